From an optimization exercise on the open Yosys and OpenROAD flow, aimed at small area; shortcuts taken in it are not production practice. At most, simulation tests tie the RTL to the original design; equivalence was not proved. Order is by start time. A run may have started before the one above it ended, and the first run may already hold edits. Some runs may be left out. An edit can pass the tests and still lose a function that they never use. The RTL of runs 2, 15 to 17, 21, 24, 36 and 37 was laid out without a check of its function. The flow treats the clock pin as an ideal source, which a real chip does not have.

[design/flow/run.sh]
#!/bin/bash
# synth_recipe.tcl (not shown) runs the flow's synth.tcl, then flattens the netlist and writes it again
# the make line also repeats each setting of config.mk as NAME=value (left out here)
make -C /OpenROAD-flow-scripts/flow DESIGN_CONFIG=/design/flow/config.mk WORK_HOME=/design/flow/orfs CLKGATE_MAP_FILE= SYNTH_SCRIPT=/design/flow/synth_recipe.tcl finish
[design/flow/config.mk]
export PLATFORM = sky130hd
export DESIGN_NAME = filter_fir
export DESIGN_NICKNAME = filter_fir
export VERILOG_FILES = /design/flow/design.v
export SDC_FILE = /design/flow/constraint.sdc
export NUM_CORES = 8
export LEC_CHECK = 0
export CAP_MARGIN = 20
export CORE_MARGIN = 2
export CORE_UTILIZATION = 40
export SLEW_MARGIN = 20
[design/flow/constraint.sdc]
create_clock -name core_clock -period 6.5 [get_ports {clk}]
set_input_delay 1.3000 -clock core_clock [delete_from_list [all_inputs] [get_ports {clk}]]
set_output_delay 1.3000 -clock core_clock [all_outputs]
set_load 0.01 [all_outputs]
[design/flow/design.v]
module fir_direct #(
    parameter int tap_len = 63,
    parameter int data_width = 16,
    parameter int coef_width = 16
)(
    input  logic clk,
    input  logic rst,
    input  logic cke, 
    input  logic signed [data_width-1:0] din,
    output logic signed [data_width-1:0] dout,
    input  logic [tap_len*coef_width-1:0] fir_coef  
);
localparam int mul_width = data_width + coef_width;  
localparam int acc_width = mul_width + $clog2(tap_len);  
localparam int num_stages = $clog2(tap_len);  
logic signed [data_width-1:0] sr [tap_len-1:0];
always_ff @(posedge clk) begin
    if (rst) begin
        for (integer i = 0; i < tap_len; i = i + 1) begin
            sr[i] <= '0;
        end
    end else if (cke) begin
        for (integer i = 0; i < tap_len - 1; i = i + 1) begin
            sr[i] <= sr[i+1];  
        end
        sr[tap_len-1] <= din;  
    end
end
logic signed [mul_width-1:0] mul_results [tap_len-1:0];
always_ff @(posedge clk) begin
    if (cke) begin
        for (int i = 0; i < tap_len; i = i + 1) begin
            mul_results[i] <= sr[tap_len - 1 - i] * $signed(fir_coef[i*coef_width +: coef_width]);
        end
    end
end
logic signed [acc_width-1:0] p_sums [num_stages:0][tap_len-1:0];
genvar stage, i;
generate
    for (i = 0; i < tap_len; i = i + 1) begin : gen_init_sum
        always_ff @(posedge clk) begin  
            if (cke) begin
                p_sums[0][i] <= mul_results[i];
            end
        end
    end
    for (stage = 0; stage < num_stages; stage = stage + 1) begin : gen_adder_stages
        localparam int num_inputs = (tap_len + (1 << stage) - 1) >> stage;
        localparam int num_outputs = (num_inputs + 1) >> 1;
        always_ff @(posedge clk) begin
            if (cke) begin
                for (int j = 0; j < num_outputs; j = j + 1) begin
                    if ( (2*j + 1) < num_inputs ) begin  
                        p_sums[stage+1][j] <= p_sums[stage][2*j] + p_sums[stage][2*j+1];
                    end else begin   
                        p_sums[stage+1][j] <= p_sums[stage][2*j];
                    end
                end
            end
        end
    end
endgenerate
logic signed [acc_width-1:0] mac_out;
assign mac_out = p_sums[num_stages][0];
logic signed [data_width-1:0] dout_reg;
logic signed [acc_width-1:0] scaled_out_reg;
assign scaled_out_reg = mac_out >>> 15;  
localparam int PIPELINE_LATENCY = 2 + num_stages;  
localparam signed [data_width-1:0] MAX_VAL = (1 << (data_width - 1)) - 1;
localparam signed [data_width-1:0] MIN_VAL = -(1 << (data_width - 1));
logic [$clog2(PIPELINE_LATENCY):0] latency_cnt;
logic output_valid;
always_ff @(posedge clk) begin
    if (rst) begin
        latency_cnt <= '0;
        output_valid <= 1'b0;
        dout_reg <= '0;
    end else if (cke) begin
        if (latency_cnt < PIPELINE_LATENCY) begin
            latency_cnt <= latency_cnt + 1;
            dout_reg <= '0;  
            output_valid <= 1'b0;
        end else begin
            output_valid <= 1'b1;
            if (scaled_out_reg > MAX_VAL) begin
                dout_reg <= MAX_VAL;     
            end else if (scaled_out_reg < MIN_VAL) begin
                dout_reg <= MIN_VAL;     
            end else begin
                dout_reg <= scaled_out_reg[data_width-1:0];
            end
        end
    end
end
assign dout = dout_reg;
endmodule
module filter_fir(
    input clk,rst,
    input signed [15:0]din,
    output signed [15:0]dout
    );
    parameter tap_len=63;
    parameter [tap_len*16-1:0]fir_coef = {
                                            16'd77, 16'd50, 16'd66, 16'd84, 16'd104, 16'd128, 16'd154, 16'd183, 16'd215, 16'd249,
                                            16'd286, 16'd325, 16'd366, 16'd408, 16'd453, 16'd498, 16'd543, 16'd589, 16'd635, 16'd680,
                                            16'd723, 16'd765, 16'd805, 16'd842, 16'd875, 16'd906, 16'd932, 16'd954, 16'd971, 16'd984,
                                            16'd991, 16'd994, 16'd991, 16'd984, 16'd971, 16'd954, 16'd932, 16'd906, 16'd875, 16'd842,
                                            16'd805, 16'd765, 16'd723, 16'd680, 16'd635, 16'd589, 16'd543, 16'd498, 16'd453, 16'd408,
                                            16'd366, 16'd325, 16'd286, 16'd249, 16'd215, 16'd183, 16'd154, 16'd128, 16'd104, 16'd84,
                                            16'd66, 16'd50, 16'd77};
    fir_direct #(.tap_len(tap_len))fir(
        .clk(clk),
        .rst(rst),
        .cke(1'b1),  
        .din(din),
        .dout(dout),
        .fir_coef(fir_coef)
        );
endmodule
==> results of run 1 <==
[cell families (layout without fill, tap and decap cells)]
family                   after synthesis  count (layout)  synth area share
AND/OR/NAND/NOR                     6214            6214            0.0806
XOR/XNOR                            2973            2973            0.0691
AO/OA/AOI/OAI                       6375            6375             0.108
flip-flops                          6178            6178             0.328
multiplexers                          58              58           0.00161
other                                  0              20                 0
buffers and inverters               6514            7668            0.0649
adder cells (fa/ha/maj)             8731            8731             0.347
[layout by cell type (no fill, tap or decap), drive strengths merged, types with 141 or more instances in the layout]
cell    count
inv      6344
o21a      404
or2       141
nand2b    342
a21o      979
dfxtp    6178
nand3     468
clkbuf    910
nor2     2051
nand2    1019
and3      237
ha       5839
xor2      828
xnor2    2145
o21ai    1273
a31oi     197
a21oi    1962
o21bai    342
nor3      441
nor2b     985
fa       2877
a211oi    191
clkinv    159
[synth_stat cells, types with 34 or more instances]
master / number
a2111oi_0: 43
a211o_1: 50
a211oi_1: 190
a21boi_0: 98
a21o_1: 979
a21oi_1: 1960
a31o_2: 66
a31oi_1: 197
a41o_1: 34
a41oi_1: 54
and2_1: 117
and3_1: 237
and4_1: 34
clkbuf_1: 211
dfxtp_1: 6178
fa_1: 2877
ha_1: 5839
inv_1: 6287
mux2i_1: 38
nand2_1: 1019
nand2b_1: 342
nand3_1: 468
nand4_1: 117
nor2_1: 2051
nor2b_1: 985
nor3_1: 441
nor4_1: 45
o2111ai_1: 57
o211ai_1: 96
o21a_1: 404
o21ai_0: 1267
o21bai_1: 342
o31a_1: 39
o31ai_1: 94
o41ai_1: 72
or2_2: 140
or3_1: 106
xnor2_1: 2145
xor2_1: 828
[critical path: cells and delay by family (launching register included)]
kind | cells | cell delay, ps
AOI/OAI and AO/OA | 9 | 2010
xor gates and xnor gates | 1 | 170
adders and majority gates | 6 | 2740
buffers and inverters | 3 | 280
DFF | 1 | 520
and+or+nand+nor | 1 | 220
[cell type report]
cell class                 instances  area, um2  area share
multi-input combinational      24400     229000       0.548
sequential                      6178     124000       0.297
inverter                        6289      23600      0.0566
clock buffer                     910      19700      0.0472
tap                            12500      15700      0.0376
clock inverter                   353       4780      0.0115
timing repair buffer             116       1070     0.00257
antenna                           20       50.0    0.000120
[layer usage]
metal,up-vias,global-route usage,share of wire
met5,-,0,0.00012
met4,16,0.0517,0.031
met3,1147,0.0206,0.034
met2,3336,0.304,0.46
met1,118000,0.247,0.48
li1,123000,-,-
[per-stage QoR]
step | hold slack (ps) | setup WS (ps) | util
after floorplan | 310 | 867 | -
after global placement | 310 | 250 | 0.418
after detailed placement | 312 | 476 | 0.418
after CTS | 246 | 430 | 0.444
after global routing | 258 | 117 | 0.444
final | 253 | 474 | 0.444
[worst max-delay path by stage]
stage	from	end	slack, ps	cells past startpoint
after global placement	fir.sr[32][6]$_SDFF_PP0_	fir.mul_results[30][26]$_DFF_P_	250	20
after global routing	fir.sr[16][2]$_SDFF_PP0_	fir.mul_results[46][25]$_DFF_P_	120	21
final	fir.sr[32][6]$_SDFF_PP0_	fir.mul_results[30][26]$_DFF_P_	470	20
after CTS	fir.sr[32][6]$_SDFF_PP0_	fir.mul_results[30][26]$_DFF_P_	430	20
after floorplan	fir.sr[32][9]$_SDFF_PP0_	fir.mul_results[30][26]$_DFF_P_	870	19
after detailed placement	fir.sr[32][6]$_SDFF_PP0_	fir.mul_results[30][26]$_DFF_P_	480	20
==> reports/qor.txt, run 1 <==
HP Class - flop to flop
RSZ-0062 raised after global routing - no
CTS sink count - 6178
synthesized instance count - 37000
dpl cells - 49500
Sum Neg Setup Slack - 0 ps
GR Overflow Total - 0
hold bufs inserted after CTS - 0
row cnt - 356
Syn Nets - 45800
CTS tree - done
Reg-to-Reg Start - fir.sr[32][6]$_SDFF_PP0_
Hold Path Sink - fir.p_sums[413][15]$_DFF_P_
DR vias - 245000
Starting Density - 0.401
Vias/cell - 4.84
Ys Warns - 4
top-area cell type share of the netlist area - 0.328
CP cell instances - fa_1 -> fa_1 -> fa_1 -> fa_1 -> inv_1 -> fa_1 -> inv_1 -> ha_1 -> a21o_1 -> a21o_1 -> a22oi_1 -> o21ai_1 -> o41a_1 -> and4_1 -> a2111oi_0 -> buf_4 -> o21ai_0 -> a21o_1 -> a211oi_1 -> xnor2_1
cell count of the worst hold path - 0
Die Height - 974 um
final setup violation count - 0
status - finished clean
Slew HR - 0.141
Post-Syn Area - 377000 um2
worst-margin pin slew - 1290 ps
Max FO, Critical Path - 6
post-route ant nets - 0
Tcrit/Tclk final - 0.927
register bit total from synthesis - 6178
placed wire-length estimate - 703000 um
Post-DP Area - 393000 um2
fill cell count - 88400
Period minus WS final - 6030 ps
Worst R2R End - fir.mul_results[30][26]$_DFF_P_
Port Buf Inserts - 33
H-tree Lvls - 6
worst setup path class - flop to flop
R2R depth - 20
post-synth top area cell - dfxtp_1
Req. time, crit path - 7490 ps
Max clock buf depth - 5
register name with the most flops - fir.p_sums
Die ar. - 949000 um2
final clock skew - 102 ps
Post-layout nets - 46400
Max Cap Violations - 0
final non-filler cell total - 50700
Core Box Area - 939000 um2
Fmax achieved - 166 MHz
Root Buffer - clkbuf_16
Yosys cell types - 89
Post-CTS Setup Inserts - 0
CTS resizes - 0
Worst-Skew Late Latency - 1070 ps
Global Route Usage Sum - 0.181
share of layout cells above drive strength 1 - 0.0404
max FFs per register - 3582
Final Instance Area - 417000 um2
first-pass GRT wire length - 1390000 um
max-slew violations - 0
Post-Syn Area per Cell - 10.2 um2
routed length per instance - 17.0 um
number of global-route vias before repair - 255000
top cells by area, synth - dfxtp_1 (33%), ha_1 (19%), fa_1 (15%)
TritonRoute pass-1 iters - 7
sequential area share after synthesis - 0.328
number of flops mapped to enable cells by yosys - 0
IO Count - 34
CP most frequent cell - fa_1
number of DRC markers in iteration 0 - 12100
Hold Path Origin - fir.mul_results[27][15]$_DFF_P_
Critical Path Max Stage Delay - 520 ps
routability cong. - 0.881
final hold vios - 0
largest net degree at the start of global routing - 129
drt drc - 0
ys async rst share - 0
slowest CP cell - dfxtp_1
Die X-Extent - 974 um
clock slew at reported path FFs - 60 ps
Synth Flop Type - dfxtp_1
Layout area overhead - 10.7%
Worst Setup End Kind - flop
top flop regs - fir.p_sums x3582, fir.mul_results x1568, fir.sr x1008
arrival time worst endpoint - 7020 ps
Worst setup SP type - flop
Post-Route WL - 865000 um
initial antenna violation count - 75
Inserted Clock Buffers - 699
R2R setup slack - 470 ps
Power of run 1 is not shown: the default activity estimate is doubtful for this run.
==> run 2: changes to the inputs <==
==> design/flow/design.v (replaced) <==
module filter_fir(input clk, input rst, input signed [15:0] din, output signed [15:0] dout);
  reg [15:0] dl [0:7];
  reg [3:0] cnt;
  reg [15:0] w [0:62];
  reg [30:0] s1, s2;
  reg [15:0] yo;
  wire signed [30:0] W0 = {{15{w[0][15]}}, w[0]};
  wire signed [30:0] W1 = {{15{w[1][15]}}, w[1]};
  wire signed [30:0] W2 = {{15{w[2][15]}}, w[2]};
  wire signed [30:0] W3 = {{15{w[3][15]}}, w[3]};
  wire signed [30:0] W4 = {{15{w[4][15]}}, w[4]};
  wire signed [30:0] W5 = {{15{w[5][15]}}, w[5]};
  wire signed [30:0] W6 = {{15{w[6][15]}}, w[6]};
  wire signed [30:0] W7 = {{15{w[7][15]}}, w[7]};
  wire signed [30:0] W8 = {{15{w[8][15]}}, w[8]};
  wire signed [30:0] W9 = {{15{w[9][15]}}, w[9]};
  wire signed [30:0] W10 = {{15{w[10][15]}}, w[10]};
  wire signed [30:0] W11 = {{15{w[11][15]}}, w[11]};
  wire signed [30:0] W12 = {{15{w[12][15]}}, w[12]};
  wire signed [30:0] W13 = {{15{w[13][15]}}, w[13]};
  wire signed [30:0] W14 = {{15{w[14][15]}}, w[14]};
  wire signed [30:0] W15 = {{15{w[15][15]}}, w[15]};
  wire signed [30:0] W16 = {{15{w[16][15]}}, w[16]};
  wire signed [30:0] W17 = {{15{w[17][15]}}, w[17]};
  wire signed [30:0] W18 = {{15{w[18][15]}}, w[18]};
  wire signed [30:0] W19 = {{15{w[19][15]}}, w[19]};
  wire signed [30:0] W20 = {{15{w[20][15]}}, w[20]};
  wire signed [30:0] W21 = {{15{w[21][15]}}, w[21]};
  wire signed [30:0] W22 = {{15{w[22][15]}}, w[22]};
  wire signed [30:0] W23 = {{15{w[23][15]}}, w[23]};
  wire signed [30:0] W24 = {{15{w[24][15]}}, w[24]};
  wire signed [30:0] W25 = {{15{w[25][15]}}, w[25]};
  wire signed [30:0] W26 = {{15{w[26][15]}}, w[26]};
  wire signed [30:0] W27 = {{15{w[27][15]}}, w[27]};
  wire signed [30:0] W28 = {{15{w[28][15]}}, w[28]};
  wire signed [30:0] W29 = {{15{w[29][15]}}, w[29]};
  wire signed [30:0] W30 = {{15{w[30][15]}}, w[30]};
  wire signed [30:0] W31 = {{15{w[31][15]}}, w[31]};
  wire signed [30:0] W32 = {{15{w[32][15]}}, w[32]};
  wire signed [30:0] W33 = {{15{w[33][15]}}, w[33]};
  wire signed [30:0] W34 = {{15{w[34][15]}}, w[34]};
  wire signed [30:0] W35 = {{15{w[35][15]}}, w[35]};
  wire signed [30:0] W36 = {{15{w[36][15]}}, w[36]};
  wire signed [30:0] W37 = {{15{w[37][15]}}, w[37]};
  wire signed [30:0] W38 = {{15{w[38][15]}}, w[38]};
  wire signed [30:0] W39 = {{15{w[39][15]}}, w[39]};
  wire signed [30:0] W40 = {{15{w[40][15]}}, w[40]};
  wire signed [30:0] W41 = {{15{w[41][15]}}, w[41]};
  wire signed [30:0] W42 = {{15{w[42][15]}}, w[42]};
  wire signed [30:0] W43 = {{15{w[43][15]}}, w[43]};
  wire signed [30:0] W44 = {{15{w[44][15]}}, w[44]};
  wire signed [30:0] W45 = {{15{w[45][15]}}, w[45]};
  wire signed [30:0] W46 = {{15{w[46][15]}}, w[46]};
  wire signed [30:0] W47 = {{15{w[47][15]}}, w[47]};
  wire signed [30:0] W48 = {{15{w[48][15]}}, w[48]};
  wire signed [30:0] W49 = {{15{w[49][15]}}, w[49]};
  wire signed [30:0] W50 = {{15{w[50][15]}}, w[50]};
  wire signed [30:0] W51 = {{15{w[51][15]}}, w[51]};
  wire signed [30:0] W52 = {{15{w[52][15]}}, w[52]};
  wire signed [30:0] W53 = {{15{w[53][15]}}, w[53]};
  wire signed [30:0] W54 = {{15{w[54][15]}}, w[54]};
  wire signed [30:0] W55 = {{15{w[55][15]}}, w[55]};
  wire signed [30:0] W56 = {{15{w[56][15]}}, w[56]};
  wire signed [30:0] W57 = {{15{w[57][15]}}, w[57]};
  wire signed [30:0] W58 = {{15{w[58][15]}}, w[58]};
  wire signed [30:0] W59 = {{15{w[59][15]}}, w[59]};
  wire signed [30:0] W60 = {{15{w[60][15]}}, w[60]};
  wire signed [30:0] W61 = {{15{w[61][15]}}, w[61]};
  wire signed [30:0] W62 = {{15{w[62][15]}}, w[62]};
  wire [30:0] a = +(W0<<<1) +(W0<<<4) +(W3<<<3) +(W6<<<3) +(W8<<<2) -(W11<<<0) +(W11<<<3) -(W18<<<1) -(W20<<<2) -(W22<<<3) +(W25<<<1) -(W25<<<4) -(W27<<<3) -(W30<<<4) -(W33<<<4) -(W37<<<4) -(W40<<<2) -(W42<<<1) +(W48<<<2) +(W51<<<3) -(W55<<<0) +(W56<<<4) +(W61<<<2) -(W62<<<1) +(W62<<<4);
  wire [30:0] b = -(W0<<<4) +(W0<<<6) +(W6<<<0) +(W16<<<1) -(W36<<<1) -(W44<<<1) -(W49<<<0) -(W51<<<1) +(W55<<<2) -(W61<<<4);
  wire [30:0] o = +(W0<<<0) -(W0<<<2) +(W0<<<4) +(W0<<<6) +(W1<<<1) +(W4<<<1) +(W7<<<1) -(W10<<<0) -(W12<<<0) +(W12<<<2) -(W17<<<0) -(W21<<<0) -(W23<<<1) -(W26<<<0) -(W26<<<2) +(W29<<<2) +(W30<<<1) -(W31<<<2) +(W34<<<1) -(W34<<<3) +(W36<<<0) -(W38<<<3) -(W39<<<1) -(W41<<<0) +(W45<<<0) +(W52<<<2) -(W54<<<0) +(W57<<<3) +(W58<<<1) +(W61<<<1) -(W62<<<0) +(W62<<<6);
  wire [30:0] yv = s1 + o;
  integer i;
  always @(posedge clk) begin
    dl[0] <= din;
    for (i=1;i<8;i=i+1) dl[i] <= dl[i-1];
    if (rst) cnt <= 4'd8; else if (cnt != 4'd0) cnt <= cnt - 4'd1;
    if (rst) begin
      for (i=0;i<63;i=i+1) w[i] <= 16'd0;
      s1 <= 31'd0; s2 <= 31'd0; yo <= 16'd0;
    end else begin
      w[0] <= (cnt != 4'd0) ? 16'd0 : dl[7];
      for (i=1;i<63;i=i+1) w[i] <= w[i-1];
      s2 <= s2 + a;
      s1 <= s1 + s2 + b;
      yo <= yv[30:15];
    end
  end
  assign dout = yo;
endmodule
==> reports/qor.txt, run 2 <==
final clock skew - 26.9 ps
Core Box Area - 172000 um2
final setup violation count - 21
Req. time, crit path - 7220 ps
met2 wire length - 87500 um
post-synth top area cell - fa_1
setup ws final - -689 ps
slowest CP cell - nor3_4
worst setup path class - flop to flop
Sum Neg Setup Slack - -9370 ps
Synth Flop Type - dfxtp_1
Inserted Clock Buffers - 134
first-pass GRT wire length - 269000 um
Max clock buf depth - 3
register bit total from synthesis - 1218
row cnt - 152
most frequent cell after synthesis - inv_1
Failing Checks - setup timing
sequential area share after synthesis - 0.352
IO Count - 34
share of layout cells above drive strength 1 - 0.136
R2R setup slack - -690 ps
hold bufs inserted after CTS - 0
routability cong. - 0.900
top cells by area, synth - fa_1 (40%), dfxtp_1 (35%), inv_1 (8.1%)
ys async rst share - 0
final hold vios - 0
number of global-route vias before repair - 44000
Post-DP Area - 76200 um2
max FFs per register - 1008
Final Instance Area - 81300 um2
CTS tree - done
Post-Syn Area - 69200 um2
CTS sink count - 1218
top flop regs - w x1008, dl x128
Post-Syn Area per Cell - 11.7 um2
Worst Setup End Kind - flop
Syn Nets - 7461
Critical Path Max Stage Delay - 590 ps
Ys Warns - 3
initial antenna violation count - 4
Layout area overhead - 17.4%
Slew HR - 0.336
Post-Route WL - 172000 um
Starting Density - 0.403
GR Overflow Total - 0
arrival time worst endpoint - 7900 ps
Max Cap Violations - 0
Die Height - 420 um
largest net degree at the start of global routing - 202
clock slew at reported path FFs - 60 ps
CP most frequent cell - fa_1
max-slew violations - 0
RSZ-0062 raised after global routing - yes
routed length per instance - 19.4 um
metal3 WL - 5750 um
drt drc - 0
Period minus WS final - 7190 ps
top-area cell type share of the netlist area - 0.402
dpl cells - 8621
CP bufs+invs - 8
TritonRoute pass-1 iters - 5
status - complete, but fails checks
Tcrit/Tclk final - 1.11
DR vias - 38700
Worst setup SP type - flop
number of DRC markers in iteration 0 - 1907
Yosys cell types - 65
Vias/cell - 4.36
met1 WL - 71500 um
Global Route Usage Sum - 0.206
Fmax achieved - 139 MHz
Worst-Skew Late Latency - 780 ps
Die ar. - 176000 um2
top sig layer - met4
Max FO, Critical Path - 3
synthesized instance count - 5892
Port Buf Inserts - 33
final non-filler cell total - 8878
most common cell after layout, fill and taps aside - inv_1
HP Class - flop to flop
CP delay by family, top - adder cells
post-route ant nets - 0
worst-margin pin slew - 996 ps
register name with the most flops - w
Root Buffer - clkbuf_16
most frequent cells in the layout - inv_1 (1467), fa_1 (1360), dfxtp_1 (1186), nor2b_1 (772), buf_4 (487)
Die X-Extent - 420 um
placed wire-length estimate - 143000 um
top post-synthesis cells by count - inv_1 (1497), fa_1 (1391), dfxtp_1 (1218)
number of flops mapped to enable cells by yosys - 0
H-tree Lvls - 4
fin util - 0.473
Post-layout nets - 8031
[run 2: repair_timing]
item	CTS	global route
gates resized for setup	99	56
setup buffers	13	8
gates cloned	0	0
hold endpoints to repair	0	0
pin swaps	63	53
setup endpoints to repair	30	30
[run 2: path summary, 6_finish.rpt]
kind / endpoint / start / cells after the start
max reg2reg: yo[13]$_SDFF_PP0_ / w[0][4]$_SDFF_PP0_ / 26
min: dl[6][14]$_DFF_P_ / dl[5][14]$_DFF_P_ / 0
min reg2reg: dl[6][14]$_DFF_P_ / dl[5][14]$_DFF_P_ / 0
max: yo[13]$_SDFF_PP0_ / w[0][4]$_SDFF_PP0_ / 26
[run 2: worst register-to-register path: stages (launching register included)]
cell and delay, ps:
dfxtp_4 370, inv_2 60, buf_12 130, fa_1 520
inv_2 50, fa_1 500, inv_1 60, fa_2 360
fa_1 540, inv_1 50, fa_1 540, fa_1 480
fa_1 500, inv_1 50, fa_1 480, inv_1 50
ha_1 280, nand4_1 100, o21ai_2 140, buf_6 180
a211oi_4 90, nor3_4 600, nor3_4 110, o21ai_4 260
a311oi_2 150, or3_1 320, a21oi_1 140
[run 2: layout make-up]
type | instances | area [um2]
fill | 15500 | 90500
multi-input combinational | 3053 | 39300
sequential | 1218 | 24500
inverter | 1497 | 5630
timing repair buffer | 558 | 4580
clock buffer | 184 | 3780
tap | 2310 | 2890
clock inverter | 55 | 642
antenna | 3 | 7.51
[run 2: per-layer routing]
layer | vias up | global-route usage
li1 | 17900 | -
met5 | - | 0
met3 | 263 | 0.0282
met2 | 592 | 0.358
met1 | 19900 | 0.261
met4 | 0 | 0.0803
[run 2: stage by stage]
| step | hold WS, ps | setup slack, ps |
|---|---|---|
| after floorplan | 310 | -282 |
| after global placement | 311 | -853 |
| after detailed placement | 312 | -868 |
| after CTS | 324 | -700 |
| after global routing | 328 | -905 |
| final | 322 | -689 |
[run 2: logic make-up (layout without fill, tap and decap cells)]
kind of cell | count (synthesis) | in the layout | share of synthesized area
DFF | 1218 | 1218 | 0.352
adders and majority gates | 1551 | 1551 | 0.431
other | 0 | 3 | 0
muxes | 1 | 1 | 0.000145
and+or+nand+nor | 1204 | 1204 | 0.0967
xor gates and xnor gates | 103 | 103 | 0.0130
buffers and inverters | 1621 | 2294 | 0.0879
AOI/OAI and AO/OA | 194 | 194 | 0.0188
Power of run 2 is not shown: default switching activity piles up to over one toggle a cycle in this logic, so the estimate is an artifact.
--- run 3: outline of the changes from run 2 ---
design/flow/design.v: 91 -> 4616 lines; modules unchanged: 0
  filter_fir: edited, 91 -> 4602 lines, shown in part
  fir_fa: new, 4 lines
  fir_ha: new, 4 lines
  fir_nand2: new, 3 lines
  fir_nor2: new, 3 lines
==> module filter_fir, changes in run 3, first 81 of 4688 lines <==
@@ -1,91 +1,4602 @@
 module filter_fir(input clk, input rst, input signed [15:0] din, output signed [15:0] dout);
-  reg [15:0] dl [0:7];
-  reg [3:0] cnt;
-  reg [15:0] w [0:62];
-  reg [30:0] s1, s2;
+  reg [15:0] d0;
+  reg [15:0] d1;
+  reg [15:0] d2;
+  reg [15:0] d3;
+  reg [15:0] d4;
+  reg [15:0] d5;
+  reg [15:0] d6;
+  reg [2:0] cnt;
+  reg [15:0] w0;   
+  reg [15:0] w1;   
+  reg [15:0] w2;   
+  reg [15:0] w3;   
+  reg [15:0] w4;   
+  reg [15:0] w5;   
+  reg [15:0] w6;   
+  reg [15:0] w7;   
+  reg [15:0] w8;   
+  reg [15:0] w9;   
+  reg [15:0] w10;   
+  reg [15:0] w11;   
+  reg [15:0] w12;   
+  reg [15:0] w13;   
+  reg [15:0] w14;   
+  reg [15:0] w15;   
+  reg [15:0] w16;   
+  reg [15:0] w17;   
+  reg [15:0] w18;   
+  reg [15:0] w19;   
+  reg [15:0] w20;   
+  reg [15:0] w21;   
+  reg [15:0] w22;   
+  reg [15:0] w23;   
+  reg [15:0] w24;   
+  reg [15:0] w25;   
+  reg [15:0] w26;   
+  reg [15:0] w27;   
+  reg [15:0] w28;   
+  reg [15:0] w29;   
+  reg [15:0] w30;   
+  reg [15:0] w31;   
+  reg [15:0] w32;   
+  reg [15:0] w33;   
+  reg [15:0] w34;   
+  reg [15:0] w35;   
+  reg [15:0] w36;   
+  reg [15:0] w37;   
+  reg [15:0] w38;   
+  reg [15:0] w39;   
+  reg [15:0] w40;   
+  reg [15:0] w41;   
+  reg [15:0] w42;   
+  reg [15:0] w43;   
+  reg [15:0] w44;   
+  reg [15:0] w45;   
+  reg [15:0] w46;   
+  reg [15:0] w47;   
+  reg [15:0] w48;   
+  reg [15:0] w49;   
+  reg [15:0] w50;   
+  reg [15:0] w51;   
+  reg [15:0] w52;   
+  reg [15:0] w53;   
+  reg [15:0] w54;   
+  reg [15:0] w55;   
+  reg [15:0] w56;   
+  reg [15:0] w57;   
+  reg [15:0] w58;   
+  reg [15:0] w59;   
+  reg [15:0] w60;   
+  reg [15:0] w61;   
+  reg [15:0] w62;   
+  reg [30:0] s2, s1;   
+  reg s2_c8;
+  reg s2_c12;
+  reg s2_c15;
==> module fir_fa as of run 3 <==
module fir_fa(input a, input b, input ci, output s, output co);
  assign s = a ^ b ^ ci;
  assign co = (a & b) | (ci & (a ^ b));
endmodule
==> module fir_ha as of run 3 <==
module fir_ha(input a, input b, output s, output co);
  assign s = a ^ b;
  assign co = a & b;
endmodule
==> module fir_nand2 as of run 3 <==
module fir_nand2 #(parameter N = 1) (input [N-1:0] a, input [N-1:0] b, output [N-1:0] y);
  assign y = ~(a & b);
endmodule
==> module fir_nor2 as of run 3 <==
module fir_nor2 #(parameter N = 1) (input [N-1:0] a, input [N-1:0] b, output [N-1:0] y);
  assign y = ~(a | b);
endmodule
--- a/design/flow/config.mk
+++ b/design/flow/config.mk
@@ -9,3 +9,4 @@
 export CORE_MARGIN = 2
 export CORE_UTILIZATION = 40
 export SLEW_MARGIN = 20
+export SYNTH_HIERARCHICAL = 1
==> reports/qor.txt, run 3 <==
Ys Warns - 7
Worst setup SP type - flop
CTS sink count - 1246
RSZ-0062 raised after global routing - no
Period minus WS final - 5790 ps
worst-margin pin slew - 1140 ps
Post-Syn Area per Cell - 13.8 um2
Syn Nets - 5280
Post-layout nets - 5474
final clock skew - 31.4 ps
CTS resizes - 0
largest net degree at the start of global routing - 176
fin util - 0.456
row cnt - 136
Yosys cell types - 35
Post-CTS Setup Inserts - 0
status - finished clean
register bit total from synthesis - 1246
Sum Neg Setup Slack - 0 ps
GR Util met3 - 0.0357
Die X-Extent - 375 um
top post-synthesis cells by count - dfxtp_1 (1246), fa_1 (1111), nand2_1 (593)
Fmax achieved - 173 MHz
slowest CP cell - dfxtp_1
arrival time worst endpoint - 6390 ps
dpl cells - 5840
Ant. Diodes - 0
ys async rst share - 0
Slew HR - 0.240
routability cong. - 0.907
final setup violation count - 0
number of flops mapped to enable cells by yosys - 0
drt drc - 0
Synth Flop Type - dfxtp_1
H-tree Lvls - 4
cell count of the worst hold path - 0
CTS tree - done
Hold Path Origin - d2[5]$_DFF_P_
R2R depth - 14
fill cell count - 12300
Core Box Area - 137000 um2
post-route ant nets - 0
top-area cell type share of the netlist area - 0.453
top flop regs - s1 x31, s2 x31, ya x25
placed wire-length estimate - 118000 um
IO Count - 34
hold bufs inserted after CTS - 0
synthesized instance count - 3987
Die Height - 375 um
first-pass GRT wire length - 219000 um
Req. time, crit path - 7110 ps
Layout area overhead - 13.6%
sequential area share after synthesis - 0.453
share of layout cells above drive strength 1 - 0.0596
Global Route Usage Sum - 0.219
routed length per instance - 24.2 um
CP most frequent cell - fa_1
post-synth top area cell - dfxtp_1
Max clock buf depth - 3
critical path launch point - w0[5]$_DFF_P_
initial antenna violation count - 0
final non-filler cell total - 6075
CP cell instances - buf_4 -> fa_1 -> fa_1 -> fa_1 -> fa_1 -> fa_1 -> fa_1 -> inv_1 -> fa_1 -> fa_1 -> ha_1 -> fa_1 -> fa_1 -> nand2_1
Starting Density - 0.402
Inserted Clock Buffers - 133
global routing's busiest layer - met2
most common cell after layout, fill and taps aside - dfxtp_1
GR Overflow Total - 0
Post-DP Area - 57900 um2
clock slew at reported path FFs - 60 ps
Root Buffer - clkbuf_16
Die ar. - 141000 um2
Post-Syn Area - 55100 um2
number of DRC markers in iteration 0 - 1750
Worst-Skew Late Latency - 770 ps
Post-Route WL - 147000 um
Vias/cell - 4.70
Critical Path Max Stage Delay - 520 ps
Port Buf Inserts - 33
routing usage on met2 - 0.393
grt met1 use - 0.248
TritonRoute pass-1 iters - 5
Max FO, Critical Path - 5
Reg-to-Reg Start - w0[5]$_DFF_P_
Final Instance Area - 62500 um2
DR vias - 28600
max-slew violations - 0
most frequent cells in the layout - dfxtp_1 (1246), fa_1 (1111), nand2_1 (593), nor2_1 (510), inv_1 (258)
HP Class - flop to flop
final hold vios - 0
Max Cap Violations - 0
number of global-route vias before repair - 32600
top cells by area, synth - dfxtp_1 (45%), fa_1 (40%), nand2_1 (4.0%)
worst setup path class - flop to flop
most frequent cell after synthesis - dfxtp_1
Worst Setup End Kind - flop
Tcrit/Tclk final - 0.890
==> run 3: cell count changes after synthesis, moves of 34 or more <==
cell      delta
inv_1     -1238
nor2b_1    -734
nand2_1    +573
fa_1       -280
nor2_1     +196
clkbuf_1   -117
xnor2_1     -69
a21oi_1     -49
a21o_1      -34
==> run 3: path summary, 6_finish.rpt <==
check / end / slack [ps]
worst max-delay path: s2[14]$_DFF_P_ / 710
worst min-delay path: d3[5]$_DFF_P_ / 320
worst max register to register: s2[14]$_DFF_P_ / 710
worst min register to register: d3[5]$_DFF_P_ / 320
==> run 3: final cells by class <==
| type | count | area (um2) | share of cell area |
|---|---|---|---|
| clock inverters | 49 | 717 | 0.0115 |
| repair buffers | 65 | 626 | 0.0100 |
| clock buffers | 186 | 3890 | 0.0623 |
| multi-input cells | 2476 | 29100 | 0.466 |
| flip-flops and latches | 1246 | 24900 | 0.399 |
| well taps | 1794 | 2240 | 0.0359 |
| inverters | 259 | 976 | 0.0156 |
==> run 3: worst max-delay path, delay by kind of cell, from the launching register on <==
family / cells / cell delay, ps
adders and majority gates: 11 / 4630
DFF: 1 / 520
buffers and inverters: 2 / 410
and+or+nand+nor: 1 / 50
==> run 3: logic make-up (layout without fill, tap and decap cells) <==
kind of cell / after synthesis / in the layout / synth area share
fa+ha+maj: 1276 / 1276 / 0.441
mux: 1 / 1 / 0.000273
xor+xnor: 10 / 10 / 0.00159
flops: 1246 / 1246 / 0.453
compound gates: 29 / 29 / 0.00405
simple gates: 1160 / 1160 / 0.0816
buf+inv: 265 / 559 / 0.0181
==> run 3: layer usage <==
| metal | vias up | routed length, um |
|---|---|---|
| li1 | 12500 | - |
| met1 | 15100 | 54800 |
| met2 | 687 | 77400 |
| met3 | 310 | 5700 |
| met4 | 0 | 8990 |
| met5 | - | 0 |
==> run 3: per-module statistics from Yosys (local to each module, per instance), excerpt <==
module,cells,copies in the design
filter_fir,1667,1
fir_fa,1,1111
fir_ha,1,129
==> run 3: per-stage QoR <==
| step | hold WS [ps] | worst slack (ps) |
|---|---|---|
| after floorplan | 310 | -356 |
| after global placement | 311 | 701 |
| after detailed placement | 312 | 667 |
| after CTS | 318 | 667 |
| after global routing | 316 | 496 |
| final | 316 | 714 |
Power of run 3 is not shown: the default activity estimate is doubtful for this run.
==> run 4: changes to the inputs <==
--- a/design/flow/config.mk
+++ b/design/flow/config.mk
@@ -8,5 +8,7 @@
 export CAP_MARGIN = 20
 export CORE_MARGIN = 2
 export CORE_UTILIZATION = 40
+export CTS_BUF_LIST = sky130_fd_sc_hd__clkbuf_4
+export CTS_CLUSTER_SIZE = 30
 export SLEW_MARGIN = 20
 export SYNTH_HIERARCHICAL = 1
==> reports/qor.txt, run 4 <==
Max clock buf depth - 4
mux cell area share after synthesis - 0.000273
Vias/cell - 4.65
Syn Nets - 5280
row cnt - 136
Post-CTS Setup Inserts - 0
Layout area overhead - 12.4%
Slew HR - 0.241
fin util - 0.452
Post-Syn Area - 55100 um2
status - finished clean
initial antenna violation count - 2
final setup violation count - 0
RSZ-0062 raised after global routing - no
CP bufs+invs - 0
Post-Syn Area per Cell - 13.8 um2
top post-synthesis cells by count - dfxtp_1 (1246), fa_1 (1111), nand2_1 (593)
IO Count - 34
Max Cap Violations - 0
number of global-route vias before repair - 34300
most common cell after layout, fill and taps aside - dfxtp_1
Period minus WS final - 5870 ps
Max FO, Critical Path - 6
Tcrit/Tclk final - 0.903
Critical Path Max Stage Delay - 610 ps
Post-layout nets - 5681
adder-cell share of the synthesized area - 0.441
arrival time worst endpoint - 6910 ps
Synth Area in XOR/XNOR - 0.00159
sequential area share after synthesis - 0.453
routed length per instance - 23.1 um
top flop regs - s1 x31, s2 x31, ya x25
simple-gate share of the synthesized area - 0.0816
Core Box Area - 137000 um2
hold bufs inserted after CTS - 0
Fmax achieved - 170 MHz
pre-CTS setup slack - 667 ps
share of layout cells above drive strength 1 - 0.114
Synth Flop Type - dfxtp_1
CTS resizes - 0
clock slew at reported path FFs - 60 ps
final clock skew - 83.3 ps
Die Height - 375 um
worst-margin pin slew - 1140 ps
CP cell instances - fa_1 -> fa_1 -> fa_1 -> fa_1 -> fa_1 -> fa_1 -> fa_1 -> fa_1 -> ha_1 -> fa_1 -> fa_1 -> fa_1 -> nor2b_1
Req. time, crit path - 7540 ps
Compound-Gate Fraction of Synth Area - 0.00405
TritonRoute pass-1 iters - 5
CP delay by family, top - adder cells
placed wire-length estimate - 118000 um
H-tree Lvls - 5
first-pass GRT wire length - 222000 um
Global Route Usage Sum - 0.221
top-area cell type share of the netlist area - 0.453
slowest CP cell - dfxtp_1
Port Buf Inserts - 33
largest family of logic cells by synthesized area - adder cells
top cells by area, synth - dfxtp_1 (45%), fa_1 (40%), nand2_1 (4.0%)
setup ws final - 629 ps
GR Overflow Total - 0
synthesized instance count - 3987
post-synth top area cell - dfxtp_1
number of DRC markers in iteration 0 - 1683
Die ar. - 141000 um2
CTS sink count - 1246
DR vias - 29800
Worst Setup End Kind - flop
number of flops mapped to enable cells by yosys - 0
most frequent cell after synthesis - dfxtp_1
Worst setup SP type - flop
Ys Warns - 7
ys async rst share - 0
CTS tree - done
most frequent cells in the layout - dfxtp_1 (1246), fa_1 (1111), nand2_1 (593), nor2_1 (510), clkbuf_4 (462)
routability cong. - 0.907
largest net degree at the start of global routing - 176
Root Buffer - clkbuf_4
Yosys cell types - 35
Starting Density - 0.402
Post-Route WL - 148000 um
Worst-Skew Late Latency - 1250 ps
max-slew violations - 0
HP Class - flop to flop
Die X-Extent - 375 um
final hold vios - 0
WHS - 286 ps
CP most frequent cell - fa_1
register bit total from synthesis - 1246
drt drc - 0
post-route ant nets - 0
worst setup path class - flop to flop
Inserted Clock Buffers - 340
==> run 4: cells by family (layout without fill, tap and decap cells) <==
logic type / count (synthesis) / count (layout)
fa+ha+maj: 1276 / 1276
buf+inv: 265 / 881
xor+xnor: 10 / 10
compound gates: 29 / 29
simple gates: 1160 / 1160
mux: 1 / 1
flops: 1246 / 1246
other cells: 0 / 10
==> run 4: Yosys stat by module (local to each module, per instance), a selection <==
module	area (um2)	flip-flops and latches
filter_fir	27100	1246
fir_fa	20.0	0
fir_ha	12.5	0
==> run 4: routing by layer <==
layer | track usage | vias up | routed length (um)
li1 | - | 13100 | -
met1 | 0.245 | 15500 | 54800
met2 | 0.393 | 810 | 78300
met3 | 0.0432 | 368 | 5790
met4 | 0.132 | 0 | 9330
met5 | 0 | - | 0
==> run 4: worst paths after layout <==
path | from | end | slack, ps | depth (start not counted)
worst max-delay path | w0[13]$_DFF_P_ | ya[24]$_SDFF_PP0_ | 630 | 13
worst min-delay path | d5[7]$_DFF_P_ | d6[7]$_DFF_P_ | 290 | 0
worst max register to register | w0[13]$_DFF_P_ | ya[24]$_SDFF_PP0_ | 630 | 13
worst min register to register | d5[7]$_DFF_P_ | d6[7]$_DFF_P_ | 290 | 0
==> run 4: cell type report <==
class / instances / area [um2]
inverter: 259 / 976
timing repair buffer: 65 / 626
sequential: 1246 / 24900
tap: 1794 / 2240
multi-input combinational: 2476 / 29100
fill: 12500 / 75100
clock inverter: 95 / 503
antenna: 10 / 25.0
clock buffer: 462 / 3470
==> run 4: metrics by stage <==
step,instances,cell area [um2],setup TNS [ps]
floorplan,3987,55100,-203460
global placement,5840,57900,0
detailed placement,5840,57900,0
CTS,6397,61900,0
global route,6407,61900,0
finish,6407,61900,0
Power of run 4 is not shown: the default activity estimate is doubtful for this run.
==> run 5: changes to the inputs <==
--- a/design/flow/config.mk
+++ b/design/flow/config.mk
@@ -8,7 +8,8 @@
 export CAP_MARGIN = 20
 export CORE_MARGIN = 2
 export CORE_UTILIZATION = 40
-export CTS_BUF_LIST = sky130_fd_sc_hd__clkbuf_4
-export CTS_CLUSTER_SIZE = 30
+export CTS_BUF_LIST = sky130_fd_sc_hd__clkbuf_2 sky130_fd_sc_hd__clkbuf_4 sky130_fd_sc_hd__clkbuf_8
+export CTS_CLUSTER_DIAMETER = 60
+export CTS_CLUSTER_SIZE = 20
 export SLEW_MARGIN = 20
 export SYNTH_HIERARCHICAL = 1
==> reports/qor.txt, run 5 <==
cell count of the worst hold path - 0
final setup violation count - 0
Hold Path Origin - d2[8]$_DFF_P_
Post-Syn Area per Cell - 13.8 um2
top cells by area, synth - dfxtp_1 (45%), fa_1 (40%), nand2_1 (4.0%)
Synth Flop Type - dfxtp_1
Worst setup SP type - flop
row cnt - 136
ys async rst share - 0
fill cell count - 12500
Post-layout nets - 5445
final clock skew - 65.3 ps
Slew HR - 0.228
status - finished clean
Global Route Usage Sum - 0.216
Req. time, crit path - 7220 ps
Worst Setup End Kind - flop
worst-margin pin slew - 1160 ps
Post-DP Area - 57900 um2
Compound-Gate Fraction of Synth Area - 0.00405
placed wire-length estimate - 118000 um
Worst-Skew Late Latency - 880 ps
R2R depth - 14
most frequent cell after synthesis - dfxtp_1
H-tree Lvls - 3
Starting Density - 0.402
most frequent cells in the layout - dfxtp_1 (1246), fa_1 (1111), nand2_1 (593), nor2_1 (510), inv_1 (258)
TritonRoute pass-1 iters - 5
Port Buf Inserts - 33
Post-Route WL - 145000 um
Die X-Extent - 375 um
HP Class - flop to flop
setup ws final - 701 ps
register bit total from synthesis - 1246
Root Buffer - clkbuf_8
Tcrit/Tclk final - 0.892
CTS resizes - 0
routability cong. - 0.907
arrival time worst endpoint - 6510 ps
simple-gate share of the synthesized area - 0.0816
mux cell area share after synthesis - 0.000273
R2R setup slack - 700 ps
synthesized instance count - 3987
fin util - 0.441
Worst R2R End - s2[17]$_DFF_P_
Post-Syn Area - 55100 um2
slowest CP cell - dfxtp_1
Vias/cell - 4.67
Inserted Clock Buffers - 104
pre-CTS setup slack - 667 ps
DR vias - 28200
clock slew at reported path FFs - 110 ps
Layout area overhead - 9.68%
number of DRC markers in iteration 0 - 1697
Final Instance Area - 60400 um2
dpl cells - 5840
sequential area share after synthesis - 0.453
CP most frequent cell - fa_1
final non-filler cell total - 6031
largest family of logic cells by synthesized area - adder cells
Hold Path Sink - d3[8]$_DFF_P_
Die ar. - 141000 um2
worst setup path class - flop to flop
Die Height - 375 um
Max FO, Critical Path - 5
CP delay by family, top - adder cells
most common cell after layout, fill and taps aside - dfxtp_1
Syn Nets - 5280
top post-synthesis cells by count - dfxtp_1 (1246), fa_1 (1111), nand2_1 (593)
adder-cell share of the synthesized area - 0.441
RSZ-0062 raised after global routing - no
number of global-route vias before repair - 32200
CTS tree - done
IO Count - 34
Period minus WS final - 5800 ps
post-synth top area cell - dfxtp_1
hold bufs inserted after CTS - 0
Synth Area in XOR/XNOR - 0.00159
Max clock buf depth - 3
Reg-to-Reg Start - w0[6]$_DFF_P_
CP cell instances - buf_4 -> fa_1 -> fa_1 -> fa_1 -> fa_1 -> fa_1 -> fa_1 -> inv_1 -> fa_1 -> fa_1 -> ha_1 -> fa_1 -> fa_1 -> nand2_1
drt drc - 0
Yosys cell types - 35
Fmax achieved - 172 MHz
top flop regs - s1 x31, s2 x31, ya x25
largest net degree at the start of global routing - 176
top-area cell type share of the netlist area - 0.453
initial antenna violation count - 2
Max Cap Violations - 0
max-slew violations - 0
number of flops mapped to enable cells by yosys - 0
routed length per instance - 24.0 um
Ys Warns - 7
Post-CTS Setup Inserts - 0
GR Overflow Total - 0
post-route ant nets - 0
share of layout cells above drive strength 1 - 0.0539
final hold vios - 0
CP bufs+invs - 2
first-pass GRT wire length - 216000 um
CTS sink count - 1246
Core Box Area - 137000 um2
Critical Path Max Stage Delay - 530 ps
run 5: cell counts after synthesis:
No cell type changed its count.
run 5: how the worst max path moves through the flow:
stage                              start             endpoint  slack [ps]  depth (start not counted)
after floorplan                      rst  cnt[0]$_SDFFE_PP1P_        -360                          3
after global placement    w0[11]$_DFF_P_       s2[24]$_DFF_P_         700                         14
after detailed placement  w0[11]$_DFF_P_       s2[24]$_DFF_P_         670                         14
after CTS                 w0[11]$_DFF_P_       s2[24]$_DFF_P_         660                         14
after global routing      w0[13]$_DFF_P_    ya[24]$_SDFF_PP0_         490                         13
final                      w0[6]$_DFF_P_       s2[17]$_DFF_P_         700                         14
run 5: Yosys stat by module, one instance, submodules excluded, excerpt:
module	flip-flops and latches	copies in the design
filter_fir	1246	1
fir_ha	0	129
fir_fa	0	1111
run 5: metrics by stage:
stage	setup TNS (ps)	hold WS [ps]
floorplan	-203460	310
global placement	0	311
detailed placement	0	312
CTS	0	323
global route	0	330
finish	0	326
run 5: worst register-to-register path, stage by stage, from the launching register on:
cell	delay, ps
dfxtp_1	530
buf_4	320
fa_1	450
fa_1	440
fa_1	530
fa_1	400
fa_1	470
fa_1	390
inv_1	80
fa_1	420
fa_1	430
ha_1	260
fa_1	400
fa_1	490
nand2_1	50
run 5: area by class of cell:
| class | count | area, um2 | share of cell area |
|---|---|---|---|
| Antenna cell | 4 | 10.0 | 0.000166 |
| Clock buffer | 115 | 1550 | 0.0257 |
| Clock inverter | 72 | 916 | 0.0152 |
| Inverter | 259 | 976 | 0.0162 |
| Multi-Input combinational cell | 2476 | 29100 | 0.482 |
| Sequential cell | 1246 | 24900 | 0.413 |
| Tap cell | 1794 | 2240 | 0.0372 |
| Timing Repair Buffer | 65 | 626 | 0.0104 |
run 5: metal layers:
layer,vias up,share of wire,GRT usage
met5,-,0,0
met4,0,0.063,0.117
met3,294,0.034,0.0313
met2,585,0.53,0.388
met1,14900,0.38,0.248
li1,12400,-,-
run 5: cells by family after synthesis:
group / Yosys count
AO/OA/AOI/OAI: 29
XOR/XNOR: 10
adder cells (fa/ha/maj): 1276
buffers and inverters: 265
flip-flops: 1246
multiplexers: 1
AND/OR/NAND/NOR: 1160
Power of run 5 is not shown: the default activity estimate is doubtful for this run.
--- run 6: outline of the changes from run 5 ---
design/flow/design.v: 4616 -> 3884 lines; modules unchanged: 4
  filter_fir: edited, 4602 -> 3870 lines, shown in part
==> module filter_fir, changes in run 6, first 109 of 7402 lines <==
@@ -70,528 +70,1705 @@
   reg [15:0] w60;   
   reg [15:0] w61;   
   reg [15:0] w62;   
-  reg [30:0] s2, s1;   
+  reg [30:0] s1;   
+  reg s1_c8;
+  reg s1_c13;
+  reg s1_c18;
+  reg s1_c24;
+  reg [27:0] s2;   
   reg s2_c8;
   reg s2_c12;
   reg s2_c15;
   reg s2_c18;
-  reg s2_c21;
-  reg s2_c25;
-  reg s1_c9;
-  reg s1_c14;
-  reg s1_c19;
-  reg s1_c25;
-  reg [30:6] ya;
-  reg ya_c6;
+  reg s2_c22;
+  reg [24:0] s3;   
+  reg s3_c9;
+  reg s3_c15;
+  reg s3_c21;
+  reg [30:8] ya;
   reg ya_c8;
-  reg ya_c10;
-  reg ya_c12;
-  reg ya_c14;
+  reg ya_c13;
   reg ya_c15;
-  reg ya_c16;
   reg ya_c18;
-  reg ya_c21;
-  reg ya_c25;
+  reg ya_c24;
   reg [15:0] yo;
   wire ONE = 1'b1;
   wire rstn = ~rst;
-  wire gn = ~(rst | (cnt != 3'd0));
-  wire s11447;
-  wire c11448;
-  wire s11449;
-  wire c11450;
-  wire s11451;
-  wire c11452;
-  wire s11453;
-  wire c11454;
-  wire s11455;
-  wire c11456;
-  wire s11457;
-  wire c11458;
-  wire s11459;
-  wire c11460;
-  wire s11461;
-  wire c11462;
-  wire s11463;
-  wire c11464;
-  wire s11465;
-  wire c11466;
-  wire s11467;
-  wire c11468;
-  wire s11469;
-  wire c11470;
-  wire s11471;
-  wire c11472;
-  wire s11473;
-  wire c11474;
-  wire s11475;
-  wire c11476;
-  wire s11477;
-  wire c11478;
-  wire s11479;
-  wire c11480;
-  wire s11481;
-  wire c11482;
-  wire s11483;
-  wire c11484;
-  wire s11485;
-  wire c11486;
-  wire s11487;
-  wire c11488;
-  wire s11489;
-  wire c11490;
-  wire s11491;
-  wire c11492;
-  wire s11493;
-  wire c11494;
-  wire s11495;
-  wire c11496;
-  wire s11497;
-  wire c11498;
-  wire s11499;
-  wire c11500;
-  wire s11501;
-  wire c11502;
-  wire s11503;
-  wire c11504;
-  wire s11505;
-  wire c11506;
-  wire s11507;
-  wire c11508;
-  wire s11509;
-  wire c11510;
-  wire s11511;
==> design/flow/config.mk (replaced) <==
export PLATFORM = sky130hd
export DESIGN_NAME = filter_fir
export DESIGN_NICKNAME = filter_fir
export VERILOG_FILES = /design/flow/design.v
export SDC_FILE = /design/flow/constraint.sdc
export NUM_CORES = 8
export LEC_CHECK = 0
export CAP_MARGIN = 20
export CORE_MARGIN = 2
export CORE_UTILIZATION = 60
export CTS_BUF_LIST = sky130_fd_sc_hd__clkbuf_4 sky130_fd_sc_hd__clkbuf_8
export CTS_CLUSTER_DIAMETER = 50
export CTS_CLUSTER_SIZE = 18
export PLACE_DENSITY = 0.7
export SLEW_MARGIN = 20
export SYNTH_HIERARCHICAL = 1
==> reports/qor.txt, run 6 <==
status - finished clean
arrival time worst endpoint - 6550 ps
Max FO, Critical Path - 6
final setup violation count - 0
top post-synthesis cells by count - dfxtp_1 (1263), fa_1 (824), nand2_1 (381)
Core Box Area - 79300 um2
register name with the most flops - s1
Root Buffer - clkbuf_8
synthesized instance count - 3314
drt drc - 0
HP Class - flop to flop
CTS resizes - 0
sequential area share after synthesis - 0.524
Worst-Skew Late Latency - 760 ps
Period minus WS final - 5920 ps
worst-margin pin slew - 1220 ps
top-area cell type share of the netlist area - 0.524
hold bufs inserted after CTS - 0
setup ws final - 576 ps
Die X-Extent - 288 um
slowest CP cell - dfxtp_1
IO Count - 34
most frequent cell after synthesis - dfxtp_1
final hold vios - 0
DR vias - 23700
ys async rst share - 0
number of flops mapped to enable cells by yosys - 0
Worst Setup End Kind - flop
initial antenna violation count - 6
post-synth top area cell - dfxtp_1
share of layout cells above drive strength 1 - 0.0681
Fmax achieved - 169 MHz
Slew HR - 0.181
Post-Syn Area - 48200 um2
Layout area overhead - 9.26%
final clock skew - 44.0 ps
Syn Nets - 4329
final non-filler cell total - 4623
Inserted Clock Buffers - 109
Starting Density - 0.609
R2R setup slack - 580 ps
Sum Neg Setup Slack - 0 ps
Max Cap Violations - 0
post-route ant nets - 0
Die ar. - 82700 um2
routed length per instance - 24.2 um
CTS sink count - 1263
largest net degree at the start of global routing - 145
Die Height - 288 um
register bit total from synthesis - 1263
register area - 25300 um2
Worst setup SP type - flop
max FFs per register - 31
CP cell instances - buf_4 -> fa_1 -> fa_1 -> fa_1 -> fa_1 -> inv_1 -> fa_1 -> fa_1 -> ha_1 -> fa_1 -> fa_1 -> fa_1 -> fa_1 -> fa_1 -> nand2_1
H-tree Lvls - 3
GR Overflow Total - 0
first-pass GRT wire length - 171000 um
Yosys cell types - 38
worst setup path class - flop to flop
number of global-route vias before repair - 27700
most frequent cells in the layout - dfxtp_1 (1263), fa_1 (824), nand2_1 (378), inv_1 (300), nor2_1 (267)
Synth Flop Type - dfxtp_1
TritonRoute pass-1 iters - 5
Port Buf Inserts - 33
CP delay by family, top - adder cells
Post-layout nets - 4505
placed wire-length estimate - 86500 um
Vias/cell - 5.13
Max clock buf depth - 3
top flop regs - s1 x31, s2 x28, s3 x25
most common cell after layout, fill and taps aside - dfxtp_1
top cells by area, synth - dfxtp_1 (52%), fa_1 (34%), ha_1 (4.5%)
multi-input logic area - 21800 um2
CP bufs+invs - 2
RSZ-0062 raised after global routing - no
Critical Path Max Stage Delay - 640 ps
Req. time, crit path - 7120 ps
clock slew at reported path FFs - 110 ps
row cnt - 103
Post-Syn Area per Cell - 14.6 um2
routability cong. - 0.969
CP most frequent cell - fa_1
Post-Route WL - 112000 um
Ys Warns - 7
dpl cells - 4429
CTS tree - done
max-slew violations - 0
pre-CTS setup slack - 600 ps
Tcrit/Tclk final - 0.911
Post-CTS Setup Inserts - 0
fill cell count - 5737
Global Route Usage Sum - 0.289
number of DRC markers in iteration 0 - 1309
[run 6: final cells by class]
type                    instances  area share
flip-flops and latches       1263       0.480
multi-input cells            1742       0.413
clock buffers                 126      0.0321
well taps                    1050      0.0249
inverters                     304      0.0218
clock inverters                64      0.0156
repair buffers                 70      0.0120
diodes                          4    0.000190
[run 6: Yosys stat by module, one instance, submodules excluded, a selection]
module	cell area, um2	copies in the design	flops+latches
filter_fir	27700	1	1263
fir_fa	20.0	824	0
fir_ha	12.5	135	0
[run 6: per-stage QoR]
| step | hold slack [ps] | instance area [um2] | utilization |
|---|---|---|---|
| global placement | 310 | 50200 | 0.633 |
| detailed placement | 312 | 50200 | 0.633 |
| floorplan | 310 | 48200 | - |
| CTS | 310 | 52700 | 0.665 |
| global route | 308 | 52700 | 0.665 |
| finish | 300 | 52700 | 0.665 |
[run 6: final timing paths]
| check | cells past startpoint | to | startpoint |
|---|---|---|---|
| setup reg to reg | 15 | s1[23]$_DFF_P_ | w0[14]$_DFF_P_ |
| setup / recovery | 15 | s1[23]$_DFF_P_ | w0[14]$_DFF_P_ |
| hold reg to reg | 0 | w36[0]$_DFF_P_ | w35[0]$_DFF_P_ |
| hold / removal | 0 | w36[0]$_DFF_P_ | w35[0]$_DFF_P_ |
[run 6: routing by layer]
| layer | part of all wire | up-vias | routed length (um) | global-route usage |
|---|---|---|---|---|
| met5 | 0 | - | 0 | 0 |
| met4 | 0.048 | 0 | 5330 | 0.119 |
| met3 | 0.052 | 227 | 5870 | 0.0502 |
| met2 | 0.49 | 667 | 55000 | 0.482 |
| met1 | 0.41 | 12400 | 45800 | 0.379 |
| li1 | - | 10400 | - | - |
[run 6: kinds of logic after synthesis]
group | synth area share
DFF | 0.524
adders and majority gates | 0.387
and+or+nand+nor | 0.0573
buffers and inverters | 0.0244
AOI/OAI and AO/OA | 0.00498
xor gates and xnor gates | 0.00182
Power of run 6 is not shown: the default activity estimate is doubtful for this run.
==> run 7: changes to the inputs <==
==> design/flow/config.mk (replaced) <==
export PLATFORM = sky130hd
export DESIGN_NAME = filter_fir
export DESIGN_NICKNAME = filter_fir
export VERILOG_FILES = /design/flow/design.v
export SDC_FILE = /design/flow/constraint.sdc
export NUM_CORES = 8
export LEC_CHECK = 0
export CAP_MARGIN = 20
export CORE_MARGIN = 2
export CORE_UTILIZATION = 40
export CTS_BUF_LIST = sky130_fd_sc_hd__clkbuf_2 sky130_fd_sc_hd__clkbuf_4 sky130_fd_sc_hd__clkbuf_8
export CTS_CLUSTER_DIAMETER = 60
export CTS_CLUSTER_SIZE = 20
export SLEW_MARGIN = 20
export SYNTH_HIERARCHICAL = 1
==> reports/qor.txt, run 7 <==
register bit total from synthesis - 1263
Period minus WS final - 5840 ps
Compound-Gate Fraction of Synth Area - 0.00498
Worst setup SP type - flop
critical path launch point - w0[13]$_DFF_P_
most frequent cell after synthesis - dfxtp_1
pre-CTS setup slack - 684 ps
number of DRC markers in iteration 0 - 1314
CTS tree - done
setup ws final - 657 ps
number of flops mapped to enable cells by yosys - 0
Reg-to-Reg Start - w0[13]$_DFF_P_
DR vias - 22500
Global Route Usage Sum - 0.194
worst-margin pin slew - 910 ps
CTS resizes - 0
mux cell area share after synthesis - 0
placed wire-length estimate - 88400 um
most common cell after layout, fill and taps aside - dfxtp_1
final clock skew - 55.1 ps
Syn Nets - 4329
most frequent cells in the layout - dfxtp_1 (1263), fa_1 (824), nand2_1 (379), inv_1 (301), nor2_1 (267)
final setup violation count - 0
register name with the most flops - s1
R2R setup slack - 660 ps
worst setup path class - flop to flop
Root Buffer - clkbuf_8
top post-synthesis cells by count - dfxtp_1 (1263), fa_1 (824), nand2_1 (381)
adder-cell share of the synthesized area - 0.387
Synth Flop Type - dfxtp_1
RSZ-0062 raised after global routing - no
row cnt - 127
status - finished clean
IO Count - 34
Ys Warns - 7
HP Class - flop to flop
ys async rst share - 0
Post-layout nets - 4494
top-area cell type share of the netlist area - 0.524
Max Cap Violations - 0
Post-Route WL - 112000 um
Hold Path Sink - w10[8]$_DFF_P_
synthesized instance count - 3314
Tcrit/Tclk final - 0.899
Core Box Area - 120000 um2
fill cell count - 10900
Worst R2R End - s3[20]$_DFF_P_
Max clock buf depth - 3
post-synth top area cell - dfxtp_1
max-slew violations - 0
Post-Syn Area per Cell - 14.6 um2
share of layout cells above drive strength 1 - 0.0607
Slew HR - 0.393
Vias/cell - 4.36
top cells by area, synth - dfxtp_1 (52%), fa_1 (34%), ha_1 (4.5%)
Die ar. - 123000 um2
GR Overflow Total - 0
TritonRoute pass-1 iters - 5
Die X-Extent - 351 um
sequential area share after synthesis - 0.524
Synth Area in XOR/XNOR - 0.00182
Inserted Clock Buffers - 96
fin util - 0.442
largest family of logic cells by synthesized area - adder cells
max FFs per register - 31
top flop regs - s1 x31, s2 x28, s3 x25
largest net degree at the start of global routing - 72
post-route ant nets - 0
Hold Path Origin - w9[8]$_DFF_P_
H-tree Lvls - 3
Layout area overhead - 9.81%
Die Height - 351 um
simple-gate share of the synthesized area - 0.0573
cell count of the worst hold path - 0
Yosys cell types - 38
routed length per instance - 21.7 um
Worst Setup End Kind - flop
Req. time, crit path - 7210 ps
CTS sink count - 1263
Post-Syn Area - 48200 um2
first-pass GRT wire length - 170000 um
arrival time worst endpoint - 6550 ps
Worst-Skew Late Latency - 870 ps
Sum Neg Setup Slack - 0 ps
Post-CTS Setup Inserts - 0
drt drc - 0
Max FO, Critical Path - 8
Starting Density - 0.403
final hold vios - 0
Port Buf Inserts - 33
WHS - 318 ps
hold bufs inserted after CTS - 0
number of global-route vias before repair - 26000
clock slew at reported path FFs - 110 ps
Fmax achieved - 171 MHz
routability cong. - 0.893
initial antenna violation count - 3
R2R depth - 13
run 7: worst max-delay path, stage by stage, from the launching register on:
cell and delay [ps]:
dfxtp_1 760, fa_1 530, fa_1 390, fa_1 450, fa_1 450, inv_1 100, fa_1 430, fa_1 470
fa_1 420, fa_1 380, fa_1 380, fa_1 400, fa_1 490, nand2_1 50
run 7: cell type report:
type                            count  area [um2]  area share
Tap cell                         1612        2020      0.0381
Timing Repair Buffer               72         624      0.0118
Clock inverter                     56         667      0.0126
Sequential cell                  1263       25300       0.477
Clock buffer                      106        1420      0.0267
Antenna cell                        4        10.0    0.000189
Inverter                          304        1150      0.0217
Multi-Input combinational cell   1742       21800       0.411
run 7: modules after synthesis, one instance, submodules excluded, excerpt:
module	flops+latches	times used	cell area (um2)
filter_fir	1263	1	27700
fir_ha	0	135	12.5
fir_fa	0	824	20.0
run 7: stage by stage:
stage | cell area (um2) | std cells
floorplan | 48200 | 3314
global placement | 50900 | 4993
detailed placement | 50900 | 4993
CTS | 53000 | 5155
global route | 53000 | 5158
finish | 53000 | 5159
run 7: routing by layer:
metal	up-vias	share of wire	track usage
li1	10300	-	-
met1	11600	0.40	0.231
met2	337	0.52	0.345
met3	207	0.028	0.0293
met4	0	0.055	0.0913
met5	-	0	0
run 7: kinds of logic (layout without fill, tap and decap cells):
group | after synthesis | after routing
AO/OA/AOI/OAI | 33 | 33
XOR/XNOR | 10 | 10
adder cells (fa/ha/maj) | 999 | 999
buffers and inverters | 309 | 538
flip-flops | 1263 | 1263
other | 0 | 4
AND/OR/NAND/NOR | 700 | 700
run 7: how the worst max path moves through the flow:
stage,endpoint,slack [ps]
finish,s3[20]$_DFF_P_,660
global route,s3[20]$_DFF_P_,460
CTS,s3[20]$_DFF_P_,660
detailed placement,s2[11]$_DFF_P_,680
global placement,ya[23]$_SDFF_PP0_,740
floorplan,w24[0]$_DFF_P_,420
Power of run 7 is not shown: the default activity estimate is doubtful for this run.
==> run 8: changes to the inputs <==
==> design/flow/flow/run.sh (new file) <==
#!/bin/bash
set -euo pipefail
CTS="-sink_clustering_enable -repair_clock_nets -dont_use_dummy_load -sink_clustering_size 20 -sink_clustering_max_diameter 60 -buf_list {sky130_fd_sc_hd__clkbuf_2 sky130_fd_sc_hd__clkbuf_4 sky130_fd_sc_hd__clkbuf_8}"
bash standard.sh "CTS_ARGS=$CTS" "BUFFER_PORTS_ARGS=-buffer_cell sky130_fd_sc_hd__buf_1" finish > standard_flow.log 2>&1
==> design/flow/standard.sh (new file) <==
#!/bin/bash
# synth_recipe.tcl (not shown) runs the flow's synth.tcl, then flattens the netlist and writes it again
# the make line also repeats each setting of config.mk as NAME=value (left out here)
make -C /OpenROAD-flow-scripts/flow DESIGN_CONFIG=/design/flow/config.mk WORK_HOME=/design/flow/orfs CLKGATE_MAP_FILE= SYNTH_SCRIPT=/design/flow/synth_recipe.tcl "${@:-finish}"
removed: design/flow/run.sh
==> reports/qor.txt, run 8 <==
status - finished clean
final clock skew - 99.0 ps
Post-Syn Area per Cell - 14.6 um2
top post-synthesis cells by count - dfxtp_1 (1263), fa_1 (824), nand2_1 (381)
Req. time, crit path - 7140 ps
Die ar. - 123000 um2
number of DRC markers in iteration 0 - 1123
row cnt - 127
Core Box Area - 120000 um2
top-area cell type share of the netlist area - 0.524
sequential area share after synthesis - 0.524
arrival time worst endpoint - 6730 ps
final setup violation count - 0
register bit total from synthesis - 1263
max FFs per register - 31
Global Route Usage Sum - 0.192
Starting Density - 0.403
initial antenna violation count - 4
Post-CTS Setup Inserts - 0
Max clock buf depth - 3
share of layout cells above drive strength 1 - 0.0412
placed wire-length estimate - 87300 um
Ys Warns - 7
Critical Path Max Stage Delay - 900 ps
Die X-Extent - 351 um
Slew HR - 0.309
first-pass GRT wire length - 169000 um
routed length per instance - 22.0 um
top flop regs - s1 x31, s2 x28, s3 x25
GR Overflow Total - 0
largest net degree at the start of global routing - 157
post-synth top area cell - dfxtp_1
CTS sink count - 1263
final hold vios - 0
max-slew violations - 0
H-tree Lvls - 3
drt drc - 0
CP cell instances - fa_1 -> fa_1 -> fa_1 -> fa_1 -> inv_1 -> fa_1 -> fa_1 -> fa_1 -> fa_1 -> fa_1 -> fa_1 -> fa_1 -> nand2_1
RSZ-0062 raised after global routing - no
IO Count - 34
register name with the most flops - s1
worst setup path class - flop to flop
HP Class - flop to flop
Vias/cell - 4.41
Layout area overhead - 7.76%
slowest CP cell - dfxtp_1
Max FO, Critical Path - 10
Root Buffer - clkbuf_8
Synth Flop Type - dfxtp_1
hold bufs inserted after CTS - 0
Inserted Clock Buffers - 95
Die Height - 351 um
number of global-route vias before repair - 25900
critical path launch point - w0[13]$_DFF_P_
fill cell count - 11000
TritonRoute pass-1 iters - 5
top cells by area, synth - dfxtp_1 (52%), fa_1 (34%), ha_1 (4.5%)
Hold Path Origin - w50[14]$_DFF_P_
number of flops mapped to enable cells by yosys - 0
Syn Nets - 4329
Sum Neg Setup Slack - 0 ps
CTS tree - done
most frequent cell after synthesis - dfxtp_1
Post-Route WL - 112000 um
Port Buf Inserts - 33
worst-margin pin slew - 1040 ps
DR vias - 22500
Tcrit/Tclk final - 0.937
ys async rst share - 0
clock slew at reported path FFs - 120 ps
CTS resizes - 0
Fmax achieved - 164 MHz
Period minus WS final - 6090 ps
most common cell after layout, fill and taps aside - dfxtp_1
most frequent cells in the layout - dfxtp_1 (1263), fa_1 (824), nand2_1 (379), inv_1 (301), nor2_1 (267)
Yosys cell types - 38
Worst setup SP type - flop
Max Cap Violations - 0
routability cong. - 0.891
CP most frequent cell - fa_1
Post-Syn Area - 48200 um2
Post-layout nets - 4488
post-route ant nets - 0
Worst-Skew Late Latency - 850 ps
synthesized instance count - 3314
Worst Setup End Kind - flop
Reg-to-Reg Start - w0[13]$_DFF_P_
run 8: through the flow:
step	setup WS [ps]	hold slack [ps]	util	area, um2	std cells
2_1_floorplan	421	310	-	48200	3314
3_3_place_gp	658	310	0.423	50700	4988
3_5_place_dp	498	312	0.423	50700	4988
4_1_cts	424	256	0.434	52000	5083
5_1_grt	172	256	0.434	52000	5089
6_report	411	247	0.434	52000	5089
run 8: critical path: cells and delay by family, from the launching register on:
family                   cells  cell delay [ps]
buffers and inverters        1              110
adder cells (fa/ha/maj)     11             4830
flip-flops                   1              900
AND/OR/NAND/NOR              1               40
run 8: final timing paths:
path | end | slack (ps) | depth (start not counted)
max | s3[20]$_DFF_P_ | 410 | 13
min | w51[14]$_DFF_P_ | 250 | 0
max reg2reg | s3[20]$_DFF_P_ | 410 | 13
min reg2reg | w51[14]$_DFF_P_ | 250 | 0
run 8: metal layers:
metal,share of wire,up-vias,track usage,wire length [um]
li1,-,10200,-,-
met1,0.40,11600,0.230,44800
met2,0.51,382,0.339,57200
met3,0.030,227,0.0290,3320
met4,0.058,0,0.0941,6450
met5,0,-,0,0
run 8: cells by family after synthesis:
kind of cell,after synthesis,share of synthesized area
DFF,1263,0.524
adders and majority gates,999,0.387
and+or+nand+nor,700,0.0573
buffers and inverters,309,0.0244
AOI/OAI and AO/OA,33,0.00498
xor gates and xnor gates,10,0.00182
run 8: area by class of cell:
type | count | area (um2) | area share
Sequential cell | 1263 | 25300 | 0.486
Multi-Input combinational cell | 1742 | 21800 | 0.419
Tap cell | 1612 | 2020 | 0.0388
Clock buffer | 95 | 1310 | 0.0252
Inverter | 304 | 1150 | 0.0221
Timing Repair Buffer | 67 | 408 | 0.00785
Antenna cell | 6 | 15.0 | 0.000289
run 8: per-module statistics from Yosys (local to each module, per instance), excerpt:
module,cell area (um2),flip-flops and latches,times used,cells
filter_fir,27700,1263,1,1731
fir_fa,20.0,0,824,1
fir_ha,12.5,0,135,1
Power of run 8 is not shown: the default activity estimate is doubtful for this run.
==> run 9: changes to the inputs <==
==> design/flow/flow/run.sh (replaced) <==
#!/bin/bash
set -euo pipefail
CTS="-sink_clustering_enable -repair_clock_nets -dont_use_dummy_load -sink_clustering_size 30 -sink_clustering_max_diameter 80 -buf_list {sky130_fd_sc_hd__clkbuf_16}"
bash standard.sh "CTS_ARGS=$CTS" "BUFFER_PORTS_ARGS=-buffer_cell sky130_fd_sc_hd__buf_1" finish > standard_flow.log 2>&1
==> design/flow/config.mk (replaced) <==
export PLATFORM = sky130hd
export DESIGN_NAME = filter_fir
export DESIGN_NICKNAME = filter_fir
export VERILOG_FILES = /design/flow/design.v
export SDC_FILE = /design/flow/constraint.sdc
export NUM_CORES = 8
export LEC_CHECK = 0
export CAP_MARGIN = 20
export CORE_MARGIN = 2
export CORE_UTILIZATION = 40
export SLEW_MARGIN = 20
export SYNTH_HIERARCHICAL = 1
==> reports/qor.txt, run 9 <==
status - finished clean
arrival time worst endpoint - 6590 ps
Hold Path Sink - d2[7]$_DFF_P_
Port Buf Inserts - 33
Core Box Area - 120000 um2
largest net degree at the start of global routing - 157
fill cell count - 11000
Die ar. - 123000 um2
number of DRC markers in iteration 0 - 1174
Post-CTS Setup Inserts - 0
IO Count - 34
share of layout cells above drive strength 1 - 0.0309
Die Height - 351 um
post-synth top area cell - dfxtp_1
row cnt - 127
R2R setup slack - 480 ps
number of global-route vias before repair - 25600
routed length per instance - 22.1 um
CTS resizes - 0
Ant. Diodes - 0
ys async rst share - 0
top cells by area, synth - dfxtp_1 (52%), fa_1 (34%), ha_1 (4.5%)
routability cong. - 0.891
placed wire-length estimate - 87300 um
number of flops mapped to enable cells by yosys - 0
Post-layout nets - 4451
Max Cap Violations - 0
Sum Neg Setup Slack - 0 ps
Max clock buf depth - 3
initial antenna violation count - 2
Yosys cell types - 38
CTS tree - done
clock slew at reported path FFs - 110 ps
Layout area overhead - 8.03%
H-tree Lvls - 2
Max FO, Critical Path - 10
final hold vios - 0
Worst Setup End Kind - flop
CTS sink count - 1263
Period minus WS final - 6020 ps
max FFs per register - 31
Global Route Usage Sum - 0.191
DR vias - 22300
Slew HR - 0.299
register area - 25300 um2
RSZ-0062 raised after global routing - no
slowest CP cell - dfxtp_1
Worst setup SP type - flop
Tcrit/Tclk final - 0.927
post-route ant nets - 0
most frequent cell after synthesis - dfxtp_1
HP Class - flop to flop
Worst-Skew Late Latency - 720 ps
multi-input logic area - 21800 um2
Fmax achieved - 166 MHz
TritonRoute pass-1 iters - 5
CP cell instances - fa_1 -> fa_1 -> fa_1 -> fa_1 -> inv_1 -> fa_1 -> fa_1 -> fa_1 -> fa_1 -> fa_1 -> fa_1 -> fa_1 -> nand2_1
Ys Warns - 7
Worst R2R End - s3[20]$_DFF_P_
first-pass GRT wire length - 168000 um
most frequent cells in the layout - dfxtp_1 (1263), fa_1 (824), nand2_1 (379), inv_1 (301), nor2_1 (267)
final setup violation count - 0
Post-Route WL - 111000 um
Reg-to-Reg Start - w0[13]$_DFF_P_
top flop regs - s1 x31, s2 x28, s3 x25
Inserted Clock Buffers - 58
Die X-Extent - 351 um
Post-Syn Area - 48200 um2
Critical Path Max Stage Delay - 880 ps
Synth Flop Type - dfxtp_1
register bit total from synthesis - 1263
drt drc - 0
CP bufs+invs - 1
hold bufs inserted after CTS - 0
top-area cell type share of the netlist area - 0.524
Starting Density - 0.403
Syn Nets - 4329
final clock skew - 81.3 ps
max-slew violations - 0
CP delay by family, top - adder cells
Req. time, crit path - 7070 ps
cell count of the worst hold path - 0
Post-Syn Area per Cell - 14.6 um2
top post-synthesis cells by count - dfxtp_1 (1263), fa_1 (824), nand2_1 (381)
Root Buffer - clkbuf_16
synthesized instance count - 3314
register name with the most flops - s1
worst setup path class - flop to flop
most common cell after layout, fill and taps aside - dfxtp_1
GR Overflow Total - 0
sequential area share after synthesis - 0.524
Vias/cell - 4.43
R2R depth - 13
worst-margin pin slew - 1050 ps
CP most frequent cell - fa_1
Hold Path Origin - d1[7]$_DFF_P_
[run 9: area by class of cell]
type / count / area share
Clock buffer: 58 / 0.0279
Inverter: 304 / 0.0221
Multi-Input combinational cell: 1742 / 0.418
Sequential cell: 1263 / 0.485
Tap cell: 1612 / 0.0387
Timing Repair Buffer: 67 / 0.00783
[run 9: kinds of logic (layout without fill, tap and decap cells)]
family / after synthesis / after routing / share of synthesized area
fa+ha+maj: 999 / 999 / 0.387
buf+inv: 309 / 429 / 0.0244
flops: 1263 / 1263 / 0.524
simple gates: 700 / 700 / 0.0573
compound gates: 33 / 33 / 0.00498
xor+xnor: 10 / 10 / 0.00182
[run 9: per-module statistics from Yosys (local to each module, per instance), excerpt]
| module | cells inside | cell area [um2] | flip-flops and latches |
|---|---|---|---|
| fir_fa | 1 | 20.0 | 0 |
| filter_fir | 1731 | 27700 | 1263 |
| fir_ha | 1 | 12.5 | 0 |
[run 9: through the flow]
stage | hold WS (ps) | instance area, um2 | setup slack (ps) | utilization | instances
floorplan | 310 | 48200 | 421 | - | 3314
global placement | 310 | 50700 | 658 | 0.423 | 4988
detailed placement | 312 | 50700 | 498 | 0.423 | 4988
CTS | 261 | 52100 | 449 | 0.435 | 5046
global route | 249 | 52100 | 216 | 0.435 | 5046
finish | 258 | 52100 | 475 | 0.435 | 5046
[run 9: worst max path at each step]
stage,slack [ps],depth (start not counted),end,from
after global routing,220,13,s3[20]$_DFF_P_,w0[13]$_DFF_P_
after CTS,450,13,s3[20]$_DFF_P_,w0[13]$_DFF_P_
after floorplan,420,5,w24[0]$_DFF_P_,rst
final,480,13,s3[20]$_DFF_P_,w0[13]$_DFF_P_
after global placement,660,13,s3[20]$_DFF_P_,w0[13]$_DFF_P_
after detailed placement,500,13,s3[20]$_DFF_P_,w0[13]$_DFF_P_
[run 9: metal layers]
metal	wire, um	track usage	vias to the layer above	part of all wire
met4	6250	0.0931	0	0.056
met2	57100	0.337	331	0.51
met3	3020	0.0222	195	0.027
li1	-	-	10200	-
met5	0	0	-	0
met1	45000	0.232	11600	0.40
Power of run 9 is not shown: the default activity estimate is doubtful for this run.
==> run 10: changes to the inputs <==
==> design/flow/flow/run.sh (replaced) <==
#!/bin/bash
set -euo pipefail
CTS="-sink_clustering_enable -repair_clock_nets -dont_use_dummy_load -sink_clustering_size 20 -sink_clustering_max_diameter 60 -buf_list {sky130_fd_sc_hd__clkbuf_8}"
bash standard.sh "CTS_ARGS=$CTS" "BUFFER_PORTS_ARGS=-buffer_cell sky130_fd_sc_hd__buf_1" finish > standard_flow.log 2>&1
--- a/design/flow/config.mk
+++ b/design/flow/config.mk
@@ -7,6 +7,7 @@
 export LEC_CHECK = 0
 export CAP_MARGIN = 20
 export CORE_MARGIN = 2
-export CORE_UTILIZATION = 40
+export CORE_UTILIZATION = 60
+export PLACE_DENSITY = 0.7
 export SLEW_MARGIN = 20
 export SYNTH_HIERARCHICAL = 1
==> reports/qor.txt, run 10 <==
status - finished clean
most frequent cells in the layout - dfxtp_1 (1263), fa_1 (824), nand2_1 (378), inv_1 (300), nor2_1 (267)
Worst-Skew Late Latency - 730 ps
Die ar. - 82700 um2
Reg-to-Reg Start - w0[13]$_DFF_P_
DR vias - 23400
Post-Route WL - 111000 um
worst-margin pin slew - 1030 ps
Die Height - 288 um
Post-Syn Area - 48200 um2
register bit total from synthesis - 1263
Vias/cell - 5.19
clock slew at reported path FFs - 110 ps
number of DRC markers in iteration 0 - 1559
Tcrit/Tclk final - 0.917
Post-CTS Setup Inserts - 0
share of layout cells above drive strength 1 - 0.0398
routability cong. - 0.965
Syn Nets - 4329
Max FO, Critical Path - 7
Worst Setup End Kind - flop
Sum Neg Setup Slack - 0 ps
placed wire-length estimate - 87000 um
final setup violation count - 0
H-tree Lvls - 3
most frequent cell after synthesis - dfxtp_1
Die X-Extent - 288 um
initial antenna violation count - 2
HP Class - flop to flop
Period minus WS final - 5960 ps
Inserted Clock Buffers - 84
critical path launch point - w0[13]$_DFF_P_
Synth Flop Type - dfxtp_1
IO Count - 34
RSZ-0062 raised after global routing - no
Max clock buf depth - 3
drt drc - 0
number of global-route vias before repair - 27200
final clock skew - 69.2 ps
Hold Path Origin - w16[9]$_DFF_P_
worst setup path class - flop to flop
post-route ant nets - 0
final hold vios - 0
Yosys cell types - 38
register name with the most flops - s1
Worst setup SP type - flop
Layout area overhead - 5.97%
max FFs per register - 31
CTS sink count - 1263
Ys Warns - 7
Port Buf Inserts - 33
top flop regs - s1 x31, s2 x28, s3 x25
Post-Syn Area per Cell - 14.6 um2
top post-synthesis cells by count - dfxtp_1 (1263), fa_1 (824), nand2_1 (381)
Max Cap Violations - 0
Post-layout nets - 4481
synthesized instance count - 3314
Slew HR - 0.310
first-pass GRT wire length - 170000 um
Global Route Usage Sum - 0.289
Final Instance Area - 51100 um2
TritonRoute pass-1 iters - 5
routed length per instance - 24.7 um
ys async rst share - 0
largest net degree at the start of global routing - 69
CTS tree - done
GR Overflow Total - 0
number of flops mapped to enable cells by yosys - 0
Core Box Area - 79300 um2
top-area cell type share of the netlist area - 0.524
Root Buffer - clkbuf_8
max-slew violations - 0
sequential area share after synthesis - 0.524
hold bufs inserted after CTS - 0
Req. time, crit path - 7050 ps
post-synth top area cell - dfxtp_1
top cells by area, synth - dfxtp_1 (52%), fa_1 (34%), ha_1 (4.5%)
Fmax achieved - 168 MHz
row cnt - 103
arrival time worst endpoint - 6500 ps
most common cell after layout, fill and taps aside - dfxtp_1
Post-DP Area - 50000 um2
CTS resizes - 0
Starting Density - 0.609
-- run 10: final cells by class --
cell class | instances | area, um2
Antenna cell | 2 | 5.00
Clock buffer | 84 | 1160
Fill cell | 5891 | 28100
Inverter | 304 | 1150
Multi-Input combinational cell | 1742 | 21800
Sequential cell | 1263 | 25300
Tap cell | 1050 | 1310
Timing Repair Buffer | 71 | 413
-- run 10: worst paths after layout --
check | end | slack [ps] | cells past startpoint
max | s3[20]$_DFF_P_ | 540 | 13
min | w17[9]$_DFF_P_ | 290 | 0
max reg2reg | s3[20]$_DFF_P_ | 540 | 13
min reg2reg | w17[9]$_DFF_P_ | 290 | 0
-- run 10: Yosys stat by module, one instance, submodules excluded, a selection --
| module | flip-flops and latches | cells inside |
|---|---|---|
| filter_fir | 1263 | 1731 |
| fir_ha | 0 | 1 |
| fir_fa | 0 | 1 |
-- run 10: per-stage QoR --
step            util  setup WS, ps  hold slack, ps  std cells
4_1_cts        0.645           489             279       4514
2_1_floorplan      -           421             310       3314
5_1_grt        0.645           379             293       4516
3_5_place_dp   0.630           519             312       4430
3_3_place_gp   0.630           707             310       4430
6_report       0.645           541             288       4516
-- run 10: kinds of logic (layout without fill, tap and decap cells) --
group	Yosys count	in the layout	synth area share
DFF	1263	1263	0.524
buffers and inverters	309	459	0.0244
AOI/OAI and AO/OA	33	33	0.00498
and+or+nand+nor	700	700	0.0573
adders and majority gates	999	999	0.387
other	0	2	0
xor gates and xnor gates	10	10	0.00182
-- run 10: worst max-delay path: stages (launching register included) --
cell     delay (ps)
dfxtp_1         690
fa_1            530
fa_1            390
fa_1            450
fa_1            420
inv_1           100
fa_1            440
fa_1            490
fa_1            440
fa_1            440
fa_1            400
fa_1            420
fa_1            520
nand2_1          60
-- run 10: routing by layer --
metal  wire (um)  up-vias  GRT usage
met4        5390        0      0.124
met3        6590      239     0.0605
met5           0        -          0
met2       54600      652      0.477
met1       44900    12300      0.374
li1            -    10200          -
Power of run 10 is not shown: the default activity estimate is doubtful for this run.
## Run 11: large edit since run 10, in outline
design/flow/design.v: 3884 -> 3825 lines; modules unchanged: 4
  filter_fir: edited, 3870 -> 3811 lines, shown in part
==> module filter_fir, changes in run 11, first 116 of 7312 lines <==
@@ -71,3568 +71,3483 @@
   reg [15:0] w61;   
   reg [15:0] w62;   
   reg [30:0] s1;   
-  reg s1_c8;
-  reg s1_c13;
-  reg s1_c18;
-  reg s1_c24;
+  reg s1_c10;
+  reg s1_c16;
+  reg s1_c21;
+  reg s1_c28;
   reg [27:0] s2;   
-  reg s2_c8;
-  reg s2_c12;
-  reg s2_c15;
-  reg s2_c18;
-  reg s2_c22;
+  reg s2_c9;
+  reg s2_c14;
+  reg s2_c19;
+  reg s2_c25;
   reg [24:0] s3;   
-  reg s3_c9;
-  reg s3_c15;
-  reg s3_c21;
-  reg [30:8] ya;
-  reg ya_c8;
-  reg ya_c13;
+  reg s3_c11;
+  reg s3_c20;
+  reg [30:10] ya;
+  reg ya_c10;
   reg ya_c15;
-  reg ya_c18;
-  reg ya_c24;
+  reg ya_c16;
+  reg ya_c22;
   reg [15:0] yo;
   wire ONE = 1'b1;
   wire rstn = ~rst;
-  wire s8586;
-  wire c8587;
-  wire s8588;
-  wire c8589;
-  wire s8590;
-  wire c8591;
-  wire s8592;
-  wire c8593;
-  wire s8594;
-  wire c8595;
-  wire s8596;
-  wire c8597;
-  wire s8598;
-  wire c8599;
-  wire s8600;
-  wire c8601;
-  wire s8602;
-  wire c8603;
-  wire s8604;
-  wire c8605;
-  wire s8606;
-  wire c8607;
-  wire s8608;
-  wire c8609;
-  wire s8610;
-  wire c8611;
-  wire s8612;
-  wire c8613;
-  wire s8614;
-  wire c8615;
-  wire s8616;
-  wire c8617;
-  wire s8618;
-  wire c8619;
-  wire s8620;
-  wire c8621;
-  wire s8622;
-  wire c8623;
-  wire s8624;
-  wire c8625;
-  wire s8626;
-  wire c8627;
-  wire s8628;
-  wire c8629;
-  wire s8630;
-  wire c8631;
-  wire s8632;
-  wire c8633;
-  wire s8634;
-  wire c8635;
-  wire s8636;
-  wire c8637;
-  wire s8638;
-  wire c8639;
-  wire s8640;
-  wire c8641;
-  wire s8642;
-  wire c8643;
-  wire s8644;
-  wire c8645;
-  wire s8646;
-  wire c8647;
-  wire s8648;
-  wire c8649;
-  wire s8650;
-  wire c8651;
-  wire s8652;
-  wire c8653;
-  wire s8654;
-  wire c8655;
-  wire s8656;
-  wire c8657;
-  wire s8658;
-  wire c8659;
-  wire s8660;
==> design/flow/flow/run.sh (replaced) <==
#!/bin/bash
# The standard layout (standard.sh) with the clock tree built without dummy load cells
# and the port buffers made of the smallest buffer cell.
set -euo pipefail
CTS="-sink_clustering_enable -repair_clock_nets -dont_use_dummy_load -sink_clustering_size 18 -sink_clustering_max_diameter 50 -buf_list {sky130_fd_sc_hd__clkbuf_8}"
bash standard.sh "CTS_ARGS=$CTS" "BUFFER_PORTS_ARGS=-buffer_cell sky130_fd_sc_hd__buf_1" finish > standard_flow.log 2>&1
==> reports/qor.txt, run 11 <==
status - finished clean
number of DRC markers in iteration 0 - 1461
most frequent cells in the layout - dfxtp_1 (1258), fa_1 (823), nor2_1 (325), nand2_1 (322), inv_1 (296)
CTS resizes - 0
number of flops mapped to enable cells by yosys - 0
top-area cell type share of the netlist area - 0.529
most common cell after layout, fill and taps aside - dfxtp_1
Max clock buf depth - 3
post-synth top area cell - dfxtp_1
Layout area overhead - 6.84%
top cells by area, synth - dfxtp_1 (53%), fa_1 (35%), ha_1 (4.0%)
Port Buf Inserts - 33
Die Height - 286 um
register area - 25200 um2
Synth Flop Type - dfxtp_1
hold bufs inserted after CTS - 0
routability cong. - 0.943
top post-synthesis cells by count - dfxtp_1 (1258), fa_1 (823), nor2_1 (325)
worst setup path class - flop to flop
post-route ant nets - 0
multi-input logic area - 21300 um2
first-pass GRT wire length - 166000 um
TritonRoute pass-1 iters - 5
sequential area share after synthesis - 0.529
Post-Syn Area per Cell - 14.6 um2
initial antenna violation count - 6
Inserted Clock Buffers - 109
Die ar. - 81700 um2
share of layout cells above drive strength 1 - 0.0475
Post-Syn Area - 47600 um2
drt drc - 0
Root Buffer - clkbuf_8
row cnt - 103
routed length per instance - 24.4 um
final clock skew - 119 ps
Die X-Extent - 286 um
Sum Neg Setup Slack - 0 ps
top flop regs - s1 x31, s2 x28, s3 x25
Global Route Usage Sum - 0.285
Syn Nets - 4248
RSZ-0062 raised after global routing - no
Fmax achieved - 162 MHz
Vias/cell - 5.15
register name with the most flops - s1
Max Cap Violations - 0
Req. time, crit path - 7100 ps
most frequent cell after synthesis - dfxtp_1
Post-CTS Setup Inserts - 0
final hold vios - 0
max-slew violations - 0
H-tree Lvls - 3
register bit total from synthesis - 1258
Ys Warns - 7
Core Box Area - 78700 um2
IO Count - 34
fill cell count - 5747
GR Overflow Total - 0
Post-Route WL - 109000 um
Tcrit/Tclk final - 0.951
number of global-route vias before repair - 27000
HP Class - flop to flop
Post-layout nets - 4430
ys async rst share - 0
Starting Density - 0.605
clock slew at reported path FFs - 110 ps
max FFs per register - 31
Yosys cell types - 35
largest net degree at the start of global routing - 71
Worst setup SP type - flop
worst-margin pin slew - 1130 ps
placed wire-length estimate - 84400 um
Worst-Skew Late Latency - 770 ps
Period minus WS final - 6180 ps
CTS tree - done
Max FO, Critical Path - 3
DR vias - 23100
fin util - 0.646
final setup violation count - 0
arrival time worst endpoint - 6790 ps
Worst Setup End Kind - flop
Slew HR - 0.247
CTS sink count - 1258
synthesized instance count - 3255
## run 11: cell count changes after synthesis, moves of 3 or more
cell,delta
inv_1,-4
nor2b_1,-28
and2_1,+4
ha_1,-21
nand2_1,-57
nor3_1,-4
nand3_1,+5
o31ai_1,+3
nor2_1,+58
dfxtp_1,-5
o21ai_0,-3
## run 11: kinds of logic (layout without fill, tap and decap cells)
group,Yosys count,count (layout),synth area share
flops,1258,1258,0.529
fa+ha+maj,975,975,0.386
xor+xnor,10,10,0.00184
other cells,0,3,0
compound gates,33,33,0.00489
buf+inv,302,482,0.0240
simple gates,677,677,0.0550
## run 11: per-module statistics from Yosys (local to each module, per instance), a selection
| module | flip-flops and latches | copies in the design |
|---|---|---|
| fir_ha | 0 | 116 |
| fir_fa | 0 | 823 |
| filter_fir | 1258 | 1 |
## run 11: final timing paths
| path | depth (start not counted) | to | start | slack (ps) |
|---|---|---|---|---|
| hold / removal | 0 | d2[5]$_DFF_P_ | d1[5]$_DFF_P_ | 300 |
| setup / recovery | 15 | s3[19]$_DFF_P_ | w0[9]$_DFF_P_ | 320 |
| hold reg to reg | 0 | d2[5]$_DFF_P_ | d1[5]$_DFF_P_ | 300 |
| setup reg to reg | 15 | s3[19]$_DFF_P_ | w0[9]$_DFF_P_ | 320 |
## run 11: metrics by stage
stage                     setup WS, ps  cell area [um2]  hold WS [ps]  std cells
after floorplan                    516            47600           310       3255
after global placement             348            49400           310       4376
after detailed placement           275            49400           312       4376
after CTS                          288            50900           297       4485
after global routing               143            50900           299       4488
final                              318            50900           298       4488
## run 11: cell type report
class / count / share of cell area
clock buffers: 109 / 0.0295
well taps: 1050 / 0.0258
multi-input cells: 1695 / 0.419
inverters: 299 / 0.0222
diodes: 3 / 0.000147
repair buffers: 74 / 0.00855
flip-flops and latches: 1258 / 0.495
## run 11: critical path: stages, from the launching register on
cell and delay (ps):
dfxtp_1 360, buf_4 170, fa_1 500, fa_1 430
fa_1 540, fa_1 420, ha_1 200, fa_1 390
fa_1 410, fa_1 440, fa_1 410, fa_1 390
fa_1 400, fa_1 390, fa_1 510, nor2_1 50
## run 11: per-layer routing
layer  up-vias  track usage  wire length [um]
met2       667        0.463             52700
met5         -            0                 0
li1      10100            -                 -
met4         0        0.130              5690
met1     12100        0.373             44300
met3       258       0.0595              6650
Power of run 11 is not shown: the default activity estimate is doubtful for this run.
==> run 12: changes to the inputs <==
==> design/flow/flow/run.sh (replaced) <==
#!/bin/bash
# The standard layout (standard.sh) with the clock tree built without dummy load cells
# and the port buffers made of the smallest buffer cell.
set -euo pipefail
CTS="-sink_clustering_enable -repair_clock_nets -dont_use_dummy_load -sink_clustering_size 20 -sink_clustering_max_diameter 60 -buf_list {sky130_fd_sc_hd__clkbuf_2 sky130_fd_sc_hd__clkbuf_4 sky130_fd_sc_hd__clkbuf_8}"
bash standard.sh "CTS_ARGS=$CTS" "BUFFER_PORTS_ARGS=-buffer_cell sky130_fd_sc_hd__buf_1" finish > standard_flow.log 2>&1
--- a/design/flow/config.mk
+++ b/design/flow/config.mk
@@ -7,7 +7,6 @@
 export LEC_CHECK = 0
 export CAP_MARGIN = 20
 export CORE_MARGIN = 2
-export CORE_UTILIZATION = 60
-export PLACE_DENSITY = 0.7
+export CORE_UTILIZATION = 40
 export SLEW_MARGIN = 20
 export SYNTH_HIERARCHICAL = 1
==> reports/qor.txt, run 12 <==
number of flops mapped to enable cells by yosys - 0
Die Height - 349 um
arrival time worst endpoint - 6860 ps
Synth Flop Type - dfxtp_1
Slew HR - 0.293
RSZ-0062 raised after global routing - no
Fmax achieved - 162 MHz
cell count of the worst hold path - 1
status - finished clean
placed wire-length estimate - 85900 um
number of global-route vias before repair - 25600
drt drc - 0
ys async rst share - 0
post-synth top area cell - dfxtp_1
fill cell count - 10700
worst-margin pin slew - 1060 ps
max-slew violations - 0
most frequent cells in the layout - dfxtp_1 (1258), fa_1 (823), nor2_1 (325), nand2_1 (322), inv_1 (296)
Die ar. - 122000 um2
CTS tree - done
post-route ant nets - 0
routed length per instance - 22.4 um
Syn Nets - 4248
Post-Route WL - 111000 um
R2R depth - 15
Worst R2R End - s2[24]$_DFF_P_
share of layout cells above drive strength 1 - 0.0438
most common cell after layout, fill and taps aside - dfxtp_1
hold bufs inserted after CTS - 0
top flop regs - s1 x31, s2 x28, s3 x25
Ys Warns - 7
Sum Neg Setup Slack - 0 ps
most frequent cell after synthesis - dfxtp_1
Root Buffer - clkbuf_8
largest net degree at the start of global routing - 148
Core Box Area - 118000 um2
register bit total from synthesis - 1258
top post-synthesis cells by count - dfxtp_1 (1258), fa_1 (823), nor2_1 (325)
Hold Path Origin - w4[13]$_DFF_P_
Post-CTS Setup Inserts - 0
Starting Density - 0.403
Global Route Usage Sum - 0.193
max FFs per register - 31
number of DRC markers in iteration 0 - 1287
CTS resizes - 0
Layout area overhead - 7.80%
initial antenna violation count - 5
final setup violation count - 0
worst setup path class - flop to flop
Post-Syn Area - 47600 um2
row cnt - 126
Max clock buf depth - 3
Port Buf Inserts - 33
Worst-Skew Late Latency - 860 ps
Worst setup SP type - flop
final clock skew - 151 ps
first-pass GRT wire length - 168000 um
Max FO, Critical Path - 3
register name with the most flops - s1
top-area cell type share of the netlist area - 0.529
sequential area share after synthesis - 0.529
R2R setup slack - 320 ps
IO Count - 34
Post-layout nets - 4417
Die X-Extent - 349 um
final hold vios - 0
synthesized instance count - 3255
HP Class - flop to flop
Period minus WS final - 6180 ps
TritonRoute pass-1 iters - 5
CTS sink count - 1258
Max Cap Violations - 0
Worst Setup End Kind - flop
routability cong. - 0.868
clock slew at reported path FFs - 110 ps
Req. time, crit path - 7180 ps
H-tree Lvls - 3
Vias/cell - 4.50
Tcrit/Tclk final - 0.951
DR vias - 22300
Hold Path Sink - w5[13]$_DFF_P_
Reg-to-Reg Start - w0[10]$_DFF_P_
Inserted Clock Buffers - 97
top cells by area, synth - dfxtp_1 (53%), fa_1 (35%), ha_1 (4.0%)
Yosys cell types - 35
GR Overflow Total - 0
Post-Syn Area per Cell - 14.6 um2
## run 12: worst max path at each step
stage | start | end | slack [ps]
after floorplan | w0[11]$_DFF_P_ | s2[24]$_DFF_P_ | 520
after global placement | w0[10]$_DFF_P_ | s2[24]$_DFF_P_ | 400
after detailed placement | w0[9]$_DFF_P_ | s3[19]$_DFF_P_ | 320
after CTS | w0[10]$_DFF_P_ | s2[24]$_DFF_P_ | 290
after global routing | w0[10]$_DFF_P_ | s2[24]$_DFF_P_ | 90
final | w0[10]$_DFF_P_ | s2[24]$_DFF_P_ | 320
## run 12: cell families (layout without fill, tap and decap cells)
family | Yosys count | after routing | synth area share
simple gates | 677 | 677 | 0.0550
buf+inv | 302 | 469 | 0.0240
compound gates | 33 | 33 | 0.00489
xor+xnor | 10 | 10 | 0.00184
flops | 1258 | 1258 | 0.529
other cells | 0 | 1 | 0
fa+ha+maj | 975 | 975 | 0.386
## run 12: worst max-delay path: stages, from the launching register on
cell and delay [ps]:
dfxtp_1 500, fa_1 480, fa_1 400, fa_1 460, fa_1 460, fa_1 410, inv_1 90, fa_1 430
fa_1 420, ha_1 240, fa_1 390, fa_1 410, fa_1 400, fa_1 390, fa_1 500, nand2_1 50
## run 12: per-module statistics from Yosys (local to each module, per instance), excerpt
module,area (um2),flops+latches,times used,cells
fir_fa,20.0,0,823,1
filter_fir,27400,1258,1,1694
fir_ha,12.5,0,116,1
## run 12: through the flow
step	instances	utilization	hold slack [ps]	cell area, um2	worst slack [ps]
final	4959	0.435	249	51400	316
after CTS	4958	0.435	257	51400	292
after floorplan	3255	-	310	47600	516
after global placement	4861	0.424	310	50000	400
after global routing	4959	0.435	271	51400	89.1
after detailed placement	4861	0.424	312	50000	321
## run 12: layout make-up
cell class | instances | area (um2) | share of cell area
flip-flops and latches | 1258 | 25200 | 0.490
multi-input cells | 1695 | 21300 | 0.415
well taps | 1536 | 1920 | 0.0374
clock buffers | 97 | 1340 | 0.0260
inverters | 299 | 1130 | 0.0220
repair buffers | 73 | 453 | 0.00882
diodes | 1 | 2.50 | 0.0000487
## run 12: routing by layer
layer  share of wire  vias up  track usage
li1                -    10100            -
met1            0.42    11700        0.242
met2            0.50      380        0.329
met3           0.041      205       0.0384
met4           0.045        2       0.0752
met5        0.000099        -            0
Power of run 12 is not shown: the default activity estimate is doubtful for this run.
## Run 13: large edit since run 12, in outline
design/flow/design.v: 3825 -> 3833 lines; modules unchanged: 4
  filter_fir: edited, 3811 -> 3819 lines, shown in part
==> module filter_fir, changes in run 13, first 109 of 7298 lines <==
@@ -6,7 +6,7 @@
   reg [15:0] d4;
   reg [15:0] d5;
   reg [15:0] d6;
-  reg [2:0] cnt;
+  reg [6:0] cnt;
   reg [15:0] w0;   
   reg [15:0] w1;   
   reg [15:0] w2;   
@@ -73,3648 +73,3654 @@
   reg [30:0] s1;   
   reg s1_c10;
   reg s1_c16;
-  reg s1_c21;
-  reg s1_c28;
-  reg [27:0] s2;   
-  reg s2_c9;
-  reg s2_c14;
-  reg s2_c19;
-  reg s2_c25;
+  reg s1_c22;
+  reg [28:0] s2;   
+  reg s2_c8;
+  reg s2_c12;
+  reg s2_c15;
+  reg s2_c18;
+  reg s2_c21;
+  reg s2_c27;
   reg [24:0] s3;   
   reg s3_c11;
   reg s3_c20;
-  reg [30:10] ya;
-  reg ya_c10;
+  reg [30:9] ya;
+  reg ya_c9;
+  reg ya_c14;
   reg ya_c15;
-  reg ya_c16;
-  reg ya_c22;
+  reg ya_c19;
+  reg ya_c25;
   reg [15:0] yo;
   wire ONE = 1'b1;
   wire rstn = ~rst;
-  wire i26098;
-  wire i26099;
-  wire i26100;
-  wire i26101;
-  wire i26102;
-  wire i26103;
-  wire i26104;
-  wire i26105;
-  wire i26106;
-  wire i26107;
-  wire i26108;
-  wire i26109;
-  wire i26110;
-  wire i26111;
-  wire i26112;
-  wire i26113;
-  wire i26114;
-  wire i26115;
-  wire i26116;
-  wire i26117;
-  wire i26118;
-  wire i26119;
-  wire i26120;
-  wire i26121;
-  wire i26122;
-  wire i26123;
-  wire i26124;
-  wire i26125;
-  wire i26126;
-  wire i26127;
-  wire i26128;
-  wire i26129;
-  wire i26130;
-  wire i26131;
-  wire i26132;
-  wire i26133;
-  wire i26134;
-  wire i26135;
-  wire i26136;
-  wire i26137;
-  wire i26138;
-  wire i26139;
-  wire i26140;
-  wire s26141;
-  wire c26142;
-  wire s26143;
-  wire c26144;
-  wire s26145;
-  wire c26146;
-  wire s26147;
-  wire c26148;
-  wire s26149;
-  wire c26150;
-  wire s26151;
-  wire c26152;
-  wire s26153;
-  wire c26154;
-  wire s26155;
-  wire c26156;
-  wire s26157;
-  wire c26158;
-  wire s26159;
-  wire c26160;
-  wire s26161;
-  wire c26162;
==> design/flow/flow/run.sh (replaced) <==
#!/bin/bash
# The standard layout (standard.sh) with the clock tree built without dummy load cells
# and the port buffers made of the smallest buffer cell.
set -euo pipefail
CTS="-sink_clustering_enable -repair_clock_nets -dont_use_dummy_load -sink_clustering_size 16 -sink_clustering_max_diameter 50 -buf_list {sky130_fd_sc_hd__clkbuf_4 sky130_fd_sc_hd__clkbuf_8}"
bash standard.sh "CTS_ARGS=$CTS" "BUFFER_PORTS_ARGS=-buffer_cell sky130_fd_sc_hd__buf_1" finish > standard_flow.log 2>&1
==> reports/qor.txt, run 13 <==
status - finished clean
Fmax achieved - 163 MHz
Port Buf Inserts - 33
first-pass GRT wire length - 155000 um
drt drc - 0
TritonRoute pass-1 iters - 5
clock slew at reported path FFs - 90 ps
Sum Neg Setup Slack - 0 ps
Synth Flop Type - dfxtp_1
Layout area overhead - 8.42%
max FFs per register - 31
Yosys cell types - 41
top flop regs - s1 x31, s2 x29, s3 x25
GR Overflow Total - 0
Die X-Extent - 345 um
R2R setup slack - 350 ps
placed wire-length estimate - 83300 um
Worst Setup End Kind - flop
Tcrit/Tclk final - 0.946
CTS sink count - 1266
RSZ-0062 raised after global routing - no
Root Buffer - clkbuf_8
Die ar. - 119000 um2
Max FO, Critical Path - 3
Starting Density - 0.402
initial antenna violation count - 5
post-route ant nets - 0
arrival time worst endpoint - 6820 ps
Max Cap Violations - 0
Inserted Clock Buffers - 116
routed length per instance - 21.9 um
CTS tree - done
Req. time, crit path - 7170 ps
most frequent cell after synthesis - dfxtp_1
Ys Warns - 7
number of flops mapped to enable cells by yosys - 0
ys async rst share - 0
hold bufs inserted after CTS - 0
HP Class - flop to flop
Worst-Skew Late Latency - 860 ps
top cells by area, synth - dfxtp_1 (54%), fa_1 (35%), ha_1 (4.1%)
Die Height - 345 um
DR vias - 19900
post-synth top area cell - dfxtp_1
top-area cell type share of the netlist area - 0.544
top post-synthesis cells by count - dfxtp_1 (1266), fa_1 (826), inv_1 (334)
Global Route Usage Sum - 0.181
worst-margin pin slew - 1120 ps
Post-Route WL - 102000 um
share of layout cells above drive strength 1 - 0.0529
worst setup path class - flop to flop
largest net degree at the start of global routing - 38
final clock skew - 116 ps
Period minus WS final - 6150 ps
final setup violation count - 0
Post-Syn Area - 46600 um2
CTS resizes - 0
synthesized instance count - 2919
H-tree Lvls - 3
most common cell after layout, fill and taps aside - dfxtp_1
Worst setup SP type - flop
Vias/cell - 4.31
routability cong. - 0.869
Max clock buf depth - 3
Syn Nets - 3915
fill cell count - 10400
Slew HR - 0.255
register bit total from synthesis - 1266
max-slew violations - 0
IO Count - 34
Post-Syn Area per Cell - 16.0 um2
Core Box Area - 116000 um2
number of DRC markers in iteration 0 - 873
sequential area share after synthesis - 0.544
most frequent cells in the layout - dfxtp_1 (1266), fa_1 (826), inv_1 (333), ha_1 (152), nor2_1 (127)
Post-CTS Setup Inserts - 0
final hold vios - 0
row cnt - 125
number of global-route vias before repair - 23700
Post-layout nets - 4099
register name with the most flops - s1
==> run 13: path summary, 6_finish.rpt <==
| kind | start | cells after the start | end |
|---|---|---|---|
| hold / removal | w6[11]$_DFF_P_ | 0 | w7[11]$_DFF_P_ |
| hold reg to reg | w6[11]$_DFF_P_ | 0 | w7[11]$_DFF_P_ |
| setup reg to reg | w12[1]$_DFF_P_ | 14 | s1[9]$_DFF_P_ |
| setup / recovery | w12[1]$_DFF_P_ | 14 | s1[9]$_DFF_P_ |
==> run 13: logic make-up (layout without fill, tap and decap cells) <==
kind of cell | Yosys count | after routing | synth area share
xor gates and xnor gates | 15 | 15 | 0.00282
buffers and inverters | 339 | 521 | 0.0273
DFF | 1266 | 1266 | 0.544
AOI/OAI and AO/OA | 42 | 42 | 0.00628
other | 0 | 1 | 0
adders and majority gates | 978 | 978 | 0.395
and+or+nand+nor | 279 | 279 | 0.0246
==> run 13: per-module statistics from Yosys, one instance, submodules excluded, excerpt <==
| module | copies in the design | area [um2] |
|---|---|---|
| fir_ha | 111 | 12.5 |
| fir_fa | 826 | 20.0 |
| filter_fir | 1 | 27900 |
==> run 13: routing by layer <==
metal / vias to the layer above / share of wire / GRT usage
met1: 10400 / 0.42 / 0.227
li1: 9096 / - / -
met5: - / 0.00026 / 0
met2: 300 / 0.51 / 0.318
met4: 4 / 0.031 / 0.0582
met3: 179 / 0.036 / 0.0325
==> run 13: layout make-up <==
| type | instances | area [um2] | area share |
|---|---|---|---|
| well taps | 1524 | 1910 | 0.0377 |
| multi-input cells | 1314 | 20000 | 0.396 |
| clock buffers | 116 | 1600 | 0.0316 |
| diodes | 1 | 2.50 | 0.0000495 |
| repair buffers | 71 | 409 | 0.00809 |
| inverters | 334 | 1250 | 0.0248 |
| flip-flops and latches | 1266 | 25300 | 0.501 |
==> run 13: per-stage QoR <==
step	instance area (um2)	worst slack, ps	cells	hold WS, ps	utilization
finish	50600	354	4626	220	0.436
global route	50600	170	4626	228	0.436
CTS	50600	302	4625	210	0.436
detailed placement	49000	306	4509	312	0.422
global placement	49000	413	4509	310	0.422
floorplan	46600	339	2919	310	-
==> run 13: critical path, stage by stage (launching register included) <==
cell	delay [ps]
dfxtp_1	480
ha_1	320
fa_1	460
fa_1	520
fa_1	440
fa_1	430
fa_1	410
fa_1	410
fa_1	410
fa_1	400
fa_1	390
fa_1	400
fa_1	400
fa_1	490
nor2_1	50
Power of run 13 is not shown: the default activity estimate is doubtful for this run.
==> run 14: changes to the inputs <==
==> design/flow/flow/run.sh (replaced) <==
#!/bin/bash
# The standard layout (standard.sh) with the clock tree built without dummy load cells
# and the port buffers made of the smallest buffer cell.
set -euo pipefail
CTS="-sink_clustering_enable -repair_clock_nets -dont_use_dummy_load -sink_clustering_size 20 -sink_clustering_max_diameter 60 -buf_list {sky130_fd_sc_hd__clkbuf_2 sky130_fd_sc_hd__clkbuf_4 sky130_fd_sc_hd__clkbuf_8}"
bash standard.sh "CTS_ARGS=$CTS" "BUFFER_PORTS_ARGS=-buffer_cell sky130_fd_sc_hd__buf_1" finish > standard_flow.log 2>&1
==> reports/qor.txt, run 14 <==
Critical Path Max Stage Delay - 520 ps
Syn Nets - 3915
TritonRoute pass-1 iters - 4
share of layout cells above drive strength 1 - 0.0455
slowest CP cell - fa_1
status - finished clean
most common cell after layout, fill and taps aside - dfxtp_1
number of flops mapped to enable cells by yosys - 0
Max FO, Critical Path - 3
most frequent cells in the layout - dfxtp_1 (1266), fa_1 (826), inv_1 (333), ha_1 (152), nor2_1 (127)
clock slew at reported path FFs - 120 ps
Root Buffer - clkbuf_8
placed wire-length estimate - 83300 um
H-tree Lvls - 3
register area - 25300 um2
Post-Syn Area - 46600 um2
largest family of logic cells by synthesized area - adder cells
HP Class - flop to flop
register name with the most flops - s1
mux cell area share after synthesis - 0
CP most frequent cell - fa_1
IO Count - 34
Global Route Usage Sum - 0.179
Worst Setup End Kind - flop
post-synth top area cell - dfxtp_1
most frequent cell after synthesis - dfxtp_1
first-pass GRT wire length - 153000 um
Post-layout nets - 4075
top post-synthesis cells by count - dfxtp_1 (1266), fa_1 (826), inv_1 (334)
CTS tree - done
Die X-Extent - 345 um
drt drc - 0
Tcrit/Tclk final - 0.951
multi-input logic area - 20000 um2
Post-DP Area - 49000 um2
Max clock buf depth - 3
routability cong. - 0.869
final clock skew - 125 ps
Die Height - 345 um
Inserted Clock Buffers - 92
top cells by area, synth - dfxtp_1 (54%), fa_1 (35%), ha_1 (4.1%)
CTS resizes - 0
Synth Area in XOR/XNOR - 0.00282
Slew HR - 0.241
sequential area share after synthesis - 0.544
post-route ant nets - 0
final hold vios - 0
Core Box Area - 116000 um2
CP bufs+invs - 0
register bit total from synthesis - 1266
RSZ-0062 raised after global routing - no
row cnt - 125
DR vias - 19800
Req. time, crit path - 7110 ps
Die ar. - 119000 um2
fin util - 0.433
top flop regs - s1 x31, s2 x29, s3 x25
worst-margin pin slew - 1140 ps
initial antenna violation count - 5
Post-Syn Area per Cell - 16.0 um2
Post-CTS Setup Inserts - 0
synthesized instance count - 2919
Period minus WS final - 6180 ps
CP delay by family, top - adder cells
Worst setup SP type - flop
Worst-Skew Late Latency - 830 ps
Vias/cell - 4.31
simple-gate share of the synthesized area - 0.0246
worst setup path class - flop to flop
max-slew violations - 0
Ys Warns - 7
CTS sink count - 1266
Port Buf Inserts - 33
Fmax achieved - 162 MHz
Layout area overhead - 7.72%
final setup violation count - 0
Starting Density - 0.402
WHS - 233 ps
Max Cap Violations - 0
Post-Route WL - 101000 um
Sum Neg Setup Slack - 0 ps
arrival time worst endpoint - 6800 ps
Yosys cell types - 41
number of global-route vias before repair - 23400
Final Instance Area - 50200 um2
fill cell count - 10400
GR Overflow Total - 0
ys async rst share - 0
adder-cell share of the synthesized area - 0.395
CP cell instances - ha_1 -> fa_1 -> fa_1 -> fa_1 -> fa_1 -> fa_1 -> fa_1 -> fa_1 -> fa_1 -> fa_1 -> fa_1 -> fa_1 -> fa_1 -> nor2_1
top-area cell type share of the netlist area - 0.544
hold bufs inserted after CTS - 0
max FFs per register - 31
Compound-Gate Fraction of Synth Area - 0.00628
Synth Flop Type - dfxtp_1
largest net degree at the start of global routing - 38
routed length per instance - 21.9 um
number of DRC markers in iteration 0 - 911
==> run 14: cell counts after synthesis <==
No cell type changed its count.
==> run 14: kinds of logic (layout without fill, tap and decap cells) <==
logic type | Yosys count | in the layout
compound gates | 42 | 42
xor+xnor | 15 | 15
fa+ha+maj | 978 | 978
buf+inv | 339 | 497
flops | 1266 | 1266
other cells | 0 | 2
simple gates | 279 | 279
==> run 14: area by class of cell <==
cell class / instances / share of cell area
multi-input cells: 1314 / 0.399
inverters: 334 / 0.0250
diodes: 2 / 0.0000996
repair buffers: 71 / 0.00815
flip-flops and latches: 1266 / 0.505
clock buffers: 92 / 0.0252
well taps: 1524 / 0.0380
==> run 14: per-module statistics from Yosys (local to each module, per instance), excerpt <==
module      copies in the design  cell area, um2  cells inside  flops+latches
filter_fir                     1           27900          1774           1266
fir_ha                       111            12.5             1              0
fir_fa                       826            20.0             1              0
==> run 14: through the flow <==
step | setup slack (ps) | cells
after floorplan | 339 | 2919
after global placement | 413 | 4509
after detailed placement | 306 | 4509
after CTS | 243 | 4601
after global routing | 118 | 4602
final | 316 | 4603
==> run 14: path summary, 6_finish.rpt <==
check | startpoint | end | slack (ps) | cells past startpoint
setup / recovery | w12[1]$_DFF_P_ | s1[9]$_DFF_P_ | 320 | 14
hold / removal | w48[2]$_DFF_P_ | w49[2]$_DFF_P_ | 230 | 0
setup reg to reg | w12[1]$_DFF_P_ | s1[9]$_DFF_P_ | 320 | 14
hold reg to reg | w48[2]$_DFF_P_ | w49[2]$_DFF_P_ | 230 | 0
==> run 14: worst reg2reg max path, delay by kind of cell (launching register included) <==
kind / cells / cell delay [ps]
fa+ha+maj: 13 / 5480
flops: 1 / 480
simple gates: 1 / 50
==> run 14: routing by layer <==
metal	vias up	GRT usage	wire [um]
met1	10300	0.227	42400
met5	-	0	13
li1	9048	-	-
met4	2	0.0559	3370
met2	295	0.316	51800
met3	174	0.0285	3220
Power of run 14 is not shown: the default activity estimate is doubtful for this run.
==> run 15: too many edits to list; what changed since run 14 <==
design/flow/design.v: 3833 -> 3639 lines; modules unchanged: 4
  filter_fir: edited, 3819 -> 3625 lines, shown in part
==> module filter_fir, changes in run 15, first 111 of 6961 lines <==
@@ -71,3531 +71,3254 @@
   reg [15:0] w61;   
   reg [15:0] w62;   
   reg [30:0] s1;   
-  reg s1_c10;
-  reg s1_c16;
-  reg s1_c22;
-  reg [28:0] s2;   
-  reg s2_c8;
-  reg s2_c12;
-  reg s2_c15;
-  reg s2_c18;
-  reg s2_c21;
-  reg s2_c27;
+  reg s1_c9;
+  reg s1_c13;
+  reg s1_c17;
+  reg s1_c21;
+  reg s1_c27;
+  reg [27:0] s2;   
+  reg s2_c9;
+  reg s2_c14;
+  reg s2_c19;
+  reg s2_c25;
   reg [24:0] s3;   
   reg s3_c11;
-  reg s3_c20;
-  reg [30:9] ya;
-  reg ya_c9;
-  reg ya_c14;
+  reg s3_c18;
+  reg [30:10] ya;
+  reg ya_c10;
   reg ya_c15;
-  reg ya_c19;
-  reg ya_c25;
+  reg ya_c20;
+  reg ya_c29;
   reg [15:0] yo;
   wire ONE = 1'b1;
   wire rstn = ~rst;
-  wire i50807;
-  wire i50808;
-  wire i50809;
-  wire i50810;
-  wire i50811;
-  wire i50812;
-  wire i50813;
-  wire i50814;
-  wire i50815;
-  wire i50816;
-  wire i50817;
-  wire i50818;
-  wire i50819;
-  wire i50820;
-  wire i50821;
-  wire i50822;
-  wire i50823;
-  wire i50824;
-  wire i50825;
-  wire i50826;
-  wire i50827;
-  wire i50828;
-  wire i50829;
-  wire i50830;
-  wire i50831;
-  wire i50832;
-  wire i50833;
-  wire i50834;
-  wire i50835;
-  wire i50836;
-  wire i50837;
-  wire i50838;
-  wire i50839;
-  wire i50840;
-  wire i50841;
-  wire i50842;
-  wire i50843;
-  wire i50844;
-  wire i50845;
-  wire i50846;
-  wire i50847;
-  wire i50848;
-  wire i50849;
-  wire i50850;
-  wire i50851;
-  wire i50852;
-  wire i50853;
-  wire i50854;
-  wire i50855;
-  wire i50856;
-  wire i50857;
-  wire i50858;
-  wire i50859;
-  wire i50860;
-  wire i50861;
-  wire i50862;
-  wire i50863;
-  wire i50864;
-  wire i50865;
-  wire s50866;
-  wire c50867;
-  wire s50868;
-  wire c50869;
-  wire s50870;
-  wire c50871;
-  wire s50872;
-  wire c50873;
-  wire s50874;
-  wire c50875;
-  wire s50876;
==> design/flow/flow/run.sh (replaced) <==
#!/bin/bash
# The standard layout (standard.sh) with the clock tree built without dummy load cells
# and the port buffers made of the smallest buffer cell.
set -euo pipefail
CTS="-sink_clustering_enable -repair_clock_nets -dont_use_dummy_load -sink_clustering_size 18 -sink_clustering_max_diameter 55 -buf_list {sky130_fd_sc_hd__clkbuf_4 sky130_fd_sc_hd__clkbuf_8}"
bash standard.sh "CTS_ARGS=$CTS" "BUFFER_PORTS_ARGS=-buffer_cell sky130_fd_sc_hd__buf_1" finish > standard_flow.log 2>&1
==> reports/qor.txt, run 15 <==
dpl cells - 4318
Max clock buf depth - 3
largest net degree at the start of global routing - 39
Die X-Extent - 341 um
Worst-Skew Late Latency - 800 ps
final hold vios - 0
Vias/cell - 4.42
max-slew violations - 0
Tcrit/Tclk final - 0.953
register name with the most flops - s1
status - finished clean
drt drc - 0
post-route ant nets - 0
worst-margin pin slew - 1060 ps
Slew HR - 0.293
top post-synthesis cells by count - dfxtp_1 (1263), fa_1 (806), inv_1 (226)
Req. time, crit path - 7070 ps
Post-Syn Area per Cell - 16.5 um2
Sum Neg Setup Slack - 0 ps
placed wire-length estimate - 79900 um
arrival time worst endpoint - 6770 ps
top-area cell type share of the netlist area - 0.558
setup ws final - 306 ps
routed length per instance - 22.4 um
Syn Nets - 3698
number of flops mapped to enable cells by yosys - 0
pre-CTS setup slack - 278 ps
Max Cap Violations - 0
GR Overflow Total - 0
final non-filler cell total - 4425
fin util - 0.436
most common cell after layout, fill and taps aside - dfxtp_1
number of global-route vias before repair - 23800
share of layout cells above drive strength 1 - 0.0503
first-pass GRT wire length - 153000 um
max FFs per register - 31
Core Box Area - 112000 um2
Post-Route WL - 98900 um
worst setup path class - flop to flop
CTS sink count - 1263
initial antenna violation count - 3
Synth Flop Type - dfxtp_1
TritonRoute pass-1 iters - 5
Root Buffer - clkbuf_8
most frequent cell after synthesis - dfxtp_1
Period minus WS final - 6190 ps
register bit total from synthesis - 1263
routability cong. - 0.884
top cells by area, synth - dfxtp_1 (56%), fa_1 (36%), ha_1 (3.3%)
Starting Density - 0.403
Global Route Usage Sum - 0.182
Max FO, Critical Path - 7
HP Class - flop to flop
final clock skew - 115 ps
Worst Setup End Kind - flop
Post-CTS Setup Inserts - 0
Fmax achieved - 161 MHz
CTS tree - done
Post-Syn Area - 45300 um2
row cnt - 123
final setup violation count - 0
Inserted Clock Buffers - 103
DR vias - 19600
H-tree Lvls - 3
top flop regs - s1 x31, s2 x28, s3 x25
number of DRC markers in iteration 0 - 923
ys async rst share - 0
Die ar. - 116000 um2
RSZ-0062 raised after global routing - no
post-synth top area cell - dfxtp_1
Worst setup SP type - flop
most frequent cells in the layout - dfxtp_1 (1263), fa_1 (806), inv_1 (224), nand2_1 (134), ha_1 (118)
Ys Warns - 7
hold bufs inserted after CTS - 0
Port Buf Inserts - 33
Yosys cell types - 40
Die Height - 341 um
clock slew at reported path FFs - 110 ps
Layout area overhead - 8.11%
sequential area share after synthesis - 0.558
Post-layout nets - 3865
synthesized instance count - 2756
IO Count - 34
CTS resizes - 0
==> run 15: cell count changes after synthesis, moves of 4 or more <==
cell     previous run  this run
fa_1              826       806
ha_1              152       118
inv_1             334       226
nand2_1           111       135
nor2_1            127       100
o31ai_1             2         6
xnor2_1            10         5
==> run 15: worst paths after layout <==
kind                                    start              to  slack, ps  cells after the start
worst max-delay path            w0[7]$_DFF_P_  s1[20]$_DFF_P_        310                     14
worst min-delay path            w6[9]$_DFF_P_   w7[9]$_DFF_P_        220                      0
worst max register to register  w0[7]$_DFF_P_  s1[20]$_DFF_P_        310                     14
worst min register to register  w6[9]$_DFF_P_   w7[9]$_DFF_P_        220                      0
==> run 15: area by class of cell <==
cell class	count	area, um2
Tap cell	1500	1880
Clock buffer	103	1420
Sequential cell	1263	25300
Inverter	226	848
Antenna cell	4	10.0
Timing Repair Buffer	69	394
Fill cell	9873	63500
Multi-Input combinational cell	1260	19200
==> run 15: kinds of logic after synthesis <==
logic type | after synthesis | synth area share
AO/OA/AOI/OAI | 45 | 0.00673
XOR/XNOR | 11 | 0.00212
adder cells (fa/ha/maj) | 926 | 0.389
buffers and inverters | 233 | 0.0195
flip-flops | 1263 | 0.558
multiplexers | 1 | 0.000221
AND/OR/NAND/NOR | 277 | 0.0249
==> run 15: Yosys stat by module, one instance, submodules excluded, excerpt <==
module | flip-flops and latches | copies in the design | cells
fir_fa | 0 | 806 | 1
filter_fir | 1263 | 1 | 1638
fir_ha | 0 | 105 | 1
==> run 15: metal layers <==
layer / part of all wire / up-vias / GRT usage
li1: - / 8654 / -
met1: 0.43 / 10500 / 0.235
met2: 0.51 / 304 / 0.317
met3: 0.029 / 148 / 0.0275
met4: 0.028 / 0 / 0.0517
met5: 0 / - / 0
==> run 15: stage by stage <==
stage | hold WS, ps | instance area (um2)
floorplan | 310 | 45300
global placement | 310 | 47600
detailed placement | 312 | 47600
CTS | 215 | 49000
global route | 229 | 49000
finish | 217 | 49000
==> run 15: critical path: stages, from the launching register on <==
cell and delay, ps:
dfxtp_1 780, fa_1 560, fa_1 430, fa_1 490, fa_1 490, inv_1 50
fa_1 450, fa_1 400, fa_1 390, fa_1 390, ha_1 240, fa_1 380
fa_1 410, fa_1 490, nor2_1 40
Power of run 15 is not shown: the default activity estimate is doubtful for this run.
==> run 16: changes to the inputs <==
==> design/flow/flow/run.sh (replaced) <==
#!/bin/bash
# The standard layout (standard.sh) with the clock tree built without dummy load cells
# and the port buffers made of the smallest buffer cell.
set -euo pipefail
CTS="-sink_clustering_enable -repair_clock_nets -dont_use_dummy_load -sink_clustering_size 20 -sink_clustering_max_diameter 60 -buf_list {sky130_fd_sc_hd__clkbuf_2 sky130_fd_sc_hd__clkbuf_4 sky130_fd_sc_hd__clkbuf_8}"
bash standard.sh "CTS_ARGS=$CTS" "BUFFER_PORTS_ARGS=-buffer_cell sky130_fd_sc_hd__buf_1" finish > standard_flow.log 2>&1
==> reports/qor.txt, run 16 <==
status - finished clean
setup ws final - 275 ps
Hold Path Origin - w1[4]$_DFF_P_
Inserted Clock Buffers - 96
Fmax achieved - 161 MHz
Hold Path Sink - w2[4]$_DFF_P_
Yosys cell types - 40
routability cong. - 0.884
drt drc - 0
post-synth top area cell - dfxtp_1
R2R depth - 15
Period minus WS final - 6230 ps
post-route ant nets - 0
Max clock buf depth - 3
Max Cap Violations - 0
top post-synthesis cells by count - dfxtp_1 (1263), fa_1 (806), inv_1 (226)
max-slew violations - 0
number of flops mapped to enable cells by yosys - 0
Tcrit/Tclk final - 0.958
DR vias - 19600
register bit total from synthesis - 1263
TritonRoute pass-1 iters - 5
Post-Syn Area - 45300 um2
fill cell count - 9910
HP Class - flop to flop
max FFs per register - 31
most common cell after layout, fill and taps aside - dfxtp_1
Port Buf Inserts - 33
ys async rst share - 0
Layout area overhead - 7.89%
Vias/cell - 4.43
top flop regs - s1 x31, s2 x28, s3 x25
Reg-to-Reg Start - w0[7]$_DFF_P_
Synth Flop Type - dfxtp_1
Die Height - 341 um
Req. time, crit path - 7110 ps
Global Route Usage Sum - 0.181
IO Count - 34
Post-Route WL - 98600 um
worst setup path class - flop to flop
register name with the most flops - s1
Starting Density - 0.403
Worst-Skew Late Latency - 800 ps
final hold vios - 0
Ys Warns - 7
pre-CTS setup slack - 278 ps
Worst setup SP type - flop
GR Overflow Total - 0
initial antenna violation count - 3
most frequent cells in the layout - dfxtp_1 (1263), fa_1 (806), inv_1 (224), nand2_1 (134), ha_1 (118)
R2R setup slack - 270 ps
Post-Syn Area per Cell - 16.5 um2
Post-DP Area - 47600 um2
Max FO, Critical Path - 7
top-area cell type share of the netlist area - 0.558
CTS tree - done
multi-input logic area - 19200 um2
routed length per instance - 22.3 um
Post-layout nets - 3858
CTS sink count - 1263
Worst Setup End Kind - flop
top cells by area, synth - dfxtp_1 (56%), fa_1 (36%), ha_1 (3.3%)
number of DRC markers in iteration 0 - 995
Slew HR - 0.292
final clock skew - 124 ps
H-tree Lvls - 3
Die X-Extent - 341 um
Final Instance Area - 48900 um2
Syn Nets - 3698
final setup violation count - 0
Die ar. - 116000 um2
register area - 25300 um2
RSZ-0062 raised after global routing - no
cell count of the worst hold path - 0
clock slew at reported path FFs - 110 ps
most frequent cell after synthesis - dfxtp_1
largest net degree at the start of global routing - 39
sequential area share after synthesis - 0.558
Core Box Area - 112000 um2
Post-CTS Setup Inserts - 0
placed wire-length estimate - 79900 um
final non-filler cell total - 4417
worst-margin pin slew - 1060 ps
dpl cells - 4318
first-pass GRT wire length - 152000 um
CTS resizes - 0
share of layout cells above drive strength 1 - 0.0480
hold bufs inserted after CTS - 0
arrival time worst endpoint - 6840 ps
row cnt - 123
Worst R2R End - s3[17]$_DFF_P_
Sum Neg Setup Slack - 0 ps
synthesized instance count - 2756
Root Buffer - clkbuf_8
number of global-route vias before repair - 23700
run 16: cell counts after synthesis:
Identical to the previous run, type by type.
run 16: cells by family after synthesis:
logic type	count (synthesis)	share of synthesized area
DFF	1263	0.558
adders and majority gates	926	0.389
and+or+nand+nor	277	0.0249
buffers and inverters	233	0.0195
AOI/OAI and AO/OA	45	0.00673
xor gates and xnor gates	11	0.00212
muxes	1	0.000221
run 16: per-stage QoR:
stage,utilization,hold slack [ps]
after floorplan,-,310
after global placement,0.423,310
after detailed placement,0.423,312
after CTS,0.435,205
after global routing,0.435,226
final,0.435,218
run 16: area by class of cell:
cell class,count,area share
sequential,1263,0.517
multi-input combinational,1260,0.392
tap,1500,0.0384
clock buffer,96,0.0270
inverter,226,0.0173
timing repair buffer,69,0.00806
antenna,3,0.000153
run 16: layer usage:
layer,track usage,vias to the layer above,wire (um)
met5,0,-,0
met4,0.0492,0,2720
met3,0.0274,151,3200
met2,0.318,311,50600
met1,0.234,10500,42100
li1,-,8641,-
run 16: critical path, cell delays in order, from the launching register on:
cell and delay [ps]:
dfxtp_1 770, buf_4 240, fa_1 400, fa_1 410, fa_1 410, inv_1 90, fa_1 440, fa_1 470
ha_1 260, fa_1 390, fa_1 400, fa_1 400, fa_1 400, fa_1 400, fa_1 500, nand2_1 50
run 16: worst max-delay path by stage:
stage	from	end	slack [ps]	depth (start not counted)
global route	w0[0]$_DFF_P_	s1[12]$_DFF_P_	120	15
CTS	w0[7]$_DFF_P_	s1[20]$_DFF_P_	260	14
detailed placement	w0[7]$_DFF_P_	s3[17]$_DFF_P_	280	15
floorplan	w0[0]$_DFF_P_	s1[8]$_DFF_P_	440	14
finish	w0[7]$_DFF_P_	s3[17]$_DFF_P_	270	15
global placement	w0[7]$_DFF_P_	s1[20]$_DFF_P_	350	14
run 16: per-module statistics from Yosys, one instance, submodules excluded, a selection:
module / flops+latches / cells / copies in the design / area [um2]
filter_fir: 1263 / 1638 / 1 / 27100
fir_ha: 0 / 1 / 105 / 12.5
fir_fa: 0 / 1 / 806 / 20.0
Power of run 16 is not shown: the default activity estimate is doubtful for this run.
## Run 17: large edit since run 16, in outline
design/flow/design.v: 3639 -> 3609 lines; modules unchanged: 4
  filter_fir: edited, 3625 -> 3595 lines, shown in part
==> module filter_fir, changes in run 17, first 111 of 6648 lines <==
@@ -71,1166 +71,1568 @@
   reg [15:0] w61;   
   reg [15:0] w62;   
   reg [30:0] s1;   
-  reg s1_c9;
-  reg s1_c13;
+  reg s1_c10;
   reg s1_c17;
-  reg s1_c21;
-  reg s1_c27;
+  reg s1_c24;
   reg [27:0] s2;   
-  reg s2_c9;
-  reg s2_c14;
-  reg s2_c19;
-  reg s2_c25;
+  reg s2_c10;
+  reg s2_c16;
+  reg s2_c22;
   reg [24:0] s3;   
-  reg s3_c11;
-  reg s3_c18;
+  reg s3_c12;
+  reg s3_c21;
   reg [30:10] ya;
   reg ya_c10;
   reg ya_c15;
-  reg ya_c20;
-  reg ya_c29;
+  reg ya_c16;
+  reg ya_c21;
   reg [15:0] yo;
   wire ONE = 1'b1;
   wire rstn = ~rst;
-  wire s29448;
-  wire c29449;
-  wire s29450;
-  wire c29451;
-  wire s29452;
-  wire c29453;
-  wire s29454;
-  wire c29455;
-  wire s29456;
-  wire c29457;
-  wire s29458;
-  wire c29459;
-  wire s29460;
-  wire c29461;
-  wire s29462;
-  wire c29463;
-  wire s29464;
-  wire c29465;
-  wire s29466;
-  wire c29467;
-  wire s29468;
-  wire c29469;
-  wire s29470;
-  wire c29471;
-  wire s29472;
-  wire c29473;
-  wire s29474;
-  wire c29475;
-  wire s29476;
-  wire c29477;
-  wire s29478;
-  wire c29479;
-  wire s29480;
-  wire c29481;
-  wire s29482;
-  wire c29483;
-  wire s29484;
-  wire c29485;
-  wire s29486;
-  wire c29487;
-  wire s29488;
-  wire c29489;
-  wire s29490;
-  wire c29491;
-  wire s29492;
-  wire c29493;
-  wire s29494;
-  wire c29495;
-  wire s29496;
-  wire c29497;
-  wire s29498;
-  wire c29499;
-  wire s29500;
-  wire c29501;
-  wire s29502;
-  wire c29503;
-  wire s29504;
-  wire c29505;
-  wire s29506;
-  wire c29507;
-  wire s29508;
-  wire c29509;
-  wire s29510;
-  wire c29511;
-  wire s29512;
-  wire c29513;
-  wire s29514;
-  wire c29515;
-  wire s29516;
-  wire c29517;
-  wire s29518;
-  wire c29519;
-  wire s29520;
-  wire c29521;
-  wire s29522;
-  wire c29523;
-  wire s29524;
==> reports/qor.txt, run 17 <==
Core Box Area - 112000 um2
Critical Path Max Stage Delay - 600 ps
mux cell area share after synthesis - 0
most frequent cell after synthesis - dfxtp_1
clock slew at reported path FFs - 120 ps
post-synth top area cell - dfxtp_1
Die ar. - 116000 um2
register bit total from synthesis - 1260
IO Count - 34
register name with the most flops - s1
ys async rst share - 0
Tcrit/Tclk final - 0.978
simple-gate share of the synthesized area - 0.0263
metal3 WL - 2450 um
most frequent cells in the layout - dfxtp_1 (1257), fa_1 (804), inv_1 (289), nor2_1 (115), nand2_1 (101)
Max FO, Critical Path - 5
Yosys cell types - 41
Post-Syn Area per Cell - 16.2 um2
row cnt - 123
Die X-Extent - 340 um
Port Buf Inserts - 33
met1 WL - 41800 um
final clock skew - 75.8 ps
number of global-route vias before repair - 23100
Worst R2R End - s2[15]$_DFF_P_
CTS tree - done
Vias/cell - 4.35
first-pass GRT wire length - 147000 um
setup ws final - 141 ps
routability cong. - 0.887
Global Route Usage Sum - 0.174
Layout area overhead - 7.62%
routed length per instance - 21.6 um
sequential area share after synthesis - 0.558
final setup violation count - 0
number of DRC markers in iteration 0 - 909
Syn Nets - 3695
max FFs per register - 31
Inserted Clock Buffers - 84
Fmax achieved - 157 MHz
Starting Density - 0.403
post-route ant nets - 0
top-area cell type share of the netlist area - 0.558
Post-Route WL - 95900 um
WHS - 266 ps
share of layout cells above drive strength 1 - 0.0526
synthesized instance count - 2782
Post-Syn Area - 45200 um2
worst-margin pin slew - 1110 ps
arrival time worst endpoint - 6970 ps
Max clock buf depth - 3
cell count of the worst hold path - 0
drt drc - 0
HP Class - flop to flop
final hold vios - 0
met2 wire length - 49100 um
Synth Flop Type - dfxtp_1
placed wire-length estimate - 77400 um
Worst Setup End Kind - flop
top sig layer - met4
CP cell instances - inv_1 -> fa_1 -> fa_1 -> fa_1 -> fa_1 -> fa_1 -> fa_1 -> ha_1 -> fa_1 -> fa_1 -> fa_1 -> fa_1 -> fa_1 -> nor2_1
R2R depth - 14
Compound-Gate Fraction of Synth Area - 0.00571
R2R setup slack - 140 ps
Reg-to-Reg Start - w0[2]$_DFF_P_
CTS sink count - 1260
Post-CTS Setup Inserts - 0
Sum Neg Setup Slack - 0 ps
GR Overflow Total - 0
CP bufs+invs - 1
Synth Area in XOR/XNOR - 0.00310
pre-CTS setup slack - 38.0 ps
Ys Warns - 7
Worst-Skew Late Latency - 750 ps
TritonRoute pass-1 iters - 5
Slew HR - 0.258
top cells by area, synth - dfxtp_1 (56%), fa_1 (36%), ha_1 (2.5%)
RSZ-0062 raised after global routing - no
Max Cap Violations - 0
top flop regs - s1 x31, s2 x28, s3 x25
number of flops mapped to enable cells by yosys - 0
Worst setup SP type - flop
Hold Path Origin - w46[4]$_DFF_P_
largest family of logic cells by synthesized area - adder cells
initial antenna violation count - 3
worst setup path class - flop to flop
Period minus WS final - 6360 ps
Req. time, crit path - 7110 ps
Final Instance Area - 48600 um2
max-slew violations - 0
Hold Path Sink - w47[4]$_DFF_P_
fill cell count - 9973
CP most frequent cell - fa_1
CP delay by family, top - adder cells
Post-DP Area - 47500 um2
slowest CP cell - fa_1
top post-synthesis cells by count - dfxtp_1 (1260), fa_1 (804), inv_1 (290)
Root Buffer - clkbuf_8
Die Height - 340 um
largest net degree at the start of global routing - 52
Post-layout nets - 3842
DR vias - 19300
adder-cell share of the synthesized area - 0.382
status - finished clean
most common cell after layout, fill and taps aside - dfxtp_1
H-tree Lvls - 3
[run 17: cell count changes in the layout (fill, tap and decap cells not counted), moves of 12 or more]
| cell | change |
|---|---|
| clkbuf_8 | -12 |
| nor2_1 | +15 |
| ha_1 | -27 |
| and2_1 | +13 |
| nand2_1 | -33 |
| or2_2 | +16 |
| inv_1 | +65 |
[run 17: worst max path at each step]
stage                        startpoint        endpoint  cells after the start
after floorplan           w0[3]$_DFF_P_  s1[16]$_DFF_P_                     14
after global placement    w0[8]$_DFF_P_  s1[23]$_DFF_P_                     14
after detailed placement  w0[8]$_DFF_P_  s1[23]$_DFF_P_                     14
after CTS                 w0[9]$_DFF_P_  s1[23]$_DFF_P_                     14
after global routing      w0[5]$_DFF_P_  s1[16]$_DFF_P_                     14
final                     w0[2]$_DFF_P_  s2[15]$_DFF_P_                     14
[run 17: routing by layer]
| layer | up-vias | track usage |
|---|---|---|
| li1 | 8578 | - |
| met1 | 10300 | 0.229 |
| met2 | 249 | 0.303 |
| met3 | 132 | 0.0242 |
| met4 | 0 | 0.0453 |
| met5 | - | 0 |
[run 17: cell families after synthesis]
kind of cell,after synthesis
and+or+nand+nor,277
xor gates and xnor gates,16
AOI/OAI and AO/OA,35
buffers and inverters,299
DFF,1260
adders and majority gates,895
[run 17: cell type report]
class                      count  area (um2)  area share
antenna                        1        2.50   0.0000515
clock buffer                  84        1160      0.0238
inverter                     290        1090      0.0224
multi-input combinational   1223       18900       0.388
sequential                  1260       25200       0.519
tap                         1500        1880      0.0386
timing repair buffer          70         402     0.00826
[run 17: modules after synthesis, one instance, submodules excluded, a selection]
module | cells | copies in the design
fir_fa | 1 | 804
fir_ha | 1 | 79
filter_fir | 1727 | 1
[run 17: timing repair]
action | 4_1_cts | 5_1_grt
hold buffers | 0 | 0
setup endpoints to repair | 1 | 2
gates resized for setup | 1 | 2
[run 17: per-stage QoR]
step                       util  instances
after floorplan               -       2782
after global placement    0.423       4343
after detailed placement  0.423       4343
after CTS                 0.433       4427
after global routing      0.433       4428
final                     0.433       4428
Power of run 17 is not shown: the default activity estimate is doubtful for this run.
--- run 18: outline of the changes from run 17 ---
design/flow/design.v: 3609 -> 3541 lines; modules unchanged: 4
  filter_fir: edited, 3595 -> 3527 lines, shown in part
==> module filter_fir, changes in run 18, first 111 of 6677 lines <==
@@ -72,3232 +72,3158 @@
   reg [15:0] w62;   
   reg [30:0] s1;   
   reg s1_c10;
-  reg s1_c17;
-  reg s1_c24;
+  reg s1_c16;
+  reg s1_c23;
   reg [27:0] s2;   
-  reg s2_c10;
-  reg s2_c16;
-  reg s2_c22;
+  reg s2_c8;
+  reg s2_c13;
+  reg s2_c17;
+  reg s2_c20;
+  reg s2_c26;
   reg [24:0] s3;   
-  reg s3_c12;
-  reg s3_c21;
+  reg s3_c11;
+  reg s3_c19;
   reg [30:10] ya;
   reg ya_c10;
   reg ya_c15;
-  reg ya_c16;
-  reg ya_c21;
+  reg ya_c17;
+  reg ya_c24;
   reg [15:0] yo;
   wire ONE = 1'b1;
   wire rstn = ~rst;
-  wire i28066;
-  wire i28067;
-  wire i28068;
-  wire i28069;
-  wire i28070;
-  wire i28071;
-  wire i28072;
-  wire i28073;
-  wire i28074;
-  wire i28075;
-  wire i28076;
-  wire i28077;
-  wire i28078;
-  wire i28079;
-  wire i28080;
-  wire i28081;
-  wire i28082;
-  wire i28083;
-  wire i28084;
-  wire i28085;
-  wire i28086;
-  wire i28087;
-  wire i28088;
-  wire i28089;
-  wire i28090;
-  wire i28091;
-  wire i28092;
-  wire i28093;
-  wire i28094;
-  wire i28095;
-  wire i28096;
-  wire i28097;
-  wire i28098;
-  wire i28099;
-  wire i28100;
-  wire i28101;
-  wire i28102;
-  wire i28103;
-  wire i28104;
-  wire i28105;
-  wire i28106;
-  wire i28107;
-  wire i28108;
-  wire i28109;
-  wire i28110;
-  wire i28111;
-  wire i28112;
-  wire i28113;
-  wire i28114;
-  wire i28115;
-  wire i28116;
-  wire i28117;
-  wire i28118;
-  wire i28119;
-  wire i28120;
-  wire i28121;
-  wire i28122;
-  wire i28123;
-  wire i28124;
-  wire s28125;
-  wire c28126;
-  wire s28127;
-  wire c28128;
-  wire s28129;
-  wire c28130;
-  wire s28131;
-  wire c28132;
-  wire s28133;
-  wire c28134;
-  wire s28135;
-  wire c28136;
-  wire s28137;
-  wire c28138;
-  wire s28139;
-  wire c28140;
-  wire s28141;
-  wire c28142;
-  wire s28143;
-  wire c28144;
==> reports/qor.txt, run 18 <==
status - finished clean
placed wire-length estimate - 80800 um
arrival time worst endpoint - 6850 ps
final non-filler cell total - 4416
hold bufs inserted after CTS - 0
CP cell instances - inv_1 -> fa_1 -> fa_1 -> fa_1 -> ha_1 -> fa_1 -> fa_1 -> ha_1 -> fa_1 -> fa_1 -> fa_1 -> fa_1 -> fa_1 -> fa_1 -> nand2_1
first-pass GRT wire length - 151000 um
top-area cell type share of the netlist area - 0.559
Post-Syn Area per Cell - 16.4 um2
number of global-route vias before repair - 23100
sequential area share after synthesis - 0.559
Post-CTS Setup Inserts - 0
IO Count - 34
Vias/cell - 4.41
TritonRoute pass-1 iters - 5
Starting Density - 0.403
Yosys cell types - 42
pre-CTS setup slack - 151 ps
synthesized instance count - 2761
initial antenna violation count - 8
Ys Warns - 7
max FFs per register - 31
worst-margin pin slew - 987 ps
Post-layout nets - 3835
fin util - 0.434
Max clock buf depth - 3
Layout area overhead - 7.72%
register bit total from synthesis - 1262
number of flops mapped to enable cells by yosys - 0
Slew HR - 0.342
ys async rst share - 0
most frequent cells in the layout - dfxtp_1 (1261), fa_1 (806), inv_1 (253), nand2_1 (141), ha_1 (95)
routed length per instance - 22.5 um
fill cell count - 9913
final hold vios - 0
H-tree Lvls - 3
CTS tree - done
Root Buffer - clkbuf_8
CP delay by family, top - adder cells
Worst Setup End Kind - flop
top flop regs - s1 x31, s2 x28, s3 x25
Post-Route WL - 99500 um
Global Route Usage Sum - 0.181
HP Class - flop to flop
drt drc - 0
Period minus WS final - 6280 ps
most frequent cell after synthesis - dfxtp_1
Req. time, crit path - 7070 ps
final clock skew - 89.5 ps
Worst-Skew Late Latency - 770 ps
post-route ant nets - 0
register name with the most flops - s1
Tcrit/Tclk final - 0.965
CTS sink count - 1262
Max FO, Critical Path - 6
Die X-Extent - 340 um
Sum Neg Setup Slack - 0 ps
Worst setup SP type - flop
Fmax achieved - 159 MHz
top cells by area, synth - dfxtp_1 (56%), fa_1 (36%), ha_1 (2.6%)
CTS resizes - 0
Synth Flop Type - dfxtp_1
worst setup path class - flop to flop
Max Cap Violations - 0
CP most frequent cell - fa_1
most common cell after layout, fill and taps aside - dfxtp_1
share of layout cells above drive strength 1 - 0.0491
slowest CP cell - dfxtp_1
setup ws final - 225 ps
largest net degree at the start of global routing - 61
Die Height - 340 um
post-synth top area cell - dfxtp_1
CP bufs+invs - 1
number of DRC markers in iteration 0 - 1048
RSZ-0062 raised after global routing - no
Die ar. - 116000 um2
row cnt - 123
Syn Nets - 3680
clock slew at reported path FFs - 110 ps
final setup violation count - 0
top post-synthesis cells by count - dfxtp_1 (1262), fa_1 (806), inv_1 (254)
Post-Syn Area - 45200 um2
Critical Path Max Stage Delay - 570 ps
Inserted Clock Buffers - 87
routability cong. - 0.887
Port Buf Inserts - 33
max-slew violations - 0
DR vias - 19500
dpl cells - 4327
GR Overflow Total - 0
Core Box Area - 112000 um2
==> run 18: changes by cell type in the layout (fill, tap and decap cells not counted), sizes merged, moves of 8 or more <==
cell   previous run  this run
nand2           103       142
inv             290       254
nor2            115        80
or2              17         0
nand3             6        14
==> run 18: cell families (layout without fill, tap and decap cells) <==
family,count (synthesis),after routing,synth area share
flip-flops,1262,1262,0.559
adder cells (fa/ha/maj),901,901,0.383
AND/OR/NAND/NOR,277,277,0.0259
buffers and inverters,260,413,0.0216
AO/OA/AOI/OAI,49,49,0.00751
XOR/XNOR,12,12,0.00233
other,0,2,0
==> run 18: layout make-up <==
class                      instances  area (um2)  area share
sequential                      1262       25300       0.519
antenna                            2        5.00    0.000103
inverter                         254         953      0.0196
clock buffer                      87        1200      0.0246
tap                             1500        1880      0.0386
multi-input combinational       1239       19000       0.389
timing repair buffer              72         417     0.00856
==> run 18: path summary, 6_finish.rpt <==
kind | end | slack [ps] | start | cells after the start
max reg2reg | s1[22]$_DFF_P_ | 220 | w0[8]$_DFF_P_ | 15
min | w49[12]$_DFF_P_ | 280 | w48[12]$_DFF_P_ | 0
max | s1[22]$_DFF_P_ | 220 | w0[8]$_DFF_P_ | 15
min reg2reg | w49[12]$_DFF_P_ | 280 | w48[12]$_DFF_P_ | 0
==> run 18: metal layers <==
layer | global-route usage | share of wire | wire length, um
met4 | 0.0574 | 0.032 | 3180
met5 | 0 | 0 | 0
met2 | 0.300 | 0.49 | 49000
met3 | 0.0318 | 0.043 | 4320
met1 | 0.243 | 0.43 | 42900
==> run 18: Yosys stat by module (local to each module, per instance), excerpt <==
module      flops+latches  copies in the design
filter_fir           1262                     1
fir_fa                  0                   806
fir_ha                  0                    77
==> run 18: worst register-to-register path, stage by stage, from the launching register on <==
cell	delay [ps]
dfxtp_1	570
inv_1	180
fa_1	440
fa_1	410
fa_1	510
ha_1	320
fa_1	560
fa_1	420
ha_1	210
fa_1	400
fa_1	390
fa_1	400
fa_1	420
fa_1	390
fa_1	490
nand2_1	50
==> run 18: per-stage QoR <==
stage,hold slack (ps),cell area (um2)
floorplan,310,45200
global placement,310,47500
detailed placement,312,47500
CTS,267,48700
global route,269,48700
finish,279,48700
Power of run 18 is not shown: the default activity estimate is doubtful for this run.
==> run 19: changes to the inputs <==
==> design/flow/flow/run.sh (replaced) <==
#!/bin/bash
# The standard layout (standard.sh) with the clock tree built without dummy load cells
# and the port buffers made of the smallest buffer cell.
set -euo pipefail
CTS="-sink_clustering_enable -repair_clock_nets -dont_use_dummy_load -sink_clustering_size 22 -sink_clustering_max_diameter 50 -buf_list {sky130_fd_sc_hd__clkbuf_8}"
bash standard.sh "CTS_ARGS=$CTS" "BUFFER_PORTS_ARGS=-buffer_cell sky130_fd_sc_hd__buf_1" finish > standard_flow.log 2>&1
==> reports/qor.txt, run 19 <==
share of layout cells above drive strength 1 - 0.0549
largest net degree at the start of global routing - 61
Root Buffer - clkbuf_8
Max Cap Violations - 0
Worst setup SP type - flop
IO Count - 34
Req. time, crit path - 7100 ps
Port Buf Inserts - 33
worst setup path class - flop to flop
Critical Path Max Stage Delay - 560 ps
max-slew violations - 0
routability cong. - 0.887
GR Overflow Total - 0
hold bufs inserted after CTS - 0
DR vias - 19600
most common cell after layout, fill and taps aside - dfxtp_1
slowest CP cell - dfxtp_1
Max clock buf depth - 3
Starting Density - 0.403
top-area cell type share of the netlist area - 0.559
Post-Route WL - 99800 um
TritonRoute pass-1 iters - 5
Period minus WS final - 6270 ps
Core Box Area - 112000 um2
Post-DP Area - 47500 um2
most frequent cells in the layout - dfxtp_1 (1262), fa_1 (806), inv_1 (253), nand2_1 (141), clkbuf_8 (106)
Syn Nets - 3680
CTS tree - done
initial antenna violation count - 8
Vias/cell - 4.42
Slew HR - 0.350
CP bufs+invs - 1
worst-margin pin slew - 975 ps
max FFs per register - 31
H-tree Lvls - 3
Post-layout nets - 3854
Max FO, Critical Path - 6
ys async rst share - 0
status - finished clean
Sum Neg Setup Slack - 0 ps
register name with the most flops - s1
final setup violation count - 0
post-route ant nets - 0
Post-Syn Area per Cell - 16.4 um2
Ys Warns - 7
placed wire-length estimate - 80800 um
Global Route Usage Sum - 0.182
Yosys cell types - 42
first-pass GRT wire length - 152000 um
cell count of the worst hold path - 0
final clock skew - 104 ps
CP cell instances - inv_1 -> fa_1 -> fa_1 -> fa_1 -> ha_1 -> fa_1 -> fa_1 -> ha_1 -> fa_1 -> fa_1 -> fa_1 -> fa_1 -> fa_1 -> fa_1 -> nand2_1
register bit total from synthesis - 1262
CP delay by family, top - adder cells
sequential area share after synthesis - 0.559
number of global-route vias before repair - 23300
Tcrit/Tclk final - 0.965
top flop regs - s1 x31, s2 x28, s3 x25
HP Class - flop to flop
CTS sink count - 1262
final hold vios - 0
arrival time worst endpoint - 6870 ps
Synth Flop Type - dfxtp_1
pre-CTS setup slack - 151 ps
Worst-Skew Late Latency - 810 ps
number of DRC markers in iteration 0 - 1045
Final Instance Area - 48900 um2
Die ar. - 116000 um2
number of flops mapped to enable cells by yosys - 0
clock slew at reported path FFs - 110 ps
R2R depth - 15
Layout area overhead - 8.31%
Inserted Clock Buffers - 106
most frequent cell after synthesis - dfxtp_1
top cells by area, synth - dfxtp_1 (56%), fa_1 (36%), ha_1 (2.6%)
Die X-Extent - 340 um
Post-Syn Area - 45200 um2
CTS resizes - 0
synthesized instance count - 2761
Die Height - 340 um
RSZ-0062 raised after global routing - no
post-synth top area cell - dfxtp_1
drt drc - 0
CP Depth - 15
CP most frequent cell - fa_1
Worst Setup End Kind - flop
routed length per instance - 22.5 um
setup ws final - 227 ps
Post-CTS Setup Inserts - 0
Fmax achieved - 159 MHz
row cnt - 123
top post-synthesis cells by count - dfxtp_1 (1262), fa_1 (806), inv_1 (254)
[run 19: cell count changes in the layout (fill, tap and decap cells not counted), sizes merged]
cell / delta
diode: +2
clkbuf: +19
[run 19: through the flow]
| step | cells | hold WS, ps | util |
|---|---|---|---|
| final | 4437 | 252 | 0.436 |
| after global routing | 4436 | 243 | 0.436 |
| after CTS | 4433 | 251 | 0.436 |
| after detailed placement | 4327 | 312 | 0.423 |
| after global placement | 4327 | 310 | 0.423 |
| after floorplan | 2761 | 310 | - |
[run 19: final timing paths]
| check | slack [ps] | to | from |
|---|---|---|---|
| setup / recovery | 230 | s1[22]$_DFF_P_ | w0[8]$_DFF_P_ |
| hold / removal | 250 | w44[4]$_DFF_P_ | w43[4]$_DFF_P_ |
| setup reg to reg | 230 | s1[22]$_DFF_P_ | w0[8]$_DFF_P_ |
| hold reg to reg | 250 | w44[4]$_DFF_P_ | w43[4]$_DFF_P_ |
[run 19: per-module statistics from Yosys, one instance, submodules excluded, excerpt]
module / copies in the design / area [um2] / flops+latches / cells
filter_fir: 1 / 27400 / 1262 / 1688
fir_fa: 806 / 20.0 / 0 / 1
fir_ha: 77 / 12.5 / 0 / 1
[run 19: cells by family (layout without fill, tap and decap cells)]
family,after synthesis,in the layout,synth area share
fa+ha+maj,901,901,0.383
flops,1262,1262,0.559
other cells,0,4,0
simple gates,277,277,0.0259
compound gates,49,49,0.00751
xor+xnor,12,12,0.00233
buf+inv,260,432,0.0216
[run 19: layout make-up]
cell class | count | area (um2)
antenna | 4 | 10.0
clock buffer | 106 | 1460
fill | 9887 | 63300
inverter | 254 | 953
multi-input combinational | 1239 | 19000
sequential | 1262 | 25300
tap | 1500 | 1880
timing repair buffer | 72 | 417
[run 19: per-layer routing]
layer  vias to the layer above  global-route usage  routed length [um]
met5                         -                   0                   0
met4                         0              0.0676                3880
met3                       185              0.0364                4590
met2                       404               0.297               48600
met1                     10400               0.242               42800
li1                       8628                   -                   -
Power of run 19 is not shown: the default activity estimate is doubtful for this run.
==> run 20: changes to the inputs <==
==> design/flow/flow/run.sh (replaced) <==
#!/bin/bash
# The standard layout (standard.sh) with the clock tree built without dummy load cells
# and the port buffers made of the smallest buffer cell.
set -euo pipefail
CTS="-sink_clustering_enable -repair_clock_nets -dont_use_dummy_load -sink_clustering_size 30 -sink_clustering_max_diameter 60 -buf_list {sky130_fd_sc_hd__clkbuf_16}"
bash standard.sh "CTS_ARGS=$CTS" "BUFFER_PORTS_ARGS=-buffer_cell sky130_fd_sc_hd__buf_1" finish > standard_flow.log 2>&1
==> reports/qor.txt, run 20 <==
Port Buf Inserts - 33
Slew HR - 0.346
CP delay by family, top - adder cells
worst-margin pin slew - 981 ps
global routing's busiest layer - met2
number of global-route vias before repair - 23000
top post-synthesis cells by count - dfxtp_1 (1262), fa_1 (806), inv_1 (254)
row cnt - 123
register bit total from synthesis - 1262
slowest CP cell - dfxtp_1
Worst-Skew Late Latency - 670 ps
worst setup path class - flop to flop
drt drc - 0
TritonRoute pass-1 iters - 4
HP Class - flop to flop
Layout area overhead - 9.33%
most frequent cells in the layout - dfxtp_1 (1262), fa_1 (806), inv_1 (253), nand2_1 (141), ha_1 (95)
CTS resizes - 0
status - finished clean
Post-CTS Setup Inserts - 0
Max FO, Critical Path - 6
arrival time worst endpoint - 6760 ps
initial antenna violation count - 7
top cells by area, synth - dfxtp_1 (56%), fa_1 (36%), ha_1 (2.6%)
Post-layout nets - 3825
Die ar. - 116000 um2
IO Count - 34
Starting Density - 0.403
Die X-Extent - 340 um
Global Route Usage Sum - 0.182
routing usage on met2 - 0.299
H-tree Lvls - 3
Syn Nets - 3680
Root Buffer - clkbuf_16
CP cell instances - inv_1 -> fa_1 -> fa_1 -> fa_1 -> ha_1 -> fa_1 -> fa_1 -> ha_1 -> fa_1 -> fa_1 -> fa_1 -> fa_1 -> fa_1 -> fa_1 -> nand2_1
share of layout cells above drive strength 1 - 0.0455
grt met1 use - 0.243
final hold vios - 0
Max clock buf depth - 3
Worst setup SP type - flop
clock slew at reported path FFs - 90 ps
Post-Syn Area per Cell - 16.4 um2
Vias/cell - 4.41
Fmax achieved - 159 MHz
most common cell after layout, fill and taps aside - dfxtp_1
first-pass GRT wire length - 151000 um
GR Util met3 - 0.0352
post-synth top area cell - dfxtp_1
Req. time, crit path - 6980 ps
Synth Flop Type - dfxtp_1
largest net degree at the start of global routing - 61
Sum Neg Setup Slack - 0 ps
synthesized instance count - 2761
Worst Setup End Kind - flop
final clock skew - 85.3 ps
most frequent cell after synthesis - dfxtp_1
Post-Syn Area - 45200 um2
ys async rst share - 0
max-slew violations - 0
placed wire-length estimate - 80800 um
top flop regs - s1 x31, s2 x28, s3 x25
GR Overflow Total - 0
Tcrit/Tclk final - 0.966
Critical Path Max Stage Delay - 570 ps
DR vias - 19400
CTS tree - done
routed length per instance - 22.6 um
max FFs per register - 31
Max Cap Violations - 0
sequential area share after synthesis - 0.559
final setup violation count - 0
RSZ-0062 raised after global routing - no
top-area cell type share of the netlist area - 0.559
Inserted Clock Buffers - 77
routability cong. - 0.887
Ys Warns - 7
CTS sink count - 1262
Yosys cell types - 42
Die Height - 340 um
CP most frequent cell - fa_1
post-route ant nets - 0
register name with the most flops - s1
Core Box Area - 112000 um2
Post-Route WL - 99400 um
Period minus WS final - 6280 ps
number of flops mapped to enable cells by yosys - 0
hold bufs inserted after CTS - 0
CP bufs+invs - 1
number of DRC markers in iteration 0 - 1092
## run 20: cell counts after synthesis
No cell type changed its count.
## run 20: per-layer routing
metal  vias to the layer above  share of wire
met1                     10300           0.43
met2                       387           0.49
met4                         0          0.034
met5                         -              0
li1                       8572              -
met3                       156          0.048
## run 20: worst paths after layout
| path | startpoint | endpoint | slack (ps) | cells past startpoint |
|---|---|---|---|---|
| worst max register to register | w0[8]$_DFF_P_ | s1[22]$_DFF_P_ | 220 | 15 |
| worst min register to register | w9[5]$_DFF_P_ | w10[5]$_DFF_P_ | 270 | 0 |
| worst max-delay path | w0[8]$_DFF_P_ | s1[22]$_DFF_P_ | 220 | 15 |
| worst min-delay path | w9[5]$_DFF_P_ | w10[5]$_DFF_P_ | 270 | 0 |
## run 20: cell families (layout without fill, tap and decap cells)
family	after synthesis	count (layout)	share of synthesized area
DFF	1262	1262	0.559
adders and majority gates	901	901	0.383
and+or+nand+nor	277	277	0.0259
buffers and inverters	260	403	0.0216
AOI/OAI and AO/OA	49	49	0.00751
xor gates and xnor gates	12	12	0.00233
other	0	1	0
## run 20: metrics by stage
stage / utilization / hold WS (ps) / instances / setup WS [ps] / area (um2)
after floorplan: - / 310 / 2761 / 307 / 45200
after global placement: 0.423 / 310 / 4327 / 229 / 47500
after detailed placement: 0.423 / 312 / 4327 / 151 / 47500
after CTS: 0.440 / 267 / 4404 / 147 / 49400
after global routing: 0.440 / 261 / 4404 / 24.2 / 49400
final: 0.440 / 271 / 4405 / 220 / 49400
## run 20: area by class of cell
class / instances / area (um2)
Inverter: 254 / 953
Antenna cell: 1 / 2.50
Fill cell: 9827 / 62800
Clock buffer: 77 / 1930
Tap cell: 1500 / 1880
Sequential cell: 1262 / 25300
Multi-Input combinational cell: 1239 / 19000
Timing Repair Buffer: 72 / 417
## run 20: worst register-to-register path, stage by stage (launching register included)
cell,delay [ps]
dfxtp_1,570
inv_1,180
fa_1,440
fa_1,400
fa_1,510
ha_1,320
fa_1,560
fa_1,420
ha_1,220
fa_1,400
fa_1,390
fa_1,400
fa_1,410
fa_1,390
fa_1,490
nand2_1,50
## run 20: Yosys stat by module (local to each module, per instance), excerpt
module	area, um2	flip-flops and latches	cells
filter_fir	27400	1262	1688
fir_fa	20.0	0	1
fir_ha	12.5	0	1
Power of run 20 is not shown: the default activity estimate is doubtful for this run.
==> run 21: too many edits to list; what changed since run 20 <==
design/flow/design.v: 3541 -> 3397 lines; modules unchanged: 4
  filter_fir: edited, 3527 -> 3383 lines, shown in part
==> module filter_fir, changes in run 21, first 110 of 6457 lines <==
@@ -71,15 +71,14 @@
   reg [15:0] w61;   
   reg [15:0] w62;   
   reg [30:0] s1;   
-  reg s1_c10;
-  reg s1_c16;
-  reg s1_c23;
+  reg s1_c9;
+  reg s1_c15;
+  reg s1_c20;
+  reg s1_c26;
   reg [27:0] s2;   
-  reg s2_c8;
-  reg s2_c13;
-  reg s2_c17;
-  reg s2_c20;
-  reg s2_c26;
+  reg s2_c10;
+  reg s2_c16;
+  reg s2_c22;
   reg [24:0] s3;   
   reg s3_c11;
   reg s3_c19;
@@ -87,3143 +86,3003 @@
   reg ya_c10;
   reg ya_c15;
   reg ya_c17;
-  reg ya_c24;
+  reg ya_c25;
   reg [15:0] yo;
   wire ONE = 1'b1;
   wire rstn = ~rst;
-  wire s54085;
-  wire c54086;
-  wire s54087;
-  wire c54088;
-  wire s54089;
-  wire c54090;
-  wire s54091;
-  wire c54092;
-  wire s54093;
-  wire c54094;
-  wire s54095;
-  wire c54096;
-  wire s54097;
-  wire c54098;
-  wire s54099;
-  wire c54100;
-  wire s54101;
-  wire c54102;
-  wire s54103;
-  wire c54104;
-  wire s54105;
-  wire c54106;
-  wire s54107;
-  wire c54108;
-  wire s54109;
-  wire c54110;
-  wire s54111;
-  wire c54112;
-  wire s54113;
-  wire c54114;
-  wire s54115;
-  wire c54116;
-  wire s54117;
-  wire c54118;
-  wire s54119;
-  wire c54120;
-  wire s54121;
-  wire c54122;
-  wire s54123;
-  wire c54124;
-  wire s54125;
-  wire c54126;
-  wire s54127;
-  wire c54128;
-  wire s54129;
-  wire c54130;
-  wire s54131;
-  wire c54132;
-  wire s54133;
-  wire c54134;
-  wire s54135;
-  wire c54136;
-  wire s54137;
-  wire c54138;
-  wire s54139;
-  wire c54140;
-  wire s54141;
-  wire c54142;
-  wire s54143;
-  wire c54144;
-  wire s54145;
-  wire c54146;
-  wire s54147;
-  wire c54148;
-  wire s54149;
-  wire c54150;
-  wire s54151;
-  wire c54152;
-  wire s54153;
-  wire c54154;
-  wire s54155;
-  wire c54156;
-  wire s54157;
-  wire c54158;
-  wire s54159;
-  wire c54160;
-  wire s54161;
-  wire c54162;
==> design/flow/flow/run.sh (replaced) <==
#!/bin/bash
# The standard layout (standard.sh) with the clock tree built without dummy load cells
# and the port buffers made of the smallest buffer cell.
set -euo pipefail
CTS="-sink_clustering_enable -repair_clock_nets -dont_use_dummy_load -sink_clustering_size 20 -sink_clustering_max_diameter 60 -buf_list {sky130_fd_sc_hd__clkbuf_2 sky130_fd_sc_hd__clkbuf_4 sky130_fd_sc_hd__clkbuf_8}"
bash standard.sh "CTS_ARGS=$CTS" "BUFFER_PORTS_ARGS=-buffer_cell sky130_fd_sc_hd__buf_1" finish > standard_flow.log 2>&1
==> reports/qor.txt, run 21 <==
setup ws final - 280 ps
Syn Nets - 3591
status - finished clean
pre-CTS setup slack - 186 ps
number of flops mapped to enable cells by yosys - 0
initial antenna violation count - 5
GR Overflow Total - 0
final setup violation count - 0
clock slew at reported path FFs - 110 ps
worst-margin pin slew - 919 ps
Worst Setup End Kind - flop
most common cell after layout, fill and taps aside - dfxtp_1
DR vias - 19100
top post-synthesis cells by count - dfxtp_1 (1261), fa_1 (807), inv_1 (209)
CP most frequent cell - fa_1
most frequent cells in the layout - dfxtp_1 (1260), fa_1 (807), inv_1 (208), nor2_1 (100), clkbuf_8 (89)
Period minus WS final - 6220 ps
Ys Warns - 7
CTS tree - done
Port Buf Inserts - 33
CP bufs+invs - 1
adder-cell share of the synthesized area - 0.381
IO Count - 34
synthesized instance count - 2691
simple-gate share of the synthesized area - 0.0291
top-area cell type share of the netlist area - 0.562
row cnt - 122
Starting Density - 0.405
register name with the most flops - s1
Fmax achieved - 161 MHz
Max FO, Critical Path - 6
Root Buffer - clkbuf_8
fill cell count - 9871
worst setup path class - flop to flop
HP Class - flop to flop
Post-Syn Area - 44900 um2
Synth Area in XOR/XNOR - 0.00254
Inserted Clock Buffers - 89
Post-Syn Area per Cell - 16.7 um2
CP delay by family, top - adder cells
routed length per instance - 22.3 um
number of DRC markers in iteration 0 - 965
Post-Route WL - 96700 um
RSZ-0062 raised after global routing - no
final hold vios - 0
slowest CP cell - dfxtp_1
CTS sink count - 1261
post-synth top area cell - dfxtp_1
register bit total from synthesis - 1261
Tcrit/Tclk final - 0.957
Die X-Extent - 339 um
final clock skew - 111 ps
sequential area share after synthesis - 0.562
placed wire-length estimate - 77100 um
final non-filler cell total - 4336
ys async rst share - 0
top flop regs - s1 x31, s2 x28, s3 x25
Synth Flop Type - dfxtp_1
dpl cells - 4245
Layout area overhead - 7.86%
Vias/cell - 4.40
routability cong. - 0.885
Req. time, crit path - 7060 ps
Worst-Skew Late Latency - 760 ps
Critical Path Max Stage Delay - 580 ps
share of layout cells above drive strength 1 - 0.0576
Yosys cell types - 46
Max Cap Violations - 0
mux cell area share after synthesis - 0.000446
post-route ant nets - 0
Max clock buf depth - 3
H-tree Lvls - 3
drt drc - 0
max-slew violations - 0
Compound-Gate Fraction of Synth Area - 0.00621
largest family of logic cells by synthesized area - adder cells
CP cell instances - buf_4 -> fa_1 -> fa_1 -> fa_1 -> fa_1 -> ha_1 -> fa_1 -> fa_1 -> fa_1 -> fa_1 -> fa_1 -> fa_1 -> fa_1 -> nand2_1
max FFs per register - 31
Sum Neg Setup Slack - 0 ps
Die Height - 339 um
first-pass GRT wire length - 148000 um
Global Route Usage Sum - 0.176
Post-layout nets - 3748
largest net degree at the start of global routing - 38
Worst setup SP type - flop
Slew HR - 0.385
number of global-route vias before repair - 22800
most frequent cell after synthesis - dfxtp_1
fin util - 0.436
arrival time worst endpoint - 6780 ps
top cells by area, synth - dfxtp_1 (56%), fa_1 (36%), ha_1 (2.1%)
Core Box Area - 111000 um2
Die ar. - 115000 um2
TritonRoute pass-1 iters - 4
==> run 21: changes by cell type in the layout (fill, tap and decap cells not counted), sizes merged, moves of 15 or more <==
cell	change
nand2	-69
ha	-20
nor2	+21
nor2b	+15
or2	+18
and2	+19
inv	-45
==> run 21: cell families after synthesis <==
logic type	after synthesis
AO/OA/AOI/OAI	37
XOR/XNOR	13
adder cells (fa/ha/maj)	884
buffers and inverters	219
flip-flops	1261
multiplexers	2
AND/OR/NAND/NOR	275
==> run 21: through the flow <==
stage / cell area [um2] / hold WS, ps
5_1_grt: 48400 / 263
3_3_place_gp: 47200 / 310
3_5_place_dp: 47200 / 312
6_report: 48400 / 264
4_1_cts: 48400 / 256
2_1_floorplan: 44900 / 310
==> run 21: layout make-up <==
cell class / instances / area [um2] / share of cell area
antenna: 2 / 5.00 / 0.000103
tap: 1488 / 1860 / 0.0384
inverter: 209 / 785 / 0.0162
multi-input combinational: 1211 / 18900 / 0.389
sequential: 1261 / 25200 / 0.521
clock buffer: 89 / 1220 / 0.0253
timing repair buffer: 76 / 454 / 0.00938
==> run 21: path summary, 6_finish.rpt <==
path | start | end | slack, ps | cells past startpoint
max | w0[7]$_DFF_P_ | s1[19]$_DFF_P_ | 280 | 14
min | w9[12]$_DFF_P_ | w10[12]$_DFF_P_ | 260 | 0
max reg2reg | w0[7]$_DFF_P_ | s1[19]$_DFF_P_ | 280 | 14
min reg2reg | w9[12]$_DFF_P_ | w10[12]$_DFF_P_ | 260 | 0
==> run 21: modules after synthesis, one instance, submodules excluded, excerpt <==
module | copies in the design | flops+latches | cells
filter_fir | 1 | 1261 | 1679
fir_fa | 807 | 0 | 1
fir_ha | 64 | 0 | 1
==> run 21: repair_timing <==
action | in CTS | in global routing
setup endpoints to repair | 0 | 1
setup buffers | 0 | 0
gates resized for setup | 0 | 1
hold buffers | 0 | 0
==> run 21: worst reg2reg max path: stages, from the launching register on <==
cell and delay (ps):
dfxtp_1 580, buf_4 300, fa_1 450, fa_1 560
fa_1 440, fa_1 390, ha_1 230, fa_1 410
fa_1 430, fa_1 450, fa_1 410, fa_1 420
fa_1 400, fa_1 490, nand2_1 50
==> run 21: routing by layer <==
metal / vias up / GRT usage / wire, um
met4: 0 / 0.0400 / 2010
met5: - / 0 / 0
li1: 8386 / - / -
met3: 127 / 0.0238 / 3180
met1: 10300 / 0.243 / 43400
met2: 294 / 0.297 / 48000
Power of run 21 is not shown: the default activity estimate is doubtful for this run.
==> run 22: too many edits to list; what changed since run 21 <==
design/flow/design.v: 3397 -> 3397 lines; modules unchanged: 4
  filter_fir: edited, 3383 -> 3383 lines, shown in part
==> module filter_fir as of run 22, first 88 of 3383 lines <==
module filter_fir(input clk, input rst, input signed [15:0] din, output signed [15:0] dout);
  reg [15:0] d0;
  reg [15:0] d1;
  reg [15:0] d2;
  reg [15:0] d3;
  reg [15:0] d4;
  reg [15:0] d5;
  reg [15:0] d6;
  reg [6:0] cnt;
  reg [15:0] w0;   
  reg [15:0] w1;   
  reg [15:0] w2;   
  reg [15:0] w3;   
  reg [15:0] w4;   
  reg [15:0] w5;   
  reg [15:0] w6;   
  reg [15:0] w7;   
  reg [15:0] w8;   
  reg [15:0] w9;   
  reg [15:0] w10;   
  reg [15:0] w11;   
  reg [15:0] w12;   
  reg [15:0] w13;   
  reg [15:0] w14;   
  reg [15:0] w15;   
  reg [15:0] w16;   
  reg [15:0] w17;   
  reg [15:0] w18;   
  reg [15:0] w19;   
  reg [15:0] w20;   
  reg [15:0] w21;   
  reg [15:0] w22;   
  reg [15:0] w23;   
  reg [15:0] w24;   
  reg [15:0] w25;   
  reg [15:0] w26;   
  reg [15:0] w27;   
  reg [15:0] w28;   
  reg [15:0] w29;   
  reg [15:0] w30;   
  reg [15:0] w31;   
  reg [15:0] w32;   
  reg [15:0] w33;   
  reg [15:0] w34;   
  reg [15:0] w35;   
  reg [15:0] w36;   
  reg [15:0] w37;   
  reg [15:0] w38;   
  reg [15:0] w39;   
  reg [15:0] w40;   
  reg [15:0] w41;   
  reg [15:0] w42;   
  reg [15:0] w43;   
  reg [15:0] w44;   
  reg [15:0] w45;   
  reg [15:0] w46;   
  reg [15:0] w47;   
  reg [15:0] w48;   
  reg [15:0] w49;   
  reg [15:0] w50;   
  reg [15:0] w51;   
  reg [15:0] w52;   
  reg [15:0] w53;   
  reg [15:0] w54;   
  reg [15:0] w55;   
  reg [15:0] w56;   
  reg [15:0] w57;   
  reg [15:0] w58;   
  reg [15:0] w59;   
  reg [15:0] w60;   
  reg [15:0] w61;   
  reg [15:0] w62;   
  reg [30:0] s1;   
  reg s1_c9;
  reg s1_c15;
  reg s1_c20;
  reg s1_c26;
  reg [27:0] s2;   
  reg s2_c10;
  reg s2_c16;
  reg s2_c22;
  reg [24:0] s3;   
  reg s3_c11;
  reg s3_c19;
  reg [30:10] ya;
  reg ya_c10;
  reg ya_c15;
  reg ya_c17;
==> design/flow/flow/run.sh (replaced) <==
#!/bin/bash
# The standard layout (standard.sh) with the clock tree built without dummy load cells
# and the port buffers made of the smallest buffer cell.
set -euo pipefail
CTS="-sink_clustering_enable -repair_clock_nets -dont_use_dummy_load -sink_clustering_size 18 -sink_clustering_max_diameter 55 -buf_list {sky130_fd_sc_hd__clkbuf_4 sky130_fd_sc_hd__clkbuf_8}"
bash standard.sh "CTS_ARGS=$CTS" "BUFFER_PORTS_ARGS=-buffer_cell sky130_fd_sc_hd__buf_1" finish > standard_flow.log 2>&1
==> reports/qor.txt, run 22 <==
status - finished clean
top post-synthesis cells by count - dfxtp_1 (1261), fa_1 (807), inv_1 (207)
fill cell count - 9856
final setup violation count - 0
first-pass GRT wire length - 147000 um
Post-Route WL - 95800 um
worst-margin pin slew - 900 ps
clock slew at reported path FFs - 100 ps
drt drc - 0
CTS resizes - 0
Max clock buf depth - 3
Sum Neg Setup Slack - 0 ps
Global Route Usage Sum - 0.177
DR vias - 19000
Worst Setup End Kind - flop
GR Overflow Total - 0
most frequent cell after synthesis - dfxtp_1
Max FO, Critical Path - 4
number of DRC markers in iteration 0 - 1228
arrival time worst endpoint - 6820 ps
synthesized instance count - 2685
max-slew violations - 0
most common cell after layout, fill and taps aside - dfxtp_1
Post-Syn Area per Cell - 16.7 um2
register name with the most flops - s1
Worst setup SP type - flop
H-tree Lvls - 3
CP delay by family, top - adder cells
Root Buffer - clkbuf_8
Die Height - 339 um
hold bufs inserted after CTS - 0
WHS - 271 ps
Core Box Area - 111000 um2
max FFs per register - 31
post-synth top area cell - dfxtp_1
Syn Nets - 3585
final hold vios - 0
Die ar. - 115000 um2
routability cong. - 0.897
Fmax achieved - 160 MHz
CP bufs+invs - 1
Post-Syn Area - 44800 um2
Post-layout nets - 3743
worst setup path class - flop to flop
top cells by area, synth - dfxtp_1 (56%), fa_1 (36%), ha_1 (2.1%)
CP cell instances - inv_1 -> fa_1 -> fa_1 -> fa_1 -> fa_1 -> fa_1 -> ha_1 -> fa_1 -> fa_1 -> fa_1 -> fa_1 -> fa_1 -> fa_1 -> nor2_1
top flop regs - s1 x31, s2 x28, s3 x25
Max Cap Violations - 0
Post-CTS Setup Inserts - 0
routed length per instance - 22.1 um
final non-filler cell total - 4335
number of global-route vias before repair - 22800
register bit total from synthesis - 1261
IO Count - 34
Ys Warns - 7
Worst-Skew Late Latency - 780 ps
Die X-Extent - 339 um
largest net degree at the start of global routing - 36
Period minus WS final - 6270 ps
CTS tree - done
Yosys cell types - 48
slowest CP cell - fa_1
Tcrit/Tclk final - 0.964
Vias/cell - 4.37
Req. time, crit path - 7060 ps
Layout area overhead - 7.99%
Synth Flop Type - dfxtp_1
final clock skew - 94.9 ps
Port Buf Inserts - 33
CP most frequent cell - fa_1
Slew HR - 0.396
most frequent cells in the layout - dfxtp_1 (1261), fa_1 (807), inv_1 (205), nand2_1 (136), clkbuf_8 (97)
share of layout cells above drive strength 1 - 0.0630
TritonRoute pass-1 iters - 5
Critical Path Max Stage Delay - 570 ps
post-route ant nets - 0
row cnt - 122
Inserted Clock Buffers - 97
dpl cells - 4232
RSZ-0062 raised after global routing - no
top-area cell type share of the netlist area - 0.563
placed wire-length estimate - 77700 um
Starting Density - 0.404
initial antenna violation count - 7
CTS sink count - 1261
sequential area share after synthesis - 0.563
HP Class - flop to flop
number of flops mapped to enable cells by yosys - 0
ys async rst share - 0
-- run 22: final cells by class --
class	instances	area, um2	share of cell area
sequential	1261	25200	0.522
multi-input combinational	1208	18800	0.388
tap	1488	1860	0.0385
clock buffer	97	1340	0.0276
inverter	207	777	0.0161
timing repair buffer	68	399	0.00825
antenna	6	15.0	0.000310
-- run 22: logic make-up after synthesis --
logic type                 count (synthesis)  synth area share
DFF                                     1261             0.563
adders and majority gates                884             0.382
and+or+nand+nor                          271            0.0276
buffers and inverters                    216            0.0181
AOI/OAI and AO/OA                         42           0.00659
xor gates and xnor gates                  10           0.00195
muxes                                      1          0.000223
-- run 22: per-layer routing --
| metal | vias to the layer above | global-route usage | part of all wire |
|---|---|---|---|
| met1 | 10100 | 0.239 | 0.44 |
| met3 | 150 | 0.0333 | 0.044 |
| met2 | 329 | 0.290 | 0.49 |
| met4 | 0 | 0.0525 | 0.029 |
| met5 | - | 0 | 0 |
| li1 | 8368 | - | - |
-- run 22: through the flow --
stage | area, um2 | worst slack (ps) | utilization
final | 48400 | 232 | 0.437
after floorplan | 44800 | 489 | -
after detailed placement | 47000 | 214 | 0.424
after global routing | 48400 | 66.7 | 0.437
after CTS | 48400 | 170 | 0.436
after global placement | 47000 | 209 | 0.424
-- run 22: path summary, 6_finish.rpt --
| kind | start | endpoint | slack, ps | cells after the start |
|---|---|---|---|---|
| worst max-delay path | w62[1]$_DFF_P_ | s2[9]$_DFF_P_ | 230 | 14 |
| worst min-delay path | w37[7]$_DFF_P_ | w38[7]$_DFF_P_ | 270 | 0 |
| worst max register to register | w62[1]$_DFF_P_ | s2[9]$_DFF_P_ | 230 | 14 |
| worst min register to register | w37[7]$_DFF_P_ | w38[7]$_DFF_P_ | 270 | 0 |
-- run 22: per-module statistics from Yosys (local to each module, per instance), excerpt --
| module | cell area (um2) | times used | cells inside | flip-flops and latches |
|---|---|---|---|---|
| fir_fa | 20.0 | 807 | 1 | 0 |
| filter_fir | 27300 | 1 | 1657 | 1261 |
| fir_ha | 12.5 | 64 | 1 | 0 |
Power of run 22 is not shown: the default activity estimate is doubtful for this run.
==> run 23: changes to the inputs <==
==> design/flow/flow/run.sh (replaced) <==
#!/bin/bash
# The standard layout (standard.sh) with the clock tree built without dummy load cells
# and the port buffers made of the smallest buffer cell.
set -euo pipefail
CTS="-sink_clustering_enable -repair_clock_nets -dont_use_dummy_load -sink_clustering_size 19 -sink_clustering_max_diameter 58 -buf_list {sky130_fd_sc_hd__clkbuf_2 sky130_fd_sc_hd__clkbuf_4 sky130_fd_sc_hd__clkbuf_8}"
bash standard.sh "CTS_ARGS=$CTS" "BUFFER_PORTS_ARGS=-buffer_cell sky130_fd_sc_hd__buf_1" finish > standard_flow.log 2>&1
==> reports/qor.txt, run 23 <==
Sum Neg Setup Slack - 0 ps
fill cell count - 9869
top post-synthesis cells by count - dfxtp_1 (1261), fa_1 (807), inv_1 (207)
worst-margin pin slew - 917 ps
Hold Path Sink - w54[5]$_DFF_P_
dpl cells - 4232
Vias/cell - 4.39
top cells by area, synth - dfxtp_1 (56%), fa_1 (36%), ha_1 (2.1%)
placed wire-length estimate - 77700 um
routability cong. - 0.897
clock slew at reported path FFs - 110 ps
DR vias - 19000
Port Buf Inserts - 33
row cnt - 122
final setup violation count - 0
Worst setup SP type - flop
Die Height - 339 um
Period minus WS final - 6270 ps
CTS sink count - 1261
Max clock buf depth - 3
max FFs per register - 31
routed length per instance - 22.1 um
Core Box Area - 111000 um2
synthesized instance count - 2685
Synth Flop Type - dfxtp_1
WHS - 268 ps
Worst R2R End - s2[9]$_DFF_P_
most common cell after layout, fill and taps aside - dfxtp_1
cell count of the worst hold path - 0
Worst Setup End Kind - flop
Final Instance Area - 48200 um2
Global Route Usage Sum - 0.176
sequential area share after synthesis - 0.563
most frequent cell after synthesis - dfxtp_1
hold bufs inserted after CTS - 0
status - finished clean
post-route ant nets - 0
Slew HR - 0.388
GR Overflow Total - 0
CTS tree - done
Inserted Clock Buffers - 87
HP Class - flop to flop
number of global-route vias before repair - 22700
ys async rst share - 0
number of flops mapped to enable cells by yosys - 0
share of layout cells above drive strength 1 - 0.0597
Root Buffer - clkbuf_8
final clock skew - 96.5 ps
final non-filler cell total - 4322
Die ar. - 115000 um2
arrival time worst endpoint - 6790 ps
Post-CTS Setup Inserts - 0
drt drc - 0
register bit total from synthesis - 1261
R2R depth - 14
H-tree Lvls - 3
Yosys cell types - 48
Post-layout nets - 3733
final hold vios - 0
Tcrit/Tclk final - 0.964
register area - 25200 um2
CTS resizes - 0
RSZ-0062 raised after global routing - no
Hold Path Origin - w53[5]$_DFF_P_
Starting Density - 0.404
register name with the most flops - s1
Layout area overhead - 7.66%
post-synth top area cell - dfxtp_1
Post-Syn Area per Cell - 16.7 um2
Reg-to-Reg Start - w62[1]$_DFF_P_
multi-input logic area - 18800 um2
TritonRoute pass-1 iters - 5
Worst-Skew Late Latency - 750 ps
R2R setup slack - 230 ps
number of DRC markers in iteration 0 - 1260
IO Count - 34
top-area cell type share of the netlist area - 0.563
Fmax achieved - 160 MHz
initial antenna violation count - 6
Post-DP Area - 47000 um2
top flop regs - s1 x31, s2 x28, s3 x25
Max Cap Violations - 0
Syn Nets - 3585
Post-Syn Area - 44800 um2
most frequent cells in the layout - dfxtp_1 (1261), fa_1 (807), inv_1 (205), nand2_1 (136), clkbuf_8 (87)
largest net degree at the start of global routing - 36
Max FO, Critical Path - 4
worst setup path class - flop to flop
first-pass GRT wire length - 146000 um
Post-Route WL - 95700 um
Ys Warns - 7
max-slew violations - 0
Req. time, crit path - 7020 ps
Die X-Extent - 339 um
## run 23: cell types whose count changed in the layout (fill, tap and decap cells not counted), sizes merged
cell / change
clkbuf: -10
diode: -3
## run 23: cells by family after synthesis
group                    share of synthesized area
AO/OA/AOI/OAI                              0.00659
XOR/XNOR                                   0.00195
adder cells (fa/ha/maj)                      0.382
buffers and inverters                       0.0181
flip-flops                                   0.563
multiplexers                              0.000223
AND/OR/NAND/NOR                             0.0276
## run 23: per-layer routing
metal  global-route usage  up-vias  share of wire
met5                    0        -              0
met4               0.0556        0          0.032
met3               0.0314      150          0.043
met2                0.288      365           0.49
met1                0.239    10100           0.44
li1                     -     8341              -
## run 23: per-stage QoR
step	util	setup slack (ps)
6_report	0.435	234
5_1_grt	0.435	40.8
4_1_cts	0.435	173
3_5_place_dp	0.424	214
3_3_place_gp	0.424	209
2_1_floorplan	-	489
## run 23: Yosys stat by module (local to each module, per instance), excerpt
module | area, um2 | cells inside
fir_ha | 12.5 | 1
filter_fir | 27300 | 1657
fir_fa | 20.0 | 1
## run 23: final cells by class
cell class / count / area share
multi-input cells: 1208 / 0.389
repair buffers: 68 / 0.00827
clock buffers: 87 / 0.0248
diodes: 3 / 0.000156
flip-flops and latches: 1261 / 0.523
inverters: 207 / 0.0161
well taps: 1488 / 0.0386
## run 23: worst max path at each step
stage / start / endpoint / slack [ps]
4_1_cts: w62[1]$_DFF_P_ / s2[9]$_DFF_P_ / 170
6_report: w62[1]$_DFF_P_ / s2[9]$_DFF_P_ / 230
3_3_place_gp: w0[11]$_DFF_P_ / s2[21]$_DFF_P_ / 210
2_1_floorplan: w0[3]$_DFF_P_ / s1[14]$_DFF_P_ / 490
3_5_place_dp: w0[11]$_DFF_P_ / ya[24]$_DFF_P_ / 210
5_1_grt: w0[10]$_DFF_P_ / s1[25]$_DFF_P_ / 40
## run 23: critical path, cell delays in order, from the launching register on
cell and delay [ps]:
dfxtp_1 550, inv_1 110, fa_1 480, fa_1 580
fa_1 430, fa_1 520, fa_1 430, ha_1 310
fa_1 420, fa_1 460, fa_1 410, fa_1 410
fa_1 400, fa_1 500, nor2_1 50
Power of run 23 is not shown: the default activity estimate is doubtful for this run.
--- run 24: outline of the changes from run 23 ---
design/flow/design.v: 3397 -> 3504 lines; modules unchanged: 4
  filter_fir: edited, 3383 -> 3490 lines, shown in part
==> module filter_fir, changes in run 24, first 110 of 6418 lines <==
@@ -71,1833 +71,1970 @@
   reg [15:0] w61;   
   reg [15:0] w62;   
   reg [30:0] s1;   
-  reg s1_c9;
-  reg s1_c15;
-  reg s1_c20;
-  reg s1_c26;
+  reg s1_c12;
+  reg s1_c19;
+  reg s1_c27;
   reg [27:0] s2;   
   reg s2_c10;
   reg s2_c16;
   reg s2_c22;
   reg [24:0] s3;   
-  reg s3_c11;
-  reg s3_c19;
-  reg [30:10] ya;
-  reg ya_c10;
+  reg s3_c10;
+  reg s3_c15;
+  reg s3_c20;
+  reg [30:11] ya;
+  reg ya_c11;
   reg ya_c15;
   reg ya_c17;
-  reg ya_c25;
+  reg ya_c24;
   reg [15:0] yo;
   wire ONE = 1'b1;
   wire rstn = ~rst;
-  wire i25284;
-  wire i25285;
-  wire s27238;
-  wire c27239;
-  wire s27240;
-  wire c27241;
-  wire s27242;
-  wire c27243;
-  wire s27244;
-  wire c27245;
-  wire s27246;
-  wire c27247;
-  wire s27248;
-  wire c27249;
-  wire s27250;
-  wire c27251;
-  wire s27252;
-  wire c27253;
-  wire s27254;
-  wire c27255;
-  wire s27256;
-  wire c27257;
-  wire s27258;
-  wire c27259;
-  wire s27260;
-  wire c27261;
-  wire s27262;
-  wire c27263;
-  wire s27264;
-  wire c27265;
-  wire s27266;
-  wire c27267;
-  wire s27268;
-  wire c27269;
-  wire s27270;
-  wire c27271;
-  wire s27272;
-  wire c27273;
-  wire s27274;
-  wire c27275;
-  wire s27276;
-  wire c27277;
-  wire s27278;
-  wire c27279;
-  wire s27280;
-  wire c27281;
-  wire s27282;
-  wire c27283;
-  wire s27284;
-  wire c27285;
-  wire s27286;
-  wire c27287;
-  wire s27288;
-  wire c27289;
-  wire s27290;
-  wire c27291;
-  wire s27292;
-  wire c27293;
-  wire s27294;
-  wire c27295;
-  wire s27296;
-  wire c27297;
-  wire s27298;
-  wire c27299;
-  wire s27300;
-  wire c27301;
-  wire s27302;
-  wire c27303;
-  wire s27304;
-  wire c27305;
-  wire s27306;
-  wire c27307;
-  wire s27308;
-  wire c27309;
-  wire s27310;
-  wire c27311;
-  wire s27312;
-  wire c27313;
==> reports/qor.txt, run 24 <==
status - finished clean
IO Count - 34
number of global-route vias before repair - 22500
worst-margin pin slew - 1100 ps
Post-Syn Area per Cell - 16.6 um2
sequential area share after synthesis - 0.565
RSZ-0062 raised after global routing - no
placed wire-length estimate - 80700 um
Syn Nets - 3574
clock slew at reported path FFs - 110 ps
GR Overflow Total - 0
Max Cap Violations - 0
CTS resizes - 0
Period minus WS final - 6220 ps
routing usage on met2 - 0.295
top flop regs - s1 x31, s2 x28, s3 x25
global routing's busiest layer - met2
Critical Path Max Stage Delay - 590 ps
drt drc - 0
Root Buffer - clkbuf_8
TritonRoute pass-1 iters - 5
largest net degree at the start of global routing - 39
Fmax achieved - 161 MHz
R2R depth - 13
most common cell after layout, fill and taps aside - dfxtp_1
Max clock buf depth - 3
initial antenna violation count - 5
max FFs per register - 31
Max FO, Critical Path - 3
Worst-Skew Late Latency - 760 ps
Die ar. - 114000 um2
first-pass GRT wire length - 149000 um
top-area cell type share of the netlist area - 0.565
CP most frequent cell - fa_1
final clock skew - 124 ps
max-slew violations - 0
DR vias - 19200
final hold vios - 0
synthesized instance count - 2684
post-synth top area cell - dfxtp_1
Yosys cell types - 43
most frequent cell after synthesis - dfxtp_1
Port Buf Inserts - 33
Post-layout nets - 3740
Sum Neg Setup Slack - 0 ps
Starting Density - 0.404
top post-synthesis cells by count - dfxtp_1 (1260), fa_1 (804), inv_1 (222)
register name with the most flops - s1
pre-CTS setup slack - 301 ps
H-tree Lvls - 3
Tcrit/Tclk final - 0.956
CTS sink count - 1260
Vias/cell - 4.41
Synth Flop Type - dfxtp_1
Ys Warns - 7
CTS tree - done
Core Box Area - 111000 um2
HP Class - flop to flop
grt met1 use - 0.239
register bit total from synthesis - 1260
Slew HR - 0.269
hold bufs inserted after CTS - 0
Global Route Usage Sum - 0.181
Worst Setup End Kind - flop
most frequent cells in the layout - dfxtp_1 (1260), fa_1 (804), inv_1 (221), nand2_1 (99), clkbuf_8 (91)
top cells by area, synth - dfxtp_1 (56%), fa_1 (36%), ha_1 (1.9%)
cell count of the worst hold path - 0
Worst setup SP type - flop
row cnt - 122
Post-Syn Area - 44700 um2
Layout area overhead - 8.06%
routed length per instance - 22.9 um
Inserted Clock Buffers - 91
Die X-Extent - 338 um
Post-Route WL - 99200 um
CP cell instances - fa_1 -> fa_1 -> fa_1 -> fa_1 -> fa_1 -> fa_1 -> fa_1 -> fa_1 -> fa_1 -> fa_1 -> fa_1 -> fa_1 -> nand2_1
Req. time, crit path - 7090 ps
number of flops mapped to enable cells by yosys - 0
worst setup path class - flop to flop
ys async rst share - 0
number of DRC markers in iteration 0 - 1029
setup ws final - 284 ps
Post-CTS Setup Inserts - 0
slowest CP cell - dfxtp_1
share of layout cells above drive strength 1 - 0.0548
arrival time worst endpoint - 6810 ps
post-route ant nets - 0
final setup violation count - 0
GR Util met3 - 0.0437
Die Height - 338 um
routability cong. - 0.894
## run 24: cell count changes after synthesis, moves of 3 or more
cell,before,now
a31o_1,0,3
nand2_1,136,101
ha_1,75,68
nand2b_1,3,18
nor2_1,55,88
inv_1,207,222
a211oi_1,3,0
fa_1,807,804
or2_2,33,3
and3_1,5,18
## run 24: per-module statistics from Yosys (local to each module, per instance), excerpt
| module | copies in the design | cells inside |
|---|---|---|
| fir_ha | 54 | 1 |
| filter_fir | 1 | 1669 |
| fir_fa | 804 | 1 |
## run 24: worst max-delay path: cells and delay by family, from the launching register on
kind | cells | cell delay, ps
DFF | 1 | 590
and+or+nand+nor | 1 | 50
adders and majority gates | 12 | 5440
## run 24: cell type report
cell class / instances / area (um2)
flip-flops and latches: 1260 / 25200
well taps: 1488 / 1860
diodes: 4 / 10.0
multi-input cells: 1190 / 18600
clock buffers: 91 / 1250
repair buffers: 85 / 514
inverters: 222 / 833
fillers: 9710 / 62400
## run 24: kinds of logic after synthesis
group                      synth area share
DFF                                   0.565
adders and majority gates             0.380
and+or+nand+nor                      0.0264
buffers and inverters                0.0200
AOI/OAI and AO/OA                   0.00639
xor gates and xnor gates            0.00255
muxes                              0.000224
## run 24: through the flow
step                      utilization  std cells  hold WS [ps]  area, um2
after floorplan                     -       2684           310      44700
after global placement          0.425       4245           309      47000
after detailed placement        0.425       4245           312      47000
after CTS                       0.436       4336           265      48300
after global routing            0.436       4339           257      48300
final                           0.436       4340           253      48300
## run 24: worst paths after layout
check | end | from | slack [ps]
setup / recovery | s2[21]$_DFF_P_ | w1[7]$_DFF_P_ | 280
hold / removal | w34[12]$_DFF_P_ | w33[12]$_DFF_P_ | 250
setup reg to reg | s2[21]$_DFF_P_ | w1[7]$_DFF_P_ | 280
hold reg to reg | w34[12]$_DFF_P_ | w33[12]$_DFF_P_ | 250
## run 24: routing by layer
metal	routed length, um	part of all wire	vias up
li1	-	-	8368
met4	3120	0.031	0
met1	42500	0.43	10200
met2	47800	0.48	447
met3	5740	0.058	173
met5	0	0	-
Power of run 24 is not shown: the default activity estimate is doubtful for this run.
## Run 25: large edit since run 24, in outline
design/flow/design.v: 3504 -> 3496 lines; modules unchanged: 4
  filter_fir: edited, 3490 -> 3482 lines, shown in part
==> module filter_fir as of run 25, first 88 of 3482 lines <==
module filter_fir(input clk, input rst, input signed [15:0] din, output signed [15:0] dout);
  reg [15:0] d0;
  reg [15:0] d1;
  reg [15:0] d2;
  reg [15:0] d3;
  reg [15:0] d4;
  reg [15:0] d5;
  reg [15:0] d6;
  reg [6:0] cnt;
  reg [15:0] w0;   
  reg [15:0] w1;   
  reg [15:0] w2;   
  reg [15:0] w3;   
  reg [15:0] w4;   
  reg [15:0] w5;   
  reg [15:0] w6;   
  reg [15:0] w7;   
  reg [15:0] w8;   
  reg [15:0] w9;   
  reg [15:0] w10;   
  reg [15:0] w11;   
  reg [15:0] w12;   
  reg [15:0] w13;   
  reg [15:0] w14;   
  reg [15:0] w15;   
  reg [15:0] w16;   
  reg [15:0] w17;   
  reg [15:0] w18;   
  reg [15:0] w19;   
  reg [15:0] w20;   
  reg [15:0] w21;   
  reg [15:0] w22;   
  reg [15:0] w23;   
  reg [15:0] w24;   
  reg [15:0] w25;   
  reg [15:0] w26;   
  reg [15:0] w27;   
  reg [15:0] w28;   
  reg [15:0] w29;   
  reg [15:0] w30;   
  reg [15:0] w31;   
  reg [15:0] w32;   
  reg [15:0] w33;   
  reg [15:0] w34;   
  reg [15:0] w35;   
  reg [15:0] w36;   
  reg [15:0] w37;   
  reg [15:0] w38;   
  reg [15:0] w39;   
  reg [15:0] w40;   
  reg [15:0] w41;   
  reg [15:0] w42;   
  reg [15:0] w43;   
  reg [15:0] w44;   
  reg [15:0] w45;   
  reg [15:0] w46;   
  reg [15:0] w47;   
  reg [15:0] w48;   
  reg [15:0] w49;   
  reg [15:0] w50;   
  reg [15:0] w51;   
  reg [15:0] w52;   
  reg [15:0] w53;   
  reg [15:0] w54;   
  reg [15:0] w55;   
  reg [15:0] w56;   
  reg [15:0] w57;   
  reg [15:0] w58;   
  reg [15:0] w59;   
  reg [15:0] w60;   
  reg [15:0] w61;   
  reg [15:0] w62;   
  reg [30:0] s1;   
  reg s1_c12;
  reg s1_c19;
  reg s1_c27;
  reg [27:0] s2;   
  reg s2_c10;
  reg s2_c16;
  reg s2_c22;
  reg [24:0] s3;   
  reg s3_c9;
  reg s3_c15;
  reg s3_c21;
  reg [30:11] ya;
  reg ya_c11;
  reg ya_c15;
  reg ya_c17;
==> reports/qor.txt, run 25 <==
Yosys cell types - 45
max-slew violations - 0
Post-layout nets - 3718
Worst setup SP type - flop
Max clock buf depth - 3
CTS resizes - 0
number of global-route vias before repair - 22400
TritonRoute pass-1 iters - 5
Compound-Gate Fraction of Synth Area - 0.00693
Sum Neg Setup Slack - 0 ps
hold bufs inserted after CTS - 0
Die Height - 338 um
CP cell instances - fa_1 -> fa_1 -> fa_1 -> ha_1 -> fa_1 -> fa_1 -> fa_1 -> fa_1 -> fa_1 -> fa_1 -> fa_1 -> fa_1 -> nand2_1
routed length per instance - 22.4 um
CTS tree - done
final setup violation count - 0
placed wire-length estimate - 78400 um
IO Count - 34
most frequent cells in the layout - dfxtp_1 (1260), fa_1 (804), inv_1 (203), nand2_1 (127), clkbuf_8 (87)
HP Class - flop to flop
max FFs per register - 31
Synth Flop Type - dfxtp_1
Fmax achieved - 160 MHz
Max FO, Critical Path - 5
cell count of the worst hold path - 0
Layout area overhead - 7.72%
top cells by area, synth - dfxtp_1 (57%), fa_1 (36%), ha_1 (2.0%)
mux cell area share after synthesis - 0.000224
Worst R2R End - s2[21]$_DFF_P_
Reg-to-Reg Start - w62[10]$_DFF_P_
Tcrit/Tclk final - 0.964
synthesized instance count - 2672
Req. time, crit path - 7050 ps
metal3 WL - 3520 um
number of DRC markers in iteration 0 - 1041
Hold Path Origin - w18[5]$_DFF_P_
Worst Setup End Kind - flop
DR vias - 19100
CP most frequent cell - fa_1
top post-synthesis cells by count - dfxtp_1 (1260), fa_1 (804), inv_1 (206)
top flop regs - s1 x31, s2 x28, s3 x25
slowest CP cell - dfxtp_1
met2 wire length - 47300 um
Syn Nets - 3564
register name with the most flops - s1
Post-Syn Area - 44600 um2
final clock skew - 106 ps
Port Buf Inserts - 33
GR Overflow Total - 0
R2R setup slack - 240 ps
Global Route Usage Sum - 0.180
arrival time worst endpoint - 6810 ps
row cnt - 122
ys async rst share - 0
CTS sink count - 1260
first-pass GRT wire length - 146000 um
Inserted Clock Buffers - 87
Slew HR - 0.393
sequential area share after synthesis - 0.565
Root Buffer - clkbuf_8
Synth Area in XOR/XNOR - 0.00196
most common cell after layout, fill and taps aside - dfxtp_1
worst setup path class - flop to flop
Core Box Area - 111000 um2
top-area cell type share of the netlist area - 0.565
drt drc - 0
number of flops mapped to enable cells by yosys - 0
Vias/cell - 4.42
worst-margin pin slew - 910 ps
Die ar. - 114000 um2
share of layout cells above drive strength 1 - 0.0492
R2R depth - 13
RSZ-0062 raised after global routing - no
clock slew at reported path FFs - 120 ps
Post-CTS Setup Inserts - 0
Hold Path Sink - w19[5]$_DFF_P_
final hold vios - 0
initial antenna violation count - 6
Die X-Extent - 338 um
most frequent cell after synthesis - dfxtp_1
largest net degree at the start of global routing - 36
CP bufs+invs - 0
CP delay by family, top - adder cells
Critical Path Max Stage Delay - 700 ps
status - finished clean
Worst-Skew Late Latency - 780 ps
Ys Warns - 7
Period minus WS final - 6260 ps
largest family of logic cells by synthesized area - adder cells
met1 WL - 43400 um
Max Cap Violations - 0
Post-Route WL - 96800 um
Post-Syn Area per Cell - 16.7 um2
simple-gate share of the synthesized area - 0.0264
routability cong. - 0.913
H-tree Lvls - 3
post-synth top area cell - dfxtp_1
post-route ant nets - 0
Starting Density - 0.403
register bit total from synthesis - 1260
adder-cell share of the synthesized area - 0.381
top sig layer - met4
run 25: cell count changes in the layout (fill, tap and decap cells not counted), moves of 7 or more:
cell,change
nand2_1,+28
buf_4,-14
inv_1,-18
nor2_1,-18
and3_1,-15
a21oi_1,+7
run 25: cell type report:
cell class | count | area (um2)
Fill cell | 9775 | 62600
Sequential cell | 1260 | 25200
Multi-Input combinational cell | 1200 | 18600
Tap cell | 1488 | 1860
Clock buffer | 87 | 1200
Inverter | 206 | 773
Timing Repair Buffer | 71 | 409
Antenna cell | 1 | 2.50
run 25: modules after synthesis (local to each module, per instance), excerpt:
module,times used,cell area [um2]
filter_fir,1,27200
fir_fa,804,20.0
fir_ha,56,12.5
run 25: worst max path at each step:
stage / slack, ps / cells past startpoint / endpoint / startpoint
after global placement: 300 / 13 / s2[21]$_DFF_P_ / w62[10]$_DFF_P_
final: 240 / 13 / s2[21]$_DFF_P_ / w62[10]$_DFF_P_
after floorplan: 520 / 14 / s1[26]$_DFF_P_ / w0[14]$_DFF_P_
after detailed placement: 230 / 13 / s2[21]$_DFF_P_ / w62[10]$_DFF_P_
after CTS: 190 / 13 / ya[23]$_DFF_P_ / w0[10]$_DFF_P_
after global routing: 60 / 13 / ya[23]$_DFF_P_ / w0[10]$_DFF_P_
run 25: logic make-up after synthesis:
logic type | Yosys count
AOI/OAI and AO/OA | 48
DFF | 1260
and+or+nand+nor | 266
xor gates and xnor gates | 10
adders and majority gates | 875
muxes | 1
buffers and inverters | 212
run 25: routing by layer:
layer | vias to the layer above | track usage
li1 | 8330 | -
met1 | 10300 | 0.248
met2 | 326 | 0.298
met3 | 146 | 0.0248
met4 | 0 | 0.0510
met5 | - | 0
run 25: per-stage QoR:
| stage | instances | setup WS, ps | hold WS [ps] | cell area (um2) | utilization |
|---|---|---|---|---|---|
| floorplan | 2672 | 522 | 310 | 44600 | - |
| global placement | 4225 | 296 | 310 | 46900 | 0.423 |
| detailed placement | 4225 | 227 | 312 | 46900 | 0.423 |
| CTS | 4312 | 186 | 231 | 48100 | 0.434 |
| global route | 4313 | 60.4 | 225 | 48100 | 0.434 |
| finish | 4313 | 236 | 228 | 48100 | 0.434 |
Power of run 25 is not shown: the default activity estimate is doubtful for this run.
==> run 26: changes to the inputs <==
--- a/design/flow/config.mk
+++ b/design/flow/config.mk
@@ -7,6 +7,7 @@
 export LEC_CHECK = 0
 export CAP_MARGIN = 20
 export CORE_MARGIN = 2
-export CORE_UTILIZATION = 40
+export CORE_UTILIZATION = 55
+export PLACE_DENSITY = 0.65
 export SLEW_MARGIN = 20
 export SYNTH_HIERARCHICAL = 1
==> reports/qor.txt, run 26 <==
top-area cell type share of the netlist area - 0.565
Yosys cell types - 45
Synth Area in XOR/XNOR - 0.00196
GR Overflow Total - 0
Die ar. - 83400 um2
Die X-Extent - 289 um
final non-filler cell total - 3889
Tcrit/Tclk final - 0.948
largest family of logic cells by synthesized area - adder cells
Worst Setup End Kind - flop
mux cell area share after synthesis - 0.000224
hold bufs inserted after CTS - 0
initial antenna violation count - 2
final hold vios - 0
Max FO, Critical Path - 6
Synth Flop Type - dfxtp_1
CP delay by family, top - adder cells
most frequent cells in the layout - dfxtp_1 (1260), fa_1 (804), inv_1 (205), nand2_1 (127), clkbuf_8 (91)
Period minus WS final - 6160 ps
arrival time worst endpoint - 6690 ps
routability cong. - 0.930
max FFs per register - 31
CP most frequent cell - fa_1
first-pass GRT wire length - 142000 um
Die Height - 289 um
HP Class - flop to flop
slowest CP cell - dfxtp_1
H-tree Lvls - 3
Critical Path Max Stage Delay - 580 ps
Starting Density - 0.555
CTS resizes - 0
sequential area share after synthesis - 0.565
Post-layout nets - 3722
clock slew at reported path FFs - 110 ps
Core Box Area - 80400 um2
register bit total from synthesis - 1260
CTS sink count - 1260
WHS - 245 ps
Worst setup SP type - flop
CP bufs+invs - 1
number of DRC markers in iteration 0 - 940
Ys Warns - 7
final clock skew - 99.2 ps
status - finished clean
simple-gate share of the synthesized area - 0.0264
Post-Syn Area per Cell - 16.7 um2
Fmax achieved - 162 MHz
Global Route Usage Sum - 0.241
top flop regs - s1 x31, s2 x28, s3 x25
drt drc - 0
CTS tree - done
synthesized instance count - 2672
Root Buffer - clkbuf_8
post-synth top area cell - dfxtp_1
most frequent cell after synthesis - dfxtp_1
number of flops mapped to enable cells by yosys - 0
DR vias - 19000
Slew HR - 0.374
TritonRoute pass-1 iters - 4
most common cell after layout, fill and taps aside - dfxtp_1
max-slew violations - 0
worst setup path class - flop to flop
adder-cell share of the synthesized area - 0.381
routed length per instance - 24.0 um
final setup violation count - 0
worst-margin pin slew - 937 ps
register name with the most flops - s1
Max clock buf depth - 3
Req. time, crit path - 7030 ps
row cnt - 104
Vias/cell - 4.88
placed wire-length estimate - 75800 um
Post-Syn Area - 44600 um2
number of global-route vias before repair - 22400
largest net degree at the start of global routing - 36
IO Count - 34
Port Buf Inserts - 33
share of layout cells above drive strength 1 - 0.0509
CP cell instances - buf_4 -> fa_1 -> fa_1 -> fa_1 -> fa_1 -> ha_1 -> fa_1 -> fa_1 -> fa_1 -> fa_1 -> fa_1 -> fa_1 -> fa_1 -> nor2_1
RSZ-0062 raised after global routing - no
Sum Neg Setup Slack - 0 ps
Layout area overhead - 6.65%
ys async rst share - 0
post-route ant nets - 0
Compound-Gate Fraction of Synth Area - 0.00693
Syn Nets - 3564
Max Cap Violations - 0
dpl cells - 3797
top cells by area, synth - dfxtp_1 (57%), fa_1 (36%), ha_1 (2.0%)
Worst-Skew Late Latency - 740 ps
Post-Route WL - 93500 um
Inserted Clock Buffers - 91
top post-synthesis cells by count - dfxtp_1 (1260), fa_1 (804), inv_1 (206)
Post-CTS Setup Inserts - 0
[run 26: cell families (layout without fill, tap and decap cells)]
| group | Yosys count | in the layout |
|---|---|---|
| compound gates | 48 | 48 |
| xor+xnor | 10 | 10 |
| fa+ha+maj | 875 | 875 |
| buf+inv | 212 | 368 |
| flops | 1260 | 1260 |
| mux | 1 | 1 |
| other cells | 0 | 1 |
| simple gates | 266 | 266 |
[run 26: final cells by class]
class	instances	area, um2
Antenna cell	1	2.50
Clock buffer	91	1250
Fill cell	6153	32800
Inverter	206	773
Multi-Input combinational cell	1200	18600
Sequential cell	1260	25200
Tap cell	1060	1330
Timing Repair Buffer	71	409
[run 26: routing by layer]
metal / vias up / track usage / part of all wire
met5: - / 0 / 0
met4: 0 / 0.0499 / 0.020
met3: 110 / 0.0367 / 0.036
met2: 318 / 0.420 / 0.52
met1: 10200 / 0.324 / 0.43
li1: 8342 / - / -
[run 26: through the flow]
step           cell area, um2  utilization  setup slack [ps]
6_report                47600        0.592               339
5_1_grt                 47600        0.592               153
4_1_cts                 47600        0.592               317
3_5_place_dp            46300        0.576               329
3_3_place_gp            46300        0.576               311
2_1_floorplan           44600            -               522
[run 26: worst paths after layout]
path,from,depth (start not counted),slack (ps),to
setup / recovery,w0[10]$_DFF_P_,14,340,s1[18]$_DFF_P_
hold / removal,w40[2]$_DFF_P_,0,250,w41[2]$_DFF_P_
setup reg to reg,w0[10]$_DFF_P_,14,340,s1[18]$_DFF_P_
hold reg to reg,w40[2]$_DFF_P_,0,250,w41[2]$_DFF_P_
[run 26: worst register-to-register path, cell delays in order (launching register included)]
cell	delay [ps]
dfxtp_1	580
buf_4	240
fa_1	430
fa_1	460
fa_1	540
fa_1	420
ha_1	310
fa_1	410
fa_1	400
fa_1	410
fa_1	440
fa_1	410
fa_1	390
fa_1	490
nor2_1	40
[run 26: modules after synthesis, one instance, submodules excluded, a selection]
module / area [um2] / flops+latches
fir_ha: 12.5 / 0
filter_fir: 27200 / 1260
fir_fa: 20.0 / 0
Power of run 26 is not shown: the default activity estimate is doubtful for this run.
==> run 27: changes to the inputs <==
==> design/flow/flow/run.sh (replaced) <==
#!/bin/bash
# The standard layout (standard.sh) with the clock tree built without dummy load cells
# and the port buffers made of the smallest buffer cell.
set -euo pipefail
CTS="-sink_clustering_enable -repair_clock_nets -dont_use_dummy_load -sink_clustering_size 20 -sink_clustering_max_diameter 45 -buf_list {sky130_fd_sc_hd__clkbuf_8}"
bash standard.sh "CTS_ARGS=$CTS" "BUFFER_PORTS_ARGS=-buffer_cell sky130_fd_sc_hd__buf_1" finish > standard_flow.log 2>&1
--- a/design/flow/config.mk
+++ b/design/flow/config.mk
@@ -7,7 +7,7 @@
 export LEC_CHECK = 0
 export CAP_MARGIN = 20
 export CORE_MARGIN = 2
-export CORE_UTILIZATION = 55
-export PLACE_DENSITY = 0.65
+export CORE_UTILIZATION = 40
+export PLACE_DENSITY = 0.85
 export SLEW_MARGIN = 20
 export SYNTH_HIERARCHICAL = 1
==> reports/qor.txt, run 27 <==
status - finished clean
Slew HR - 0.221
max FFs per register - 31
share of layout cells above drive strength 1 - 0.0506
Max clock buf depth - 3
Post-CTS Setup Inserts - 0
DR vias - 19300
top-area cell type share of the netlist area - 0.565
IO Count - 34
number of flops mapped to enable cells by yosys - 0
post-route ant nets - 0
final hold vios - 0
Worst Setup End Kind - flop
most frequent cells in the layout - dfxtp_1 (1260), fa_1 (804), inv_1 (205), nand2_1 (127), clkbuf_8 (92)
Vias/cell - 4.47
top flop regs - s1 x31, s2 x28, s3 x25
Fmax achieved - 164 MHz
final clock skew - 118 ps
synthesized instance count - 2672
Ys Warns - 7
initial antenna violation count - 1
worst-margin pin slew - 1170 ps
Syn Nets - 3564
arrival time worst endpoint - 6700 ps
Root Buffer - clkbuf_8
Period minus WS final - 6110 ps
routing usage on met2 - 0.276
CTS resizes - 0
worst setup path class - flop to flop
hold bufs inserted after CTS - 0
grt met1 use - 0.215
most frequent cell after synthesis - dfxtp_1
CTS sink count - 1260
most common cell after layout, fill and taps aside - dfxtp_1
Yosys cell types - 45
Max Cap Violations - 0
H-tree Lvls - 3
placed wire-length estimate - 72000 um
Global Route Usage Sum - 0.168
top cells by area, synth - dfxtp_1 (57%), fa_1 (36%), ha_1 (2.0%)
Tcrit/Tclk final - 0.940
final setup violation count - 0
ys async rst share - 0
number of global-route vias before repair - 22500
largest net degree at the start of global routing - 40
Synth Flop Type - dfxtp_1
routability cong. - 0.942
max-slew violations - 0
register bit total from synthesis - 1260
Req. time, crit path - 7090 ps
first-pass GRT wire length - 139000 um
routed length per instance - 20.9 um
Inserted Clock Buffers - 92
top post-synthesis cells by count - dfxtp_1 (1260), fa_1 (804), inv_1 (206)
RSZ-0062 raised after global routing - no
Worst setup SP type - flop
number of DRC markers in iteration 0 - 1305
Post-Syn Area per Cell - 16.7 um2
CTS tree - done
Sum Neg Setup Slack - 0 ps
Port Buf Inserts - 33
drt drc - 0
global routing's busiest layer - met2
Post-layout nets - 3722
clock slew at reported path FFs - 110 ps
R2R depth - 14
GR Overflow Total - 0
Post-Route WL - 90100 um
register name with the most flops - s1
Worst-Skew Late Latency - 780 ps
Core Box Area - 111000 um2
sequential area share after synthesis - 0.565
Max FO, Critical Path - 5
cell count of the worst hold path - 0
Starting Density - 0.403
post-synth top area cell - dfxtp_1
GR Util met3 - 0.0367
HP Class - flop to flop
Die X-Extent - 338 um
Post-Syn Area - 44600 um2
Die Height - 338 um
TritonRoute pass-1 iters - 6
Layout area overhead - 7.86%
row cnt - 122
Die ar. - 114000 um2
==> run 27: Yosys stat by module, one instance, submodules excluded, excerpt <==
module      cells  flip-flops and latches
filter_fir   1639                    1260
fir_fa          1                       0
fir_ha          1                       0
==> run 27: cell type report <==
cell class	count	area, um2
Fill cell	9410	62600
Sequential cell	1260	25200
Multi-Input combinational cell	1200	18600
Tap cell	1488	1860
Clock buffer	92	1270
Inverter	206	773
Timing Repair Buffer	70	402
Antenna cell	1	2.50
==> run 27: critical path, cell delays in order, from the launching register on <==
cell and delay [ps]:
dfxtp_1 530, fa_1 480, fa_1 490, fa_1 420, fa_1 490, ha_1 230, fa_1 380, fa_1 400
fa_1 390, fa_1 420, fa_1 400, fa_1 390, fa_1 390, fa_1 500, nand2_1 50
==> run 27: cells by family (layout without fill, tap and decap cells) <==
logic type / count (synthesis) / after routing / synth area share
flops: 1260 / 1260 / 0.565
fa+ha+maj: 875 / 875 / 0.381
simple gates: 266 / 266 / 0.0264
buf+inv: 212 / 368 / 0.0184
compound gates: 48 / 48 / 0.00693
xor+xnor: 10 / 10 / 0.00196
mux: 1 / 1 / 0.000224
other cells: 0 / 1 / 0
==> run 27: per-layer routing <==
metal | vias to the layer above | wire (um)
li1 | 8324 | -
met1 | 10200 | 36800
met2 | 561 | 43900
met3 | 221 | 5320
met4 | 0 | 4130
met5 | - | 0
==> run 27: through the flow <==
step	cell area [um2]	hold WS (ps)	util	instances	setup WS [ps]
2_1_floorplan	44600	310	-	2672	522
3_3_place_gp	46800	310	0.423	4224	482
3_5_place_dp	46800	312	0.423	4224	384
4_1_cts	48100	259	0.435	4316	372
5_1_grt	48100	257	0.435	4317	253
6_report	48100	255	0.435	4317	389
==> run 27: worst paths after layout <==
check | startpoint | endpoint | slack [ps]
min reg2reg | w27[13]$_DFF_P_ | w28[13]$_DFF_P_ | 260
max reg2reg | w0[1]$_DFF_P_ | s1[11]$_DFF_P_ | 390
max | w0[1]$_DFF_P_ | s1[11]$_DFF_P_ | 390
min | w27[13]$_DFF_P_ | w28[13]$_DFF_P_ | 260
Power of run 27 is not shown: the default activity estimate is doubtful for this run.
==> run 28: changes to the inputs <==
==> design/flow/flow/run.sh (replaced) <==
#!/bin/bash
# The standard layout (standard.sh) with the clock tree built without dummy load cells
# and the port buffers made of the smallest buffer cell.
set -euo pipefail
CTS="-sink_clustering_enable -repair_clock_nets -dont_use_dummy_load -sink_clustering_size 19 -sink_clustering_max_diameter 55 -buf_list {sky130_fd_sc_hd__clkbuf_4 sky130_fd_sc_hd__clkbuf_8}"
bash standard.sh "CTS_ARGS=$CTS" "BUFFER_PORTS_ARGS=-buffer_cell sky130_fd_sc_hd__buf_1" finish > standard_flow.log 2>&1
--- a/design/flow/config.mk
+++ b/design/flow/config.mk
@@ -8,6 +8,6 @@
 export CAP_MARGIN = 20
 export CORE_MARGIN = 2
 export CORE_UTILIZATION = 40
-export PLACE_DENSITY = 0.85
+export PLACE_DENSITY = 0.75
 export SLEW_MARGIN = 20
 export SYNTH_HIERARCHICAL = 1
==> reports/qor.txt, run 28 <==
initial antenna violation count - 1
post-route ant nets - 0
Worst setup SP type - flop
IO Count - 34
share of layout cells above drive strength 1 - 0.0475
HP Class - flop to flop
Layout area overhead - 7.56%
Fmax achieved - 161 MHz
Post-Route WL - 88700 um
Tcrit/Tclk final - 0.954
max-slew violations - 0
top post-synthesis cells by count - dfxtp_1 (1260), fa_1 (804), inv_1 (206)
status - finished clean
top cells by area, synth - dfxtp_1 (57%), fa_1 (36%), ha_1 (2.0%)
Die Height - 338 um
R2R depth - 13
most common cell after layout, fill and taps aside - dfxtp_1
max FFs per register - 31
final clock skew - 123 ps
Vias/cell - 4.35
most frequent cell after synthesis - dfxtp_1
number of global-route vias before repair - 21600
Post-Syn Area per Cell - 16.7 um2
GR Overflow Total - 0
hold bufs inserted after CTS - 0
Max clock buf depth - 3
Global Route Usage Sum - 0.166
sequential area share after synthesis - 0.565
Synth Flop Type - dfxtp_1
register bit total from synthesis - 1260
Period minus WS final - 6200 ps
arrival time worst endpoint - 6780 ps
Post-layout nets - 3713
TritonRoute pass-1 iters - 5
Sum Neg Setup Slack - 0 ps
fill cell count - 9735
CTS resizes - 0
DR vias - 18700
Worst-Skew Late Latency - 780 ps
Syn Nets - 3564
Inserted Clock Buffers - 81
clock slew at reported path FFs - 120 ps
largest net degree at the start of global routing - 42
worst-margin pin slew - 964 ps
post-synth top area cell - dfxtp_1
Root Buffer - clkbuf_8
R2R setup slack - 300 ps
CP cell instances - fa_1 -> fa_1 -> fa_1 -> ha_1 -> fa_1 -> fa_1 -> fa_1 -> fa_1 -> fa_1 -> fa_1 -> fa_1 -> fa_1 -> nand2_1
ys async rst share - 0
setup ws final - 300 ps
top-area cell type share of the netlist area - 0.565
final setup violation count - 0
CTS sink count - 1260
number of flops mapped to enable cells by yosys - 0
Starting Density - 0.403
crit path capture - s2[21]$_DFF_P_
worst setup path class - flop to flop
RSZ-0062 raised after global routing - no
Worst R2R End - s2[21]$_DFF_P_
placed wire-length estimate - 71900 um
CTS tree - done
number of DRC markers in iteration 0 - 1117
critical path launch point - w62[10]$_DFF_P_
most frequent cells in the layout - dfxtp_1 (1260), fa_1 (804), inv_1 (205), nand2_1 (127), clkbuf_8 (81)
synthesized instance count - 2672
routed length per instance - 20.6 um
CP bufs+invs - 0
Post-Syn Area - 44600 um2
routability cong. - 0.916
Die X-Extent - 338 um
Critical Path Max Stage Delay - 660 ps
Req. time, crit path - 7080 ps
Port Buf Inserts - 33
Yosys cell types - 45
CP Depth - 13
WHS - 270 ps
row cnt - 122
CP delay by family, top - adder cells
first-pass GRT wire length - 135000 um
Core Box Area - 111000 um2
Max Cap Violations - 0
final hold vios - 0
pre-CTS setup slack - 353 ps
Slew HR - 0.357
Die ar. - 114000 um2
Max FO, Critical Path - 5
drt drc - 0
Post-CTS Setup Inserts - 0
register name with the most flops - s1
top flop regs - s1 x31, s2 x28, s3 x25
slowest CP cell - dfxtp_1
Ys Warns - 7
Worst Setup End Kind - flop
Reg-to-Reg Start - w62[10]$_DFF_P_
CP most frequent cell - fa_1
H-tree Lvls - 3
## run 28: cell types whose count changed in the layout (fill, tap and decap cells not counted)
| cell | before | now |
|---|---|---|
| o21ai_2 | 2 | 1 |
| o21ai_1 | 1 | 2 |
| buf_4 | 37 | 39 |
| a21o_1 | 2 | 1 |
| diode_2 | 1 | 2 |
| clkbuf_8 | 92 | 81 |
| inv_2 | 1 | 0 |
| a21o_2 | 0 | 1 |
| clkinv_2 | 0 | 1 |
## run 28: how the worst min path moves through the flow
stage | depth (start not counted) | start | to | slack [ps]
3_5_place_dp | 0 | w50[14]$_DFF_P_ | w51[14]$_DFF_P_ | 310
6_report | 0 | w13[13]$_DFF_P_ | w14[13]$_DFF_P_ | 270
4_1_cts | 0 | w13[13]$_DFF_P_ | w14[13]$_DFF_P_ | 270
3_3_place_gp | 0 | w51[5]$_DFF_P_ | w52[5]$_DFF_P_ | 310
2_1_floorplan | 0 | d0[0]$_DFF_P_ | d1[0]$_DFF_P_ | 310
5_1_grt | 0 | w33[12]$_DFF_P_ | w34[12]$_DFF_P_ | 270
## run 28: logic make-up (layout without fill, tap and decap cells)
kind of cell / Yosys count / after routing / synth area share
flops: 1260 / 1260 / 0.565
fa+ha+maj: 875 / 875 / 0.381
simple gates: 266 / 266 / 0.0264
buf+inv: 212 / 359 / 0.0184
compound gates: 48 / 48 / 0.00693
xor+xnor: 10 / 10 / 0.00196
mux: 1 / 1 / 0.000224
other cells: 0 / 2 / 0
## run 28: area by class of cell
class                   instances  area (um2)  share of cell area
repair buffers                 72         417             0.00868
flip-flops and latches       1260       25200               0.526
well taps                    1488        1860              0.0388
multi-input cells            1200       18600               0.387
diodes                          2        5.00            0.000104
clock buffers                  81        1110              0.0232
inverters                     206         774              0.0161
## run 28: metal layers
layer / up-vias / GRT usage / share of wire
li1: 8310 / - / -
met1: 9875 / 0.218 / 0.42
met2: 412 / 0.270 / 0.49
met3: 150 / 0.0346 / 0.051
met4: 0 / 0.0629 / 0.038
met5: - / 0 / 0
## run 28: Yosys stat by module (local to each module, per instance), a selection
| module | flip-flops and latches | cells inside | cell area [um2] | copies in the design |
|---|---|---|---|---|
| fir_ha | 0 | 1 | 12.5 | 56 |
| fir_fa | 0 | 1 | 20.0 | 804 |
| filter_fir | 1260 | 1639 | 27200 | 1 |
## run 28: metrics by stage
| stage | area [um2] | std cells | utilization |
|---|---|---|---|
| global route | 48000 | 4308 | 0.434 |
| global placement | 46900 | 4226 | 0.423 |
| floorplan | 44600 | 2672 | - |
| detailed placement | 46900 | 4226 | 0.423 |
| CTS | 48000 | 4307 | 0.434 |
| finish | 48000 | 4309 | 0.434 |
## run 28: worst reg2reg max path, stage by stage (launching register included)
cell	delay (ps)
dfxtp_1	660
fa_1	530
fa_1	400
fa_1	480
ha_1	330
fa_1	550
fa_1	440
fa_1	460
fa_1	430
fa_1	400
fa_1	390
fa_1	390
fa_1	480
nand2_1	50
Power of run 28 is not shown: the default activity estimate is doubtful for this run.
==> run 29: changes to the inputs <==
==> design/flow/flow/run.sh (replaced) <==
#!/bin/bash
# The standard layout (standard.sh) with: the clock tree built without dummy load cells,
# port buffers of the smallest buffer cell, and a post-CTS step that upsizes clock leaf buffers
# whose sinks would see a slow clock slew.
set -euo pipefail
CTS="-sink_clustering_enable -repair_clock_nets -dont_use_dummy_load -sink_clustering_size 24 -sink_clustering_max_diameter 50 -buf_list {sky130_fd_sc_hd__clkbuf_4 sky130_fd_sc_hd__clkbuf_8}"
export LEAF_SLEW_PS=90
bash standard.sh "CTS_ARGS=$CTS" "BUFFER_PORTS_ARGS=-buffer_cell sky130_fd_sc_hd__buf_1" "POST_CTS_TCL=$(pwd)/flow/post_cts.tcl" finish > standard_flow.log 2>&1
==> design/flow/flow/post_cts.tcl (new file) <==
# Upsize the clock-tree leaf buffers whose flip-flop clock pins see a slow slew
# (placement-based estimate), so that the routed clock meets the slew limit.
estimate_parasitics -placement
set thr $::env(LEAF_SLEW_PS)
set n_up 0
set gworst 0.0
foreach net [get_nets -quiet clknet_leaf_*] {
  set worst 0.0
  foreach pin [get_pins -quiet -of_objects $net -filter "direction==input"] {
    foreach a {max min} {
      foreach e {rise fall} {
        set s [get_property $pin slew_${a}_$e]
        if {[string is double -strict $s]} {
          set ps [expr {[sta::time_ui_sta $s] * 1e12}]
          if {$ps > $worst} { set worst $ps }
        }
      }
    }
  }
  if {$worst > $gworst} { set gworst $worst }
  if {$worst > $thr} {
    foreach d [get_pins -quiet -of_objects $net -filter "direction==output"] {
      set inst [get_cells -of_objects $d]
      set cname [get_property $inst ref_name]
      set to ""
      if {$cname eq "sky130_fd_sc_hd__clkbuf_4"} { set to sky130_fd_sc_hd__clkbuf_8 }
      if {$cname eq "sky130_fd_sc_hd__clkbuf_8"} { set to sky130_fd_sc_hd__clkbuf_16 }
      if {$to ne ""} {
        replace_cell [get_full_name $inst] $to
        incr n_up
        puts "post_cts: upsized [get_full_name $inst] $cname -> $to (estimated sink slew [format %.1f $worst] ps)"
      }
    }
  }
}
puts "post_cts: worst estimated leaf sink slew [format %.1f $gworst] ps, upsized $n_up clock buffers"
if {$n_up > 0} {
  detailed_placement
  check_placement -verbose
  estimate_parasitics -placement
}
--- a/design/flow/config.mk
+++ b/design/flow/config.mk
@@ -8,6 +8,6 @@
 export CAP_MARGIN = 20
 export CORE_MARGIN = 2
 export CORE_UTILIZATION = 40
-export PLACE_DENSITY = 0.75
+export PLACE_DENSITY = 0.85
 export SLEW_MARGIN = 20
 export SYNTH_HIERARCHICAL = 1
==> reports/qor.txt, run 29 <==
status - finished clean
synthesized instance count - 2672
final clock skew - 98.1 ps
sequential area share after synthesis - 0.565
Die X-Extent - 338 um
Core Box Area - 111000 um2
worst-margin pin slew - 860 ps
Starting Density - 0.403
final hold vios - 0
arrival time worst endpoint - 6820 ps
Max FO, Critical Path - 5
Post-Syn Area per Cell - 16.7 um2
Max Cap Violations - 0
top-area cell type share of the netlist area - 0.565
CP cell instances - fa_1 -> fa_1 -> fa_1 -> ha_1 -> fa_1 -> fa_1 -> fa_1 -> fa_1 -> fa_1 -> fa_1 -> fa_1 -> fa_1 -> nand2_1
Post-Syn Area - 44600 um2
TritonRoute pass-1 iters - 5
IO Count - 34
Synth Flop Type - dfxtp_1
ys async rst share - 0
routed length per instance - 21.0 um
post-synth top area cell - dfxtp_1
drt drc - 0
CP most frequent cell - fa_1
final setup violation count - 0
Tcrit/Tclk final - 0.951
Worst Setup End Kind - flop
number of flops mapped to enable cells by yosys - 0
CTS tree - done
Vias/cell - 4.46
Slew HR - 0.427
Port Buf Inserts - 33
multi-input logic area - 18600 um2
Syn Nets - 3564
most frequent cell after synthesis - dfxtp_1
top cells by area, synth - dfxtp_1 (57%), fa_1 (36%), ha_1 (2.0%)
slowest CP cell - dfxtp_1
Layout area overhead - 8.65%
CTS sink count - 1260
WHS - 258 ps
RSZ-0062 raised after global routing - no
max FFs per register - 31
worst setup path class - flop to flop
max-slew violations - 0
Worst setup SP type - flop
R2R depth - 13
register bit total from synthesis - 1260
Die ar. - 114000 um2
top flop regs - s1 x31, s2 x28, s3 x25
Post-layout nets - 3702
post-route ant nets - 0
final non-filler cell total - 4299
Req. time, crit path - 7130 ps
Post-Route WL - 90400 um
routability cong. - 0.942
Ys Warns - 7
most frequent cells in the layout - dfxtp_1 (1260), fa_1 (804), inv_1 (205), nand2_1 (127), ha_1 (70)
HP Class - flop to flop
R2R setup slack - 320 ps
Critical Path Max Stage Delay - 650 ps
dpl cells - 4224
number of global-route vias before repair - 22300
Fmax achieved - 162 MHz
Hold Path Sink - w6[6]$_DFF_P_
largest net degree at the start of global routing - 40
Worst R2R End - s2[21]$_DFF_P_
Yosys cell types - 45
Reg-to-Reg Start - w62[10]$_DFF_P_
clock slew at reported path FFs - 90 ps
Worst-Skew Late Latency - 790 ps
DR vias - 19200
placed wire-length estimate - 72000 um
first-pass GRT wire length - 138000 um
Global Route Usage Sum - 0.168
Hold Path Origin - w5[6]$_DFF_P_
cell count of the worst hold path - 0
register name with the most flops - s1
register area - 25200 um2
fill cell count - 9362
Period minus WS final - 6180 ps
top post-synthesis cells by count - dfxtp_1 (1260), fa_1 (804), inv_1 (206)
GR Overflow Total - 0
Die Height - 338 um
initial antenna violation count - 2
number of DRC markers in iteration 0 - 1373
most common cell after layout, fill and taps aside - dfxtp_1
row cnt - 122
share of layout cells above drive strength 1 - 0.0438
Sum Neg Setup Slack - 0 ps
[run 29: layer usage]
metal  vias up  wire (um)  global-route usage  part of all wire
met4         0       4390              0.0748             0.049
met2       575      44100               0.277              0.49
li1       8299          -                   -                 -
met3       226       5590              0.0390             0.062
met1     10100      36300               0.212              0.40
met5         -          0                   0                 0
[run 29: kinds of logic (layout without fill, tap and decap cells)]
kind of cell | after synthesis | count (layout) | share of synthesized area
AO/OA/AOI/OAI | 48 | 48 | 0.00693
adder cells (fa/ha/maj) | 875 | 875 | 0.381
buffers and inverters | 212 | 348 | 0.0184
multiplexers | 1 | 1 | 0.000224
other | 0 | 3 | 0
XOR/XNOR | 10 | 10 | 0.00196
AND/OR/NAND/NOR | 266 | 266 | 0.0264
flip-flops | 1260 | 1260 | 0.565
[run 29: worst max path at each step]
stage	to	cells after the start	start
floorplan	s1[26]$_DFF_P_	14	w0[14]$_DFF_P_
global placement	s2[21]$_DFF_P_	13	w62[10]$_DFF_P_
detailed placement	s3[20]$_DFF_P_	15	w0[11]$_DFF_P_
global route	s2[21]$_DFF_P_	13	w62[10]$_DFF_P_
finish	s2[21]$_DFF_P_	13	w62[10]$_DFF_P_
[run 29: worst max-delay path: cells and delay by family, from the launching register on]
family	cells	cell delay, ps
flip-flops	1	650
adder cells (fa/ha/maj)	12	5330
AND/OR/NAND/NOR	1	50
[run 29: through the flow]
step,worst slack (ps),cell area [um2],util
2_1_floorplan,522,44600,-
3_3_place_gp,482,46800,0.423
5_1_grt,215,48500,0.438
6_report,316,48500,0.438
3_5_place_dp,384,46800,0.423
[run 29: cell type report]
| cell class | instances | share of cell area |
|---|---|---|
| inverters | 206 | 0.0160 |
| repair buffers | 71 | 0.00870 |
| clock buffers | 71 | 0.0329 |
| multi-input cells | 1200 | 0.383 |
| flip-flops and latches | 1260 | 0.520 |
| diodes | 3 | 0.000155 |
| well taps | 1488 | 0.0384 |
[run 29: per-module statistics from Yosys, one instance, submodules excluded, a selection]
module	cells inside	area, um2	flip-flops and latches	times used
filter_fir	1639	27200	1260	1
fir_fa	1	20.0	0	804
fir_ha	1	12.5	0	56
Power of run 29 is not shown: the default activity estimate is doubtful for this run.
==> run 30: changes to the inputs <==
==> design/flow/flow/run.sh (replaced) <==
#!/bin/bash
# The standard layout (standard.sh) with the clock tree built without dummy load cells
# and the port buffers made of the smallest buffer cell.
set -euo pipefail
CTS="-sink_clustering_enable -repair_clock_nets -dont_use_dummy_load -sink_clustering_size 19 -sink_clustering_max_diameter 58 -buf_list {sky130_fd_sc_hd__clkbuf_2 sky130_fd_sc_hd__clkbuf_4 sky130_fd_sc_hd__clkbuf_8}"
bash standard.sh "CTS_ARGS=$CTS" "BUFFER_PORTS_ARGS=-buffer_cell sky130_fd_sc_hd__buf_1" finish > standard_flow.log 2>&1
==> design/flow/config.mk (replaced) <==
export PLATFORM = sky130hd
export DESIGN_NAME = filter_fir
export DESIGN_NICKNAME = filter_fir
export VERILOG_FILES = /design/flow/design.v
export SDC_FILE = /design/flow/constraint.sdc
export NUM_CORES = 8
export LEC_CHECK = 0
export CAP_MARGIN = 5
export CORE_MARGIN = 2
export CORE_UTILIZATION = 40
export SLEW_MARGIN = 5
export SYNTH_HIERARCHICAL = 1
removed: design/flow/flow/post_cts.tcl
==> reports/qor.txt, run 30 <==
Period minus WS final - 6200 ps
Critical Path Max Stage Delay - 780 ps
hold bufs inserted after CTS - 0
register bit total from synthesis - 1260
Post-Route WL - 96700 um
Worst setup SP type - flop
Fmax achieved - 161 MHz
CP cell instances - fa_1 -> fa_1 -> fa_1 -> fa_1 -> fa_1 -> fa_1 -> ha_1 -> fa_1 -> fa_1 -> fa_1 -> fa_1 -> fa_1 -> fa_1
max FFs per register - 31
Synth Flop Type - dfxtp_1
RSZ-0062 raised after global routing - no
slowest CP cell - dfxtp_1
CP Depth - 13
IO Count - 34
worst-margin pin slew - 1210 ps
first-pass GRT wire length - 147000 um
post-route ant nets - 0
R2R setup slack - 300 ps
top sig layer - met4
register name with the most flops - s1
top flop regs - s1 x31, s2 x28, s3 x25
cell count of the worst hold path - 0
arrival time worst endpoint - 6790 ps
Worst R2R End - ya[23]$_DFF_P_
fin util - 0.434
final hold vios - 0
GR Overflow Total - 0
Worst Setup End Kind - flop
CP bufs+invs - 0
Max FO, Critical Path - 8
Global Route Usage Sum - 0.180
sequential area share after synthesis - 0.565
TritonRoute pass-1 iters - 5
clock slew at reported path FFs - 100 ps
ys async rst share - 0
Yosys cell types - 45
Sum Neg Setup Slack - 0 ps
most frequent cells in the layout - dfxtp_1 (1260), fa_1 (804), inv_1 (203), nand2_1 (127), clkbuf_8 (85)
Ys Warns - 7
most common cell after layout, fill and taps aside - dfxtp_1
number of flops mapped to enable cells by yosys - 0
crit path capture - ya[23]$_DFF_P_
met1 WL - 43400 um
number of global-route vias before repair - 22400
worst setup path class - flop to flop
Tcrit/Tclk final - 0.954
Inserted Clock Buffers - 85
Vias/cell - 4.40
CP delay by family, top - adder cells
CTS tree - done
routed length per instance - 22.4 um
Post-CTS Setup Inserts - 0
placed wire-length estimate - 78400 um
H-tree Lvls - 3
row cnt - 122
max-slew violations - 0
initial antenna violation count - 4
met2 wire length - 47100 um
HP Class - flop to flop
CP most frequent cell - fa_1
final clock skew - 94.5 ps
Layout area overhead - 7.65%
largest net degree at the start of global routing - 36
final setup violation count - 0
top post-synthesis cells by count - dfxtp_1 (1260), fa_1 (804), inv_1 (206)
Post-Syn Area - 44600 um2
Die X-Extent - 338 um
DR vias - 19000
CTS resizes - 0
Port Buf Inserts - 33
routability cong. - 0.913
Die Height - 338 um
number of DRC markers in iteration 0 - 997
Root Buffer - clkbuf_8
Starting Density - 0.403
post-synth top area cell - dfxtp_1
Post-Syn Area per Cell - 16.7 um2
synthesized instance count - 2672
Reg-to-Reg Start - w0[10]$_DFF_P_
CTS sink count - 1260
Max clock buf depth - 3
Syn Nets - 3564
Core Box Area - 111000 um2
critical path launch point - w0[10]$_DFF_P_
Req. time, crit path - 7090 ps
top-area cell type share of the netlist area - 0.565
metal3 WL - 3630 um
Slew HR - 0.188
Die ar. - 114000 um2
most frequent cell after synthesis - dfxtp_1
fill cell count - 9787
R2R depth - 13
Worst-Skew Late Latency - 760 ps
Post-layout nets - 3716
status - finished clean
share of layout cells above drive strength 1 - 0.0482
Max Cap Violations - 0
drt drc - 0
top cells by area, synth - dfxtp_1 (57%), fa_1 (36%), ha_1 (2.0%)
run 30: cell count changes in the layout (fill, tap and decap cells not counted):
cell       change
o21ai_1        +1
clkinv_1       +2
inv_1          -2
o21ai_2        -1
buf_12         -1
clkbuf_16     -55
buf_4          +1
diode_2        -2
clkbuf_8      +69
run 30: Yosys stat by module, one instance, submodules excluded, a selection:
module	flops+latches	cell area (um2)	times used	cells inside
fir_fa	0	20.0	804	1
filter_fir	1260	27200	1	1639
fir_ha	0	12.5	56	1
run 30: metrics by stage:
stage	cells	instance area, um2	setup slack (ps)	hold WS [ps]
floorplan	2672	44600	522	310
global route	4311	48000	73.2	265
CTS	4310	48000	228	250
global placement	4225	46900	296	310
detailed placement	4225	46900	272	312
finish	4311	48000	301	261
run 30: metal layers:
layer | GRT usage | vias up
met5 | 0 | -
met4 | 0.0513 | 0
met3 | 0.0274 | 130
met2 | 0.297 | 306
met1 | 0.248 | 10200
li1 | - | 8330
run 30: worst min path at each step:
stage	start	to	slack, ps
5_1_grt	w18[5]$_DFF_P_	w19[5]$_DFF_P_	270
3_3_place_gp	w5[3]$_DFF_P_	w6[3]$_DFF_P_	310
4_1_cts	w18[5]$_DFF_P_	w19[5]$_DFF_P_	250
3_5_place_dp	d0[8]$_DFF_P_	d1[8]$_DFF_P_	310
2_1_floorplan	d0[0]$_DFF_P_	d1[0]$_DFF_P_	310
6_report	w18[5]$_DFF_P_	w19[5]$_DFF_P_	260
run 30: cells by family after synthesis:
logic type | Yosys count | share of synthesized area
flops | 1260 | 0.565
mux | 1 | 0.000224
fa+ha+maj | 875 | 0.381
compound gates | 48 | 0.00693
buf+inv | 212 | 0.0184
xor+xnor | 10 | 0.00196
simple gates | 266 | 0.0264
run 30: layout make-up:
cell class	instances	area (um2)	share of cell area
Clock buffer	85	1170	0.0244
Timing Repair Buffer	71	409	0.00852
Tap cell	1488	1860	0.0388
Antenna cell	1	2.50	0.0000521
Inverter	206	773	0.0161
Multi-Input combinational cell	1200	18600	0.387
Sequential cell	1260	25200	0.525
Power of run 30 is not shown: the default activity estimate is doubtful for this run.
==> run 31: changes to the inputs <==
--- a/design/flow/config.mk
+++ b/design/flow/config.mk
@@ -5,8 +5,8 @@
 export SDC_FILE = /design/flow/constraint.sdc
 export NUM_CORES = 8
 export LEC_CHECK = 0
-export CAP_MARGIN = 5
+export CAP_MARGIN = 0
 export CORE_MARGIN = 2
 export CORE_UTILIZATION = 40
-export SLEW_MARGIN = 5
+export SLEW_MARGIN = 0
 export SYNTH_HIERARCHICAL = 1
==> reports/qor.txt, run 31 <==
Fmax achieved - 161 MHz
Starting Density - 0.403
most common cell after layout, fill and taps aside - dfxtp_1
final clock skew - 94.5 ps
number of DRC markers in iteration 0 - 997
routability cong. - 0.913
max-slew violations - 0
row cnt - 122
TritonRoute pass-1 iters - 5
ys async rst share - 0
most frequent cells in the layout - dfxtp_1 (1260), fa_1 (804), inv_1 (203), nand2_1 (127), clkbuf_8 (85)
status - finished clean
placed wire-length estimate - 78400 um
worst setup path class - flop to flop
cell count of the worst hold path - 0
Yosys cell types - 45
Tcrit/Tclk final - 0.954
Global Route Usage Sum - 0.180
top post-synthesis cells by count - dfxtp_1 (1260), fa_1 (804), inv_1 (206)
Req. time, crit path - 7090 ps
CTS sink count - 1260
sequential area share after synthesis - 0.565
hold bufs inserted after CTS - 0
clock slew at reported path FFs - 100 ps
DR vias - 19000
Post-layout nets - 3716
arrival time worst endpoint - 6790 ps
Slew HR - 0.188
Hold Path Origin - w18[5]$_DFF_P_
initial antenna violation count - 4
R2R depth - 13
final hold vios - 0
Post-Syn Area - 44600 um2
first-pass GRT wire length - 147000 um
Hold Path Sink - w19[5]$_DFF_P_
top flop regs - s1 x31, s2 x28, s3 x25
Max FO, Critical Path - 8
share of layout cells above drive strength 1 - 0.0482
fill cell count - 9787
Post-Syn Area per Cell - 16.7 um2
Vias/cell - 4.40
Die ar. - 114000 um2
register bit total from synthesis - 1260
CTS tree - done
Port Buf Inserts - 33
RSZ-0062 raised after global routing - no
Worst R2R End - ya[23]$_DFF_P_
largest net degree at the start of global routing - 36
Period minus WS final - 6200 ps
register name with the most flops - s1
drt drc - 0
IO Count - 34
top cells by area, synth - dfxtp_1 (57%), fa_1 (36%), ha_1 (2.0%)
HP Class - flop to flop
Worst-Skew Late Latency - 760 ps
number of global-route vias before repair - 22400
Synth Flop Type - dfxtp_1
CTS resizes - 0
Max Cap Violations - 0
Root Buffer - clkbuf_8
Sum Neg Setup Slack - 0 ps
Worst Setup End Kind - flop
Max clock buf depth - 3
synthesized instance count - 2672
Core Box Area - 111000 um2
Inserted Clock Buffers - 85
Die Height - 338 um
Syn Nets - 3564
most frequent cell after synthesis - dfxtp_1
post-route ant nets - 0
routed length per instance - 22.4 um
number of flops mapped to enable cells by yosys - 0
R2R setup slack - 300 ps
Reg-to-Reg Start - w0[10]$_DFF_P_
Die X-Extent - 338 um
H-tree Lvls - 3
Worst setup SP type - flop
Ys Warns - 7
max FFs per register - 31
top-area cell type share of the netlist area - 0.565
post-synth top area cell - dfxtp_1
Post-Route WL - 96700 um
Post-CTS Setup Inserts - 0
worst-margin pin slew - 1210 ps
final setup violation count - 0
GR Overflow Total - 0
Layout area overhead - 7.65%
[run 31: cell counts in the layout (fill, tap and decap cells not counted)]
Identical to the previous run, type by type.
[run 31: how the worst max path moves through the flow]
stage | from | to | slack, ps
detailed placement | w62[10]$_DFF_P_ | s2[21]$_DFF_P_ | 270
floorplan | w0[14]$_DFF_P_ | s1[26]$_DFF_P_ | 520
global route | w0[10]$_DFF_P_ | ya[23]$_DFF_P_ | 70
global placement | w62[10]$_DFF_P_ | s2[21]$_DFF_P_ | 300
CTS | w0[10]$_DFF_P_ | ya[23]$_DFF_P_ | 230
finish | w0[10]$_DFF_P_ | ya[23]$_DFF_P_ | 300
[run 31: layout make-up]
type,instances,area (um2),area share
Antenna cell,1,2.50,0.0000521
Clock buffer,85,1170,0.0244
Inverter,206,773,0.0161
Timing Repair Buffer,71,409,0.00852
Sequential cell,1260,25200,0.525
Tap cell,1488,1860,0.0388
Multi-Input combinational cell,1200,18600,0.387
[run 31: Yosys stat by module (local to each module, per instance), excerpt]
module / cell area, um2 / flip-flops and latches
filter_fir: 27200 / 1260
fir_fa: 20.0 / 0
fir_ha: 12.5 / 0
[run 31: logic make-up after synthesis]
logic type,count (synthesis),synth area share
flops,1260,0.565
fa+ha+maj,875,0.381
buf+inv,212,0.0184
compound gates,48,0.00693
xor+xnor,10,0.00196
simple gates,266,0.0264
mux,1,0.000224
[run 31: critical path, cell delays in order (launching register included)]
cell     delay [ps]
dfxtp_1         780
fa_1            560
fa_1            470
fa_1            450
fa_1            410
fa_1            430
fa_1            410
ha_1            220
fa_1            380
fa_1            390
fa_1            390
fa_1            390
fa_1            390
fa_1            420
[run 31: per-layer routing]
layer | share of wire | vias to the layer above | track usage
li1 | - | 8330 | -
met1 | 0.45 | 10200 | 0.248
met2 | 0.49 | 306 | 0.297
met3 | 0.038 | 130 | 0.0274
met4 | 0.027 | 0 | 0.0513
met5 | 0 | - | 0
[run 31: through the flow]
stage	hold slack, ps	cells	area (um2)	worst slack (ps)	util
after floorplan	310	2672	44600	522	-
after global placement	310	4225	46900	296	0.423
after detailed placement	312	4225	46900	272	0.423
after CTS	250	4310	48000	228	0.434
after global routing	265	4311	48000	73.2	0.434
final	261	4311	48000	301	0.434
Power of run 31 is not shown: the default activity estimate is doubtful for this run.
==> run 32: changes to the inputs <==
--- a/design/flow/config.mk
+++ b/design/flow/config.mk
@@ -6,6 +6,8 @@
 export NUM_CORES = 8
 export LEC_CHECK = 0
 export CAP_MARGIN = 0
+export CELL_PAD_IN_SITES_DETAIL_PLACEMENT = 0
+export CELL_PAD_IN_SITES_GLOBAL_PLACEMENT = 0
 export CORE_MARGIN = 2
 export CORE_UTILIZATION = 40
 export SLEW_MARGIN = 0
==> reports/qor.txt, run 32 <==
CTS tree - done
cell count of the worst hold path - 0
top flop regs - s1 x31, s2 x28, s3 x25
Root Buffer - clkbuf_8
final non-filler cell total - 4311
Reg-to-Reg Start - w0[10]$_DFF_P_
Post-Route WL - 96700 um
Req. time, crit path - 7090 ps
WHS - 261 ps
Die ar. - 114000 um2
placed wire-length estimate - 78400 um
post-route ant nets - 0
max-slew violations - 0
Max FO, Critical Path - 8
Period minus WS final - 6200 ps
Worst R2R End - ya[23]$_DFF_P_
row cnt - 122
routability cong. - 0.913
top-area cell type share of the netlist area - 0.565
Max Cap Violations - 0
dpl cells - 4225
CTS resizes - 0
worst-margin pin slew - 1210 ps
Core Box Area - 111000 um2
final setup violation count - 0
Synth Flop Type - dfxtp_1
most frequent cell after synthesis - dfxtp_1
clock slew at reported path FFs - 100 ps
post-synth top area cell - dfxtp_1
hold bufs inserted after CTS - 0
Layout area overhead - 7.65%
initial antenna violation count - 4
status - finished clean
final hold vios - 0
Hold Path Sink - w19[5]$_DFF_P_
Sum Neg Setup Slack - 0 ps
RSZ-0062 raised after global routing - no
Die Height - 338 um
CTS sink count - 1260
synthesized instance count - 2672
R2R depth - 13
Yosys cell types - 45
worst setup path class - flop to flop
arrival time worst endpoint - 6790 ps
GR Overflow Total - 0
drt drc - 0
Port Buf Inserts - 33
share of layout cells above drive strength 1 - 0.0482
number of flops mapped to enable cells by yosys - 0
most common cell after layout, fill and taps aside - dfxtp_1
Inserted Clock Buffers - 85
ys async rst share - 0
TritonRoute pass-1 iters - 5
routed length per instance - 22.4 um
largest net degree at the start of global routing - 36
most frequent cells in the layout - dfxtp_1 (1260), fa_1 (804), inv_1 (203), nand2_1 (127), clkbuf_8 (85)
Fmax achieved - 161 MHz
Worst-Skew Late Latency - 760 ps
top cells by area, synth - dfxtp_1 (57%), fa_1 (36%), ha_1 (2.0%)
Die X-Extent - 338 um
number of global-route vias before repair - 22400
Syn Nets - 3564
final clock skew - 94.5 ps
Max clock buf depth - 3
Post-Syn Area per Cell - 16.7 um2
fin util - 0.434
HP Class - flop to flop
number of DRC markers in iteration 0 - 997
Post-layout nets - 3716
max FFs per register - 31
Worst Setup End Kind - flop
sequential area share after synthesis - 0.565
Post-CTS Setup Inserts - 0
first-pass GRT wire length - 147000 um
Post-Syn Area - 44600 um2
Slew HR - 0.188
Ys Warns - 7
Tcrit/Tclk final - 0.954
top post-synthesis cells by count - dfxtp_1 (1260), fa_1 (804), inv_1 (206)
Global Route Usage Sum - 0.180
H-tree Lvls - 3
DR vias - 19000
Hold Path Origin - w18[5]$_DFF_P_
IO Count - 34
R2R setup slack - 300 ps
Worst setup SP type - flop
register name with the most flops - s1
Vias/cell - 4.40
Starting Density - 0.403
register bit total from synthesis - 1260
==> run 32: worst max path at each step <==
stage                     from        endpoint  depth (start not counted)  slack [ps]
2_1_floorplan   w0[14]$_DFF_P_  s1[26]$_DFF_P_                         14         520
3_3_place_gp   w62[10]$_DFF_P_  s2[21]$_DFF_P_                         13         300
3_5_place_dp   w62[10]$_DFF_P_  s2[21]$_DFF_P_                         13         270
4_1_cts         w0[10]$_DFF_P_  ya[23]$_DFF_P_                         13         230
5_1_grt         w0[10]$_DFF_P_  ya[23]$_DFF_P_                         13          70
6_report        w0[10]$_DFF_P_  ya[23]$_DFF_P_                         13         300
==> run 32: stage by stage <==
stage | instance area [um2] | setup slack (ps)
floorplan | 44600 | 522
global placement | 46900 | 296
detailed placement | 46900 | 272
CTS | 48000 | 228
global route | 48000 | 73.2
finish | 48000 | 301
==> run 32: layer usage <==
metal,GRT usage,part of all wire
met3,0.0274,0.038
met5,0,0
met1,0.248,0.45
met4,0.0513,0.027
met2,0.297,0.49
==> run 32: modules after synthesis (local to each module, per instance), a selection <==
module      times used  flip-flops and latches  area (um2)
filter_fir           1                    1260       27200
fir_fa             804                       0        20.0
fir_ha              56                       0        12.5
==> run 32: kinds of logic (layout without fill, tap and decap cells) <==
kind of cell | count (synthesis) | count (layout) | share of synthesized area
flip-flops | 1260 | 1260 | 0.565
buffers and inverters | 212 | 362 | 0.0184
multiplexers | 1 | 1 | 0.000224
adder cells (fa/ha/maj) | 875 | 875 | 0.381
XOR/XNOR | 10 | 10 | 0.00196
AND/OR/NAND/NOR | 266 | 266 | 0.0264
AO/OA/AOI/OAI | 48 | 48 | 0.00693
other | 0 | 1 | 0
==> run 32: worst max-delay path, cell delays in order (launching register included) <==
cell and delay, ps:
dfxtp_1 780, fa_1 560, fa_1 470, fa_1 450, fa_1 410, fa_1 430, fa_1 410, ha_1 220
fa_1 380, fa_1 390, fa_1 390, fa_1 390, fa_1 390, fa_1 420
==> run 32: layout make-up <==
cell class | instances | area (um2)
Fill cell | 9787 | 62600
Timing Repair Buffer | 71 | 409
Tap cell | 1488 | 1860
Sequential cell | 1260 | 25200
Antenna cell | 1 | 2.50
Clock buffer | 85 | 1170
Inverter | 206 | 773
Multi-Input combinational cell | 1200 | 18600
Power of run 32 is not shown: the default activity estimate is doubtful for this run.
==> run 33: changes to the inputs <==
--- a/design/flow/config.mk
+++ b/design/flow/config.mk
@@ -6,9 +6,9 @@
 export NUM_CORES = 8
 export LEC_CHECK = 0
 export CAP_MARGIN = 0
-export CELL_PAD_IN_SITES_DETAIL_PLACEMENT = 0
-export CELL_PAD_IN_SITES_GLOBAL_PLACEMENT = 0
 export CORE_MARGIN = 2
 export CORE_UTILIZATION = 40
+export GPL_ROUTABILITY_DRIVEN = 0
+export GPL_TIMING_DRIVEN = 0
 export SLEW_MARGIN = 0
 export SYNTH_HIERARCHICAL = 1
==> reports/qor.txt, run 33 <==
status - finished clean
RSZ-0062 raised after global routing - no
number of global-route vias before repair - 21900
Sum Neg Setup Slack - 0 ps
Post-Syn Area per Cell - 16.7 um2
Global Route Usage Sum - 0.174
CP delay by family, top - adder cells
Core Box Area - 111000 um2
most common cell after layout, fill and taps aside - dfxtp_1
Max FO, Critical Path - 8
Fmax achieved - 159 MHz
slowest CP cell - dfxtp_1
Layout area overhead - 7.52%
multi-input logic area - 18600 um2
number of flops mapped to enable cells by yosys - 0
Worst-Skew Late Latency - 780 ps
Period minus WS final - 6310 ps
number of DRC markers in iteration 0 - 1048
Max clock buf depth - 3
top post-synthesis cells by count - dfxtp_1 (1260), fa_1 (804), inv_1 (206)
Post-Route WL - 93300 um
clock slew at reported path FFs - 110 ps
DR vias - 18700
final hold vios - 0
share of layout cells above drive strength 1 - 0.0443
CTS tree - done
Tcrit/Tclk final - 0.970
Port Buf Inserts - 32
routed length per instance - 21.8 um
top-area cell type share of the netlist area - 0.565
HP Class - flop to flop
first-pass GRT wire length - 142000 um
post-route ant nets - 0
Slew HR - 0.354
largest net degree at the start of global routing - 44
max-slew violations - 0
Die Height - 338 um
post-synth top area cell - dfxtp_1
placed wire-length estimate - 75200 um
top cells by area, synth - dfxtp_1 (57%), fa_1 (36%), ha_1 (2.0%)
hold bufs inserted after CTS - 0
most frequent cells in the layout - dfxtp_1 (1249), fa_1 (804), inv_1 (204), nand2_1 (127), clkbuf_8 (87)
GR Overflow Total - 0
Post-Syn Area - 44600 um2
CP most frequent cell - fa_1
Req. time, crit path - 7100 ps
Post-CTS Setup Inserts - 0
CP bufs+invs - 1
max FFs per register - 31
ys async rst share - 0
synthesized instance count - 2672
Synth Flop Type - dfxtp_1
IO Count - 34
register area - 25200 um2
final clock skew - 96.3 ps
worst-margin pin slew - 969 ps
H-tree Lvls - 3
Max Cap Violations - 0
fill cell count - 9760
Inserted Clock Buffers - 87
CP cell instances - fa_1 -> fa_1 -> fa_1 -> fa_1 -> inv_1 -> fa_1 -> fa_1 -> fa_1 -> fa_1 -> fa_1 -> fa_1 -> fa_1 -> fa_1 -> nand2_1
Die ar. - 114000 um2
arrival time worst endpoint - 6910 ps
Yosys cell types - 45
CTS sink count - 1260
Ys Warns - 7
row cnt - 122
TritonRoute pass-1 iters - 5
Die X-Extent - 338 um
drt drc - 0
register bit total from synthesis - 1260
sequential area share after synthesis - 0.565
fin util - 0.433
top flop regs - s1 x31, s2 x28, s3 x25
Syn Nets - 3564
Worst Setup End Kind - flop
final setup violation count - 0
most frequent cell after synthesis - dfxtp_1
Root Buffer - clkbuf_8
register name with the most flops - s1
Critical Path Max Stage Delay - 590 ps
Starting Density - 0.403
worst setup path class - flop to flop
Post-layout nets - 3690
Vias/cell - 4.36
Worst setup SP type - flop
initial antenna violation count - 4
-- run 33: path summary, 6_finish.rpt --
check | cells after the start | slack [ps] | from | to
worst max-delay path | 14 | 190 | w0[3]$_DFF_P_ | s3[14]$_DFF_P_
worst min-delay path | 0 | 270 | w60[3]$_DFF_P_ | w61[3]$_DFF_P_
worst max register to register | 14 | 190 | w0[3]$_DFF_P_ | s3[14]$_DFF_P_
worst min register to register | 0 | 270 | w60[3]$_DFF_P_ | w61[3]$_DFF_P_
-- run 33: logic make-up (layout without fill, tap and decap cells) --
kind of cell               Yosys count  after routing  share of synthesized area
xor gates and xnor gates            10             10                    0.00196
and+or+nand+nor                    266            266                     0.0264
buffers and inverters              212            336                     0.0184
adders and majority gates          875            875                      0.381
AOI/OAI and AO/OA                   48             48                    0.00693
muxes                                1              1                   0.000224
other                                0              4                          0
DFF                               1260           1260                      0.565
-- run 33: through the flow --
step | std cells | area (um2) | hold slack (ps) | setup WS [ps]
final | 4288 | 48000 | 271 | 193
after global routing | 4287 | 48000 | 262 | 9.52
after CTS | 4284 | 47900 | 269 | 35.3
after detailed placement | 4197 | 46700 | 312 | -164
after global placement | 4192 | 46600 | 310 | -5040
after floorplan | 2672 | 44600 | 310 | 522
-- run 33: metal layers --
layer | track usage | up-vias | share of wire
li1 | - | 8278 | -
met1 | 0.242 | 10000 | 0.46
met2 | 0.290 | 257 | 0.49
met3 | 0.0236 | 117 | 0.028
met4 | 0.0382 | 0 | 0.020
met5 | 0 | - | 0
-- run 33: layout make-up --
class / instances / share of cell area
Inverter: 206 / 0.0162
Sequential cell: 1260 / 0.526
Timing Repair Buffer: 37 / 0.00506
Tap cell: 1488 / 0.0388
Buffer: 6 / 0.000991
Clock buffer: 87 / 0.0250
Antenna cell: 4 / 0.000209
Multi-Input combinational cell: 1200 / 0.388
-- run 33: repair_timing --
item	in CTS	in global routing
endpoints found under the setup margin	4	4
pin swaps	0	0
gates resized for setup	3	8
endpoints found under the hold margin	0	0
-- run 33: modules after synthesis, one instance, submodules excluded, a selection --
module,flops+latches,times used
filter_fir,1260,1
fir_fa,0,804
fir_ha,0,56
Power of run 33 is not shown: the default activity estimate is doubtful for this run.
==> run 34: changes to the inputs <==
==> design/flow/flow/run.sh (replaced) <==
#!/bin/bash
# The standard layout (standard.sh) with the clock tree built without dummy load cells
# and the port buffers made of the smallest buffer cell.
set -euo pipefail
CTS="-sink_clustering_enable -repair_clock_nets -dont_use_dummy_load -sink_clustering_size 19 -sink_clustering_max_diameter 58 -sink_clustering_levels 2 -buf_list {sky130_fd_sc_hd__clkbuf_2 sky130_fd_sc_hd__clkbuf_4 sky130_fd_sc_hd__clkbuf_8}"
bash standard.sh "CTS_ARGS=$CTS" "BUFFER_PORTS_ARGS=-buffer_cell sky130_fd_sc_hd__buf_1" finish > standard_flow.log 2>&1
==> reports/qor.txt, run 34 <==
cell count of the worst hold path - 0
final non-filler cell total - 4288
number of DRC markers in iteration 0 - 1048
GR Overflow Total - 0
Yosys cell types - 45
placed wire-length estimate - 75200 um
Synth Flop Type - dfxtp_1
synthesized instance count - 2672
Final Instance Area - 48000 um2
number of flops mapped to enable cells by yosys - 0
CP cell instances - fa_1 -> fa_1 -> fa_1 -> fa_1 -> inv_1 -> fa_1 -> fa_1 -> fa_1 -> fa_1 -> fa_1 -> fa_1 -> fa_1 -> fa_1 -> nand2_1
post-synth top area cell - dfxtp_1
RSZ-0062 raised after global routing - no
CTS sink count - 1260
register bit total from synthesis - 1260
hold bufs inserted after CTS - 0
Max Cap Violations - 0
Post-DP Area - 46700 um2
routed length per instance - 21.8 um
CP most frequent cell - fa_1
drt drc - 0
sequential area share after synthesis - 0.565
most frequent cell after synthesis - dfxtp_1
number of global-route vias before repair - 21900
CTS tree - done
arrival time worst endpoint - 6910 ps
Syn Nets - 3564
status - finished clean
HP Class - flop to flop
Critical Path Max Stage Delay - 590 ps
Max clock buf depth - 3
largest net degree at the start of global routing - 44
CP delay by family, top - adder cells
Worst R2R End - s3[14]$_DFF_P_
critical path launch point - w0[3]$_DFF_P_
final setup violation count - 0
top post-synthesis cells by count - dfxtp_1 (1260), fa_1 (804), inv_1 (206)
Reg-to-Reg Start - w0[3]$_DFF_P_
slowest CP cell - dfxtp_1
Max FO, Critical Path - 8
CP bufs+invs - 1
Die Height - 338 um
max-slew violations - 0
WHS - 271 ps
Post-CTS Setup Inserts - 0
R2R depth - 14
worst setup path class - flop to flop
Vias/cell - 4.36
Port Buf Inserts - 32
Tcrit/Tclk final - 0.970
Worst Setup End Kind - flop
final clock skew - 96.3 ps
final hold vios - 0
DR vias - 18700
ys async rst share - 0
first-pass GRT wire length - 142000 um
R2R setup slack - 190 ps
Ys Warns - 7
top flop regs - s1 x31, s2 x28, s3 x25
Req. time, crit path - 7100 ps
share of layout cells above drive strength 1 - 0.0443
initial antenna violation count - 4
Global Route Usage Sum - 0.174
Root Buffer - clkbuf_8
pre-CTS setup slack - -164 ps
Hold Path Sink - w61[3]$_DFF_P_
Period minus WS final - 6310 ps
Core Box Area - 111000 um2
Starting Density - 0.403
H-tree Lvls - 3
Post-Syn Area - 44600 um2
Post-layout nets - 3690
most common cell after layout, fill and taps aside - dfxtp_1
Worst-Skew Late Latency - 780 ps
setup ws final - 193 ps
top-area cell type share of the netlist area - 0.565
Post-Syn Area per Cell - 16.7 um2
clock slew at reported path FFs - 110 ps
Inserted Clock Buffers - 87
post-route ant nets - 0
Post-Route WL - 93300 um
max FFs per register - 31
Fmax achieved - 159 MHz
most frequent cells in the layout - dfxtp_1 (1249), fa_1 (804), inv_1 (204), nand2_1 (127), clkbuf_8 (87)
Die X-Extent - 338 um
Slew HR - 0.354
row cnt - 122
TritonRoute pass-1 iters - 5
top cells by area, synth - dfxtp_1 (57%), fa_1 (36%), ha_1 (2.0%)
dpl cells - 4197
worst-margin pin slew - 969 ps
Layout area overhead - 7.52%
CP Depth - 14
register name with the most flops - s1
Die ar. - 114000 um2
IO Count - 34
Hold Path Origin - w60[3]$_DFF_P_
Worst setup SP type - flop
==> run 34: cell counts after synthesis <==
No cell type changed its count.
==> run 34: kinds of logic (layout without fill, tap and decap cells) <==
group,count (synthesis),after routing,share of synthesized area
DFF,1260,1260,0.565
AOI/OAI and AO/OA,48,48,0.00693
other,0,4,0
muxes,1,1,0.000224
buffers and inverters,212,336,0.0184
adders and majority gates,875,875,0.381
xor gates and xnor gates,10,10,0.00196
and+or+nand+nor,266,266,0.0264
==> run 34: repair_timing <==
item	in CTS	in global routing
hold endpoints to repair	0	0
gates resized for setup	3	8
pin swaps	0	0
endpoints found under the setup margin	4	4
==> run 34: cell type report <==
cell class,count,area [um2]
Inverter,206,776
Multi-Input combinational cell,1200,18600
Clock buffer,87,1200
Tap cell,1488,1860
Fill cell,9760,62700
Timing Repair Buffer,37,243
Buffer,6,47.5
Sequential cell,1260,25200
Antenna cell,4,10.0
==> run 34: worst max-delay path by stage <==
| stage | endpoint | slack (ps) |
|---|---|---|
| after global routing | s1[11]$_DFF_P_ | 10 |
| final | s3[14]$_DFF_P_ | 190 |
| after floorplan | s1[26]$_DFF_P_ | 520 |
| after detailed placement | s1[11]$_DFF_P_ | -160 |
| after global placement | s1[10]$_DFF_P_ | -5040 |
| after CTS | ya[23]$_DFF_P_ | 40 |
==> run 34: through the flow <==
step                TNS, ps   util
floorplan                 0      -
global placement    -354250  0.421
detailed placement     -199  0.422
CTS                       0  0.433
global route              0  0.433
finish                    0  0.433
==> run 34: layer usage <==
layer	wire, um	global-route usage	share of wire
met3	2600	0.0236	0.028
met4	1820	0.0382	0.020
met1	43000	0.242	0.46
met5	0	0	0
met2	45900	0.290	0.49
==> run 34: worst reg2reg max path, delay by kind of cell (launching register included) <==
family	cells	cell delay, ps
simple gates	1	40
flops	1	590
fa+ha+maj	12	5450
buf+inv	1	80
==> run 34: per-module statistics from Yosys, one instance, submodules excluded, excerpt <==
module	copies in the design	cells inside	flip-flops and latches
fir_ha	56	1	0
fir_fa	804	1	0
filter_fir	1	1639	1260
Power of run 34 is not shown: the default activity estimate is doubtful for this run.
==> run 35: changes to the inputs <==
--- a/design/flow/design.v
+++ b/design/flow/design.v
@@ -6,7 +6,7 @@
   reg [15:0] d4;
   reg [15:0] d5;
   reg [15:0] d6;
-  reg [6:0] cnt;
+  reg [3:0] cnt;
   reg [15:0] w0;   
   reg [15:0] w1;   
   reg [15:0] w2;   
@@ -3182,24 +3182,16 @@
   fir_ha u_s38041 (.a(i37575), .b(c38040), .s(s38041), .co(c38042));
   fir_ha u_s38043 (.a(i37576), .b(c38042), .s(s38043), .co(c38044));
   fir_ha u_s38045 (.a(i37577), .b(c38044), .s(s38045), .co(c38046));
-  wire g7 = rst | (cnt >= 7'd60);    
+  wire g7 = rst | (cnt >= 4'd6);    
   wire gn7 = ~g7;
-  wire g8 = rst | (cnt >= 7'd59);    
+  wire g8 = rst | (cnt >= 4'd5);    
   wire gn8 = ~g8;
-  wire g9 = rst | (cnt >= 7'd58);    
+  wire g9 = rst | (cnt >= 4'd4);    
   wire gn9 = ~g9;
-  wire g19 = rst | (cnt >= 7'd48);    
-  wire gn19 = ~g19;
-  wire g28 = rst | (cnt >= 7'd39);    
-  wire gn28 = ~g28;
-  wire g37 = rst | (cnt >= 7'd30);    
-  wire gn37 = ~g37;
-  wire g46 = rst | (cnt >= 7'd21);    
-  wire gn46 = ~g46;
-  wire g56 = rst | (cnt >= 7'd11);    
-  wire gn56 = ~g56;
-  wire g66 = rst | (cnt >= 7'd1);    
-  wire gn66 = ~g66;
+  wire g10 = rst | (cnt >= 4'd3);    
+  wire gn10 = ~g10;
+  wire g12 = rst | (cnt >= 4'd1);    
+  wire gn12 = ~g12;
   wire [15:0] wn0;
   fir_nand2 #(15) u_g0 (.a({15{gn7}}), .b(d6[14:0]), .y(wn0[14:0]));
   fir_nor2 #(1) u_h0 (.a(g7), .b(d6[15]), .y(wn0[15]));
@@ -3215,8 +3207,8 @@
   wire [15:0] wn10 = w9;
   wire [15:0] wn11 = w10;
   wire [15:0] wn12;
-  fir_nand2 #(15) u_g12 (.a({15{gn19}}), .b(w11[14:0]), .y(wn12[14:0]));
-  fir_nor2 #(1) u_h12 (.a(g19), .b(w11[15]), .y(wn12[15]));
+  fir_nand2 #(15) u_g12 (.a({15{gn12}}), .b(w11[14:0]), .y(wn12[14:0]));
+  fir_nor2 #(1) u_h12 (.a(g12), .b(w11[15]), .y(wn12[15]));
   wire [15:0] wn13 = w12;
   wire [15:0] wn14 = w13;
   wire [15:0] wn15 = w14;
@@ -3226,8 +3218,8 @@
   wire [15:0] wn19 = w18;
   wire [15:0] wn20 = w19;
   wire [15:0] wn21;
-  fir_nor2 #(15) u_g21 (.a({15{g28}}), .b(w20[14:0]), .y(wn21[14:0]));
-  fir_nand2 #(1) u_h21 (.a(gn28), .b(w20[15]), .y(wn21[15]));
+  fir_nor2 #(15) u_g21 (.a({15{g9}}), .b(w20[14:0]), .y(wn21[14:0]));
+  fir_nand2 #(1) u_h21 (.a(gn9), .b(w20[15]), .y(wn21[15]));
   wire [15:0] wn22 = w21;
   wire [15:0] wn23 = w22;
   wire [15:0] wn24 = w23;
@@ -3237,8 +3229,8 @@
   wire [15:0] wn28 = w27;
   wire [15:0] wn29 = w28;
   wire [15:0] wn30;
-  assign wn30[14:0] = w29[14:0] & {15{gn37}};
-  assign wn30[15:15] = w29[15:15] | {1{g37}};
+  assign wn30[14:0] = w29[14:0] & {15{gn9}};
+  assign wn30[15:15] = w29[15:15] | {1{g9}};
   wire [15:0] wn31 = w30;
   wire [15:0] wn32 = w31;
   wire [15:0] wn33 = w32;
@@ -3248,8 +3240,8 @@
   wire [15:0] wn37 = w36;
   wire [15:0] wn38 = w37;
   wire [15:0] wn39;
-  fir_nand2 #(15) u_g39 (.a({15{gn46}}), .b(w38[14:0]), .y(wn39[14:0]));
-  fir_nor2 #(1) u_h39 (.a(g46), .b(w38[15]), .y(wn39[15]));
+  fir_nand2 #(15) u_g39 (.a({15{gn9}}), .b(w38[14:0]), .y(wn39[14:0]));
+  fir_nor2 #(1) u_h39 (.a(g9), .b(w38[15]), .y(wn39[15]));
   wire [15:0] wn40 = w39;
   wire [15:0] wn41 = w40;
   wire [15:0] wn42 = w41;
@@ -3260,8 +3252,8 @@
   wire [15:0] wn47 = w46;
   wire [15:0] wn48 = w47;
   wire [15:0] wn49;
-  fir_nand2 #(15) u_g49 (.a({15{gn56}}), .b(w48[14:0]), .y(wn49[14:0]));
-  fir_nor2 #(1) u_h49 (.a(g56), .b(w48[15]), .y(wn49[15]));
+  fir_nand2 #(15) u_g49 (.a({15{gn10}}), .b(w48[14:0]), .y(wn49[14:0]));
+  fir_nor2 #(1) u_h49 (.a(g10), .b(w48[15]), .y(wn49[15]));
   wire [15:0] wn50 = w49;
   wire [15:0] wn51 = w50;
   wire [15:0] wn52 = w51;
@@ -3272,8 +3264,8 @@
   wire [15:0] wn57 = w56;
   wire [15:0] wn58 = w57;
   wire [15:0] wn59;
-  assign wn59[14:0] = w58[14:0] | {15{g66}};
-  assign wn59[15:15] = w58[15:15] & {1{gn66}};
+  assign wn59[14:0] = w58[14:0] | {15{g10}};
+  assign wn59[15:15] = w58[15:15] & {1{gn10}};
   wire [15:0] wn60 = w59;
   wire [15:0] wn61 = w60;
   wire [15:0] wn62 = w61;
@@ -3395,7 +3387,7 @@
     d4 <= d3;
     d5 <= d4;
     d6 <= d5;
-    if (rst) cnt <= 7'd66; else if (cnt != 7'd0) cnt <= cnt - 7'd1;
+    if (rst) cnt <= 4'd12; else if (cnt != 4'd0) cnt <= cnt - 4'd1;
     w0 <= wn0;
     w1 <= wn1;
     w2 <= wn2;
==> design/flow/flow/run.sh (replaced) <==
#!/bin/bash
# The standard layout (standard.sh) with the clock tree built without dummy load cells
# and the port buffers made of the smallest buffer cell.
set -euo pipefail
CTS="-sink_clustering_enable -repair_clock_nets -dont_use_dummy_load -sink_clustering_size 19 -sink_clustering_max_diameter 58 -buf_list {sky130_fd_sc_hd__clkbuf_2 sky130_fd_sc_hd__clkbuf_4 sky130_fd_sc_hd__clkbuf_8}"
bash standard.sh "CTS_ARGS=$CTS" "BUFFER_PORTS_ARGS=-buffer_cell sky130_fd_sc_hd__buf_1" finish > standard_flow.log 2>&1
==> reports/qor.txt, run 35 <==
register bit total from synthesis - 1257
metal3 WL - 4290 um
top-area cell type share of the netlist area - 0.567
H-tree Lvls - 3
Post-layout nets - 3662
number of global-route vias before repair - 21700
worst setup path class - flop to flop
Max FO, Critical Path - 8
setup ws final - 227 ps
register name with the most flops - s1
synthesized instance count - 2643
final clock skew - 109 ps
R2R setup slack - 230 ps
post-route ant nets - 0
CTS sink count - 1257
top sig layer - met4
Max clock buf depth - 3
Die Height - 337 um
ys async rst share - 0
Synth Flop Type - dfxtp_1
Req. time, crit path - 7110 ps
CP most frequent cell - fa_1
Ys Warns - 7
share of layout cells above drive strength 1 - 0.0427
Inserted Clock Buffers - 87
status - finished clean
Critical Path Max Stage Delay - 620 ps
max-slew violations - 0
CP cell instances - fa_1 -> fa_1 -> fa_1 -> fa_1 -> ha_1 -> fa_1 -> fa_1 -> fa_1 -> fa_1 -> fa_1 -> fa_1 -> fa_1 -> fa_1 -> nand2_1
Starting Density - 0.402
simple-gate share of the synthesized area - 0.0248
R2R depth - 14
placed wire-length estimate - 73800 um
TritonRoute pass-1 iters - 4
most frequent cells in the layout - dfxtp_1 (1244), fa_1 (804), inv_1 (202), nand2_1 (125), clkbuf_8 (87)
sequential area share after synthesis - 0.567
Worst R2R End - s1[11]$_DFF_P_
Worst Setup End Kind - flop
HP Class - flop to flop
Root Buffer - clkbuf_8
Reg-to-Reg Start - w0[1]$_DFF_P_
Hold Path Origin - w59[5]$_DFF_P_
Post-Syn Area - 44400 um2
Layout area overhead - 7.40%
fill cell count - 9736
fin util - 0.432
final setup violation count - 0
first-pass GRT wire length - 140000 um
Global Route Usage Sum - 0.173
adder-cell share of the synthesized area - 0.384
number of DRC markers in iteration 0 - 835
Compound-Gate Fraction of Synth Area - 0.00516
row cnt - 122
Port Buf Inserts - 33
Max Cap Violations - 0
Vias/cell - 4.35
initial antenna violation count - 3
largest family of logic cells by synthesized area - adder cells
Yosys cell types - 40
Die X-Extent - 337 um
mux cell area share after synthesis - 0
arrival time worst endpoint - 6880 ps
Post-CTS Setup Inserts - 0
critical path launch point - w0[1]$_DFF_P_
worst-margin pin slew - 1270 ps
pre-CTS setup slack - -119 ps
IO Count - 34
max FFs per register - 31
most frequent cell after synthesis - dfxtp_1
Die ar. - 114000 um2
Synth Area in XOR/XNOR - 0.00158
Period minus WS final - 6270 ps
Tcrit/Tclk final - 0.965
Fmax achieved - 159 MHz
crit path capture - s1[11]$_DFF_P_
RSZ-0062 raised after global routing - no
clock slew at reported path FFs - 110 ps
CTS tree - done
DR vias - 18500
top cells by area, synth - dfxtp_1 (57%), fa_1 (36%), ha_1 (2.0%)
Worst setup SP type - flop
Slew HR - 0.154
largest net degree at the start of global routing - 50
most common cell after layout, fill and taps aside - dfxtp_1
met1 WL - 41300 um
Post-Syn Area per Cell - 16.8 um2
Core Box Area - 110000 um2
top flop regs - s1 x31, s2 x28, s3 x25
post-synth top area cell - dfxtp_1
met2 wire length - 44300 um
slowest CP cell - dfxtp_2
drt drc - 0
routed length per instance - 21.7 um
final hold vios - 0
number of flops mapped to enable cells by yosys - 0
GR Overflow Total - 0
top post-synthesis cells by count - dfxtp_1 (1257), fa_1 (804), inv_1 (205)
Worst-Skew Late Latency - 770 ps
Post-Route WL - 92200 um
Sum Neg Setup Slack - 0 ps
Syn Nets - 3537
run 35: cell count changes in the layout (fill, tap and decap cells not counted), sizes merged, moves of 3 or more:
cell | before | now
clkbuf | 88 | 92
nand2b | 23 | 9
nor3 | 9 | 3
or3 | 2 | 19
buf | 42 | 37
o21ai | 11 | 4
diode | 4 | 1
dfxtp | 1260 | 1257
run 35: per-stage QoR:
step	cells	cell area, um2	hold slack [ps]
finish	4255	47700	267
global route	4255	47700	263
CTS	4254	47700	262
detailed placement	4167	46500	312
global placement	4164	46400	310
floorplan	2643	44400	310
run 35: timing repair:
item	in CTS	in global routing
endpoints found under the setup margin	3	4
hold buffers	0	0
resized for setup	6	7
run 35: kinds of logic (layout without fill, tap and decap cells):
| kind of cell | Yosys count | count (layout) |
|---|---|---|
| AOI/OAI and AO/OA | 35 | 35 |
| xor gates and xnor gates | 8 | 8 |
| adders and majority gates | 879 | 879 |
| buffers and inverters | 211 | 334 |
| DFF | 1257 | 1257 |
| other | 0 | 1 |
| and+or+nand+nor | 253 | 253 |
run 35: worst max-delay path, delay by kind of cell, from the launching register on:
kind / cells / cell delay (ps)
adder cells (fa/ha/maj): 13 / 5480
flip-flops: 1 / 620
AND/OR/NAND/NOR: 1 / 50
run 35: layer usage:
metal	global-route usage	vias up
li1	-	8164
met5	0	-
met3	0.0368	126
met2	0.281	294
met1	0.235	9919
met4	0.0468	0
run 35: per-module statistics from Yosys, one instance, submodules excluded, excerpt:
module      flops+latches  copies in the design
fir_ha                  0                    56
filter_fir           1257                     1
fir_fa                  0                   804
run 35: worst min path at each step:
stage	end	slack, ps	cells past startpoint
after floorplan	d1[0]$_DFF_P_	310	0
after global placement	w47[4]$_DFF_P_	310	0
after detailed placement	w43[4]$_DFF_P_	310	0
after CTS	w60[5]$_DFF_P_	260	0
after global routing	w24[4]$_DFF_P_	260	0
final	w60[5]$_DFF_P_	270	0
run 35: area by class of cell:
class	instances	area [um2]	area share
repair buffers	36	199	0.00417
flip-flops and latches	1257	25200	0.528
inverters	205	772	0.0162
multi-input cells	1175	18400	0.387
clock buffers	87	1200	0.0251
diodes	1	2.50	0.0000525
plain buffers	6	27.5	0.000577
well taps	1488	1860	0.0391
Power of run 35 is not shown: the default activity estimate is doubtful for this run.
## Run 36: large edit since run 35, in outline
design/flow/design.v: 3488 -> 3507 lines; modules unchanged: 4
  filter_fir: edited, 3474 -> 3493 lines, shown in part
==> module filter_fir, changes in run 36, first 110 of 2608 lines <==
@@ -82,29 +82,18 @@
   reg s3_c9;
   reg s3_c15;
   reg s3_c21;
-  reg [30:11] ya;
+  reg [30:15] ya;
   reg ya_c11;
   reg ya_c15;
   reg ya_c17;
   reg ya_c24;
+  reg ya_p;    
   reg [15:0] yo;
   wire ONE = 1'b1;
   wire rstn = ~rst;
-  wire i25279;
-  wire i25280;
-  wire i25281;
-  wire s28346;
-  wire c28347;
-  wire s28348;
-  wire c28349;
-  wire s28350;
-  wire c28351;
-  wire s28352;
-  wire c28353;
-  wire s28354;
-  wire c28355;
-  wire s28356;
-  wire c28357;
+  wire i25291;
+  wire i25292;
+  wire i25293;
   wire s28358;
   wire c28359;
   wire s28360;
@@ -381,18 +370,18 @@
   wire c28631;
   wire s28632;
   wire c28633;
-  wire i28634;
-  wire i28635;
-  wire i28636;
-  wire i28637;
-  wire i28638;
-  wire i28639;
-  wire i28640;
-  wire i28641;
-  wire i28642;
-  wire i28643;
-  wire i28644;
-  wire i28645;
+  wire s28634;
+  wire c28635;
+  wire s28636;
+  wire c28637;
+  wire s28638;
+  wire c28639;
+  wire s28640;
+  wire c28641;
+  wire s28642;
+  wire c28643;
+  wire s28644;
+  wire c28645;
   wire i28646;
   wire i28647;
   wire i28648;
@@ -425,18 +414,18 @@
   wire i28675;
   wire i28676;
   wire i28677;
-  wire s28678;
-  wire c28679;
-  wire s28680;
-  wire c28681;
-  wire s28682;
-  wire c28683;
-  wire s28684;
-  wire c28685;
-  wire s28686;
-  wire c28687;
-  wire s28688;
-  wire c28689;
+  wire i28678;
+  wire i28679;
+  wire i28680;
+  wire i28681;
+  wire i28682;
+  wire i28683;
+  wire i28684;
+  wire i28685;
+  wire i28686;
+  wire i28687;
+  wire i28688;
+  wire i28689;
   wire s28690;
   wire c28691;
   wire s28692;
@@ -563,21 +552,21 @@
   wire c28813;
   wire s28814;
   wire c28815;
-  wire i28816;
-  wire i28817;
-  wire i28818;
-  wire i32598;
-  wire i32599;
-  wire i32600;
-  wire i32601;
-  wire i32602;
-  wire i32603;
==> reports/qor.txt, run 36 <==
top-area cell type share of the netlist area - 0.566
worst-margin pin slew - 1380 ps
DR vias - 18800
Port Buf Inserts - 33
Worst-Skew Late Latency - 780 ps
Post-Syn Area per Cell - 16.7 um2
Sum Neg Setup Slack - 0 ps
Core Box Area - 110000 um2
first-pass GRT wire length - 141000 um
Global Route Usage Sum - 0.173
ys async rst share - 0
clock slew at reported path FFs - 110 ps
Die Height - 337 um
top cells by area, synth - dfxtp_1 (57%), fa_1 (36%), ha_1 (2.0%)
most common cell after layout, fill and taps aside - dfxtp_1
CTS tree - done
Synth Flop Type - dfxtp_1
top flop regs - s1 x31, s2 x28, s3 x25
TritonRoute pass-1 iters - 5
top post-synthesis cells by count - dfxtp_1 (1254), fa_1 (801), inv_1 (206)
status - finished clean
CTS sink count - 1254
Max clock buf depth - 3
GR Overflow Total - 0
final setup violation count - 0
register bit total from synthesis - 1254
number of global-route vias before repair - 22000
Root Buffer - clkbuf_8
drt drc - 0
global routing's busiest layer - met2
Die X-Extent - 337 um
WHS - 248 ps
max FFs per register - 31
Worst Setup End Kind - flop
GR Util met3 - 0.0276
Period minus WS final - 6300 ps
Vias/cell - 4.41
Slew HR - 0.0799
Fmax achieved - 159 MHz
placed wire-length estimate - 73800 um
Post-Syn Area - 44400 um2
row cnt - 122
Tcrit/Tclk final - 0.969
arrival time worst endpoint - 6930 ps
Starting Density - 0.402
Yosys cell types - 40
grt met1 use - 0.242
sequential area share after synthesis - 0.566
Req. time, crit path - 7130 ps
routed length per instance - 21.7 um
largest net degree at the start of global routing - 52
final clock skew - 107 ps
number of flops mapped to enable cells by yosys - 0
share of layout cells above drive strength 1 - 0.0421
Syn Nets - 3546
Post-Route WL - 92700 um
final hold vios - 0
routing usage on met2 - 0.282
most frequent cells in the layout - dfxtp_1 (1241), fa_1 (801), inv_1 (204), nand2_1 (128), clkbuf_8 (88)
initial antenna violation count - 4
most frequent cell after synthesis - dfxtp_1
Ys Warns - 7
Max FO, Critical Path - 8
H-tree Lvls - 3
Inserted Clock Buffers - 88
HP Class - flop to flop
Layout area overhead - 7.39%
worst setup path class - flop to flop
Die ar. - 114000 um2
Post-layout nets - 3671
register name with the most flops - s1
IO Count - 34
RSZ-0062 raised after global routing - no
synthesized instance count - 2655
post-synth top area cell - dfxtp_1
Worst setup SP type - flop
max-slew violations - 0
number of DRC markers in iteration 0 - 1143
post-route ant nets - 0
fill cell count - 9730
Max Cap Violations - 0
## run 36: critical path, stage by stage, from the launching register on
cell	delay [ps]
dfxtp_1	570
fa_1	570
fa_1	450
fa_1	420
fa_1	400
fa_1	470
fa_1	440
fa_1	390
fa_1	390
fa_1	390
fa_1	390
fa_1	390
fa_1	390
fa_1	490
nor2_1	40
## run 36: cells by family (layout without fill, tap and decap cells)
logic type               count (synthesis)  count (layout)  synth area share
AND/OR/NAND/NOR                        263             263            0.0254
buffers and inverters                  213             336            0.0186
other                                    0               4                 0
adder cells (fa/ha/maj)                875             875             0.382
XOR/XNOR                                10              10           0.00197
flip-flops                            1254            1254             0.566
AO/OA/AOI/OAI                           40              40           0.00654
## run 36: final timing paths
check | startpoint | endpoint | slack, ps | cells after the start
max | w0[14]$_DFF_P_ | s1[26]$_DFF_P_ | 200 | 14
min reg2reg | w5[5]$_DFF_P_ | w6[5]$_DFF_P_ | 250 | 0
max reg2reg | w0[14]$_DFF_P_ | s1[26]$_DFF_P_ | 200 | 14
min | w5[5]$_DFF_P_ | w6[5]$_DFF_P_ | 250 | 0
## run 36: what timing repair did
item	CTS	global route
resized for setup	7	8
endpoints found under the setup margin	6	4
endpoints found under the hold margin	0	0
hold buffers	0	0
cloned	0	0
buffers inserted	0	0
## run 36: modules after synthesis (local to each module, per instance), a selection
module / flip-flops and latches / copies in the design
fir_ha: 0 / 55
fir_fa: 0 / 801
filter_fir: 1254 / 1
## run 36: cell type report
| type | instances | area, um2 | area share |
|---|---|---|---|
| timing repair buffer | 35 | 171 | 0.00360 |
| multi-input combinational | 1188 | 18500 | 0.387 |
| antenna | 4 | 10.0 | 0.000210 |
| inverter | 207 | 779 | 0.0164 |
| tap | 1488 | 1860 | 0.0391 |
| buffer | 6 | 47.5 | 0.000997 |
| clock buffer | 88 | 1210 | 0.0254 |
| sequential | 1254 | 25100 | 0.527 |
## run 36: metrics by stage
stage | util | instance area, um2 | setup slack [ps] | instances
global route | 0.432 | 47700 | 14.2 | 4267
finish | 0.432 | 47700 | 200 | 4270
global placement | 0.420 | 46400 | -304 | 4176
detailed placement | 0.421 | 46400 | -270 | 4178
CTS | 0.432 | 47600 | 5.02 | 4266
floorplan | - | 44400 | 561 | 2655
## run 36: per-layer routing
metal  vias up  routed length (um)
met5         -                   0
met4         0                2040
met3       136                4040
met2       356               44500
met1     10100               42100
li1       8247                   -
Power of run 36 is not shown: the default activity estimate is doubtful for this run.
## Run 37: large edit since run 36, in outline
design/flow/design.v: 3507 -> 3456 lines; modules unchanged: 4
  filter_fir: edited, 3493 -> 3442 lines, shown in part
==> module filter_fir, changes in run 37, first 110 of 6502 lines <==
@@ -71,19 +71,18 @@
   reg [15:0] w61;   
   reg [15:0] w62;   
   reg [30:0] s1;   
-  reg s1_c12;
-  reg s1_c19;
-  reg s1_c27;
+  reg s1_c10;
+  reg s1_c16;
+  reg s1_c22;
   reg [27:0] s2;   
   reg s2_c10;
   reg s2_c16;
   reg s2_c22;
   reg [24:0] s3;   
-  reg s3_c9;
-  reg s3_c15;
-  reg s3_c21;
+  reg s3_c11;
+  reg s3_c18;
   reg [30:15] ya;
-  reg ya_c11;
+  reg ya_c10;
   reg ya_c15;
   reg ya_c17;
   reg ya_c24;
@@ -91,3114 +90,3067 @@
   reg [15:0] yo;
   wire ONE = 1'b1;
   wire rstn = ~rst;
-  wire i25291;
-  wire i25292;
-  wire i25293;
-  wire s28358;
-  wire c28359;
-  wire s28360;
-  wire c28361;
-  wire s28362;
-  wire c28363;
-  wire s28364;
-  wire c28365;
-  wire s28366;
-  wire c28367;
-  wire s28368;
-  wire c28369;
-  wire s28370;
-  wire c28371;
-  wire s28372;
-  wire c28373;
-  wire s28374;
-  wire c28375;
-  wire s28376;
-  wire c28377;
-  wire s28378;
-  wire c28379;
-  wire s28380;
-  wire c28381;
-  wire s28382;
-  wire c28383;
-  wire s28384;
-  wire c28385;
-  wire s28386;
-  wire c28387;
-  wire s28388;
-  wire c28389;
-  wire s28390;
-  wire c28391;
-  wire s28392;
-  wire c28393;
-  wire s28394;
-  wire c28395;
-  wire s28396;
-  wire c28397;
-  wire s28398;
-  wire c28399;
-  wire s28400;
-  wire c28401;
-  wire s28402;
-  wire c28403;
-  wire s28404;
-  wire c28405;
-  wire s28406;
-  wire c28407;
-  wire s28408;
-  wire c28409;
-  wire s28410;
-  wire c28411;
-  wire s28412;
-  wire c28413;
-  wire s28414;
-  wire c28415;
-  wire s28416;
-  wire c28417;
-  wire s28418;
-  wire c28419;
-  wire s28420;
-  wire c28421;
-  wire s28422;
-  wire c28423;
-  wire s28424;
-  wire c28425;
-  wire s28426;
-  wire c28427;
-  wire s28428;
-  wire c28429;
-  wire s28430;
-  wire c28431;
-  wire s28432;
-  wire c28433;
-  wire s28434;
==> reports/qor.txt, run 37 <==
status - finished clean
largest net degree at the start of global routing - 49
fill cell count - 9762
Fmax achieved - 156 MHz
IO Count - 34
CTS tree - done
Root Buffer - clkbuf_8
worst-margin pin slew - 1180 ps
Critical Path Max Stage Delay - 540 ps
number of global-route vias before repair - 22800
Inserted Clock Buffers - 95
CP most frequent cell - fa_1
multi-input logic area - 18500 um2
final hold vios - 0
Slew HR - 0.216
routed length per instance - 23.1 um
Max FO, Critical Path - 5
Period minus WS final - 6400 ps
RSZ-0062 raised after global routing - no
Post-Syn Area - 44400 um2
row cnt - 122
drt drc - 0
final clock skew - 104 ps
post-route ant nets - 0
Core Box Area - 110000 um2
Layout area overhead - 7.61%
top-area cell type share of the netlist area - 0.566
Ys Warns - 7
Port Buf Inserts - 33
max FFs per register - 31
Post-Syn Area per Cell - 16.8 um2
final setup violation count - 0
hold bufs inserted after CTS - 0
Max clock buf depth - 3
CTS resizes - 5
Die ar. - 114000 um2
most frequent cell after synthesis - dfxtp_1
clock slew at reported path FFs - 110 ps
most frequent cells in the layout - dfxtp_1 (1238), fa_1 (803), inv_1 (194), nand2_1 (99), clkbuf_8 (95)
HP Class - flop to flop
DR vias - 18700
CTS sink count - 1253
CP cell instances - fa_1 -> fa_1 -> fa_1 -> fa_1 -> fa_1 -> fa_1 -> fa_1 -> fa_1 -> fa_1 -> fa_1 -> fa_1 -> fa_1 -> nor2_1
top post-synthesis cells by count - dfxtp_1 (1253), fa_1 (803), inv_1 (195)
number of flops mapped to enable cells by yosys - 0
Die Height - 337 um
initial antenna violation count - 12
Tcrit/Tclk final - 0.984
Starting Density - 0.402
Synth Flop Type - dfxtp_1
TritonRoute pass-1 iters - 5
Worst setup SP type - flop
Worst Setup End Kind - flop
register bit total from synthesis - 1253
Die X-Extent - 337 um
GR Overflow Total - 0
Max Cap Violations - 0
Syn Nets - 3525
sequential area share after synthesis - 0.566
top flop regs - s1 x31, s2 x28, s3 x25
Post-CTS Setup Inserts - 0
Post-layout nets - 3657
max-slew violations - 0
Global Route Usage Sum - 0.186
share of layout cells above drive strength 1 - 0.0456
ys async rst share - 0
Post-Route WL - 98300 um
register area - 25100 um2
Worst-Skew Late Latency - 780 ps
Yosys cell types - 37
number of DRC markers in iteration 0 - 1000
H-tree Lvls - 3
post-synth top area cell - dfxtp_1
Req. time, crit path - 7080 ps
slowest CP cell - fa_1
placed wire-length estimate - 77900 um
dpl cells - 4157
most common cell after layout, fill and taps aside - dfxtp_1
synthesized instance count - 2634
register name with the most flops - s1
worst setup path class - flop to flop
top cells by area, synth - dfxtp_1 (57%), fa_1 (36%), ha_1 (2.0%)
final non-filler cell total - 4256
Vias/cell - 4.40
arrival time worst endpoint - 6980 ps
first-pass GRT wire length - 150000 um
## run 37: cell count changes in the layout (fill, tap and decap cells not counted), sizes merged, moves of 7 or more
cell    change
clkbuf     +12
inv        -11
nor3        -7
and2       +17
nand2      -29
or3        +15
## run 37: final cells by class
type	count	share of cell area
clock buffers	95	0.0274
diodes	4	0.000210
plain buffers	11	0.00144
multi-input cells	1174	0.387
inverters	196	0.0155
flip-flops and latches	1253	0.526
well taps	1488	0.0390
repair buffers	35	0.00359
## run 37: path summary, 6_finish.rpt
| kind | cells after the start | start | to | slack, ps |
|---|---|---|---|---|
| max reg2reg | 13 | w62[3]$_DFF_P_ | s2[15]$_DFF_P_ | 100 |
| min | 0 | w18[2]$_DFF_P_ | w19[2]$_DFF_P_ | 270 |
| min reg2reg | 0 | w18[2]$_DFF_P_ | w19[2]$_DFF_P_ | 270 |
| max | 13 | w62[3]$_DFF_P_ | s2[15]$_DFF_P_ | 100 |
## run 37: through the flow
stage	hold slack [ps]	TNS (ps)	setup slack (ps)	area [um2]	utilization
2_1_floorplan	310	0	698	44400	-
3_3_place_gp	310	-425	-179	46300	0.420
3_5_place_dp	312	-285	-174	46400	0.420
4_1_cts	272	0	0.646	47700	0.432
5_1_grt	272	0	0.599	47700	0.432
6_report	271	0	104	47700	0.432
## run 37: per-layer routing
| layer | global-route usage | wire length (um) |
|---|---|---|
| met1 | 0.243 | 41700 |
| met2 | 0.321 | 50000 |
| met3 | 0.0279 | 3610 |
| met4 | 0.0543 | 3010 |
| met5 | 0 | 0 |
## run 37: kinds of logic after synthesis
family                     after synthesis  share of synthesized area
adders and majority gates              875                      0.383
xor gates and xnor gates                14                    0.00276
AOI/OAI and AO/OA                       26                    0.00418
buffers and inverters                  207                     0.0181
and+or+nand+nor                        259                     0.0267
DFF                                   1253                      0.566
## run 37: modules after synthesis (local to each module, per instance), excerpt
module	cell area (um2)	cells	times used	flops+latches
filter_fir	27000	1635	1	1253
fir_ha	12.5	1	56	0
fir_fa	20.0	1	803	0
## run 37: critical path: cells and delay by family (launching register included)
| kind | cells | cell delay (ps) |
|---|---|---|
| adder cells (fa/ha/maj) | 12 | 5690 |
| flip-flops | 1 | 530 |
| AND/OR/NAND/NOR | 1 | 50 |
Power of run 37 is not shown: the default activity estimate is doubtful for this run.
--- run 38: outline of the changes from run 37 ---
design/flow/design.v: 3456 -> 3449 lines; modules unchanged: 4
  filter_fir: edited, 3442 -> 3435 lines, shown in part
==> module filter_fir, changes in run 38, first 110 of 6407 lines <==
@@ -71,3086 +71,3076 @@
   reg [15:0] w61;   
   reg [15:0] w62;   
   reg [30:0] s1;   
-  reg s1_c10;
-  reg s1_c16;
-  reg s1_c22;
+  reg s1_c11;
+  reg s1_c17;
+  reg s1_c23;
   reg [27:0] s2;   
   reg s2_c10;
   reg s2_c16;
   reg s2_c22;
   reg [24:0] s3;   
-  reg s3_c11;
-  reg s3_c18;
+  reg s3_c10;
+  reg s3_c16;
+  reg s3_c21;
   reg [30:15] ya;
-  reg ya_c10;
+  reg ya_c11;
   reg ya_c15;
-  reg ya_c17;
-  reg ya_c24;
+  reg ya_c18;
+  reg ya_c28;
   reg ya_p;    
   reg [15:0] yo;
   wire ONE = 1'b1;
   wire rstn = ~rst;
-  wire i12458;
-  wire i12459;
-  wire s14536;
-  wire c14537;
-  wire s14538;
-  wire c14539;
-  wire s14540;
-  wire c14541;
-  wire s14542;
-  wire c14543;
-  wire s14544;
-  wire c14545;
-  wire s14546;
-  wire c14547;
-  wire s14548;
-  wire c14549;
-  wire s14550;
-  wire c14551;
-  wire s14552;
-  wire c14553;
-  wire s14554;
-  wire c14555;
-  wire s14556;
-  wire c14557;
-  wire s14558;
-  wire c14559;
-  wire s14560;
-  wire c14561;
-  wire s14562;
-  wire c14563;
-  wire s14564;
-  wire c14565;
-  wire s14566;
-  wire c14567;
-  wire s14568;
-  wire c14569;
-  wire s14570;
-  wire c14571;
-  wire s14572;
-  wire c14573;
-  wire s14574;
-  wire c14575;
-  wire s14576;
-  wire c14577;
-  wire s14578;
-  wire c14579;
-  wire s14580;
-  wire c14581;
-  wire s14582;
-  wire c14583;
-  wire s14584;
-  wire c14585;
-  wire s14586;
-  wire c14587;
-  wire s14588;
-  wire c14589;
-  wire s14590;
-  wire c14591;
-  wire s14592;
-  wire c14593;
-  wire s14594;
-  wire c14595;
-  wire s14596;
-  wire c14597;
-  wire s14598;
-  wire c14599;
-  wire s14600;
-  wire c14601;
-  wire s14602;
-  wire c14603;
-  wire s14604;
-  wire c14605;
-  wire s14606;
-  wire c14607;
-  wire s14608;
-  wire c14609;
-  wire s14610;
-  wire c14611;
==> reports/qor.txt, run 38 <==
Port Buf Inserts - 33
dpl cells - 4151
multi-input logic area - 18400 um2
register area - 25100 um2
Post-CTS Setup Inserts - 0
Max Cap Violations - 0
arrival time worst endpoint - 6970 ps
R2R setup slack - 160 ps
DR vias - 18400
Vias/cell - 4.33
slowest CP cell - dfxtp_1
Worst R2R End - s2[9]$_DFF_P_
Post-Syn Area per Cell - 16.9 um2
R2R depth - 13
CP most frequent cell - fa_1
post-synth top area cell - dfxtp_1
Die Height - 337 um
Fmax achieved - 158 MHz
routed length per instance - 21.4 um
number of flops mapped to enable cells by yosys - 0
row cnt - 122
Ys Warns - 7
Period minus WS final - 6340 ps
Slew HR - 0.149
top cells by area, synth - dfxtp_1 (57%), fa_1 (36%), ha_1 (2.0%)
final non-filler cell total - 4243
Post-Syn Area - 44300 um2
max-slew violations - 0
Synth Flop Type - dfxtp_1
hold bufs inserted after CTS - 0
clock slew at reported path FFs - 110 ps
cell count of the worst hold path - 0
Die ar. - 113000 um2
pre-CTS setup slack - 2.28 ps
CTS resizes - 0
Worst setup SP type - flop
max FFs per register - 31
Die X-Extent - 337 um
worst setup path class - flop to flop
final clock skew - 101 ps
most common cell after layout, fill and taps aside - dfxtp_1
drt drc - 0
CP bufs+invs - 0
Req. time, crit path - 7130 ps
critical path launch point - w62[2]$_DFF_P_
initial antenna violation count - 3
ys async rst share - 0
Starting Density - 0.402
most frequent cells in the layout - dfxtp_1 (1247), fa_1 (803), inv_1 (194), nand2_1 (127), clkbuf_8 (91)
final setup violation count - 0
TritonRoute pass-1 iters - 5
worst-margin pin slew - 1270 ps
Syn Nets - 3520
CP cell instances - fa_1 -> fa_1 -> ha_1 -> fa_1 -> fa_1 -> fa_1 -> fa_1 -> fa_1 -> fa_1 -> fa_1 -> fa_1 -> fa_1 -> nor2_1
HP Class - flop to flop
largest net degree at the start of global routing - 52
Critical Path Max Stage Delay - 770 ps
GR Overflow Total - 0
final hold vios - 0
post-route ant nets - 0
register name with the most flops - s1
Post-layout nets - 3649
top post-synthesis cells by count - dfxtp_1 (1254), fa_1 (803), inv_1 (196)
Worst Setup End Kind - flop
Inserted Clock Buffers - 91
Global Route Usage Sum - 0.172
fill cell count - 9806
Core Box Area - 110000 um2
sequential area share after synthesis - 0.567
IO Count - 34
RSZ-0062 raised after global routing - no
Yosys cell types - 40
Max FO, Critical Path - 5
crit path capture - s2[9]$_DFF_P_
register bit total from synthesis - 1254
CTS tree - done
top-area cell type share of the netlist area - 0.567
CTS sink count - 1254
Final Instance Area - 47600 um2
Worst-Skew Late Latency - 760 ps
CP delay by family, top - adder cells
Post-DP Area - 46300 um2
Sum Neg Setup Slack - 0 ps
H-tree Lvls - 3
Tcrit/Tclk final - 0.975
status - finished clean
Post-Route WL - 91000 um
CP Depth - 13
number of global-route vias before repair - 21900
first-pass GRT wire length - 140000 um
Root Buffer - clkbuf_8
number of DRC markers in iteration 0 - 828
Reg-to-Reg Start - w62[2]$_DFF_P_
Max clock buf depth - 3
top flop regs - s1 x31, s2 x28, s3 x25
synthesized instance count - 2627
placed wire-length estimate - 73700 um
share of layout cells above drive strength 1 - 0.0407
Layout area overhead - 7.51%
most frequent cell after synthesis - dfxtp_1
setup ws final - 163 ps
==> run 38: cells by family (layout without fill, tap and decap cells) <==
family	after synthesis	count (layout)	synth area share
adder cells (fa/ha/maj)	877	877	0.384
AND/OR/NAND/NOR	255	255	0.0249
flip-flops	1254	1254	0.567
AO/OA/AOI/OAI	27	27	0.00449
other	0	1	0
XOR/XNOR	14	14	0.00277
buffers and inverters	200	327	0.0170
==> run 38: area by class of cell <==
class / count / share of cell area
Clock buffer: 91 / 0.0263
Timing Repair Buffer: 36 / 0.00402
Inverter: 196 / 0.0155
Buffer: 4 / 0.000368
Multi-Input combinational cell: 1173 / 0.387
Antenna cell: 1 / 0.0000526
Tap cell: 1488 / 0.0391
Sequential cell: 1254 / 0.528
==> run 38: how the worst min path moves through the flow <==
| stage | from | to | slack, ps |
|---|---|---|---|
| after floorplan | d0[0]$_DFF_P_ | d1[0]$_DFF_P_ | 310 |
| after global placement | w14[14]$_DFF_P_ | w15[14]$_DFF_P_ | 310 |
| after detailed placement | d4[14]$_DFF_P_ | d5[14]$_DFF_P_ | 310 |
| after CTS | d5[5]$_DFF_P_ | d6[5]$_DFF_P_ | 280 |
| after global routing | w58[10]$_DFF_P_ | w59[10]$_DFF_P_ | 280 |
| final | d5[5]$_DFF_P_ | d6[5]$_DFF_P_ | 270 |
==> run 38: metal layers <==
metal / GRT usage / wire length [um]
met5: 0 / 0
met4: 0.0461 / 2320
met3: 0.0284 / 3280
met2: 0.287 / 45000
met1: 0.233 / 40500
==> run 38: metrics by stage <==
step                utilization  hold WS, ps
finish                    0.432          273
global route              0.432          278
CTS                       0.432          276
detailed placement        0.420          312
global placement          0.420          310
floorplan                     -          310
==> run 38: worst register-to-register path: stages (launching register included) <==
cell,delay [ps]
dfxtp_1,770
fa_1,530
fa_1,440
ha_1,330
fa_1,540
fa_1,450
fa_1,480
fa_1,440
fa_1,420
fa_1,440
fa_1,420
fa_1,430
fa_1,510
nor2_1,50
==> run 38: modules after synthesis (local to each module, per instance), excerpt <==
module      cells inside  area, um2
fir_fa                 1       20.0
filter_fir          1596      26900
fir_ha                 1       12.5
Power of run 38 is not shown: the default activity estimate is doubtful for this run.

-- afterwards: timing with drivers on the ports --
The flow's constraints put no driver on any port. The routed layouts listed below were extracted and timed again, unchanged, in two steps. Step 1 assumes that a clkbuf_16 drives the clock port and a buf_2 every other input. Step 2 moves the port delays by t, midway between the first and last clock arrival at a register: inputs arrive t later, outputs are due t later. That takes back most of the time a late clock gives input paths. Slacks: ideal ports / drivers / drivers and shift; pairs: ideal ports / drivers.
| run | t, ns | slack for setup (ns) | worst setup path at the end |
|---|---|---|---|
| run 1 | 1.184 | 0.474 / 0.474 / 0.474 | register to register |
| run 2 | 0.850 | -0.689 / -0.689 / -0.689 | register to register |
| run 3 | 0.828 | 0.714 / 0.714 / 0.714 | register to register |
| run 4 | 1.283 | 0.629 / 0.629 / 0.629 | register to register |
| run 5 | 0.919 | 0.701 / 0.701 / 0.701 | register to register |
| run 6 | 0.810 | 0.576 / 0.576 / 0.576 | register to register |
| run 7 | 0.905 | 0.657 / 0.657 / 0.657 | register to register |
| run 8 | 0.855 | 0.411 / 0.411 / 0.411 | register to register |
| run 9 | 0.745 | 0.475 / 0.475 / 0.475 | register to register |
| run 10 | 0.760 | 0.541 / 0.541 / 0.541 | register to register |
| run 11 | 0.782 | 0.318 / 0.318 / 0.318 | register to register |
| run 12 | 0.852 | 0.316 / 0.316 / 0.316 | register to register |
| run 13 | 0.868 | 0.354 / 0.354 / 0.354 | register to register |
| run 14 | 0.831 | 0.316 / 0.316 / 0.316 | register to register |
| run 15 | 0.808 | 0.306 / 0.306 / 0.306 | register to register |
| run 16 | 0.803 | 0.275 / 0.275 / 0.275 | register to register |
| run 17 | 0.785 | 0.141 / 0.141 / 0.141 | register to register |
| run 18 | 0.792 | 0.225 / 0.225 / 0.225 | register to register |
| run 19 | 0.836 | 0.227 / 0.227 / 0.227 | register to register |
| run 20 | 0.699 | 0.220 / 0.220 / 0.220 | register to register |
| run 21 | 0.776 | 0.280 / 0.280 / 0.280 | register to register |
| run 22 | 0.784 | 0.232 / 0.232 / 0.232 | register to register |
| run 23 | 0.767 | 0.234 / 0.234 / 0.234 | register to register |
| run 24 | 0.769 | 0.284 / 0.284 / 0.284 | register to register |
| run 25 | 0.789 | 0.236 / 0.236 / 0.236 | register to register |
| run 26 | 0.754 | 0.339 / 0.339 / 0.339 | register to register |
| run 27 | 0.784 | 0.389 / 0.389 / 0.389 | register to register |
| run 28 | 0.787 | 0.300 / 0.300 / 0.300 | register to register |
| run 29 | 0.805 | 0.316 / 0.316 / 0.316 | register to register |
| run 30 | 0.781 | 0.301 / 0.301 / 0.301 | register to register |
| run 31 | 0.781 | 0.301 / 0.301 / 0.301 | register to register |
| run 32 | 0.781 | 0.301 / 0.301 / 0.301 | register to register |
| run 33 | 0.791 | 0.193 / 0.193 / 0.193 | register to register |
| run 34 | 0.791 | 0.193 / 0.193 / 0.193 | register to register |
| run 35 | 0.785 | 0.227 / 0.227 / 0.227 | register to register |
| run 36 | 0.794 | 0.200 / 0.200 / 0.200 | register to register |
| run 37 | 0.794 | 0.104 / 0.104 / 0.104 | register to register |
| run 38 | 0.770 | 0.163 / 0.163 / 0.163 | register to register |
